What follows belongs to an exercise in optimizing a design on an open flow for small area; a production flow would make more cautious choices. RTL that was checked went through simulation tests only; none was proved equivalent to the original. Order is by start time. A run may have started before the one above it ended, and the first run may already hold edits. Some runs may be left out. An edit can pass the tests and still lose a function that they never use. Only the layout flow was run in runs 13, 14, 16 and 24; the RTL was not checked for function there.

$ cat design/flow/config.mk
export PLATFORM = sky130hd
export DESIGN_NAME = Top_Module_Controller_and_FIR
export DESIGN_NICKNAME = Top_Module_Controller_and_FIR
export VERILOG_FILES = /design/flow/design.v
export SDC_FILE = /design/flow/constraint.sdc
export NUM_CORES = 4
export LEC_CHECK = 0
export CAP_MARGIN = 20
export CORE_MARGIN = 2
export CORE_UTILIZATION = 40
export SLEW_MARGIN = 20
$ cat design/flow/constraint.sdc
create_clock -name core_clock -period 10.0 [get_ports {clk}]
set_input_delay 2.0000 -clock core_clock [delete_from_list [all_inputs] [get_ports {clk}]]
set_output_delay 2.0000 -clock core_clock [all_outputs]
set_load 0.01 [all_outputs]
$ cat design/flow/design.v
module FIR_Filter_Optimized(
  input clk,
  input CLK_Filter,
  input rst_n,
  input wire[7:0] ADC_Value,
  output reg[19:0] Out_Filtered);
wire signed[8:0] coeffs[21:0];
reg [15:0] previous_Value[21:0];
reg [19:0] product[21:0];
assign coeffs[0]=2;
assign coeffs[1]=10;
assign coeffs[2]=16;
assign coeffs[3]=28;
assign coeffs[4]=43;
assign coeffs[5]=60;
assign coeffs[6]=78;
assign coeffs[7]=95;
assign coeffs[8]=111;
assign coeffs[9]=122;
assign coeffs[10]= 128;
always @(posedge clk)
begin
    if(rst_n)
        begin
	product[0] <= 0;
	product[1] <= 0;
	product[2] <= 0;
	product[3] <= 0;
	product[4] <= 0;
	product[5] <= 0;
	product[6] <= 0;
	product[7] <= 0;
	product[8] <= 0;
	product[9] <= 0;
	product[10] <= 0;
	product[11] <= 0;
	product[12] <= 0;
	product[13] <= 0;
	product[14] <= 0;
	product[15] <= 0;
	product[16] <= 0;
	product[17] <= 0;
	product[18] <= 0;
	product[19] <= 0;
	product[20] <= 0;
	product[21] <= 0;
	previous_Value[21]     <= 0;
        previous_Value[20]     <= 0;
	previous_Value[19]     <= 0;
        previous_Value[18]     <= 0;
	previous_Value[17]     <= 0;
        previous_Value[16]     <= 0;
	previous_Value[15]     <= 0;
        previous_Value[14]     <= 0;
       	previous_Value[13]     <= 0;
        previous_Value[12]     <= 0;
	previous_Value[11]     <= 0;
        previous_Value[10]     <= 0;
       	previous_Value[9]     <= 0;
        previous_Value[8]     <= 0;
	previous_Value[7]     <= 0;
        previous_Value[6]     <= 0;
       	previous_Value[5]     <= 0;
        previous_Value[4]     <= 0;
	previous_Value[3]     <= 0;
        previous_Value[2]     <= 0;
       	previous_Value[1]     <= 0;
        previous_Value[0]     <= 0;
        Out_Filtered    <= 0;
        end
    else if (CLK_Filter)
        begin     
	previous_Value[21]     <= previous_Value[20];
       	previous_Value[20]     <= previous_Value[19];
	previous_Value[19]     <= previous_Value[18];
        previous_Value[18]     <= previous_Value[17];
        previous_Value[17]     <= previous_Value[16];
        previous_Value[16]     <= previous_Value[15];
	previous_Value[15]     <= previous_Value[14];
        previous_Value[14]     <= previous_Value[13];
        previous_Value[13]     <= previous_Value[12];
        previous_Value[12]     <= previous_Value[11];
	previous_Value[11]     <= previous_Value[10];
        previous_Value[10]     <= previous_Value[9];
        previous_Value[9]     <= previous_Value[8];
        previous_Value[8]     <= previous_Value[7];
	previous_Value[7]     <= previous_Value[6];
        previous_Value[6]     <= previous_Value[5];
        previous_Value[5]     <= previous_Value[4];
        previous_Value[4]     <= previous_Value[3];
        previous_Value[3]     <= previous_Value[2];
        previous_Value[2]     <= previous_Value[1];
        previous_Value[1]     <= previous_Value[0];
        previous_Value[0]     <= ADC_Value;
	product[0] <= coeffs[0] * previous_Value[0];
		product[1] <= coeffs[1] * previous_Value[1];
		product[2] <= coeffs[2] * previous_Value[2];
		product[3] <= coeffs[3] * previous_Value[3];
		product[4] <= coeffs[4] * previous_Value[4];
		product[5] <= coeffs[5] * previous_Value[5];
		product[6] <= coeffs[6] * previous_Value[6];
		product[7] <= coeffs[7] * previous_Value[7];
		product[8] <= coeffs[8] * previous_Value[8];
		product[9] <= coeffs[9] * previous_Value[9];
		product[10] <= coeffs[10] * previous_Value[10];
		product[11] <= coeffs[10] * previous_Value[11];
		product[12] <= coeffs[9] * previous_Value[12];
		product[13] <= coeffs[8] * previous_Value[13];
		product[14] <= coeffs[7] * previous_Value[14];
		product[15] <= coeffs[6] * previous_Value[15];
		product[16] <= coeffs[5] * previous_Value[16];
		product[17] <= coeffs[4] * previous_Value[17];
		product[18] <= coeffs[3] * previous_Value[18];
		product[19] <= coeffs[2] * previous_Value[19];
		product[20] <= coeffs[1] * previous_Value[20];
		product[21] <= coeffs[0] * previous_Value[21];	
	 Out_Filtered <= (product[0] + product[1] + 
                              product[2] + product[3] + product[4] + product[5] + 
                              product[6] + product[7] + product[8] + product[9] + 
                              product[10] + product[11] + product[12] + product[13] + 
                              product[14] + product[15] + product[16] + product[17] + 
                              product[18] + product[19] + product[20] + product[21]);
	end
end
endmodule
module Controller_StateMachine(ADC,clk,Find_Setting, rst_n, LED_Drive,DC_Comp,LED_IR,LED_RED,PGA_Gain, RED_ADC_Value, IR_ADC_Value, CLK_Filter);
	output reg [3:0] LED_Drive;
	output reg [6:0] DC_Comp;
	output reg LED_IR;
	output reg LED_RED;
	output reg [3:0] PGA_Gain;
	output reg [7:0] RED_ADC_Value;
	output reg [7:0] IR_ADC_Value;
	output reg CLK_Filter;
	input wire [7:0] ADC;
	input wire clk;
	input wire rst_n;
	input wire Find_Setting;
	reg [6:0] RED_OP;
	reg [3:0] RED_Gain;
	reg [6:0] IR_OP;
	reg [3:0] IR_Gain;
	reg [7:0] V_offset;
	reg [3:0] acceptable_offset;
	reg [7:0] V_min_1s;
	reg [7:0] V_max_1s;
	reg [15:0] Gain_wait_time;
	reg [15:0] Alternating_Wait_Time;
	reg [15:0] Counter_CLK_Filter;
	reg [15:0] Min_Max_Wait_Counter;
	reg Min_Max_Found;
	reg [7:0] Min_Max_Difference;
	reg [7:0] DC_Middle;
	reg idle_state;
	reg [3:0] currentState;
	reg [3:0] previousState;
	reg [3:0] nextState;
	parameter Reset_State = 0;
	parameter Find_New_Settings_State=1;
	parameter RED_LED_OP_Search_State =2;
	parameter RED_LED_Gain_Search_State =3 ;
	parameter INRED_OP_Search_State =4;
	parameter INRED_Gain_Search_State =5 ;
	parameter Alternating_RED_LED_State = 6;
	parameter Alternating_IR_LED_State = 7;
	parameter Alternating_LED_State = 8;
	parameter FIR_Filter_State = 9;
	parameter Idle_State = 10;
	reg CLK_Filter_v;
	reg [7:0] RED_ADC_Value_v;
	reg [7:0] IR_ADC_Value_v;
	always@(posedge clk) begin
		if(rst_n ==1)
			begin
			Counter_CLK_Filter=0;
			CLK_Filter_v = 0;
			end
		if(Counter_CLK_Filter==1)
			begin
			Counter_CLK_Filter = 0;
			if (CLK_Filter_v == 1)
				CLK_Filter_v=0;
			else
				CLK_Filter_v =1;
			end
		Counter_CLK_Filter = Counter_CLK_Filter+1;
		CLK_Filter <= CLK_Filter_v;
	end
	always@(posedge clk) begin    		 
		if (Find_Setting==1)
			begin
			currentState = Find_New_Settings_State;
			end
		if (rst_n == 1)
			begin
			currentState  = Reset_State;
			nextState     = Reset_State;
			previousState = Reset_State;
			end
	case(currentState)
			Reset_State:
				begin					
					LED_Drive = 10;
					DC_Comp = 0;  
					LED_IR = 0;	 
					LED_RED = 1 ;  
					PGA_Gain = 0;  
					V_offset = 0;
					acceptable_offset = 10;
					Gain_wait_time = 545;
					Min_Max_Wait_Counter=0;
					V_min_1s = 255;
					V_max_1s = 0;
					DC_Middle = 0;
					Min_Max_Found=0;
					Min_Max_Difference=0;
					Alternating_Wait_Time = 10;
					IR_ADC_Value_v = 0;
					RED_ADC_Value_v = 0;
					currentState = nextState;  
				end
			Find_New_Settings_State:
				begin
					currentState = 	RED_LED_OP_Search_State;		
				end
			RED_LED_OP_Search_State:
				begin
					if (Min_Max_Wait_Counter<20)
						begin
						if(ADC < V_min_1s)
							V_min_1s = ADC;
						if(ADC > V_max_1s)
							V_max_1s = ADC;
						end
					else
						begin
						Min_Max_Difference = V_max_1s-V_min_1s;
						DC_Middle =  (Min_Max_Difference >>2) + V_min_1s;
						if(DC_Middle < 127)
							V_offset = 127-DC_Middle;
						else
							V_offset = DC_Middle-127;
						V_max_1s = 0;
						V_min_1s = 255;
						Min_Max_Wait_Counter = 0;
						Min_Max_Found = 1;
						end
					if(V_offset<= acceptable_offset & Min_Max_Found == 1)
						begin
						RED_OP = DC_Comp;
						Min_Max_Found=0;
						currentState = RED_LED_Gain_Search_State;
					 	end
					if(Min_Max_Found == 1 & V_min_1s > 127)
						begin
						DC_Comp = DC_Comp +10;
						Min_Max_Found = 0;
						end
					else if (Min_Max_Found == 1 & V_max_1s < 127)
						begin
						DC_Comp = DC_Comp-10;
						Min_Max_Found = 0;
						end
					else if ( Min_Max_Found == 1 & DC_Middle < 127)
						begin
						DC_Comp = DC_Comp-5;
						Min_Max_Found = 0;
						end
					else if (Min_Max_Found == 1 & DC_Middle > 127)
						begin
						DC_Comp = DC_Comp+5;
						Min_Max_Found = 0;
						end
					Min_Max_Wait_Counter = Min_Max_Wait_Counter+1;
				end
			RED_LED_Gain_Search_State:
				begin
					if(ADC < 240 & ADC > 5 & Gain_wait_time >= 545)  
					begin
					PGA_Gain = PGA_Gain + 1;
					Gain_wait_time = 0;
					end
				if (ADC > 240 | ADC < 5)
					begin
					RED_Gain = PGA_Gain;
					Gain_wait_time = 0;
					currentState = Reset_State;  
					nextState = INRED_OP_Search_State;
					end	
				Gain_wait_time = Gain_wait_time + 1;
				end
			INRED_OP_Search_State:
				begin
					LED_IR = 1;	 
					LED_RED = 0;
					if (Min_Max_Wait_Counter<20)
						begin
						if(ADC < V_min_1s)
							V_min_1s = ADC;
						if(ADC > V_max_1s)
							V_max_1s = ADC;
						end
					else
						begin
						Min_Max_Difference = V_max_1s-V_min_1s;
						DC_Middle =  (Min_Max_Difference >>2) + V_min_1s;
						if(DC_Middle < 127)
							V_offset = 127-DC_Middle;
						else
							V_offset = DC_Middle-127;
						V_max_1s = 0;
						V_min_1s = 255;
						Min_Max_Wait_Counter = 0;
						Min_Max_Found = 1;
						end
					if(V_offset<= acceptable_offset & Min_Max_Found == 1)
						begin
						IR_OP = DC_Comp;
						Min_Max_Found=0;
						currentState = INRED_Gain_Search_State;
					 	end
					if(Min_Max_Found == 1 & V_min_1s > 127)
						begin
						DC_Comp = DC_Comp +10;
						Min_Max_Found = 0;
						end
					else if (Min_Max_Found == 1 & V_max_1s < 127)
						begin
						DC_Comp = DC_Comp- 10;
						Min_Max_Found = 0;
						end
					else if ( Min_Max_Found == 1 & DC_Middle < 127)
						begin
						DC_Comp = DC_Comp-5;
						Min_Max_Found = 0;
						end
					else if (Min_Max_Found == 1 & DC_Middle > 127)
						begin
						DC_Comp = DC_Comp+5;
						Min_Max_Found = 0;
						end
					Min_Max_Wait_Counter = Min_Max_Wait_Counter+1;
				end
			INRED_Gain_Search_State:
				begin
					if(ADC < 240 & ADC > 5 & Gain_wait_time >= 545) 
					begin
					PGA_Gain = PGA_Gain +1;
					Gain_wait_time = 0;
					end
				if (ADC > 240 | ADC < 5)
					begin
					IR_Gain = PGA_Gain;
					Gain_wait_time = 0;
					currentState = Alternating_LED_State;
					end	
				Gain_wait_time = Gain_wait_time + 1;
				end
			Alternating_LED_State:
				begin
				if(Alternating_Wait_Time >= 10)  
					begin
					Alternating_Wait_Time = 0;
					if(previousState == Alternating_IR_LED_State)
						currentState= Alternating_RED_LED_State;
					else if(previousState == Alternating_RED_LED_State)
						currentState= Alternating_IR_LED_State;
					else 	
						currentState= Alternating_RED_LED_State;
					end
				if(previousState == Alternating_IR_LED_State)
					begin
					IR_ADC_Value_v = ADC;	 
					end
				if(previousState == Alternating_RED_LED_State)
					begin
					RED_ADC_Value_v = ADC;	 
					end
				Alternating_Wait_Time = Alternating_Wait_Time+1;
				end
			Alternating_RED_LED_State:
				begin
				LED_IR = 0;	 
				LED_RED = 1;
				DC_Comp = RED_OP;
				PGA_Gain = RED_Gain;
				currentState = Alternating_LED_State;
				previousState = Alternating_RED_LED_State;
				end
			Alternating_IR_LED_State:
				begin
				LED_IR = 1;	 
				LED_RED = 0;
				DC_Comp = IR_OP;
				PGA_Gain = IR_Gain;
				currentState = Alternating_LED_State;
				previousState = Alternating_IR_LED_State;
				end
			FIR_Filter_State:
				begin
				idle_state =1 ;
				end 
		endcase
		RED_ADC_Value <= RED_ADC_Value_v;
		IR_ADC_Value <= IR_ADC_Value_v;
end	
endmodule
module Top_Module_Controller_and_FIR(ADC,clk,Find_Setting, rst_n, LED_Drive,DC_Comp,LED_IR,LED_RED,PGA_Gain,Out_IR_Filtered,Out_RED_Filtered);
	output wire [3:0] LED_Drive;
	output wire [6:0] DC_Comp;
	output wire LED_IR;
	output wire LED_RED;
	output wire [3:0] PGA_Gain;
	wire [7:0] RED_ADC_Value;
	wire [7:0] IR_ADC_Value;
	wire CLK_Filter;
	input wire [7:0] ADC;
	input wire clk;
	input wire rst_n;
	input wire Find_Setting;
	output wire[19:0] Out_IR_Filtered;
	output wire[19:0] Out_RED_Filtered;	
	Controller_StateMachine Controller(
	.LED_Drive(LED_Drive), 
	.DC_Comp(DC_Comp), 
	.LED_IR(LED_IR), 
	.LED_RED(LED_RED), 
	.PGA_Gain(PGA_Gain),
	.RED_ADC_Value(RED_ADC_Value),
	.IR_ADC_Value(IR_ADC_Value),
	.CLK_Filter(CLK_Filter),
	.ADC(ADC), 
	.clk(clk),
	.rst_n(rst_n),
	.Find_Setting(Find_Setting));
	FIR_Filter_Optimized FIR_Filter_RED(
	.clk(clk),
	.CLK_Filter(CLK_Filter),
	.rst_n(rst_n),
	.ADC_Value(RED_ADC_Value),
	.Out_Filtered(Out_RED_Filtered)
	);
	FIR_Filter_Optimized FIR_Filter_IR(
	.clk(clk),
	.CLK_Filter(CLK_Filter),
	.rst_n(rst_n),
	.ADC_Value(IR_ADC_Value),
	.Out_Filtered(Out_IR_Filtered)
	);
endmodule
$ cat design/flow/run.sh
#!/bin/bash
# synth_recipe.tcl (not shown) runs the flow's synth.tcl, then flattens the netlist and writes it again
# the make line also repeats each setting of config.mk as NAME=value (left out here)
make -C /OpenROAD-flow-scripts/flow DESIGN_CONFIG=/design/flow/config.mk WORK_HOME=/design/flow/orfs CLKGATE_MAP_FILE= SYNTH_SCRIPT=/design/flow/synth_recipe.tcl finish
==> run notes, run 1 <==
Share of async-settable or async-resettable flops after synthesis = 0%
Cell variety after synth = 79
Hold crit path type = reg2reg
Crit-path max FO = 10
Core Box Area = 185600 sq um
Initial core utilization = 40.34%
Global-route wire length before repair = 284100 um
Synth Area in Simple Gates = 8.463%
Post-CTS Hold Buffers = 0
# IOs = 68
Cell occurring most often along the worst timing path = sky130_fd_sc_hd__o21a_1
Fin. Hold Viols = 0
Maximum level of the CTS H-tree = 3
Maximum clock insertion buffer count = 3
Total wire length after detailed routing = 171600 um
Multiplexer share of the synthesized area = 7.942%
Gpl congestion = 0.8667
Via count normalized by instance count = 4.938
Post-cts sizing count = 0
Synth Area in Compound Gates = 7.200%
Area growth from synthesis to final layout = 9.484%
Clock tree from TritonCTS = yes
Largest stage delay on the critical path = 0.40 ns
Arrival @ worst endpoint = 7.65 ns
Total routing resource utilization after global routing = 18.48%
Fillers = 17703
Slew of the pin with the lowest slew margin = 1.099 ns
Worst setup slack for register-to-register paths = 2.94 ns
Clock root cell = sky130_fd_sc_hd__clkbuf_16
Worst slack, placed = 2.997 ns
Height of the chip = 436.7 um
CP required = 10.59 ns
Fin nets = 9195
Post-synthesis register bit count = 953
Die width = 436.7 um
Clock-pin slew of the registers on the worst-case setup and hold paths = 0.06 ns
Residual DRC count = 0
Max Clock Skew = 0.03274 ns
Number of warnings printed during yosys synthesis = 4
Pin count of the biggest net entering global routing = 204
Total die area = 190700 sq um
Drt first-iter violations = 2322
Post-synth EDFFs = 132
Antenna Nets Post-Route = 0
Startpoint kind of the worst setup timing path = register
Number of max-cap violations = 0
Total of buffers placed on input and output ports = 63
Critical path class = reg2reg
Worst Hold Slack = 0.4613 ns
Share of synthesized cell area in full adder, half adder and majority cells = 38.41%
Number of instances in the synthesized netlist = 7407
Worst setup slack after layout = 2.941 ns
Avg WL per Cell = 17.20 um
Final slew viol count = 0
Finish-stage setup viols = 0
Fraction of synthesized cell area in xor and xnor cells = 3.591%
CP max-delay cell = sky130_fd_sc_hd__edfxtp_1
Utilization after layout = 44.17%
Final min period = 7.059 ns
DP HPWL = 132400 um
Drt first pass iters = 5
Average cell area after synthesis = 10.11 sq um
Buffers inserted by post-CTS timing repair = 0
Cts bufs inserted = 111
Worst setup EP type = register
Via count of the first global-routing pass = 51562
Post-synthesis sequential area ratio = 27.24%
Final critical-path share of the clock period = 70.59%
Via total after detailed routing = 49289
Result of the run = finished clean
Post-synth design cell area = 74880 sq um
Most used DFF post-synth = sky130_fd_sc_hd__dfxtp_1
# rows = 158
Max Fclk = 141.7 MHz
Number of antenna violations at the first check in global routing = 1
Share of cells above drive strength 1 = 3.173%
Sinks on the clock net = 953
Skew-Pair Late Insertion Delay = 0.76 ns
Worst-case headroom to the max-slew limit = 26.71%
Combinational family with the most area after synthesis = adder cells
Global-route congestion overflow total = 0
Total negative slack = 0 ns
Unrepaired setup endpoints after global routing = no
-- sequential cells by signal (all words and copies together) (netlist names), 16 cells and up --
signal,count
FIR_Filter_IR.product,216
FIR_Filter_RED.product,216
FIR_Filter_IR.previous_Value,160
FIR_Filter_RED.previous_Value,160
FIR_Filter_IR.Out_Filtered,20
FIR_Filter_RED.Out_Filtered,20
Controller.Alternating_Wait_Time,16
Controller.Counter_CLK_Filter,16
Controller.Gain_wait_time,16
Controller.Min_Max_Wait_Counter,16
-- routing by layer --
layer | wire length (um) | vias up | part of all wire, % | GRT usage, %
li1 | - | 24093 | - | -
met1 | 82340 | 24383 | 48 | 26.03
met2 | 80160 | 621 | 47 | 30.37
met3 | 5798 | 190 | 3.4 | 2.051
met4 | 3326 | 2 | 1.9 | 4.348
met5 | 13 | - | 0.0076 | 0
-- synthesized netlist by cell type, drive strengths merged (17+ instances only) --
| cell | n | share of area (%) |
|---|---|---|
| ha | 910 | 15 |
| xor2 | 74 | 0.87 |
| a21oi | 361 | 2.4 |
| nor2 | 1022 | 5.1 |
| o21bai | 127 | 1.3 |
| o211ai | 22 | 0.22 |
| mux2i | 593 | 7.9 |
| inv | 1183 | 5.9 |
| fa | 868 | 23 |
| nor4 | 22 | 0.20 |
| and3 | 21 | 0.18 |
| nor3b | 23 | 0.24 |
| o22ai | 21 | 0.18 |
| nand3 | 53 | 0.35 |
| a211oi | 56 | 0.57 |
| dfxtp | 821 | 22 |
| xnor2 | 233 | 2.7 |
| and2 | 23 | 0.19 |
| o41ai | 17 | 0.20 |
| nor3 | 55 | 0.37 |
| nor2b | 24 | 0.20 |
| buf | 69 | 0.38 |
| o21ai | 66 | 0.44 |
| edfxtp | 132 | 5.3 |
| clkbuf | 166 | 0.83 |
| a21o | 90 | 0.90 |
| nand2 | 199 | 1.0 |
-- layout by cell type, fill, tap and decap left out, types with 132 or more instances in the layout --
| cell | n |
|---|---|
| sky130_fd_sc_hd__inv_1 | 1181 |
| sky130_fd_sc_hd__edfxtp_1 | 132 |
| sky130_fd_sc_hd__xnor2_1 | 233 |
| sky130_fd_sc_hd__a21oi_1 | 361 |
| sky130_fd_sc_hd__mux2i_1 | 593 |
| sky130_fd_sc_hd__dfxtp_1 | 820 |
| sky130_fd_sc_hd__nor2_1 | 1021 |
| sky130_fd_sc_hd__fa_1 | 868 |
| sky130_fd_sc_hd__ha_1 | 910 |
| sky130_fd_sc_hd__nand2_1 | 198 |
-- logic make-up (layout without fill, tap and decap cells) --
kind of cell,after synthesis,after routing
AO/OA/AOI/OAI,848,848
AND/OR/NAND/NOR,1507,1507
XOR/XNOR,307,307
buffers and inverters,1418,1486
other,2,28
multiplexers,594,594
adder cells (fa/ha/maj),1778,1778
flip-flops,953,953
-- worst paths after layout --
kind                          startpoint                          end  cells after the start
max reg2reg       Controller.V_min_1s[1]        Controller.DC_Comp[6]                     32
min          Controller.previousState[1]  Controller.previousState[1]                      2
max               Controller.V_min_1s[1]        Controller.DC_Comp[6]                     32
min reg2reg  Controller.previousState[1]  Controller.previousState[1]                      2
-- cell type report --
| type | instances | area, sq um | share of cell area [%] |
|---|---|---|---|
| Multi-Input combinational cell | 5061 | 49250 | 60.07 |
| Timing Repair Buffer | 96 | 920.9 | 1.123 |
| Tap cell | 2480 | 3103 | 3.785 |
| Antenna cell | 1 | 2.502 | 0.003052 |
| Clock buffer | 150 | 3187 | 3.887 |
| Inverter | 1183 | 4448 | 5.425 |
| Sequential cell | 953 | 20400 | 24.89 |
| Clock inverter | 57 | 668.1 | 0.8150 |
-- through the flow --
step / std cells / instance area, sq um
floorplan: 7432 / 74980
global placement: 9773 / 78120
detailed placement: 9773 / 78130
CTS: 9980 / 81980
global route: 9980 / 81980
finish: 9981 / 81980
-- critical path, delay by kind of cell (launching register included) --
kind | cells | cell delay (ns)
flops | 1 | 0.40
compound gates | 14 | 2.95
simple gates | 12 | 2.22
buf+inv | 2 | 0.25
xor+xnor | 1 | 0.14
fa+ha+maj | 3 | 0.89
Power of run 1 is not shown: the default activity estimate is doubtful for this run.
==> inputs of run 2 (changes only) <==
==> design/flow/design.v (replaced) <==
module FIR_Filter_Optimized(
  input clk,
  input CLK_Filter,
  input rst_n,
  input wire [7:0] RED_ADC_Value,
  input wire [7:0] IR_ADC_Next,
  output reg [19:0] Out_RED_Filtered,
  output reg [19:0] Out_IR_Filtered);
reg [8*46-1:0] sr;    
reg [4:0] h;          
reg [19:0] ir_hold;
wire [7:0] mn0 = ~(sr[31:24] & {8{h >= 5'd2}});
wire [7:0] mn1 = ~(sr[47:40] & {8{h >= 5'd3}});
wire [7:0] mn2 = ~(sr[63:56] & {8{h >= 5'd4}});
wire [7:0] mn3 = ~(sr[79:72] & {8{h >= 5'd5}});
wire [7:0] mn4 = ~(sr[95:88] & {8{h >= 5'd6}});
wire [7:0] mn5 = ~(sr[111:104] & {8{h >= 5'd7}});
wire [7:0] mn6 = ~(sr[127:120] & {8{h >= 5'd8}});
wire [7:0] mn7 = ~(sr[143:136] & {8{h >= 5'd9}});
wire [7:0] mn8 = ~(sr[159:152] & {8{h >= 5'd10}});
wire [7:0] mn9 = ~(sr[175:168] & {8{h >= 5'd11}});
wire [7:0] mn10 = ~(sr[191:184] & {8{h >= 5'd12}});
wire [7:0] mn11 = ~(sr[207:200] & {8{h >= 5'd13}});
wire [7:0] mn12 = ~(sr[223:216] & {8{h >= 5'd14}});
wire [7:0] mn13 = ~(sr[239:232] & {8{h >= 5'd15}});
wire [7:0] mn14 = ~(sr[255:248] & {8{h >= 5'd16}});
wire [7:0] mn15 = ~(sr[271:264] & {8{h >= 5'd17}});
wire [7:0] mn16 = ~(sr[287:280] & {8{h >= 5'd18}});
wire [7:0] mn17 = ~(sr[303:296] & {8{h >= 5'd19}});
wire [7:0] mn18 = ~(sr[319:312] & {8{h >= 5'd20}});
wire [7:0] mn19 = ~(sr[335:328] & {8{h >= 5'd21}});
wire [7:0] mn20 = ~(sr[351:344] & {8{h >= 5'd22}});
wire [7:0] mn21 = ~(sr[367:360] & {8{h >= 5'd23}});
wire hs1, hc2, fs3, fc4, fs5, fc6, fs7, fc8, fs9, fc10, fs11, fc12, fs13, fc14, fs15, fc16, hs17, hc18, fs19, fc20, fs21, fc22, fs23, fc24, fs25, fc26, fs27, fc28, fs29, fc30, fs31, fc32, hs33, hc34, fs35, fc36, fs37, fc38, fs39, fc40, fs41, fc42, fs43, fc44, fs45, fc46, fs47, fc48, hs49, hc50, fs51, fc52, fs53, fc54, fs55, fc56, fs57, fc58, fs59, fc60, fs61, fc62, fs63, fc64, hs65, hc66, fs67, fc68, fs69, fc70, fs71, fc72, fs73, fc74, fs75, fc76, fs77, fc78, fs79, fc80, hs81, hc82, fs83, fc84, fs85, fc86, fs87, fc88, fs89, fc90, fs91, fc92, fs93, fc94, fs95, fc96, hs97, hc98, fs99, fc100, fs101, fc102, fs103, fc104, fs105, fc106, fs107, fc108, fs109, fc110, fs111, fc112, hs113, hc114, fs115, fc116, fs117, fc118, fs119, fc120, fs121, fc122, fs123, fc124, fs125, fc126, fs127, fc128, nv129, nv130, nv131, nv132, nv133, nv134, nv135, nv136, nv137, nv138, nv139, nv140, nv141, nv142, nv143, nv144, nv145, nv146, nv147, nv148, nv149, nv150, nv151, nv152, nv153, nv154, nv155, nv156, nv157, nv158, nv159, nv160, nv161, nv162, nv163, nv164, nv165, nv166, nv167, nv168, nv169, nv170, nv171, nv172, nv173, nv174, nv175, nv176, nv177, nv178, nv179, nv180, nv181, nv182, fs183, fc184, hs185, hc186, fs187, fc188, fs189, fc190, fs191, fc192, fs193, fc194, fs195, fc196, fs197, fc198, fs199, fc200, fs201, fc202, fs203, fc204, fs205, fc206, fs207, fc208, fs209, fc210, fs211, fc212, fs213, fc214, fs215, fc216, fs217, fc218, fs219, fc220, fs221, fc222, fs223, fc224, fs225, fc226, fs227, fc228, fs229, fc230, fs231, fc232, fs233, fc234, fs235, fc236, fs237, fc238, fs239, fc240, fs241, fc242, fs243, fc244, fs245, fc246, fs247, fc248, fs249, fc250, fs251, fc252, fs253, fc254, fs255, fc256, fs257, fc258, fs259, fc260, fs261, fc262, fs263, fc264, fs265, fc266, fs267, fc268, fs269, fc270, fs271, fc272, fs273, fc274, fs275, fc276, fs277, fc278, fs279, fc280, fs281, fc282, fs283, fc284, fs285, fc286, fs287, fc288, fs289, fc290, fs291, fc292, fs293, fc294, fs295, fc296, hs297, hc298, fs299, fc300, fs301, fc302, fs303, fc304, fs305, fc306, fs307, fc308, fs309, fc310, fs311, fc312, fs313, fc314, fs315, fc316, fs317, fc318, fs319, fc320, fs321, fc322, fs323, fc324, fs325, fc326, fs327, fc328, fs329, fc330, fs331, fc332, fs333, fc334, fs335, fc336, fs337, fc338, fs339, fc340, fs341, fc342, fs343, fc344, fs345, fc346, fs347, fc348, fs349, fc350, fs351, fc352, fs353, fc354, fs355, fc356, fs357, fc358, fs359, fc360, fs361, fc362, fs363, fc364, fs365, fc366, fs367, fc368, fs369, fc370, fs371, fc372, fs373, fc374, fs375, fc376, fs377, fc378, fs379, fc380, fs381, fc382, fs383, fc384, fs385, fc386, fs387, fc388, fs389, fc390, fs391, fc392, fs393, fc394, fs395, fc396, fs397, fc398, fs399, fc400, fs401, fc402, fs403, fc404, fs405, fc406, fs407, fc408, fs409, fc410, fs411, fc412, fs413, fc414, fs415, fc416, fs417, fc418, fs419, fc420, fs421, fc422, fs423, fc424, fs425, fc426, fs427, fc428, fs429, fc430, fs431, fc432, fs433, fc434, fs435, fc436, fs437, fc438, fs439, fc440, fs441, fc442, fs443, fc444, fs445, fc446, fs447, fc448, fs449, fc450, fs451, fc452, fs453, fc454, fs455, fc456, fs457, fc458, fs459, fc460, fs461, fc462, fs463, fc464, fs465, fc466, fs467, fc468, fs469, fc470, fs471, fc472, fs473, fc474, fs475, fc476, fs477, fc478, fs479, fc480, fs481, fc482, fs483, fc484, fs485, fc486, hs487, hc488, fs489, fc490, fs491, fc492, fs493, fc494, fs495, fc496, fs497, fc498, fs499, fc500, fs501, fc502, fs503, fc504, fs505, fc506, fs507, fc508, fs509, fc510, fs511, fc512, fs513, fc514, fs515, fc516, fs517, fc518, fs519, fc520, fs521, fc522, fs523, fc524, fs525, fc526, fs527, fc528, fs529, fc530, hs531, hc532, fs533, fc534, fs535, fc536, fs537, fc538, fs539, fc540, fs541, fc542, fs543, fc544, fs545, fc546, fs547, fc548, fs549, fc550, fs551, fc552, fs553, fc554, fs555, fc556, fs557, fc558, fs559, fc560, fs561, fc562, fs563, fc564, fs565, fc566, fs567, fc568, fs569, fc570, fs571, fc572, fs573, fc574, fs575, fc576, fs577, fc578, fs579, fc580, fs581, fc582, fs583, fc584, fs585, fc586, fs587, fc588, fs589, fc590, fs591, fc592, fs593, fc594, fs595, fc596, fs597, fc598, fs599, fc600, hs601, hc602, fs603, fc604, fs605, fc606, fs607, fc608, fs609, fc610, fs611, fc612, fs613, fc614, fs615, fc616, fs617, fc618, fs619, fc620, fs621, fc622, fs623, fc624, fs625, fc626, hs627, hc628, fs629, fc630, fs631, fc632, fs633, fc634, fs635, fc636, fs637, fc638, fs639, fc640, fs641, fc642, fs643, fc644, fs645, fc646, hs647, hc648, fs649, fc650, fs651, fc652, fs653, fc654, fs655, fc656, fs657, fc658, fs659, fc660, fs661, fc662, fs663, fc664, hs665, hc666, fs667, fc668, hs669, hc670, hs671, hc672, hs673, hc674;
HA uhs1(.a(mn1[0]), .b(mn20[0]), .s(hs1), .co(hc2));
FA ufs3(.a(mn1[1]), .b(mn20[1]), .c(hc2), .s(fs3), .co(fc4));
FA ufs5(.a(mn1[2]), .b(mn20[2]), .c(fc4), .s(fs5), .co(fc6));
FA ufs7(.a(mn1[3]), .b(mn20[3]), .c(fc6), .s(fs7), .co(fc8));
FA ufs9(.a(mn1[4]), .b(mn20[4]), .c(fc8), .s(fs9), .co(fc10));
FA ufs11(.a(mn1[5]), .b(mn20[5]), .c(fc10), .s(fs11), .co(fc12));
FA ufs13(.a(mn1[6]), .b(mn20[6]), .c(fc12), .s(fs13), .co(fc14));
FA ufs15(.a(mn1[7]), .b(mn20[7]), .c(fc14), .s(fs15), .co(fc16));
HA uhs17(.a(mn3[0]), .b(mn18[0]), .s(hs17), .co(hc18));
FA ufs19(.a(mn3[1]), .b(mn18[1]), .c(hc18), .s(fs19), .co(fc20));
FA ufs21(.a(mn3[2]), .b(mn18[2]), .c(fc20), .s(fs21), .co(fc22));
FA ufs23(.a(mn3[3]), .b(mn18[3]), .c(fc22), .s(fs23), .co(fc24));
FA ufs25(.a(mn3[4]), .b(mn18[4]), .c(fc24), .s(fs25), .co(fc26));
FA ufs27(.a(mn3[5]), .b(mn18[5]), .c(fc26), .s(fs27), .co(fc28));
FA ufs29(.a(mn3[6]), .b(mn18[6]), .c(fc28), .s(fs29), .co(fc30));
FA ufs31(.a(mn3[7]), .b(mn18[7]), .c(fc30), .s(fs31), .co(fc32));
HA uhs33(.a(mn4[0]), .b(mn17[0]), .s(hs33), .co(hc34));
FA ufs35(.a(mn4[1]), .b(mn17[1]), .c(hc34), .s(fs35), .co(fc36));
FA ufs37(.a(mn4[2]), .b(mn17[2]), .c(fc36), .s(fs37), .co(fc38));
FA ufs39(.a(mn4[3]), .b(mn17[3]), .c(fc38), .s(fs39), .co(fc40));
FA ufs41(.a(mn4[4]), .b(mn17[4]), .c(fc40), .s(fs41), .co(fc42));
FA ufs43(.a(mn4[5]), .b(mn17[5]), .c(fc42), .s(fs43), .co(fc44));
FA ufs45(.a(mn4[6]), .b(mn17[6]), .c(fc44), .s(fs45), .co(fc46));
FA ufs47(.a(mn4[7]), .b(mn17[7]), .c(fc46), .s(fs47), .co(fc48));
HA uhs49(.a(mn5[0]), .b(mn16[0]), .s(hs49), .co(hc50));
FA ufs51(.a(mn5[1]), .b(mn16[1]), .c(hc50), .s(fs51), .co(fc52));
FA ufs53(.a(mn5[2]), .b(mn16[2]), .c(fc52), .s(fs53), .co(fc54));
FA ufs55(.a(mn5[3]), .b(mn16[3]), .c(fc54), .s(fs55), .co(fc56));
FA ufs57(.a(mn5[4]), .b(mn16[4]), .c(fc56), .s(fs57), .co(fc58));
FA ufs59(.a(mn5[5]), .b(mn16[5]), .c(fc58), .s(fs59), .co(fc60));
FA ufs61(.a(mn5[6]), .b(mn16[6]), .c(fc60), .s(fs61), .co(fc62));
FA ufs63(.a(mn5[7]), .b(mn16[7]), .c(fc62), .s(fs63), .co(fc64));
HA uhs65(.a(mn6[0]), .b(mn15[0]), .s(hs65), .co(hc66));
FA ufs67(.a(mn6[1]), .b(mn15[1]), .c(hc66), .s(fs67), .co(fc68));
FA ufs69(.a(mn6[2]), .b(mn15[2]), .c(fc68), .s(fs69), .co(fc70));
FA ufs71(.a(mn6[3]), .b(mn15[3]), .c(fc70), .s(fs71), .co(fc72));
FA ufs73(.a(mn6[4]), .b(mn15[4]), .c(fc72), .s(fs73), .co(fc74));
FA ufs75(.a(mn6[5]), .b(mn15[5]), .c(fc74), .s(fs75), .co(fc76));
FA ufs77(.a(mn6[6]), .b(mn15[6]), .c(fc76), .s(fs77), .co(fc78));
FA ufs79(.a(mn6[7]), .b(mn15[7]), .c(fc78), .s(fs79), .co(fc80));
HA uhs81(.a(mn7[0]), .b(mn14[0]), .s(hs81), .co(hc82));
FA ufs83(.a(mn7[1]), .b(mn14[1]), .c(hc82), .s(fs83), .co(fc84));
FA ufs85(.a(mn7[2]), .b(mn14[2]), .c(fc84), .s(fs85), .co(fc86));
FA ufs87(.a(mn7[3]), .b(mn14[3]), .c(fc86), .s(fs87), .co(fc88));
FA ufs89(.a(mn7[4]), .b(mn14[4]), .c(fc88), .s(fs89), .co(fc90));
FA ufs91(.a(mn7[5]), .b(mn14[5]), .c(fc90), .s(fs91), .co(fc92));
FA ufs93(.a(mn7[6]), .b(mn14[6]), .c(fc92), .s(fs93), .co(fc94));
FA ufs95(.a(mn7[7]), .b(mn14[7]), .c(fc94), .s(fs95), .co(fc96));
HA uhs97(.a(mn8[0]), .b(mn13[0]), .s(hs97), .co(hc98));
FA ufs99(.a(mn8[1]), .b(mn13[1]), .c(hc98), .s(fs99), .co(fc100));
FA ufs101(.a(mn8[2]), .b(mn13[2]), .c(fc100), .s(fs101), .co(fc102));
FA ufs103(.a(mn8[3]), .b(mn13[3]), .c(fc102), .s(fs103), .co(fc104));
FA ufs105(.a(mn8[4]), .b(mn13[4]), .c(fc104), .s(fs105), .co(fc106));
FA ufs107(.a(mn8[5]), .b(mn13[5]), .c(fc106), .s(fs107), .co(fc108));
FA ufs109(.a(mn8[6]), .b(mn13[6]), .c(fc108), .s(fs109), .co(fc110));
FA ufs111(.a(mn8[7]), .b(mn13[7]), .c(fc110), .s(fs111), .co(fc112));
HA uhs113(.a(mn9[0]), .b(mn12[0]), .s(hs113), .co(hc114));
FA ufs115(.a(mn9[1]), .b(mn12[1]), .c(hc114), .s(fs115), .co(fc116));
FA ufs117(.a(mn9[2]), .b(mn12[2]), .c(fc116), .s(fs117), .co(fc118));
FA ufs119(.a(mn9[3]), .b(mn12[3]), .c(fc118), .s(fs119), .co(fc120));
FA ufs121(.a(mn9[4]), .b(mn12[4]), .c(fc120), .s(fs121), .co(fc122));
FA ufs123(.a(mn9[5]), .b(mn12[5]), .c(fc122), .s(fs123), .co(fc124));
FA ufs125(.a(mn9[6]), .b(mn12[6]), .c(fc124), .s(fs125), .co(fc126));
FA ufs127(.a(mn9[7]), .b(mn12[7]), .c(fc126), .s(fs127), .co(fc128));
assign nv129 = ~hs17;
assign nv130 = ~fs19;
assign nv131 = ~fs21;
assign nv132 = ~fs23;
assign nv133 = ~fs25;
assign nv134 = ~fs27;
assign nv135 = ~fs29;
assign nv136 = ~fs31;
assign nv137 = ~fc32;
assign nv138 = ~hs49;
assign nv139 = ~fs51;
assign nv140 = ~fs53;
assign nv141 = ~fs55;
assign nv142 = ~fs57;
assign nv143 = ~fs59;
assign nv144 = ~fs61;
assign nv145 = ~fs63;
assign nv146 = ~fc64;
assign nv147 = ~hs65;
assign nv148 = ~fs67;
assign nv149 = ~fs69;
assign nv150 = ~fs71;
assign nv151 = ~fs73;
assign nv152 = ~fs75;
assign nv153 = ~fs77;
assign nv154 = ~fs79;
assign nv155 = ~fc80;
assign nv156 = ~hs81;
assign nv157 = ~fs83;
assign nv158 = ~fs85;
assign nv159 = ~fs87;
assign nv160 = ~fs89;
assign nv161 = ~fs91;
assign nv162 = ~fs93;
assign nv163 = ~fs95;
assign nv164 = ~fc96;
assign nv165 = ~hs97;
assign nv166 = ~fs99;
assign nv167 = ~fs101;
assign nv168 = ~fs103;
assign nv169 = ~fs105;
assign nv170 = ~fs107;
assign nv171 = ~fs109;
assign nv172 = ~fs111;
assign nv173 = ~fc112;
assign nv174 = ~hs113;
assign nv175 = ~fs115;
assign nv176 = ~fs117;
assign nv177 = ~fs119;
assign nv178 = ~fs121;
assign nv179 = ~fs123;
assign nv180 = ~fs125;
assign nv181 = ~fs127;
assign nv182 = ~fc128;
FA ufs183(.a(1'b1), .b(hs33), .c(nv156), .s(fs183), .co(fc184));
HA uhs185(.a(nv165), .b(fs183), .s(hs185), .co(hc186));
FA ufs187(.a(mn0[0]), .b(mn21[0]), .c(hs1), .s(fs187), .co(fc188));
FA ufs189(.a(hs33), .b(hs113), .c(nv147), .s(fs189), .co(fc190));
FA ufs191(.a(fs35), .b(fc184), .c(fs187), .s(fs191), .co(fc192));
FA ufs193(.a(nv157), .b(nv166), .c(fs189), .s(fs193), .co(fc194));
FA ufs195(.a(hc186), .b(fs191), .c(fs193), .s(fs195), .co(fc196));
FA ufs197(.a(1'b1), .b(mn0[1]), .c(mn21[1]), .s(fs197), .co(fc198));
FA ufs199(.a(nv129), .b(nv138), .c(fs197), .s(fs199), .co(fc200));
FA ufs201(.a(fs3), .b(fs35), .c(fs115), .s(fs201), .co(fc202));
FA ufs203(.a(fc188), .b(fc190), .c(nv148), .s(fs203), .co(fc204));
FA ufs205(.a(fs199), .b(fs37), .c(fc192), .s(fs205), .co(fc206));
FA ufs207(.a(nv158), .b(nv167), .c(fs201), .s(fs207), .co(fc208));
FA ufs209(.a(fc194), .b(fs203), .c(fs205), .s(fs209), .co(fc210));
FA ufs211(.a(fs207), .b(fc196), .c(fs209), .s(fs211), .co(fc212));
FA ufs213(.a(1'b1), .b(mn0[2]), .c(mn21[2]), .s(fs213), .co(fc214));
FA ufs215(.a(hs1), .b(hs33), .c(nv174), .s(fs215), .co(fc216));
FA ufs217(.a(fc198), .b(fs213), .c(nv130), .s(fs217), .co(fc218));
FA ufs219(.a(nv139), .b(fs215), .c(fc200), .s(fs219), .co(fc220));
FA ufs221(.a(fs5), .b(fs37), .c(fs117), .s(fs221), .co(fc222));
FA ufs223(.a(fc202), .b(nv149), .c(fc204), .s(fs223), .co(fc224));
FA ufs225(.a(fs217), .b(fs219), .c(fs39), .s(fs225), .co(fc226));
FA ufs227(.a(fc206), .b(fs221), .c(nv159), .s(fs227), .co(fc228));
FA ufs229(.a(nv168), .b(fc208), .c(fs223), .s(fs229), .co(fc230));
FA ufs231(.a(fs225), .b(fc210), .c(fs227), .s(fs231), .co(fc232));
FA ufs233(.a(fs229), .b(fc212), .c(fs231), .s(fs233), .co(fc234));
FA ufs235(.a(mn0[3]), .b(mn21[3]), .c(mn2[0]), .s(fs235), .co(fc236));
FA ufs237(.a(mn19[0]), .b(hs65), .c(nv165), .s(fs237), .co(fc238));
FA ufs239(.a(fc214), .b(fs235), .c(fs3), .s(fs239), .co(fc240));
FA ufs241(.a(fs35), .b(fc216), .c(nv175), .s(fs241), .co(fc242));
FA ufs243(.a(fs237), .b(nv131), .c(nv140), .s(fs243), .co(fc244));
FA ufs245(.a(fs239), .b(fc218), .c(fs241), .s(fs245), .co(fc246));
FA ufs247(.a(fc220), .b(fc222), .c(fs7), .s(fs247), .co(fc248));
FA ufs249(.a(fs39), .b(fs119), .c(nv150), .s(fs249), .co(fc250));
FA ufs251(.a(fc224), .b(fs243), .c(fs245), .s(fs251), .co(fc252));
FA ufs253(.a(fs41), .b(fc226), .c(nv160), .s(fs253), .co(fc254));
FA ufs255(.a(nv169), .b(fc228), .c(fs247), .s(fs255), .co(fc256));
FA ufs257(.a(fc230), .b(fs249), .c(fs251), .s(fs257), .co(fc258));
FA ufs259(.a(fc232), .b(fs253), .c(fs255), .s(fs259), .co(fc260));
FA ufs261(.a(fs257), .b(fc234), .c(fs259), .s(fs261), .co(fc262));
FA ufs263(.a(1'b1), .b(mn0[4]), .c(mn21[4]), .s(fs263), .co(fc264));
FA ufs265(.a(mn2[1]), .b(mn19[1]), .c(hs17), .s(fs265), .co(fc266));
FA ufs267(.a(hs33), .b(nv156), .c(fc236), .s(fs267), .co(fc268));
FA ufs269(.a(fs263), .b(fs67), .c(fc238), .s(fs269), .co(fc270));
FA ufs271(.a(fs265), .b(nv166), .c(fs267), .s(fs271), .co(fc272));
FA ufs273(.a(fs5), .b(fs37), .c(fc240), .s(fs273), .co(fc274));
FA ufs275(.a(nv176), .b(fc242), .c(fs269), .s(fs275), .co(fc276));
FA ufs277(.a(fs271), .b(fs273), .c(nv132), .s(fs277), .co(fc278));
FA ufs279(.a(nv141), .b(fc244), .c(fc246), .s(fs279), .co(fc280));
FA ufs281(.a(fs275), .b(fs9), .c(fs41), .s(fs281), .co(fc282));
FA ufs283(.a(fs121), .b(fc248), .c(nv151), .s(fs283), .co(fc284));
FA ufs285(.a(fc250), .b(fs277), .c(fc252), .s(fs285), .co(fc286));
FA ufs287(.a(fs279), .b(fs43), .c(nv161), .s(fs287), .co(fc288));
FA ufs289(.a(nv170), .b(fc254), .c(fc256), .s(fs289), .co(fc290));
FA ufs291(.a(fs281), .b(fs283), .c(fc258), .s(fs291), .co(fc292));
FA ufs293(.a(fs285), .b(fc260), .c(fs287), .s(fs293), .co(fc294));
FA ufs295(.a(fs289), .b(fs291), .c(fc262), .s(fs295), .co(fc296));
HA uhs297(.a(fs293), .b(fs295), .s(hs297), .co(hc298));
FA ufs299(.a(mn0[5]), .b(mn21[5]), .c(mn2[2]), .s(fs299), .co(fc300));
FA ufs301(.a(mn19[2]), .b(hs49), .c(hs65), .s(fs301), .co(fc302));
FA ufs303(.a(fc264), .b(fs299), .c(fs19), .s(fs303), .co(fc304));
FA ufs305(.a(fs35), .b(fc266), .c(fs301), .s(fs305), .co(fc306));
FA ufs307(.a(nv157), .b(fc268), .c(fs69), .s(fs307), .co(fc308));
FA ufs309(.a(fc270), .b(nv167), .c(fs303), .s(fs309), .co(fc310));
FA ufs311(.a(fs305), .b(fc272), .c(fc274), .s(fs311), .co(fc312));
FA ufs313(.a(fs7), .b(fs39), .c(fs307), .s(fs313), .co(fc314));
FA ufs315(.a(nv177), .b(fc276), .c(fs309), .s(fs315), .co(fc316));
FA ufs317(.a(nv133), .b(nv142), .c(fc278), .s(fs317), .co(fc318));
FA ufs319(.a(fs311), .b(fc280), .c(fs313), .s(fs319), .co(fc320));
FA ufs321(.a(fs315), .b(fs11), .c(fs43), .s(fs321), .co(fc322));
FA ufs323(.a(fs123), .b(fc282), .c(nv152), .s(fs323), .co(fc324));
FA ufs325(.a(fc284), .b(fs317), .c(fc286), .s(fs325), .co(fc326));
FA ufs327(.a(fs319), .b(fs45), .c(nv162), .s(fs327), .co(fc328));
FA ufs329(.a(nv171), .b(fc288), .c(fc290), .s(fs329), .co(fc330));
FA ufs331(.a(fs321), .b(fs323), .c(fc292), .s(fs331), .co(fc332));
FA ufs333(.a(fs325), .b(fc294), .c(fs327), .s(fs333), .co(fc334));
FA ufs335(.a(fs329), .b(fs331), .c(fs333), .s(fs335), .co(fc336));
FA ufs337(.a(fc296), .b(hc298), .c(fs335), .s(fs337), .co(fc338));
FA ufs339(.a(1'b1), .b(mn0[6]), .c(mn21[6]), .s(fs339), .co(fc340));
FA ufs341(.a(mn2[3]), .b(mn19[3]), .c(mn10[0]), .s(fs341), .co(fc342));
FA ufs343(.a(mn11[0]), .b(hs81), .c(hs97), .s(fs343), .co(fc344));
FA ufs345(.a(hs113), .b(fc300), .c(fs339), .s(fs345), .co(fc346));
FA ufs347(.a(fs341), .b(fs51), .c(fs67), .s(fs347), .co(fc348));
FA ufs349(.a(fc302), .b(fs343), .c(fs345), .s(fs349), .co(fc350));
FA ufs351(.a(fs21), .b(fs37), .c(fc304), .s(fs351), .co(fc352));
FA ufs353(.a(fc306), .b(nv158), .c(fs347), .s(fs353), .co(fc354));
FA ufs355(.a(fs349), .b(fc308), .c(fs71), .s(fs355), .co(fc356));
FA ufs357(.a(fs351), .b(nv168), .c(fc310), .s(fs357), .co(fc358));
FA ufs359(.a(fs353), .b(fc312), .c(fs9), .s(fs359), .co(fc360));
FA ufs361(.a(fs41), .b(nv178), .c(fc314), .s(fs361), .co(fc362));
FA ufs363(.a(fs355), .b(fc316), .c(fs357), .s(fs363), .co(fc364));
FA ufs365(.a(nv134), .b(nv143), .c(fc318), .s(fs365), .co(fc366));
FA ufs367(.a(fs359), .b(fc320), .c(fs361), .s(fs367), .co(fc368));
FA ufs369(.a(fs363), .b(fs13), .c(fs45), .s(fs369), .co(fc370));
FA ufs371(.a(fs125), .b(fc322), .c(nv153), .s(fs371), .co(fc372));
FA ufs373(.a(fc324), .b(fs365), .c(fc326), .s(fs373), .co(fc374));
FA ufs375(.a(fs367), .b(fs47), .c(nv163), .s(fs375), .co(fc376));
FA ufs377(.a(nv172), .b(fc328), .c(fc330), .s(fs377), .co(fc378));
FA ufs379(.a(fs369), .b(fs371), .c(fc332), .s(fs379), .co(fc380));
FA ufs381(.a(fs373), .b(fc334), .c(fs375), .s(fs381), .co(fc382));
FA ufs383(.a(fs377), .b(fs379), .c(fc336), .s(fs383), .co(fc384));
FA ufs385(.a(fs381), .b(fc338), .c(fs383), .s(fs385), .co(fc386));
FA ufs387(.a(1'b1), .b(mn0[7]), .c(mn21[7]), .s(fs387), .co(fc388));
FA ufs389(.a(mn2[4]), .b(mn19[4]), .c(mn10[1]), .s(fs389), .co(fc390));
FA ufs391(.a(mn11[1]), .b(fc340), .c(fc342), .s(fs391), .co(fc392));
FA ufs393(.a(fs387), .b(fs389), .c(fs83), .s(fs393), .co(fc394));
FA ufs395(.a(fs99), .b(fs115), .c(fc344), .s(fs395), .co(fc396));
FA ufs397(.a(fc346), .b(fs391), .c(fs53), .s(fs397), .co(fc398));
FA ufs399(.a(fs69), .b(fc348), .c(fs393), .s(fs399), .co(fc400));
FA ufs401(.a(fs395), .b(fc350), .c(fc352), .s(fs401), .co(fc402));
FA ufs403(.a(fs23), .b(fs39), .c(fs397), .s(fs403), .co(fc404));
FA ufs405(.a(nv159), .b(fc354), .c(fs399), .s(fs405), .co(fc406));
FA ufs407(.a(fs73), .b(fc356), .c(nv169), .s(fs407), .co(fc408));
FA ufs409(.a(fc358), .b(fs401), .c(fs403), .s(fs409), .co(fc410));
FA ufs411(.a(fs405), .b(fs11), .c(fs43), .s(fs411), .co(fc412));
FA ufs413(.a(fc360), .b(nv179), .c(fc362), .s(fs413), .co(fc414));
FA ufs415(.a(fc364), .b(fs407), .c(fs409), .s(fs415), .co(fc416));
FA ufs417(.a(nv135), .b(nv144), .c(fc366), .s(fs417), .co(fc418));
FA ufs419(.a(fs411), .b(fc368), .c(fs413), .s(fs419), .co(fc420));
FA ufs421(.a(fs415), .b(fc48), .c(nv164), .s(fs421), .co(fc422));
FA ufs423(.a(nv173), .b(fs15), .c(fs47), .s(fs423), .co(fc424));
FA ufs425(.a(fs127), .b(fc370), .c(nv154), .s(fs425), .co(fc426));
FA ufs427(.a(fc372), .b(fs417), .c(fc374), .s(fs427), .co(fc428));
FA ufs429(.a(fs419), .b(fc376), .c(fc378), .s(fs429), .co(fc430));
FA ufs431(.a(fs421), .b(fs423), .c(fs425), .s(fs431), .co(fc432));
FA ufs433(.a(fs427), .b(fc380), .c(fs429), .s(fs433), .co(fc434));
FA ufs435(.a(fc382), .b(fs431), .c(fs433), .s(fs435), .co(fc436));
FA ufs437(.a(fc384), .b(fs435), .c(fc386), .s(fs437), .co(fc438));
FA ufs439(.a(1'b1), .b(mn2[5]), .c(mn19[5]), .s(fs439), .co(fc440));
FA ufs441(.a(mn10[2]), .b(mn11[2]), .c(fc388), .s(fs441), .co(fc442));
FA ufs443(.a(fc390), .b(fs439), .c(fc392), .s(fs443), .co(fc444));
FA ufs445(.a(fs441), .b(fs85), .c(fs101), .s(fs445), .co(fc446));
FA ufs447(.a(fs117), .b(fc394), .c(fc396), .s(fs447), .co(fc448));
FA ufs449(.a(fs443), .b(fc398), .c(fs55), .s(fs449), .co(fc450));
FA ufs451(.a(fs71), .b(fs445), .c(fs447), .s(fs451), .co(fc452));
FA ufs453(.a(fc400), .b(fc402), .c(fs25), .s(fs453), .co(fc454));
FA ufs455(.a(fs41), .b(nv160), .c(fc404), .s(fs455), .co(fc456));
FA ufs457(.a(fs449), .b(fc406), .c(fs451), .s(fs457), .co(fc458));
FA ufs459(.a(fs75), .b(nv170), .c(fc408), .s(fs459), .co(fc460));
FA ufs461(.a(fs453), .b(fc410), .c(fs455), .s(fs461), .co(fc462));
FA ufs463(.a(fs457), .b(fs13), .c(fs45), .s(fs463), .co(fc464));
FA ufs465(.a(fc412), .b(nv180), .c(fc414), .s(fs465), .co(fc466));
FA ufs467(.a(fs459), .b(fc416), .c(fs461), .s(fs467), .co(fc468));
FA ufs469(.a(fc16), .b(fc48), .c(fc128), .s(fs469), .co(fc470));
FA ufs471(.a(nv155), .b(nv136), .c(nv145), .s(fs471), .co(fc472));
FA ufs473(.a(fc418), .b(fs463), .c(fc420), .s(fs473), .co(fc474));
FA ufs475(.a(fs465), .b(fs467), .c(fc422), .s(fs475), .co(fc476));
FA ufs477(.a(fc424), .b(fs469), .c(fc426), .s(fs477), .co(fc478));
FA ufs479(.a(fs471), .b(fc428), .c(fs473), .s(fs479), .co(fc480));
FA ufs481(.a(fc430), .b(fs475), .c(fs477), .s(fs481), .co(fc482));
FA ufs483(.a(fc432), .b(fs479), .c(fc434), .s(fs483), .co(fc484));
FA ufs485(.a(fs481), .b(fc436), .c(fs483), .s(fs485), .co(fc486));
HA uhs487(.a(fc438), .b(fs485), .s(hs487), .co(hc488));
FA ufs489(.a(mn2[6]), .b(mn19[6]), .c(mn10[3]), .s(fs489), .co(fc490));
FA ufs491(.a(mn11[3]), .b(fc440), .c(fs489), .s(fs491), .co(fc492));
FA ufs493(.a(fc442), .b(fs491), .c(fc444), .s(fs493), .co(fc494));
FA ufs495(.a(fc446), .b(fc448), .c(fs87), .s(fs495), .co(fc496));
FA ufs497(.a(fs103), .b(fs119), .c(fs493), .s(fs497), .co(fc498));
FA ufs499(.a(fs57), .b(fs73), .c(fc450), .s(fs499), .co(fc500));
FA ufs501(.a(fc452), .b(fs495), .c(fs497), .s(fs501), .co(fc502));
FA ufs503(.a(fs27), .b(fs43), .c(fc454), .s(fs503), .co(fc504));
FA ufs505(.a(nv161), .b(fc456), .c(fs499), .s(fs505), .co(fc506));
FA ufs507(.a(fc458), .b(fs501), .c(fs77), .s(fs507), .co(fc508));
FA ufs509(.a(nv171), .b(fc460), .c(fs503), .s(fs509), .co(fc510));
FA ufs511(.a(fc462), .b(fs505), .c(nv137), .s(fs511), .co(fc512));
FA ufs513(.a(nv146), .b(fs15), .c(fs47), .s(fs513), .co(fc514));
FA ufs515(.a(fc464), .b(nv181), .c(fc466), .s(fs515), .co(fc516));
FA ufs517(.a(fs507), .b(fs509), .c(fc468), .s(fs517), .co(fc518));
FA ufs519(.a(fc470), .b(fc472), .c(fs511), .s(fs519), .co(fc520));
FA ufs521(.a(fs513), .b(fc474), .c(fs515), .s(fs521), .co(fc522));
FA ufs523(.a(fs517), .b(fc476), .c(fc478), .s(fs523), .co(fc524));
FA ufs525(.a(fs519), .b(fc480), .c(fs521), .s(fs525), .co(fc526));
FA ufs527(.a(fc482), .b(fs523), .c(fs525), .s(fs527), .co(fc528));
FA ufs529(.a(fc484), .b(fs527), .c(fc486), .s(fs529), .co(fc530));
HA uhs531(.a(hc488), .b(fs529), .s(hs531), .co(hc532));
FA ufs533(.a(mn2[7]), .b(mn19[7]), .c(mn10[4]), .s(fs533), .co(fc534));
FA ufs535(.a(mn11[4]), .b(fc490), .c(fs533), .s(fs535), .co(fc536));
FA ufs537(.a(fc492), .b(fs535), .c(fc494), .s(fs537), .co(fc538));
FA ufs539(.a(fs89), .b(fs105), .c(fs121), .s(fs539), .co(fc540));
FA ufs541(.a(fc496), .b(fc498), .c(fs537), .s(fs541), .co(fc542));
FA ufs543(.a(fs59), .b(fs75), .c(fc500), .s(fs543), .co(fc544));
FA ufs545(.a(fs539), .b(fc502), .c(fs541), .s(fs545), .co(fc546));
FA ufs547(.a(fs29), .b(fs45), .c(fc504), .s(fs547), .co(fc548));
FA ufs549(.a(nv162), .b(fc506), .c(fs543), .s(fs549), .co(fc550));
FA ufs551(.a(fs545), .b(fc16), .c(fc48), .s(fs551), .co(fc552));
FA ufs553(.a(nv182), .b(fs79), .c(fc508), .s(fs553), .co(fc554));
FA ufs555(.a(nv172), .b(fc510), .c(fs547), .s(fs555), .co(fc556));
FA ufs557(.a(fs549), .b(fc512), .c(fc514), .s(fs557), .co(fc558));
FA ufs559(.a(fs551), .b(fc516), .c(fs553), .s(fs559), .co(fc560));
FA ufs561(.a(fs555), .b(fc518), .c(fc520), .s(fs561), .co(fc562));
FA ufs563(.a(fs557), .b(fc522), .c(fs559), .s(fs563), .co(fc564));
FA ufs565(.a(fc524), .b(fs561), .c(fc526), .s(fs565), .co(fc566));
FA ufs567(.a(fs563), .b(fc528), .c(fs565), .s(fs567), .co(fc568));
FA ufs569(.a(fs567), .b(fc530), .c(hc532), .s(fs569), .co(fc570));
FA ufs571(.a(1'b1), .b(mn10[5]), .c(mn11[5]), .s(fs571), .co(fc572));
FA ufs573(.a(fc534), .b(fs571), .c(fc536), .s(fs573), .co(fc574));
FA ufs575(.a(fs573), .b(fc538), .c(fs91), .s(fs575), .co(fc576));
FA ufs577(.a(fs107), .b(fs123), .c(fc540), .s(fs577), .co(fc578));
FA ufs579(.a(fc542), .b(fs61), .c(fs77), .s(fs579), .co(fc580));
FA ufs581(.a(fc544), .b(fs575), .c(fs577), .s(fs581), .co(fc582));
FA ufs583(.a(fc546), .b(fc80), .c(nv173), .s(fs583), .co(fc584));
FA ufs585(.a(fs31), .b(fs47), .c(fc548), .s(fs585), .co(fc586));
FA ufs587(.a(nv163), .b(fc550), .c(fs579), .s(fs587), .co(fc588));
FA ufs589(.a(fs581), .b(fc552), .c(fc554), .s(fs589), .co(fc590));
FA ufs591(.a(fs583), .b(fc556), .c(fs585), .s(fs591), .co(fc592));
FA ufs593(.a(fs587), .b(fc558), .c(fs589), .s(fs593), .co(fc594));
FA ufs595(.a(fc560), .b(fs591), .c(fc562), .s(fs595), .co(fc596));
FA ufs597(.a(fs593), .b(fc564), .c(fs595), .s(fs597), .co(fc598));
FA ufs599(.a(fc566), .b(fs597), .c(fc568), .s(fs599), .co(fc600));
HA uhs601(.a(fc570), .b(fs599), .s(hs601), .co(hc602));
FA ufs603(.a(mn10[6]), .b(mn11[6]), .c(fc572), .s(fs603), .co(fc604));
FA ufs605(.a(fs603), .b(fc574), .c(fs93), .s(fs605), .co(fc606));
FA ufs607(.a(fs109), .b(fs125), .c(fc576), .s(fs607), .co(fc608));
FA ufs609(.a(fc578), .b(fc32), .c(fc48), .s(fs609), .co(fc610));
FA ufs611(.a(nv164), .b(fs63), .c(fs79), .s(fs611), .co(fc612));
FA ufs613(.a(fc580), .b(fc582), .c(fs605), .s(fs613), .co(fc614));
FA ufs615(.a(fs607), .b(fc584), .c(fc586), .s(fs615), .co(fc616));
FA ufs617(.a(fs609), .b(fc588), .c(fs611), .s(fs617), .co(fc618));
FA ufs619(.a(fs613), .b(fc590), .c(fs615), .s(fs619), .co(fc620));
FA ufs621(.a(fc592), .b(fs617), .c(fc594), .s(fs621), .co(fc622));
FA ufs623(.a(fs619), .b(fc596), .c(fs621), .s(fs623), .co(fc624));
FA ufs625(.a(fc598), .b(fs623), .c(fc600), .s(fs625), .co(fc626));
HA uhs627(.a(hc602), .b(fs625), .s(hs627), .co(hc628));
FA ufs629(.a(mn10[7]), .b(mn11[7]), .c(fc604), .s(fs629), .co(fc630));
FA ufs631(.a(fs629), .b(fc64), .c(fc80), .s(fs631), .co(fc632));
FA ufs633(.a(fs95), .b(fs111), .c(fs127), .s(fs633), .co(fc634));
FA ufs635(.a(fc606), .b(fc608), .c(fc610), .s(fs635), .co(fc636));
FA ufs637(.a(fc612), .b(fs631), .c(fc614), .s(fs637), .co(fc638));
FA ufs639(.a(fs633), .b(fc616), .c(fs635), .s(fs639), .co(fc640));
FA ufs641(.a(fc618), .b(fs637), .c(fc620), .s(fs641), .co(fc642));
FA ufs643(.a(fs639), .b(fc622), .c(fs641), .s(fs643), .co(fc644));
FA ufs645(.a(fc624), .b(fs643), .c(fc626), .s(fs645), .co(fc646));
HA uhs647(.a(hc628), .b(fs645), .s(hs647), .co(hc648));
FA ufs649(.a(fc630), .b(fc96), .c(fc112), .s(fs649), .co(fc650));
FA ufs651(.a(fc128), .b(fc632), .c(fc634), .s(fs651), .co(fc652));
FA ufs653(.a(fs649), .b(fc636), .c(fs651), .s(fs653), .co(fc654));
FA ufs655(.a(fc638), .b(fc640), .c(fs653), .s(fs655), .co(fc656));
FA ufs657(.a(fc642), .b(fs655), .c(fc644), .s(fs657), .co(fc658));
FA ufs659(.a(fs657), .b(fc646), .c(hc648), .s(fs659), .co(fc660));
FA ufs661(.a(fc650), .b(fc652), .c(fc654), .s(fs661), .co(fc662));
FA ufs663(.a(fc656), .b(fs661), .c(fc658), .s(fs663), .co(fc664));
HA uhs665(.a(fc660), .b(fs663), .s(hs665), .co(hc666));
FA ufs667(.a(1'b1), .b(fc662), .c(fc664), .s(fs667), .co(fc668));
HA uhs669(.a(hc666), .b(fs667), .s(hs669), .co(hc670));
HA uhs671(.a(fc668), .b(hc670), .s(hs671), .co(hc672));
HA uhs673(.a(1'b1), .b(hc672), .s(hs673), .co(hc674));
wire [19:0] sum_n = {hs673, hs671, hs669, hs665, fs659, hs647, hs627, hs601, fs569, hs531, hs487, fs437, fs385, fs337, hs297, fs261, fs233, fs211, fs195, hs185};
always @(posedge clk) begin
  sr <= {sr[8*45-1:0], CLK_Filter ? RED_ADC_Value : IR_ADC_Next};
  ir_hold <= ~sum_n;
  if (rst_n) begin
    h <= 5'd0;
    Out_RED_Filtered <= 20'd0;
    Out_IR_Filtered <= 20'd0;
  end else if (CLK_Filter) begin
    if (h != 5'd23) h <= h + 5'd1;
    Out_RED_Filtered <= ~sum_n;
    Out_IR_Filtered <= ir_hold;
  end
end
endmodule
module FA(input a, input b, input c, output s, output co);
assign s = a ^ b ^ c;
assign co = (a & b) | (c & (a ^ b));
endmodule
module HA(input a, input b, output s, output co);
assign s = a ^ b;
assign co = a & b;
endmodule
module Controller_StateMachine(ADC, clk, Find_Setting, rst_n, LED_Drive, DC_Comp, LED_IR, LED_RED, PGA_Gain,
                               RED_ADC_Value, IR_ADC_Next, CLK_Filter);
	input  wire [7:0] ADC;
	input  wire clk;
	input  wire rst_n;           
	input  wire Find_Setting;
	output wire [3:0] LED_Drive;
	output reg  [6:0] DC_Comp;
	output wire LED_IR;
	output wire LED_RED;
	output reg  [3:0] PGA_Gain;
	output reg  [7:0] RED_ADC_Value;  
	output wire [7:0] IR_ADC_Next;    
	output reg  CLK_Filter;
	localparam [3:0] S_IDLE  = 4'd0,   
	                 S_RST4  = 4'd1,   
	                 S_ROP   = 4'd2,
	                 S_RGAIN = 4'd3,
	                 S_IOP   = 4'd4,
	                 S_IGAIN = 4'd5,
	                 S_AR    = 4'd6,
	                 S_AI    = 4'd7,
	                 S_ALT   = 4'd8;
	reg [3:0]  st;
	reg [1:0]  prev;         
	reg [15:0] gw;           
	reg [3:0]  aw;           
	reg [4:0]  cnt;          
	reg [7:0]  vmin, vmax;
	reg [6:0]  rop, iop;
	reg [3:0]  rg, ig;
	reg        led_ir;
	reg [7:0]  IR_ADC_Value;
	assign LED_Drive = 4'd10;
	assign LED_IR  = led_ir;
	assign LED_RED = ~led_ir;
	wire in_reset = (st == S_IDLE) | (st == S_RST4);
	wire is_op    = (st == S_ROP) | (st == S_IOP);
	wire is_gain  = (st == S_RGAIN) | (st == S_IGAIN);
	wire win_done = (cnt >= 5'd20);
	wire [7:0] diff = vmax - vmin;
	wire [7:0] mid  = {2'b00, diff[7:2]} + vmin;
	wire accept = (mid >= 8'd117) & (mid <= 8'd137);
	wire in_rng = (ADC < 8'd240) & (ADC > 8'd5);
	wire clip   = (ADC > 8'd240) | (ADC < 8'd5);
	wire gw_ok  = (gw >= 16'd545);
	wire aw_ok  = (aw >= 4'd10);
	assign IR_ADC_Next = rst_n ? 8'd0 :
	                     Find_Setting ? IR_ADC_Value :
	                     in_reset ? 8'd0 :
	                     ((st == S_ALT) & (prev == 2'd2)) ? ADC : IR_ADC_Value;
	always @(posedge clk) begin
		IR_ADC_Value <= IR_ADC_Next;
		if (rst_n) CLK_Filter <= 1'b0;
		else CLK_Filter <= ~CLK_Filter;
	end
	always @(posedge clk) begin
		if (rst_n) begin
			st <= S_IDLE;
			prev <= 2'd0;
			led_ir <= 1'b0;
			DC_Comp <= 7'd0;
			PGA_Gain <= 4'd0;
			gw <= 16'd545;
			cnt <= 5'd0;
			vmin <= 8'd255;
			vmax <= 8'd0;
			aw <= 4'd10;
			RED_ADC_Value <= 8'd0;
		end else if (Find_Setting) begin
			st <= S_ROP;
		end else begin
			case (st)
			S_IDLE, S_RST4: begin
				led_ir <= 1'b0;
				DC_Comp <= 7'd0;
				PGA_Gain <= 4'd0;
				gw <= 16'd545;
				cnt <= 5'd0;
				vmin <= 8'd255;
				vmax <= 8'd0;
				aw <= 4'd10;
				RED_ADC_Value <= 8'd0;
				st <= (st == S_RST4) ? S_IOP : S_IDLE;
			end
			S_ROP, S_IOP: begin
				if (st == S_IOP) led_ir <= 1'b1;
				if (!win_done) begin
					if (ADC < vmin) vmin <= ADC;
					if (ADC > vmax) vmax <= ADC;
					cnt <= cnt + 5'd1;
				end else begin
					vmin <= 8'd255;
					vmax <= 8'd0;
					cnt <= 5'd1;
					if (accept) begin
						if (st == S_ROP) begin rop <= DC_Comp; st <= S_RGAIN; end
						else begin iop <= DC_Comp; st <= S_IGAIN; end
					end else
						DC_Comp <= DC_Comp + 7'd10;
				end
			end
			S_RGAIN, S_IGAIN: begin
				if (in_rng & gw_ok) PGA_Gain <= PGA_Gain + 4'd1;
				if ((in_rng & gw_ok) | clip) gw <= 16'd1;
				else gw <= gw + 16'd1;
				if (clip) begin
					if (st == S_RGAIN) begin rg <= PGA_Gain; st <= S_RST4; end
					else begin ig <= PGA_Gain; st <= S_ALT; end
				end
			end
			S_ALT: begin
				if (aw_ok) begin
					aw <= 4'd1;
					st <= (prev == 2'd1) ? S_AI : S_AR;
				end else
					aw <= aw + 4'd1;
				if (prev == 2'd1) RED_ADC_Value <= ADC;
			end
			S_AR: begin
				led_ir <= 1'b0;
				DC_Comp <= rop;
				PGA_Gain <= rg;
				st <= S_ALT;
				prev <= 2'd1;
			end
			S_AI: begin
				led_ir <= 1'b1;
				DC_Comp <= iop;
				PGA_Gain <= ig;
				st <= S_ALT;
				prev <= 2'd2;
			end
			default: ;
			endcase
		end
	end
endmodule
module Top_Module_Controller_and_FIR(ADC,clk,Find_Setting, rst_n, LED_Drive,DC_Comp,LED_IR,LED_RED,PGA_Gain,Out_IR_Filtered,Out_RED_Filtered);
	output wire [3:0] LED_Drive;
	output wire [6:0] DC_Comp;
	output wire LED_IR;
	output wire LED_RED;
	output wire [3:0] PGA_Gain;
	input wire [7:0] ADC;
	input wire clk;
	input wire rst_n;
	input wire Find_Setting;
	output wire [19:0] Out_IR_Filtered;
	output wire [19:0] Out_RED_Filtered;
	wire [7:0] RED_ADC_Value;
	wire [7:0] IR_ADC_Next;
	wire CLK_Filter;
	Controller_StateMachine Controller(
	.ADC(ADC), .clk(clk), .Find_Setting(Find_Setting), .rst_n(rst_n),
	.LED_Drive(LED_Drive), .DC_Comp(DC_Comp), .LED_IR(LED_IR), .LED_RED(LED_RED), .PGA_Gain(PGA_Gain),
	.RED_ADC_Value(RED_ADC_Value), .IR_ADC_Next(IR_ADC_Next), .CLK_Filter(CLK_Filter));
	FIR_Filter_Optimized Filters(
	.clk(clk), .CLK_Filter(CLK_Filter), .rst_n(rst_n),
	.RED_ADC_Value(RED_ADC_Value), .IR_ADC_Next(IR_ADC_Next),
	.Out_RED_Filtered(Out_RED_Filtered), .Out_IR_Filtered(Out_IR_Filtered));
endmodule
--- a/design/flow/config.mk
+++ b/design/flow/config.mk
@@ -11 +11,2 @@
 export SLEW_MARGIN = 20
+export SYNTH_HIERARCHICAL = 1
==> run 2 against run 1 <==
Clock skew down 0.0098 ns. Non-clock buffer count grew 13. Cell area fell by 69%. Via count decreased by 74%. Sequential share of layout area increased by 17 points. Synthesized area is 70% lower. Final cell count down 74%. Synthesized cell count is 76% lower. Worst hold slack lost 0.15 ns.
==> run notes, run 2 <==
Result of the run = finished clean
Cell occurring most often along the worst timing path = sky130_fd_sc_hd__fa_1
Top cell types by occurrence after synthesis = 509 x sky130_fd_sc_hd__dfxtp_1, 292 x sky130_fd_sc_hd__fa_1, 211 x sky130_fd_sc_hd__nand2_1
Die width = 239.1 um (-45%)
Reg-to-reg endpoint = Filters.Out_RED_Filtered[19]
# IOs = 68 (unchanged)
Share of async-settable or async-resettable flops after synthesis = 0% (unchanged)
# rows = 86 (-46%)
Core Box Area = 54880 sq um (-70%)
Top library cells by usage in the layout, fill and taps aside = 503 x sky130_fd_sc_hd__dfxtp_1, 273 x sky130_fd_sc_hd__fa_1, 209 x sky130_fd_sc_hd__nand2_1
Most used DFF post-synth = sky130_fd_sc_hd__dfxtp_1
Final critical-path share of the clock period = 96.94% (+26 points)
Initial core utilization = 40.29% (-0.048 points)
Post-synthesis register bit count = 531 (-44%)
Via count of the first global-routing pass = 13570 (-74%)
Cell variety after synth = 75 (-5.1%)
Skew-Pair Late Insertion Delay = 0.60 ns (-0.16 ns)
Worst-case headroom to the max-slew limit = 27.23% (+0.52 points)
Number of antenna violations at the first check in global routing = 1 (unchanged)
Total wire length after detailed routing = 48950 um (-71%)
Arrival @ worst endpoint = 10.12 ns (+2.47 ns)
Post-synth top area cell = sky130_fd_sc_hd__dfxtp_1
Area share of the leading cell type in the synthesized netlist = 46.08% (+23 points)
Number of cells on the worst reg-to-reg path = 28 (-13%)
Post-synth design cell area = 22110 sq um (-70%)
Drt first pass iters = 5 (unchanged)
Register bank with the most flops = Filters.sr
Startpoint kind of the worst setup timing path = register
Worst path buffer plus inverter count = 1 (-1)
Global-route congestion overflow total = 0 (unchanged)
Residual DRC count = 0 (unchanged)
Largest stage delay on the critical path = 0.57 ns (+0.17 ns)
Crit-path max FO = 9 (-1)
Maximum level of the CTS H-tree = 2 (-1)
R2r startpoint = Filters.h[1]
Area growth from synthesis to final layout = 16.62%
Number of warnings printed during yosys synthesis = 8 (+4)
Fin nets = 2253 (-75%)
Fin. Hold Viols = 0 (unchanged)
Gpl congestion = 0.9260 (+6.8%)
Post-CTS Hold Buffers = 0 (unchanged)
Height of the chip = 239.1 um (-45%)
Total routing resource utilization after global routing = 17.72% (-0.76 points)
Worst setup EP type = register
Share of cells above drive strength 1 = 10.92% (+7.7 points)
Number of max-cap violations = 0 (unchanged)
Drt first-iter violations = 678 (-71%)
Largest delay contributor family on the critical path = adder cells
Finished Layout Cells = 2637 (-74%)
CP required = 10.43 ns (-0.16 ns)
Number of instances in the synthesized netlist = 1767 (-76%)
Worst setup slack for register-to-register paths = 0.31 ns (-2.64 ns)
Max Fclk = 103.2 MHz (-27%)
Sinks on the clock net = 531 (-44%)
Antenna Nets Post-Route = 0 (unchanged)
Cell types occupying the most area after synthesis = sky130_fd_sc_hd__dfxtp_1 46%, sky130_fd_sc_hd__fa_1 26%, sky130_fd_sc_hd__nand2_1 3.6%
Final min period = 9.694 ns (+2.636 ns)
Final slew viol count = 0 (unchanged)
Total of buffers placed on input and output ports = 63 (unchanged)
CP max-delay cell = sky130_fd_sc_hd__or4_4
Worst slack, placed = -0.03252 ns (-3.030 ns)
Via total after detailed routing = 12810 (-74%)
Pin count of the biggest net entering global routing = 77 (-62%)
DP HPWL = 38680 um (-71%)
Max Clock Skew = 0.02292 ns (-0.009821 ns)
Via count normalized by instance count = 4.858 (-1.6%)
Most instantiated library cell after synthesis = sky130_fd_sc_hd__dfxtp_1
Cell depth of the worst setup path = 28 (-13%)
Antenna Diode Count = 0 (-1)
Most common cell after layout, fill and taps aside = sky130_fd_sc_hd__dfxtp_1
Post-synthesis sequential area ratio = 49.07% (+22 points)
End point of the critical path = Filters.Out_RED_Filtered[19]
Launch point of the critical path = Filters.h[1]
Clock-pin slew of the registers on the worst-case setup and hold paths = 0.06 ns (about the same)
Global-route wire length before repair = 76850 um (-73%)
Finish-stage setup viols = 0 (unchanged)
Slew of the pin with the lowest slew margin = 1.088 ns (-0.01186 ns)
Placed Instances = 2532 (-74%)
Average cell area after synthesis = 12.51 sq um (+24%)
Worst setup slack after layout = 0.3056 ns (-2.636 ns)
Clock tree from TritonCTS = yes
Clock root cell = sky130_fd_sc_hd__clkbuf_16
Critical path class = reg2reg
Maximum clock insertion buffer count = 3 (unchanged)
Number of flip-flops under the largest register name = 368
Total die area = 57170 sq um (-70%)
Post-synth EDFFs = 22 (-83%)
Avg WL per Cell = 18.56 um (+8.0%)
Hold crit path type = reg2reg
Cts bufs inserted = 53 (-52%)
[run 2: changes by cell type after synthesis, sizes merged, moves of 47 or more]
cell    delta
inv     -1070
nor2     -872
ha       -850
fa       -576
mux2i    -554
a21oi    -325
dfxtp    -312
xnor2    -226
clkbuf   -136
o21bai   -126
edfxtp   -110
a21o      -82
xor2      -56
buf       -47
[run 2: per-module statistics from Yosys, one instance, submodules excluded, excerpt]
| module | cells | copies in the design |
|---|---|---|
| FIR_Filter_Optimized | 855 | 1 |
| Controller_StateMachine | 602 | 1 |
| FA | 1 | 291 |
| HA | 1 | 19 |
[run 2: worst min-delay path by stage]
stage               cells past startpoint            start               to
finish                                  0  Filters.sr[241]  Filters.sr[249]
global route                            0   Filters.sr[10]   Filters.sr[18]
CTS                                     0   Filters.sr[54]   Filters.sr[62]
detailed placement                      0  Filters.sr[167]  Filters.sr[175]
global placement                        0   Filters.sr[14]   Filters.sr[22]
floorplan                               0   Filters.sr[96]  Filters.sr[104]
[run 2: per-stage QoR]
stage,area (sq um),TNS (ns),hold slack (ns),utilization [%]
after floorplan,22150,0,0.3096,-
after global placement,23710,0,0.3102,43.21
after detailed placement,23710,-0.03252,0.3121,43.21
after CTS,25550,0,0.3084,46.55
after global routing,25790,-0.01807,0.3199,46.99
final,25790,0,0.3083,46.99
[run 2: what timing repair did]
item                                    in CTS  in global routing
endpoints found under the setup margin       1                  5
resized for setup                            1                 52
setup buffers                                0                  7
pin swaps                                    0                  6
[run 2: area by class of cell]
| cell class | count | area (sq um) |
|---|---|---|
| Clock buffer | 71 | 1516 |
| Clock inverter | 27 | 315.3 |
| Fill cell | 4862 | 29090 |
| Inverter | 113 | 430.4 |
| Multi-Input combinational cell | 1082 | 10790 |
| Sequential cell | 531 | 10870 |
| Tap cell | 704 | 880.8 |
| Timing Repair Buffer | 109 | 985.9 |
[run 2: kinds of logic (layout without fill, tap and decap cells)]
family / Yosys count / in the layout / synth area share (%)
other cells: 3 / 14 / 0.05092
simple gates: 465 / 465 / 9.139
xor+xnor: 25 / 25 / 0.9903
flops: 531 / 531 / 49.07
compound gates: 178 / 178 / 5.636
fa+ha+maj: 352 / 352 / 29.83
buf+inv: 165 / 320 / 3.039
mux: 48 / 48 / 2.241
[run 2: routing by layer]
metal | GRT usage [%] | wire [um] | up-vias | share of wire, %
met2 | 29.62 | 23980 | 247 | 49
met5 | 0 | 0 | - | 0
met3 | 3.176 | 1852 | 82 | 3.8
met4 | 4.773 | 1118 | 0 | 2.3
met1 | 23.74 | 22000 | 6484 | 45
li1 | - | - | 5997 | -
Power of run 2 is not shown: the default activity estimate is doubtful for this run.
==> inputs of run 3 (changes only) <==
--- a/design/flow/config.mk
+++ b/design/flow/config.mk
@@ -9,3 +9,4 @@
 export CORE_MARGIN = 2
-export CORE_UTILIZATION = 40
+export CORE_UTILIZATION = 60
+export CTS_BUF_LIST = sky130_fd_sc_hd__clkbuf_4
 export SLEW_MARGIN = 20
==> run 3 against run 2 <==
Sequential cell count unchanged. Worst hold slack worse by 0.028 ns. Global-route usage up 9.1 points. Register-to-register slack about the same. Non-clock buffer count down 7.
==> run notes, run 3 <==
Cell types occupying the most area after synthesis = sky130_fd_sc_hd__dfxtp_1 46%, sky130_fd_sc_hd__fa_1 26%, sky130_fd_sc_hd__nand2_1 3.6%
Critical path class = reg2reg
Total die area = 38400 sq um (-33%)
Startpoint kind of the worst setup timing path = register
Antenna Nets Post-Route = 0 (unchanged)
Via count normalized by instance count = 5.225 (+7.6%)
Cts bufs inserted = 133 (+150%)
Core Box Area = 36430 sq um (-34%)
Share of async-settable or async-resettable flops after synthesis = 0% (unchanged)
DP HPWL = 38040 um (-1.7%)
Max Fclk = 103.2 MHz (about the same)
Number of max-cap violations = 0 (unchanged)
Die width = 196.0 um (-18%)
Clock tree from TritonCTS = yes
Clock root cell = sky130_fd_sc_hd__clkbuf_4
Post-synth design cell area = 22110 sq um (unchanged)
Most instantiated library cell after synthesis = sky130_fd_sc_hd__dfxtp_1
Register bank with the most flops = Filters.sr
Hold crit path type = reg2reg
Total of buffers placed on input and output ports = 63 (unchanged)
Post-synthesis register bit count = 531 (unchanged)
Global-route congestion overflow total = 0 (unchanged)
Top cell types by occurrence after synthesis = 509 x sky130_fd_sc_hd__dfxtp_1, 292 x sky130_fd_sc_hd__fa_1, 211 x sky130_fd_sc_hd__nand2_1
Area growth from synthesis to final layout = 13.65%
Via total after detailed routing = 13210 (+3.1%)
Top library cells by usage in the layout, fill and taps aside = 504 x sky130_fd_sc_hd__dfxtp_1, 277 x sky130_fd_sc_hd__fa_1, 211 x sky130_fd_sc_hd__nand2_1
Post-synth top area cell = sky130_fd_sc_hd__dfxtp_1
Final critical-path share of the clock period = 96.89% (about the same)
Via count of the first global-routing pass = 14332 (+5.6%)
Post-synth EDFFs = 22 (unchanged)
Arrival @ worst endpoint = 10.35 ns (+0.23 ns)
Fin nets = 2326 (+3.2%)
Maximum clock insertion buffer count = 3 (unchanged)
Share of cells above drive strength 1 = 14.43% (+3.5 points)
Total negative slack = 0 ns (unchanged)
Finish-stage setup viols = 0 (unchanged)
Worst-case headroom to the max-slew limit = 33.87% (+6.6 points)
# rows = 70 (-19%)
Height of the chip = 196.0 um (-18%)
Fillers = 2801 (-42%)
Skew-Pair Late Insertion Delay = 0.85 ns (+0.25 ns)
Global-route wire length before repair = 77160 um (+0.40%)
# IOs = 68 (unchanged)
Cell variety after synth = 75 (unchanged)
Pin count of the biggest net entering global routing = 77 (unchanged)
Clock-pin slew of the registers on the worst-case setup and hold paths = 0.07 ns (about the same)
Largest stage delay on the critical path = 0.54 ns (-0.03 ns)
Post-synthesis sequential area ratio = 49.07% (unchanged)
Avg WL per Cell = 19.21 um (+3.5%)
Final slew viol count = 0 (unchanged)
Final min period = 9.689 ns (-0.005633 ns)
Worst path buffer plus inverter count = 1 (unchanged)
Area share of the leading cell type in the synthesized netlist = 46.08% (unchanged)
Most used DFF post-synth = sky130_fd_sc_hd__dfxtp_1
Residual DRC count = 0 (unchanged)
Average cell area after synthesis = 12.51 sq um (unchanged)
Crit-path max FO = 8 (-1)
Post-CTS Hold Buffers = 0 (unchanged)
Largest delay contributor family on the critical path = adder cells
Cell occurring most often along the worst timing path = sky130_fd_sc_hd__fa_1
CP max-delay cell = sky130_fd_sc_hd__or4_4
Fin. Hold Viols = 0 (unchanged)
Worst setup EP type = register
Number of warnings printed during yosys synthesis = 8 (unchanged)
Number of instances in the synthesized netlist = 1767 (unchanged)
Maximum level of the CTS H-tree = 4 (+2)
Sinks on the clock net = 531 (unchanged)
Slew of the pin with the lowest slew margin = 0.9828 ns (-0.1047 ns)
Drt first-iter violations = 691 (+1.9%)
Total routing resource utilization after global routing = 26.78% (+9.1 points)
Result of the run = finished clean
Initial core utilization = 60.69% (+20 points)
Drt first pass iters = 5 (unchanged)
Gpl congestion = 0.9191 (-0.75%)
Max Clock Skew = 0.07482 ns (+0.05190 ns)
CP required = 10.66 ns (+0.23 ns)
Most common cell after layout, fill and taps aside = sky130_fd_sc_hd__dfxtp_1
Number of antenna violations at the first check in global routing = 2 (+1)
Number of flip-flops under the largest register name = 368 (unchanged)
Total wire length after detailed routing = 48570 um (-0.78%)
-- run 3: final timing paths --
path	depth (start not counted)	startpoint	to	slack (ns)
max	28	Filters.h[4]	Filters.Out_RED_Filtered[19]	0.31
min	0	Filters.sr[160]	Filters.sr[168]	0.28
max reg2reg	28	Filters.h[4]	Filters.Out_RED_Filtered[19]	0.31
min reg2reg	0	Filters.sr[160]	Filters.sr[168]	0.28
-- run 3: timing repair --
item,in CTS,in global routing
endpoints found under the setup margin,0,5
buffers inserted,0,3
gates resized for setup,0,27
-- run 3: per-stage QoR --
step                hold slack, ns  cell area, sq um  cells  worst slack, ns  util [%]
floorplan                   0.3096             22150   1778           0.4564         -
global placement            0.3097             23390   2293           0.1225     64.20
detailed placement          0.3121             23390   2293          0.01921     64.20
CTS                         0.2820             25040   2523          0.02200     68.71
global route                0.2867             25130   2528        -0.003360     68.97
finish                      0.2800             25130   2528           0.3113     68.97
-- run 3: layout make-up --
type                            instances  area, sq um  area share, %
Timing Repair Buffer                  102        920.9          3.664
Multi-Input combinational cell       1082        10690          42.54
Sequential cell                       531        10860          43.22
Tap cell                              468        585.6          2.330
Clock inverter                         49        284.0          1.130
Antenna cell                            2        5.005        0.01992
Inverter                              113        424.2          1.688
Clock buffer                          181         1359          5.407
-- run 3: per-module statistics from Yosys, one instance, submodules excluded, excerpt --
module                   flops+latches  cell area, sq um
HA                                   0             12.51
FA                                   0             20.02
FIR_Filter_Optimized               433             10660
Controller_StateMachine             98              5386
-- run 3: per-layer routing --
layer  up-vias  track usage (%)  part of all wire, %
li1       6216                -                    -
met1      6586            35.60                   44
met2       325            44.22                   50
met3        83            5.587                  4.3
met4         0            9.175                  2.3
met5         -                0                    0
-- run 3: kinds of logic (layout without fill, tap and decap cells) --
| group | count (synthesis) | count (layout) | share of synthesized area [%] |
|---|---|---|---|
| fa+ha+maj | 352 | 352 | 29.83 |
| buf+inv | 165 | 445 | 3.039 |
| flops | 531 | 531 | 49.07 |
| simple gates | 465 | 465 | 9.139 |
| compound gates | 178 | 178 | 5.636 |
| xor+xnor | 25 | 25 | 0.9903 |
| mux | 48 | 48 | 2.241 |
| other cells | 3 | 16 | 0.05092 |
Power of run 3 is not shown: the default activity estimate is doubtful for this run.
==> inputs of run 4 (changes only) <==
--- a/design/flow/design.v
+++ b/design/flow/design.v
@@ -6,7 +6,10 @@
   input wire [7:0] IR_ADC_Next,
-  output reg [19:0] Out_RED_Filtered,
-  output reg [19:0] Out_IR_Filtered);
+  output wire [19:0] Out_RED_Filtered,
+  output wire [19:0] Out_IR_Filtered);
 reg [8*46-1:0] sr;    
 reg [4:0] h;          
-reg [19:0] ir_hold;
+reg [18:0] ir_hold;
+reg [18:0] out_red, out_ir;
+assign Out_RED_Filtered = {1'b0, out_red};
+assign Out_IR_Filtered = {1'b0, out_ir};
 wire [7:0] mn0 = ~(sr[31:24] & {8{h >= 5'd2}});
@@ -33,3 +36,3 @@
 wire [7:0] mn21 = ~(sr[367:360] & {8{h >= 5'd23}});
-wire hs1, hc2, fs3, fc4, fs5, fc6, fs7, fc8, fs9, fc10, fs11, fc12, fs13, fc14, fs15, fc16, hs17, hc18, fs19, fc20, fs21, fc22, fs23, fc24, fs25, fc26, fs27, fc28, fs29, fc30, fs31, fc32, hs33, hc34, fs35, fc36, fs37, fc38, fs39, fc40, fs41, fc42, fs43, fc44, fs45, fc46, fs47, fc48, hs49, hc50, fs51, fc52, fs53, fc54, fs55, fc56, fs57, fc58, fs59, fc60, fs61, fc62, fs63, fc64, hs65, hc66, fs67, fc68, fs69, fc70, fs71, fc72, fs73, fc74, fs75, fc76, fs77, fc78, fs79, fc80, hs81, hc82, fs83, fc84, fs85, fc86, fs87, fc88, fs89, fc90, fs91, fc92, fs93, fc94, fs95, fc96, hs97, hc98, fs99, fc100, fs101, fc102, fs103, fc104, fs105, fc106, fs107, fc108, fs109, fc110, fs111, fc112, hs113, hc114, fs115, fc116, fs117, fc118, fs119, fc120, fs121, fc122, fs123, fc124, fs125, fc126, fs127, fc128, nv129, nv130, nv131, nv132, nv133, nv134, nv135, nv136, nv137, nv138, nv139, nv140, nv141, nv142, nv143, nv144, nv145, nv146, nv147, nv148, nv149, nv150, nv151, nv152, nv153, nv154, nv155, nv156, nv157, nv158, nv159, nv160, nv161, nv162, nv163, nv164, nv165, nv166, nv167, nv168, nv169, nv170, nv171, nv172, nv173, nv174, nv175, nv176, nv177, nv178, nv179, nv180, nv181, nv182, fs183, fc184, hs185, hc186, fs187, fc188, fs189, fc190, fs191, fc192, fs193, fc194, fs195, fc196, fs197, fc198, fs199, fc200, fs201, fc202, fs203, fc204, fs205, fc206, fs207, fc208, fs209, fc210, fs211, fc212, fs213, fc214, fs215, fc216, fs217, fc218, fs219, fc220, fs221, fc222, fs223, fc224, fs225, fc226, fs227, fc228, fs229, fc230, fs231, fc232, fs233, fc234, fs235, fc236, fs237, fc238, fs239, fc240, fs241, fc242, fs243, fc244, fs245, fc246, fs247, fc248, fs249, fc250, fs251, fc252, fs253, fc254, fs255, fc256, fs257, fc258, fs259, fc260, fs261, fc262, fs263, fc264, fs265, fc266, fs267, fc268, fs269, fc270, fs271, fc272, fs273, fc274, fs275, fc276, fs277, fc278, fs279, fc280, fs281, fc282, fs283, fc284, fs285, fc286, fs287, fc288, fs289, fc290, fs291, fc292, fs293, fc294, fs295, fc296, hs297, hc298, fs299, fc300, fs301, fc302, fs303, fc304, fs305, fc306, fs307, fc308, fs309, fc310, fs311, fc312, fs313, fc314, fs315, fc316, fs317, fc318, fs319, fc320, fs321, fc322, fs323, fc324, fs325, fc326, fs327, fc328, fs329, fc330, fs331, fc332, fs333, fc334, fs335, fc336, fs337, fc338, fs339, fc340, fs341, fc342, fs343, fc344, fs345, fc346, fs347, fc348, fs349, fc350, fs351, fc352, fs353, fc354, fs355, fc356, fs357, fc358, fs359, fc360, fs361, fc362, fs363, fc364, fs365, fc366, fs367, fc368, fs369, fc370, fs371, fc372, fs373, fc374, fs375, fc376, fs377, fc378, fs379, fc380, fs381, fc382, fs383, fc384, fs385, fc386, fs387, fc388, fs389, fc390, fs391, fc392, fs393, fc394, fs395, fc396, fs397, fc398, fs399, fc400, fs401, fc402, fs403, fc404, fs405, fc406, fs407, fc408, fs409, fc410, fs411, fc412, fs413, fc414, fs415, fc416, fs417, fc418, fs419, fc420, fs421, fc422, fs423, fc424, fs425, fc426, fs427, fc428, fs429, fc430, fs431, fc432, fs433, fc434, fs435, fc436, fs437, fc438, fs439, fc440, fs441, fc442, fs443, fc444, fs445, fc446, fs447, fc448, fs449, fc450, fs451, fc452, fs453, fc454, fs455, fc456, fs457, fc458, fs459, fc460, fs461, fc462, fs463, fc464, fs465, fc466, fs467, fc468, fs469, fc470, fs471, fc472, fs473, fc474, fs475, fc476, fs477, fc478, fs479, fc480, fs481, fc482, fs483, fc484, fs485, fc486, hs487, hc488, fs489, fc490, fs491, fc492, fs493, fc494, fs495, fc496, fs497, fc498, fs499, fc500, fs501, fc502, fs503, fc504, fs505, fc506, fs507, fc508, fs509, fc510, fs511, fc512, fs513, fc514, fs515, fc516, fs517, fc518, fs519, fc520, fs521, fc522, fs523, fc524, fs525, fc526, fs527, fc528, fs529, fc530, hs531, hc532, fs533, fc534, fs535, fc536, fs537, fc538, fs539, fc540, fs541, fc542, fs543, fc544, fs545, fc546, fs547, fc548, fs549, fc550, fs551, fc552, fs553, fc554, fs555, fc556, fs557, fc558, fs559, fc560, fs561, fc562, fs563, fc564, fs565, fc566, fs567, fc568, fs569, fc570, fs571, fc572, fs573, fc574, fs575, fc576, fs577, fc578, fs579, fc580, fs581, fc582, fs583, fc584, fs585, fc586, fs587, fc588, fs589, fc590, fs591, fc592, fs593, fc594, fs595, fc596, fs597, fc598, fs599, fc600, hs601, hc602, fs603, fc604, fs605, fc606, fs607, fc608, fs609, fc610, fs611, fc612, fs613, fc614, fs615, fc616, fs617, fc618, fs619, fc620, fs621, fc622, fs623, fc624, fs625, fc626, hs627, hc628, fs629, fc630, fs631, fc632, fs633, fc634, fs635, fc636, fs637, fc638, fs639, fc640, fs641, fc642, fs643, fc644, fs645, fc646, hs647, hc648, fs649, fc650, fs651, fc652, fs653, fc654, fs655, fc656, fs657, fc658, fs659, fc660, fs661, fc662, fs663, fc664, hs665, hc666, fs667, fc668, hs669, hc670, hs671, hc672, hs673, hc674;
+wire hs1, hc2, fs3, fc4, fs5, fc6, fs7, fc8, fs9, fc10, fs11, fc12, fs13, fc14, fs15, fc16, hs17, hc18, fs19, fc20, fs21, fc22, fs23, fc24, fs25, fc26, fs27, fc28, fs29, fc30, fs31, fc32, hs33, hc34, fs35, fc36, fs37, fc38, fs39, fc40, fs41, fc42, fs43, fc44, fs45, fc46, fs47, fc48, hs49, hc50, fs51, fc52, fs53, fc54, fs55, fc56, fs57, fc58, fs59, fc60, fs61, fc62, fs63, fc64, hs65, hc66, fs67, fc68, fs69, fc70, fs71, fc72, fs73, fc74, fs75, fc76, fs77, fc78, fs79, fc80, hs81, hc82, fs83, fc84, fs85, fc86, fs87, fc88, fs89, fc90, fs91, fc92, fs93, fc94, fs95, fc96, hs97, hc98, fs99, fc100, fs101, fc102, fs103, fc104, fs105, fc106, fs107, fc108, fs109, fc110, fs111, fc112, hs113, hc114, fs115, fc116, fs117, fc118, fs119, fc120, fs121, fc122, fs123, fc124, fs125, fc126, fs127, fc128, nv129, nv130, nv131, nv132, nv133, nv134, nv135, nv136, nv137, nv138, nv139, nv140, nv141, nv142, nv143, nv144, nv145, nv146, nv147, nv148, nv149, nv150, nv151, nv152, nv153, nv154, nv155, nv156, nv157, nv158, nv159, nv160, nv161, nv162, nv163, nv164, nv165, nv166, nv167, nv168, nv169, nv170, nv171, nv172, nv173, nv174, nv175, nv176, nv177, nv178, nv179, nv180, nv181, nv182, fs183, fc184, hs185, hc186, fs187, fc188, fs189, fc190, fs191, fc192, fs193, fc194, fs195, fc196, fs197, fc198, fs199, fc200, fs201, fc202, fs203, fc204, fs205, fc206, fs207, fc208, fs209, fc210, fs211, fc212, fs213, fc214, fs215, fc216, fs217, fc218, fs219, fc220, fs221, fc222, fs223, fc224, fs225, fc226, fs227, fc228, fs229, fc230, fs231, fc232, fs233, fc234, fs235, fc236, fs237, fc238, fs239, fc240, fs241, fc242, fs243, fc244, fs245, fc246, fs247, fc248, fs249, fc250, fs251, fc252, fs253, fc254, fs255, fc256, fs257, fc258, fs259, fc260, fs261, fc262, fs263, fc264, fs265, fc266, fs267, fc268, fs269, fc270, fs271, fc272, fs273, fc274, fs275, fc276, fs277, fc278, fs279, fc280, fs281, fc282, fs283, fc284, fs285, fc286, fs287, fc288, fs289, fc290, fs291, fc292, fs293, fc294, fs295, fc296, hs297, hc298, fs299, fc300, fs301, fc302, fs303, fc304, fs305, fc306, fs307, fc308, fs309, fc310, fs311, fc312, fs313, fc314, fs315, fc316, fs317, fc318, fs319, fc320, fs321, fc322, fs323, fc324, fs325, fc326, fs327, fc328, fs329, fc330, fs331, fc332, fs333, fc334, fs335, fc336, fs337, fc338, fs339, fc340, fs341, fc342, fs343, fc344, fs345, fc346, fs347, fc348, fs349, fc350, fs351, fc352, fs353, fc354, fs355, fc356, fs357, fc358, fs359, fc360, fs361, fc362, fs363, fc364, fs365, fc366, fs367, fc368, fs369, fc370, fs371, fc372, fs373, fc374, fs375, fc376, fs377, fc378, fs379, fc380, fs381, fc382, fs383, fc384, fs385, fc386, fs387, fc388, fs389, fc390, fs391, fc392, fs393, fc394, fs395, fc396, fs397, fc398, fs399, fc400, fs401, fc402, fs403, fc404, fs405, fc406, fs407, fc408, fs409, fc410, fs411, fc412, fs413, fc414, fs415, fc416, fs417, fc418, fs419, fc420, fs421, fc422, fs423, fc424, fs425, fc426, fs427, fc428, fs429, fc430, fs431, fc432, fs433, fc434, fs435, fc436, fs437, fc438, fs439, fc440, fs441, fc442, fs443, fc444, fs445, fc446, fs447, fc448, fs449, fc450, fs451, fc452, fs453, fc454, fs455, fc456, fs457, fc458, fs459, fc460, fs461, fc462, fs463, fc464, fs465, fc466, fs467, fc468, fs469, fc470, fs471, fc472, fs473, fc474, fs475, fc476, fs477, fc478, fs479, fc480, fs481, fc482, fs483, fc484, fs485, fc486, hs487, hc488, fs489, fc490, fs491, fc492, fs493, fc494, fs495, fc496, fs497, fc498, fs499, fc500, fs501, fc502, fs503, fc504, fs505, fc506, fs507, fc508, fs509, fc510, fs511, fc512, fs513, fc514, fs515, fc516, fs517, fc518, fs519, fc520, fs521, fc522, fs523, fc524, fs525, fc526, fs527, fc528, fs529, fc530, hs531, hc532, fs533, fc534, fs535, fc536, fs537, fc538, fs539, fc540, fs541, fc542, fs543, fc544, fs545, fc546, fs547, fc548, fs549, fc550, fs551, fc552, fs553, fc554, fs555, fc556, fs557, fc558, fs559, fc560, fs561, fc562, fs563, fc564, fs565, fc566, fs567, fc568, fs569, fc570, fs571, fc572, fs573, fc574, fs575, fc576, fs577, fc578, fs579, fc580, fs581, fc582, fs583, fc584, fs585, fc586, fs587, fc588, fs589, fc590, fs591, fc592, fs593, fc594, fs595, fc596, fs597, fc598, fs599, fc600, hs601, hc602, fs603, fc604, fs605, fc606, fs607, fc608, fs609, fc610, fs611, fc612, fs613, fc614, fs615, fc616, fs617, fc618, fs619, fc620, fs621, fc622, fs623, fc624, fs625, fc626, hs627, hc628, fs629, fc630, fs631, fc632, fs633, fc634, fs635, fc636, fs637, fc638, fs639, fc640, fs641, fc642, fs643, fc644, fs645, fc646, hs647, hc648, fs649, fc650, fs651, fc652, fs653, fc654, fs655, fc656, fs657, fc658, fs659, fc660, fs661, fc662, fs663, fc664, hs665, hc666, fs667, fc668, hs669, hc670, hs671, hc672;
 HA uhs1(.a(mn1[0]), .b(mn20[0]), .s(hs1), .co(hc2));
@@ -397,4 +400,3 @@
 HA uhs671(.a(fc668), .b(hc670), .s(hs671), .co(hc672));
-HA uhs673(.a(1'b1), .b(hc672), .s(hs673), .co(hc674));
-wire [19:0] sum_n = {hs673, hs671, hs669, hs665, fs659, hs647, hs627, hs601, fs569, hs531, hs487, fs437, fs385, fs337, hs297, fs261, fs233, fs211, fs195, hs185};
+wire [18:0] sum_n = {hs671, hs669, hs665, fs659, hs647, hs627, hs601, fs569, hs531, hs487, fs437, fs385, fs337, hs297, fs261, fs233, fs211, fs195, hs185};
 always @(posedge clk) begin
@@ -404,8 +406,8 @@
     h <= 5'd0;
-    Out_RED_Filtered <= 20'd0;
-    Out_IR_Filtered <= 20'd0;
+    out_red <= 19'd0;
+    out_ir <= 19'd0;
   end else if (CLK_Filter) begin
     if (h != 5'd23) h <= h + 5'd1;
-    Out_RED_Filtered <= ~sum_n;
-    Out_IR_Filtered <= ir_hold;
+    out_red <= ~sum_n;
+    out_ir <= ir_hold;
   end
@@ -450,4 +452,4 @@
 	reg [7:0]  vmin, vmax;
-	reg [6:0]  rop, iop;
-	reg [3:0]  rg, ig;
+	reg [6:0]  oth_op;
+	reg [3:0]  oth_g;
 	reg        led_ir;
@@ -517,4 +519,4 @@
 					if (accept) begin
-						if (st == S_ROP) begin rop <= DC_Comp; st <= S_RGAIN; end
-						else begin iop <= DC_Comp; st <= S_IGAIN; end
+						if (st == S_ROP) begin oth_op <= DC_Comp; st <= S_RGAIN; end
+						else st <= S_IGAIN;
 					end else
@@ -528,4 +530,4 @@
 				if (clip) begin
-					if (st == S_RGAIN) begin rg <= PGA_Gain; st <= S_RST4; end
-					else begin ig <= PGA_Gain; st <= S_ALT; end
+					if (st == S_RGAIN) begin oth_g <= PGA_Gain; st <= S_RST4; end
+					else st <= S_ALT;
 				end
@@ -540,15 +542,12 @@
 			end
-			S_AR: begin
-				led_ir <= 1'b0;
-				DC_Comp <= rop;
-				PGA_Gain <= rg;
-				st <= S_ALT;
-				prev <= 2'd1;
-			end
-			S_AI: begin
-				led_ir <= 1'b1;
-				DC_Comp <= iop;
-				PGA_Gain <= ig;
+			S_AR, S_AI: begin
+				if (led_ir != (st == S_AI)) begin
+					DC_Comp <= oth_op;
+					oth_op <= DC_Comp;
+					PGA_Gain <= oth_g;
+					oth_g <= PGA_Gain;
+				end
+				led_ir <= (st == S_AI);
 				st <= S_ALT;
-				prev <= 2'd2;
+				prev <= (st == S_AI) ? 2'd2 : 2'd1;
 			end
--- a/design/flow/config.mk
+++ b/design/flow/config.mk
@@ -10,3 +10,5 @@
 export CORE_UTILIZATION = 60
-export CTS_BUF_LIST = sky130_fd_sc_hd__clkbuf_4
+export CTS_BUF_LIST = sky130_fd_sc_hd__clkbuf_8
+export CTS_CLUSTER_DIAMETER = 60
+export CTS_CLUSTER_SIZE = 16
 export SLEW_MARGIN = 20
==> run 4 against run 3 <==
Synthesized area down 1.4%. Critical endpoint is now Filters.out_red[18]. Clock-buffer cell count down 138. Critical path depth up 2. Cell area down 4.9%. Worst hold slack better by 0.044 ns. Routed wire length down 4.3%. Core utilization down 1.9 points. Register-to-register slack worse by 0.02 ns. Final cell count down 8.2%. Sequential share of layout area up 0.59 points.
==> run notes, run 4 <==
Result of the run = finished clean
Number of instances in the synthesized netlist = 1745 (-1.2%)
Top cell types by occurrence after synthesis = 506 x sky130_fd_sc_hd__dfxtp_1, 292 x sky130_fd_sc_hd__fa_1, 223 x sky130_fd_sc_hd__nand2_1
Cts bufs inserted = 41 (-69%)
Total negative slack = 0 ns (unchanged)
Area share of the leading cell type in the synthesized netlist = 46.45% (+0.37 points)
Most used DFF post-synth = sky130_fd_sc_hd__dfxtp_1
Via total after detailed routing = 12565 (-4.9%)
Avg WL per Cell = 20.03 um (+4.2%)
Launch instance of the worst min-delay path = Filters.sr[19]
Initial core utilization = 61.16% (+0.47 points)
Most instantiated library cell after synthesis = sky130_fd_sc_hd__dfxtp_1
Skew-Pair Late Insertion Delay = 0.63 ns (-0.22 ns)
Antenna Diode Count = 0 (-2)
# IOs = 68 (unchanged)
Drt first pass iters = 5 (unchanged)
Post-CTS Hold Buffers = 0 (unchanged)
Via count normalized by instance count = 5.414 (+3.6%)
Clock tree from TritonCTS = yes
Cell types occupying the most area after synthesis = sky130_fd_sc_hd__dfxtp_1 46%, sky130_fd_sc_hd__fa_1 27%, sky130_fd_sc_hd__nand2_1 3.8%
Finished Layout Cells = 2321 (-8.2%)
Wire length on met1 = 19600 um (-7.8%)
Post-synth EDFFs = 11 (-50%)
# rows = 69 (-1.4%)
Clock root cell = sky130_fd_sc_hd__clkbuf_8
Final slew viol count = 0 (unchanged)
Placed Instances = 2259 (-1.5%)
DP HPWL = 37290 um (-2.0%)
Total of buffers placed on input and output ports = 61 (-3.2%)
Total wire length after detailed routing = 46490 um (-4.3%)
Gpl congestion = 0.9244 (+0.58%)
Finish-stage setup viols = 0 (unchanged)
Crit-path max FO = 11 (+3)
Post-synth top area cell = sky130_fd_sc_hd__dfxtp_1
Average cell area after synthesis = 12.50 sq um (-0.14%)
Worst-case headroom to the max-slew limit = 36.10% (+2.2 points)
Startpoint kind of the worst setup timing path = register
Post-synth design cell area = 21810 sq um (-1.4%)
CP required = 10.54 ns (-0.12 ns)
Final min period = 9.708 ns (+0.01911 ns)
Share of async-settable or async-resettable flops after synthesis = 0% (unchanged)
Post-synthesis register bit count = 517 (-2.6%)
Maximum level of the CTS H-tree = 2 (-2)
Arrival @ worst endpoint = 10.25 ns (-0.10 ns)
Maximum clock insertion buffer count = 3 (unchanged)
Number of max-cap violations = 0 (unchanged)
Clock-pin slew of the registers on the worst-case setup and hold paths = 0.10 ns (+0.03 ns)
Worst setup EP type = register
Via count of the first global-routing pass = 13365 (-6.7%)
Share of cells above drive strength 1 = 7.581% (-6.9 points)
Fin. Hold Viols = 0 (unchanged)
Hold crit path type = reg2reg
CP max-delay cell = sky130_fd_sc_hd__fa_1
Drt first-iter violations = 643 (-6.9%)
Core Box Area = 35660 sq um (-2.1%)
Area growth from synthesis to final layout = 9.600%
Top library cells by usage in the layout, fill and taps aside = 501 x sky130_fd_sc_hd__dfxtp_1, 289 x sky130_fd_sc_hd__fa_1, 223 x sky130_fd_sc_hd__nand2_1
Sinks on the clock net = 517 (-2.6%)
Global-route wire length before repair = 73150 um (-5.2%)
DR WL met2 = 23120 um (-4.0%)
Total die area = 37880 sq um (-1.4%)
Number of flip-flops under the largest register name = 368 (unchanged)
R2r startpoint = Filters.h[1]
Launch point of the critical path = Filters.h[1]
Antenna Nets Post-Route = 0 (unchanged)
Height of the chip = 194.6 um (-0.68%)
Number of warnings printed during yosys synthesis = 8 (unchanged)
Post-synthesis sequential area ratio = 47.97% (-1.1 points)
Number of antenna violations at the first check in global routing = 0 (-2)
Top layer in use = met4
Final critical-path share of the clock period = 97.08% (+0.19 points)
Residual DRC count = 0 (unchanged)
Fin nets = 2207 (-5.1%)
Routed met3 length = 2323 um (+11%)
Die width = 194.6 um (-0.68%)
Worst Hold Slack = 0.3236 ns (+0.04359 ns)
Max Fclk = 103.0 MHz (-0.20%)
Slew of the pin with the lowest slew margin = 0.9585 ns (-0.02433 ns)
Pin count of the biggest net entering global routing = 74 (-3.9%)
Largest stage delay on the critical path = 0.59 ns (+0.05 ns)
Total routing resource utilization after global routing = 25.61% (-1.2 points)
Register bank with the most flops = Filters.sr
Most common cell after layout, fill and taps aside = sky130_fd_sc_hd__dfxtp_1
Critical path class = reg2reg
Max Clock Skew = 0.03212 ns (-0.04269 ns)
Cell occurring most often along the worst timing path = sky130_fd_sc_hd__fa_1
Cell variety after synth = 80 (+6.7%)
Global-route congestion overflow total = 0 (unchanged)
[run 4: per-layer routing]
metal | track usage, % | up-vias
li1 | - | 5869
met1 | 32.95 | 6314
met2 | 43.98 | 300
met3 | 4.494 | 82
met4 | 8.974 | 0
met5 | 0 | -
[run 4: per-module statistics from Yosys, one instance, submodules excluded, a selection]
module                   copies in the design  area [sq um]
HA                                         18         12.51
FA                                        291         20.02
Controller_StateMachine                     1          5145
FIR_Filter_Optimized                        1         10610
[run 4: worst max-delay path, delay by kind of cell, from the launching register on]
kind / cells / cell delay (ns)
AOI/OAI and AO/OA: 2 / 0.43
and+or+nand+nor: 1 / 0.08
adders and majority gates: 23 / 8.10
buffers and inverters: 4 / 0.63
DFF: 1 / 0.38
[run 4: cells by family after synthesis]
| logic type | after synthesis | synth area share (%) |
|---|---|---|
| AOI/OAI and AO/OA | 209 | 6.914 |
| muxes | 36 | 1.698 |
| and+or+nand+nor | 433 | 8.756 |
| other | 4 | 0.06883 |
| adders and majority gates | 351 | 30.19 |
| buffers and inverters | 165 | 3.196 |
| xor gates and xnor gates | 30 | 1.205 |
| DFF | 517 | 47.97 |
[run 4: final timing paths]
kind	to	slack [ns]	cells past startpoint
min reg2reg	Filters.sr[27]	0.32	0
max	Filters.out_red[18]	0.29	30
max reg2reg	Filters.out_red[18]	0.29	30
min	Filters.sr[27]	0.32	0
[run 4: area by class of cell]
class	count	area (sq um)
Clock inverter	15	181.4
Inverter	114	431.7
Multi-Input combinational cell	1074	10760
Tap cell	461	576.8
Timing Repair Buffer	97	882.1
Sequential cell	517	10470
Fill cell	2707	11760
Clock buffer	43	591.8
[run 4: per-stage QoR]
| step | utilization (%) | worst slack, ns | instance area [sq um] |
|---|---|---|---|
| finish | 67.03 | 0.2921 | 23900 |
| detailed placement | 64.55 | 0.1120 | 23010 |
| floorplan | - | 0.4900 | 21850 |
| CTS | 66.72 | 0.06160 | 23790 |
| global route | 67.03 | -0.05462 | 23900 |
| global placement | 64.54 | 0.2349 | 23010 |
[run 4: timing repair]
item                                   CTS  global route
setup endpoints to repair                0             3
endpoints found under the hold margin    0             0
resized for setup                        0            20
buffers inserted                         0             4
Power of run 4 is not shown: the default activity estimate is doubtful for this run.
==> inputs of run 5 (changes only) <==
==> design/flow/flow/run.sh (new file) <==
#!/bin/bash
# Layout flow: the standard ORFS flow (standard.sh: the standard synthesis,
# floorplan, power grid, tap cells, placement, CTS, routing), with two settings
# passed to it through the environment:
#  - every port still gets its own buffer, but the smallest one (buf_1);
#  - the clock tree uses clkbuf_8 sink clusters and no dummy loads.
# The whole make output goes to flow_make.log in this folder; ORFS also writes
# each step's log under orfs/logs/.
set -euo pipefail
export BUFFER_PORTS_ARGS="-buffer_cell sky130_fd_sc_hd__buf_1"
export CTS_ARGS="-sink_clustering_enable -repair_clock_nets -dont_use_dummy_load -buf_list sky130_fd_sc_hd__clkbuf_8 -sink_clustering_size 18 -sink_clustering_max_diameter 60"
bash standard.sh finish > flow_make.log 2>&1
==> design/flow/standard.sh (new file) <==
#!/bin/bash
# synth_recipe.tcl (not shown) runs the flow's synth.tcl, then flattens the netlist and writes it again
# the make line also repeats each setting of config.mk as NAME=value (left out here)
make -C /OpenROAD-flow-scripts/flow DESIGN_CONFIG=/design/flow/config.mk WORK_HOME=/design/flow/orfs CLKGATE_MAP_FILE= SYNTH_SCRIPT=/design/flow/synth_recipe.tcl "${@:-finish}"
--- a/design/flow/config.mk
+++ b/design/flow/config.mk
@@ -10,5 +10,2 @@
 export CORE_UTILIZATION = 60
-export CTS_BUF_LIST = sky130_fd_sc_hd__clkbuf_8
-export CTS_CLUSTER_DIAMETER = 60
-export CTS_CLUSTER_SIZE = 16
 export SLEW_MARGIN = 20
removed: design/flow/run.sh
==> run 5 against run 4 <==
Via count fell by 0.74%. Highest routed layer unchanged. Final cell count fell by 0.73%. Critical path type unchanged. Sequential share of layout area rose by 1.1 points. Core utilization fell by 1.6 points. Largest cell class unchanged. Synthesized cell count did not move. Worst setup slack improved by 0.0024 ns. Critical path depth did not move. Global-route usage rose by 0.053 points.
==> run notes, run 5 <==
CP required = 10.52 ns (-0.02 ns)
Cell occurring most often along the worst timing path = sky130_fd_sc_hd__fa_1
Share of cells above drive strength 1 = 7.379% (-0.20 points)
Number of antenna violations at the first check in global routing = 2 (+2)
Worst Hold Slack = 0.2963 ns (-0.02730 ns)
Fin nets = 2207 (unchanged)
Antenna Diode Count = 0 (unchanged)
Result of the run = finished clean
Height of the chip = 194.6 um (unchanged)
Number of instances in the synthesized netlist = 1745 (unchanged)
Total routing resource utilization after global routing = 25.66% (+0.053 points)
CP max-delay cell = sky130_fd_sc_hd__fa_2
Post-synthesis register bit count = 517 (unchanged)
Maximum level of the CTS H-tree = 2 (unchanged)
Via count normalized by instance count = 5.413 (about the same)
Number of flip-flops under the largest register name = 368 (unchanged)
Final critical-path share of the clock period = 97.05% (about the same)
Clock-pin slew of the registers on the worst-case setup and hold paths = 0.10 ns (about the same)
Register bank with the most flops = Filters.sr
Max Fclk = 103.0 MHz (about the same)
Final min period = 9.705 ns (-0.002417 ns)
Finish-stage setup viols = 0 (unchanged)
Clock tree from TritonCTS = yes
Post-synthesis sequential area ratio = 47.97% (unchanged)
Drt first-iter violations = 636 (-1.1%)
Gpl congestion = 0.9005 (-2.6%)
Post-synth design cell area = 21810 sq um (unchanged)
DP HPWL = 37370 um (+0.23%)
Post-synth EDFFs = 11 (unchanged)
Finished Layout Cells = 2304 (-0.73%)
Total wire length after detailed routing = 46600 um (+0.24%)
Total of buffers placed on input and output ports = 61 (unchanged)
Number of warnings printed during yosys synthesis = 8 (unchanged)
Post-DP Area = 22670 sq um (-1.5%)
Pin count of the biggest net entering global routing = 74 (unchanged)
Max Clock Skew = 0.08220 ns (+0.05008 ns)
Via count of the first global-routing pass = 13130 (-1.8%)
Die width = 194.6 um (unchanged)
Skew-Pair Late Insertion Delay = 0.64 ns (about the same)
Clock root cell = sky130_fd_sc_hd__clkbuf_8
Top library cells by usage in the layout, fill and taps aside = 502 x sky130_fd_sc_hd__dfxtp_1, 278 x sky130_fd_sc_hd__fa_1, 222 x sky130_fd_sc_hd__nand2_1
Arrival @ worst endpoint = 10.23 ns (-0.02 ns)
Antenna Nets Post-Route = 0 (unchanged)
Cts bufs inserted = 39 (-4.9%)
Worst-case headroom to the max-slew limit = 29.28% (-6.8 points)
Placed Instances = 2262 (+0.13%)
Residual DRC count = 0 (unchanged)
Most common cell after layout, fill and taps aside = sky130_fd_sc_hd__dfxtp_1
Sinks on the clock net = 517 (unchanged)
Global-route congestion overflow total = 0 (unchanged)
Slew of the pin with the lowest slew margin = 1.034 ns (+0.07554 ns)
Share of async-settable or async-resettable flops after synthesis = 0% (unchanged)
# IOs = 68 (unchanged)
Crit-path max FO = 12 (+1)
Worst setup EP type = register
Initial core utilization = 61.16% (unchanged)
Critical path class = reg2reg
Post-synth top area cell = sky130_fd_sc_hd__dfxtp_1
Final slew viol count = 0 (unchanged)
Top cell types by occurrence after synthesis = 506 x sky130_fd_sc_hd__dfxtp_1, 292 x sky130_fd_sc_hd__fa_1, 223 x sky130_fd_sc_hd__nand2_1
Hold crit path type = reg2reg
Drt first pass iters = 5 (unchanged)
Fin. Hold Viols = 0 (unchanged)
Area share of the leading cell type in the synthesized netlist = 46.45% (unchanged)
# rows = 69 (unchanged)
Most instantiated library cell after synthesis = sky130_fd_sc_hd__dfxtp_1
Area growth from synthesis to final layout = 6.994%
Avg WL per Cell = 20.23 um (+0.98%)
Utilization after layout = 65.44% (-1.6 points)
Via total after detailed routing = 12472 (-0.74%)
Finished Cell Area = 23330 sq um (-2.4%)
Core Box Area = 35660 sq um (unchanged)
Total die area = 37880 sq um (unchanged)
Cell types occupying the most area after synthesis = sky130_fd_sc_hd__dfxtp_1 46%, sky130_fd_sc_hd__fa_1 27%, sky130_fd_sc_hd__nand2_1 3.8%
Fillers = 2805 (+3.6%)
Number of max-cap violations = 0 (unchanged)
Startpoint kind of the worst setup timing path = register
Largest stage delay on the critical path = 0.59 ns (about the same)
Maximum clock insertion buffer count = 3 (unchanged)
Cell variety after synth = 80 (unchanged)
Global-route wire length before repair = 73140 um (about the same)
Average cell area after synthesis = 12.50 sq um (unchanged)
Most used DFF post-synth = sky130_fd_sc_hd__dfxtp_1
## run 5: cell counts after synthesis
No cell type changed its count.
## run 5: per-layer routing
layer | GRT usage [%] | wire length, um
met5 | 0 | 0
met4 | 7.379 | 1107
met3 | 3.470 | 1780
met2 | 44.23 | 23440
met1 | 34.25 | 20270
## run 5: worst paths after layout
kind	from	slack [ns]	depth (start not counted)	endpoint
worst max-delay path	Filters.h[1]	0.29	30	Filters.out_red[18]
worst max register to register	Filters.h[1]	0.29	30	Filters.out_red[18]
worst min register to register	Filters.sr[3]	0.30	0	Filters.sr[11]
worst min-delay path	Filters.sr[3]	0.30	0	Filters.sr[11]
## run 5: modules after synthesis, one instance, submodules excluded, excerpt
module	times used	flip-flops and latches	cell area [sq um]
Controller_StateMachine	1	87	5145
FA	291	0	20.02
FIR_Filter_Optimized	1	430	10610
HA	18	0	12.51
## run 5: logic make-up after synthesis
| group | after synthesis | synth area share [%] |
|---|---|---|
| mux | 36 | 1.698 |
| simple gates | 433 | 8.756 |
| fa+ha+maj | 351 | 30.19 |
| buf+inv | 165 | 3.196 |
| xor+xnor | 30 | 1.205 |
| compound gates | 209 | 6.914 |
| flops | 517 | 47.97 |
| other cells | 4 | 0.06883 |
## run 5: through the flow
stage / TNS [ns] / worst slack [ns]
floorplan: 0 / 0.4900
global placement: 0 / 0.3049
detailed placement: 0 / 0.1372
CTS: 0 / 0.08005
global route: -0.03469 / -0.03469
finish: 0 / 0.2946
## run 5: critical path, delay by kind of cell, from the launching register on
kind / cells / cell delay (ns)
buffers and inverters: 4 / 0.55
DFF: 1 / 0.38
and+or+nand+nor: 1 / 0.09
AOI/OAI and AO/OA: 2 / 0.45
adders and majority gates: 23 / 8.13
## run 5: timing repair
item	4_1_cts	5_1_grt
buffers inserted	0	3
resized for setup	0	28
endpoints found under the hold margin	0	0
hold buffers	0	0
setup endpoints to repair	0	3
## run 5: final cells by class
type | count | area (sq um) | area share, %
well taps | 461 | 576.8 | 2.472
inverters | 114 | 431.7 | 1.850
multi-input cells | 1074 | 10780 | 46.21
flip-flops and latches | 517 | 10470 | 44.87
clock buffers | 39 | 536.8 | 2.301
repair buffers | 99 | 538.0 | 2.306
Power of run 5 is not shown: the default activity estimate is doubtful for this run.
==> inputs of run 6 (changes only) <==
--- a/design/flow/design.v
+++ b/design/flow/design.v
@@ -460,12 +460,42 @@
 	wire in_reset = (st == S_IDLE) | (st == S_RST4);
-	wire is_op    = (st == S_ROP) | (st == S_IOP);
-	wire is_gain  = (st == S_RGAIN) | (st == S_IGAIN);
-	wire win_done = (cnt >= 5'd20);
-	wire [7:0] diff = vmax - vmin;
-	wire [7:0] mid  = {2'b00, diff[7:2]} + vmin;
-	wire accept = (mid >= 8'd117) & (mid <= 8'd137);
+	wire win_done = cnt[4] & cnt[2];
+	wire aw_ok    = aw[3] & aw[1];
 	wire in_rng = (ADC < 8'd240) & (ADC > 8'd5);
 	wire clip   = (ADC > 8'd240) | (ADC < 8'd5);
-	wire gw_ok  = (gw >= 16'd545);
-	wire aw_ok  = (aw >= 4'd10);
+	wire gw_ok  = (|gw[15:10]) | (gw[9] & ((|gw[8:6]) | (gw[5] & (|gw[4:0]))));
+	wire [8:0] cmin, cmax;
+	assign cmin[0] = 1'b1;    
+	assign cmax[0] = 1'b0;    
+	genvar gi;
+	generate for (gi = 0; gi < 8; gi = gi + 1) begin : cmp
+		assign cmin[gi+1] = (ADC[gi] & ~vmin[gi]) | (cmin[gi] & (ADC[gi] | ~vmin[gi]));
+		assign cmax[gi+1] = (ADC[gi] & ~vmax[gi]) | (cmax[gi] & (ADC[gi] | ~vmax[gi]));
+	end endgenerate
+	wire lt_min = ~cmin[8];
+	wire gt_max = cmax[8];
+	wire [7:0] dcy;           
+	wire [7:2] q;             
+	assign dcy[1] = vmax[0] | ~vmin[0];
+	assign dcy[2] = (vmax[1] & ~vmin[1]) | (dcy[1] & (vmax[1] | ~vmin[1]));
+	generate for (gi = 2; gi < 7; gi = gi + 1) begin : sub
+		FA u(.a(vmax[gi]), .b(~vmin[gi]), .c(dcy[gi]), .s(q[gi]), .co(dcy[gi+1]));
+	end endgenerate
+	assign q[7] = vmax[7] ^ ~vmin[7] ^ dcy[7];
+	wire [7:0] mid;
+	wire [7:0] mcy;
+	HA m0(.a(vmin[0]), .b(q[2]), .s(mid[0]), .co(mcy[1]));
+	generate for (gi = 1; gi < 6; gi = gi + 1) begin : add
+		FA u(.a(vmin[gi]), .b(q[gi+2]), .c(mcy[gi]), .s(mid[gi]), .co(mcy[gi+1]));
+	end endgenerate
+	HA m6(.a(vmin[6]), .b(mcy[6]), .s(mid[6]), .co(mcy[7]));
+	assign mid[7] = vmin[7] ^ mcy[7];
+	wire accept = (mid >= 8'd117) & (mid <= 8'd137);
+	wire [15:0] gw_inc;
+	wire [15:0] gcy;
+	assign gw_inc[0] = ~gw[0];
+	assign gcy[1] = gw[0];
+	generate for (gi = 1; gi < 15; gi = gi + 1) begin : ginc
+		HA u(.a(gw[gi]), .b(gcy[gi]), .s(gw_inc[gi]), .co(gcy[gi+1]));
+	end endgenerate
+	assign gw_inc[15] = gw[15] ^ gcy[15];
 	assign IR_ADC_Next = rst_n ? 8'd0 :
@@ -511,4 +541,4 @@
 				if (!win_done) begin
-					if (ADC < vmin) vmin <= ADC;
-					if (ADC > vmax) vmax <= ADC;
+					if (lt_min) vmin <= ADC;
+					if (gt_max) vmax <= ADC;
 					cnt <= cnt + 5'd1;
@@ -528,3 +558,3 @@
 				if ((in_rng & gw_ok) | clip) gw <= 16'd1;
-				else gw <= gw + 16'd1;
+				else gw <= gw_inc;
 				if (clip) begin
--- a/design/flow/config.mk
+++ b/design/flow/config.mk
@@ -10,2 +10,3 @@
 export CORE_UTILIZATION = 60
+export GPL_TIMING_DRIVEN = 0
 export SLEW_MARGIN = 20
==> run 6 against run 5 <==
Still clean on timing, DRC and antenna. Via count shrank 3.1%. First-iteration DRC count shrank 26%. Die area shrank 1.4%. Clock skew shrank 0.012 ns. Final cell count shrank 2.3%. Core utilization grew 0.99 points. Routed wire length shrank 0.13%. Clock-buffer cell count grew 2.
==> run notes, run 6 <==
Fraction of synthesized cell area in xor and xnor cells = 0.4833% (-0.72 points)
Critical path class = reg2reg
Antenna Nets Post-Route = 0 (unchanged)
Via total after detailed routing = 12086 (-3.1%)
Most used DFF post-synth = sky130_fd_sc_hd__dfxtp_1
Post-synth design cell area = 21490 sq um (-1.5%)
Synth Area in Simple Gates = 8.577% (-0.18 points)
Worst setup slack for register-to-register paths = 0.23 ns (-0.06 ns)
Cell occurring most often along the worst timing path = sky130_fd_sc_hd__fa_1
Most common cell after layout, fill and taps aside = sky130_fd_sc_hd__dfxtp_1
Drt first-iter violations = 470 (-26%)
Residual DRC count = 0 (unchanged)
Arrival @ worst endpoint = 10.26 ns (+0.03 ns)
Total routing resource utilization after global routing = 25.70% (+0.037 points)
Total wire length after detailed routing = 46540 um (-0.13%)
Via count of the first global-routing pass = 13192 (+0.47%)
Number of instances in the synthesized netlist = 1661 (-4.8%)
Worst setup EP type = register
Finished Cell Area = 23510 sq um (+0.78%)
Final slew viol count = 0 (unchanged)
Finish-stage setup viols = 0 (unchanged)
CP max-delay cell = sky130_fd_sc_hd__fa_2
Area growth from synthesis to final layout = 9.433%
Antenna Diode Count = 0 (unchanged)
Cell types occupying the most area after synthesis = sky130_fd_sc_hd__dfxtp_1 47%, sky130_fd_sc_hd__fa_1 28%, sky130_fd_sc_hd__nand2_1 4.0%
Startpoint kind of the worst setup timing path = register
CP required = 10.50 ns (-0.02 ns)
Gpl congestion = 0.8980 (-0.28%)
Result of the run = finished clean
Maximum level of the CTS H-tree = 2 (unchanged)
Cell variety after synth = 86 (+7.5%)
Share of cells above drive strength 1 = 12.40% (+5.0 points)
Largest stage delay on the critical path = 0.62 ns (+0.03 ns)
# rows = 69 (unchanged)
Die width = 193.2 um (-0.72%)
Slew of the pin with the lowest slew margin = 0.9394 ns (-0.09460 ns)
Synth Area in Compound Gates = 6.365% (-0.55 points)
Post-synth EDFFs = 11 (unchanged)
Maximum clock insertion buffer count = 3 (unchanged)
Area of combinational cells with multiple inputs = 10710 sq um (-0.62%)
Post-synthesis sequential area ratio = 48.68% (+0.71 points)
Area used by sequential logic in the layout = 10470 sq um (about the same)
Fin nets = 2146 (-2.8%)
Max Fclk = 102.4 MHz (-0.63%)
Global-route wire length before repair = 72810 um (-0.45%)
Post-DP Area = 22310 sq um (-1.6%)
Share of synthesized cell area in full adder, half adder and majority cells = 30.68% (+0.48 points)
Height of the chip = 193.2 um (-0.72%)
DP HPWL = 37010 um (-0.98%)
Crit-path max FO = 10 (-2)
Number of warnings printed during yosys synthesis = 8 (unchanged)
Total of buffers placed on input and output ports = 54 (-11%)
Share of async-settable or async-resettable flops after synthesis = 0% (unchanged)
# IOs = 68 (unchanged)
Number of flip-flops under the largest register name = 368 (unchanged)
Number of max-cap violations = 0 (unchanged)
Post-synthesis register bit count = 517 (unchanged)
Average cell area after synthesis = 12.94 sq um (+3.5%)
Via count normalized by instance count = 5.369 (-0.81%)
Number of cells on the worst reg-to-reg path = 28 (-6.7%)
Global-route congestion overflow total = 0 (unchanged)
Worst-case headroom to the max-slew limit = 36.49% (+7.2 points)
Number of antenna violations at the first check in global routing = 0 (-2)
Cts bufs inserted = 41 (+5.1%)
Post-CTS Hold Buffers = 0 (unchanged)
Max Clock Skew = 0.07046 ns (-0.01175 ns)
Top cell types by occurrence after synthesis = 506 x sky130_fd_sc_hd__dfxtp_1, 301 x sky130_fd_sc_hd__fa_1, 227 x sky130_fd_sc_hd__nand2_1
Clock-pin slew of the registers on the worst-case setup and hold paths = 0.10 ns (about the same)
Area share of the leading cell type in the synthesized netlist = 47.14% (+0.69 points)
Hold path cells = 0 (unchanged)
Skew-Pair Late Insertion Delay = 0.64 ns (about the same)
Drt first pass iters = 5 (unchanged)
Avg WL per Cell = 20.68 um (+2.2%)
Most instantiated library cell after synthesis = sky130_fd_sc_hd__dfxtp_1
Hold crit path type = reg2reg
Final critical-path share of the clock period = 97.66% (+0.61 points)
Sinks on the clock net = 517 (unchanged)
Final min period = 9.766 ns (+0.06101 ns)
Fin. Hold Viols = 0 (unchanged)
Clock tree from TritonCTS = yes
Total negative slack = 0 ns (unchanged)
Fillers = 2727 (-2.8%)
Initial core utilization = 60.70% (-0.45 points)
Post-synth top area cell = sky130_fd_sc_hd__dfxtp_1
Register bank with the most flops = Filters.sr
Combinational family with the most area after synthesis = adder cells
Pin count of the biggest net entering global routing = 19 (-74%)
Clock root cell = sky130_fd_sc_hd__clkbuf_8
Core Box Area = 35400 sq um (-0.73%)
Multiplexer share of the synthesized area = 1.770% (+0.072 points)
Top library cells by usage in the layout, fill and taps aside = 503 x sky130_fd_sc_hd__dfxtp_1, 251 x sky130_fd_sc_hd__fa_1, 223 x sky130_fd_sc_hd__nand2_1
Total die area = 37340 sq um (-1.4%)
-- run 6: changes by cell type in the layout (fill, tap and decap cells not counted), sizes merged, moves of 12 or more --
cell	delta
nor2	-15
buf	+12
clkbuf	+24
inv	-20
xor2	-13
ha	-17
-- run 6: cell families (layout without fill, tap and decap cells) --
logic type / Yosys count / in the layout
compound gates: 187 / 187
xor+xnor: 11 / 11
fa+ha+maj: 347 / 347
buf+inv: 151 / 269
flops: 517 / 517
mux: 37 / 37
other cells: 4 / 15
simple gates: 407 / 407
-- run 6: worst paths after layout --
| path | startpoint | end |
|---|---|---|
| max reg2reg | Filters.h[1] | Filters.out_red[18] |
| max | Filters.h[1] | Filters.out_red[18] |
| min | Filters.sr[177] | Filters.sr[185] |
| min reg2reg | Filters.sr[177] | Filters.sr[185] |
-- run 6: Yosys stat by module, one instance, submodules excluded, excerpt --
module / flip-flops and latches / cells inside / times used / area, sq um
Controller_StateMachine: 87 / 476 / 1 / 4437
HA: 0 / 1 / 34 / 12.51
FIR_Filter_Optimized: 430 / 850 / 1 / 10600
FA: 0 / 1 / 301 / 20.02
-- run 6: per-layer routing --
| metal | up-vias | track usage [%] | wire [um] |
|---|---|---|---|
| met4 | 0 | 8.567 | 1398 |
| li1 | 5618 | - | - |
| met3 | 73 | 4.114 | 1791 |
| met2 | 248 | 45.12 | 24060 |
| met5 | - | 0 | 0 |
| met1 | 6147 | 32.64 | 19300 |
-- run 6: repair_timing --
item                       CTS  global route
setup endpoints to repair    6             3
pin swaps                    7            21
gates resized for setup     43            72
buffers inserted             9            14
-- run 6: layout make-up --
cell class / instances / area share, %
flip-flops and latches: 517 / 44.52
multi-input cells: 1004 / 45.56
well taps: 461 / 2.453
clock buffers: 41 / 2.400
plain buffers: 56 / 1.703
repair buffers: 77 / 1.809
inverters: 95 / 1.548
-- run 6: critical path: cells and delay by family, from the launching register on --
kind	cells	cell delay (ns)
AO/OA/AOI/OAI	2	0.58
AND/OR/NAND/NOR	1	0.12
buffers and inverters	4	0.55
adder cells (fa/ha/maj)	21	7.98
flip-flops	1	0.39
-- run 6: stage by stage --
| step | setup WS, ns | utilization, % | std cells | hold WS [ns] |
|---|---|---|---|---|
| 2_1_floorplan | 0.5215 | - | 1672 | 0.3096 |
| 3_3_place_gp | -0.4606 | 63.02 | 2187 | 0.3096 |
| 3_5_place_dp | -0.4986 | 63.04 | 2187 | 0.3121 |
| 4_1_cts | 0.0007976 | 65.39 | 2237 | 0.2779 |
| 5_1_grt | -0.03909 | 66.43 | 2251 | 0.2823 |
| 6_report | 0.2336 | 66.43 | 2251 | 0.2810 |
Power of run 6 is not shown: the default activity estimate is doubtful for this run.
==> inputs of run 7 (changes only) <==
--- a/design/flow/config.mk
+++ b/design/flow/config.mk
@@ -10,3 +10,2 @@
 export CORE_UTILIZATION = 60
-export GPL_TIMING_DRIVEN = 0
 export SLEW_MARGIN = 20
==> run 7 against run 6 <==
Worst hold slack improved by 0.0097 ns. Worst setup slack improved by 0.096 ns. Maximum frequency increased by 0.99%. Synthesized cell count unchanged. Still clean on timing, DRC and antenna. Via count decreased by 2.3%. Core utilization decreased by 1.7 points. Synthesized area unchanged.
==> run notes, run 7 <==
Result of the run = finished clean
Hold crit path type = reg2reg
Most instantiated library cell after synthesis = sky130_fd_sc_hd__dfxtp_1
Clock root cell = sky130_fd_sc_hd__clkbuf_8
Clock tree from TritonCTS = yes
Combinational family with the most area after synthesis = adder cells
CP required = 10.48 ns (-0.02 ns)
Worst slack, placed = 0.1778 ns (+0.6764 ns)
Max Fclk = 103.4 MHz (+0.99%)
Maximum clock insertion buffer count = 3 (unchanged)
Post-synth design cell area = 21490 sq um (unchanged)
Initial core utilization = 60.70% (unchanged)
Via count normalized by instance count = 5.318 (-0.96%)
Area share of the leading cell type in the synthesized netlist = 47.14% (unchanged)
Total of buffers placed on input and output ports = 61 (+13%)
Total die area = 37340 sq um (unchanged)
Via count of the first global-routing pass = 12543 (-4.9%)
Share of synthesized cell area in full adder, half adder and majority cells = 30.68% (unchanged)
Total negative slack = 0 ns (unchanged)
Register bank with the most flops = Filters.sr
Global-route congestion overflow total = 0 (unchanged)
Drt first pass iters = 5 (unchanged)
Largest stage delay on the critical path = 0.60 ns (-0.02 ns)
Post-synth top area cell = sky130_fd_sc_hd__dfxtp_1
DP HPWL = 36950 um (-0.16%)
Multiplexer share of the synthesized area = 1.770% (unchanged)
CP max-delay cell = sky130_fd_sc_hd__fa_2
Number of flip-flops under the largest register name = 368 (unchanged)
Skew-Pair Late Insertion Delay = 0.62 ns (-0.02 ns)
Share of cells above drive strength 1 = 7.955% (-4.4 points)
Crit-path max FO = 6 (-4)
Pin count of the biggest net entering global routing = 58 (+39)
Avg WL per Cell = 20.50 um (-0.83%)
Total wire length after detailed routing = 45540 um (-2.2%)
Area growth from synthesis to final layout = 6.673%
Max Clock Skew = 0.08050 ns (+0.01005 ns)
Most common cell after layout, fill and taps aside = sky130_fd_sc_hd__dfxtp_1
Worst-case headroom to the max-slew limit = 36.76% (+0.27 points)
Top library cells by usage in the layout, fill and taps aside = 502 x sky130_fd_sc_hd__dfxtp_1, 292 x sky130_fd_sc_hd__fa_1, 227 x sky130_fd_sc_hd__nand2_1
Number of instances in the synthesized netlist = 1661 (unchanged)
Final min period = 9.671 ns (-0.09562 ns)
Cell occurring most often along the worst timing path = sky130_fd_sc_hd__fa_1
Worst setup slack after layout = 0.3292 ns (+0.09562 ns)
Cell variety after synth = 86 (unchanged)
Global-route wire length before repair = 70830 um (-2.7%)
Cts bufs inserted = 39 (-4.9%)
Drt first-iter violations = 594 (+26%)
Final slew viol count = 0 (unchanged)
Post-synth EDFFs = 11 (unchanged)
Via total after detailed routing = 11811 (-2.3%)
Slew of the pin with the lowest slew margin = 0.9354 ns (-0.004003 ns)
Total routing resource utilization after global routing = 25.06% (-0.64 points)
Cell types occupying the most area after synthesis = sky130_fd_sc_hd__dfxtp_1 47%, sky130_fd_sc_hd__fa_1 28%, sky130_fd_sc_hd__nand2_1 4.0%
Maximum level of the CTS H-tree = 2 (unchanged)
Sinks on the clock net = 517 (unchanged)
Antenna Diode Count = 0 (unchanged)
Finish-stage setup viols = 0 (unchanged)
Worst setup slack for register-to-register paths = 0.33 ns (+0.10 ns)
Die width = 193.2 um (unchanged)
Residual DRC count = 0 (unchanged)
Most used DFF post-synth = sky130_fd_sc_hd__dfxtp_1
Clock-pin slew of the registers on the worst-case setup and hold paths = 0.10 ns (about the same)
Top cell types by occurrence after synthesis = 506 x sky130_fd_sc_hd__dfxtp_1, 301 x sky130_fd_sc_hd__fa_1, 227 x sky130_fd_sc_hd__nand2_1
Fin nets = 2116 (-1.4%)
Number of warnings printed during yosys synthesis = 8 (unchanged)
Gpl congestion = 0.8998 (+0.20%)
Fraction of synthesized cell area in xor and xnor cells = 0.4833% (unchanged)
Height of the chip = 193.2 um (unchanged)
# rows = 69 (unchanged)
Antenna Nets Post-Route = 0 (unchanged)
Post-synthesis register bit count = 517 (unchanged)
# IOs = 68 (unchanged)
Post-synthesis sequential area ratio = 48.68% (unchanged)
Final critical-path share of the clock period = 96.71% (-0.96 points)
Post-CTS Hold Buffers = 0 (unchanged)
Startpoint kind of the worst setup timing path = register
Synth Area in Compound Gates = 6.365% (unchanged)
Core Box Area = 35400 sq um (unchanged)
Worst setup EP type = register
Number of max-cap violations = 0 (unchanged)
Number of antenna violations at the first check in global routing = 0 (unchanged)
Critical path class = reg2reg
Average cell area after synthesis = 12.94 sq um (unchanged)
Fillers = 2831 (+3.8%)
Fin. Hold Viols = 0 (unchanged)
Share of async-settable or async-resettable flops after synthesis = 0% (unchanged)
Synth Area in Simple Gates = 8.577% (unchanged)
Arrival @ worst endpoint = 10.15 ns (-0.11 ns)
run 7: cell counts after synthesis:
Identical to the previous run, type by type.
run 7: layout make-up:
class	count	area (sq um)	area share [%]
inverter	95	360.3	1.572
tap	461	576.8	2.517
sequential	517	10470	45.69
timing repair buffer	105	573.1	2.500
multi-input combinational	1004	10400	45.38
clock buffer	39	536.8	2.342
run 7: critical path, delay by kind of cell (launching register included):
family	cells	cell delay [ns]
adders and majority gates	22	8.29
AOI/OAI and AO/OA	2	0.45
DFF	1	0.38
buffers and inverters	2	0.22
and+or+nand+nor	2	0.18
run 7: worst paths after layout:
check	from	to	depth (start not counted)
worst max-delay path	Filters.h[1]	Filters.out_red[18]	28
worst min-delay path	Filters.sr[13]	Filters.sr[21]	0
worst max register to register	Filters.h[1]	Filters.out_red[18]	28
worst min register to register	Filters.sr[13]	Filters.sr[21]	0
run 7: per-layer routing:
layer  global-route usage (%)  up-vias  routed length, um  share of wire, %
li1                         -     5562                  -                 -
met1                    33.95     5946              19930                44
met2                    42.38      236              22630                50
met3                    3.853       67               1813               4.0
met4                    7.068        0               1169               2.6
met5                        0        -                  0                 0
run 7: per-module statistics from Yosys, one instance, submodules excluded, excerpt:
module | cells inside | times used | flip-flops and latches
Controller_StateMachine | 476 | 1 | 87
FA | 1 | 301 | 0
FIR_Filter_Optimized | 850 | 1 | 430
HA | 1 | 34 | 0
run 7: timing repair:
| action | CTS | global route |
|---|---|---|
| hold endpoints to repair | 0 | 0 |
| setup endpoints to repair | 0 | 3 |
| setup buffers | 0 | 7 |
| gates resized for setup | 0 | 22 |
run 7: cell families after synthesis:
family | after synthesis
compound gates | 187
xor+xnor | 11
fa+ha+maj | 347
buf+inv | 151
flops | 517
mux | 37
other cells | 4
simple gates | 407
run 7: through the flow:
step / util (%) / hold WS, ns / std cells / area (sq um)
after floorplan: - / 0.3096 / 1672 / 21530
after global placement: 62.91 / 0.3097 / 2175 / 22270
after detailed placement: 62.91 / 0.3121 / 2175 / 22270
after CTS: 64.43 / 0.2930 / 2214 / 22810
after global routing: 64.75 / 0.2935 / 2221 / 22920
final: 64.75 / 0.2907 / 2221 / 22920
Power of run 7 is not shown: the default activity estimate is doubtful for this run.
==> inputs of run 8 (changes only) <==
--- a/design/flow/flow/run.sh
+++ b/design/flow/flow/run.sh
@@ -10,3 +10,3 @@
 export BUFFER_PORTS_ARGS="-buffer_cell sky130_fd_sc_hd__buf_1"
-export CTS_ARGS="-sink_clustering_enable -repair_clock_nets -dont_use_dummy_load -buf_list sky130_fd_sc_hd__clkbuf_8 -sink_clustering_size 18 -sink_clustering_max_diameter 60"
+export CTS_ARGS="-sink_clustering_enable -repair_clock_nets -dont_use_dummy_load -buf_list sky130_fd_sc_hd__clkbuf_8 -sink_clustering_size 20 -sink_clustering_max_diameter 50"
 bash standard.sh finish > flow_make.log 2>&1
--- a/design/flow/config.mk
+++ b/design/flow/config.mk
@@ -9,3 +9,3 @@
 export CORE_MARGIN = 2
-export CORE_UTILIZATION = 60
+export CORE_UTILIZATION = 70
 export SLEW_MARGIN = 20
==> run 8 against run 7 <==
Still clean. Critical path depth did not move. Worst hold slack got worse by 0.062 ns. First-iteration DRC count rose by 21%. Via count rose by 1.1%. Clock-buffer cell count rose by 1. Core utilization rose by 10 points. Critical endpoint unchanged. Highest routed layer is now met5.
==> run notes, run 8 <==
Fin. Hold Viols = 0 (unchanged)
Synth Area in Compound Gates = 6.365% (unchanged)
Worst setup slack for register-to-register paths = 0.34 ns (about the same)
Clock tree from TritonCTS = yes
Area growth from synthesis to final layout = 6.324%
Final slew viol count = 0 (unchanged)
Slew of the pin with the lowest slew margin = 1.021 ns (+0.08576 ns)
Number of instances in the synthesized netlist = 1661 (unchanged)
Final critical-path share of the clock period = 96.62% (about the same)
Cell variety after synth = 86 (unchanged)
Global-route wire length before repair = 66470 um (-6.2%)
Utilization after layout = 75.08% (+10 points)
Worst hold path endpoint = Filters.sr[319]
Share of synthesized cell area in full adder, half adder and majority cells = 30.68% (unchanged)
Post-synthesis register bit count = 517 (unchanged)
DP HPWL = 34540 um (-6.5%)
Routed met3 length = 1979 um (+9.2%)
Multiplexer share of the synthesized area = 1.770% (unchanged)
Post-synth top area cell = sky130_fd_sc_hd__dfxtp_1
Global-route congestion overflow total = 0 (unchanged)
Total wire length after detailed routing = 43030 um (-5.5%)
Top library cells by usage in the layout, fill and taps aside = 500 x sky130_fd_sc_hd__dfxtp_1, 293 x sky130_fd_sc_hd__fa_1, 227 x sky130_fd_sc_hd__nand2_1
Antenna Nets Post-Route = 0 (unchanged)
Gpl congestion = 0.9144 (+1.6%)
Clock-pin slew of the registers on the worst-case setup and hold paths = 0.11 ns (about the same)
Total routing resource utilization after global routing = 28.03% (+3.0 points)
Top layer in use = met5
Post-synth EDFFs = 11 (unchanged)
Reg-to-reg endpoint = Filters.out_red[18]
DR WL met2 = 21640 um (-4.4%)
Number of cells on the worst reg-to-reg path = 28 (unchanged)
Residual DRC count = 0 (unchanged)
Height of the chip = 179.2 um (-7.3%)
Clock root cell = sky130_fd_sc_hd__clkbuf_8
CP required = 10.42 ns (-0.06 ns)
Placed Instances = 2105 (-3.2%)
Number of flip-flops under the largest register name = 368 (unchanged)
Pin count of the biggest net entering global routing = 74 (+28%)
Wire length on met1 = 18090 um (-9.2%)
Average cell area after synthesis = 12.94 sq um (unchanged)
Hold crit path type = reg2reg
Area share of the leading cell type in the synthesized netlist = 47.14% (unchanged)
Launch instance of the worst min-delay path = Filters.sr[311]
Arrival @ worst endpoint = 10.08 ns (-0.07 ns)
Finish-stage setup viols = 0 (unchanged)
Post-synthesis sequential area ratio = 48.68% (unchanged)
Share of async-settable or async-resettable flops after synthesis = 0% (unchanged)
Most used DFF post-synth = sky130_fd_sc_hd__dfxtp_1
Result of the run = finished clean
Avg WL per Cell = 20.03 um (-2.3%)
Worst-case headroom to the max-slew limit = 31.67% (-5.1 points)
Top cell types by occurrence after synthesis = 506 x sky130_fd_sc_hd__dfxtp_1, 301 x sky130_fd_sc_hd__fa_1, 227 x sky130_fd_sc_hd__nand2_1
Post-synth design cell area = 21490 sq um (unchanged)
Via total after detailed routing = 11944 (+1.1%)
Most instantiated library cell after synthesis = sky130_fd_sc_hd__dfxtp_1
Most common cell after layout, fill and taps aside = sky130_fd_sc_hd__dfxtp_1
Cell types occupying the most area after synthesis = sky130_fd_sc_hd__dfxtp_1 47%, sky130_fd_sc_hd__fa_1 28%, sky130_fd_sc_hd__nand2_1 4.0%
Cell occurring most often along the worst timing path = sky130_fd_sc_hd__fa_1
Cts bufs inserted = 40 (+2.6%)
# rows = 64 (-7.2%)
Total of buffers placed on input and output ports = 61 (unchanged)
CP max-delay cell = sky130_fd_sc_hd__fa_1
Hold path cells = 0 (unchanged)
Die width = 179.2 um (-7.3%)
Number of warnings printed during yosys synthesis = 8 (unchanged)
Total die area = 32110 sq um (-14%)
Share of cells above drive strength 1 = 7.872% (-0.082 points)
# IOs = 68 (unchanged)
Number of antenna violations at the first check in global routing = 1 (+1)
Sinks on the clock net = 517 (unchanged)
Worst slack, placed = 0.1350 ns (-0.04278 ns)
Worst setup slack after layout = 0.3384 ns (+0.009174 ns)
Core Box Area = 30430 sq um (-14%)
Maximum level of the CTS H-tree = 2 (unchanged)
Via count of the first global-routing pass = 12448 (-0.76%)
Via count normalized by instance count = 5.558 (+4.5%)
Finished Layout Cells = 2149 (-3.2%)
Register bank with the most flops = Filters.sr
Startpoint kind of the worst setup timing path = register
Max Clock Skew = 0.1205 ns (+0.03995 ns)
Fraction of synthesized cell area in xor and xnor cells = 0.4833% (unchanged)
Maximum clock insertion buffer count = 3 (unchanged)
Fin nets = 2109 (-0.33%)
Skew-Pair Late Insertion Delay = 0.62 ns (about the same)
Critical path class = reg2reg
Synth Area in Simple Gates = 8.577% (unchanged)
Drt first-iter violations = 718 (+21%)
Crit-path max FO = 9 (+3)
Post-CTS Hold Buffers = 0 (unchanged)
Largest stage delay on the critical path = 0.51 ns (-0.09 ns)
Drt first pass iters = 5 (unchanged)
Final min period = 9.662 ns (-0.009174 ns)
R2r startpoint = Filters.h[0]
Number of max-cap violations = 0 (unchanged)
Max Fclk = 103.5 MHz (about the same)
Combinational family with the most area after synthesis = adder cells
Antenna Diode Count = 0 (unchanged)
Worst setup EP type = register
Initial core utilization = 70.61% (+9.9 points)
-- run 8: changes by cell type in the layout (fill, tap and decap cells not counted), moves of 2 or more --
| cell | before | now |
|---|---|---|
| sky130_fd_sc_hd__dfxtp_1 | 502 | 500 |
| sky130_fd_sc_hd__a21oi_4 | 0 | 2 |
| sky130_fd_sc_hd__ha_4 | 0 | 2 |
| sky130_fd_sc_hd__dfxtp_2 | 1 | 4 |
| sky130_fd_sc_hd__ha_1 | 41 | 39 |
| sky130_fd_sc_hd__buf_4 | 42 | 34 |
-- run 8: metrics by stage --
step / TNS (ns) / instance area, sq um / hold slack (ns)
detailed placement: 0 / 22140 / 0.3121
global route: -0.01828 / 22850 / 0.2339
global placement: 0 / 22140 / 0.3096
CTS: 0 / 22690 / 0.2276
floorplan: 0 / 21530 / 0.3096
finish: 0 / 22850 / 0.2292
-- run 8: how the worst max path moves through the flow --
stage,depth (start not counted),to,from
5_1_grt,30,Filters.out_red[18],Filters.h[0]
2_1_floorplan,29,Filters.out_red[18],Filters.h[0]
6_report,28,Filters.out_red[18],Filters.h[0]
4_1_cts,28,Filters.out_red[18],Filters.h[1]
3_5_place_dp,28,Filters.out_red[18],Filters.h[1]
3_3_place_gp,27,Filters.out_red[18],Filters.h[2]
-- run 8: layout make-up --
cell class / instances / area, sq um
Clock buffer: 40 / 550.5
Inverter: 95 / 362.8
Timing Repair inverter: 1 / 7.507
Timing Repair Buffer: 96 / 499.2
Fill cell: 2028 / 7584
Sequential cell: 517 / 10470
Multi-Input combinational cell: 1004 / 10460
Tap cell: 396 / 495.5
-- run 8: cells by family after synthesis --
group | count (synthesis)
AOI/OAI and AO/OA | 187
other | 4
buffers and inverters | 151
adders and majority gates | 347
xor gates and xnor gates | 11
muxes | 37
and+or+nand+nor | 407
DFF | 517
-- run 8: repair_timing --
action / CTS / global route
setup buffers: 0 / 3
endpoints found under the setup margin: 0 / 4
gates resized for setup: 0 / 36
-- run 8: modules after synthesis, one instance, submodules excluded, excerpt --
| module | cell area, sq um | flip-flops and latches | cells inside | times used |
|---|---|---|---|---|
| FIR_Filter_Optimized | 10600 | 430 | 850 | 1 |
| Controller_StateMachine | 4437 | 87 | 476 | 1 |
| FA | 20.02 | 0 | 1 | 301 |
| HA | 12.51 | 0 | 1 | 34 |
-- run 8: metal layers --
metal / vias to the layer above / global-route usage (%)
met2: 317 / 48.21
li1: 5547 / -
met4: 2 / 8.569
met1: 5993 / 36.95
met3: 85 / 4.453
met5: - / 0
-- run 8: worst max-delay path: cells and delay by family (launching register included) --
family | cells | cell delay (ns)
fa+ha+maj | 23 | 8.08
simple gates | 2 | 0.60
buf+inv | 2 | 0.23
compound gates | 1 | 0.23
flops | 1 | 0.36
Power of run 8 is not shown: the default activity estimate is doubtful for this run.
==> inputs of run 9 (changes only) <==
--- a/design/flow/design.v
+++ b/design/flow/design.v
@@ -449,4 +449,3 @@
 	reg [15:0] gw;           
-	reg [3:0]  aw;           
-	reg [4:0]  cnt;          
+	reg [4:0]  cnt;
 	reg [7:0]  vmin, vmax;
@@ -461,3 +460,4 @@
 	wire win_done = cnt[4] & cnt[2];
-	wire aw_ok    = aw[3] & aw[1];
+	wire aw_ok    = cnt[3] & cnt[1];
+	wire in_alt   = (st == S_ALT) | (st == S_AR) | (st == S_AI);
 	wire in_rng = (ADC < 8'd240) & (ADC > 8'd5);
@@ -520,3 +520,2 @@
 			vmax <= 8'd0;
-			aw <= 4'd10;
 			RED_ADC_Value <= 8'd0;
@@ -524,2 +523,3 @@
 			st <= S_ROP;
+			if (in_alt) cnt <= 5'd1;
 		end else begin
@@ -534,3 +534,2 @@
 				vmax <= 8'd0;
-				aw <= 4'd10;
 				RED_ADC_Value <= 8'd0;
@@ -561,3 +560,3 @@
 					if (st == S_RGAIN) begin oth_g <= PGA_Gain; st <= S_RST4; end
-					else st <= S_ALT;
+					else begin st <= S_ALT; cnt <= 5'd10; end
 				end
@@ -566,6 +565,6 @@
 				if (aw_ok) begin
-					aw <= 4'd1;
+					cnt <= 5'd1;
 					st <= (prev == 2'd1) ? S_AI : S_AR;
 				end else
-					aw <= aw + 4'd1;
+					cnt <= cnt + 5'd1;
 				if (prev == 2'd1) RED_ADC_Value <= ADC;
--- a/design/flow/flow/run.sh
+++ b/design/flow/flow/run.sh
@@ -10,3 +10,3 @@
 export BUFFER_PORTS_ARGS="-buffer_cell sky130_fd_sc_hd__buf_1"
-export CTS_ARGS="-sink_clustering_enable -repair_clock_nets -dont_use_dummy_load -buf_list sky130_fd_sc_hd__clkbuf_8 -sink_clustering_size 20 -sink_clustering_max_diameter 50"
+export CTS_ARGS="-sink_clustering_enable -repair_clock_nets -dont_use_dummy_load -buf_list sky130_fd_sc_hd__clkbuf_8 -sink_clustering_size 18 -sink_clustering_max_diameter 60"
 bash standard.sh finish > flow_make.log 2>&1
--- a/design/flow/config.mk
+++ b/design/flow/config.mk
@@ -7,6 +7,6 @@
 export LEC_CHECK = 0
-export CAP_MARGIN = 20
+export CAP_MARGIN = 0
 export CORE_MARGIN = 2
-export CORE_UTILIZATION = 70
-export SLEW_MARGIN = 20
+export CORE_UTILIZATION = 60
+export SLEW_MARGIN = 0
 export SYNTH_HIERARCHICAL = 1
==> run 9 against run 8 <==
Cell area is 0.98% lower. Sequential cell count is 4 lower. Global-route usage shrank 3.1 points. First-iteration DRC count fell by 25%. Synthesized area is 1.3% lower. Via count shrank 2.4%. Maximum frequency is 0.82% lower. Register-to-register slack got worse by 0.08 ns. Clock-buffer cell count fell by 1. Routed wire length up 1.3%. Synthesized cell count is 0.54% lower. Critical endpoint unchanged.
==> run notes, run 9 <==
Number of antenna violations at the first check in global routing = 0 (-1)
Worst Hold Slack = 0.2708 ns (+0.04166 ns)
Worst setup EP type = register
Max Fclk = 102.7 MHz (-0.82%)
Antenna Nets Post-Route = 0 (unchanged)
Average cell area after synthesis = 12.84 sq um (-0.74%)
Skew-Pair Late Insertion Delay = 0.65 ns (+0.03 ns)
Synth Area in Simple Gates = 7.992% (-0.59 points)
Number of flip-flops under the largest register name = 368 (unchanged)
Total negative slack = 0 ns (unchanged)
Cell types occupying the most area after synthesis = sky130_fd_sc_hd__dfxtp_1 47%, sky130_fd_sc_hd__fa_1 28%, sky130_fd_sc_hd__nand2_1 3.8%
# rows = 68 (+6.3%)
Worst slack, placed = 0.1000 ns (-0.03497 ns)
Total wire length after detailed routing = 43580 um (+1.3%)
Via total after detailed routing = 11655 (-2.4%)
Height of the chip = 192.0 um (+7.2%)
Cts bufs inserted = 39 (-2.5%)
Post-synthesis register bit count = 513 (-0.77%)
Global-route wire length before repair = 67820 um (+2.0%)
Cell variety after synth = 81 (-5.8%)
Final slew viol count = 0 (unchanged)
Share of synthesized cell area in full adder, half adder and majority cells = 31.03% (+0.35 points)
Top cell types by occurrence after synthesis = 502 x sky130_fd_sc_hd__dfxtp_1, 301 x sky130_fd_sc_hd__fa_1, 212 x sky130_fd_sc_hd__nand2_1
Multiplexer share of the synthesized area = 1.746% (-0.024 points)
Total routing resource utilization after global routing = 24.92% (-3.1 points)
Critical path class = reg2reg
Maximum level of the CTS H-tree = 2 (unchanged)
Area share of the leading cell type in the synthesized netlist = 47.38% (+0.23 points)
Post-synth design cell area = 21210 sq um (-1.3%)
Most used DFF post-synth = sky130_fd_sc_hd__dfxtp_1
Clock root cell = sky130_fd_sc_hd__clkbuf_8
Avg WL per Cell = 19.83 um (-0.98%)
Post-synthesis sequential area ratio = 48.93% (+0.25 points)
Core Box Area = 34710 sq um (+14%)
Launch point of the critical path = Filters.h[0]
Cell occurring most often along the worst timing path = sky130_fd_sc_hd__fa_1
Initial core utilization = 61.11% (-9.5 points)
Most common cell after layout, fill and taps aside = sky130_fd_sc_hd__dfxtp_1
CP max-delay cell = sky130_fd_sc_hd__or4_4
Worst setup slack after layout = 0.2587 ns (-0.07964 ns)
Arrival @ worst endpoint = 10.25 ns (+0.17 ns)
Drt first-iter violations = 539 (-25%)
R2r startpoint = Filters.h[0]
Via count of the first global-routing pass = 12194 (-2.0%)
Gpl congestion = 0.8861 (-3.1%)
Fillers = 2722 (+34%)
Crit-path max FO = 9 (unchanged)
# IOs = 68 (unchanged)
Fin. Hold Viols = 0 (unchanged)
Pin count of the biggest net entering global routing = 66 (-11%)
Slew of the pin with the lowest slew margin = 1.147 ns (+0.1257 ns)
Final min period = 9.741 ns (+0.07964 ns)
End point of the critical path = Filters.out_red[18]
Number of cells on the worst reg-to-reg path = 28 (unchanged)
Via count normalized by instance count = 5.303 (-4.6%)
Clock tree from TritonCTS = yes
Result of the run = finished clean
CP required = 10.50 ns (+0.08 ns)
Clock-pin slew of the registers on the worst-case setup and hold paths = 0.10 ns (about the same)
Number of max-cap violations = 0 (unchanged)
Die width = 192.0 um (+7.2%)
Number of warnings printed during yosys synthesis = 8 (unchanged)
Synth Area in Compound Gates = 6.659% (+0.29 points)
Utilization after layout = 65.17% (-9.9 points)
Largest stage delay on the critical path = 0.56 ns (+0.05 ns)
Drt first pass iters = 5 (unchanged)
Fraction of synthesized cell area in xor and xnor cells = 0.3303% (-0.15 points)
Worst-case headroom to the max-slew limit = 22.95% (-8.7 points)
Reg-to-reg endpoint = Filters.out_red[18]
Worst setup slack for register-to-register paths = 0.26 ns (-0.08 ns)
Max Clock Skew = 0.1111 ns (-0.009316 ns)
Top library cells by usage in the layout, fill and taps aside = 499 x sky130_fd_sc_hd__dfxtp_1, 293 x sky130_fd_sc_hd__fa_1, 212 x sky130_fd_sc_hd__nand2_1
Final critical-path share of the clock period = 97.41% (+0.80 points)
Residual DRC count = 0 (unchanged)
Finish-stage setup viols = 0 (unchanged)
Most instantiated library cell after synthesis = sky130_fd_sc_hd__dfxtp_1
Area growth from synthesis to final layout = 6.642%
Sinks on the clock net = 513 (-0.77%)
DP HPWL = 35310 um (+2.2%)
Combinational family with the most area after synthesis = adder cells
Global-route congestion overflow total = 0 (unchanged)
Total of buffers placed on input and output ports = 61 (unchanged)
Share of cells above drive strength 1 = 7.176% (-0.70 points)
Number of instances in the synthesized netlist = 1652 (-0.54%)
Startpoint kind of the worst setup timing path = register
Post-synth top area cell = sky130_fd_sc_hd__dfxtp_1
Hold crit path type = reg2reg
Post-synth EDFFs = 11 (unchanged)
Register bank with the most flops = Filters.sr
Fin nets = 2097 (-0.57%)
Maximum clock insertion buffer count = 3 (unchanged)
Total die area = 36880 sq um (+15%)
Share of async-settable or async-resettable flops after synthesis = 0% (unchanged)
-- run 9: cell count changes in the layout (fill, tap and decap cells not counted), moves of 7 or more --
| cell | before | now |
|---|---|---|
| sky130_fd_sc_hd__inv_1 | 92 | 99 |
| sky130_fd_sc_hd__o32a_1 | 8 | 0 |
| sky130_fd_sc_hd__nand3_1 | 15 | 22 |
| sky130_fd_sc_hd__nand2_1 | 227 | 212 |
| sky130_fd_sc_hd__a21oi_1 | 34 | 44 |
| sky130_fd_sc_hd__a22o_1 | 12 | 19 |
| sky130_fd_sc_hd__o21ai_0 | 23 | 16 |
| sky130_fd_sc_hd__nor2_1 | 85 | 94 |
-- run 9: repair_timing --
action / in CTS / in global routing
gates resized for setup: 0 / 20
buffers inserted: 0 / 1
endpoints found under the setup margin: 0 / 3
hold buffers: 0 / 0
-- run 9: area by class of cell --
cell class | count | area [sq um] | area share, %
well taps | 455 | 569.3 | 2.517
multi-input cells | 992 | 10240 | 45.29
repair buffers | 97 | 503.0 | 2.223
clock buffers | 39 | 536.8 | 2.373
inverters | 101 | 379.1 | 1.676
diodes | 1 | 2.502 | 0.01106
flip-flops and latches | 513 | 10390 | 45.91
-- run 9: through the flow --
step,area (sq um),std cells
floorplan,21250,1663
global placement,22010,2157
detailed placement,22010,2157
CTS,22550,2196
global route,22620,2197
finish,22620,2198
-- run 9: routing by layer --
| metal | global-route usage, % | wire length [um] | share of wire [%] |
|---|---|---|---|
| met4 | 6.371 | 773 | 1.8 |
| met5 | 0 | 0 | 0 |
| met1 | 33.87 | 19220 | 44 |
| met3 | 3.983 | 1684 | 3.9 |
| met2 | 42.14 | 21910 | 50 |
-- run 9: cell families after synthesis --
kind of cell             after synthesis
other                                  4
multiplexers                          36
AND/OR/NAND/NOR                      390
XOR/XNOR                               8
adder cells (fa/ha/maj)              346
flip-flops                           513
buffers and inverters                158
AO/OA/AOI/OAI                        197
-- run 9: worst min-delay path by stage --
stage                                from         endpoint  cells past startpoint
after floorplan            Filters.sr[96]  Filters.sr[104]                      0
after global placement    Filters.sr[193]  Filters.sr[201]                      0
after detailed placement  Filters.sr[167]  Filters.sr[175]                      0
after CTS                 Filters.sr[303]  Filters.sr[311]                      0
after global routing      Filters.sr[303]  Filters.sr[311]                      0
final                     Filters.sr[303]  Filters.sr[311]                      0
-- run 9: worst max-delay path, delay by kind of cell (launching register included) --
kind	cells	cell delay, ns
adders and majority gates	23	8.12
and+or+nand+nor	2	0.69
DFF	1	0.35
buffers and inverters	2	0.26
AOI/OAI and AO/OA	1	0.23
-- run 9: per-module statistics from Yosys, one instance, submodules excluded, a selection --
module	times used	flip-flops and latches	area [sq um]	cells
HA	34	0	12.51	1
FIR_Filter_Optimized	1	430	10600	850
FA	301	0	20.02	1
Controller_StateMachine	1	83	4163	467
Power of run 9 is not shown: the default activity estimate is doubtful for this run.
==> inputs of run 10 (changes only) <==
--- a/design/flow/config.mk
+++ b/design/flow/config.mk
@@ -7,6 +7,6 @@
 export LEC_CHECK = 0
-export CAP_MARGIN = 0
+export CAP_MARGIN = 20
 export CORE_MARGIN = 2
 export CORE_UTILIZATION = 60
-export SLEW_MARGIN = 0
+export SLEW_MARGIN = 20
 export SYNTH_HIERARCHICAL = 1
==> run 10 against run 9 <==
Die area stayed put. Sequential share of layout area hardly changed. Clock skew is 0.00091 ns higher. Maximum frequency hardly changed. Via count is 0.61% higher. First-iteration DRC count is 3.5% higher. Non-clock buffer count stayed put. Global-route usage stayed put. Sequential cell count stayed put. Routed wire length hardly changed. Synthesized cell count stayed put. Critical path type unchanged.
==> run notes, run 10 <==
Register bank with the most flops = Filters.sr
Total wire length after detailed routing = 43620 um (about the same)
Launch instance of the worst min-delay path = Filters.sr[303]
Reg-to-reg endpoint = Filters.out_red[18]
Max Fclk = 102.6 MHz (about the same)
Placed Instances = 2157 (unchanged)
CP max-delay cell = sky130_fd_sc_hd__or4_4
Total routing resource utilization after global routing = 24.92% (unchanged)
Hold crit path type = reg2reg
Final critical-path share of the clock period = 97.45% (about the same)
Core Box Area = 34710 sq um (unchanged)
Via total after detailed routing = 11726 (+0.61%)
Skew-Pair Late Insertion Delay = 0.65 ns (about the same)
Global-route wire length before repair = 67820 um (unchanged)
Worst Hold Slack = 0.2716 ns (+0.0007270 ns)
Fillers = 2721 (-0.037%)
Cell occurring most often along the worst timing path = sky130_fd_sc_hd__fa_1
Worst hold path endpoint = Filters.sr[311]
Area growth from synthesis to final layout = 6.700% (about the same)
Number of warnings printed during yosys synthesis = 8 (unchanged)
Via count normalized by instance count = 5.335 (+0.61%)
Cell variety after synth = 81 (unchanged)
Clock-pin slew of the registers on the worst-case setup and hold paths = 0.10 ns (about the same)
Total of buffers placed on input and output ports = 61 (unchanged)
Most instantiated library cell after synthesis = sky130_fd_sc_hd__dfxtp_1
Initial core utilization = 61.11% (unchanged)
Cts bufs inserted = 39 (unchanged)
Share of async-settable or async-resettable flops after synthesis = 0% (unchanged)
Top library cells by usage in the layout, fill and taps aside = 499 x sky130_fd_sc_hd__dfxtp_1, 293 x sky130_fd_sc_hd__fa_1, 212 x sky130_fd_sc_hd__nand2_1
Pin count of the biggest net entering global routing = 66 (unchanged)
Post-synthesis register bit count = 513 (unchanged)
Number of max-cap violations = 0 (unchanged)
Cell types occupying the most area after synthesis = sky130_fd_sc_hd__dfxtp_1 47%, sky130_fd_sc_hd__fa_1 28%, sky130_fd_sc_hd__nand2_1 3.8%
Antenna Nets Post-Route = 0 (unchanged)
Largest stage delay on the critical path = 0.56 ns (about the same)
Drt first-iter violations = 558 (+3.5%)
Startpoint kind of the worst setup timing path = register
Top cell types by occurrence after synthesis = 502 x sky130_fd_sc_hd__dfxtp_1, 301 x sky130_fd_sc_hd__fa_1, 212 x sky130_fd_sc_hd__nand2_1
Worst setup EP type = register
Worst setup slack for register-to-register paths = 0.25 ns (about the same)
Hold path cells = 0 (unchanged)
Result of the run = finished clean
Fin. Hold Viols = 0 (unchanged)
Total die area = 36880 sq um (unchanged)
Maximum level of the CTS H-tree = 2 (unchanged)
Final min period = 9.745 ns (+0.004120 ns)
Sinks on the clock net = 513 (unchanged)
Residual DRC count = 0 (unchanged)
CP required = 10.51 ns (about the same)
Avg WL per Cell = 19.84 um (about the same)
Gpl congestion = 0.8861 (unchanged)
Maximum clock insertion buffer count = 3 (unchanged)
Area share of the leading cell type in the synthesized netlist = 47.38% (unchanged)
Share of cells above drive strength 1 = 7.348% (+0.17 points)
Number of flip-flops under the largest register name = 368 (unchanged)
Final slew viol count = 0 (unchanged)
Max Clock Skew = 0.1120 ns (+0.0009120 ns)
# rows = 68 (unchanged)
Number of cells on the worst reg-to-reg path = 28 (unchanged)
Post-synth design cell area = 21210 sq um (unchanged)
Slew of the pin with the lowest slew margin = 0.7637 ns (-0.3832 ns)
Height of the chip = 192.0 um (unchanged)
Post-synth top area cell = sky130_fd_sc_hd__dfxtp_1
Finished Layout Cells = 2198 (unchanged)
Global-route congestion overflow total = 0 (unchanged)
Fin nets = 2097 (unchanged)
Clock root cell = sky130_fd_sc_hd__clkbuf_8
Most used DFF post-synth = sky130_fd_sc_hd__dfxtp_1
Post-CTS Hold Buffers = 0 (unchanged)
Area of combinational cells with multiple inputs = 10260 sq um (+0.12%)
Average cell area after synthesis = 12.84 sq um (unchanged)
Arrival @ worst endpoint = 10.25 ns (about the same)
Post-synthesis sequential area ratio = 48.93% (unchanged)
Most common cell after layout, fill and taps aside = sky130_fd_sc_hd__dfxtp_1
Post-synth EDFFs = 11 (unchanged)
Via count of the first global-routing pass = 12194 (unchanged)
Finish-stage setup viols = 0 (unchanged)
# IOs = 68 (unchanged)
Number of antenna violations at the first check in global routing = 0 (unchanged)
Clock tree from TritonCTS = yes
Crit-path max FO = 9 (unchanged)
Die width = 192.0 um (unchanged)
Number of instances in the synthesized netlist = 1652 (unchanged)
Worst-case headroom to the max-slew limit = 49.08% (+26 points)
Area used by sequential logic in the layout = 10390 sq um (unchanged)
DP HPWL = 35310 um (unchanged)
R2r startpoint = Filters.h[0]
Critical path class = reg2reg
Drt first pass iters = 5 (unchanged)
-- run 10: per-module statistics from Yosys (local to each module, per instance), excerpt --
| module | area [sq um] | flops+latches |
|---|---|---|
| FIR_Filter_Optimized | 10600 | 430 |
| Controller_StateMachine | 4163 | 83 |
| FA | 20.02 | 0 |
| HA | 12.51 | 0 |
-- run 10: how the worst max path moves through the flow --
stage | from | to | slack [ns] | depth (start not counted)
4_1_cts | Filters.h[2] | Filters.out_red[18] | 0.06 | 27
2_1_floorplan | Filters.h[0] | Filters.out_red[18] | 0.52 | 29
3_3_place_gp | Filters.h[2] | Filters.out_red[18] | 0.28 | 27
6_report | Filters.h[0] | Filters.out_red[18] | 0.25 | 28
3_5_place_dp | Filters.h[2] | Filters.out_red[18] | 0.10 | 27
5_1_grt | Filters.h[1] | Filters.out_red[18] | -0.06 | 31
-- run 10: through the flow --
step	utilization (%)	TNS [ns]	setup slack, ns	area [sq um]
2_1_floorplan	-	0	0.5215	21250
3_3_place_gp	63.42	0	0.2785	22010
3_5_place_dp	63.42	0	0.1000	22010
4_1_cts	64.96	0	0.05720	22550
5_1_grt	65.20	-0.05949	-0.05949	22630
6_report	65.20	0	0.2546	22630
-- run 10: metal layers --
layer | vias to the layer above | share of wire, % | GRT usage (%)
met2 | 244 | 50 | 42.14
met3 | 50 | 4.0 | 3.983
met4 | 0 | 1.7 | 6.371
met5 | - | 0 | 0
li1 | 5507 | - | -
met1 | 5925 | 44 | 33.87
-- run 10: layout make-up --
class / count / share of cell area [%]
multi-input cells: 992 / 45.32
well taps: 455 / 2.515
inverters: 101 / 1.675
diodes: 1 / 0.01106
repair buffers: 97 / 2.222
flip-flops and latches: 513 / 45.89
clock buffers: 39 / 2.371
-- run 10: cell families after synthesis --
group,Yosys count,synth area share (%)
flops,513,48.93
simple gates,390,7.992
xor+xnor,8,0.3303
other cells,4,0.07076
buf+inv,158,3.244
compound gates,197,6.659
fa+ha+maj,346,31.03
mux,36,1.746
-- run 10: worst max-delay path, delay by kind of cell, from the launching register on --
kind / cells / cell delay, ns
DFF: 1 / 0.35
AOI/OAI and AO/OA: 1 / 0.23
adders and majority gates: 23 / 8.12
and+or+nand+nor: 2 / 0.69
buffers and inverters: 2 / 0.26
-- run 10: timing repair --
action / 4_1_cts / 5_1_grt
setup buffers: 0 / 1
gates resized for setup: 0 / 20
setup endpoints to repair: 0 / 3
Power of run 10 is not shown: the default activity estimate is doubtful for this run.
==> inputs of run 11 (changes only) <==
--- a/design/flow/flow/run.sh
+++ b/design/flow/flow/run.sh
@@ -10,3 +10,3 @@
 export BUFFER_PORTS_ARGS="-buffer_cell sky130_fd_sc_hd__buf_1"
-export CTS_ARGS="-sink_clustering_enable -repair_clock_nets -dont_use_dummy_load -buf_list sky130_fd_sc_hd__clkbuf_8 -sink_clustering_size 18 -sink_clustering_max_diameter 60"
+export CTS_ARGS="-sink_clustering_enable -repair_clock_nets -dont_use_dummy_load -buf_list sky130_fd_sc_hd__clkbuf_4 -root_buf sky130_fd_sc_hd__clkbuf_8 -tree_buf sky130_fd_sc_hd__clkbuf_8 -sink_clustering_size 12 -sink_clustering_max_diameter 40"
 bash standard.sh finish > flow_make.log 2>&1
==> run 11 against run 10 <==
Clock skew fell by 0.014 ns. First-iteration DRC count shrank 17%. Non-clock buffer count unchanged. Die area is the same. Sequential share of layout area is 0.14 points lower. Critical path depth unchanged. Clock-buffer cell count grew 27. Worst setup slack better by 0.0045 ns. Via count up 1.0%. Register-to-register slack is essentially flat. Synthesized cell count unchanged. Worst hold slack lost 0.012 ns. Critical endpoint unchanged.
==> run notes, run 11 <==
Result of the run = finished clean
Avg WL per Cell = 19.73 um (-0.56%)
Antenna Diode Count = 0 (-1)
Via count of the first global-routing pass = 12456 (+2.1%)
Number of cells on the worst reg-to-reg path = 28 (unchanged)
Antenna Nets Post-Route = 0 (unchanged)
Worst setup EP type = register
Post-synth design cell area = 21210 sq um (unchanged)
Cell variety after synth = 81 (unchanged)
Fin. Hold Viols = 0 (unchanged)
Most common cell after layout, fill and taps aside = sky130_fd_sc_hd__dfxtp_1
Height of the chip = 192.0 um (unchanged)
Global-route wire length before repair = 68430 um (+0.90%)
Post-synthesis sequential area ratio = 48.93% (unchanged)
Crit-path max FO = 9 (unchanged)
Max Fclk = 102.7 MHz (about the same)
DP HPWL = 35310 um (unchanged)
CP required = 10.49 ns (-0.02 ns)
Post-CTS Hold Buffers = 0 (unchanged)
Clock tree from TritonCTS = yes
Max Clock Skew = 0.09852 ns (-0.01353 ns)
Via total after detailed routing = 11847 (+1.0%)
Post-synth top area cell = sky130_fd_sc_hd__dfxtp_1
Post-synth EDFFs = 11 (unchanged)
Top layer in use = met4
Top library cells by usage in the layout, fill and taps aside = 498 x sky130_fd_sc_hd__dfxtp_1, 287 x sky130_fd_sc_hd__fa_1, 211 x sky130_fd_sc_hd__nand2_1
Cts bufs inserted = 66 (+69%)
Startpoint kind of the worst setup timing path = register
Worst-case headroom to the max-slew limit = 48.65% (-0.44 points)
DR WL met2 = 21820 um (-0.34%)
Post-synthesis register bit count = 513 (unchanged)
Placed Instances = 2157 (unchanged)
Fin nets = 2124 (+1.3%)
Cell occurring most often along the worst timing path = sky130_fd_sc_hd__fa_1
Skew-Pair Late Insertion Delay = 0.63 ns (-0.02 ns)
Area growth from synthesis to final layout = 7.048%
Area used by sequential logic in the layout = 10390 sq um (about the same)
Finish-stage setup viols = 0 (unchanged)
Arrival @ worst endpoint = 10.23 ns (-0.02 ns)
Via count normalized by instance count = 5.327 (-0.15%)
Total wire length after detailed routing = 43890 um (+0.62%)
Maximum level of the CTS H-tree = 3 (+1)
Hold path cells = 0 (unchanged)
Fillers = 2717 (-0.15%)
Number of instances in the synthesized netlist = 1652 (unchanged)
Top cell types by occurrence after synthesis = 502 x sky130_fd_sc_hd__dfxtp_1, 301 x sky130_fd_sc_hd__fa_1, 212 x sky130_fd_sc_hd__nand2_1
Hold crit path type = reg2reg
Number of antenna violations at the first check in global routing = 0 (unchanged)
Final min period = 9.741 ns (-0.004495 ns)
Cell types occupying the most area after synthesis = sky130_fd_sc_hd__dfxtp_1 47%, sky130_fd_sc_hd__fa_1 28%, sky130_fd_sc_hd__nand2_1 3.8%
# IOs = 68 (unchanged)
Maximum clock insertion buffer count = 3 (unchanged)
Average cell area after synthesis = 12.84 sq um (unchanged)
Most instantiated library cell after synthesis = sky130_fd_sc_hd__dfxtp_1
Routed met3 length = 1628 um (-6.2%)
Area of combinational cells with multiple inputs = 10310 sq um (+0.51%)
Share of cells above drive strength 1 = 9.271% (+1.9 points)
Final critical-path share of the clock period = 97.41% (about the same)
Largest stage delay on the critical path = 0.57 ns (about the same)
Die width = 192.0 um (unchanged)
Drt first-iter violations = 463 (-17%)
Final slew viol count = 0 (unchanged)
Number of warnings printed during yosys synthesis = 8 (unchanged)
Global-route congestion overflow total = 0 (unchanged)
Clock root cell = sky130_fd_sc_hd__clkbuf_8
Critical path class = reg2reg
Pin count of the biggest net entering global routing = 66 (unchanged)
Total negative slack = 0 ns (unchanged)
Share of async-settable or async-resettable flops after synthesis = 0% (unchanged)
Drt first pass iters = 5 (unchanged)
Total die area = 36880 sq um (unchanged)
Initial core utilization = 61.11% (unchanged)
Clock-pin slew of the registers on the worst-case setup and hold paths = 0.11 ns (about the same)
Slew of the pin with the lowest slew margin = 0.7703 ns (+0.006573 ns)
Number of max-cap violations = 0 (unchanged)
Sinks on the clock net = 513 (unchanged)
Wire length on met1 = 19330 um (+0.46%)
Most used DFF post-synth = sky130_fd_sc_hd__dfxtp_1
Unrepaired setup endpoints after global routing = no
Gpl congestion = 0.8861 (unchanged)
Residual DRC count = 0 (unchanged)
CP max-delay cell = sky130_fd_sc_hd__or4_4
Number of flip-flops under the largest register name = 368 (unchanged)
Core Box Area = 34710 sq um (unchanged)
Total of buffers placed on input and output ports = 61 (unchanged)
Finished Layout Cells = 2224 (+1.2%)
Register bank with the most flops = Filters.sr
Area share of the leading cell type in the synthesized netlist = 47.38% (unchanged)
# rows = 68 (unchanged)
Total routing resource utilization after global routing = 25.19% (+0.27 points)
run 11: what timing repair did:
action                                  in CTS  in global routing
setup buffers                                0                  1
resized for setup                            0                 35
endpoints found under the setup margin       0                  3
run 11: through the flow:
step	area, sq um	hold WS [ns]	utilization (%)	setup WS [ns]
floorplan	21250	0.3096	-	0.5215
global placement	22010	0.3096	63.42	0.2785
detailed placement	22010	0.3121	63.42	0.1000
CTS	22570	0.2578	65.01	0.07482
global route	22710	0.2501	65.42	0.005523
finish	22710	0.2596	65.42	0.2591
run 11: area by class of cell:
cell class                 count  area share (%)
clock buffer                  66           2.430
multi-input combinational    992           45.40
inverter                     101           1.670
sequential                   513           45.74
timing repair buffer          97           2.248
tap                          455           2.507
run 11: kinds of logic after synthesis:
logic type	after synthesis	synth area share, %
other	4	0.07076
AO/OA/AOI/OAI	197	6.659
AND/OR/NAND/NOR	390	7.992
multiplexers	36	1.746
adder cells (fa/ha/maj)	346	31.03
flip-flops	513	48.93
buffers and inverters	158	3.244
XOR/XNOR	8	0.3303
run 11: final timing paths:
check,from,slack (ns),end
setup / recovery,Filters.h[0],0.26,Filters.out_red[18]
hold / removal,Filters.sr[356],0.26,Filters.sr[364]
setup reg to reg,Filters.h[0],0.26,Filters.out_red[18]
hold reg to reg,Filters.sr[356],0.26,Filters.sr[364]
run 11: modules after synthesis, one instance, submodules excluded, excerpt:
module                   flops+latches  cells  times used
Controller_StateMachine             83    467           1
HA                                   0      1          34
FIR_Filter_Optimized               430    850           1
FA                                   0      1         301
run 11: routing by layer:
layer / up-vias / global-route usage, %
met2: 250 / 42.17
met3: 78 / 4.422
met5: - / 0
met1: 5936 / 33.77
met4: 0 / 7.810
li1: 5583 / -
run 11: worst max-delay path: cells and delay by family (launching register included):
family / cells / cell delay, ns
AO/OA/AOI/OAI: 1 / 0.23
AND/OR/NAND/NOR: 2 / 0.70
adder cells (fa/ha/maj): 23 / 8.06
buffers and inverters: 2 / 0.25
flip-flops: 1 / 0.38
Power of run 11 is not shown: the default activity estimate is doubtful for this run.
==> inputs of run 12 (changes only) <==
--- a/design/flow/flow/run.sh
+++ b/design/flow/flow/run.sh
@@ -10,3 +10,3 @@
 export BUFFER_PORTS_ARGS="-buffer_cell sky130_fd_sc_hd__buf_1"
-export CTS_ARGS="-sink_clustering_enable -repair_clock_nets -dont_use_dummy_load -buf_list sky130_fd_sc_hd__clkbuf_4 -root_buf sky130_fd_sc_hd__clkbuf_8 -tree_buf sky130_fd_sc_hd__clkbuf_8 -sink_clustering_size 12 -sink_clustering_max_diameter 40"
+export CTS_ARGS="-sink_clustering_enable -repair_clock_nets -dont_use_dummy_load -buf_list sky130_fd_sc_hd__clkbuf_16 -sink_clustering_size 30 -sink_clustering_max_diameter 45"
 bash standard.sh finish > flow_make.log 2>&1
==> run 12 against run 11 <==
Die area unchanged. Cell area increased by 2.2%. Largest cell class unchanged. First-iteration DRC count rose by 1.9%. Sequential cell count unchanged. Via count down 0.61%. Synthesized area did not move.
==> run notes, run 12 <==
Number of flip-flops under the largest register name = 368 (unchanged)
Residual DRC count = 0 (unchanged)
Skew-Pair Late Insertion Delay = 0.59 ns (-0.04 ns)
Startpoint kind of the worst setup timing path = register
Cell types occupying the most area after synthesis = sky130_fd_sc_hd__dfxtp_1 47%, sky130_fd_sc_hd__fa_1 28%, sky130_fd_sc_hd__nand2_1 3.8%
Total of buffers placed on input and output ports = 61 (unchanged)
Worst-case headroom to the max-slew limit = 49.29% (+0.65 points)
Clock root cell = sky130_fd_sc_hd__clkbuf_16
Top cell types by occurrence after synthesis = 502 x sky130_fd_sc_hd__dfxtp_1, 301 x sky130_fd_sc_hd__fa_1, 212 x sky130_fd_sc_hd__nand2_1
Share of async-settable or async-resettable flops after synthesis = 0% (unchanged)
Maximum level of the CTS H-tree = 2 (-1)
Fin nets = 2100 (-1.1%)
Register bank with the most flops = Filters.sr
Pin count of the biggest net entering global routing = 66 (unchanged)
Initial core utilization = 61.11% (unchanged)
Fillers = 2640 (-2.8%)
Worst path buffer plus inverter count = 2 (unchanged)
Avg WL per Cell = 19.94 um (+1.0%)
Worst hold path endpoint = Filters.sr[21]
Reg-to-reg endpoint = Filters.out_red[18]
Launch instance of the worst min-delay path = Filters.sr[13]
DP HPWL = 35310 um (unchanged)
Area growth from synthesis to final layout = 9.431%
Global routing usage on met1 = 33.77% (about the same)
Via total after detailed routing = 11775 (-0.61%)
Cell occurring most often along the worst timing path = sky130_fd_sc_hd__fa_1
Final critical-path share of the clock period = 97.15% (-0.26 points)
Most used DFF post-synth = sky130_fd_sc_hd__dfxtp_1
Result of the run = finished clean
Antenna Nets Post-Route = 0 (unchanged)
Drt first pass iters = 5 (unchanged)
Max Clock Skew = 0.06722 ns (-0.03130 ns)
Core Box Area = 34710 sq um (unchanged)
Crit-path max FO = 9 (unchanged)
Finish-stage setup viols = 0 (unchanged)
# IOs = 68 (unchanged)
Post-synth EDFFs = 11 (unchanged)
Largest delay contributor family on the critical path = adder cells
Post-synth design cell area = 21210 sq um (unchanged)
Largest stage delay on the critical path = 0.56 ns (about the same)
Gpl congestion = 0.8861 (unchanged)
Post-CTS Hold Buffers = 0 (unchanged)
Global Route met3 Usage = 4.038% (-0.38 points)
Unrepaired setup endpoints after global routing = no
Average cell area after synthesis = 12.84 sq um (unchanged)
Height of the chip = 192.0 um (unchanged)
Met2 capacity usage during global routing = 42.71% (+0.54 points)
Number of antenna violations at the first check in global routing = 0 (unchanged)
Total wire length after detailed routing = 43870 um (about the same)
Post-synthesis sequential area ratio = 48.93% (unchanged)
Top library cells by usage in the layout, fill and taps aside = 498 x sky130_fd_sc_hd__dfxtp_1, 287 x sky130_fd_sc_hd__fa_1, 212 x sky130_fd_sc_hd__nand2_1
Maximum clock insertion buffer count = 3 (unchanged)
Post-synth top area cell = sky130_fd_sc_hd__dfxtp_1
Most common cell after layout, fill and taps aside = sky130_fd_sc_hd__dfxtp_1
Total routing resource utilization after global routing = 24.99% (-0.19 points)
Hold path cells = 0 (unchanged)
Final slew viol count = 0 (unchanged)
Die width = 192.0 um (unchanged)
Critical path class = reg2reg
Slew of the pin with the lowest slew margin = 0.7606 ns (-0.009701 ns)
Via count of the first global-routing pass = 12276 (-1.4%)
Fin. Hold Viols = 0 (unchanged)
Global-route congestion overflow total = 0 (unchanged)
Antenna Diode Count = 0 (unchanged)
Area share of the leading cell type in the synthesized netlist = 47.38% (unchanged)
Total negative slack = 0 ns (unchanged)
Number of cells on the worst reg-to-reg path = 28 (unchanged)
Sinks on the clock net = 513 (unchanged)
Worst setup EP type = register
Number of warnings printed during yosys synthesis = 8 (unchanged)
Cell depth of the worst setup path = 28 (unchanged)
Arrival @ worst endpoint = 10.16 ns (-0.07 ns)
Via count normalized by instance count = 5.352 (+0.48%)
CP max-delay cell = sky130_fd_sc_hd__or4_4
Final min period = 9.715 ns (-0.02575 ns)
Cell variety after synth = 81 (unchanged)
Cts bufs inserted = 42 (-36%)
Clock tree from TritonCTS = yes
Post-synthesis register bit count = 513 (unchanged)
Most used routing layer = met2
Share of cells above drive strength 1 = 7.966% (-1.3 points)
Most instantiated library cell after synthesis = sky130_fd_sc_hd__dfxtp_1
Clock-pin slew of the registers on the worst-case setup and hold paths = 0.07 ns (-0.04 ns)
Drt first-iter violations = 472 (+1.9%)
Worst setup slack for register-to-register paths = 0.28 ns (+0.03 ns)
Number of instances in the synthesized netlist = 1652 (unchanged)
Number of max-cap violations = 0 (unchanged)
# rows = 68 (unchanged)
Hold crit path type = reg2reg
R2r startpoint = Filters.h[0]
CP required = 10.45 ns (-0.04 ns)
Global-route wire length before repair = 68140 um (-0.42%)
Max Fclk = 102.9 MHz (+0.26%)
Total die area = 36880 sq um (unchanged)
==> run 12: final cells by class <==
cell class              count  area [sq um]  area share (%)
flip-flops and latches    513         10390           44.75
multi-input cells         992         10320           44.44
clock buffers              42          1051           4.528
well taps                 455         569.3           2.452
repair buffers             97         510.5           2.199
inverters                 101         379.1           1.633
==> run 12: metrics by stage <==
stage               setup WS [ns]  area [sq um]  std cells  hold slack (ns)  utilization [%]
floorplan                  0.5215         21250       1663           0.3096                -
CTS                       0.04068         23060       2199           0.3025            66.44
finish                     0.2848         23210       2200           0.3047            66.87
detailed placement         0.1000         22010       2157           0.3121            63.42
global route              0.02391         23210       2200           0.3073            66.87
global placement           0.2785         22010       2157           0.3096            63.42
==> run 12: how the worst max path moves through the flow <==
stage,slack [ns],to,start
finish,0.28,Filters.out_red[18],Filters.h[0]
global route,0.02,Filters.out_red[18],Filters.h[1]
CTS,0.04,Filters.out_red[18],Filters.h[2]
detailed placement,0.10,Filters.out_red[18],Filters.h[2]
global placement,0.28,Filters.out_red[18],Filters.h[2]
floorplan,0.52,Filters.out_red[18],Filters.h[0]
==> run 12: Yosys stat by module (local to each module, per instance), a selection <==
| module | copies in the design | cells | flops+latches |
|---|---|---|---|
| HA | 34 | 1 | 0 |
| Controller_StateMachine | 1 | 467 | 83 |
| FA | 301 | 1 | 0 |
| FIR_Filter_Optimized | 1 | 850 | 430 |
==> run 12: metal layers <==
metal	up-vias	part of all wire (%)
li1	5516	-
met1	5975	44
met2	235	51
met3	49	4.1
met4	0	1.8
met5	-	0
==> run 12: repair_timing <==
action / in CTS / in global routing
resized for setup: 0 / 35
setup endpoints to repair: 0 / 3
setup buffers: 0 / 1
==> run 12: cell families after synthesis <==
| kind of cell | after synthesis | synth area share, % |
|---|---|---|
| fa+ha+maj | 346 | 31.03 |
| xor+xnor | 8 | 0.3303 |
| buf+inv | 158 | 3.244 |
| simple gates | 390 | 7.992 |
| other cells | 4 | 0.07076 |
| compound gates | 197 | 6.659 |
| flops | 513 | 48.93 |
| mux | 36 | 1.746 |
Power of run 12 is not shown: the default activity estimate is doubtful for this run.
==> inputs of run 13 (changes only) <==
==> design/flow/design.v (replaced) <==
module FIR_Filter_Optimized(
  input clk,
  input CLK_Filter,
  input rst_n,
  input wire [7:0] RED_ADC_Value,
  input wire [7:0] IR_ADC_Next,
  output wire [19:0] Out_RED_Filtered,
  output wire [19:0] Out_IR_Filtered);
reg [8*46-1:0] sr;    
reg [4:0] h;          
reg [18:0] ir_hold;
reg [18:0] out_red, out_ir;
assign Out_RED_Filtered = {1'b0, out_red};
assign Out_IR_Filtered = {1'b0, out_ir};
wire [7:0] mn0 = ~(sr[31:24] & {8{h >= 5'd2}});
wire [7:0] mn1 = ~(sr[47:40] & {8{h >= 5'd3}});
wire [7:0] mn2 = ~(sr[63:56] & {8{h >= 5'd4}});
wire [7:0] mn3 = ~(sr[79:72] & {8{h >= 5'd5}});
wire [7:0] mn4 = ~(sr[95:88] & {8{h >= 5'd6}});
wire [7:0] mn5 = ~(sr[111:104] & {8{h >= 5'd7}});
wire [7:0] mn6 = ~(sr[127:120] & {8{h >= 5'd8}});
wire [7:0] mn7 = ~(sr[143:136] & {8{h >= 5'd9}});
wire [7:0] mn8 = ~(sr[159:152] & {8{h >= 5'd10}});
wire [7:0] mn9 = ~(sr[175:168] & {8{h >= 5'd11}});
wire [7:0] mn10 = ~(sr[191:184] & {8{h >= 5'd12}});
wire [7:0] mn11 = ~(sr[207:200] & {8{h >= 5'd13}});
wire [7:0] mn12 = ~(sr[223:216] & {8{h >= 5'd14}});
wire [7:0] mn13 = ~(sr[239:232] & {8{h >= 5'd15}});
wire [7:0] mn14 = ~(sr[255:248] & {8{h >= 5'd16}});
wire [7:0] mn15 = ~(sr[271:264] & {8{h >= 5'd17}});
wire [7:0] mn16 = ~(sr[287:280] & {8{h >= 5'd18}});
wire [7:0] mn17 = ~(sr[303:296] & {8{h >= 5'd19}});
wire [7:0] mn18 = ~(sr[319:312] & {8{h >= 5'd20}});
wire [7:0] mn19 = ~(sr[335:328] & {8{h >= 5'd21}});
wire [7:0] mn20 = ~(sr[351:344] & {8{h >= 5'd22}});
wire [7:0] mn21 = ~(sr[367:360] & {8{h >= 5'd23}});
wire hs1, hc2, fs3, fc4, fs5, fc6, fs7, fc8, fs9, fc10, fs11, fc12, fs13, fc14, fs15, fc16, hs17, hc18, fs19, fc20, fs21, fc22, fs23, fc24, fs25, fc26, fs27, fc28, fs29, fc30, fs31, fc32, hs33, hc34, fs35, fc36, fs37, fc38, fs39, fc40, fs41, fc42, fs43, fc44, fs45, fc46, fs47, fc48, hs49, hc50, fs51, fc52, fs53, fc54, fs55, fc56, fs57, fc58, fs59, fc60, fs61, fc62, fs63, fc64, hs65, hc66, fs67, fc68, fs69, fc70, fs71, fc72, fs73, fc74, fs75, fc76, fs77, fc78, fs79, fc80, hs81, hc82, fs83, fc84, fs85, fc86, fs87, fc88, fs89, fc90, fs91, fc92, fs93, fc94, fs95, fc96, hs97, hc98, fs99, fc100, fs101, fc102, fs103, fc104, fs105, fc106, fs107, fc108, fs109, fc110, fs111, fc112, hs113, hc114, fs115, fc116, fs117, fc118, fs119, fc120, fs121, fc122, fs123, fc124, fs125, fc126, fs127, fc128, nv129, nv130, fs131, fc132, nv133, fs134, fc135, fs136, fc137, nv138, nv139, fs140, fc141, fs142, fc143, fs144, fc145, nv146, nv147, fs148, fc149, fs150, fc151, fs152, fc153, fs154, fc155, nv156, nv157, fs158, fc159, fs160, fc161, fs162, fc163, fs164, fc165, fs166, fc167, nv168, nv169, fs170, fc171, fs172, fc173, fs174, fc175, fs176, fc177, fs178, fc179, fs180, fc181, nv182, fs183, fc184, fs185, fc186, fs187, fc188, fs189, fc190, fs191, fc192, fs193, fc194, nv195, nv196, fs197, fc198, fs199, fc200, fs201, fc202, fs203, fc204, fs205, fc206, fs207, fc208, nv209, nv210, fs211, fc212, fs213, fc214, fs215, fc216, fs217, fc218, fs219, fc220, nv221, nv222, fs223, fc224, fs225, fc226, fs227, fc228, fs229, fc230, nv231, nv232, fs233, fc234, fs235, fc236, fs237, fc238, nv239, fs240, fc241, fs242, fc243, nv244, fs245, fc246, nv247, nv248, fs249, fc250, hs251, hc252, fs253, fc254, fs255, fc256, fs257, fc258, fs259, fc260, fs261, fc262, fs263, fc264, fs265, fc266, fs267, fc268, fs269, fc270, fs271, fc272, fs273, fc274, fs275, fc276, fs277, fc278, fs279, fc280, fs281, fc282, fs283, fc284, fs285, fc286, fs287, fc288, fs289, fc290, fs291, fc292, fs293, fc294, fs295, fc296, fs297, fc298, fs299, fc300, fs301, fc302, fs303, fc304, fs305, fc306, fs307, fc308, fs309, fc310, fs311, fc312, fs313, fc314, fs315, fc316, fs317, fc318, fs319, fc320, fs321, fc322, fs323, fc324, fs325, fc326, fs327, fc328, fs329, fc330, fs331, fc332, hs333, hc334, fs335, fc336, fs337, fc338, fs339, fc340, fs341, fc342, fs343, fc344, fs345, fc346, fs347, fc348, fs349, fc350, fs351, fc352, fs353, fc354, fs355, fc356, fs357, fc358, fs359, fc360, fs361, fc362, fs363, fc364, fs365, fc366, fs367, fc368, fs369, fc370, fs371, fc372, fs373, fc374, fs375, fc376, fs377, fc378, fs379, fc380, fs381, fc382, fs383, fc384, fs385, fc386, fs387, fc388, fs389, fc390, fs391, fc392, fs393, fc394, fs395, fc396, fs397, fc398, fs399, fc400, fs401, fc402, fs403, fc404, fs405, fc406, fs407, fc408, fs409, fc410, fs411, fc412, fs413, fc414, fs415, fc416, fs417, fc418, fs419, fc420, fs421, fc422, fs423, fc424, fs425, fc426, fs427, fc428, fs429, fc430, fs431, fc432, fs433, fc434, fs435, fc436, fs437, fc438, fs439, fc440, fs441, fc442, fs443, fc444, fs445, fc446, fs447, fc448, fs449, fc450, fs451, fc452, fs453, fc454, fs455, fc456, fs457, fc458, fs459, fc460, fs461, fc462, fs463, fc464, fs465, fc466, fs467, fc468, fs469, fc470, fs471, fc472, fs473, fc474, fs475, fc476, hs477, hc478, fs479, fc480, fs481, fc482, fs483, fc484, fs485, fc486, fs487, fc488, fs489, fc490, fs491, fc492, fs493, fc494, fs495, fc496, fs497, fc498, fs499, fc500, fs501, fc502, fs503, fc504, fs505, fc506, fs507, fc508, fs509, fc510, fs511, fc512, hs513, hc514, fs515, fc516, fs517, fc518, fs519, fc520, fs521, fc522, fs523, fc524, fs525, fc526, fs527, fc528, fs529, fc530, fs531, fc532, fs533, fc534, fs535, fc536, fs537, fc538, fs539, fc540, fs541, fc542, fs543, fc544, fs545, fc546, fs547, fc548, fs549, fc550, fs551, fc552, fs553, fc554, fs555, fc556, fs557, fc558, fs559, fc560, fs561, fc562, fs563, fc564, fs565, fc566, fs567, fc568, fs569, fc570, fs571, fc572, hs573, hc574, fs575, fc576, fs577, fc578, fs579, fc580, fs581, fc582, fs583, fc584, fs585, fc586, fs587, fc588, fs589, fc590, fs591, fc592, fs593, fc594, fs595, fc596, hs597, hc598, fs599, fc600, fs601, fc602, fs603, fc604, fs605, fc606, fs607, fc608, fs609, fc610, fs611, fc612, fs613, fc614, fs615, fc616, hs617, hc618, fs619, fc620, fs621, fc622, fs623, fc624, fs625, fc626, fs627, fc628, fs629, fc630, fs631, fc632, fs633, fc634, hs635, hc636, fs637, fc638, hs639, hc640, hs641, hc642;
HA uhs1(.a(mn1[0]), .b(mn20[0]), .s(hs1), .co(hc2));
FA ufs3(.a(mn1[1]), .b(mn20[1]), .c(hc2), .s(fs3), .co(fc4));
FA ufs5(.a(mn1[2]), .b(mn20[2]), .c(fc4), .s(fs5), .co(fc6));
FA ufs7(.a(mn1[3]), .b(mn20[3]), .c(fc6), .s(fs7), .co(fc8));
FA ufs9(.a(mn1[4]), .b(mn20[4]), .c(fc8), .s(fs9), .co(fc10));
FA ufs11(.a(mn1[5]), .b(mn20[5]), .c(fc10), .s(fs11), .co(fc12));
FA ufs13(.a(mn1[6]), .b(mn20[6]), .c(fc12), .s(fs13), .co(fc14));
FA ufs15(.a(mn1[7]), .b(mn20[7]), .c(fc14), .s(fs15), .co(fc16));
HA uhs17(.a(mn3[0]), .b(mn18[0]), .s(hs17), .co(hc18));
FA ufs19(.a(mn3[1]), .b(mn18[1]), .c(hc18), .s(fs19), .co(fc20));
FA ufs21(.a(mn3[2]), .b(mn18[2]), .c(fc20), .s(fs21), .co(fc22));
FA ufs23(.a(mn3[3]), .b(mn18[3]), .c(fc22), .s(fs23), .co(fc24));
FA ufs25(.a(mn3[4]), .b(mn18[4]), .c(fc24), .s(fs25), .co(fc26));
FA ufs27(.a(mn3[5]), .b(mn18[5]), .c(fc26), .s(fs27), .co(fc28));
FA ufs29(.a(mn3[6]), .b(mn18[6]), .c(fc28), .s(fs29), .co(fc30));
FA ufs31(.a(mn3[7]), .b(mn18[7]), .c(fc30), .s(fs31), .co(fc32));
HA uhs33(.a(mn4[0]), .b(mn17[0]), .s(hs33), .co(hc34));
FA ufs35(.a(mn4[1]), .b(mn17[1]), .c(hc34), .s(fs35), .co(fc36));
FA ufs37(.a(mn4[2]), .b(mn17[2]), .c(fc36), .s(fs37), .co(fc38));
FA ufs39(.a(mn4[3]), .b(mn17[3]), .c(fc38), .s(fs39), .co(fc40));
FA ufs41(.a(mn4[4]), .b(mn17[4]), .c(fc40), .s(fs41), .co(fc42));
FA ufs43(.a(mn4[5]), .b(mn17[5]), .c(fc42), .s(fs43), .co(fc44));
FA ufs45(.a(mn4[6]), .b(mn17[6]), .c(fc44), .s(fs45), .co(fc46));
FA ufs47(.a(mn4[7]), .b(mn17[7]), .c(fc46), .s(fs47), .co(fc48));
HA uhs49(.a(mn5[0]), .b(mn16[0]), .s(hs49), .co(hc50));
FA ufs51(.a(mn5[1]), .b(mn16[1]), .c(hc50), .s(fs51), .co(fc52));
FA ufs53(.a(mn5[2]), .b(mn16[2]), .c(fc52), .s(fs53), .co(fc54));
FA ufs55(.a(mn5[3]), .b(mn16[3]), .c(fc54), .s(fs55), .co(fc56));
FA ufs57(.a(mn5[4]), .b(mn16[4]), .c(fc56), .s(fs57), .co(fc58));
FA ufs59(.a(mn5[5]), .b(mn16[5]), .c(fc58), .s(fs59), .co(fc60));
FA ufs61(.a(mn5[6]), .b(mn16[6]), .c(fc60), .s(fs61), .co(fc62));
FA ufs63(.a(mn5[7]), .b(mn16[7]), .c(fc62), .s(fs63), .co(fc64));
HA uhs65(.a(mn6[0]), .b(mn15[0]), .s(hs65), .co(hc66));
FA ufs67(.a(mn6[1]), .b(mn15[1]), .c(hc66), .s(fs67), .co(fc68));
FA ufs69(.a(mn6[2]), .b(mn15[2]), .c(fc68), .s(fs69), .co(fc70));
FA ufs71(.a(mn6[3]), .b(mn15[3]), .c(fc70), .s(fs71), .co(fc72));
FA ufs73(.a(mn6[4]), .b(mn15[4]), .c(fc72), .s(fs73), .co(fc74));
FA ufs75(.a(mn6[5]), .b(mn15[5]), .c(fc74), .s(fs75), .co(fc76));
FA ufs77(.a(mn6[6]), .b(mn15[6]), .c(fc76), .s(fs77), .co(fc78));
FA ufs79(.a(mn6[7]), .b(mn15[7]), .c(fc78), .s(fs79), .co(fc80));
HA uhs81(.a(mn7[0]), .b(mn14[0]), .s(hs81), .co(hc82));
FA ufs83(.a(mn7[1]), .b(mn14[1]), .c(hc82), .s(fs83), .co(fc84));
FA ufs85(.a(mn7[2]), .b(mn14[2]), .c(fc84), .s(fs85), .co(fc86));
FA ufs87(.a(mn7[3]), .b(mn14[3]), .c(fc86), .s(fs87), .co(fc88));
FA ufs89(.a(mn7[4]), .b(mn14[4]), .c(fc88), .s(fs89), .co(fc90));
FA ufs91(.a(mn7[5]), .b(mn14[5]), .c(fc90), .s(fs91), .co(fc92));
FA ufs93(.a(mn7[6]), .b(mn14[6]), .c(fc92), .s(fs93), .co(fc94));
FA ufs95(.a(mn7[7]), .b(mn14[7]), .c(fc94), .s(fs95), .co(fc96));
HA uhs97(.a(mn8[0]), .b(mn13[0]), .s(hs97), .co(hc98));
FA ufs99(.a(mn8[1]), .b(mn13[1]), .c(hc98), .s(fs99), .co(fc100));
FA ufs101(.a(mn8[2]), .b(mn13[2]), .c(fc100), .s(fs101), .co(fc102));
FA ufs103(.a(mn8[3]), .b(mn13[3]), .c(fc102), .s(fs103), .co(fc104));
FA ufs105(.a(mn8[4]), .b(mn13[4]), .c(fc104), .s(fs105), .co(fc106));
FA ufs107(.a(mn8[5]), .b(mn13[5]), .c(fc106), .s(fs107), .co(fc108));
FA ufs109(.a(mn8[6]), .b(mn13[6]), .c(fc108), .s(fs109), .co(fc110));
FA ufs111(.a(mn8[7]), .b(mn13[7]), .c(fc110), .s(fs111), .co(fc112));
HA uhs113(.a(mn9[0]), .b(mn12[0]), .s(hs113), .co(hc114));
FA ufs115(.a(mn9[1]), .b(mn12[1]), .c(hc114), .s(fs115), .co(fc116));
FA ufs117(.a(mn9[2]), .b(mn12[2]), .c(fc116), .s(fs117), .co(fc118));
FA ufs119(.a(mn9[3]), .b(mn12[3]), .c(fc118), .s(fs119), .co(fc120));
FA ufs121(.a(mn9[4]), .b(mn12[4]), .c(fc120), .s(fs121), .co(fc122));
FA ufs123(.a(mn9[5]), .b(mn12[5]), .c(fc122), .s(fs123), .co(fc124));
FA ufs125(.a(mn9[6]), .b(mn12[6]), .c(fc124), .s(fs125), .co(fc126));
FA ufs127(.a(mn9[7]), .b(mn12[7]), .c(fc126), .s(fs127), .co(fc128));
assign nv129 = ~hs81;
assign nv130 = ~hs97;
FA ufs131(.a(hs65), .b(fs83), .c(fs99), .s(fs131), .co(fc132));
assign nv133 = ~fs131;
FA ufs134(.a(hs17), .b(hs49), .c(fs67), .s(fs134), .co(fc135));
FA ufs136(.a(fs85), .b(fs101), .c(fc132), .s(fs136), .co(fc137));
assign nv138 = ~fs134;
assign nv139 = ~fs136;
FA ufs140(.a(hs113), .b(fs19), .c(fs51), .s(fs140), .co(fc141));
FA ufs142(.a(fs69), .b(fc135), .c(fs140), .s(fs142), .co(fc143));
FA ufs144(.a(fc137), .b(fs87), .c(fs103), .s(fs144), .co(fc145));
assign nv146 = ~fs142;
assign nv147 = ~fs144;
FA ufs148(.a(hs97), .b(fs115), .c(fs21), .s(fs148), .co(fc149));
FA ufs150(.a(fs53), .b(fc141), .c(fs71), .s(fs150), .co(fc151));
FA ufs152(.a(fs148), .b(fc143), .c(fs89), .s(fs152), .co(fc153));
FA ufs154(.a(fs105), .b(fc145), .c(fs150), .s(fs154), .co(fc155));
assign nv156 = ~fs152;
assign nv157 = ~fs154;
FA ufs158(.a(hs81), .b(fs99), .c(fs117), .s(fs158), .co(fc159));
FA ufs160(.a(fc149), .b(fs23), .c(fs55), .s(fs160), .co(fc161));
FA ufs162(.a(fs158), .b(fs73), .c(fc151), .s(fs162), .co(fc163));
FA ufs164(.a(fs160), .b(fs91), .c(fs107), .s(fs164), .co(fc165));
FA ufs166(.a(fc153), .b(fc155), .c(fs162), .s(fs166), .co(fc167));
assign nv168 = ~fs164;
assign nv169 = ~fs166;
FA ufs170(.a(fs83), .b(fs101), .c(fc159), .s(fs170), .co(fc171));
FA ufs172(.a(fs119), .b(fs25), .c(fs57), .s(fs172), .co(fc173));
FA ufs174(.a(fc161), .b(fs170), .c(fs75), .s(fs174), .co(fc175));
FA ufs176(.a(fc163), .b(fs172), .c(fs93), .s(fs176), .co(fc177));
FA ufs178(.a(fs109), .b(fc165), .c(fc167), .s(fs178), .co(fc179));
FA ufs180(.a(fs174), .b(fs176), .c(fs178), .s(fs180), .co(fc181));
assign nv182 = ~fs180;
FA ufs183(.a(fs85), .b(fs103), .c(fc171), .s(fs183), .co(fc184));
FA ufs185(.a(fs121), .b(fs27), .c(fs59), .s(fs185), .co(fc186));
FA ufs187(.a(fc173), .b(fs183), .c(fs77), .s(fs187), .co(fc188));
FA ufs189(.a(fc175), .b(fs185), .c(fs95), .s(fs189), .co(fc190));
FA ufs191(.a(fs111), .b(fc177), .c(fc179), .s(fs191), .co(fc192));
FA ufs193(.a(fs187), .b(fs189), .c(fs191), .s(fs193), .co(fc194));
assign nv195 = ~fc181;
assign nv196 = ~fs193;
FA ufs197(.a(fs87), .b(fs105), .c(fc184), .s(fs197), .co(fc198));
FA ufs199(.a(fs123), .b(fs29), .c(fs61), .s(fs199), .co(fc200));
FA ufs201(.a(fc186), .b(fs197), .c(fc96), .s(fs201), .co(fc202));
FA ufs203(.a(fc112), .b(fs79), .c(fc188), .s(fs203), .co(fc204));
FA ufs205(.a(fs199), .b(fc190), .c(fs201), .s(fs205), .co(fc206));
FA ufs207(.a(fc192), .b(fs203), .c(fs205), .s(fs207), .co(fc208));
assign nv209 = ~fc194;
assign nv210 = ~fs207;
FA ufs211(.a(fs89), .b(fs107), .c(fc198), .s(fs211), .co(fc212));
FA ufs213(.a(fs125), .b(fc80), .c(fs31), .s(fs213), .co(fc214));
FA ufs215(.a(fs63), .b(fc200), .c(fs211), .s(fs215), .co(fc216));
FA ufs217(.a(fc202), .b(fc204), .c(fs213), .s(fs217), .co(fc218));
FA ufs219(.a(fs215), .b(fc206), .c(fs217), .s(fs219), .co(fc220));
assign nv221 = ~fc208;
assign nv222 = ~fs219;
FA ufs223(.a(fs91), .b(fs109), .c(fc32), .s(fs223), .co(fc224));
FA ufs225(.a(fc64), .b(fc212), .c(fs127), .s(fs225), .co(fc226));
FA ufs227(.a(fc214), .b(fs223), .c(fc216), .s(fs227), .co(fc228));
FA ufs229(.a(fs225), .b(fc218), .c(fs227), .s(fs229), .co(fc230));
assign nv231 = ~fc220;
assign nv232 = ~fs229;
FA ufs233(.a(fs93), .b(fc128), .c(fs111), .s(fs233), .co(fc234));
FA ufs235(.a(fc224), .b(fc226), .c(fs233), .s(fs235), .co(fc236));
FA ufs237(.a(fc228), .b(fs235), .c(fc230), .s(fs237), .co(fc238));
assign nv239 = ~fs237;
FA ufs240(.a(fc112), .b(fs95), .c(fc234), .s(fs240), .co(fc241));
FA ufs242(.a(fs240), .b(fc236), .c(fc238), .s(fs242), .co(fc243));
assign nv244 = ~fs242;
FA ufs245(.a(fc96), .b(fc241), .c(fc243), .s(fs245), .co(fc246));
assign nv247 = ~fs245;
assign nv248 = ~fc246;
FA ufs249(.a(1'b1), .b(hs33), .c(nv129), .s(fs249), .co(fc250));
HA uhs251(.a(nv130), .b(fs249), .s(hs251), .co(hc252));
FA ufs253(.a(mn0[0]), .b(mn21[0]), .c(hs1), .s(fs253), .co(fc254));
FA ufs255(.a(hs33), .b(hs113), .c(fs35), .s(fs255), .co(fc256));
FA ufs257(.a(fc250), .b(fs253), .c(hc252), .s(fs257), .co(fc258));
FA ufs259(.a(fs255), .b(nv133), .c(fs257), .s(fs259), .co(fc260));
FA ufs261(.a(1'b1), .b(mn0[1]), .c(mn21[1]), .s(fs261), .co(fc262));
FA ufs263(.a(fs261), .b(fs3), .c(fs35), .s(fs263), .co(fc264));
FA ufs265(.a(fs115), .b(fc254), .c(fs37), .s(fs265), .co(fc266));
FA ufs267(.a(fc256), .b(fs263), .c(nv138), .s(fs267), .co(fc268));
FA ufs269(.a(fc258), .b(fs265), .c(nv139), .s(fs269), .co(fc270));
FA ufs271(.a(fs267), .b(fc260), .c(fs269), .s(fs271), .co(fc272));
FA ufs273(.a(1'b1), .b(mn0[2]), .c(mn21[2]), .s(fs273), .co(fc274));
FA ufs275(.a(hs1), .b(hs33), .c(fc262), .s(fs275), .co(fc276));
FA ufs277(.a(fs273), .b(fs275), .c(fs5), .s(fs277), .co(fc278));
FA ufs279(.a(fs37), .b(fs117), .c(fc264), .s(fs279), .co(fc280));
FA ufs281(.a(fc266), .b(fs39), .c(fs277), .s(fs281), .co(fc282));
FA ufs283(.a(fs279), .b(fc268), .c(nv146), .s(fs283), .co(fc284));
FA ufs285(.a(nv147), .b(fc270), .c(fs281), .s(fs285), .co(fc286));
FA ufs287(.a(fs283), .b(fc272), .c(fs285), .s(fs287), .co(fc288));
FA ufs289(.a(mn0[3]), .b(mn21[3]), .c(mn2[0]), .s(fs289), .co(fc290));
FA ufs291(.a(mn19[0]), .b(hs65), .c(fc274), .s(fs291), .co(fc292));
FA ufs293(.a(fs289), .b(fs3), .c(fs35), .s(fs293), .co(fc294));
FA ufs295(.a(fc276), .b(fs291), .c(fs293), .s(fs295), .co(fc296));
FA ufs297(.a(fc278), .b(fc280), .c(fs7), .s(fs297), .co(fc298));
FA ufs299(.a(fs39), .b(fs119), .c(fs295), .s(fs299), .co(fc300));
FA ufs301(.a(fs41), .b(fc282), .c(fs297), .s(fs301), .co(fc302));
FA ufs303(.a(fc284), .b(fs299), .c(fc286), .s(fs303), .co(fc304));
FA ufs305(.a(nv156), .b(fs301), .c(nv157), .s(fs305), .co(fc306));
FA ufs307(.a(fc288), .b(fs303), .c(fs305), .s(fs307), .co(fc308));
FA ufs309(.a(1'b1), .b(mn0[4]), .c(mn21[4]), .s(fs309), .co(fc310));
FA ufs311(.a(mn2[1]), .b(mn19[1]), .c(hs17), .s(fs311), .co(fc312));
FA ufs313(.a(hs33), .b(fc290), .c(fs309), .s(fs313), .co(fc314));
FA ufs315(.a(fs67), .b(fs311), .c(fc292), .s(fs315), .co(fc316));
FA ufs317(.a(fs313), .b(fs5), .c(fs37), .s(fs317), .co(fc318));
FA ufs319(.a(fc294), .b(fs315), .c(fs317), .s(fs319), .co(fc320));
FA ufs321(.a(fc296), .b(fs9), .c(fs41), .s(fs321), .co(fc322));
FA ufs323(.a(fs121), .b(fc298), .c(fc300), .s(fs323), .co(fc324));
FA ufs325(.a(fs319), .b(fs43), .c(fc302), .s(fs325), .co(fc326));
FA ufs327(.a(fs321), .b(fs323), .c(fc304), .s(fs327), .co(fc328));
FA ufs329(.a(nv168), .b(fs325), .c(fc306), .s(fs329), .co(fc330));
FA ufs331(.a(nv169), .b(fs327), .c(fc308), .s(fs331), .co(fc332));
HA uhs333(.a(fs329), .b(fs331), .s(hs333), .co(hc334));
FA ufs335(.a(mn0[5]), .b(mn21[5]), .c(mn2[2]), .s(fs335), .co(fc336));
FA ufs337(.a(mn19[2]), .b(hs49), .c(hs65), .s(fs337), .co(fc338));
FA ufs339(.a(fc310), .b(fs335), .c(fs19), .s(fs339), .co(fc340));
FA ufs341(.a(fs35), .b(fc312), .c(fs337), .s(fs341), .co(fc342));
FA ufs343(.a(fc314), .b(fs69), .c(fs339), .s(fs343), .co(fc344));
FA ufs345(.a(fs341), .b(fc316), .c(fc318), .s(fs345), .co(fc346));
FA ufs347(.a(fs7), .b(fs39), .c(fs343), .s(fs347), .co(fc348));
FA ufs349(.a(fc320), .b(fs345), .c(fs347), .s(fs349), .co(fc350));
FA ufs351(.a(fs11), .b(fs43), .c(fs123), .s(fs351), .co(fc352));
FA ufs353(.a(fc322), .b(fc324), .c(fs349), .s(fs353), .co(fc354));
FA ufs355(.a(fs45), .b(fc326), .c(fs351), .s(fs355), .co(fc356));
FA ufs357(.a(fs353), .b(fc328), .c(fs355), .s(fs357), .co(fc358));
FA ufs359(.a(fc330), .b(fs357), .c(nv182), .s(fs359), .co(fc360));
FA ufs361(.a(fc332), .b(hc334), .c(fs359), .s(fs361), .co(fc362));
FA ufs363(.a(1'b1), .b(mn0[6]), .c(mn21[6]), .s(fs363), .co(fc364));
FA ufs365(.a(mn2[3]), .b(mn19[3]), .c(mn10[0]), .s(fs365), .co(fc366));
FA ufs367(.a(mn11[0]), .b(hs81), .c(hs97), .s(fs367), .co(fc368));
FA ufs369(.a(hs113), .b(fc336), .c(fs363), .s(fs369), .co(fc370));
FA ufs371(.a(fs365), .b(fs51), .c(fs67), .s(fs371), .co(fc372));
FA ufs373(.a(fc338), .b(fs367), .c(fs369), .s(fs373), .co(fc374));
FA ufs375(.a(fs21), .b(fs37), .c(fc340), .s(fs375), .co(fc376));
FA ufs377(.a(fc342), .b(fs371), .c(fs373), .s(fs377), .co(fc378));
FA ufs379(.a(fs71), .b(fs375), .c(fc344), .s(fs379), .co(fc380));
FA ufs381(.a(fs377), .b(fc346), .c(fs9), .s(fs381), .co(fc382));
FA ufs383(.a(fs41), .b(fc348), .c(fs379), .s(fs383), .co(fc384));
FA ufs385(.a(fs381), .b(fc350), .c(fs383), .s(fs385), .co(fc386));
FA ufs387(.a(fs13), .b(fs45), .c(fs125), .s(fs387), .co(fc388));
FA ufs389(.a(fc352), .b(fc354), .c(fs385), .s(fs389), .co(fc390));
FA ufs391(.a(fs47), .b(fc356), .c(fs387), .s(fs391), .co(fc392));
FA ufs393(.a(fs389), .b(fs391), .c(fc358), .s(fs393), .co(fc394));
FA ufs395(.a(nv195), .b(fs393), .c(nv196), .s(fs395), .co(fc396));
FA ufs397(.a(fc360), .b(fs395), .c(fc362), .s(fs397), .co(fc398));
FA ufs399(.a(1'b1), .b(mn0[7]), .c(mn21[7]), .s(fs399), .co(fc400));
FA ufs401(.a(mn2[4]), .b(mn19[4]), .c(mn10[1]), .s(fs401), .co(fc402));
FA ufs403(.a(mn11[1]), .b(fc364), .c(fc366), .s(fs403), .co(fc404));
FA ufs405(.a(fs399), .b(fs401), .c(fs83), .s(fs405), .co(fc406));
FA ufs407(.a(fs99), .b(fs115), .c(fc368), .s(fs407), .co(fc408));
FA ufs409(.a(fc370), .b(fs403), .c(fs53), .s(fs409), .co(fc410));
FA ufs411(.a(fs69), .b(fc372), .c(fs405), .s(fs411), .co(fc412));
FA ufs413(.a(fs407), .b(fc374), .c(fc376), .s(fs413), .co(fc414));
FA ufs415(.a(fs23), .b(fs39), .c(fs409), .s(fs415), .co(fc416));
FA ufs417(.a(fs411), .b(fc378), .c(fs73), .s(fs417), .co(fc418));
FA ufs419(.a(fc380), .b(fs413), .c(fs415), .s(fs419), .co(fc420));
FA ufs421(.a(fs11), .b(fs43), .c(fc382), .s(fs421), .co(fc422));
FA ufs423(.a(fs417), .b(fc384), .c(fs419), .s(fs423), .co(fc424));
FA ufs425(.a(fs421), .b(fc386), .c(fs423), .s(fs425), .co(fc426));
FA ufs427(.a(fc48), .b(fs15), .c(fs47), .s(fs427), .co(fc428));
FA ufs429(.a(fs127), .b(fc388), .c(fc390), .s(fs429), .co(fc430));
FA ufs431(.a(fs425), .b(fc392), .c(fs427), .s(fs431), .co(fc432));
FA ufs433(.a(fs429), .b(fs431), .c(fc394), .s(fs433), .co(fc434));
FA ufs435(.a(nv209), .b(nv210), .c(fs433), .s(fs435), .co(fc436));
FA ufs437(.a(fc396), .b(fs435), .c(fc398), .s(fs437), .co(fc438));
FA ufs439(.a(1'b1), .b(mn2[5]), .c(mn19[5]), .s(fs439), .co(fc440));
FA ufs441(.a(mn10[2]), .b(mn11[2]), .c(fc400), .s(fs441), .co(fc442));
FA ufs443(.a(fc402), .b(fs439), .c(fc404), .s(fs443), .co(fc444));
FA ufs445(.a(fs441), .b(fs85), .c(fs101), .s(fs445), .co(fc446));
FA ufs447(.a(fs117), .b(fc406), .c(fc408), .s(fs447), .co(fc448));
FA ufs449(.a(fs443), .b(fc410), .c(fs55), .s(fs449), .co(fc450));
FA ufs451(.a(fs71), .b(fs445), .c(fs447), .s(fs451), .co(fc452));
FA ufs453(.a(fc412), .b(fc414), .c(fs25), .s(fs453), .co(fc454));
FA ufs455(.a(fs41), .b(fc416), .c(fs449), .s(fs455), .co(fc456));
FA ufs457(.a(fs451), .b(fs75), .c(fc418), .s(fs457), .co(fc458));
FA ufs459(.a(fs453), .b(fc420), .c(fs455), .s(fs459), .co(fc460));
FA ufs461(.a(fs13), .b(fs45), .c(fc422), .s(fs461), .co(fc462));
FA ufs463(.a(fs457), .b(fc424), .c(fs459), .s(fs463), .co(fc464));
FA ufs465(.a(fc16), .b(fc48), .c(fc128), .s(fs465), .co(fc466));
FA ufs467(.a(fs461), .b(fc426), .c(fs463), .s(fs467), .co(fc468));
FA ufs469(.a(fc428), .b(fs465), .c(fc430), .s(fs469), .co(fc470));
FA ufs471(.a(fs467), .b(fc432), .c(fs469), .s(fs471), .co(fc472));
FA ufs473(.a(nv221), .b(fc434), .c(nv222), .s(fs473), .co(fc474));
FA ufs475(.a(fs471), .b(fc436), .c(fs473), .s(fs475), .co(fc476));
HA uhs477(.a(fc438), .b(fs475), .s(hs477), .co(hc478));
FA ufs479(.a(mn2[6]), .b(mn19[6]), .c(mn10[3]), .s(fs479), .co(fc480));
FA ufs481(.a(mn11[3]), .b(fc440), .c(fs479), .s(fs481), .co(fc482));
FA ufs483(.a(fc442), .b(fs481), .c(fc444), .s(fs483), .co(fc484));
FA ufs485(.a(fc446), .b(fc448), .c(fs87), .s(fs485), .co(fc486));
FA ufs487(.a(fs103), .b(fs119), .c(fs483), .s(fs487), .co(fc488));
FA ufs489(.a(fs57), .b(fs73), .c(fc450), .s(fs489), .co(fc490));
FA ufs491(.a(fc452), .b(fs485), .c(fs487), .s(fs491), .co(fc492));
FA ufs493(.a(fs27), .b(fs43), .c(fc454), .s(fs493), .co(fc494));
FA ufs495(.a(fc456), .b(fs489), .c(fs491), .s(fs495), .co(fc496));
FA ufs497(.a(fs77), .b(fc458), .c(fs493), .s(fs497), .co(fc498));
FA ufs499(.a(fc460), .b(fs495), .c(fs15), .s(fs499), .co(fc500));
FA ufs501(.a(fs47), .b(fc462), .c(fs497), .s(fs501), .co(fc502));
FA ufs503(.a(fc464), .b(fc466), .c(fs499), .s(fs503), .co(fc504));
FA ufs505(.a(fs501), .b(fc468), .c(fs503), .s(fs505), .co(fc506));
FA ufs507(.a(fc470), .b(nv231), .c(fs505), .s(fs507), .co(fc508));
FA ufs509(.a(nv232), .b(fc472), .c(fc474), .s(fs509), .co(fc510));
FA ufs511(.a(fs507), .b(fc476), .c(fs509), .s(fs511), .co(fc512));
HA uhs513(.a(hc478), .b(fs511), .s(hs513), .co(hc514));
FA ufs515(.a(mn2[7]), .b(mn19[7]), .c(mn10[4]), .s(fs515), .co(fc516));
FA ufs517(.a(mn11[4]), .b(fc480), .c(fs515), .s(fs517), .co(fc518));
FA ufs519(.a(fc482), .b(fs517), .c(fc484), .s(fs519), .co(fc520));
FA ufs521(.a(fs89), .b(fs105), .c(fs121), .s(fs521), .co(fc522));
FA ufs523(.a(fc486), .b(fc488), .c(fs519), .s(fs523), .co(fc524));
FA ufs525(.a(fs59), .b(fs75), .c(fc490), .s(fs525), .co(fc526));
FA ufs527(.a(fs521), .b(fc492), .c(fs523), .s(fs527), .co(fc528));
FA ufs529(.a(fs29), .b(fs45), .c(fc494), .s(fs529), .co(fc530));
FA ufs531(.a(fs525), .b(fc496), .c(fs527), .s(fs531), .co(fc532));
FA ufs533(.a(fc16), .b(fc48), .c(fs79), .s(fs533), .co(fc534));
FA ufs535(.a(fc498), .b(fs529), .c(fs531), .s(fs535), .co(fc536));
FA ufs537(.a(fc500), .b(fs533), .c(fc502), .s(fs537), .co(fc538));
FA ufs539(.a(fs535), .b(fc504), .c(fs537), .s(fs539), .co(fc540));
FA ufs541(.a(fc506), .b(fs539), .c(fc508), .s(fs541), .co(fc542));
FA ufs543(.a(nv239), .b(fc510), .c(fs541), .s(fs543), .co(fc544));
FA ufs545(.a(fc512), .b(fs543), .c(hc514), .s(fs545), .co(fc546));
FA ufs547(.a(1'b1), .b(mn10[5]), .c(mn11[5]), .s(fs547), .co(fc548));
FA ufs549(.a(fc516), .b(fs547), .c(fc518), .s(fs549), .co(fc550));
FA ufs551(.a(fs549), .b(fc520), .c(fs91), .s(fs551), .co(fc552));
FA ufs553(.a(fs107), .b(fs123), .c(fc522), .s(fs553), .co(fc554));
FA ufs555(.a(fc524), .b(fs61), .c(fs77), .s(fs555), .co(fc556));
FA ufs557(.a(fc526), .b(fs551), .c(fs553), .s(fs557), .co(fc558));
FA ufs559(.a(fc528), .b(fc80), .c(fs31), .s(fs559), .co(fc560));
FA ufs561(.a(fs47), .b(fc530), .c(fs555), .s(fs561), .co(fc562));
FA ufs563(.a(fs557), .b(fc532), .c(fc534), .s(fs563), .co(fc564));
FA ufs565(.a(fs559), .b(fs561), .c(fc536), .s(fs565), .co(fc566));
FA ufs567(.a(fs563), .b(fc538), .c(fs565), .s(fs567), .co(fc568));
FA ufs569(.a(fc540), .b(fs567), .c(fc542), .s(fs569), .co(fc570));
FA ufs571(.a(nv244), .b(fc544), .c(fs569), .s(fs571), .co(fc572));
HA uhs573(.a(fc546), .b(fs571), .s(hs573), .co(hc574));
FA ufs575(.a(mn10[6]), .b(mn11[6]), .c(fc548), .s(fs575), .co(fc576));
FA ufs577(.a(fs575), .b(fc550), .c(fs93), .s(fs577), .co(fc578));
FA ufs579(.a(fs109), .b(fs125), .c(fc552), .s(fs579), .co(fc580));
FA ufs581(.a(fc554), .b(fc32), .c(fc48), .s(fs581), .co(fc582));
FA ufs583(.a(fs63), .b(fs79), .c(fc556), .s(fs583), .co(fc584));
FA ufs585(.a(fc558), .b(fs577), .c(fs579), .s(fs585), .co(fc586));
FA ufs587(.a(fc560), .b(fs581), .c(fc562), .s(fs587), .co(fc588));
FA ufs589(.a(fs583), .b(fs585), .c(fc564), .s(fs589), .co(fc590));
FA ufs591(.a(fs587), .b(fc566), .c(fs589), .s(fs591), .co(fc592));
FA ufs593(.a(fc568), .b(fs591), .c(fc570), .s(fs593), .co(fc594));
FA ufs595(.a(nv247), .b(fc572), .c(fs593), .s(fs595), .co(fc596));
HA uhs597(.a(hc574), .b(fs595), .s(hs597), .co(hc598));
FA ufs599(.a(mn10[7]), .b(mn11[7]), .c(fc576), .s(fs599), .co(fc600));
FA ufs601(.a(fs599), .b(fc64), .c(fc80), .s(fs601), .co(fc602));
FA ufs603(.a(fs95), .b(fs111), .c(fs127), .s(fs603), .co(fc604));
FA ufs605(.a(fc578), .b(fc580), .c(fc582), .s(fs605), .co(fc606));
FA ufs607(.a(fc584), .b(fs601), .c(fc586), .s(fs607), .co(fc608));
FA ufs609(.a(fs603), .b(fs605), .c(fc588), .s(fs609), .co(fc610));
FA ufs611(.a(fs607), .b(fc590), .c(fs609), .s(fs611), .co(fc612));
FA ufs613(.a(fc592), .b(fs611), .c(nv248), .s(fs613), .co(fc614));
FA ufs615(.a(fc594), .b(fs613), .c(fc596), .s(fs615), .co(fc616));
HA uhs617(.a(hc598), .b(fs615), .s(hs617), .co(hc618));
FA ufs619(.a(fc600), .b(fc96), .c(fc112), .s(fs619), .co(fc620));
FA ufs621(.a(fc128), .b(fc602), .c(fc604), .s(fs621), .co(fc622));
FA ufs623(.a(fs619), .b(fc606), .c(fs621), .s(fs623), .co(fc624));
FA ufs625(.a(fc608), .b(fc610), .c(fs623), .s(fs625), .co(fc626));
FA ufs627(.a(fc612), .b(fs625), .c(fc614), .s(fs627), .co(fc628));
FA ufs629(.a(fs627), .b(fc616), .c(hc618), .s(fs629), .co(fc630));
FA ufs631(.a(fc620), .b(fc622), .c(fc624), .s(fs631), .co(fc632));
FA ufs633(.a(fc626), .b(fs631), .c(fc628), .s(fs633), .co(fc634));
HA uhs635(.a(fc630), .b(fs633), .s(hs635), .co(hc636));
FA ufs637(.a(1'b1), .b(fc632), .c(fc634), .s(fs637), .co(fc638));
HA uhs639(.a(hc636), .b(fs637), .s(hs639), .co(hc640));
HA uhs641(.a(fc638), .b(hc640), .s(hs641), .co(hc642));
wire [18:0] sum_n = {hs641, hs639, hs635, fs629, hs617, hs597, hs573, fs545, hs513, hs477, fs437, fs397, fs361, hs333, fs307, fs287, fs271, fs259, hs251};
always @(posedge clk) begin
  sr <= {sr[8*45-1:0], CLK_Filter ? RED_ADC_Value : IR_ADC_Next};
  ir_hold <= ~sum_n;
  if (rst_n) begin
    h <= 5'd0;
    out_red <= 19'd0;
    out_ir <= 19'd0;
  end else if (CLK_Filter) begin
    if (h != 5'd23) h <= h + 5'd1;
    out_red <= ~sum_n;
    out_ir <= ir_hold;
  end
end
endmodule
module FA(input a, input b, input c, output s, output co);
assign s = a ^ b ^ c;
assign co = (a & b) | (c & (a ^ b));
endmodule
module HA(input a, input b, output s, output co);
assign s = a ^ b;
assign co = a & b;
endmodule
module Controller_StateMachine(ADC, clk, Find_Setting, rst_n, LED_Drive, DC_Comp, LED_IR, LED_RED, PGA_Gain,
                               RED_ADC_Value, IR_ADC_Next, CLK_Filter);
	input  wire [7:0] ADC;
	input  wire clk;
	input  wire rst_n;           
	input  wire Find_Setting;
	output wire [3:0] LED_Drive;
	output reg  [6:0] DC_Comp;
	output wire LED_IR;
	output wire LED_RED;
	output reg  [3:0] PGA_Gain;
	output reg  [7:0] RED_ADC_Value;  
	output wire [7:0] IR_ADC_Next;    
	output reg  CLK_Filter;
	localparam [3:0] S_IDLE  = 4'd0,   
	                 S_RST4  = 4'd1,   
	                 S_ROP   = 4'd2,
	                 S_RGAIN = 4'd3,
	                 S_IOP   = 4'd4,
	                 S_IGAIN = 4'd5,
	                 S_AR    = 4'd6,
	                 S_AI    = 4'd7,
	                 S_ALT   = 4'd8;
	reg [3:0]  st;
	reg [1:0]  prev;         
	reg [15:0] gw;           
	reg [4:0]  cnt;
	reg [7:0]  vmin, vmax;
	reg [6:0]  oth_op;
	reg [3:0]  oth_g;
	reg        led_ir;
	reg [7:0]  IR_ADC_Value;
	assign LED_Drive = 4'd10;
	assign LED_IR  = led_ir;
	assign LED_RED = ~led_ir;
	wire in_reset = (st == S_IDLE) | (st == S_RST4);
	wire win_done = cnt[4] & cnt[2];
	wire aw_ok    = cnt[3] & cnt[1];
	wire in_alt   = (st == S_ALT) | (st == S_AR) | (st == S_AI);
	wire in_rng = (ADC < 8'd240) & (ADC > 8'd5);
	wire clip   = (ADC > 8'd240) | (ADC < 8'd5);
	wire gw_ok  = (|gw[15:10]) | (gw[9] & ((|gw[8:6]) | (gw[5] & (|gw[4:0]))));
	wire [8:0] cmin, cmax;
	assign cmin[0] = 1'b1;    
	assign cmax[0] = 1'b0;    
	genvar gi;
	generate for (gi = 0; gi < 8; gi = gi + 1) begin : cmp
		assign cmin[gi+1] = (ADC[gi] & ~vmin[gi]) | (cmin[gi] & (ADC[gi] | ~vmin[gi]));
		assign cmax[gi+1] = (ADC[gi] & ~vmax[gi]) | (cmax[gi] & (ADC[gi] | ~vmax[gi]));
	end endgenerate
	wire lt_min = ~cmin[8];
	wire gt_max = cmax[8];
	wire [7:0] dcy;           
	wire [7:2] q;             
	assign dcy[1] = vmax[0] | ~vmin[0];
	assign dcy[2] = (vmax[1] & ~vmin[1]) | (dcy[1] & (vmax[1] | ~vmin[1]));
	generate for (gi = 2; gi < 7; gi = gi + 1) begin : sub
		FA u(.a(vmax[gi]), .b(~vmin[gi]), .c(dcy[gi]), .s(q[gi]), .co(dcy[gi+1]));
	end endgenerate
	assign q[7] = vmax[7] ^ ~vmin[7] ^ dcy[7];
	wire [7:0] mid;
	wire [7:0] mcy;
	HA m0(.a(vmin[0]), .b(q[2]), .s(mid[0]), .co(mcy[1]));
	generate for (gi = 1; gi < 6; gi = gi + 1) begin : add
		FA u(.a(vmin[gi]), .b(q[gi+2]), .c(mcy[gi]), .s(mid[gi]), .co(mcy[gi+1]));
	end endgenerate
	HA m6(.a(vmin[6]), .b(mcy[6]), .s(mid[6]), .co(mcy[7]));
	assign mid[7] = vmin[7] ^ mcy[7];
	wire accept = (mid >= 8'd117) & (mid <= 8'd137);
	wire [15:0] gw_inc;
	wire [15:0] gcy;
	assign gw_inc[0] = ~gw[0];
	assign gcy[1] = gw[0];
	generate for (gi = 1; gi < 15; gi = gi + 1) begin : ginc
		HA u(.a(gw[gi]), .b(gcy[gi]), .s(gw_inc[gi]), .co(gcy[gi+1]));
	end endgenerate
	assign gw_inc[15] = gw[15] ^ gcy[15];
	assign IR_ADC_Next = rst_n ? 8'd0 :
	                     Find_Setting ? IR_ADC_Value :
	                     in_reset ? 8'd0 :
	                     ((st == S_ALT) & (prev == 2'd2)) ? ADC : IR_ADC_Value;
	always @(posedge clk) begin
		IR_ADC_Value <= IR_ADC_Next;
		if (rst_n) CLK_Filter <= 1'b0;
		else CLK_Filter <= ~CLK_Filter;
	end
	always @(posedge clk) begin
		if (rst_n) begin
			st <= S_IDLE;
			prev <= 2'd0;
			led_ir <= 1'b0;
			DC_Comp <= 7'd0;
			PGA_Gain <= 4'd0;
			gw <= 16'd545;
			cnt <= 5'd0;
			vmin <= 8'd255;
			vmax <= 8'd0;
			RED_ADC_Value <= 8'd0;
		end else if (Find_Setting) begin
			st <= S_ROP;
			if (in_alt) cnt <= 5'd1;
		end else begin
			case (st)
			S_IDLE, S_RST4: begin
				led_ir <= 1'b0;
				DC_Comp <= 7'd0;
				PGA_Gain <= 4'd0;
				gw <= 16'd545;
				cnt <= 5'd0;
				vmin <= 8'd255;
				vmax <= 8'd0;
				RED_ADC_Value <= 8'd0;
				st <= (st == S_RST4) ? S_IOP : S_IDLE;
			end
			S_ROP, S_IOP: begin
				if (st == S_IOP) led_ir <= 1'b1;
				if (!win_done) begin
					if (lt_min) vmin <= ADC;
					if (gt_max) vmax <= ADC;
					cnt <= cnt + 5'd1;
				end else begin
					vmin <= 8'd255;
					vmax <= 8'd0;
					cnt <= 5'd1;
					if (accept) begin
						if (st == S_ROP) begin oth_op <= DC_Comp; st <= S_RGAIN; end
						else st <= S_IGAIN;
					end else
						DC_Comp <= DC_Comp + 7'd10;
				end
			end
			S_RGAIN, S_IGAIN: begin
				if (in_rng & gw_ok) PGA_Gain <= PGA_Gain + 4'd1;
				if ((in_rng & gw_ok) | clip) gw <= 16'd1;
				else gw <= gw_inc;
				if (clip) begin
					if (st == S_RGAIN) begin oth_g <= PGA_Gain; st <= S_RST4; end
					else begin st <= S_ALT; cnt <= 5'd10; end
				end
			end
			S_ALT: begin
				if (aw_ok) begin
					cnt <= 5'd1;
					st <= (prev == 2'd1) ? S_AI : S_AR;
				end else
					cnt <= cnt + 5'd1;
				if (prev == 2'd1) RED_ADC_Value <= ADC;
			end
			S_AR, S_AI: begin
				if (led_ir != (st == S_AI)) begin
					DC_Comp <= oth_op;
					oth_op <= DC_Comp;
					PGA_Gain <= oth_g;
					oth_g <= PGA_Gain;
				end
				led_ir <= (st == S_AI);
				st <= S_ALT;
				prev <= (st == S_AI) ? 2'd2 : 2'd1;
			end
			default: ;
			endcase
		end
	end
endmodule
module Top_Module_Controller_and_FIR(ADC,clk,Find_Setting, rst_n, LED_Drive,DC_Comp,LED_IR,LED_RED,PGA_Gain,Out_IR_Filtered,Out_RED_Filtered);
	output wire [3:0] LED_Drive;
	output wire [6:0] DC_Comp;
	output wire LED_IR;
	output wire LED_RED;
	output wire [3:0] PGA_Gain;
	input wire [7:0] ADC;
	input wire clk;
	input wire rst_n;
	input wire Find_Setting;
	output wire [19:0] Out_IR_Filtered;
	output wire [19:0] Out_RED_Filtered;
	wire [7:0] RED_ADC_Value;
	wire [7:0] IR_ADC_Next;
	wire CLK_Filter;
	Controller_StateMachine Controller(
	.ADC(ADC), .clk(clk), .Find_Setting(Find_Setting), .rst_n(rst_n),
	.LED_Drive(LED_Drive), .DC_Comp(DC_Comp), .LED_IR(LED_IR), .LED_RED(LED_RED), .PGA_Gain(PGA_Gain),
	.RED_ADC_Value(RED_ADC_Value), .IR_ADC_Next(IR_ADC_Next), .CLK_Filter(CLK_Filter));
	FIR_Filter_Optimized Filters(
	.clk(clk), .CLK_Filter(CLK_Filter), .rst_n(rst_n),
	.RED_ADC_Value(RED_ADC_Value), .IR_ADC_Next(IR_ADC_Next),
	.Out_RED_Filtered(Out_RED_Filtered), .Out_IR_Filtered(Out_IR_Filtered));
endmodule
--- a/design/flow/flow/run.sh
+++ b/design/flow/flow/run.sh
@@ -10,3 +10,3 @@
 export BUFFER_PORTS_ARGS="-buffer_cell sky130_fd_sc_hd__buf_1"
-export CTS_ARGS="-sink_clustering_enable -repair_clock_nets -dont_use_dummy_load -buf_list sky130_fd_sc_hd__clkbuf_16 -sink_clustering_size 30 -sink_clustering_max_diameter 45"
+export CTS_ARGS="-sink_clustering_enable -repair_clock_nets -dont_use_dummy_load -buf_list sky130_fd_sc_hd__clkbuf_8 -sink_clustering_size 18 -sink_clustering_max_diameter 60"
 bash standard.sh finish > flow_make.log 2>&1
==> run 13 against run 12 <==
Still clean on timing, DRC and antenna. Die area is 0.52% lower. Final cell count fell by 0.27%. Worst hold slack worse by 0.011 ns. Core utilization fell by 0.88 points. Largest cell class unchanged.
==> run notes, run 13 <==
Fin. Hold Viols = 0 (unchanged)
Via count of the first global-routing pass = 12463 (+1.5%)
Number of flip-flops under the largest register name = 368 (unchanged)
Skew-Pair Late Insertion Delay = 0.63 ns (+0.04 ns)
Core Box Area = 34630 sq um (-0.25%)
Cell occurring most often along the worst timing path = sky130_fd_sc_hd__fa_1
Initial core utilization = 60.93% (-0.18 points)
Wire length on met1 = 18970 um (-0.67%)
Post-synth top area cell = sky130_fd_sc_hd__dfxtp_1
Critical path class = reg2reg
CP required = 10.50 ns (+0.05 ns)
Gpl congestion = 0.8816 (-0.51%)
Most common cell after layout, fill and taps aside = sky130_fd_sc_hd__dfxtp_1
DR WL met2 = 22020 um (-0.77%)
Post-synthesis register bit count = 513 (unchanged)
Clock root cell = sky130_fd_sc_hd__clkbuf_8
Area of combinational cells with multiple inputs = 10360 sq um (+0.46%)
Maximum level of the CTS H-tree = 2 (unchanged)
Post-synthesis sequential area ratio = 49.19% (+0.26 points)
Number of antenna violations at the first check in global routing = 0 (unchanged)
Total of buffers placed on input and output ports = 61 (unchanged)
Final critical-path share of the clock period = 96.94% (-0.21 points)
Fillers = 2680 (+1.5%)
Post-CTS Hold Buffers = 0 (unchanged)
Antenna Diode Count = 0 (unchanged)
Area growth from synthesis to final layout = 8.296%
Startpoint kind of the worst setup timing path = register
Maximum clock insertion buffer count = 3 (unchanged)
Most instantiated library cell after synthesis = sky130_fd_sc_hd__dfxtp_1
Number of instances in the synthesized netlist = 1622 (-1.8%)
Drt first pass iters = 4 (-1)
Utilization after layout = 65.99% (-0.88 points)
Crit-path max FO = 5 (-4)
Largest stage delay on the critical path = 0.57 ns (about the same)
Number of warnings printed during yosys synthesis = 8 (unchanged)
Sinks on the clock net = 513 (unchanged)
Post-synth design cell area = 21100 sq um (-0.53%)
Top cell types by occurrence after synthesis = 502 x sky130_fd_sc_hd__dfxtp_1, 301 x sky130_fd_sc_hd__fa_1, 212 x sky130_fd_sc_hd__nand2_1
Worst setup EP type = register
Post-synth EDFFs = 11 (unchanged)
Via total after detailed routing = 11846 (+0.60%)
Fin nets = 2094 (-0.29%)
Max Fclk = 103.2 MHz (+0.22%)
Register bank with the most flops = Filters.sr
Worst setup slack for register-to-register paths = 0.31 ns (+0.02 ns)
Launch point of the critical path = Filters.h[0]
Routed met3 length = 1449 um (-20%)
Number of cells on the worst reg-to-reg path = 29 (+3.6%)
Cts bufs inserted = 39 (-7.1%)
Share of cells above drive strength 1 = 10.81% (+2.8 points)
Worst-case headroom to the max-slew limit = 32.44% (-17 points)
Max Clock Skew = 0.05701 ns (-0.01021 ns)
# IOs = 68 (unchanged)
Cell variety after synth = 81 (unchanged)
Via count normalized by instance count = 5.399 (+0.88%)
Global-route wire length before repair = 68080 um (about the same)
Clock tree from TritonCTS = yes
Number of max-cap violations = 0 (unchanged)
Result of the run = finished clean
R2r startpoint = Filters.h[0]
Antenna Nets Post-Route = 0 (unchanged)
CP max-delay cell = sky130_fd_sc_hd__fa_1
Clock-pin slew of the registers on the worst-case setup and hold paths = 0.09 ns (+0.02 ns)
Drt first-iter violations = 500 (+5.9%)
Top layer in use = met4
Area share of the leading cell type in the synthesized netlist = 47.63% (+0.25 points)
Share of async-settable or async-resettable flops after synthesis = 0% (unchanged)
DP HPWL = 35210 um (-0.30%)
Slew of the pin with the lowest slew margin = 1.006 ns (+0.2450 ns)
Final slew viol count = 0 (unchanged)
Height of the chip = 191.5 um (-0.26%)
Finish-stage setup viols = 0 (unchanged)
Total die area = 36680 sq um (-0.52%)
Total routing resource utilization after global routing = 25.15% (+0.16 points)
Final min period = 9.694 ns (-0.02112 ns)
Top library cells by usage in the layout, fill and taps aside = 496 x sky130_fd_sc_hd__dfxtp_1, 267 x sky130_fd_sc_hd__fa_1, 211 x sky130_fd_sc_hd__nand2_1
Residual DRC count = 0 (unchanged)
Arrival @ worst endpoint = 10.19 ns (+0.03 ns)
Total wire length after detailed routing = 43820 um (-0.13%)
Reg-to-reg endpoint = Filters.out_red[18]
Avg WL per Cell = 19.97 um (+0.14%)
Die width = 191.5 um (-0.26%)
Hold crit path type = reg2reg
Global-route congestion overflow total = 0 (unchanged)
Pin count of the biggest net entering global routing = 74 (+12%)
Area used by sequential logic in the layout = 10390 sq um (about the same)
Most used DFF post-synth = sky130_fd_sc_hd__dfxtp_1
End point of the critical path = Filters.out_red[18]
# rows = 68 (unchanged)
Average cell area after synthesis = 13.01 sq um (+1.3%)
Cell types occupying the most area after synthesis = sky130_fd_sc_hd__dfxtp_1 48%, sky130_fd_sc_hd__fa_1 29%, sky130_fd_sc_hd__nand2_1 3.8%
## run 13: stage by stage
| stage | setup WS (ns) | area (sq um) | hold slack (ns) | instances | TNS (ns) |
|---|---|---|---|---|---|
| after floorplan | 0.2122 | 21140 | 0.3096 | 1633 | 0 |
| after detailed placement | -0.1136 | 22080 | 0.3121 | 2149 | -0.1136 |
| after CTS | 0.03193 | 22710 | 0.2899 | 2191 | 0 |
| after global routing | -0.01536 | 22850 | 0.2983 | 2194 | -0.01536 |
| after global placement | 0.06030 | 22080 | 0.3097 | 2149 | 0 |
| final | 0.3060 | 22850 | 0.2938 | 2194 | 0 |
## run 13: area by class of cell
class                           instances  share of cell area (%)
Sequential cell                       513                   45.48
Multi-Input combinational cell        992                   45.35
Timing Repair Buffer                  124                   3.159
Tap cell                              455                   2.491
Clock buffer                           39                   2.349
Inverter                               71                   1.166
## run 13: kinds of logic after synthesis
group	Yosys count	share of synthesized area (%)
xor gates and xnor gates	8	0.3321
other	4	0.07114
adders and majority gates	346	31.19
buffers and inverters	128	2.728
and+or+nand+nor	390	8.035
muxes	36	1.755
DFF	513	49.19
AOI/OAI and AO/OA	197	6.695
## run 13: worst max-delay path, delay by kind of cell (launching register included)
family | cells | cell delay (ns)
and+or+nand+nor | 3 | 0.38
DFF | 1 | 0.37
AOI/OAI and AO/OA | 2 | 0.30
buffers and inverters | 1 | 0.17
adders and majority gates | 23 | 8.34
## run 13: worst min path at each step
stage | startpoint | endpoint | depth (start not counted)
6_report | Filters.sr[6] | Filters.sr[14] | 0
5_1_grt | Filters.sr[99] | Filters.sr[107] | 0
4_1_cts | Filters.sr[6] | Filters.sr[14] | 0
3_3_place_gp | Filters.sr[226] | Filters.sr[234] | 0
2_1_floorplan | Filters.sr[96] | Filters.sr[104] | 0
3_5_place_dp | Filters.sr[3] | Filters.sr[11] | 0
## run 13: timing repair
action | in CTS | in global routing
setup endpoints to repair | 3 | 3
buffers inserted | 3 | 2
cloned | 0 | 0
gates resized for setup | 22 | 37
pin swaps | 4 | 16
endpoints found under the hold margin | 0 | 0
## run 13: per-module statistics from Yosys, one instance, submodules excluded, a selection
| module | cells | times used | flip-flops and latches | cell area [sq um] |
|---|---|---|---|---|
| Controller_StateMachine | 467 | 1 | 83 | 4163 |
| FIR_Filter_Optimized | 820 | 1 | 430 | 10490 |
| FA | 1 | 301 | 0 | 20.02 |
| HA | 1 | 34 | 0 | 12.51 |
## run 13: routing by layer
metal	vias to the layer above	track usage, %
met1	6045	32.94
met4	0	9.112
met5	-	0
met3	76	3.305
li1	5499	-
met2	226	43.13
Power of run 13 is not shown: the default activity estimate is doubtful for this run.
==> inputs of run 14 (changes only) <==
--- a/design/flow/design.v
+++ b/design/flow/design.v
@@ -9,3 +9,3 @@
 reg [8*46-1:0] sr;    
-reg [4:0] h;          
+reg [23:1] v;         
 reg [18:0] ir_hold;
@@ -14,24 +14,24 @@
 assign Out_IR_Filtered = {1'b0, out_ir};
-wire [7:0] mn0 = ~(sr[31:24] & {8{h >= 5'd2}});
-wire [7:0] mn1 = ~(sr[47:40] & {8{h >= 5'd3}});
-wire [7:0] mn2 = ~(sr[63:56] & {8{h >= 5'd4}});
-wire [7:0] mn3 = ~(sr[79:72] & {8{h >= 5'd5}});
-wire [7:0] mn4 = ~(sr[95:88] & {8{h >= 5'd6}});
-wire [7:0] mn5 = ~(sr[111:104] & {8{h >= 5'd7}});
-wire [7:0] mn6 = ~(sr[127:120] & {8{h >= 5'd8}});
-wire [7:0] mn7 = ~(sr[143:136] & {8{h >= 5'd9}});
-wire [7:0] mn8 = ~(sr[159:152] & {8{h >= 5'd10}});
-wire [7:0] mn9 = ~(sr[175:168] & {8{h >= 5'd11}});
-wire [7:0] mn10 = ~(sr[191:184] & {8{h >= 5'd12}});
-wire [7:0] mn11 = ~(sr[207:200] & {8{h >= 5'd13}});
-wire [7:0] mn12 = ~(sr[223:216] & {8{h >= 5'd14}});
-wire [7:0] mn13 = ~(sr[239:232] & {8{h >= 5'd15}});
-wire [7:0] mn14 = ~(sr[255:248] & {8{h >= 5'd16}});
-wire [7:0] mn15 = ~(sr[271:264] & {8{h >= 5'd17}});
-wire [7:0] mn16 = ~(sr[287:280] & {8{h >= 5'd18}});
-wire [7:0] mn17 = ~(sr[303:296] & {8{h >= 5'd19}});
-wire [7:0] mn18 = ~(sr[319:312] & {8{h >= 5'd20}});
-wire [7:0] mn19 = ~(sr[335:328] & {8{h >= 5'd21}});
-wire [7:0] mn20 = ~(sr[351:344] & {8{h >= 5'd22}});
-wire [7:0] mn21 = ~(sr[367:360] & {8{h >= 5'd23}});
+wire [7:0] mn0 = ~(sr[31:24] & {8{v[2]}});
+wire [7:0] mn1 = ~(sr[47:40] & {8{v[3]}});
+wire [7:0] mn2 = ~(sr[63:56] & {8{v[4]}});
+wire [7:0] mn3 = ~(sr[79:72] & {8{v[5]}});
+wire [7:0] mn4 = ~(sr[95:88] & {8{v[6]}});
+wire [7:0] mn5 = ~(sr[111:104] & {8{v[7]}});
+wire [7:0] mn6 = ~(sr[127:120] & {8{v[8]}});
+wire [7:0] mn7 = ~(sr[143:136] & {8{v[9]}});
+wire [7:0] mn8 = ~(sr[159:152] & {8{v[10]}});
+wire [7:0] mn9 = ~(sr[175:168] & {8{v[11]}});
+wire [7:0] mn10 = ~(sr[191:184] & {8{v[12]}});
+wire [7:0] mn11 = ~(sr[207:200] & {8{v[13]}});
+wire [7:0] mn12 = ~(sr[223:216] & {8{v[14]}});
+wire [7:0] mn13 = ~(sr[239:232] & {8{v[15]}});
+wire [7:0] mn14 = ~(sr[255:248] & {8{v[16]}});
+wire [7:0] mn15 = ~(sr[271:264] & {8{v[17]}});
+wire [7:0] mn16 = ~(sr[287:280] & {8{v[18]}});
+wire [7:0] mn17 = ~(sr[303:296] & {8{v[19]}});
+wire [7:0] mn18 = ~(sr[319:312] & {8{v[20]}});
+wire [7:0] mn19 = ~(sr[335:328] & {8{v[21]}});
+wire [7:0] mn20 = ~(sr[351:344] & {8{v[22]}});
+wire [7:0] mn21 = ~(sr[367:360] & {8{v[23]}});
 wire hs1, hc2, fs3, fc4, fs5, fc6, fs7, fc8, fs9, fc10, fs11, fc12, fs13, fc14, fs15, fc16, hs17, hc18, fs19, fc20, fs21, fc22, fs23, fc24, fs25, fc26, fs27, fc28, fs29, fc30, fs31, fc32, hs33, hc34, fs35, fc36, fs37, fc38, fs39, fc40, fs41, fc42, fs43, fc44, fs45, fc46, fs47, fc48, hs49, hc50, fs51, fc52, fs53, fc54, fs55, fc56, fs57, fc58, fs59, fc60, fs61, fc62, fs63, fc64, hs65, hc66, fs67, fc68, fs69, fc70, fs71, fc72, fs73, fc74, fs75, fc76, fs77, fc78, fs79, fc80, hs81, hc82, fs83, fc84, fs85, fc86, fs87, fc88, fs89, fc90, fs91, fc92, fs93, fc94, fs95, fc96, hs97, hc98, fs99, fc100, fs101, fc102, fs103, fc104, fs105, fc106, fs107, fc108, fs109, fc110, fs111, fc112, hs113, hc114, fs115, fc116, fs117, fc118, fs119, fc120, fs121, fc122, fs123, fc124, fs125, fc126, fs127, fc128, nv129, nv130, fs131, fc132, nv133, fs134, fc135, fs136, fc137, nv138, nv139, fs140, fc141, fs142, fc143, fs144, fc145, nv146, nv147, fs148, fc149, fs150, fc151, fs152, fc153, fs154, fc155, nv156, nv157, fs158, fc159, fs160, fc161, fs162, fc163, fs164, fc165, fs166, fc167, nv168, nv169, fs170, fc171, fs172, fc173, fs174, fc175, fs176, fc177, fs178, fc179, fs180, fc181, nv182, fs183, fc184, fs185, fc186, fs187, fc188, fs189, fc190, fs191, fc192, fs193, fc194, nv195, nv196, fs197, fc198, fs199, fc200, fs201, fc202, fs203, fc204, fs205, fc206, fs207, fc208, nv209, nv210, fs211, fc212, fs213, fc214, fs215, fc216, fs217, fc218, fs219, fc220, nv221, nv222, fs223, fc224, fs225, fc226, fs227, fc228, fs229, fc230, nv231, nv232, fs233, fc234, fs235, fc236, fs237, fc238, nv239, fs240, fc241, fs242, fc243, nv244, fs245, fc246, nv247, nv248, fs249, fc250, hs251, hc252, fs253, fc254, fs255, fc256, fs257, fc258, fs259, fc260, fs261, fc262, fs263, fc264, fs265, fc266, fs267, fc268, fs269, fc270, fs271, fc272, fs273, fc274, fs275, fc276, fs277, fc278, fs279, fc280, fs281, fc282, fs283, fc284, fs285, fc286, fs287, fc288, fs289, fc290, fs291, fc292, fs293, fc294, fs295, fc296, fs297, fc298, fs299, fc300, fs301, fc302, fs303, fc304, fs305, fc306, fs307, fc308, fs309, fc310, fs311, fc312, fs313, fc314, fs315, fc316, fs317, fc318, fs319, fc320, fs321, fc322, fs323, fc324, fs325, fc326, fs327, fc328, fs329, fc330, fs331, fc332, hs333, hc334, fs335, fc336, fs337, fc338, fs339, fc340, fs341, fc342, fs343, fc344, fs345, fc346, fs347, fc348, fs349, fc350, fs351, fc352, fs353, fc354, fs355, fc356, fs357, fc358, fs359, fc360, fs361, fc362, fs363, fc364, fs365, fc366, fs367, fc368, fs369, fc370, fs371, fc372, fs373, fc374, fs375, fc376, fs377, fc378, fs379, fc380, fs381, fc382, fs383, fc384, fs385, fc386, fs387, fc388, fs389, fc390, fs391, fc392, fs393, fc394, fs395, fc396, fs397, fc398, fs399, fc400, fs401, fc402, fs403, fc404, fs405, fc406, fs407, fc408, fs409, fc410, fs411, fc412, fs413, fc414, fs415, fc416, fs417, fc418, fs419, fc420, fs421, fc422, fs423, fc424, fs425, fc426, fs427, fc428, fs429, fc430, fs431, fc432, fs433, fc434, fs435, fc436, fs437, fc438, fs439, fc440, fs441, fc442, fs443, fc444, fs445, fc446, fs447, fc448, fs449, fc450, fs451, fc452, fs453, fc454, fs455, fc456, fs457, fc458, fs459, fc460, fs461, fc462, fs463, fc464, fs465, fc466, fs467, fc468, fs469, fc470, fs471, fc472, fs473, fc474, fs475, fc476, hs477, hc478, fs479, fc480, fs481, fc482, fs483, fc484, fs485, fc486, fs487, fc488, fs489, fc490, fs491, fc492, fs493, fc494, fs495, fc496, fs497, fc498, fs499, fc500, fs501, fc502, fs503, fc504, fs505, fc506, fs507, fc508, fs509, fc510, fs511, fc512, hs513, hc514, fs515, fc516, fs517, fc518, fs519, fc520, fs521, fc522, fs523, fc524, fs525, fc526, fs527, fc528, fs529, fc530, fs531, fc532, fs533, fc534, fs535, fc536, fs537, fc538, fs539, fc540, fs541, fc542, fs543, fc544, fs545, fc546, fs547, fc548, fs549, fc550, fs551, fc552, fs553, fc554, fs555, fc556, fs557, fc558, fs559, fc560, fs561, fc562, fs563, fc564, fs565, fc566, fs567, fc568, fs569, fc570, fs571, fc572, hs573, hc574, fs575, fc576, fs577, fc578, fs579, fc580, fs581, fc582, fs583, fc584, fs585, fc586, fs587, fc588, fs589, fc590, fs591, fc592, fs593, fc594, fs595, fc596, hs597, hc598, fs599, fc600, fs601, fc602, fs603, fc604, fs605, fc606, fs607, fc608, fs609, fc610, fs611, fc612, fs613, fc614, fs615, fc616, hs617, hc618, fs619, fc620, fs621, fc622, fs623, fc624, fs625, fc626, fs627, fc628, fs629, fc630, fs631, fc632, fs633, fc634, hs635, hc636, fs637, fc638, hs639, hc640, hs641, hc642;
@@ -375,3 +375,3 @@
   if (rst_n) begin
-    h <= 5'd0;
+    v <= 23'd0;
     out_red <= 19'd0;
@@ -379,3 +379,3 @@
   end else if (CLK_Filter) begin
-    if (h != 5'd23) h <= h + 5'd1;
+    v <= {v[22:1], 1'b1} | v;
     out_red <= ~sum_n;
==> run 14 against run 13 <==
Die area increased by 2.4%. Final cell count decreased by 0.36%. Worst hold slack improved by 0.0093 ns. Critical path depth decreased by 4. Non-clock buffer count decreased by 46. Routed wire length increased by 4.8%. Cell area decreased by 0.43%. Sequential share of layout area increased by 1.7 points. Critical path type unchanged. Critical endpoint unchanged.
==> run notes, run 14 <==
Top cell types by occurrence after synthesis = 520 x sky130_fd_sc_hd__dfxtp_1, 301 x sky130_fd_sc_hd__fa_1, 216 x sky130_fd_sc_hd__nand2_1
Unrepaired setup endpoints after global routing = no
Via count normalized by instance count = 5.361 (-0.70%)
Most common cell after layout, fill and taps aside = sky130_fd_sc_hd__dfxtp_1
Core Box Area = 35480 sq um (+2.5%)
Arrival @ worst endpoint = 10.03 ns (-0.16 ns)
DP HPWL = 36850 um (+4.7%)
Cell variety after synth = 73 (-9.9%)
Post-synth design cell area = 21610 sq um (+2.4%)
Maximum level of the CTS H-tree = 2 (unchanged)
Most instantiated library cell after synthesis = sky130_fd_sc_hd__dfxtp_1
Final critical-path share of the clock period = 94.95% (-2.0 points)
Clock tree from TritonCTS = yes
Number of instances in the synthesized netlist = 1673 (+3.1%)
Max Fclk = 105.3 MHz (+2.1%)
Result of the run = finished clean
Sinks on the clock net = 531 (+3.5%)
Register bank with the most flops = Filters.sr
Post-synth EDFFs = 11 (unchanged)
Initial core utilization = 60.90% (about the same)
Cell types occupying the most area after synthesis = sky130_fd_sc_hd__dfxtp_1 48%, sky130_fd_sc_hd__fa_1 28%, sky130_fd_sc_hd__nand2_1 3.8%
Hold crit path type = reg2reg
Synth Area in Simple Gates = 8.529% (+0.49 points)
CP required = 10.53 ns (+0.03 ns)
Gpl congestion = 0.9393 (+6.5%)
Combinational family with the most area after synthesis = adder cells
Worst setup EP type = register
Global-route wire length before repair = 72380 um (+6.3%)
Residual DRC count = 0 (unchanged)
Fraction of synthesized cell area in xor and xnor cells = 0.2779% (-0.054 points)
Finished Cell Area = 22750 sq um (-0.43%)
Post-CTS Hold Buffers = 0 (unchanged)
Final slew viol count = 0 (unchanged)
Total of buffers placed on input and output ports = 61 (unchanged)
Top library cells by usage in the layout, fill and taps aside = 519 x sky130_fd_sc_hd__dfxtp_1, 301 x sky130_fd_sc_hd__fa_1, 216 x sky130_fd_sc_hd__nand2_1
Drt first pass iters = 6 (+2)
Share of async-settable or async-resettable flops after synthesis = 0% (unchanged)
Synth Area in Compound Gates = 6.734% (+0.039 points)
# rows = 69 (+1.5%)
Post-cts sizing count = 0 (-100%)
Antenna Diode Count = 0 (unchanged)
Finish-stage setup viols = 0 (unchanged)
Post-DP Area = 22220 sq um (+0.60%)
Multiplexer share of the synthesized area = 1.575% (-0.18 points)
Critical path class = reg2reg
Number of warnings printed during yosys synthesis = 8 (unchanged)
Share of cells above drive strength 1 = 6.087% (-4.7 points)
Antenna Nets Post-Route = 0 (unchanged)
Fin nets = 2076 (-0.86%)
Max Clock Skew = 0.05386 ns (-0.003151 ns)
Startpoint kind of the worst setup timing path = register
Largest regs = Filters.sr: 368 flops, Filters.v: 23 flops
Pin count of the biggest net entering global routing = 68 (-8.1%)
Fin. Hold Viols = 0 (unchanged)
Die width = 193.8 um (+1.2%)
Avg WL per Cell = 21.01 um (+5.2%)
Final min period = 9.495 ns (-0.1993 ns)
Worst-case headroom to the max-slew limit = 29.92% (-2.5 points)
Total negative slack = 0 ns (unchanged)
Most used DFF post-synth = sky130_fd_sc_hd__dfxtp_1
Height of the chip = 193.8 um (+1.2%)
Slew of the pin with the lowest slew margin = 1.043 ns (+0.03759 ns)
Total wire length after detailed routing = 45920 um (+4.8%)
Number of flip-flops under the largest register name = 368 (unchanged)
Cts bufs inserted = 39 (unchanged)
Area share of the leading cell type in the synthesized netlist = 48.17% (+0.55 points)
Skew-Pair Late Insertion Delay = 0.63 ns (about the same)
# IOs = 68 (unchanged)
Global-route congestion overflow total = 0 (unchanged)
Total routing resource utilization after global routing = 25.62% (+0.47 points)
Number of max-cap violations = 0 (unchanged)
Fillers = 2793 (+4.2%)
Total die area = 37550 sq um (+2.4%)
Clock-pin slew of the registers on the worst-case setup and hold paths = 0.10 ns (about the same)
Post-synthesis sequential area ratio = 49.70% (+0.51 points)
Maximum clock insertion buffer count = 3 (unchanged)
Number of antenna violations at the first check in global routing = 4 (+4)
Area growth from synthesis to final layout = 5.292%
Average cell area after synthesis = 12.92 sq um (-0.71%)
Share of synthesized cell area in full adder, half adder and majority cells = 30.22% (-0.97 points)
Via count of the first global-routing pass = 12311 (-1.2%)
Crit-path max FO = 10 (+5)
Buffers inserted by post-CTS timing repair = 0 (-3)
Via total after detailed routing = 11720 (-1.1%)
Drt first-iter violations = 618 (+24%)
Clock root cell = sky130_fd_sc_hd__clkbuf_8
Post-synth top area cell = sky130_fd_sc_hd__dfxtp_1
Post-synthesis register bit count = 531 (+3.5%)
-- run 14: layout make-up --
type                    count  area [sq um]  share of cell area, %
flip-flops and latches    531         10740                  47.22
inverters                  62         232.7                  1.023
well taps                 461         576.8                  2.535
multi-input cells        1015         10300                  45.28
repair buffers             78         360.3                  1.584
clock buffers              39         536.8                  2.359
-- run 14: metal layers --
| metal | wire length (um) | share of wire, % | vias up | GRT usage, % |
|---|---|---|---|---|
| met5 | 0 | 0 | - | 0 |
| met3 | 2847 | 6.2 | 57 | 5.775 |
| met1 | 20990 | 46 | 5882 | 37.29 |
| met2 | 20990 | 46 | 305 | 38.96 |
| met4 | 1092 | 2.4 | 0 | 7.464 |
| li1 | - | - | 5476 | - |
-- run 14: Yosys stat by module, one instance, submodules excluded, excerpt --
module | cell area, sq um | times used
FIR_Filter_Optimized | 10870 | 1
Controller_StateMachine | 4284 | 1
FA | 20.02 | 301
HA | 12.51 | 34
-- run 14: path summary, 6_finish.rpt --
kind | from | to | slack, ns | cells past startpoint
setup / recovery | Filters.v[15] | Filters.out_red[18] | 0.51 | 25
hold reg to reg | Filters.sr[15] | Filters.sr[23] | 0.30 | 0
setup reg to reg | Filters.v[15] | Filters.out_red[18] | 0.51 | 25
hold / removal | Filters.sr[15] | Filters.sr[23] | 0.30 | 0
-- run 14: through the flow --
stage               std cells  utilization, %  hold WS, ns  setup slack, ns
finish                   2186           64.12       0.3031           0.5052
global route             2186           64.12       0.3079           0.1339
CTS                      2186           64.12       0.3047           0.4685
detailed placement       2147           62.61       0.3121           0.4286
global placement         2147           62.61       0.3096           0.6343
floorplan                1684               -       0.3096           0.8083
-- run 14: cells by family after synthesis --
group	Yosys count
DFF	531
xor gates and xnor gates	6
and+or+nand+nor	427
adders and majority gates	342
muxes	33
buffers and inverters	138
other	4
AOI/OAI and AO/OA	192
-- run 14: critical path: stages (launching register included) --
cell	delay [ns]
sky130_fd_sc_hd__dfxtp_1	0.53
sky130_fd_sc_hd__nand2_1	0.10
sky130_fd_sc_hd__ha_1	0.20
sky130_fd_sc_hd__fa_1	0.38
sky130_fd_sc_hd__fa_1	0.55
sky130_fd_sc_hd__fa_1	0.46
sky130_fd_sc_hd__fa_1	0.56
sky130_fd_sc_hd__inv_1	0.10
sky130_fd_sc_hd__fa_1	0.44
sky130_fd_sc_hd__fa_1	0.40
sky130_fd_sc_hd__fa_1	0.42
sky130_fd_sc_hd__fa_1	0.42
sky130_fd_sc_hd__fa_1	0.38
sky130_fd_sc_hd__fa_1	0.39
sky130_fd_sc_hd__fa_1	0.43
sky130_fd_sc_hd__fa_1	0.40
sky130_fd_sc_hd__fa_1	0.43
sky130_fd_sc_hd__fa_1	0.43
sky130_fd_sc_hd__fa_1	0.42
sky130_fd_sc_hd__fa_1	0.46
sky130_fd_sc_hd__ha_1	0.21
sky130_fd_sc_hd__fa_1	0.37
sky130_fd_sc_hd__ha_1	0.21
sky130_fd_sc_hd__ha_1	0.19
sky130_fd_sc_hd__ha_1	0.30
sky130_fd_sc_hd__a211oi_2	0.21
Power of run 14 is not shown: the default activity estimate is doubtful for this run.
==> inputs of run 15 (changes only) <==
==> design/flow/design.v: back to that of run 9 <==
--- a/design/flow/flow/run.sh
+++ b/design/flow/flow/run.sh
@@ -5,3 +5,4 @@
 #  - every port still gets its own buffer, but the smallest one (buf_1);
-#  - the clock tree uses clkbuf_8 sink clusters and no dummy loads.
+#  - the clock tree uses clkbuf_8 sink clusters and no dummy loads;
+#  - timing-driven placement does not keep the buffers of its trial repairs.
 # The whole make output goes to flow_make.log in this folder; ORFS also writes
@@ -11,2 +12,3 @@
 export CTS_ARGS="-sink_clustering_enable -repair_clock_nets -dont_use_dummy_load -buf_list sky130_fd_sc_hd__clkbuf_8 -sink_clustering_size 18 -sink_clustering_max_diameter 60"
+export GPL_KEEP_OVERFLOW=0
 bash standard.sh finish > flow_make.log 2>&1
==> run 15 against run 14 <==
Still clean. Final cell count grew 0.23%. Clock skew grew 0.0024 ns. Sequential share of layout area shrank 1.7 points. Via count shrank 0.38%. Non-clock buffer count grew 13. Die area shrank 1.8%. Critical path type unchanged. Critical endpoint unchanged.
==> run notes, run 15 <==
Number of warnings printed during yosys synthesis = 8 (unchanged)
Maximum clock insertion buffer count = 3 (unchanged)
Post-synthesis sequential area ratio = 48.93% (-0.77 points)
Total die area = 36880 sq um (-1.8%)
Number of instances in the synthesized netlist = 1652 (-1.3%)
Clock-pin slew of the registers on the worst-case setup and hold paths = 0.11 ns (about the same)
# IOs = 68 (unchanged)
Share of async-settable or async-resettable flops after synthesis = 0% (unchanged)
Cts bufs inserted = 39 (unchanged)
Post-synth design cell area = 21210 sq um (-1.8%)
# rows = 68 (-1.4%)
Area growth from synthesis to final layout = 7.674%
Total wire length after detailed routing = 44200 um (-3.8%)
Via total after detailed routing = 11676 (-0.38%)
Fin. Hold Viols = 0 (unchanged)
Skew-Pair Late Insertion Delay = 0.61 ns (-0.02 ns)
Worst setup EP type = register
Max Clock Skew = 0.05622 ns (+0.002362 ns)
Pin count of the biggest net entering global routing = 58 (-15%)
Cell types occupying the most area after synthesis = sky130_fd_sc_hd__dfxtp_1 47%, sky130_fd_sc_hd__fa_1 28%, sky130_fd_sc_hd__nand2_1 3.8%
Crit-path max FO = 7 (-3)
Clock tree from TritonCTS = yes
Gpl congestion = 0.8909 (-5.2%)
Top library cells by usage in the layout, fill and taps aside = 496 x sky130_fd_sc_hd__dfxtp_1, 270 x sky130_fd_sc_hd__fa_1, 210 x sky130_fd_sc_hd__nand2_1
Global-route congestion overflow total = 0 (unchanged)
Residual DRC count = 0 (unchanged)
Drt first-iter violations = 661 (+7.0%)
Via count of the first global-routing pass = 12362 (+0.41%)
Number of flip-flops under the largest register name = 368 (unchanged)
Maximum level of the CTS H-tree = 2 (unchanged)
CP required = 10.49 ns (-0.04 ns)
Cell variety after synth = 81 (+11%)
Result of the run = finished clean
Share of cells above drive strength 1 = 9.562% (+3.5 points)
Number of max-cap violations = 0 (unchanged)
Worst slack, placed = -0.7371 ns (-1.166 ns)
DP HPWL = 34990 um (-5.0%)
Fin nets = 2091 (+0.72%)
Fillers = 2718 (-2.7%)
Most common cell after layout, fill and taps aside = sky130_fd_sc_hd__dfxtp_1
Core Box Area = 34710 sq um (-2.2%)
Arrival @ worst endpoint = 10.20 ns (+0.17 ns)
Largest stage delay on the critical path = 0.63 ns (+0.07 ns)
Post-synth top area cell = sky130_fd_sc_hd__dfxtp_1
Total of buffers placed on input and output ports = 61 (unchanged)
Worst-case headroom to the max-slew limit = 30.09% (+0.17 points)
Final min period = 9.708 ns (+0.2132 ns)
Drt first pass iters = 5 (-1)
Max Fclk = 103.0 MHz (-2.2%)
Die width = 192.0 um (-0.90%)
Avg WL per Cell = 20.17 um (-4.0%)
Startpoint kind of the worst setup timing path = register
Global-route wire length before repair = 68350 um (-5.6%)
Register bank with the most flops = Filters.sr
Height of the chip = 192.0 um (-0.90%)
Initial core utilization = 61.11% (+0.21 points)
Worst setup slack after layout = 0.2920 ns (-0.2132 ns)
Average cell area after synthesis = 12.84 sq um (-0.59%)
Cell occurring most often along the worst timing path = sky130_fd_sc_hd__fa_1
Post-synthesis register bit count = 513 (-3.4%)
Top cell types by occurrence after synthesis = 502 x sky130_fd_sc_hd__dfxtp_1, 301 x sky130_fd_sc_hd__fa_1, 212 x sky130_fd_sc_hd__nand2_1
Number of antenna violations at the first check in global routing = 1 (-3)
Post-synth EDFFs = 11 (unchanged)
Hold crit path type = reg2reg
Clock root cell = sky130_fd_sc_hd__clkbuf_8
Post-CTS Hold Buffers = 0 (unchanged)
Final slew viol count = 0 (unchanged)
Finish-stage setup viols = 0 (unchanged)
Hold path cells = 0 (unchanged)
Antenna Diode Count = 0 (unchanged)
Total routing resource utilization after global routing = 25.17% (-0.45 points)
Via count normalized by instance count = 5.329 (-0.60%)
Slew of the pin with the lowest slew margin = 1.041 ns (-0.002600 ns)
Area share of the leading cell type in the synthesized netlist = 47.38% (-0.80 points)
Final critical-path share of the clock period = 97.08% (+2.1 points)
Sinks on the clock net = 513 (-3.4%)
Utilization after layout = 65.80% (+1.7 points)
Antenna Nets Post-Route = 0 (unchanged)
Most instantiated library cell after synthesis = sky130_fd_sc_hd__dfxtp_1
Number of cells on the worst reg-to-reg path = 27 (+8.0%)
Most used DFF post-synth = sky130_fd_sc_hd__dfxtp_1
CP max-delay cell = sky130_fd_sc_hd__or4_4
Critical path class = reg2reg
## run 15: cell count changes in the layout (fill, tap and decap cells not counted), moves of 9 or more
cell | before | now
sky130_fd_sc_hd__buf_4 | 17 | 26
sky130_fd_sc_hd__fa_1 | 301 | 270
sky130_fd_sc_hd__a211oi_1 | 8 | 34
sky130_fd_sc_hd__a21oi_1 | 68 | 43
sky130_fd_sc_hd__a22o_1 | 7 | 19
sky130_fd_sc_hd__nor2_1 | 112 | 90
sky130_fd_sc_hd__a211oi_2 | 20 | 2
sky130_fd_sc_hd__inv_1 | 62 | 98
sky130_fd_sc_hd__dfxtp_1 | 519 | 496
sky130_fd_sc_hd__fa_2 | 0 | 31
sky130_fd_sc_hd__nand4_1 | 13 | 1
## run 15: Yosys stat by module, one instance, submodules excluded, a selection
| module | cells inside | area (sq um) | flip-flops and latches |
|---|---|---|---|
| HA | 1 | 12.51 | 0 |
| FA | 1 | 20.02 | 0 |
| Controller_StateMachine | 467 | 4163 | 83 |
| FIR_Filter_Optimized | 850 | 10600 | 430 |
## run 15: final cells by class
class | instances | area, sq um | area share [%]
Multi-Input combinational cell | 992 | 10450 | 45.76
Tap cell | 455 | 569.3 | 2.492
Clock buffer | 39 | 536.8 | 2.350
Inverter | 101 | 386.6 | 1.693
Timing Repair Buffer | 91 | 498.0 | 2.180
Sequential cell | 513 | 10400 | 45.52
## run 15: worst paths after layout
| path | start | endpoint | slack (ns) |
|---|---|---|---|
| hold / removal | Filters.sr[295] | Filters.sr[303] | 0.28 |
| setup reg to reg | Filters.h[1] | Filters.out_red[18] | 0.29 |
| setup / recovery | Filters.h[1] | Filters.out_red[18] | 0.29 |
| hold reg to reg | Filters.sr[295] | Filters.sr[303] | 0.28 |
## run 15: logic make-up after synthesis
kind of cell | count (synthesis) | share of synthesized area, %
mux | 36 | 1.746
fa+ha+maj | 346 | 31.03
other cells | 4 | 0.07076
flops | 513 | 48.93
compound gates | 197 | 6.659
xor+xnor | 8 | 0.3303
simple gates | 390 | 7.992
buf+inv | 158 | 3.244
## run 15: worst max-delay path: cells and delay by family, from the launching register on
kind,cells,cell delay [ns]
flip-flops,1,0.38
AO/OA/AOI/OAI,1,0.22
buffers and inverters,3,0.49
adder cells (fa/ha/maj),21,7.79
AND/OR/NAND/NOR,2,0.72
## run 15: timing repair
action                                  CTS  global route
endpoints found under the setup margin    8             3
gates cloned                              0             0
pin swaps                                 4            11
resized for setup                        29            46
setup buffers                             9            16
## run 15: metal layers
layer,share of wire [%],GRT usage [%],wire length (um)
met4,3.8,9.601,1680
met5,0,0,0
met3,4.2,4.202,1847
met2,50,43.13,22110
met1,42,32.24,18560
## run 15: through the flow
step                       TNS, ns  instance area (sq um)  cells  hold slack, ns
after global placement      -2.695                  21740   2122          0.3100
after CTS                        0                  22580   2175          0.2861
after floorplan                  0                  21250   1663          0.3096
after detailed placement    -3.185                  21850   2127          0.3121
final                            0                  22840   2191          0.2772
after global routing      -0.05000                  22840   2191          0.2882
Power of run 15 is not shown: the default activity estimate is doubtful for this run.
==> inputs of run 16 (changes only) <==
==> design/flow/design.v: back to that of run 13 <==
==> run 16 against run 15 <==
Final cell count down 0.32%. Cell area up 0.70%. Critical path depth down 2. Via count up 0.63%. Non-clock buffer count up 23. Clock skew up 0.012 ns. Worst hold slack better by 0.012 ns. Maximum frequency down 0.59%. Sequential share of layout area down 0.29 points. Die area down 0.52%.
==> run notes, run 16 <==
Result of the run = finished clean
Top cell types by occurrence after synthesis = 502 x sky130_fd_sc_hd__dfxtp_1, 301 x sky130_fd_sc_hd__fa_1, 212 x sky130_fd_sc_hd__nand2_1
Worst setup EP type = register
Finish-stage setup viols = 0 (unchanged)
Clock tree from TritonCTS = yes
Via total after detailed routing = 11749 (+0.63%)
Most used DFF post-synth = sky130_fd_sc_hd__dfxtp_1
Critical path class = reg2reg
Post-synth design cell area = 21100 sq um (-0.53%)
Antenna Diode Count = 0 (unchanged)
Multiplexer share of the synthesized area = 1.755% (+0.0093 points)
Post-synthesis sequential area ratio = 49.19% (+0.26 points)
Finished Cell Area = 23000 sq um (+0.70%)
Post-synth top area cell = sky130_fd_sc_hd__dfxtp_1
Total die area = 36680 sq um (-0.52%)
Worst setup slack after layout = 0.2342 ns (-0.05776 ns)
Post-synth EDFFs = 11 (unchanged)
Top library cells by usage in the layout, fill and taps aside = 496 x sky130_fd_sc_hd__dfxtp_1, 274 x sky130_fd_sc_hd__fa_1, 207 x sky130_fd_sc_hd__nand2_1
Via count normalized by instance count = 5.380 (+0.95%)
Post-DP Area = 21740 sq um (-0.50%)
Final min period = 9.766 ns (+0.05776 ns)
Average cell area after synthesis = 13.01 sq um (+1.3%)
Fin nets = 2084 (-0.33%)
Number of antenna violations at the first check in global routing = 0 (-1)
Most common cell after layout, fill and taps aside = sky130_fd_sc_hd__dfxtp_1
Gpl congestion = 0.8834 (-0.84%)
Maximum level of the CTS H-tree = 2 (unchanged)
Die width = 191.5 um (-0.26%)
Via count of the first global-routing pass = 12404 (+0.34%)
Avg WL per Cell = 20.50 um (+1.6%)
Most instantiated library cell after synthesis = sky130_fd_sc_hd__dfxtp_1
Height of the chip = 191.5 um (-0.26%)
Slew of the pin with the lowest slew margin = 0.9838 ns (-0.05678 ns)
Number of warnings printed during yosys synthesis = 8 (unchanged)
Share of cells above drive strength 1 = 11.10% (+1.5 points)
Area growth from synthesis to final layout = 9.002%
Final critical-path share of the clock period = 97.66% (+0.58 points)
Core Box Area = 34630 sq um (-0.25%)
Combinational family with the most area after synthesis = adder cells
Drt first pass iters = 4 (-1)
CP required = 10.53 ns (+0.04 ns)
Antenna Nets Post-Route = 0 (unchanged)
Startpoint kind of the worst setup timing path = register
Initial core utilization = 60.93% (-0.18 points)
Sinks on the clock net = 513 (unchanged)
DP HPWL = 35420 um (+1.2%)
Most used routing layer = met2
Total routing resource utilization after global routing = 25.55% (+0.38 points)
Pin count of the biggest net entering global routing = 58 (unchanged)
Maximum clock insertion buffer count = 3 (unchanged)
Max Fclk = 102.4 MHz (-0.59%)
Crit-path max FO = 13 (+6)
Fin. Hold Viols = 0 (unchanged)
Global-route wire length before repair = 69140 um (+1.2%)
Number of flip-flops under the largest register name = 368 (unchanged)
Number of max-cap violations = 0 (unchanged)
Cell types occupying the most area after synthesis = sky130_fd_sc_hd__dfxtp_1 48%, sky130_fd_sc_hd__fa_1 29%, sky130_fd_sc_hd__nand2_1 3.8%
Share of async-settable or async-resettable flops after synthesis = 0% (unchanged)
Met2 capacity usage during global routing = 44.33% (+1.2 points)
Cell variety after synth = 81 (unchanged)
Total wire length after detailed routing = 44770 um (+1.3%)
Worst-case headroom to the max-slew limit = 33.91% (+3.8 points)
# rows = 68 (unchanged)
Global routing usage on met1 = 32.69% (+0.45 points)
Fraction of synthesized cell area in xor and xnor cells = 0.3321% (+0.0018 points)
Hold crit path type = reg2reg
Post-synthesis register bit count = 513 (unchanged)
Register bank with the most flops = Filters.sr
Skew-Pair Late Insertion Delay = 0.62 ns (about the same)
Total of buffers placed on input and output ports = 61 (unchanged)
# IOs = 68 (unchanged)
Drt first-iter violations = 447 (-32%)
Clock root cell = sky130_fd_sc_hd__clkbuf_8
Total negative slack = 0 ns (unchanged)
Residual DRC count = 0 (unchanged)
Arrival @ worst endpoint = 10.29 ns (+0.09 ns)
Global-route congestion overflow total = 0 (unchanged)
Final slew viol count = 0 (unchanged)
Share of synthesized cell area in full adder, half adder and majority cells = 31.19% (+0.17 points)
Max Clock Skew = 0.06865 ns (+0.01243 ns)
Synth Area in Simple Gates = 8.035% (+0.043 points)
Number of instances in the synthesized netlist = 1622 (-1.8%)
Global Route met3 Usage = 3.249% (-0.95 points)
Worst slack, placed = -0.9355 ns (-0.1984 ns)
Utilization after layout = 66.42% (+0.62 points)
Area share of the leading cell type in the synthesized netlist = 47.63% (+0.25 points)
Clock-pin slew of the registers on the worst-case setup and hold paths = 0.10 ns (about the same)
Synth Area in Compound Gates = 6.695% (+0.036 points)
Cts bufs inserted = 39 (unchanged)
==> run 16: layout make-up <==
class,count,area [sq um]
clock buffers,39,536.8
repair buffers,114,680.7
multi-input cells,992,10530
fillers,2640,11630
well taps,455,569.3
flip-flops and latches,513,10400
inverters,71,281.5
==> run 16: critical path, stage by stage, from the launching register on <==
cell and delay [ns]:
sky130_fd_sc_hd__dfxtp_4 0.45, sky130_fd_sc_hd__clkinvlp_4 0.22, sky130_fd_sc_hd__o31ai_4 0.33, sky130_fd_sc_hd__nand2_1 0.09, sky130_fd_sc_hd__ha_1 0.19, sky130_fd_sc_hd__fa_1 0.41, sky130_fd_sc_hd__fa_2 0.68, sky130_fd_sc_hd__fa_2 0.47
sky130_fd_sc_hd__fa_1 0.40, sky130_fd_sc_hd__fa_1 0.57, sky130_fd_sc_hd__fa_1 0.45, sky130_fd_sc_hd__fa_1 0.59, sky130_fd_sc_hd__fa_1 0.43, sky130_fd_sc_hd__fa_1 0.45, sky130_fd_sc_hd__fa_1 0.39, sky130_fd_sc_hd__fa_1 0.39
sky130_fd_sc_hd__fa_1 0.47, sky130_fd_sc_hd__fa_2 0.36, sky130_fd_sc_hd__fa_1 0.40, sky130_fd_sc_hd__fa_1 0.44, sky130_fd_sc_hd__ha_1 0.21, sky130_fd_sc_hd__fa_1 0.37, sky130_fd_sc_hd__ha_1 0.21, sky130_fd_sc_hd__ha_1 0.19
sky130_fd_sc_hd__ha_1 0.29, sky130_fd_sc_hd__a211oi_1 0.22
==> run 16: worst paths after layout <==
kind | startpoint | endpoint | slack (ns) | cells after the start
worst max register to register | Filters.h[2] | Filters.out_red[18] | 0.23 | 25
worst min-delay path | Filters.sr[216] | Filters.sr[224] | 0.29 | 0
worst max-delay path | Filters.h[2] | Filters.out_red[18] | 0.23 | 25
worst min register to register | Filters.sr[216] | Filters.sr[224] | 0.29 | 0
==> run 16: cell families (layout without fill, tap and decap cells) <==
family,Yosys count,count (layout)
and+or+nand+nor,390,390
other,4,15
AOI/OAI and AO/OA,197,197
buffers and inverters,128,224
xor gates and xnor gates,8,8
muxes,36,36
DFF,513,513
adders and majority gates,346,346
==> run 16: stage by stage <==
step | std cells | hold slack (ns)
2_1_floorplan | 1633 | 0.3096
3_3_place_gp | 2092 | 0.3095
3_5_place_dp | 2097 | 0.3121
4_1_cts | 2152 | 0.2776
5_1_grt | 2184 | 0.2771
6_report | 2184 | 0.2897
==> run 16: modules after synthesis, one instance, submodules excluded, a selection <==
module	flops+latches	cells	copies in the design
Controller_StateMachine	83	467	1
FIR_Filter_Optimized	430	820	1
HA	0	1	34
FA	0	1	301
==> run 16: per-layer routing <==
layer / share of wire, % / routed length, um / vias to the layer above
li1: - / - / 5484
met1: 42 / 18820 / 5934
met2: 50 / 22530 / 244
met3: 3.6 / 1606 / 87
met4: 4.0 / 1801 / 0
met5: 0 / 0 / -
==> run 16: what timing repair did <==
item | 4_1_cts | 5_1_grt
pin swaps | 6 | 17
setup endpoints to repair | 8 | 5
resized for setup | 52 | 38
hold buffers | 0 | 0
buffers inserted | 16 | 32
Power of run 16 is not shown: the default activity estimate is doubtful for this run.
==> inputs of run 17 (changes only) <==
==> design/flow/design.v: back to that of run 9 <==
--- a/design/flow/flow/run.sh
+++ b/design/flow/flow/run.sh
@@ -5,4 +5,3 @@
 #  - every port still gets its own buffer, but the smallest one (buf_1);
-#  - the clock tree uses clkbuf_8 sink clusters and no dummy loads;
-#  - timing-driven placement does not keep the buffers of its trial repairs.
+#  - the clock tree uses clkbuf_8 sink clusters and no dummy loads.
 # The whole make output goes to flow_make.log in this folder; ORFS also writes
@@ -12,3 +11,2 @@
 export CTS_ARGS="-sink_clustering_enable -repair_clock_nets -dont_use_dummy_load -buf_list sky130_fd_sc_hd__clkbuf_8 -sink_clustering_size 18 -sink_clustering_max_diameter 60"
-export GPL_KEEP_OVERFLOW=0
 bash standard.sh finish > flow_make.log 2>&1
--- a/design/flow/config.mk
+++ b/design/flow/config.mk
@@ -9,3 +9,3 @@
 export CORE_MARGIN = 2
-export CORE_UTILIZATION = 60
+export CORE_UTILIZATION = 50
 export SLEW_MARGIN = 20
==> run 17 against run 16 <==
Maximum frequency is 0.94% higher. Clock skew is 0.0057 ns lower. Synthesized area is 0.53% higher. Worst setup slack better by 0.091 ns. Core utilization is 12 points lower.
==> run notes, run 17 <==
Share of cells above drive strength 1 = 7.529% (-3.6 points)
Arrival @ worst endpoint = 10.17 ns (-0.12 ns)
Maximum clock insertion buffer count = 3 (unchanged)
Number of cells on the worst reg-to-reg path = 25 (unchanged)
Residual DRC count = 0 (unchanged)
# rows = 75 (+10%)
# IOs = 68 (unchanged)
Post-synthesis sequential area ratio = 48.93% (-0.26 points)
Placed Instances = 2236 (+6.6%)
Max Fclk = 103.4 MHz (+0.94%)
Fin nets = 2095 (+0.53%)
Share of synthesized cell area in full adder, half adder and majority cells = 31.03% (-0.17 points)
Post-synth top area cell = sky130_fd_sc_hd__dfxtp_1
Critical path class = reg2reg
Register bank with the most flops = Filters.sr
Worst-case headroom to the max-slew limit = 34.04% (+0.14 points)
DP HPWL = 36810 um (+3.9%)
Area growth from synthesis to final layout = 7.243%
Finish-stage setup viols = 0 (unchanged)
Final min period = 9.674 ns (-0.09133 ns)
Via count normalized by instance count = 5.222 (-2.9%)
Via count of the first global-routing pass = 12341 (-0.51%)
Total negative slack = 0 ns (unchanged)
Sinks on the clock net = 513 (unchanged)
Worst path buffer plus inverter count = 2 (+1)
Synth Area in Compound Gates = 6.659% (-0.036 points)
Number of flip-flops under the largest register name = 368 (unchanged)
Skew-Pair Late Insertion Delay = 0.62 ns (about the same)
Drt first-iter violations = 731 (+64%)
Multiplexer share of the synthesized area = 1.746% (-0.0093 points)
Cell variety after synth = 81 (unchanged)
Finished Layout Cells = 2279 (+4.3%)
CP required = 10.50 ns (-0.03 ns)
Cell types occupying the most area after synthesis = sky130_fd_sc_hd__dfxtp_1 47%, sky130_fd_sc_hd__fa_1 28%, sky130_fd_sc_hd__nand2_1 3.8%
Share of async-settable or async-resettable flops after synthesis = 0% (unchanged)
Startpoint kind of the worst setup timing path = register
Antenna Diode Count = 0 (unchanged)
Result of the run = finished clean
Worst setup EP type = register
Most used DFF post-synth = sky130_fd_sc_hd__dfxtp_1
Clock-pin slew of the registers on the worst-case setup and hold paths = 0.10 ns (about the same)
Gpl congestion = 0.9078 (+2.8%)
Global-route wire length before repair = 70940 um (+2.6%)
Total of buffers placed on input and output ports = 61 (unchanged)
Top cell types by occurrence after synthesis = 502 x sky130_fd_sc_hd__dfxtp_1, 301 x sky130_fd_sc_hd__fa_1, 212 x sky130_fd_sc_hd__nand2_1
Initial core utilization = 50.57% (-10 points)
Average cell area after synthesis = 12.84 sq um (-1.3%)
Die width = 210.0 um (+9.6%)
Fillers = 3553 (+35%)
Synth Area in Simple Gates = 7.992% (-0.043 points)
Clock root cell = sky130_fd_sc_hd__clkbuf_8
Hold path cells = 0 (unchanged)
Largest stage delay on the critical path = 0.58 ns (-0.10 ns)
Number of max-cap violations = 0 (unchanged)
Via total after detailed routing = 11902 (+1.3%)
Crit-path max FO = 17 (+4)
Height of the chip = 210.0 um (+9.6%)
Cell occurring most often along the worst timing path = sky130_fd_sc_hd__fa_1
Post-synthesis register bit count = 513 (unchanged)
Cts bufs inserted = 41 (+5.1%)
Clock tree from TritonCTS = yes
Drt first pass iters = 5 (+1)
Post-synth EDFFs = 11 (unchanged)
Post-synth design cell area = 21210 sq um (+0.53%)
Combinational family with the most area after synthesis = adder cells
Number of antenna violations at the first check in global routing = 0 (unchanged)
CP max-delay cell = sky130_fd_sc_hd__fa_1
Most instantiated library cell after synthesis = sky130_fd_sc_hd__dfxtp_1
Global-route congestion overflow total = 0 (unchanged)
Max Clock Skew = 0.06293 ns (-0.005716 ns)
Cell depth of the worst setup path = 25 (unchanged)
Fraction of synthesized cell area in xor and xnor cells = 0.3303% (-0.0018 points)
Largest delay contributor family on the critical path = adder cells
Final slew viol count = 0 (unchanged)
Total die area = 44090 sq um (+20%)
Fin. Hold Viols = 0 (unchanged)
Maximum level of the CTS H-tree = 2 (unchanged)
Number of instances in the synthesized netlist = 1652 (+1.8%)
Avg WL per Cell = 20.04 um (-2.2%)
Top library cells by usage in the layout, fill and taps aside = 497 x sky130_fd_sc_hd__dfxtp_1, 291 x sky130_fd_sc_hd__fa_1, 212 x sky130_fd_sc_hd__nand2_1
Total routing resource utilization after global routing = 21.43% (-4.1 points)
Area share of the leading cell type in the synthesized netlist = 47.38% (-0.25 points)
Hold crit path type = reg2reg
Antenna Nets Post-Route = 0 (unchanged)
Core Box Area = 41950 sq um (+21%)
Slew of the pin with the lowest slew margin = 0.9893 ns (+0.005487 ns)
Total wire length after detailed routing = 45670 um (+2.0%)
Number of warnings printed during yosys synthesis = 8 (unchanged)
Final critical-path share of the clock period = 96.74% (-0.91 points)
Pin count of the biggest net entering global routing = 74 (+28%)
Most common cell after layout, fill and taps aside = sky130_fd_sc_hd__dfxtp_1
[run 17: cell count changes after synthesis, sizes merged]
cell  before  now
inv       70  100
[run 17: what timing repair did]
action | CTS | global route
hold buffers | 0 | 0
setup buffers | 0 | 2
gates resized for setup | 0 | 25
setup endpoints to repair | 0 | 3
[run 17: per-stage QoR]
step | area, sq um | utilization (%) | worst slack [ns] | hold slack, ns
after floorplan | 21250 | - | 0.5215 | 0.3096
after global placement | 22080 | 52.64 | 0.3404 | 0.3097
after detailed placement | 22090 | 52.65 | 0.1071 | 0.3121
after CTS | 22650 | 54.00 | 0.04964 | 0.2797
after global routing | 22750 | 54.23 | -0.01364 | 0.2769
final | 22750 | 54.23 | 0.3256 | 0.2759
[run 17: worst paths after layout]
kind | startpoint | end | slack, ns
worst max-delay path | Filters.h[4] | Filters.out_red[18] | 0.33
worst min-delay path | Filters.sr[338] | Filters.sr[346] | 0.28
worst max register to register | Filters.h[4] | Filters.out_red[18] | 0.33
worst min register to register | Filters.sr[338] | Filters.sr[346] | 0.28
[run 17: final cells by class]
| cell class | count | area, sq um | share of cell area, % |
|---|---|---|---|
| sequential | 513 | 10390 | 45.67 |
| multi-input combinational | 992 | 10270 | 45.13 |
| tap | 539 | 674.4 | 2.964 |
| clock buffer | 41 | 564.3 | 2.480 |
| timing repair buffer | 93 | 473.0 | 2.079 |
| inverter | 101 | 382.9 | 1.683 |
[run 17: cell families (layout without fill, tap and decap cells)]
| group | Yosys count | in the layout |
|---|---|---|
| xor+xnor | 8 | 8 |
| other cells | 4 | 15 |
| fa+ha+maj | 346 | 346 |
| simple gates | 390 | 390 |
| compound gates | 197 | 197 |
| mux | 36 | 36 |
| flops | 513 | 513 |
| buf+inv | 158 | 235 |
[run 17: modules after synthesis, one instance, submodules excluded, excerpt]
module / flip-flops and latches / cells / times used / cell area, sq um
Controller_StateMachine: 83 / 467 / 1 / 4163
FIR_Filter_Optimized: 430 / 850 / 1 / 10600
FA: 0 / 1 / 301 / 20.02
HA: 0 / 1 / 34 / 12.51
[run 17: layer usage]
layer	vias to the layer above	GRT usage [%]	wire length [um]
li1	5497	-	-
met1	6079	30.17	21050
met2	266	35.17	21840
met3	60	3.144	1800
met4	0	5.674	972
met5	-	0	0
Power of run 17 is not shown: the default activity estimate is doubtful for this run.
==> inputs of run 18 (changes only) <==
--- a/design/flow/config.mk
+++ b/design/flow/config.mk
@@ -9,3 +9,3 @@
 export CORE_MARGIN = 2
-export CORE_UTILIZATION = 50
+export CORE_UTILIZATION = 75
 export SLEW_MARGIN = 20
==> run 18 against run 17 <==
Still clean on timing, DRC and antenna. Sequential share of layout area up 0.40 points. Via count up 1.4%. Core utilization up 27 points. Synthesized cell count unchanged. Critical path type unchanged.
==> run notes, run 18 <==
Cell types occupying the most area after synthesis = sky130_fd_sc_hd__dfxtp_1 47%, sky130_fd_sc_hd__fa_1 28%, sky130_fd_sc_hd__nand2_1 3.8%
Global-route congestion overflow total = 0 (unchanged)
Finished Layout Cells = 2122 (-6.9%)
Antenna Nets Post-Route = 0 (unchanged)
Total die area = 29640 sq um (-33%)
Max Fclk = 102.9 MHz (-0.46%)
Via count normalized by instance count = 5.690 (+9.0%)
Drt first pass iters = 5 (unchanged)
Top library cells by usage in the layout, fill and taps aside = 496 x sky130_fd_sc_hd__dfxtp_1, 289 x sky130_fd_sc_hd__fa_1, 212 x sky130_fd_sc_hd__nand2_1
CP max-delay cell = sky130_fd_sc_hd__fa_2
Die width = 172.2 um (-18%)
Most common cell after layout, fill and taps aside = sky130_fd_sc_hd__dfxtp_1
Post-synthesis register bit count = 513 (unchanged)
Avg WL per Cell = 20.35 um (+1.6%)
Area used by sequential logic in the layout = 10390 sq um (about the same)
Worst setup slack for register-to-register paths = 0.28 ns (-0.04 ns)
Most instantiated library cell after synthesis = sky130_fd_sc_hd__dfxtp_1
Worst-case headroom to the max-slew limit = 33.31% (-0.73 points)
Number of flip-flops under the largest register name = 368 (unchanged)
Launch instance of the worst min-delay path = Filters.sr[324]
Total routing resource utilization after global routing = 30.48% (+9.0 points)
Total of buffers placed on input and output ports = 61 (unchanged)
Hold crit path type = reg2reg
Residual DRC count = 0 (unchanged)
Fillers = 1567 (-56%)
# rows = 61 (-19%)
Fin nets = 2099 (+0.19%)
Height of the chip = 172.2 um (-18%)
Top cell types by occurrence after synthesis = 502 x sky130_fd_sc_hd__dfxtp_1, 301 x sky130_fd_sc_hd__fa_1, 212 x sky130_fd_sc_hd__nand2_1
Most used DFF post-synth = sky130_fd_sc_hd__dfxtp_1
Area of combinational cells with multiple inputs = 10270 sq um (about the same)
Skew-Pair Late Insertion Delay = 0.57 ns (-0.05 ns)
Max Clock Skew = 0.07269 ns (+0.009758 ns)
Launch point of the critical path = Filters.h[0]
Clock tree from TritonCTS = yes
Core Box Area = 27780 sq um (-34%)
Post-CTS Hold Buffers = 0 (unchanged)
Gpl congestion = 0.9036 (-0.46%)
Total wire length after detailed routing = 43180 um (-5.4%)
Post-synth design cell area = 21210 sq um (unchanged)
Via total after detailed routing = 12074 (+1.4%)
Startpoint kind of the worst setup timing path = register
Final slew viol count = 0 (unchanged)
R2r startpoint = Filters.h[0]
Sinks on the clock net = 513 (unchanged)
Final min period = 9.719 ns (+0.04488 ns)
Post-synthesis sequential area ratio = 48.93% (unchanged)
Average cell area after synthesis = 12.84 sq um (unchanged)
Result of the run = finished clean
Clock root cell = sky130_fd_sc_hd__clkbuf_8
Share of async-settable or async-resettable flops after synthesis = 0% (unchanged)
Largest stage delay on the critical path = 0.59 ns (about the same)
Global-route wire length before repair = 66790 um (-5.8%)
Cell occurring most often along the worst timing path = sky130_fd_sc_hd__fa_1
Maximum clock insertion buffer count = 3 (unchanged)
Number of antenna violations at the first check in global routing = 0 (unchanged)
Post-synth top area cell = sky130_fd_sc_hd__dfxtp_1
Number of max-cap violations = 0 (unchanged)
Finish-stage setup viols = 0 (unchanged)
Maximum level of the CTS H-tree = 2 (unchanged)
Cts bufs inserted = 37 (-9.8%)
Crit-path max FO = 9 (-8)
Drt first-iter violations = 818 (+12%)
Area share of the leading cell type in the synthesized netlist = 47.38% (unchanged)
Cell variety after synth = 81 (unchanged)
# IOs = 68 (unchanged)
Number of instances in the synthesized netlist = 1652 (unchanged)
CP required = 10.45 ns (-0.05 ns)
Clock-pin slew of the registers on the worst-case setup and hold paths = 0.10 ns (about the same)
Area growth from synthesis to final layout = 6.353%
Fin. Hold Viols = 0 (unchanged)
Share of cells above drive strength 1 = 7.913% (+0.38 points)
Post-synth EDFFs = 11 (unchanged)
Register bank with the most flops = Filters.sr
DP HPWL = 34460 um (-6.4%)
Antenna Diode Count = 0 (unchanged)
Critical path class = reg2reg
Placed Instances = 2076 (-7.2%)
Worst setup EP type = register
Pin count of the biggest net entering global routing = 87 (+18%)
Final critical-path share of the clock period = 97.19% (+0.45 points)
Initial core utilization = 76.36% (+26 points)
Via count of the first global-routing pass = 12268 (-0.59%)
Slew of the pin with the lowest slew margin = 1.000 ns (+0.01100 ns)
Number of warnings printed during yosys synthesis = 8 (unchanged)
Arrival @ worst endpoint = 10.17 ns (about the same)
## run 18: cell types whose count changed in the layout (fill, tap and decap cells not counted), sizes merged
cell	previous run	this run
clkbuf	42	38
buf	92	99
clkinvlp	1	2
## run 18: stage by stage
step	util, %	hold slack [ns]	worst slack (ns)	setup TNS (ns)	cell area, sq um
6_report	81.21	0.2953	0.2807	0	22560
5_1_grt	81.21	0.2891	-0.002874	-0.002874	22560
3_5_place_dp	78.78	0.3121	0.1729	0	21890
3_3_place_gp	78.78	0.3095	0.3310	0	21890
2_1_floorplan	-	0.3096	0.5215	0	21250
4_1_cts	80.62	0.2996	0.1027	0	22400
## run 18: area by class of cell
class	count	share of cell area [%]
clock buffer	37	2.257
inverter	101	1.697
multi-input combinational	992	45.52
sequential	513	46.07
tap	378	2.096
timing repair buffer	100	2.346
timing repair inverter	1	0.02218
## run 18: layer usage
metal | part of all wire [%] | vias up | GRT usage (%)
met2 | 51 | 358 | 52.52
met1 | 41 | 6112 | 41.00
li1 | - | 5509 | -
met4 | 3.4 | 0 | 10.12
met5 | 0 | - | 0
met3 | 4.7 | 95 | 3.502
## run 18: kinds of logic after synthesis
| group | count (synthesis) | synth area share [%] |
|---|---|---|
| flops | 513 | 48.93 |
| compound gates | 197 | 6.659 |
| xor+xnor | 8 | 0.3303 |
| other cells | 4 | 0.07076 |
| buf+inv | 158 | 3.244 |
| simple gates | 390 | 7.992 |
| mux | 36 | 1.746 |
| fa+ha+maj | 346 | 31.03 |
## run 18: path summary, 6_finish.rpt
path / endpoint / depth (start not counted)
worst max-delay path: Filters.out_red[18] / 30
worst max register to register: Filters.out_red[18] / 30
worst min register to register: Filters.sr[332] / 0
worst min-delay path: Filters.sr[332] / 0
## run 18: repair_timing
item,4_1_cts,5_1_grt
buffers inserted,0,8
endpoints found under the setup margin,0,3
resized for setup,0,32
## run 18: modules after synthesis, one instance, submodules excluded, excerpt
module | cells | copies in the design
FIR_Filter_Optimized | 850 | 1
Controller_StateMachine | 467 | 1
FA | 1 | 301
HA | 1 | 34
## run 18: worst max-delay path, delay by kind of cell, from the launching register on
| family | cells | cell delay, ns |
|---|---|---|
| buf+inv | 2 | 0.25 |
| compound gates | 2 | 0.47 |
| fa+ha+maj | 24 | 8.27 |
| flops | 1 | 0.38 |
| simple gates | 2 | 0.23 |
Power of run 18 is not shown: the default activity estimate is doubtful for this run.
==> inputs of run 19 (changes only) <==
--- a/design/flow/flow/run.sh
+++ b/design/flow/flow/run.sh
@@ -10,3 +10,3 @@
 export BUFFER_PORTS_ARGS="-buffer_cell sky130_fd_sc_hd__buf_1"
-export CTS_ARGS="-sink_clustering_enable -repair_clock_nets -dont_use_dummy_load -buf_list sky130_fd_sc_hd__clkbuf_8 -sink_clustering_size 18 -sink_clustering_max_diameter 60"
+export CTS_ARGS="-sink_clustering_enable -repair_clock_nets -dont_use_dummy_load -buf_list sky130_fd_sc_hd__clkbuf_16 -sink_clustering_size 32 -sink_clustering_max_diameter 80"
 bash standard.sh finish > flow_make.log 2>&1
--- a/design/flow/config.mk
+++ b/design/flow/config.mk
@@ -9,3 +9,3 @@
 export CORE_MARGIN = 2
-export CORE_UTILIZATION = 75
+export CORE_UTILIZATION = 68
 export SLEW_MARGIN = 20
==> run 19 against run 18 <==
Core utilization fell by 7.7 points. Sequential share of layout area barely moved. Maximum frequency rose by 0.96%. Clock-buffer cell count fell by 15. Still clean. Highest routed layer unchanged. Routed wire length fell by 1.2%.
==> run notes, run 19 <==
Via total after detailed routing = 11754 (-2.7%)
Gpl congestion = 0.8803 (-2.6%)
Hold path cells = 0 (unchanged)
Arrival @ worst endpoint = 10.09 ns (-0.08 ns)
Average cell area after synthesis = 12.84 sq um (unchanged)
Cell types occupying the most area after synthesis = sky130_fd_sc_hd__dfxtp_1 47%, sky130_fd_sc_hd__fa_1 28%, sky130_fd_sc_hd__nand2_1 3.8%
Max Clock Skew = 0.03647 ns (-0.03622 ns)
Final critical-path share of the clock period = 96.27% (-0.92 points)
Worst slack, placed = 0.2170 ns (+0.04412 ns)
Clock tree from TritonCTS = yes
Hold crit path type = reg2reg
Total negative slack = 0 ns (unchanged)
Area share of the leading cell type in the synthesized netlist = 47.38% (unchanged)
Fin. Hold Viols = 0 (unchanged)
Total die area = 32620 sq um (+10%)
Register bank with the most flops = Filters.sr
Height of the chip = 180.6 um (+4.9%)
Clock root cell = sky130_fd_sc_hd__clkbuf_16
Area growth from synthesis to final layout = 6.264% (about the same)
Skew-Pair Late Insertion Delay = 0.56 ns (about the same)
DP HPWL = 34460 um (about the same)
Slew of the pin with the lowest slew margin = 1.102 ns (+0.1019 ns)
Share of cells above drive strength 1 = 6.326% (-1.6 points)
# IOs = 68 (unchanged)
Number of flip-flops under the largest register name = 368 (unchanged)
Maximum clock insertion buffer count = 3 (unchanged)
Worst setup slack for register-to-register paths = 0.37 ns (+0.09 ns)
Clock-pin slew of the registers on the worst-case setup and hold paths = 0.11 ns (about the same)
Number of antenna violations at the first check in global routing = 1 (+1)
Total of buffers placed on input and output ports = 61 (unchanged)
Number of cells on the worst reg-to-reg path = 27 (-10%)
Number of max-cap violations = 0 (unchanged)
Drt first pass iters = 5 (unchanged)
Launch instance of the worst min-delay path = Filters.sr[292]
Global-route congestion overflow total = 0 (unchanged)
Top library cells by usage in the layout, fill and taps aside = 499 x sky130_fd_sc_hd__dfxtp_1, 293 x sky130_fd_sc_hd__fa_1, 212 x sky130_fd_sc_hd__nand2_1
Avg WL per Cell = 20.13 um (-1.1%)
Cell variety after synth = 81 (unchanged)
Result of the run = finished clean
Residual DRC count = 0 (unchanged)
Fin nets = 2078 (-1.0%)
Drt first-iter violations = 642 (-22%)
Reg-to-reg endpoint = Filters.out_red[18]
Number of instances in the synthesized netlist = 1652 (unchanged)
Most used DFF post-synth = sky130_fd_sc_hd__dfxtp_1
Crit-path max FO = 15 (+6)
Finish-stage setup viols = 0 (unchanged)
Worst setup slack after layout = 0.3729 ns (+0.09224 ns)
Maximum level of the CTS H-tree = 1 (-1)
Total wire length after detailed routing = 42660 um (-1.2%)
Critical path class = reg2reg
Worst-case headroom to the max-slew limit = 25.95% (-7.4 points)
CP required = 10.46 ns (about the same)
# rows = 64 (+4.9%)
Initial core utilization = 69.17% (-7.2 points)
Utilization after layout = 73.50% (-7.7 points)
Worst Hold Slack = 0.2955 ns (+0.0002040 ns)
Sinks on the clock net = 513 (unchanged)
Post-synth top area cell = sky130_fd_sc_hd__dfxtp_1
Post-synth design cell area = 21210 sq um (unchanged)
Final slew viol count = 0 (unchanged)
Antenna Nets Post-Route = 0 (unchanged)
Global-route wire length before repair = 68170 um (+2.1%)
Max Fclk = 103.9 MHz (+0.96%)
Startpoint kind of the worst setup timing path = register
Die width = 180.6 um (+4.9%)
Most common cell after layout, fill and taps aside = sky130_fd_sc_hd__dfxtp_1
Post-synthesis register bit count = 513 (unchanged)
Most instantiated library cell after synthesis = sky130_fd_sc_hd__dfxtp_1
Via count normalized by instance count = 5.547 (-2.5%)
Share of async-settable or async-resettable flops after synthesis = 0% (unchanged)
Fillers = 2093 (+34%)
Number of warnings printed during yosys synthesis = 8 (unchanged)
Antenna Diode Count = 0 (unchanged)
Core Box Area = 30670 sq um (+10%)
Post-CTS Hold Buffers = 0 (unchanged)
Via count of the first global-routing pass = 12580 (+2.5%)
R2r startpoint = Filters.h[4]
Worst hold path endpoint = Filters.sr[300]
Total routing resource utilization after global routing = 27.31% (-3.2 points)
Post-synth EDFFs = 11 (unchanged)
Final min period = 9.627 ns (-0.09224 ns)
Top cell types by occurrence after synthesis = 502 x sky130_fd_sc_hd__dfxtp_1, 301 x sky130_fd_sc_hd__fa_1, 212 x sky130_fd_sc_hd__nand2_1
Pin count of the biggest net entering global routing = 88 (+1.1%)
Cts bufs inserted = 22 (-41%)
Worst setup EP type = register
Post-synthesis sequential area ratio = 48.93% (unchanged)
-- run 19: cell count changes in the layout (fill, tap and decap cells not counted), moves of 2 or more --
cell / previous run / this run
sky130_fd_sc_hd__clkbuf_8: 37 / 0
sky130_fd_sc_hd__clkbuf_16: 0 / 22
sky130_fd_sc_hd__buf_4: 38 / 34
sky130_fd_sc_hd__fa_1: 289 / 293
sky130_fd_sc_hd__fa_2: 12 / 8
sky130_fd_sc_hd__dfxtp_1: 496 / 499
sky130_fd_sc_hd__dfxtp_2: 4 / 2
sky130_fd_sc_hd__ha_4: 2 / 0
sky130_fd_sc_hd__inv_1: 96 / 98
sky130_fd_sc_hd__o21ai_1: 8 / 6
sky130_fd_sc_hd__o21ai_2: 1 / 3
-- run 19: cell type report --
type | instances | area (sq um) | share of cell area [%]
inverter | 101 | 379.1 | 1.682
multi-input combinational | 992 | 10240 | 45.44
clock buffer | 22 | 550.5 | 2.442
timing repair buffer | 95 | 488.0 | 2.165
sequential | 513 | 10390 | 46.08
tap | 396 | 495.5 | 2.198
-- run 19: per-layer routing --
metal	up-vias	share of wire (%)	wire length [um]	GRT usage [%]
met5	-	0	0	0
met2	301	50	21300	46.63
met1	5908	43	18200	37.15
met4	0	3.3	1401	8.581
met3	77	4.1	1754	3.072
li1	5468	-	-	-
-- run 19: per-module statistics from Yosys, one instance, submodules excluded, a selection --
module                   flip-flops and latches  times used
FIR_Filter_Optimized                        430           1
HA                                            0          34
Controller_StateMachine                      83           1
FA                                            0         301
-- run 19: logic make-up after synthesis --
group	count (synthesis)	share of synthesized area, %
other cells	4	0.07076
mux	36	1.746
xor+xnor	8	0.3303
simple gates	390	7.992
compound gates	197	6.659
buf+inv	158	3.244
flops	513	48.93
fa+ha+maj	346	31.03
-- run 19: worst max-delay path: stages (launching register included) --
cell and delay, ns:
sky130_fd_sc_hd__dfxtp_1 0.35, sky130_fd_sc_hd__buf_4 0.20, sky130_fd_sc_hd__or2_1 0.23, sky130_fd_sc_hd__or4_4 0.57, sky130_fd_sc_hd__nand2_1 0.13, sky130_fd_sc_hd__fa_1 0.43
sky130_fd_sc_hd__fa_1 0.41, sky130_fd_sc_hd__fa_1 0.48, sky130_fd_sc_hd__fa_1 0.45, sky130_fd_sc_hd__fa_1 0.43, sky130_fd_sc_hd__fa_1 0.43, sky130_fd_sc_hd__fa_1 0.39
sky130_fd_sc_hd__fa_1 0.39, sky130_fd_sc_hd__fa_1 0.52, sky130_fd_sc_hd__fa_1 0.43, sky130_fd_sc_hd__fa_1 0.40, sky130_fd_sc_hd__fa_1 0.41, sky130_fd_sc_hd__fa_1 0.44
sky130_fd_sc_hd__ha_1 0.20, sky130_fd_sc_hd__fa_1 0.37, sky130_fd_sc_hd__ha_1 0.21, sky130_fd_sc_hd__ha_1 0.20, sky130_fd_sc_hd__ha_1 0.20, sky130_fd_sc_hd__fa_1 0.36
sky130_fd_sc_hd__ha_1 0.21, sky130_fd_sc_hd__ha_1 0.19, sky130_fd_sc_hd__ha_1 0.29, sky130_fd_sc_hd__a211oi_1 0.22
-- run 19: worst max path at each step --
stage,from,slack [ns],endpoint,depth (start not counted)
CTS,Filters.h[1],0.18,Filters.out_red[18],29
detailed placement,Filters.h[1],0.22,Filters.out_red[18],29
global route,Filters.h[1],-0.02,Filters.out_red[18],31
floorplan,Filters.h[0],0.52,Filters.out_red[18],29
global placement,Filters.h[1],0.32,Filters.out_red[18],29
finish,Filters.h[4],0.37,Filters.out_red[18],27
-- run 19: repair_timing --
action	CTS	global route
endpoints found under the setup margin	0	3
setup buffers	0	1
resized for setup	0	21
endpoints found under the hold margin	0	0
-- run 19: metrics by stage --
stage / std cells / cell area (sq um)
2_1_floorplan: 1663 / 21250
3_3_place_gp: 2096 / 21920
3_5_place_dp: 2096 / 21920
4_1_cts: 2118 / 22480
5_1_grt: 2119 / 22540
6_report: 2119 / 22540
Power of run 19 is not shown: the default activity estimate is doubtful for this run.
==> inputs of run 20 (changes only) <==
--- a/design/flow/flow/run.sh
+++ b/design/flow/flow/run.sh
@@ -10,3 +10,3 @@
 export BUFFER_PORTS_ARGS="-buffer_cell sky130_fd_sc_hd__buf_1"
-export CTS_ARGS="-sink_clustering_enable -repair_clock_nets -dont_use_dummy_load -buf_list sky130_fd_sc_hd__clkbuf_16 -sink_clustering_size 32 -sink_clustering_max_diameter 80"
+export CTS_ARGS="-sink_clustering_enable -repair_clock_nets -dont_use_dummy_load -buf_list sky130_fd_sc_hd__clkbuf_8 -sink_clustering_size 18 -sink_clustering_max_diameter 60"
 bash standard.sh finish > flow_make.log 2>&1
==> run 20 against run 19 <==
Cell area fell by 0.28%. Non-clock buffer count stayed put. Register-to-register slack about the same. Die area unchanged. Clock skew increased by 0.042 ns. Sequential share of layout area is 0.12 points higher. Worst setup slack worse by 0.0040 ns. Synthesized cell count unchanged.
==> run notes, run 20 <==
Via count of the first global-routing pass = 12615 (+0.28%)
Height of the chip = 180.6 um (unchanged)
Top cell types by occurrence after synthesis = 502 x sky130_fd_sc_hd__dfxtp_1, 301 x sky130_fd_sc_hd__fa_1, 212 x sky130_fd_sc_hd__nand2_1
Area used by sequential logic in the layout = 10390 sq um (about the same)
Avg WL per Cell = 19.94 um (-0.96%)
Final min period = 9.631 ns (+0.003969 ns)
Area growth from synthesis to final layout = 5.969%
Cell variety after synth = 81 (unchanged)
Worst setup slack after layout = 0.3690 ns (-0.003969 ns)
Fillers = 2107 (+0.67%)
Number of max-cap violations = 0 (unchanged)
Via count normalized by instance count = 5.494 (-0.95%)
Placed Instances = 2096 (unchanged)
Core Box Area = 30670 sq um (unchanged)
Most used DFF post-synth = sky130_fd_sc_hd__dfxtp_1
Clock-pin slew of the registers on the worst-case setup and hold paths = 0.10 ns (about the same)
Number of flip-flops under the largest register name = 368 (unchanged)
Launch point of the critical path = Filters.h[4]
Pin count of the biggest net entering global routing = 88 (unchanged)
Startpoint kind of the worst setup timing path = register
DP HPWL = 34460 um (unchanged)
Result of the run = finished clean
Post-synthesis register bit count = 513 (unchanged)
Launch instance of the worst min-delay path = Filters.sr[256]
Hold crit path type = reg2reg
Max Fclk = 103.8 MHz (about the same)
CP required = 10.46 ns (about the same)
Arrival @ worst endpoint = 10.10 ns (about the same)
Antenna Nets Post-Route = 0 (unchanged)
Final critical-path share of the clock period = 96.31% (about the same)
Die width = 180.6 um (unchanged)
Average cell area after synthesis = 12.84 sq um (unchanged)
Most instantiated library cell after synthesis = sky130_fd_sc_hd__dfxtp_1
Post-synth EDFFs = 11 (unchanged)
Drt first pass iters = 5 (unchanged)
Post-synth design cell area = 21210 sq um (unchanged)
Worst setup EP type = register
Maximum level of the CTS H-tree = 2 (+1)
Fin nets = 2093 (+0.72%)
Total die area = 32620 sq um (unchanged)
Register bank with the most flops = Filters.sr
Cts bufs inserted = 37 (+68%)
Total wire length after detailed routing = 42550 um (-0.26%)
Utilization after layout = 73.29% (-0.20 points)
Global-route wire length before repair = 68370 um (+0.28%)
Number of antenna violations at the first check in global routing = 0 (-1)
Total of buffers placed on input and output ports = 61 (unchanged)
Crit-path max FO = 15 (unchanged)
Worst slack, placed = 0.2170 ns (unchanged)
Post-CTS Hold Buffers = 0 (unchanged)
Area share of the leading cell type in the synthesized netlist = 47.38% (unchanged)
Residual DRC count = 0 (unchanged)
Sinks on the clock net = 513 (unchanged)
Initial core utilization = 69.17% (unchanged)
Fin. Hold Viols = 0 (unchanged)
Post-synthesis sequential area ratio = 48.93% (unchanged)
Finish-stage setup viols = 0 (unchanged)
Slew of the pin with the lowest slew margin = 1.053 ns (-0.04927 ns)
R2r startpoint = Filters.h[4]
Drt first-iter violations = 607 (-5.5%)
Post-synth top area cell = sky130_fd_sc_hd__dfxtp_1
Share of cells above drive strength 1 = 6.559% (+0.23 points)
Antenna Diode Count = 0 (unchanged)
Max Clock Skew = 0.07813 ns (+0.04166 ns)
Worst-case headroom to the max-slew limit = 29.80% (+3.9 points)
Maximum clock insertion buffer count = 3 (unchanged)
Top library cells by usage in the layout, fill and taps aside = 500 x sky130_fd_sc_hd__dfxtp_1, 299 x sky130_fd_sc_hd__fa_1, 212 x sky130_fd_sc_hd__nand2_1
Finished Layout Cells = 2134 (+0.71%)
Most common cell after layout, fill and taps aside = sky130_fd_sc_hd__dfxtp_1
Final slew viol count = 0 (unchanged)
Cell types occupying the most area after synthesis = sky130_fd_sc_hd__dfxtp_1 47%, sky130_fd_sc_hd__fa_1 28%, sky130_fd_sc_hd__nand2_1 3.8%
Gpl congestion = 0.8803 (unchanged)
Clock tree from TritonCTS = yes
Worst setup slack for register-to-register paths = 0.37 ns (about the same)
Total routing resource utilization after global routing = 27.41% (+0.098 points)
# rows = 64 (unchanged)
# IOs = 68 (unchanged)
Area of combinational cells with multiple inputs = 10220 sq um (-0.20%)
Global-route congestion overflow total = 0 (unchanged)
Share of async-settable or async-resettable flops after synthesis = 0% (unchanged)
Number of warnings printed during yosys synthesis = 8 (unchanged)
Critical path class = reg2reg
Number of instances in the synthesized netlist = 1652 (unchanged)
Clock root cell = sky130_fd_sc_hd__clkbuf_8
Total negative slack = 0 ns (unchanged)
Via total after detailed routing = 11725 (-0.25%)
Skew-Pair Late Insertion Delay = 0.59 ns (+0.03 ns)
[run 20: cell counts after synthesis]
Identical to the previous run, type by type.
[run 20: kinds of logic (layout without fill, tap and decap cells)]
logic type	after synthesis	after routing	share of synthesized area [%]
multiplexers	36	36	1.746
AO/OA/AOI/OAI	197	197	6.659
buffers and inverters	158	233	3.244
AND/OR/NAND/NOR	390	390	7.992
flip-flops	513	513	48.93
XOR/XNOR	8	8	0.3303
other	4	15	0.07076
adder cells (fa/ha/maj)	346	346	31.03
[run 20: Yosys stat by module (local to each module, per instance), a selection]
module	copies in the design	cells inside
FA	301	1
HA	34	1
FIR_Filter_Optimized	1	850
Controller_StateMachine	1	467
[run 20: final cells by class]
type                    count  share of cell area, %
flip-flops and latches    513                  46.20
multi-input cells         992                  45.47
clock buffers              37                  2.265
well taps                 396                  2.204
repair buffers             95                  2.171
inverters                 101                  1.687
[run 20: critical path, stage by stage (launching register included)]
cell and delay [ns]:
sky130_fd_sc_hd__dfxtp_1 0.34, sky130_fd_sc_hd__buf_4 0.20, sky130_fd_sc_hd__or2_1 0.23, sky130_fd_sc_hd__or4_4 0.55
sky130_fd_sc_hd__nand2_1 0.13, sky130_fd_sc_hd__fa_1 0.43, sky130_fd_sc_hd__fa_1 0.49, sky130_fd_sc_hd__fa_2 0.43
sky130_fd_sc_hd__fa_1 0.47, sky130_fd_sc_hd__fa_1 0.44, sky130_fd_sc_hd__fa_1 0.40, sky130_fd_sc_hd__fa_1 0.39
sky130_fd_sc_hd__fa_1 0.39, sky130_fd_sc_hd__fa_1 0.52, sky130_fd_sc_hd__fa_1 0.43, sky130_fd_sc_hd__fa_1 0.40
sky130_fd_sc_hd__fa_1 0.41, sky130_fd_sc_hd__fa_1 0.44, sky130_fd_sc_hd__ha_1 0.20, sky130_fd_sc_hd__fa_1 0.37
sky130_fd_sc_hd__ha_1 0.21, sky130_fd_sc_hd__ha_1 0.20, sky130_fd_sc_hd__ha_1 0.20, sky130_fd_sc_hd__fa_1 0.36
sky130_fd_sc_hd__ha_1 0.21, sky130_fd_sc_hd__ha_1 0.19, sky130_fd_sc_hd__ha_1 0.29, sky130_fd_sc_hd__a211oi_1 0.22
[run 20: path summary, 6_finish.rpt]
check / depth (start not counted) / end
worst max-delay path: 27 / Filters.out_red[18]
worst min-delay path: 0 / Filters.sr[264]
worst max register to register: 27 / Filters.out_red[18]
worst min register to register: 0 / Filters.sr[264]
[run 20: routing by layer]
layer / part of all wire [%] / up-vias / wire length, um / track usage, %
li1: - / 5498 / - / -
met1: 43 / 5880 / 18250 / 37.54
met2: 50 / 279 / 21440 / 46.94
met3: 4.0 / 68 / 1710 / 2.951
met4: 2.7 / 0 / 1139 / 7.935
met5: 0 / - / 0 / 0
[run 20: repair_timing]
| action | CTS | global route |
|---|---|---|
| setup buffers | 0 | 1 |
| resized for setup | 0 | 10 |
| hold endpoints to repair | 0 | 0 |
| setup endpoints to repair | 0 | 3 |
[run 20: through the flow]
step,cell area [sq um],hold slack [ns]
finish,22480,0.3001
global route,22480,0.2969
CTS,22430,0.3021
detailed placement,21920,0.3121
global placement,21920,0.3095
floorplan,21250,0.3096
Power of run 20 is not shown: the default activity estimate is doubtful for this run.
==> inputs of run 21 (changes only) <==
--- a/design/flow/config.mk
+++ b/design/flow/config.mk
@@ -7,2 +7,3 @@
 export LEC_CHECK = 0
+export ABC_AREA = 1
 export CAP_MARGIN = 20
==> run 21 against run 20 <==
Synthesized cell count rose by 12%. Still clean on timing, DRC and antenna. Routed wire length up 9.4%. Critical path type unchanged. Sequential cell count did not move.
==> run notes, run 21 <==
Result of the run = finished clean
Antenna Diode Count = 0 (unchanged)
Total wire length after detailed routing = 46560 um (+9.4%)
Share of cells above drive strength 1 = 7.298% (+0.74 points)
Wire length on met1 = 21620 um (+18%)
Global-route wire length before repair = 71880 um (+5.1%)
Residual DRC count = 0 (unchanged)
Skew-Pair Late Insertion Delay = 0.60 ns (about the same)
Via count normalized by instance count = 5.427 (-1.2%)
Largest stage delay on the critical path = 0.59 ns (+0.04 ns)
Utilization after layout = 72.66% (-0.64 points)
Cell types occupying the most area after synthesis = sky130_fd_sc_hd__dfxtp_1 47%, sky130_fd_sc_hd__fa_1 28%, sky130_fd_sc_hd__nand2_1 6.1%
Slew of the pin with the lowest slew margin = 0.6980 ns (-0.3550 ns)
Placed Instances = 2295 (+9.5%)
Share of synthesized cell area in full adder, half adder and majority cells = 30.45% (-0.57 points)
Most used DFF post-synth = sky130_fd_sc_hd__dfxtp_1
Sinks on the clock net = 513 (unchanged)
Finish-stage setup viols = 0 (unchanged)
Global-route congestion overflow total = 0 (unchanged)
Die width = 181.7 um (+0.60%)
Final min period = 9.616 ns (-0.01472 ns)
Top library cells by usage in the layout, fill and taps aside = 497 x sky130_fd_sc_hd__dfxtp_1, 348 x sky130_fd_sc_hd__nand2_1, 295 x sky130_fd_sc_hd__fa_1
Max Clock Skew = 0.06635 ns (-0.01179 ns)
Most common cell after layout, fill and taps aside = sky130_fd_sc_hd__dfxtp_1
Number of cells on the worst reg-to-reg path = 32 (+19%)
Total of buffers placed on input and output ports = 61 (unchanged)
Post-synthesis sequential area ratio = 48.34% (-0.59 points)
Critical path class = reg2reg
Most instantiated library cell after synthesis = sky130_fd_sc_hd__dfxtp_1
Total die area = 33010 sq um (+1.2%)
Clock root cell = sky130_fd_sc_hd__clkbuf_8
Total routing resource utilization after global routing = 29.23% (+1.8 points)
Initial core utilization = 68.58% (-0.59 points)
Fraction of synthesized cell area in xor and xnor cells = 0.3671% (+0.037 points)
Worst path buffer plus inverter count = 1 (unchanged)
Worst-case headroom to the max-slew limit = 53.22% (+23 points)
Number of flip-flops under the largest register name = 368 (unchanged)
Hold crit path type = reg2reg
Via count of the first global-routing pass = 12859 (+1.9%)
Arrival @ worst endpoint = 10.06 ns (-0.04 ns)
Multiplexer share of the synthesized area = 0% (-1.7 points)
Pin count of the biggest net entering global routing = 70 (-20%)
Synth Area in Simple Gates = 11.92% (+3.9 points)
Number of instances in the synthesized netlist = 1843 (+12%)
Number of warnings printed during yosys synthesis = 8 (unchanged)
Crit-path max FO = 8 (-7)
Area growth from synthesis to final layout = 5.949% (about the same)
Avg WL per Cell = 19.95 um (about the same)
Synth Area in Compound Gates = 5.005% (-1.7 points)
Finished Layout Cells = 2334 (+9.4%)
Final critical-path share of the clock period = 96.16% (-0.15 points)
Antenna Nets Post-Route = 0 (unchanged)
Number of max-cap violations = 0 (unchanged)
Final slew viol count = 0 (unchanged)
Post-synth design cell area = 21470 sq um (+1.2%)
# IOs = 68 (unchanged)
Max Fclk = 104.0 MHz (+0.15%)
Routed met3 length = 3085 um (+80%)
Drt first pass iters = 5 (unchanged)
Cell depth of the worst setup path = 32 (+19%)
Height of the chip = 181.7 um (+0.60%)
Core Box Area = 31310 sq um (+2.1%)
Fin. Hold Viols = 0 (unchanged)
Cell occurring most often along the worst timing path = sky130_fd_sc_hd__fa_1
Hold path cells = 0 (unchanged)
Number of antenna violations at the first check in global routing = 0 (unchanged)
Post-synth top area cell = sky130_fd_sc_hd__dfxtp_1
CP required = 10.44 ns (-0.02 ns)
Clock tree from TritonCTS = yes
DR WL met2 = 20840 um (-2.8%)
Post-synth EDFFs = 11 (unchanged)
Startpoint kind of the worst setup timing path = register
Via total after detailed routing = 12667 (+8.0%)
CP max-delay cell = sky130_fd_sc_hd__fa_2
Average cell area after synthesis = 11.65 sq um (-9.3%)
Top cell types by occurrence after synthesis = 502 x sky130_fd_sc_hd__dfxtp_1, 348 x sky130_fd_sc_hd__nand2_1, 301 x sky130_fd_sc_hd__fa_1
Cell variety after synth = 53 (-35%)
Total negative slack = 0 ns (unchanged)
Fin nets = 2287 (+9.3%)
Post-synthesis register bit count = 513 (unchanged)
# rows = 65 (+1.6%)
Combinational family with the most area after synthesis = adder cells
Cts bufs inserted = 38 (+2.7%)
Register bank with the most flops = Filters.sr
Area share of the leading cell type in the synthesized netlist = 46.80% (-0.57 points)
Clock-pin slew of the registers on the worst-case setup and hold paths = 0.11 ns (about the same)
Gpl congestion = 0.9169 (+4.2%)
Largest delay contributor family on the critical path = adder cells
Maximum clock insertion buffer count = 3 (unchanged)
Worst setup EP type = register
Drt first-iter violations = 1087 (+79%)
DP HPWL = 37210 um (+8.0%)
Maximum level of the CTS H-tree = 2 (unchanged)
Unrepaired setup endpoints after global routing = no
Top layer in use = met4
Share of async-settable or async-resettable flops after synthesis = 0% (unchanged)
-- run 21: cell types whose count changed after synthesis, sizes merged, moves of 11 or more --
cell / previous run / this run
a211oi: 36 / 9
nand2b: 11 / 0
a21oi: 46 / 69
a22o: 19 / 0
inv: 100 / 150
o21ai: 25 / 84
mux2i: 28 / 0
nor2: 94 / 142
nand2: 214 / 357
clkbuf: 29 / 14
nand3: 22 / 64
-- run 21: modules after synthesis, one instance, submodules excluded, excerpt --
module	cells inside	cell area, sq um	copies in the design
FA	1	20.02	301
Controller_StateMachine	595	4279	1
FIR_Filter_Optimized	913	10740	1
HA	1	12.51	34
-- run 21: cells by family (layout without fill, tap and decap cells) --
| group | count (synthesis) | count (layout) |
|---|---|---|
| AND/OR/NAND/NOR | 597 | 597 |
| XOR/XNOR | 9 | 9 |
| AO/OA/AOI/OAI | 183 | 183 |
| buffers and inverters | 195 | 273 |
| flip-flops | 513 | 513 |
| other | 4 | 15 |
| adder cells (fa/ha/maj) | 342 | 342 |
-- run 21: worst paths after layout --
check	slack [ns]	end	startpoint
min	0.28	Filters.sr[61]	Filters.sr[53]
min reg2reg	0.28	Filters.sr[61]	Filters.sr[53]
max	0.38	Filters.out_red[18]	Filters.h[1]
max reg2reg	0.38	Filters.out_red[18]	Filters.h[1]
-- run 21: routing by layer --
layer / vias up / GRT usage (%)
met5: - / 0
met4: 0 / 7.512
met3: 65 / 5.656
met2: 372 / 43.79
met1: 6327 / 44.58
li1: 5903 / -
-- run 21: final cells by class --
type                    count  area [sq um]
multi-input cells        1146         10350
fillers                  2253          8561
well taps                 402         503.0
inverters                 151         576.8
repair buffers             84         409.1
flip-flops and latches    513         10390
clock buffers              38         523.0
-- run 21: timing repair --
| action | in CTS | in global routing |
|---|---|---|
| setup endpoints to repair | 0 | 4 |
| buffers inserted | 0 | 1 |
| hold buffers | 0 | 0 |
| gates resized for setup | 0 | 20 |
-- run 21: worst register-to-register path: cells and delay by family, from the launching register on --
kind	cells	cell delay (ns)
fa+ha+maj	25	8.45
buf+inv	1	0.12
compound gates	2	0.18
flops	1	0.40
simple gates	4	0.33
-- run 21: stage by stage --
step | instance area [sq um] | setup WS [ns] | hold WS [ns]
2_1_floorplan | 21510 | 0.7859 | 0.3096
3_3_place_gp | 22160 | 0.2819 | 0.3096
3_5_place_dp | 22160 | 0.1046 | 0.3121
6_report | 22750 | 0.3837 | 0.2805
4_1_cts | 22680 | 0.09696 | 0.2790
5_1_grt | 22750 | 0.01008 | 0.2659
Power of run 21 is not shown: the default activity estimate is doubtful for this run.
==> inputs of run 22 (changes only) <==
--- a/design/flow/config.mk
+++ b/design/flow/config.mk
@@ -7,6 +7,5 @@
 export LEC_CHECK = 0
-export ABC_AREA = 1
 export CAP_MARGIN = 20
 export CORE_MARGIN = 2
-export CORE_UTILIZATION = 68
+export CORE_UTILIZATION = 65
 export SLEW_MARGIN = 20
==> run 22 against run 21 <==
Largest cell class unchanged. Synthesized cell count decreased by 10%. Cell area is 0.57% lower. First-iteration DRC count shrank 49%. Sequential cell count did not move. Non-clock buffer count grew 11. Worst setup slack got worse by 0.081 ns. Register-to-register slack worse by 0.08 ns. Critical path depth shrank 4. Worst hold slack gained 0.013 ns. Global-route usage is 2.7 points lower. Synthesized area down 1.2%. Maximum frequency is 0.83% lower.
==> run notes, run 22 <==
Result of the run = finished clean
Post-CTS Hold Buffers = 0 (unchanged)
Post-synth design cell area = 21210 sq um (-1.2%)
Worst setup slack for register-to-register paths = 0.30 ns (-0.08 ns)
Worst setup slack after layout = 0.3028 ns (-0.08086 ns)
Maximum level of the CTS H-tree = 2 (unchanged)
Worst slack, placed = 0.1603 ns (+0.05567 ns)
Residual DRC count = 0 (unchanged)
Most common cell after layout, fill and taps aside = sky130_fd_sc_hd__dfxtp_1
Register bank with the most flops = Filters.sr
Utilization after layout = 69.88% (-2.8 points)
Number of warnings printed during yosys synthesis = 8 (unchanged)
Antenna Diode Count = 0 (unchanged)
Total wire length after detailed routing = 43310 um (-7.0%)
Initial core utilization = 65.53% (-3.0 points)
Pin count of the biggest net entering global routing = 74 (+5.7%)
Die width = 184.7 um (+1.6%)
Top library cells by usage in the layout, fill and taps aside = 496 x sky130_fd_sc_hd__dfxtp_1, 293 x sky130_fd_sc_hd__fa_1, 212 x sky130_fd_sc_hd__nand2_1
Max Fclk = 103.1 MHz (-0.83%)
CP max-delay cell = sky130_fd_sc_hd__fa_1
Share of cells above drive strength 1 = 7.582% (+0.28 points)
Launch point of the critical path = Filters.h[0]
Startpoint kind of the worst setup timing path = register
Average cell area after synthesis = 12.84 sq um (+10%)
Height of the chip = 184.7 um (+1.6%)
Drt first-iter violations = 555 (-49%)
Clock tree from TritonCTS = yes
Worst setup EP type = register
Final min period = 9.697 ns (+0.08086 ns)
Clock root cell = sky130_fd_sc_hd__clkbuf_8
Antenna Nets Post-Route = 0 (unchanged)
Largest stage delay on the critical path = 0.55 ns (-0.04 ns)
Top cell types by occurrence after synthesis = 502 x sky130_fd_sc_hd__dfxtp_1, 301 x sky130_fd_sc_hd__fa_1, 212 x sky130_fd_sc_hd__nand2_1
R2r startpoint = Filters.h[0]
Global-route congestion overflow total = 0 (unchanged)
Final slew viol count = 0 (unchanged)
Slew of the pin with the lowest slew margin = 0.9585 ns (+0.2605 ns)
Arrival @ worst endpoint = 10.18 ns (+0.12 ns)
Via total after detailed routing = 11843 (-6.5%)
Skew-Pair Late Insertion Delay = 0.59 ns (about the same)
Sinks on the clock net = 513 (unchanged)
Total die area = 34100 sq um (+3.3%)
Finish-stage setup viols = 0 (unchanged)
Crit-path max FO = 9 (+1)
Cell types occupying the most area after synthesis = sky130_fd_sc_hd__dfxtp_1 47%, sky130_fd_sc_hd__fa_1 28%, sky130_fd_sc_hd__nand2_1 3.8%
# rows = 66 (+1.5%)
Number of instances in the synthesized netlist = 1652 (-10%)
Post-synthesis sequential area ratio = 48.93% (+0.59 points)
Critical path class = reg2reg
Cell occurring most often along the worst timing path = sky130_fd_sc_hd__fa_1
Post-synth EDFFs = 11 (unchanged)
Cell variety after synth = 81 (+53%)
Number of flip-flops under the largest register name = 368 (unchanged)
Hold crit path type = reg2reg
Area growth from synthesis to final layout = 6.642%
Core Box Area = 32370 sq um (+3.4%)
Launch instance of the worst min-delay path = Filters.sr[5]
Most used DFF post-synth = sky130_fd_sc_hd__dfxtp_1
Clock-pin slew of the registers on the worst-case setup and hold paths = 0.11 ns (about the same)
Number of antenna violations at the first check in global routing = 0 (unchanged)
Post-synth top area cell = sky130_fd_sc_hd__dfxtp_1
Final critical-path share of the clock period = 96.97% (+0.81 points)
Max Clock Skew = 0.05273 ns (-0.01362 ns)
Area share of the leading cell type in the synthesized netlist = 47.38% (+0.57 points)
Share of async-settable or async-resettable flops after synthesis = 0% (unchanged)
CP required = 10.49 ns (+0.05 ns)
Drt first pass iters = 5 (unchanged)
Number of max-cap violations = 0 (unchanged)
Total routing resource utilization after global routing = 26.51% (-2.7 points)
Total negative slack = 0 ns (unchanged)
Cts bufs inserted = 39 (+2.6%)
Fin. Hold Viols = 0 (unchanged)
Via count normalized by instance count = 5.425 (about the same)
Worst-case headroom to the max-slew limit = 36.10% (-17 points)
Gpl congestion = 0.8856 (-3.4%)
Fin nets = 2096 (-8.4%)
Via count of the first global-routing pass = 12266 (-4.6%)
Avg WL per Cell = 19.84 um (-0.56%)
Maximum clock insertion buffer count = 3 (unchanged)
Global-route wire length before repair = 67230 um (-6.5%)
# IOs = 68 (unchanged)
Most instantiated library cell after synthesis = sky130_fd_sc_hd__dfxtp_1
Total of buffers placed on input and output ports = 61 (unchanged)
DP HPWL = 34860 um (-6.3%)
Post-synthesis register bit count = 513 (unchanged)
run 22: changes by cell type in the layout (fill, tap and decap cells not counted), sizes merged, moves of 9 or more:
cell    change
o21ai      -59
nand4       -9
mux2i      +28
nand3      -42
a22o       +19
nand2     -143
inv        -51
a21oi      -23
buf        +10
nor2       -48
a211oi     +27
nand2b     +11
nor2b       +9
run 22: per-stage QoR:
stage	hold slack, ns	std cells	instance area [sq um]
after global placement	0.3098	2139	21960
after CTS	0.2797	2178	22500
after global routing	0.2944	2183	22620
after floorplan	0.3096	1663	21250
after detailed placement	0.3121	2139	21960
final	0.2935	2183	22620
run 22: Yosys stat by module, one instance, submodules excluded, excerpt:
module,area (sq um),cells inside
Controller_StateMachine,4163,467
FA,20.02,1
FIR_Filter_Optimized,10600,850
HA,12.51,1
run 22: final timing paths:
| kind | endpoint | depth (start not counted) |
|---|---|---|
| worst min register to register | Filters.sr[13] | 0 |
| worst max register to register | Filters.out_red[18] | 28 |
| worst max-delay path | Filters.out_red[18] | 28 |
| worst min-delay path | Filters.sr[13] | 0 |
run 22: layout make-up:
cell class                      instances  area, sq um
Clock buffer                           39        536.8
Tap cell                              442        553.0
Timing Repair inverter                  1        7.507
Multi-Input combinational cell        992        10270
Timing Repair Buffer                   95        485.5
Sequential cell                       513        10390
Fill cell                            2428         9749
Inverter                              101        382.9
run 22: cells by family (layout without fill, tap and decap cells):
kind of cell	Yosys count	in the layout	share of synthesized area, %
compound gates	197	197	6.659
buf+inv	158	236	3.244
xor+xnor	8	8	0.3303
other cells	4	15	0.07076
flops	513	513	48.93
fa+ha+maj	346	346	31.03
simple gates	390	390	7.992
mux	36	36	1.746
run 22: timing repair:
item	in CTS	in global routing
endpoints found under the hold margin	0	0
setup buffers	0	3
setup endpoints to repair	0	3
resized for setup	0	28
run 22: layer usage:
layer  wire (um)  global-route usage [%]
met1       18540                   35.89
met2       21390                   44.53
met3        2032                   4.327
met4        1345                   7.937
met5           0                       0
run 22: critical path, delay by kind of cell (launching register included):
kind | cells | cell delay (ns)
AO/OA/AOI/OAI | 1 | 0.22
AND/OR/NAND/NOR | 2 | 0.63
flip-flops | 1 | 0.37
adder cells (fa/ha/maj) | 23 | 8.09
buffers and inverters | 2 | 0.28
Power of run 22 is not shown: the default activity estimate is doubtful for this run.
==> inputs of run 23 (changes only) <==
--- a/design/flow/config.mk
+++ b/design/flow/config.mk
@@ -9,3 +9,4 @@
 export CORE_MARGIN = 2
-export CORE_UTILIZATION = 65
+export CORE_UTILIZATION = 68
+export GPL_ROUTABILITY_DRIVEN = 0
 export SLEW_MARGIN = 20
==> run 23 against run 22 <==
Clock skew increased by 0.0059 ns. Synthesized area stayed put. Non-clock buffer count decreased by 5. Final cell count fell by 2.5%. Synthesized cell count unchanged. Sequential cell count unchanged. Highest routed layer unchanged. Sequential share of layout area grew 0.25 points. Global-route usage increased by 0.49 points.
==> run notes, run 23 <==
Result of the run = finished clean
Cell variety after synth = 81 (unchanged)
Clock-pin slew of the registers on the worst-case setup and hold paths = 0.10 ns (about the same)
Post-synth EDFFs = 11 (unchanged)
Post-synthesis sequential area ratio = 48.93% (unchanged)
Number of antenna violations at the first check in global routing = 0 (unchanged)
Residual DRC count = 0 (unchanged)
Cell types occupying the most area after synthesis = sky130_fd_sc_hd__dfxtp_1 47%, sky130_fd_sc_hd__fa_1 28%, sky130_fd_sc_hd__nand2_1 3.8%
DP HPWL = 34300 um (-1.6%)
CP max-delay cell = sky130_fd_sc_hd__fa_2
Via count of the first global-routing pass = 12512 (+2.0%)
Final critical-path share of the clock period = 96.86% (-0.11 points)
Final min period = 9.686 ns (-0.01121 ns)
Clock root cell = sky130_fd_sc_hd__clkbuf_8
Finished Layout Cells = 2129 (-2.5%)
Avg WL per Cell = 19.97 um (+0.69%)
Slew of the pin with the lowest slew margin = 1.074 ns (+0.1158 ns)
Antenna Diode Count = 0 (unchanged)
Register bank with the most flops = Filters.sr
Drt first pass iters = 5 (unchanged)
Area share of the leading cell type in the synthesized netlist = 47.38% (unchanged)
Top cell types by occurrence after synthesis = 502 x sky130_fd_sc_hd__dfxtp_1, 301 x sky130_fd_sc_hd__fa_1, 212 x sky130_fd_sc_hd__nand2_1
Pin count of the biggest net entering global routing = 88 (+19%)
Antenna Nets Post-Route = 0 (unchanged)
Utilization after layout = 73.34% (+3.5 points)
Hold crit path type = reg2reg
Number of warnings printed during yosys synthesis = 8 (unchanged)
Fin. Hold Viols = 0 (unchanged)
Arrival @ worst endpoint = 10.13 ns (-0.05 ns)
Most instantiated library cell after synthesis = sky130_fd_sc_hd__dfxtp_1
Critical path class = reg2reg
CP required = 10.45 ns (-0.04 ns)
Worst-case headroom to the max-slew limit = 27.83% (-8.3 points)
Initial core utilization = 69.17% (+3.6 points)
Number of flip-flops under the largest register name = 368 (unchanged)
Share of async-settable or async-resettable flops after synthesis = 0% (unchanged)
Skew-Pair Late Insertion Delay = 0.57 ns (-0.02 ns)
Max Clock Skew = 0.05867 ns (+0.005944 ns)
Via count normalized by instance count = 5.549 (+2.3%)
Clock tree from TritonCTS = yes
Post-DP Area = 21890 sq um (-0.33%)
Most used DFF post-synth = sky130_fd_sc_hd__dfxtp_1
Startpoint kind of the worst setup timing path = register
Worst path buffer plus inverter count = 3 (+1)
Largest delay contributor family on the critical path = adder cells
Number of max-cap violations = 0 (unchanged)
Share of cells above drive strength 1 = 7.213% (-0.37 points)
Die width = 180.6 um (-2.2%)
Fin nets = 2088 (-0.38%)
Cts bufs inserted = 37 (-5.1%)
Top library cells by usage in the layout, fill and taps aside = 497 x sky130_fd_sc_hd__dfxtp_1, 284 x sky130_fd_sc_hd__fa_1, 212 x sky130_fd_sc_hd__nand2_1
# rows = 64 (-3.0%)
Post-synthesis register bit count = 513 (unchanged)
Maximum clock insertion buffer count = 3 (unchanged)
Placed Instances = 2091 (-2.2%)
Total die area = 32620 sq um (-4.3%)
Largest stage delay on the critical path = 0.61 ns (+0.06 ns)
Post-synth top area cell = sky130_fd_sc_hd__dfxtp_1
Worst setup slack for register-to-register paths = 0.31 ns (about the same)
Via total after detailed routing = 11814 (-0.24%)
Finish-stage setup viols = 0 (unchanged)
# IOs = 68 (unchanged)
Core Box Area = 30670 sq um (-5.3%)
Worst Hold Slack = 0.2952 ns (+0.001659 ns)
Total routing resource utilization after global routing = 27.00% (+0.49 points)
Sinks on the clock net = 513 (unchanged)
Final slew viol count = 0 (unchanged)
Max Fclk = 103.2 MHz (+0.12%)
Height of the chip = 180.6 um (-2.2%)
Global-route congestion overflow total = 0 (unchanged)
Drt first-iter violations = 753 (+36%)
Crit-path max FO = 11 (+2)
Most common cell after layout, fill and taps aside = sky130_fd_sc_hd__dfxtp_1
Total wire length after detailed routing = 42530 um (-1.8%)
Cell occurring most often along the worst timing path = sky130_fd_sc_hd__fa_1
Post-synth design cell area = 21210 sq um (unchanged)
Total of buffers placed on input and output ports = 61 (unchanged)
Global-route wire length before repair = 67450 um (+0.34%)
Area growth from synthesis to final layout = 6.040%
Finished Cell Area = 22490 sq um (-0.56%)
Number of instances in the synthesized netlist = 1652 (unchanged)
Worst setup EP type = register
Average cell area after synthesis = 12.84 sq um (unchanged)
Maximum level of the CTS H-tree = 2 (unchanged)
-- run 23: worst paths after layout --
kind | from | to | cells past startpoint
worst max-delay path | Filters.h[1] | Filters.out_red[18] | 28
worst min-delay path | Filters.sr[13] | Filters.sr[21] | 0
worst max register to register | Filters.h[1] | Filters.out_red[18] | 28
worst min register to register | Filters.sr[13] | Filters.sr[21] | 0
-- run 23: kinds of logic (layout without fill, tap and decap cells) --
logic type,after synthesis,count (layout),synth area share [%]
xor+xnor,8,8,0.3303
flops,513,513,48.93
buf+inv,158,228,3.244
simple gates,390,390,7.992
compound gates,197,197,6.659
fa+ha+maj,346,346,31.03
other cells,4,15,0.07076
mux,36,36,1.746
-- run 23: per-stage QoR --
step | setup slack, ns | TNS, ns
3_3_place_gp | 0.3138 | 0
2_1_floorplan | 0.5215 | 0
6_report | 0.3140 | 0
4_1_cts | 0.03763 | 0
3_5_place_dp | 0.1170 | 0
5_1_grt | -0.02206 | -0.02206
-- run 23: modules after synthesis, one instance, submodules excluded, a selection --
module / flip-flops and latches / cells inside
Controller_StateMachine: 83 / 467
FIR_Filter_Optimized: 430 / 850
FA: 0 / 1
HA: 0 / 1
-- run 23: layer usage --
| metal | part of all wire (%) | wire length [um] | vias up | GRT usage [%] |
|---|---|---|---|---|
| li1 | - | - | 5487 | - |
| met5 | 0 | 0 | - | 0 |
| met3 | 5.3 | 2233 | 86 | 4.527 |
| met4 | 3.1 | 1336 | 0 | 8.194 |
| met2 | 49 | 20730 | 338 | 44.90 |
| met1 | 43 | 18220 | 5903 | 36.87 |
-- run 23: final cells by class --
| type | instances | area (sq um) |
|---|---|---|
| Clock buffer | 37 | 509.2 |
| Fill cell | 2083 | 8175 |
| Inverter | 101 | 382.9 |
| Multi-Input combinational cell | 992 | 10270 |
| Sequential cell | 513 | 10390 |
| Tap cell | 396 | 495.5 |
| Timing Repair Buffer | 90 | 450.4 |
-- run 23: timing repair --
action | 4_1_cts | 5_1_grt
hold buffers | 0 | 0
setup endpoints to repair | 0 | 4
resized for setup | 0 | 29
setup buffers | 0 | 1
Power of run 23 is not shown: the default activity estimate is doubtful for this run.
==> inputs of run 24 (changes only) <==
==> design/flow/design.v: back to that of run 13 <==
--- a/design/flow/config.mk
+++ b/design/flow/config.mk
@@ -10,3 +10,2 @@
 export CORE_UTILIZATION = 68
-export GPL_ROUTABILITY_DRIVEN = 0
 export SLEW_MARGIN = 20
==> run 24 against run 23 <==
Final cell count hardly changed. Largest cell class unchanged. Cell area rose by 0.85%. Via count grew 1.1%. Synthesized cell count is 1.8% lower. Critical path type unchanged. Sequential cell count unchanged. Synthesized area decreased by 0.53%. Register-to-register slack got worse by 0.04 ns. Core utilization rose by 0.81 points. Global-route usage is 0.10 points lower. Clock-buffer cell count is 2 higher.
==> run notes, run 24 <==
Fin. Hold Viols = 0 (unchanged)
Height of the chip = 180.2 um (-0.26%)
Cell types occupying the most area after synthesis = sky130_fd_sc_hd__dfxtp_1 48%, sky130_fd_sc_hd__fa_1 29%, sky130_fd_sc_hd__nand2_1 3.8%
Total routing resource utilization after global routing = 26.90% (-0.10 points)
Placed Instances = 2084 (-0.33%)
Result of the run = finished clean
Drt first pass iters = 5 (unchanged)
Startpoint kind of the worst setup timing path = register
Worst-case headroom to the max-slew limit = 31.32% (+3.5 points)
Fin nets = 2089 (+0.048%)
Number of antenna violations at the first check in global routing = 1 (+1)
Arrival @ worst endpoint = 10.20 ns (+0.07 ns)
CP max-delay cell = sky130_fd_sc_hd__fa_1
Area share of the leading cell type in the synthesized netlist = 47.63% (+0.25 points)
Finish-stage setup viols = 0 (unchanged)
Core Box Area = 30590 sq um (-0.26%)
Final slew viol count = 0 (unchanged)
Sinks on the clock net = 513 (unchanged)
Post-synth EDFFs = 11 (unchanged)
Worst setup slack after layout = 0.2750 ns (-0.03904 ns)
Post-synth design cell area = 21100 sq um (-0.53%)
Maximum level of the CTS H-tree = 2 (unchanged)
Worst slack, placed = -0.1596 ns (-0.2765 ns)
Final min period = 9.725 ns (+0.03904 ns)
Crit-path max FO = 7 (-4)
Via total after detailed routing = 11945 (+1.1%)
Total wire length after detailed routing = 42390 um (-0.33%)
Cts bufs inserted = 39 (+5.4%)
Most used DFF post-synth = sky130_fd_sc_hd__dfxtp_1
Global-route congestion overflow total = 0 (unchanged)
Max Clock Skew = 0.06220 ns (+0.003532 ns)
Register bank with the most flops = Filters.sr
Most common cell after layout, fill and taps aside = sky130_fd_sc_hd__dfxtp_1
Max Fclk = 102.8 MHz (-0.40%)
Residual DRC count = 0 (unchanged)
Post-synth top area cell = sky130_fd_sc_hd__dfxtp_1
Worst setup EP type = register
Via count of the first global-routing pass = 12621 (+0.87%)
Top cell types by occurrence after synthesis = 502 x sky130_fd_sc_hd__dfxtp_1, 301 x sky130_fd_sc_hd__fa_1, 212 x sky130_fd_sc_hd__nand2_1
Via count normalized by instance count = 5.605 (+1.0%)
Final critical-path share of the clock period = 97.25% (+0.39 points)
Global-route wire length before repair = 66870 um (-0.87%)
Slew of the pin with the lowest slew margin = 1.022 ns (-0.05197 ns)
Clock root cell = sky130_fd_sc_hd__clkbuf_8
Critical path class = reg2reg
# rows = 64 (unchanged)
Drt first-iter violations = 657 (-13%)
Finished Layout Cells = 2131 (+0.094%)
Clock tree from TritonCTS = yes
Number of max-cap violations = 0 (unchanged)
Most instantiated library cell after synthesis = sky130_fd_sc_hd__dfxtp_1
Avg WL per Cell = 19.89 um (-0.42%)
Average cell area after synthesis = 13.01 sq um (+1.3%)
Number of flip-flops under the largest register name = 368 (unchanged)
Die width = 180.2 um (-0.26%)
Skew-Pair Late Insertion Delay = 0.58 ns (about the same)
CP required = 10.48 ns (+0.03 ns)
Share of async-settable or async-resettable flops after synthesis = 0% (unchanged)
Share of cells above drive strength 1 = 9.977% (+2.8 points)
Largest stage delay on the critical path = 0.59 ns (-0.02 ns)
Antenna Nets Post-Route = 0 (unchanged)
Gpl congestion = 0.9350
Initial core utilization = 68.98% (-0.19 points)
Cell variety after synth = 81 (unchanged)
Number of warnings printed during yosys synthesis = 8 (unchanged)
Post-synthesis sequential area ratio = 49.19% (+0.26 points)
Hold crit path type = reg2reg
Post-CTS Hold Buffers = 0 (unchanged)
Clock-pin slew of the registers on the worst-case setup and hold paths = 0.11 ns (about the same)
Top library cells by usage in the layout, fill and taps aside = 496 x sky130_fd_sc_hd__dfxtp_1, 278 x sky130_fd_sc_hd__fa_1, 211 x sky130_fd_sc_hd__nand2_1
Total die area = 32450 sq um (-0.52%)
Number of instances in the synthesized netlist = 1622 (-1.8%)
Pin count of the biggest net entering global routing = 66 (-25%)
Maximum clock insertion buffer count = 3 (unchanged)
Post-synthesis register bit count = 513 (unchanged)
Total of buffers placed on input and output ports = 61 (unchanged)
# IOs = 68 (unchanged)
DP HPWL = 34080 um (-0.63%)
Area growth from synthesis to final layout = 7.507%
-- run 24: layout make-up --
cell class	instances	area, sq um
antenna	1	2.502
timing repair buffer	119	671.9
clock buffer	39	536.8
sequential	513	10390
multi-input combinational	992	10310
tap	396	495.5
fill	2111	7905
inverter	71	270.3
-- run 24: logic make-up (layout without fill, tap and decap cells) --
logic type / Yosys count / in the layout / synth area share [%]
muxes: 36 / 36 / 1.755
and+or+nand+nor: 390 / 390 / 8.035
adders and majority gates: 346 / 346 / 31.19
other: 4 / 16 / 0.07114
DFF: 513 / 513 / 49.19
xor gates and xnor gates: 8 / 8 / 0.3321
AOI/OAI and AO/OA: 197 / 197 / 6.695
buffers and inverters: 128 / 229 / 2.728
-- run 24: what timing repair did --
item | CTS | global route
buffers inserted | 2 | 4
pin swaps | 7 | 14
endpoints found under the setup margin | 3 | 5
resized for setup | 26 | 22
-- run 24: worst paths after layout --
kind	from	to	slack, ns	depth (start not counted)
min reg2reg	Filters.sr[295]	Filters.sr[303]	0.27	0
max	Filters.h[0]	Filters.out_red[18]	0.27	29
max reg2reg	Filters.h[0]	Filters.out_red[18]	0.27	29
min	Filters.sr[295]	Filters.sr[303]	0.27	0
-- run 24: Yosys stat by module (local to each module, per instance), a selection --
module	cells	area, sq um	flops+latches	copies in the design
FA	1	20.02	0	301
HA	1	12.51	0	34
Controller_StateMachine	467	4163	83	1
FIR_Filter_Optimized	820	10490	430	1
-- run 24: routing by layer --
| layer | GRT usage (%) | share of wire, % | up-vias |
|---|---|---|---|
| met3 | 4.163 | 5.3 | 99 |
| met2 | 45.79 | 50 | 329 |
| met1 | 35.29 | 41 | 6031 |
| met5 | 0 | 0 | - |
| li1 | - | - | 5486 |
| met4 | 10.19 | 3.9 | 0 |
-- run 24: critical path: cells and delay by family (launching register included) --
kind | cells | cell delay [ns]
AO/OA/AOI/OAI | 2 | 0.29
AND/OR/NAND/NOR | 3 | 0.41
flip-flops | 1 | 0.39
buffers and inverters | 1 | 0.17
adder cells (fa/ha/maj) | 23 | 8.38
-- run 24: metrics by stage --
stage / hold slack [ns] / area, sq um / utilization [%] / TNS [ns]
6_report: 0.2702 / 22680 / 74.16 / 0
5_1_grt: 0.2437 / 22680 / 74.15 / -0.09098
4_1_cts: 0.2644 / 22580 / 73.80 / 0
3_5_place_dp: 0.3121 / 21950 / 71.75 / -0.1658
3_3_place_gp: 0.3098 / 21950 / 71.75 / 0
2_1_floorplan: 0.3096 / 21140 / - / 0
Power of run 24 is not shown: the default activity estimate is doubtful for this run.

==> afterwards: timing with drivers on the ports <==
The flow's constraints put no driver on any port. The routed layouts listed below were extracted and timed again, unchanged, in two steps.
Step 1 assumes that a clkbuf_16 drives the clock port and a buf_2 every other input.
Step 2, shift: input delay + t, output delay - t, t = (earliest + latest rising clock arrival at the registers) / 2. This alone moves slack from input paths to output paths.
Three values: no drivers, after step 1, after step 2; two values: the first two.
run	t, ns	slack for setup (ns)	hold WS [ns]	worst register clock-pin slew, ns	worst data-port slew with drivers (ns)
run 1	0.830	2.941 / 2.941 / 2.941	0.461 / 0.461 / 0.461	0.07 / 0.07	0.08
run 2	0.645	0.306 / 0.306 / 0.306	0.308 / 0.308 / 0.308	0.07 / 0.07	0.03
run 3	0.867	0.311 / 0.311 / 0.311	0.280 / 0.280 / 0.280	0.07 / 0.07	0.04
run 4	0.666	0.292 / 0.292 / 0.292	0.324 / 0.324 / 0.324	0.10 / 0.10	0.03
run 5	0.653	0.295 / 0.295 / 0.295	0.296 / 0.296 / 0.296	0.11 / 0.11	0.03
run 6	0.659	0.234 / 0.234 / 0.234	0.281 / 0.281 / 0.281	0.11 / 0.11	0.08
run 7	0.633	0.329 / 0.329 / 0.329	0.291 / 0.291 / 0.291	0.11 / 0.11	0.03
run 8	0.607	0.338 / 0.338 / 0.338	0.229 / 0.229 / 0.229	0.11 / 0.11	0.03
run 9	0.642	0.259 / 0.259 / 0.259	0.271 / 0.271 / 0.271	0.11 / 0.11	0.04
run 10	0.643	0.255 / 0.255 / 0.255	0.272 / 0.272 / 0.272	0.11 / 0.11	0.04
run 11	0.640	0.259 / 0.259 / 0.259	0.260 / 0.260 / 0.260	0.12 / 0.12	0.04
run 12	0.613	0.285 / 0.285 / 0.285	0.305 / 0.305 / 0.305	0.10 / 0.10	0.04
run 13	0.653	0.306 / 0.306 / 0.306	0.294 / 0.294 / 0.294	0.10 / 0.10	0.03
run 14	0.653	0.505 / 0.505 / 0.505	0.303 / 0.303 / 0.303	0.10 / 0.10	0.03
run 15	0.639	0.292 / 0.292 / 0.292	0.277 / 0.277 / 0.277	0.11 / 0.11	0.04
run 16	0.638	0.234 / 0.234 / 0.234	0.290 / 0.290 / 0.290	0.11 / 0.11	0.03
run 17	0.641	0.326 / 0.326 / 0.326	0.276 / 0.276 / 0.276	0.11 / 0.11	0.03
run 18	0.589	0.281 / 0.281 / 0.281	0.295 / 0.295 / 0.295	0.11 / 0.11	0.04
run 19	0.589	0.373 / 0.373 / 0.373	0.295 / 0.295 / 0.295	0.12 / 0.12	0.03
run 20	0.599	0.369 / 0.369 / 0.369	0.300 / 0.300 / 0.300	0.11 / 0.11	0.03
run 21	0.617	0.384 / 0.384 / 0.384	0.280 / 0.280 / 0.280	0.11 / 0.11	0.03
run 22	0.611	0.303 / 0.303 / 0.303	0.294 / 0.294 / 0.294	0.11 / 0.11	0.04
run 23	0.597	0.314 / 0.314 / 0.314	0.295 / 0.295 / 0.295	0.11 / 0.11	0.03
run 24	0.595	0.275 / 0.275 / 0.275	0.270 / 0.270 / 0.270	0.11 / 0.11	0.03
After both steps every run listed still meets setup and hold.
